What follows belongs to an exercise in optimizing a design on an open flow for small area, a short achievable clock period and few clock cycles per item; a production flow would make more cautious choices.
Where RTL was checked, it was by simulation tests only, not by an equivalence proof against the original.
Order is by start time. A run may have started before the one above it ended, and the first run may already hold edits.
Not every run is shown, and edits may drop behaviour that the tests do not exercise.
The RTL of runs 3 to 6, 8, 11, 24, 26, 29, 30 and 32 to 34 was laid out without a check of its function.
Power and IR drop assume default switching activity.

**design.v**
```verilog
`default_nettype none
`timescale 1ns / 1ps
module mul #(
    WIDTH=25,   
    FBITS=20    
    )(
    input wire signed [WIDTH-1:0] a,    
    input wire signed [WIDTH-1:0] b,    
    output reg signed [WIDTH-1:0] val   
    );
    localparam IBITS = WIDTH - FBITS;     
    localparam MSB = 2*WIDTH - IBITS - 1;  
    localparam LSB = WIDTH - IBITS;        
    localparam HALF = {1'b1, {FBITS-1{1'b0}}}; 
    reg sig_diff;   
    reg signed [WIDTH-1:0] a1, b1;   
    reg signed [WIDTH-1:0] prod_t;   
    reg signed [2*WIDTH-1:0] prod;   
    reg [FBITS-1:0] rbits;           
    reg round;   
    reg even;    
    reg signed [WIDTH-1:0] u_result;    
    always @(*) begin
        sig_diff = a[WIDTH-1] ^ b[WIDTH-1];
        a1 = a[WIDTH-1] ? -a : a;    
        b1 = b[WIDTH-1] ? -b : b;    
        prod = a1 * b1;  
        prod_t = prod[MSB:LSB];  
        rbits  = prod[FBITS-1:0];  
        round  = prod[FBITS-1];    
        even  = ~prod[FBITS];      
         u_result = (round && !(even && rbits == HALF)) ? prod_t + 25'b1 : prod_t;  
         val = sig_diff ? -u_result : u_result;
        end
endmodule
`timescale 1ns / 1ps
 module random(
  output wire [31:0] out,
  input wire clk,  
  input wire reset,
  input wire request        
  ); 
  parameter [31:0] mod = 32'b1000_0000_0000_0000_0000_0000_0000_0000;  
  parameter [31:0] a = 32'd22695477;    
  parameter [31:0] c = 32'b1;            
  reg [31:0] temp;              
  reg [63:0] temp1;             
  reg [31:0] temp2;             
  reg [31:0] temp_out;          
  reg [1:0] state;              
always @(posedge clk) begin
        if(state == 2'b00)
            temp1 <= temp * a + c;   
        else if(state == 2'b01)
            temp2 <= temp1 % mod;    
end
always @(posedge clk or posedge reset) begin
        if (reset) begin
            temp <= 32'd13;
            state <= 2'b00;
            temp_out <= 32'd0;
        end
        else begin
            if(state == 2'b00) begin 
                state <= 2'b01;
            end
            else if(state == 2'b01) begin
                state <= 2'b10;
            end
            else begin
                temp <= temp2;         
                if(request) 
                    state <= 2'b00;    
            end
            if (request)
                temp_out <= temp2;
        end
end
assign out = temp_out;
 endmodule
`default_nettype none
`timescale 1ns / 1ps
module barnsley #(
    FP_WIDTH=25,    
    FP_INT=5       
    ) (
    input  wire clk,                                     
    input wire reset,                                    
    output wire [19:0] iter_max,                          
    input wire iter_change,                              
    output reg done,                                     
    output wire complete,                                
    output reg signed [FP_WIDTH-1:0] xn,                 
    output reg signed [FP_WIDTH-1:0] yn
    );
    reg signed [FP_WIDTH-1:0] mul_a_1, mul_b_1, mul_a_2, mul_b_2;
    wire signed [FP_WIDTH-1:0] mul_val_1, mul_val_2;
    mul #(.WIDTH(FP_WIDTH), .FBITS(FP_WIDTH - FP_INT)) mul_inst_0 (
        /*verilator lint_on PINCONNECTEMPTY*/
        .a(mul_a_1),
        .b(mul_b_1),
        .val(mul_val_1)
    );
    mul #(.WIDTH(FP_WIDTH), .FBITS(FP_WIDTH - FP_INT)) mul_inst_1 (
        /*verilator lint_on PINCONNECTEMPTY*/
        .a(mul_a_2),
        .b(mul_b_2),
        .val(mul_val_2)
    );
    wire [31:0] random_out;
    random random_inst(.out(random_out), .clk(clk), .reset(reset), .request(done) );
    reg [19:0] n;
    reg signed [FP_WIDTH-1:0] x;
    reg signed [FP_WIDTH-1:0] y;
    reg [3:0] state;  
    reg [19:0] iter_value;
    reg iter_reg;
    wire iter_button;
    always @(posedge clk) 
    begin
        iter_reg <= iter_change;
    end
    assign iter_button = iter_change & ~iter_reg;
    localparam signed [FP_WIDTH-1:0] FP_0_16 = 25'b0000000101000111101011100;  
    localparam signed [FP_WIDTH-1:0] FP_0_15 = 25'b0000000100110011001100110;  
    localparam signed [FP_WIDTH-1:0] NFP_0_15 = 25'b1111111011001100110011010;  
    localparam signed [FP_WIDTH-1:0] FP_0_85 = 25'b0000011011001100110011001;  
    localparam signed [FP_WIDTH-1:0] FP_0_04 = 25'b0000000001010001111010111;   
    localparam signed [FP_WIDTH-1:0] NFP_0_04 = 25'b1111110011001100110011010;  
    localparam signed [FP_WIDTH-1:0] FP_0_2  = 25'b0000000110011001100110011;   
    localparam signed [FP_WIDTH-1:0] FP_0_23 = 25'b0000000111010111000010100;  
    localparam signed [FP_WIDTH-1:0] FP_0_22 = 25'b0000000111000010100011110;  
    localparam signed [FP_WIDTH-1:0] FP_0_24 = 25'b0000000111101011100001010;  
    localparam signed [FP_WIDTH-1:0] FP_0_26 = 25'b0000001000010100011110101;  
    localparam signed [FP_WIDTH-1:0] NFP_0_26 = 25'b1111110111101011100001011; 
    localparam signed [FP_WIDTH-1:0] FP_0_28 = 25'b0000001000111101011100001;  
    localparam signed [FP_WIDTH-1:0] FP_1_5  = 25'b0000110000000000000000000;  
    assign complete = (n >= iter_value);
    always @(posedge clk or posedge reset) 
    begin
        if (reset) 
            begin
                x <= 0;  y <= 0;
                xn <= 0; yn <= 0;
                n <= 0;  done <= 0;
                state <= 0;
                iter_value <= 1000;
            end
        else if (iter_button) 
            begin
                done <= 0;
                if (iter_value < 10000)
                    iter_value <= iter_value + 3000; 
            end
        else if (complete)
            done <= 0;
        else
            begin
                case (state)
                    4'b0000: 
                    begin
                        done <= 0;
                        state <= 4'b0001;
                    end
                    4'b0001: 
                    begin
                        done <= 0;
                        if (random_out < 32'd21474836)
                                xn <= 0;
                        else if (random_out < 32'd1846835936)
                            begin 
                                mul_a_1 <= x;
                                mul_b_1 <= FP_0_85;  
                                mul_a_2 <= y;
                                mul_b_2 <= FP_0_04;  
                            end
                        else if (random_out < 32'd1997159792)
                            begin 
                                mul_a_1 <= x;
                                mul_b_1 <= FP_0_2;  
                                mul_a_2 <= y;
                                mul_b_2 <= (FP_0_26);  
                            end
                        else 
                            begin
                                mul_a_1 <= x;
                                mul_b_1 <= (FP_0_15);  
                                mul_a_2 <= y;
                                mul_b_2 <= FP_0_28;  
                            end
                        state <= 4'b0010;
                    end
                    4'b0010: 
                    begin
                        done <= 0;
                        if (random_out < 32'd21474836)
                                xn <= 0;
                        else if (random_out < 32'd1846835936)
                            begin
                                xn <= mul_val_1 + mul_val_2; 
                            end
                        else if (random_out < 32'd1997159792)
                            begin 
                                xn <= mul_val_1 - mul_val_2; 
                            end
                        else 
                            begin
                                xn <= -mul_val_1 + mul_val_2;
                            end
                        state <= 4'b0011;
                    end
                    4'b0011: 
                    begin
                        done <= 0;
                        if (random_out < 32'd21474836)
                            begin
                                mul_a_1 <= FP_0_16;  
                                mul_b_1 <= y; 
                            end
                        else if (random_out < 32'd1846835936)
                            begin 
                                mul_a_1 <= x;
                                mul_b_1 <= (FP_0_04);  
                                mul_a_2 <= y;
                                mul_b_2 <= FP_0_85;  
                            end
                        else if (random_out < 32'd1997159792)
                            begin 
                                mul_a_1 <= x;
                                mul_b_1 <= FP_0_23;  
                                mul_a_2 <= y;
                                mul_b_2 <= FP_0_22;  
                            end
                        else 
                            begin
                                mul_a_1 <= x;
                                mul_b_1 <= FP_0_26;  
                                mul_a_2 <= y;
                                mul_b_2 <= FP_0_24;  
                            end
                        state <= 4'b0100;
                    end 
                    4'b0100: 
                    begin
                        done <= 0;
                        if (random_out < 32'd21474836)
                            begin
                                yn <= mul_val_1;
                            end
                        else if (random_out < 32'd1846835936) 
                            begin 
                                yn <= -mul_val_1 + mul_val_2 + FP_1_5;
                            end
                        else if (random_out < 32'd1997159792)
                            begin 
                                yn <= mul_val_1 + mul_val_2 + FP_1_5;
                            end
                        else 
                            begin
                                yn <= mul_val_1 + mul_val_2;
                            end
                        state <= 4'b0101;
                    end                     
                    4'b0101:
                    begin
                        x <= xn;
                        y <= yn;
                        n <= n + 1;
                        done <= 1;
                        state <= 4'b0000;
                    end
                endcase
            end
    end
    assign iter_max = iter_value;
endmodule
```
**run.sh**
```bash
#!/bin/bash
# synth_recipe.tcl (not shown) runs the flow's synth.tcl, then flattens the netlist and writes it again
# the make line also repeats each setting of config.mk as NAME=value (left out here)
make -C /OpenROAD-flow-scripts/flow DESIGN_CONFIG=/design/flow/config.mk WORK_HOME=/design/flow/orfs CLKGATE_MAP_FILE= SYNTH_SCRIPT=/design/flow/synth_recipe.tcl finish
```
**config.mk**
```make
export PLATFORM = sky130hd
export DESIGN_NAME = barnsley
export DESIGN_NICKNAME = barnsley
export VERILOG_FILES = /design/flow/design.v
export SDC_FILE = /design/flow/constraint.sdc
export NUM_CORES = 4
export LEC_CHECK = 0
export CAP_MARGIN = 20
export CORE_MARGIN = 2
export CORE_UTILIZATION = 40
export SLEW_MARGIN = 20
```
**constraint.sdc**
```tcl
create_clock -name core_clock -period 15.0 [get_ports {clk}]
set_input_delay 3.0000 -clock core_clock [delete_from_list [all_inputs] [get_ports {clk}]]
set_output_delay 3.0000 -clock core_clock [all_outputs]
set_load 0.01 [all_outputs]
```
==> results of run 1 <==
[kinds of logic after synthesis]
| group | Yosys count |
|---|---|
| buf+inv | 1942 |
| simple gates | 1839 |
| fa+ha+maj | 1828 |
| compound gates | 843 |
| xor+xnor | 414 |
| flops | 355 |
| mux | 115 |
| other cells | 1 |
[area by class of cell]
class / count / share of cell area
tap: 2233 / 0.0373
antenna: 1 / 0.0000334
multi-input combinational: 5042 / 0.698
sequential: 355 / 0.129
clock inverter: 28 / 0.00538
timing repair buffer: 283 / 0.0311
inverter: 1667 / 0.0837
clock buffer: 52 / 0.0155
[worst reg2reg max path, delay by kind of cell (launching register included)]
family	cells	cell delay [ps]
compound gates	14	3490
mux	1	370
fa+ha+maj	9	4190
simple gates	13	3750
xor+xnor	6	1300
buf+inv	7	670
flops	1	500
[synth_stat cells, types with 12 or more instances]
master | instances | share of area
sky130_fd_sc_hd__a211oi_1 | 36 | 0.0039
sky130_fd_sc_hd__a21o_1 | 54 | 0.0059
sky130_fd_sc_hd__a21oi_1 | 193 | 0.014
sky130_fd_sc_hd__a221o_1 | 18 | 0.0026
sky130_fd_sc_hd__a221oi_1 | 17 | 0.0022
sky130_fd_sc_hd__a22o_1 | 15 | 0.0019
sky130_fd_sc_hd__a22oi_1 | 30 | 0.0033
sky130_fd_sc_hd__a31oi_1 | 19 | 0.0017
sky130_fd_sc_hd__and2_1 | 263 | 0.024
sky130_fd_sc_hd__and3_1 | 38 | 0.0035
sky130_fd_sc_hd__buf_1 | 12 | 0.00066
sky130_fd_sc_hd__clkbuf_1 | 247 | 0.013
sky130_fd_sc_hd__dfrtp_1 | 194 | 0.071
sky130_fd_sc_hd__edfxtp_1 | 151 | 0.066
sky130_fd_sc_hd__fa_1 | 1264 | 0.37
sky130_fd_sc_hd__ha_1 | 564 | 0.10
sky130_fd_sc_hd__inv_1 | 1665 | 0.091
sky130_fd_sc_hd__mux2_2 | 104 | 0.017
sky130_fd_sc_hd__nand2_1 | 631 | 0.034
sky130_fd_sc_hd__nand2b_1 | 43 | 0.0039
sky130_fd_sc_hd__nand3_1 | 61 | 0.0044
sky130_fd_sc_hd__nand4_1 | 31 | 0.0028
sky130_fd_sc_hd__nor2_1 | 508 | 0.028
sky130_fd_sc_hd__nor2b_1 | 44 | 0.0040
sky130_fd_sc_hd__nor3_1 | 76 | 0.0055
sky130_fd_sc_hd__nor4_1 | 26 | 0.0024
sky130_fd_sc_hd__o211ai_1 | 12 | 0.0013
sky130_fd_sc_hd__o21a_1 | 19 | 0.0021
sky130_fd_sc_hd__o21ai_0 | 182 | 0.013
sky130_fd_sc_hd__o21bai_1 | 54 | 0.0059
sky130_fd_sc_hd__o221ai_1 | 15 | 0.0019
sky130_fd_sc_hd__o22ai_1 | 30 | 0.0027
sky130_fd_sc_hd__o31ai_1 | 28 | 0.0031
sky130_fd_sc_hd__or2_2 | 16 | 0.0015
sky130_fd_sc_hd__or3_1 | 25 | 0.0023
sky130_fd_sc_hd__or4_1 | 27 | 0.0030
sky130_fd_sc_hd__xnor2_1 | 285 | 0.036
sky130_fd_sc_hd__xor2_1 | 124 | 0.016
[cells in the final DEF, fill, tap and decap left out, types with 61 or more instances in the layout]
master,Yosys,final
sky130_fd_sc_hd__a21oi_1,193,189
sky130_fd_sc_hd__and2_1,263,263
sky130_fd_sc_hd__buf_4,4,209
sky130_fd_sc_hd__clkdlybuf4s50_1,0,71
sky130_fd_sc_hd__dfrtp_1,194,194
sky130_fd_sc_hd__edfxtp_1,151,151
sky130_fd_sc_hd__fa_1,1264,1264
sky130_fd_sc_hd__ha_1,564,562
sky130_fd_sc_hd__inv_1,1665,1664
sky130_fd_sc_hd__mux2_2,104,104
sky130_fd_sc_hd__nand2_1,631,631
sky130_fd_sc_hd__nand3_1,61,61
sky130_fd_sc_hd__nor2_1,508,503
sky130_fd_sc_hd__nor3_1,76,73
sky130_fd_sc_hd__o21ai_0,182,179
sky130_fd_sc_hd__xnor2_1,285,266
sky130_fd_sc_hd__xor2_1,124,112
[metal layers]
metal | vias up | part of all wire | track usage
met1 | 26020 | 0.41 | 0.319
met3 | 344 | 0.058 | 0.0290
met5 | - | 0 | 0
met2 | 1647 | 0.48 | 0.415
li1 | 22880 | - | -
met4 | 0 | 0.051 | 0.105
[worst paths after layout]
check	from	end	slack, ps	depth (start not counted)
max	mul_a_1[2]$_DFFE_PP_	yn[24]$_DFFE_PP0P_	620	50
max reg2reg	mul_a_1[2]$_DFFE_PP_	yn[24]$_DFFE_PP0P_	620	50
min reg2reg	random_inst.temp1[8]$_DFFE_PP_	random_inst.temp2[8]$_DFFE_PP_	410	0
min	random_inst.temp1[8]$_DFFE_PP_	random_inst.temp2[8]$_DFFE_PP_	410	0
max in group asynchronous	reset	iter_value[4]$_DFFE_PP0P_	10430	3
min in group asynchronous	reset	random_inst.temp[18]$_DFFE_PP0P_	3270	2
[per-stage QoR]
| step | setup slack, ps | setup TNS (ps) |
|---|---|---|
| 6_report | 624 | 0 |
| 5_1_grt | -33.9 | -61.9 |
| 4_1_cts | 193 | 0 |
| 3_5_place_dp | 273 | 0 |
| 3_3_place_gp | 487 | 0 |
| 2_1_floorplan | 857 | 0 |
[repair_timing]
item,CTS,global route
buffers inserted,0,11
hold endpoints to repair,0,0
setup endpoints to repair,0,12
resized for setup,0,48
==> summary.md, run 1 <==
| Metric | Value |
|---|---|
| Cell area after layout | 0.0748 mm2 |
| Max-slew violation count | 0 |
| Core region area | 0.171 mm2 |
| Critical path capture point type | flip-flop |
| Number of vias after detailed routing | 50891 |
| Final worst path period need | 14380 ps |
| Vias in the first global route | 54489 |
| Fin. Hold Viols | 0 |
| Detailed Routing Iterations Pass 1 | 5 |
| Fraction of registers with async set or reset after synthesis | 0.572 |
| Status | complete, no violations |
| # hold bufs at CTS | 0 |
| Pin count of the biggest net entering global routing | 90 |
| Cell type with the highest occurrence count on the critical path | sky130_fd_sc_hd__fa_1 |
| Filler cell count in the final layout | 16613 |
| Routed vias/inst | 5.27 |
| Most used flip-flop cell after synthesis | sky130_fd_sc_hd__dfrtp_1 |
| # nets final | 9223 |
| Relative slew slack | 0.226 |
| DIE WIDTH | 418 um |
| Worst setup path category | flip-flop to flip-flop |
| CTS H-tree depth | 2 |
| Number of buffers created by CTS | 43 |
| Combined area of all synthesized cells | 0.0687 mm2 |
| Critical path arrival | 14900 ps |
| Pin slew with the least headroom to its limit | 1150 ps |
| Combined area of the multi-input logic cells | 0.0522 mm2 |
| Share of the synthesized area in compound gates (AO/OA/AOI/OAI) | 0.0833 |
| DRC marker count from the first detailed-route iteration | 3635 |
| Gpl congestion | 0.984 |
| Maximum number of buffers from clock root to sink | 3 |
| Mean area per synthesized cell | 9.36 um2 |
| Number of rows created at floorplan | 152 |
| CTS tree | done |
| Final global-route overflow total | 0 |
| GRT Resource Usage Total | 0.246 |
| Register Area | 0.00965 mm2 |
| Count of nets left with antenna violations after detail routing | 0 |
| Full die area | 0.175 mm2 |
| First-pass GRT wire length | 328000 um |
| Final hold slack | 415 ps |
| Critical-path maximum fanout | 7 |
| Clock root buffer | sky130_fd_sc_hd__clkbuf_16 |
| Simple-gate share of the synthesized area | 0.126 |
| Final Setup Violations | 0 |
| Main combinational cell family by area after synthesis | adder cells |
| Largest delay share family, worst path | adder cells |
| Clock Sink Count | 355 |
| Sequential fraction of the synthesis area | 0.140 |
| Placed inst area | 0.0729 mm2 |
| Nature of the critical path startpoint | flip-flop |
| Io pins | 75 |
| Arithmetic-cell share of the synthesized area counting full adders, half adders and majority gates | 0.471 |
| Yosys warnings | 3 |
| Initial core utilization | 0.401 |
| Clock-pin transition on the worst setup and hold timing paths | 60 ps |
| Non-Filler Instances | 9661 |
| Number of violations of the max-capacitance limit | 0 |
| Port Buf Inserts | 71 |
| Instance count after placement with tap cells included | 9566 |
| Fmax | 0.0696 GHz |
| Final HPWL from detailed placement | 174000 um |
| Required @ worst endpoint | 15520 ps |
| Post-detailed-route wirelength per cell | 21.7 um |
| Post-synthesis cell count | 7337 |
| Number of design rule violations left after detail routing | 0 |
| Antenna violations before repair | 3 |
| Count of flip-flops with a built-in enable after synthesis | 151 |
| CP peak stage delay | 580 ps |
| Area growth, synth to finish | 8.96% |
| Fraction of synthesized cell area in xor and xnor cells | 0.0536 |
| CP max-delay cell | sky130_fd_sc_hd__fa_1 |
| Die outline height | 418 um |
| Total Routed Length | 210000 um |
| Regs by FF count | random_inst.temp1 (31), random_inst.temp2 (31), random_inst.temp (31) |
| Period utilisation layout | 0.958 |
| Clock skew after layout | 54.8 ps |
| Final Core Density | 0.437 |
| Number of synthesized register bits | 355 |
| Clock insertion delay at the later pin of the skew report | 650 ps |
| Fraction of final layout cells with drive strength greater than 1 | 0.0719 |
| Count of distinct cell types in the synthesized netlist | 106 |
| Crit path buffers/inverters | 7 |
| Multiplexer area fraction after synthesis | 0.0187 |
| Hold/Removal Path Class | flip-flop to flip-flop |
Testbench counts, summed over its fixed seeds: cycles 480,024, points 80,000.
Power of run 1 is left out: the tool's default activity adds up to more than one toggle a clock period on the data nets, which glitch-free logic cannot reach.
--- run 2: outline of the changes from run 1 ---
design.v: 276 -> 2677 lines; modules unchanged: 0
  mul: edited, 33 -> 2605 lines, shown in part
  random: edited, 44 -> 21 lines
  barnsley: edited, 194 -> 45 lines
  code outside the modules changed too, not shown
==> module mul, changes in run 2, first 47 of 2637 lines <==
@@ -1,33 +1,2605 @@
-module mul #(
-    WIDTH=25,   
-    FBITS=20    
-    )(
-    input wire signed [WIDTH-1:0] a,    
-    input wire signed [WIDTH-1:0] b,    
-    output reg signed [WIDTH-1:0] val   
+module mul(
+    input  wire [24:0] x,
+    input  wire [24:0] y,
+    input  wire [3:0]  m,
+    output wire [24:0] xo,
+    output wire [24:0] yo
     );
-    localparam IBITS = WIDTH - FBITS;     
-    localparam MSB = 2*WIDTH - IBITS - 1;  
-    localparam LSB = WIDTH - IBITS;        
-    localparam HALF = {1'b1, {FBITS-1{1'b0}}}; 
-    reg sig_diff;   
-    reg signed [WIDTH-1:0] a1, b1;   
-    reg signed [WIDTH-1:0] prod_t;   
-    reg signed [2*WIDTH-1:0] prod;   
-    reg [FBITS-1:0] rbits;           
-    reg round;   
-    reg even;    
-    reg signed [WIDTH-1:0] u_result;    
-    always @(*) begin
-        sig_diff = a[WIDTH-1] ^ b[WIDTH-1];
-        a1 = a[WIDTH-1] ? -a : a;    
-        b1 = b[WIDTH-1] ? -b : b;    
-        prod = a1 * b1;  
-        prod_t = prod[MSB:LSB];  
-        rbits  = prod[FBITS-1:0];  
-        round  = prod[FBITS-1];    
-        even  = ~prod[FBITS];      
-         u_result = (round && !(even && rbits == HALF)) ? prod_t + 25'b1 : prod_t;  
-         val = sig_diff ? -u_result : u_result;
-        end
+    wire p0_0 = (x[0] & m[1]) | (~x[0] & m[2]);
+    wire p0_1 = (x[1] & m[1]) | (~x[1] & m[2]) | (x[0] & m[3]);
+    wire p0_2 = (x[2] & m[1]) | (~x[2] & m[2]) | (x[1] & m[3]);
+    wire p0_3 = (x[3] & m[1]) | (~x[3] & m[2]) | (x[2] & m[3]);
+    wire p0_4 = (x[4] & m[1]) | (~x[4] & m[2]) | (x[3] & m[3]);
+    wire p0_5 = (x[5] & m[1]) | (~x[5] & m[2]) | (x[4] & m[3]);
+    wire p0_6 = (x[6] & m[1]) | (~x[6] & m[2]) | (x[5] & m[3]);
+    wire p0_7 = (x[7] & m[1]) | (~x[7] & m[2]) | (x[6] & m[3]);
==> module random as of run 2 <==
module random(
    input  wire clk,
    input  wire reset,
    input  wire request,
    output reg  [3:0] m
    );
    reg [30:0] t;
    wire [30:0] t_next = t * 31'd22695477 + 31'd1;
    wire [3:0] m_t = (t < 31'd21474836)   ? 4'b0001 :
                     (t < 31'd1846835936) ? 4'b0010 :
                     (t < 31'd1997159792) ? 4'b0100 : 4'b1000;
    always @(posedge clk or posedge reset) begin
        if (reset) begin
            t <= 31'd295041202;    
            m <= 4'b0001;          
        end else if (request) begin
            t <= t_next;
            m <= m_t;
        end
    end
endmodule
==> module barnsley as of run 2 <==
module barnsley #(
    parameter FP_WIDTH=25,
    parameter FP_INT=5
    ) (
    input  wire clk,
    input  wire reset,
    output wire [19:0] iter_max,
    input  wire iter_change,
    output reg  done,
    output wire complete,
    output reg  signed [FP_WIDTH-1:0] xn,
    output reg  signed [FP_WIDTH-1:0] yn
    );
    reg  [13:0] n;           
    reg  [1:0]  lvl;         
    reg         iter_reg;
    always @(posedge clk)
        iter_reg <= iter_change;
    wire iter_button = iter_change & ~iter_reg;
    assign iter_max = (lvl == 2'd0) ? 20'd1000 :
                      (lvl == 2'd1) ? 20'd4000 :
                      (lvl == 2'd2) ? 20'd7000 : 20'd10000;
    assign complete = (n == iter_max[13:0]);
    wire gen = ~complete;
    wire [3:0] m;
    random random_inst(.clk(clk), .reset(reset), .request(gen), .m(m));
    wire [FP_WIDTH-1:0] x_nxt, y_nxt;
    mul step_inst(.x(xn), .y(yn), .m(m), .xo(x_nxt), .yo(y_nxt));
    always @(posedge clk or posedge reset) begin
        if (reset) begin
            xn <= 0; yn <= 0;
            n <= 0; done <= 0;
            lvl <= 0;
        end else begin
            if (iter_button && lvl != 2'd3)
                lvl <= lvl + 2'd1;
            done <= gen;
            n <= n + {13'd0, gen};
            if (gen) begin
                xn <= x_nxt;
                yn <= y_nxt;
            end
        end
    end
endmodule
==> run 2 against run 1 <==
Net effect:
- synthesized area fell by 39%
- final cell count fell by 37%
- largest cell class unchanged
- setup slack improved by 2400 ps
- first-iteration DRC count rose by 17%
- die area fell by 38%
- still clean on timing, DRC and antenna
- clock skew fell by 17 ps
- register-to-register slack improved by 2400 ps
- highest routed layer is now met5
- critical endpoint is now yn[23]$_DFFE_PP0N_
- sequential cell count fell by 252
==> summary.md, run 2 <==
| Metric | Value |
|---|---|
| Fraction of synthesized cell area in xor and xnor cells | 0.0422 (-0.0114) |
| Final hold slack | 499 ps (+84.1 ps) |
| Critical-path maximum fanout | 32 (+25) |
| First-pass GRT wire length | 230000 um (-30%) |
| Antenna violations before repair | 7 (+4) |
| Total Routed Length | 152000 um (-27%) |
| Multiplexer area fraction after synthesis | 0.00274 (-0.0159) |
| Start point of the critical path | random_inst.m[3]$_DFFE_PP0N_ |
| Mean area per synthesized cell | 8.77 um2 (-6.3%) |
| Worst flop-to-flop path endpoint | yn[23]$_DFFE_PP0N_ |
| Most used flip-flop cell after synthesis | sky130_fd_sc_hd__dfrtp_1 |
| Number of vias after detailed routing | 33833 (-34%) |
| Gpl congestion | 1.04 (+5.8%) |
| Main combinational cell family by area after synthesis | adder cells |
| Area growth, synth to finish | 5.68% |
| Setup total negative slack | 0 ps (unchanged) |
| Post-synthesis cell count | 4796 (-35%) |
| Clock-pin transition on the worst setup and hold timing paths | 80 ps (+20 ps) |
| Fraction of final layout cells with drive strength greater than 1 | 0.0307 (-0.0412) |
| Number of design rule violations left after detail routing | 0 (unchanged) |
| Filler cell count in the final layout | 10480 (-37%) |
| CP peak stage delay | 770 ps (+190 ps) |
| Relative slew slack | 0.152 (-0.0748) |
| Port Buf Inserts | 63 (-11%) |
| Fmax | 0.0836 GHz (+20%) |
| # hold bufs at CTS | 0 (unchanged) |
| Nature of the critical path startpoint | flip-flop |
| Die outline height | 328 um (-22%) |
| Number of buffers created by CTS | 9 (-79%) |
| Clock insertion delay at the later pin of the skew report | 440 ps (-210 ps) |
| Register-to-register setup slack | 3040 ps (+2420 ps) |
| Post-detailed-route wirelength per cell | 24.8 um (+14%) |
| Sequential fraction of the synthesis area | 0.0616 (-0.0788) |
| Required @ worst endpoint | 15300 ps (-220 ps) |
| Fraction of registers with async set or reset after synthesis | 0.990 (+0.418) |
| Full die area | 0.108 mm2 (-38%) |
| Fin. Hold Viols | 0 (unchanged) |
| Clock skew after layout | 38.1 ps (-16.7 ps) |
| Number of violations of the max-capacitance limit | 0 (unchanged) |
| Number of flip-flops in the largest register | 31 |
| Simple-gate share of the synthesized area | 0.121 (-0.00460) |
| Combined area of all synthesized cells | 0.0421 mm2 (-39%) |
| Yosys warnings | 2 (-1) |
| End point of the critical path | yn[23]$_DFFE_PP0N_ |
| Detailed Routing Iterations Pass 1 | 6 (+1) |
| Critical path arrival | 12260 ps (-2640 ps) |
| Dominant cell type by area after synthesis | sky130_fd_sc_hd__fa_1 |
| Highest-count cells in the layout ignoring fill and taps | 1220 x sky130_fd_sc_hd__inv_1, 950 x sky130_fd_sc_hd__fa_1, 405 x sky130_fd_sc_hd__nand2_1, 332 x sky130_fd_sc_hd__nor2_1, 291 x sky130_fd_sc_hd__ha_1 |
| GRT Resource Usage Total | 0.290 (+0.0445) |
| Max-slew violation count | 0 (unchanged) |
| Final Setup Violations | 0 (unchanged) |
| CTS tree | done |
| Cell type with the highest occurrence count on the critical path | sky130_fd_sc_hd__fa_1 |
| Number of synthesized register bits | 103 (-71%) |
| Status | complete, no violations |
| Arithmetic-cell share of the synthesized area counting full adders, half adders and majority gates | 0.540 (+0.0686) |
| Count of nets left with antenna violations after detail routing | 0 (unchanged) |
| # nets final | 5988 (-35%) |
| Register containing the most flip-flops in the final layout | random_inst.t |
| DRC marker count from the first detailed-route iteration | 4268 (+17%) |
| Io pins | 75 (unchanged) |
| Most common cell after layout, fill and taps aside | sky130_fd_sc_hd__inv_1 |
| Clock root buffer | sky130_fd_sc_hd__clkbuf_16 |
| Vias in the first global route | 35105 (-36%) |
| Final worst path period need | 11960 ps (-2420 ps) |
| Initial core utilization | 0.405 (+0.00341) |
| DIE WIDTH | 328 um (-22%) |
| Number of rows created at floorplan | 118 (-22%) |
| Pin slew with the least headroom to its limit | 1270 ps (+115 ps) |
| Most frequent cells after synthesis | 1222 x sky130_fd_sc_hd__inv_1, 950 x sky130_fd_sc_hd__fa_1, 405 x sky130_fd_sc_hd__nand2_1 |
| Routed vias/inst | 5.52 (+4.8%) |
| Period utilisation layout | 0.797 (-0.161) |
| Clock Sink Count | 103 (-71%) |
| Share of the synthesized area in compound gates (AO/OA/AOI/OAI) | 0.104 (+0.0202) |
| Dominant cell by count in the synthesized netlist | sky130_fd_sc_hd__inv_1 |
| Worst-case reg-to-reg path depth | 39 (-22%) |
| CP max-delay cell | sky130_fd_sc_hd__inv_2 |
| Buffers inserted by post-CTS timing repair | 0 (unchanged) |
| Worst setup path category | flip-flop to flip-flop |
| Final global-route overflow total | 0 (unchanged) |
| Regs by FF count | random_inst.t (31), xn (25), yn (25) |
| Count of flip-flops with a built-in enable after synthesis | 0 (-100%) |
| Hold/Removal Path Class | flip-flop to flip-flop |
| Share of Yosys cell area claimed by the top area cell type | 0.452 (+0.0837) |
| Pin count of the biggest net entering global routing | 98 (+8.9%) |
| Critical path capture point type | flip-flop |
| Cts repair resizes | 0 (unchanged) |
| CTS H-tree depth | 3 (+1) |
| Final HPWL from detailed placement | 127000 um (-27%) |
| Maximum number of buffers from clock root to sink | 2 (-1) |
| Unrepaired setup endpoints after global routing | no |
| Synth area leaders | sky130_fd_sc_hd__fa_1 45%, sky130_fd_sc_hd__inv_1 11%, sky130_fd_sc_hd__ha_1 8.7%, sky130_fd_sc_hd__dfrtp_1 5.1%, sky130_fd_sc_hd__nand2_1 3.6% |
| Core region area | 0.104 mm2 (-39%) |
| Count of distinct cell types in the synthesized netlist | 97 (-8.5%) |
| Startpoint of the worst register-to-register path | random_inst.m[3]$_DFFE_PP0N_ |
[run 2: layout make-up]
cell class | count | area (um2) | area share
Antenna cell | 1 | 2.50 | 0.0000563
Clock buffer | 9 | 225 | 0.00507
Clock inverter | 7 | 66.3 | 0.00149
Inverter | 1230 | 4620 | 0.104
Multi-Input combinational cell | 3278 | 34100 | 0.768
Sequential cell | 103 | 2600 | 0.0586
Tap cell | 1380 | 1730 | 0.0388
Timing Repair Buffer | 121 | 1080 | 0.0243
[run 2: critical path, delay by kind of cell, from the launching register on]
| kind | cells | cell delay [ps] |
|---|---|---|
| adder cells (fa/ha/maj) | 16 | 6320 |
| multiplexers | 1 | 270 |
| XOR/XNOR | 1 | 90 |
| AO/OA/AOI/OAI | 8 | 1420 |
| buffers and inverters | 7 | 1640 |
| AND/OR/NAND/NOR | 6 | 1350 |
| flip-flops | 1 | 650 |
[run 2: worst min path at each step]
stage,start,endpoint,cells after the start
after floorplan,n[13]$_DFF_PP0_,n[13]$_DFF_PP0_,1
after global placement,n[13]$_DFF_PP0_,n[13]$_DFF_PP0_,1
after detailed placement,n[13]$_DFF_PP0_,n[13]$_DFF_PP0_,1
after CTS,n[13]$_DFF_PP0_,n[13]$_DFF_PP0_,1
after global routing,n[13]$_DFF_PP0_,n[13]$_DFF_PP0_,1
final,n[13]$_DFF_PP0_,n[13]$_DFF_PP0_,1
[run 2: metrics by stage]
step / cell area, um2 / setup WS, ps / std cells / utilization
global placement: 44100 / 3350 / 6112 / 0.425
finish: 44400 / 3040 / 6129 / 0.428
detailed placement: 44200 / 3200 / 6112 / 0.425
global route: 44400 / 2590 / 6128 / 0.428
floorplan: 42100 / 3680 / 4805 / -
CTS: 44400 / 3160 / 6128 / 0.428
[run 2: cell families after synthesis]
logic type | after synthesis
buffers and inverters | 1424
adder cells (fa/ha/maj) | 1245
AND/OR/NAND/NOR | 1119
AO/OA/AOI/OAI | 698
XOR/XNOR | 194
flip-flops | 103
multiplexers | 11
other | 2
[run 2: layer usage]
metal | wire length, um | GRT usage
met1 | 62500 | 0.405
met2 | 66300 | 0.434
met3 | 15600 | 0.0684
met4 | 7600 | 0.122
met5 | 60 | 0
Testbench counts for the RTL of run 2, summed over its fixed seeds: cycles 80,000, points 80,000.
Power of run 2 is not shown: the default activity estimate is doubtful for this run.
==> run 3: too many edits to list; what changed since run 2 <==
design.v: 2677 -> 3822 lines; modules unchanged: 0
  fa: new, 4 lines
  ha: new, 4 lines
  mul: edited, 2605 -> 3218 lines, shown in part
  random: edited, 21 -> 545 lines, not shown
  barnsley: edited, 45 -> 45 lines
==> module fa as of run 3 <==
module fa(input wire a, input wire b, input wire c, output wire s, output wire co);
    assign s  = a ^ b ^ c;
    assign co = (a & b) | (a & c) | (b & c);
endmodule
==> module ha as of run 3 <==
module ha(input wire a, input wire b, output wire s, output wire co);
    assign s  = a ^ b;
    assign co = a & b;
endmodule
==> module mul, changes in run 3, first 34 of 5817 lines <==
@@ -1,2605 +1,3218 @@
 module mul(
     input  wire [24:0] x,
     input  wire [24:0] y,
-    input  wire [3:0]  m,
+    input  wire [3:0]  m0,
+    input  wire [3:0]  m1,
+    input  wire [3:0]  m2,
+    input  wire [3:0]  m3,
     output wire [24:0] xo,
     output wire [24:0] yo
     );
-    wire p0_0 = (x[0] & m[1]) | (~x[0] & m[2]);
-    wire p0_1 = (x[1] & m[1]) | (~x[1] & m[2]) | (x[0] & m[3]);
-    wire p0_2 = (x[2] & m[1]) | (~x[2] & m[2]) | (x[1] & m[3]);
-    wire p0_3 = (x[3] & m[1]) | (~x[3] & m[2]) | (x[2] & m[3]);
-    wire p0_4 = (x[4] & m[1]) | (~x[4] & m[2]) | (x[3] & m[3]);
-    wire p0_5 = (x[5] & m[1]) | (~x[5] & m[2]) | (x[4] & m[3]);
-    wire p0_6 = (x[6] & m[1]) | (~x[6] & m[2]) | (x[5] & m[3]);
-    wire p0_7 = (x[7] & m[1]) | (~x[7] & m[2]) | (x[6] & m[3]);
-    wire p0_8 = (x[8] & m[1]) | (~x[8] & m[2]) | (x[7] & m[3]);
-    wire p0_9 = (x[9] & m[1]) | (~x[9] & m[2]) | (x[8] & m[3]);
-    wire p0_10 = (x[10] & m[1]) | (~x[10] & m[2]) | (x[9] & m[3]);
-    wire p0_11 = (x[11] & m[1]) | (~x[11] & m[2]) | (x[10] & m[3]);
-    wire p0_12 = (x[12] & m[1]) | (~x[12] & m[2]) | (x[11] & m[3]);
-    wire p0_13 = (x[13] & m[1]) | (~x[13] & m[2]) | (x[12] & m[3]);
-    wire p0_14 = (x[14] & m[1]) | (~x[14] & m[2]) | (x[13] & m[3]);
-    wire p0_15 = (x[15] & m[1]) | (~x[15] & m[2]) | (x[14] & m[3]);
-    wire p0_16 = (x[16] & m[1]) | (~x[16] & m[2]) | (x[15] & m[3]);
-    wire p0_17 = (x[17] & m[1]) | (~x[17] & m[2]) | (x[16] & m[3]);
-    wire p0_18 = (x[18] & m[1]) | (~x[18] & m[2]) | (x[17] & m[3]);
-    wire p0_19 = (x[19] & m[1]) | (~x[19] & m[2]) | (x[18] & m[3]);
-    wire p0_20 = (x[20] & m[1]) | (~x[20] & m[2]) | (x[19] & m[3]);
-    wire p0_21 = (x[21] & m[1]) | (~x[21] & m[2]) | (x[20] & m[3]);
==> module barnsley, changes in run 3 <==
@@ -22,10 +22,10 @@
                       (lvl == 2'd2) ? 20'd7000 : 20'd10000;
     assign complete = (n == iter_max[13:0]);
     wire gen = ~complete;
-    wire [3:0] m;
-    random random_inst(.clk(clk), .reset(reset), .request(gen), .m(m));
+    wire [3:0] m0, m1, m2, m3;
+    random random_inst(.clk(clk), .reset(reset), .request(gen), .m0(m0), .m1(m1), .m2(m2), .m3(m3));
     wire [FP_WIDTH-1:0] x_nxt, y_nxt;
-    mul step_inst(.x(xn), .y(yn), .m(m), .xo(x_nxt), .yo(y_nxt));
+    mul step_inst(.x(xn), .y(yn), .m0(m0), .m1(m1), .m2(m2), .m3(m3), .xo(x_nxt), .yo(y_nxt));
     always @(posedge clk or posedge reset) begin
         if (reset) begin
             xn <= 0; yn <= 0;
--- a/config.mk
+++ b/config.mk
@@ -9,3 +9,4 @@
 export CORE_MARGIN = 2
 export CORE_UTILIZATION = 40
 export SLEW_MARGIN = 20
+export SYNTH_HIERARCHICAL = 1
==> run 3 against run 2 <==
Net effect:
- sequential cell count unchanged
- global-route usage decreased by 3.8 points
- utilization decreased by 0.23 points
- wire length decreased by 23%
- critical path type unchanged
- synthesized cell count decreased by 21%
- via count decreased by 18%
- count of clock-buffer cells in the layout unchanged
- clock skew decreased by 9.4 ps
- sequential share of layout area increased by 0.80 points
- setup slack improved by 1700 ps
- still clean on timing, DRC and antenna
- hold slack got worse by 2.0 ps
==> summary.md, run 3 <==
| Metric | Value |
|---|---|
| Count of nets left with antenna violations after detail routing | 0 (unchanged) |
| Antenna violations before repair | 0 (-7) |
| Number of vias after detailed routing | 27837 (-18%) |
| Critical path arrival | 10610 ps (-1650 ps) |
| Required @ worst endpoint | 15310 ps (about the same) |
| Clock skew after layout | 28.7 ps (-9.37 ps) |
| Initial core utilization | 0.404 (about the same) |
| Startpoint of the worst register-to-register path | random_inst.m2[2]$_DFFE_PP0P_ |
| Period utilisation layout | 0.686 (-0.111) |
| First-pass GRT wire length | 181000 um (-22%) |
| Crit path buffers/inverters | 3 (-4) |
| Maximum number of buffers from clock root to sink | 2 (unchanged) |
| Critical path capture point type | flip-flop |
| Detailed Routing Iterations Pass 1 | 6 (unchanged) |
| Max-slew violation count | 0 (unchanged) |
| Hold/Removal Path Class | flip-flop to flip-flop |
| Depth of the worst hold-timing path | 1 (unchanged) |
| Die outline height | 309 um (-5.9%) |
| Pin slew with the least headroom to its limit | 1110 ps (-156 ps) |
| Port Buf Inserts | 63 (unchanged) |
| Combined area of all synthesized cells | 0.0372 mm2 (-12%) |
| CP max-delay cell | sky130_fd_sc_hd__dfrtp_4 |
| DRC marker count from the first detailed-route iteration | 2777 (-35%) |
| Nature of the critical path startpoint | flip-flop |
| CP peak stage delay | 880 ps (+110 ps) |
| Clock-pin transition on the worst setup and hold timing paths | 110 ps (+30 ps) |
| Unrepaired setup endpoints after global routing | no |
| Clock root buffer | sky130_fd_sc_hd__clkbuf_16 |
| GRT Resource Usage Total | 0.253 (-0.0380) |
| DIE WIDTH | 309 um (-5.9%) |
| Smallest setup slack after layout | 4700 ps (+1670 ps) |
| Register containing the most flip-flops in the final layout | random_inst.t |
| Gpl congestion | 0.977 (-6.2%) |
| Launch point of the worst hold path | n[13]$_DFF_PP0_ |
| Most common cell after layout, fill and taps aside | sky130_fd_sc_hd__fa_1 |
| Final global-route overflow total | 0 (unchanged) |
| Fraction of final layout cells with drive strength greater than 1 | 0.0562 (+0.0255) |
| Setup total negative slack | 0 ps (unchanged) |
| Pin count of the biggest net entering global routing | 115 (+17%) |
| Final worst path period need | 10300 ps (-1670 ps) |
| Clock Sink Count | 103 (unchanged) |
| Regs by FF count | random_inst.t (31), xn (25), yn (25) |
| Inserted Diodes | 0 (-1) |
| CTS H-tree depth | 3 (unchanged) |
| Number of design rule violations left after detail routing | 0 (unchanged) |
| End point of the worst hold path | n[13]$_DFF_PP0_ |
| Cell type with the highest occurrence count on the critical path | sky130_fd_sc_hd__fa_1 |
| Register-to-register setup slack | 4700 ps (+1670 ps) |
| Vias in the first global route | 29302 (-17%) |
| Buffers inserted by post-CTS timing repair | 0 (unchanged) |
| Yosys warnings | 8 (+6) |
| Total Routed Length | 117000 um (-23%) |
| Critical-path maximum fanout | 114 (+260%) |
| Number of flip-flops in the largest register | 31 (unchanged) |
| Io pins | 75 (unchanged) |
| CTS tree | done |
| # nets final | 4863 (-19%) |
| Largest delay share family, worst path | adder cells |
| Number of buffers created by CTS | 9 (unchanged) |
| Highest-count cells in the layout ignoring fill and taps | 888 x sky130_fd_sc_hd__fa_1, 619 x sky130_fd_sc_hd__nand2_1, 308 x sky130_fd_sc_hd__inv_1, 295 x sky130_fd_sc_hd__ha_1, 242 x sky130_fd_sc_hd__o21ai_0 |
| Worst Setup Slack post-DPL | 4850 ps (+1650 ps) |
| Relative slew slack | 0.258 (+0.106) |
| Post-detailed-route wirelength per cell | 23.8 um (-4.2%) |
| Number of violations of the max-capacitance limit | 0 (unchanged) |
| # hold bufs at CTS | 0 (unchanged) |
| Routed vias/inst | 5.65 (+2.4%) |
| Cts repair resizes | 0 (unchanged) |
| Final Setup Violations | 0 (unchanged) |
| Worst flop-to-flop path endpoint | yn[24]$_DFFE_PP0N_ |
| Number of rows created at floorplan | 111 (-5.9%) |
| Mean area per synthesized cell | 9.86 um2 (+12%) |
| Fin. Hold Viols | 0 (unchanged) |
| Clock insertion delay at the later pin of the skew report | 430 ps (about the same) |
| Worst-case reg-to-reg path depth | 32 (-18%) |
| Post-synthesis cell count | 3770 (-21%) |
| Worst setup path category | flip-flop to flip-flop |
| Fmax | 0.0971 GHz (+16%) |
| Area growth, synth to finish | 5.18% |
| Full die area | 0.0954 mm2 (-11%) |
| Status | complete, no violations |
| Core region area | 0.0919 mm2 (-12%) |
| Final HPWL from detailed placement | 96200 um (-24%) |
==> run 3: how the worst max path moves through the flow <==
| stage | from | endpoint | depth (start not counted) |
|---|---|---|---|
| floorplan | random_inst.m2[2]$_DFFE_PP0P_ | xn[18]$_DFFE_PP0N_ | 36 |
| global placement | random_inst.m2[2]$_DFFE_PP0P_ | yn[24]$_DFFE_PP0N_ | 32 |
| detailed placement | random_inst.m2[2]$_DFFE_PP0P_ | yn[24]$_DFFE_PP0N_ | 32 |
| CTS | random_inst.m2[2]$_DFFE_PP0P_ | yn[24]$_DFFE_PP0N_ | 32 |
| global route | random_inst.m2[2]$_DFFE_PP0P_ | yn[24]$_DFFE_PP0N_ | 32 |
| finish | random_inst.m2[2]$_DFFE_PP0P_ | yn[24]$_DFFE_PP0N_ | 32 |
==> run 3: metrics by stage <==
stage                     utilization  area, um2  instances  hold WS [ps]
final                           0.425      39100       4925           497
after global routing            0.425      39100       4925           515
after CTS                       0.425      39100       4924           509
after detailed placement        0.422      38800       4908           497
after global placement          0.422      38800       4908           480
after floorplan                     -      37200       3779           464
==> run 3: final cells by class <==
cell class | count | area (um2)
Sequential cell | 103 | 2600
Tap cell | 1243 | 1560
Timing Repair Buffer | 148 | 1290
Inverter | 313 | 1180
Clock inverter | 7 | 76.3
Fill cell | 8989 | 52800
Clock buffer | 9 | 225
Multi-Input combinational cell | 3102 | 32200
==> run 3: worst reg2reg max path, delay by kind of cell, from the launching register on <==
family / cells / cell delay, ps
adder cells (fa/ha/maj): 10 / 4050
AO/OA/AOI/OAI: 8 / 1900
AND/OR/NAND/NOR: 8 / 1580
buffers and inverters: 3 / 1270
flip-flops: 1 / 880
XOR/XNOR: 2 / 260
multiplexers: 1 / 260
==> run 3: metal layers <==
metal,global-route usage,vias to the layer above,wire [um]
met3,0.0484,219,9340
met4,0.0812,0,4250
met5,0,-,0
li1,-,11994,-
met2,0.413,1365,55800
met1,0.339,14259,47700
Power of run 3 is not shown: the default activity estimate is doubtful for this run.
--- run 4: outline of the changes from run 3 ---
design.v: 3822 -> 4084 lines; modules unchanged: 2
  mul: edited, 3218 -> 3451 lines, shown in part
  random: edited, 545 -> 574 lines, not shown
  barnsley: edited, 45 -> 45 lines
==> module mul as of run 4, first 39 of 3451 lines <==
module mul(
    input  wire [24:0] x,
    input  wire [24:0] y,
    input  wire [37-1:0] ctl,
    output wire [24:0] xo,
    output wire [24:0] yo
    );
    wire pp0_0 = (x[0] & ctl[0]);
    wire pp0_1 = (x[1] & ctl[0]);
    wire pp0_2 = (x[2] & ctl[0]) | (x[0] & ctl[1]);
    wire pp0_3 = (x[3] & ctl[0]) | (x[1] & ctl[1]);
    wire pp0_4 = (x[4] & ctl[0]) | (x[2] & ctl[1]);
    wire pp0_5 = (x[5] & ctl[0]) | (x[3] & ctl[1]);
    wire pp0_6 = (x[6] & ctl[0]) | (x[4] & ctl[1]);
    wire pp0_7 = (x[7] & ctl[0]) | (x[5] & ctl[1]);
    wire pp0_8 = (x[8] & ctl[0]) | (x[6] & ctl[1]);
    wire pp0_9 = (x[9] & ctl[0]) | (x[7] & ctl[1]);
    wire pp0_10 = (x[10] & ctl[0]) | (x[8] & ctl[1]);
    wire pp0_11 = (x[11] & ctl[0]) | (x[9] & ctl[1]);
    wire pp0_12 = (x[12] & ctl[0]) | (x[10] & ctl[1]);
    wire pp0_13 = (x[13] & ctl[0]) | (x[11] & ctl[1]);
    wire pp0_14 = (x[14] & ctl[0]) | (x[12] & ctl[1]);
    wire pp0_15 = (x[15] & ctl[0]) | (x[13] & ctl[1]);
    wire pp0_16 = (x[16] & ctl[0]) | (x[14] & ctl[1]);
    wire pp0_17 = (x[17] & ctl[0]) | (x[15] & ctl[1]);
    wire pp0_18 = (x[18] & ctl[0]) | (x[16] & ctl[1]);
    wire pp0_19 = (x[19] & ctl[0]) | (x[17] & ctl[1]);
    wire pp0_20 = (x[20] & ctl[0]) | (x[18] & ctl[1]);
    wire pp0_21 = (x[21] & ctl[0]) | (x[19] & ctl[1]);
    wire pp0_22 = (x[22] & ctl[0]) | (x[20] & ctl[1]);
    wire pp0_23 = (x[23] & ctl[0]) | (x[21] & ctl[1]);
    wire pp0_24 = (~x[24] & ctl[0]) | (x[22] & ctl[1]);
    wire pp0_25 = (x[23] & ctl[1]);
    wire pp0_26 = (~x[24] & ctl[1]);
    wire pp0_27 = (x[0] & ctl[0]);
    wire pp0_28 = (x[1] & ctl[0]);
    wire pp0_29 = (x[2] & ctl[0]) | (x[0] & ctl[2]);
    wire pp0_30 = (x[3] & ctl[0]) | (x[1] & ctl[2]);
    wire pp0_31 = (x[4] & ctl[0]) | (x[2] & ctl[2]);
==> module barnsley, changes in run 4 <==
@@ -1,6 +1,6 @@
 module barnsley #(
-    parameter FP_WIDTH=25,
-    parameter FP_INT=5
+    parameter FP_WIDTH = 25,
+    parameter FP_INT = 5
     ) (
     input  wire clk,
     input  wire reset,
@@ -22,10 +22,10 @@
                       (lvl == 2'd2) ? 20'd7000 : 20'd10000;
     assign complete = (n == iter_max[13:0]);
     wire gen = ~complete;
-    wire [3:0] m0, m1, m2, m3;
-    random random_inst(.clk(clk), .reset(reset), .request(gen), .m0(m0), .m1(m1), .m2(m2), .m3(m3));
+    wire [37-1:0] ctl;
+    random random_inst(.clk(clk), .reset(reset), .request(gen), .ctl(ctl));
     wire [FP_WIDTH-1:0] x_nxt, y_nxt;
-    mul step_inst(.x(xn), .y(yn), .m0(m0), .m1(m1), .m2(m2), .m3(m3), .xo(x_nxt), .yo(y_nxt));
+    mul step_inst(.x(xn), .y(yn), .ctl(ctl), .xo(x_nxt), .yo(y_nxt));
     always @(posedge clk or posedge reset) begin
         if (reset) begin
             xn <= 0; yn <= 0;
==> run 4 against run 3 <==
Net effect:
- register-to-register slack improved by 1400 ps
- setup slack improved by 1400 ps
- utilization fell by 0.25 points
- critical path depth down 5
- non-clock buffer count down 8
- first-iteration DRC count is 1.2% lower
- hold slack lost 4.3 ps
- count of clock-buffer cells in the layout is 8 higher
==> summary.md, run 4 <==
| Metric | Value |
|---|---|
| Final global-route overflow total | 0 (unchanged) |
| Buffers inserted by post-CTS timing repair | 0 (unchanged) |
| Share of Yosys cell area claimed by the top area cell type | 0.462 |
| Maximum number of buffers from clock root to sink | 2 (unchanged) |
| Clock-pin transition on the worst setup and hold timing paths | 60 ps (-50 ps) |
| Most common cell after layout, fill and taps aside | sky130_fd_sc_hd__fa_1 |
| Max-slew violation count | 0 (unchanged) |
| Crit path buffers/inverters | 2 (-1) |
| Inserted Diodes | 0 (unchanged) |
| CP peak stage delay | 920 ps (+40 ps) |
| CTS tree | done |
| Pin count of the biggest net entering global routing | 71 (-38%) |
| Pin slew with the least headroom to its limit | 1140 ps (+25.7 ps) |
| Sequential fraction of the synthesis area | 0.0754 |
| Full die area | 0.0970 mm2 (+1.7%) |
| Dominant cell type by area after synthesis | sky130_fd_sc_hd__fa_1 |
| Final Setup Violations | 0 (unchanged) |
| Mean area per synthesized cell | 10.0 um2 (+1.7%) |
| Period utilisation layout | 0.593 (-0.0931) |
| Number of rows created at floorplan | 112 (+0.90%) |
| Filler cell count in the final layout | 9091 (+1.1%) |
| Worst setup path category | flip-flop to flip-flop |
| Post-synthesis cell count | 3770 (unchanged) |
| Fraction of registers with async set or reset after synthesis | 0.991 |
| Setup total negative slack | 0 ps (unchanged) |
| Clock Sink Count | 113 (+9.7%) |
| Die outline height | 312 um (+0.85%) |
| Clock skew after layout | 22.9 ps (-5.80 ps) |
| Critical path capture point type | flip-flop |
| Combined area of all synthesized cells | 0.0378 mm2 (+1.7%) |
| Status | complete, no violations |
| Total Routed Length | 124000 um (+6.3%) |
| Gpl congestion | 0.943 (-3.4%) |
| Count of nets left with antenna violations after detail routing | 0 (unchanged) |
| Routed vias/inst | 5.88 (+4.1%) |
| Relative slew slack | 0.241 (-0.0171) |
| Number of buffers created by CTS | 17 (+8) |
| # nets final | 4749 (-2.3%) |
| Clock root buffer | sky130_fd_sc_hd__clkbuf_16 |
| Antenna violations before repair | 1 (+1) |
| Area growth, synth to finish | 4.50% |
| Regs by FF count | random_inst.t (31), xn (25), yn (25) |
| Critical-path maximum fanout | 70 (-39%) |
| Cell type with the highest occurrence count on the critical path | sky130_fd_sc_hd__fa_1 |
| Count of distinct cell types in the synthesized netlist | 88 |
| Register containing the most flip-flops in the final layout | random_inst.t |
| # hold bufs at CTS | 0 (unchanged) |
| Unrepaired setup endpoints after global routing | no |
| GRT Resource Usage Total | 0.261 (+0.00845) |
| CTS H-tree depth | 4 (+1) |
| Number of synthesized register bits | 113 |
| Fin. Hold Viols | 0 (unchanged) |
| Most frequent cells after synthesis | 872 x sky130_fd_sc_hd__fa_1, 536 x sky130_fd_sc_hd__nand2_1, 310 x sky130_fd_sc_hd__o21ai_0 |
| Dominant cell by count in the synthesized netlist | sky130_fd_sc_hd__fa_1 |
| Critical path arrival | 9270 ps (-1340 ps) |
| Detailed Routing Iterations Pass 1 | 8 (+2) |
| Vias in the first global route | 30917 (+5.5%) |
| Yosys warnings | 8 (unchanged) |
| Highest-count cells in the layout ignoring fill and taps | 872 x sky130_fd_sc_hd__fa_1, 536 x sky130_fd_sc_hd__nand2_1, 310 x sky130_fd_sc_hd__o21ai_0, 299 x sky130_fd_sc_hd__ha_1, 245 x sky130_fd_sc_hd__inv_1 |
| Largest delay share family, worst path | compound AO/OA/AOI/OAI gates |
| Core region area | 0.0935 mm2 (+1.7%) |
| Final worst path period need | 8900 ps (-1400 ps) |
| DRC marker count from the first detailed-route iteration | 2744 (-1.2%) |
| Clock insertion delay at the later pin of the skew report | 500 ps (+70 ps) |
| Synth area leaders | sky130_fd_sc_hd__fa_1 46%, sky130_fd_sc_hd__ha_1 9.9%, sky130_fd_sc_hd__dfrtp_1 6.0%, sky130_fd_sc_hd__nand2_1 5.3%, sky130_fd_sc_hd__o21ai_0 4.1% |
| Most used flip-flop cell after synthesis | sky130_fd_sc_hd__dfrtp_1 |
| Hold/Removal Path Class | flip-flop to flip-flop |
| Number of design rule violations left after detail routing | 0 (unchanged) |
| Count of flip-flops with a built-in enable after synthesis | 0 |
| Port Buf Inserts | 63 (unchanged) |
| CP max-delay cell | sky130_fd_sc_hd__dfrtp_4 |
| Fraction of final layout cells with drive strength greater than 1 | 0.0622 (+0.00593) |
| Io pins | 75 (unchanged) |
| Number of vias after detailed routing | 28494 (+2.4%) |
| Post-detailed-route wirelength per cell | 25.7 um (+8.2%) |
| Nature of the critical path startpoint | flip-flop |
| Final HPWL from detailed placement | 93000 um (-3.4%) |
| Cts repair resizes | 0 (unchanged) |
| First-pass GRT wire length | 192000 um (+6.1%) |
| Number of flip-flops in the largest register | 31 (unchanged) |
| Initial core utilization | 0.405 (about the same) |
| Required @ worst endpoint | 15370 ps (+60 ps) |
| Number of violations of the max-capacitance limit | 0 (unchanged) |
| Fmax | 0.112 GHz (+16%) |
| DIE WIDTH | 312 um (+0.85%) |
| Final hold slack | 493 ps (-4.29 ps) |
==> run 4: layout make-up <==
cell class,count,area [um2],share of cell area
repair buffers,140,1210,0.0306
clock buffers,17,425,0.0108
flip-flops and latches,113,2870,0.0727
multi-input cells,3052,32300,0.818
well taps,1254,1570,0.0397
inverters,251,943,0.0239
clock inverters,15,163,0.00412
==> run 4: cell families (layout without fill, tap and decap cells) <==
group | count (synthesis) | after routing | share of synthesized area
adders and majority gates | 1171 | 1171 | 0.560
other | 2 | 11 | 0.000199
buffers and inverters | 614 | 423 | 0.0705
AOI/OAI and AO/OA | 765 | 765 | 0.131
xor gates and xnor gates | 78 | 78 | 0.0181
DFF | 113 | 113 | 0.0754
and+or+nand+nor | 945 | 945 | 0.117
muxes | 82 | 82 | 0.0284
==> run 4: metrics by stage <==
stage	setup slack, ps	instances	area, um2	util
detailed placement	6290	4810	38900	0.417
finish	6100	4842	39500	0.423
global placement	6400	4810	38900	0.417
global route	5680	4842	39500	0.423
CTS	6250	4842	39500	0.423
floorplan	8230	3779	37900	-
==> run 4: path summary, 6_finish.rpt <==
kind,endpoint,slack (ps),cells past startpoint,start
worst max-delay path,yn[23]$_DFFE_PP0N_,6100,27,random_inst.ctl[24]$_DFFE_PP0P_
max in group asynchronous,yn[15]$_DFFE_PP0N_,10850,3,reset
worst min register to register,n[13]$_DFF_PP0_,490,1,n[13]$_DFF_PP0_
worst max register to register,yn[23]$_DFFE_PP0N_,6100,27,random_inst.ctl[24]$_DFFE_PP0P_
min in group asynchronous,xn[18]$_DFFE_PP0N_,3060,2,reset
worst min-delay path,n[13]$_DFF_PP0_,490,1,n[13]$_DFF_PP0_
==> run 4: metal layers <==
metal | GRT usage | vias up | part of all wire
li1 | - | 12036 | -
met1 | 0.334 | 14524 | 0.39
met2 | 0.421 | 1578 | 0.47
met3 | 0.0609 | 356 | 0.092
met4 | 0.117 | 0 | 0.048
met5 | 0 | - | 0
==> run 4: modules after synthesis (local to each module, per instance) <==
module / times used / flip-flops and latches / cells
barnsley: 1 / 68 / 202
fa: 856 / 0 / 1
ha: 72 / 0 / 1
mul: 1 / 0 / 2260
random: 1 / 45 / 380
Power of run 4 is not shown: the default activity estimate is doubtful for this run.
--- run 5: outline of the changes from run 4 ---
design.v: 4084 -> 4085 lines; modules unchanged: 4
  lc: new, 3 lines
  mul: edited, 3451 -> 3449 lines, shown in part
==> module lc as of run 5 <==
module lc(input wire g, input wire p, input wire c, input wire x, output wire s);
    assign s = x ^ (g | (p & c));
endmodule
==> module mul, changes in run 5, first 47 of 1583 lines <==
@@ -2658,794 +2658,792 @@
     wire P3190 = P3174 & P3110;
     wire G3191 = G3175 | (P3176 & G3111);
     wire P3192 = P3176 & P3112;
-    wire L3193 = g2967 | (p2968 & c2965);
-    wire L3194 = G3015 | (P3016 & c2965);
-    wire L3195 = G3061 | (P3062 & c2965);
-    wire L3196 = G3063 | (P3064 & c2965);
-    wire L3197 = G3105 | (P3106 & c2965);
-    wire L3198 = G3107 | (P3108 & c2965);
-    wire L3199 = G3109 | (P3110 & c2965);
-    wire L3200 = G3111 | (P3112 & c2965);
-    wire L3201 = G3145 | (P3146 & c2965);
-    wire L3202 = G3147 | (P3148 & c2965);
-    wire L3203 = G3149 | (P3150 & c2965);
-    wire L3204 = G3151 | (P3152 & c2965);
-    wire L3205 = G3153 | (P3154 & c2965);
-    wire L3206 = G3155 | (P3156 & c2965);
-    wire L3207 = G3157 | (P3158 & c2965);
-    wire L3208 = G3159 | (P3160 & c2965);
-    wire L3209 = G3177 | (P3178 & c2965);
-    wire L3210 = G3179 | (P3180 & c2965);
-    wire L3211 = G3181 | (P3182 & c2965);
-    wire L3212 = G3183 | (P3184 & c2965);
-    wire L3213 = G3185 | (P3186 & c2965);
-    wire L3214 = G3187 | (P3188 & c2965);
-    wire L3215 = G3189 | (P3190 & c2965);
-    wire L3216 = G3191 | (P3192 & c2965);
-    wire S3217 = p2968 ^ c2965;
-    wire S3218 = p2970 ^ L3193;
-    wire S3219 = p2972 ^ L3194;
-    wire S3220 = p2974 ^ L3195;
-    wire S3221 = p2976 ^ L3196;
-    wire S3222 = p2978 ^ L3197;
-    wire S3223 = p2980 ^ L3198;
-    wire S3224 = p2982 ^ L3199;
-    wire S3225 = p2984 ^ L3200;
-    wire S3226 = p2986 ^ L3201;
-    wire S3227 = p2988 ^ L3202;
-    wire S3228 = p2990 ^ L3203;
-    wire S3229 = p2992 ^ L3204;
-    wire S3230 = p2994 ^ L3205;
-    wire S3231 = p2996 ^ L3206;
-    wire S3232 = p2998 ^ L3207;
-    wire S3233 = p3000 ^ L3208;
-    wire S3234 = p3002 ^ L3209;
-    wire S3235 = p3004 ^ L3210;
==> run 5 against run 4 <==
Net effect:
- clock skew is 10 ps higher
- global-route usage is 0.68 points higher
- utilization barely moved
- non-clock buffer count up 3
- first-iteration DRC count rose by 3.5%
- count of clock-buffer cells in the layout stayed put
- synthesized area up 2.0%
- wire length grew 3.4%
- still clean
- sequential share of layout area decreased by 0.14 points
- critical path depth decreased by 5
==> summary.md, run 5 <==
| Metric | Value |
|---|---|
| Cts repair resizes | 0 (unchanged) |
| Regs by FF count | random_inst.t (31), xn (25), yn (25) |
| Filler cell count in the final layout | 9219 (+1.4%) |
| Setup total negative slack | 0 ps (unchanged) |
| Yosys warnings | 8 (unchanged) |
| Number of violations of the max-capacitance limit | 0 (unchanged) |
| Dominant cell type by area after synthesis | sky130_fd_sc_hd__fa_1 |
| Routed vias/inst | 5.98 (+1.7%) |
| Nature of the critical path startpoint | flip-flop |
| Dominant cell by count in the synthesized netlist | sky130_fd_sc_hd__fa_1 |
| DIE WIDTH | 315 um (+0.99%) |
| Fmax | 0.117 GHz (+4.3%) |
| GRT Resource Usage Total | 0.268 (+0.00683) |
| Post-synthesis cell count | 3882 (+3.0%) |
| Share of Yosys cell area claimed by the top area cell type | 0.451 (-0.0102) |
| # nets final | 4862 (+2.4%) |
| First-pass GRT wire length | 199000 um (+3.9%) |
| Clock skew after layout | 33.2 ps (+10.3 ps) |
| Highest-count cells in the layout ignoring fill and taps | 870 x sky130_fd_sc_hd__fa_1, 549 x sky130_fd_sc_hd__nand2_1, 308 x sky130_fd_sc_hd__o21ai_0, 299 x sky130_fd_sc_hd__ha_1, 253 x sky130_fd_sc_hd__inv_1 |
| Core region area | 0.0953 mm2 (+2.0%) |
| Maximum number of buffers from clock root to sink | 2 (unchanged) |
| Fin. Hold Viols | 0 (unchanged) |
| Synth area leaders | sky130_fd_sc_hd__fa_1 45%, sky130_fd_sc_hd__ha_1 9.7%, sky130_fd_sc_hd__dfrtp_1 5.8%, sky130_fd_sc_hd__nand2_1 5.3%, sky130_fd_sc_hd__o21ai_0 4.0% |
| Most used flip-flop cell after synthesis | sky130_fd_sc_hd__dfrtp_1 |
| Worst setup path category | flip-flop to flip-flop |
| Critical-path maximum fanout | 59 (-16%) |
| Final hold slack | 508 ps (+15.0 ps) |
| Port Buf Inserts | 63 (unchanged) |
| Number of design rule violations left after detail routing | 0 (unchanged) |
| Combined area of all synthesized cells | 0.0386 mm2 (+2.0%) |
| Worst Setup Slack post-DPL | 6590 ps (+301 ps) |
| Clock root buffer | sky130_fd_sc_hd__clkbuf_16 |
| Clock-pin transition on the worst setup and hold timing paths | 60 ps (about the same) |
| Fraction of final layout cells with drive strength greater than 1 | 0.0724 (+0.0102) |
| Final global-route overflow total | 0 (unchanged) |
| Buffers inserted by post-CTS timing repair | 0 (unchanged) |
| Mean area per synthesized cell | 9.94 um2 (-0.93%) |
| Pin slew with the least headroom to its limit | 1090 ps (-46.0 ps) |
| Required @ worst endpoint | 15370 ps (about the same) |
| Gpl congestion | 0.967 (+2.5%) |
| Count of flip-flops with a built-in enable after synthesis | 0 (unchanged) |
| Register containing the most flip-flops in the final layout | random_inst.t |
| Full die area | 0.0990 mm2 (+2.0%) |
| Max-slew violation count | 0 (unchanged) |
| Number of synthesized register bits | 113 (unchanged) |
| Number of flip-flops in the largest register | 31 (unchanged) |
| Final worst path period need | 8540 ps (-364 ps) |
| Initial core utilization | 0.405 (about the same) |
| Area growth, synth to finish | 4.48% (about the same) |
| Detailed Routing Iterations Pass 1 | 8 (unchanged) |
| Number of buffers created by CTS | 17 (unchanged) |
| Most frequent cells after synthesis | 870 x sky130_fd_sc_hd__fa_1, 549 x sky130_fd_sc_hd__nand2_1, 308 x sky130_fd_sc_hd__o21ai_0 |
| Sequential fraction of the synthesis area | 0.0739 (-0.00149) |
| Total Routed Length | 129000 um (+3.4%) |
| Final Setup Violations | 0 (unchanged) |
| # hold bufs at CTS | 0 (unchanged) |
| Number of rows created at floorplan | 113 (+0.89%) |
| Cell area after layout | 0.0403 mm2 (+2.0%) |
| CTS tree | done |
| Hold/Removal Path Class | flip-flop to flip-flop |
| Period utilisation layout | 0.569 (-0.0242) |
| Smallest setup slack after layout | 6460 ps (+364 ps) |
| Clock insertion delay at the later pin of the skew report | 510 ps (about the same) |
| Relative slew slack | 0.271 (+0.0306) |
| Placed inst area | 0.0397 mm2 (+2.1%) |
| Vias in the first global route | 32008 (+3.5%) |
| Final HPWL from detailed placement | 95500 um (+2.7%) |
| Io pins | 75 (unchanged) |
| Count of distinct cell types in the synthesized netlist | 90 (+2.3%) |
| Clock Sink Count | 113 (unchanged) |
| Fraction of registers with async set or reset after synthesis | 0.991 (unchanged) |
| Critical path arrival | 8900 ps (-370 ps) |
| Number of vias after detailed routing | 29725 (+4.3%) |
| DRC marker count from the first detailed-route iteration | 2840 (+3.5%) |
| CTS H-tree depth | 4 (unchanged) |
| Post-detailed-route wirelength per cell | 25.9 um (+0.75%) |
| Antenna violations before repair | 1 (unchanged) |
| Die outline height | 315 um (+0.99%) |
| Unrepaired setup endpoints after global routing | no |
| Count of nets left with antenna violations after detail routing | 0 (unchanged) |
| Critical path capture point type | flip-flop |
| Status | complete, no violations |
| Pin count of the biggest net entering global routing | 129 (+82%) |
| Most common cell after layout, fill and taps aside | sky130_fd_sc_hd__fa_1 |
## run 5: cell count changes in the layout (fill, tap and decap cells not counted), sizes merged, moves of 5 or more
| cell | before | now |
|---|---|---|
| a21oi | 91 | 143 |
| a21o | 31 | 52 |
| xnor2 | 60 | 76 |
| nand2 | 536 | 549 |
| and3 | 9 | 20 |
| inv | 257 | 266 |
| nand3 | 31 | 39 |
| xor2 | 18 | 10 |
| nor2 | 78 | 71 |
| nor2b | 27 | 20 |
| a211oi | 10 | 5 |
| nand2b | 74 | 69 |
| o21a | 17 | 12 |
## run 5: metal layers
metal | vias up | GRT usage | wire length [um]
met5 | - | 0 | 0
met4 | 0 | 0.119 | 6240
met3 | 341 | 0.0576 | 11700
met2 | 1647 | 0.431 | 60600
met1 | 15261 | 0.347 | 50200
li1 | 12476 | - | -
## run 5: worst paths after layout
kind	start	to	slack [ps]	cells after the start
max	random_inst.ctl[34]$_DFFE_PP0P_	yn[18]$_DFFE_PP0N_	6460	22
min	n[13]$_DFF_PP0_	n[13]$_DFF_PP0_	510	1
min in group asynchronous	reset	random_inst.ctl[24]$_DFFE_PP0P_	3060	3
max in group asynchronous	reset	yn[16]$_DFFE_PP0N_	11390	3
min reg2reg	n[13]$_DFF_PP0_	n[13]$_DFF_PP0_	510	1
max reg2reg	random_inst.ctl[34]$_DFFE_PP0P_	yn[18]$_DFFE_PP0N_	6460	22
## run 5: critical path: stages, from the launching register on
cell	delay, ps
sky130_fd_sc_hd__dfrtp_4	560
sky130_fd_sc_hd__buf_4	520
sky130_fd_sc_hd__buf_4	560
sky130_fd_sc_hd__buf_4	650
sky130_fd_sc_hd__mux2i_1	150
sky130_fd_sc_hd__o21ai_0	140
sky130_fd_sc_hd__fa_1	490
sky130_fd_sc_hd__fa_1	420
sky130_fd_sc_hd__fa_1	540
sky130_fd_sc_hd__fa_1	440
sky130_fd_sc_hd__fa_1	410
sky130_fd_sc_hd__fa_1	420
sky130_fd_sc_hd__fa_1	470
sky130_fd_sc_hd__ha_1	370
sky130_fd_sc_hd__a2111o_1	430
sky130_fd_sc_hd__a31oi_1	410
sky130_fd_sc_hd__o21ai_0	280
sky130_fd_sc_hd__a21oi_1	340
sky130_fd_sc_hd__o32a_1	200
sky130_fd_sc_hd__nand3b_1	100
sky130_fd_sc_hd__a21oi_2	140
sky130_fd_sc_hd__xnor2_1	70
sky130_fd_sc_hd__mux2_4	260
## run 5: per-module statistics from Yosys (local to each module, per instance)
module / times used / cells inside / flops+latches / area [um2]
lc: 46 / 2 / 0 / 17.5
fa: 856 / 1 / 0 / 20.0
ha: 72 / 1 / 0 / 12.5
random: 1 / 380 / 45 / 3510
barnsley: 1 / 202 / 68 / 3070
mul: 1 / 2280 / 0 / 13200
## run 5: through the flow
step | utilization | cells
3_3_place_gp | 0.417 | 4936
2_1_floorplan | - | 3891
5_1_grt | 0.423 | 4968
3_5_place_dp | 0.417 | 4936
4_1_cts | 0.423 | 4968
6_report | 0.423 | 4969
## run 5: area by class of cell
class | count | area, um2 | share of cell area
multi-input cells | 3155 | 33100 | 0.820
flip-flops and latches | 113 | 2870 | 0.0713
well taps | 1265 | 1580 | 0.0393
repair buffers | 143 | 1250 | 0.0309
inverters | 260 | 977 | 0.0242
clock buffers | 17 | 425 | 0.0106
clock inverters | 15 | 138 | 0.00341
diodes | 1 | 2.50 | 0.0000621
## run 5: cells by family (layout without fill, tap and decap cells)
| family | after synthesis | after routing | synth area share |
|---|---|---|---|
| fa+ha+maj | 1169 | 1169 | 0.548 |
| simple gates | 964 | 964 | 0.117 |
| compound gates | 843 | 843 | 0.144 |
| buf+inv | 623 | 435 | 0.0700 |
| flops | 113 | 113 | 0.0739 |
| xor+xnor | 86 | 86 | 0.0195 |
| mux | 82 | 82 | 0.0278 |
| other cells | 2 | 12 | 0.000195 |
Power of run 5 is not shown: the default activity estimate is doubtful for this run.
==> run 6: too many edits to list; what changed since run 5 <==
design.v: 4085 -> 4129 lines; modules unchanged: 3
  mul: edited, 3449 -> 3449 lines, shown in part
  random: edited, 574 -> 618 lines, not shown
  barnsley: edited, 45 -> 45 lines
==> module mul as of run 6, first 39 of 3449 lines <==
module mul(
    input  wire [24:0] x,
    input  wire [24:0] y,
    input  wire [81-1:0] ctl,
    output wire [24:0] xo,
    output wire [24:0] yo
    );
    wire pp0_0 = (x[0] & ctl[0]);
    wire pp0_1 = (x[1] & ctl[0]);
    wire pp0_2 = (x[2] & ctl[0]) | (x[0] & ctl[1]);
    wire pp0_3 = (x[3] & ctl[0]) | (x[1] & ctl[1]);
    wire pp0_4 = (x[4] & ctl[0]) | (x[2] & ctl[1]);
    wire pp0_5 = (x[5] & ctl[0]) | (x[3] & ctl[1]);
    wire pp0_6 = (x[6] & ctl[0]) | (x[4] & ctl[1]);
    wire pp0_7 = (x[7] & ctl[0]) | (x[5] & ctl[1]);
    wire pp0_8 = (x[8] & ctl[0]) | (x[6] & ctl[1]);
    wire pp0_9 = (x[9] & ctl[0]) | (x[7] & ctl[1]);
    wire pp0_10 = (x[10] & ctl[0]) | (x[8] & ctl[1]);
    wire pp0_11 = (x[11] & ctl[0]) | (x[9] & ctl[1]);
    wire pp0_12 = (x[12] & ctl[0]) | (x[10] & ctl[1]);
    wire pp0_13 = (x[13] & ctl[0]) | (x[11] & ctl[1]);
    wire pp0_14 = (x[14] & ctl[0]) | (x[12] & ctl[1]);
    wire pp0_15 = (x[15] & ctl[0]) | (x[13] & ctl[1]);
    wire pp0_16 = (x[16] & ctl[0]) | (x[14] & ctl[1]);
    wire pp0_17 = (x[17] & ctl[0]) | (x[15] & ctl[1]);
    wire pp0_18 = (x[18] & ctl[0]) | (x[16] & ctl[1]);
    wire pp0_19 = (x[19] & ctl[0]) | (x[17] & ctl[1]);
    wire pp0_20 = (x[20] & ctl[0]) | (x[18] & ctl[1]);
    wire pp0_21 = (x[21] & ctl[0]) | (x[19] & ctl[1]);
    wire pp0_22 = (x[22] & ctl[0]) | (x[20] & ctl[1]);
    wire pp0_23 = (x[23] & ctl[0]) | (x[21] & ctl[1]);
    wire pp0_24 = (~x[24] & ctl[0]) | (x[22] & ctl[1]);
    wire pp0_25 = (x[23] & ctl[1]);
    wire pp0_26 = (~x[24] & ctl[1]);
    wire pp0_27 = (x[0] & ctl[2]);
    wire pp0_28 = (x[1] & ctl[2]);
    wire pp0_29 = (x[2] & ctl[2]) | (x[0] & ctl[3]);
    wire pp0_30 = (x[3] & ctl[2]) | (x[1] & ctl[3]);
    wire pp0_31 = (x[4] & ctl[2]) | (x[2] & ctl[3]);
==> module barnsley, changes in run 6 <==
@@ -22,7 +22,7 @@
                       (lvl == 2'd2) ? 20'd7000 : 20'd10000;
     assign complete = (n == iter_max[13:0]);
     wire gen = ~complete;
-    wire [37-1:0] ctl;
+    wire [81-1:0] ctl;
     random random_inst(.clk(clk), .reset(reset), .request(gen), .ctl(ctl));
     wire [FP_WIDTH-1:0] x_nxt, y_nxt;
     mul step_inst(.x(xn), .y(yn), .ctl(ctl), .xo(x_nxt), .yo(y_nxt));
==> run 6 against run 5 <==
Net effect:
- setup slack improved by 420 ps
- wire length decreased by 1.0%
- global-route usage decreased by 1.4 points
- die area is 3.8% higher
==> summary.md, run 6 <==
| Metric | Value |
|---|---|
| Count of flip-flops with a built-in enable after synthesis | 0 (unchanged) |
| Final HPWL from detailed placement | 86900 um (-9.0%) |
| Number of synthesized register bits | 113 (unchanged) |
| Regs by FF count | random_inst.t (31), xn (25), yn (25) |
| Nature of the critical path startpoint | flip-flop |
| Worst setup path category | flip-flop to flip-flop |
| Area growth, synth to finish | 3.32% |
| Routed vias/inst | 6.02 (+0.68%) |
| Setup total negative slack | 0 ps (unchanged) |
| Detailed Routing Iterations Pass 1 | 6 (-2) |
| Pin slew with the least headroom to its limit | 1050 ps (-45.9 ps) |
| Critical path arrival | 8470 ps (-430 ps) |
| Highest-count cells in the layout ignoring fill and taps | 870 x sky130_fd_sc_hd__fa_1, 447 x sky130_fd_sc_hd__nand2_1, 301 x sky130_fd_sc_hd__ha_1, 278 x sky130_fd_sc_hd__inv_1, 270 x sky130_fd_sc_hd__o21ai_0 |
| Total Routed Length | 127000 um (-1.0%) |
| Final Setup Violations | 0 (unchanged) |
| Required @ worst endpoint | 15350 ps (-20 ps) |
| Worst Setup Slack post-DPL | 7020 ps (+433 ps) |
| Die outline height | 321 um (+1.9%) |
| Yosys warnings | 8 (unchanged) |
| Core region area | 0.0997 mm2 (+4.6%) |
| Io pins | 75 (unchanged) |
| Number of buffers created by CTS | 17 (unchanged) |
| Most common cell after layout, fill and taps aside | sky130_fd_sc_hd__fa_1 |
| Number of flip-flops in the largest register | 31 (unchanged) |
| Full die area | 0.103 mm2 (+3.8%) |
| Pin count of the biggest net entering global routing | 153 (+19%) |
| Sequential fraction of the synthesis area | 0.0711 (-0.00276) |
| Hold/Removal Path Class | flip-flop to flip-flop |
| Fraction of final layout cells with drive strength greater than 1 | 0.0882 (+0.0158) |
| Filler cell count in the final layout | 9476 (+2.8%) |
| Clock skew after layout | 19.0 ps (-14.2 ps) |
| Dominant cell type by area after synthesis | sky130_fd_sc_hd__fa_1 |
| Critical path capture point type | flip-flop |
| Count of nets left with antenna violations after detail routing | 0 (unchanged) |
| Final global-route overflow total | 0 (unchanged) |
| Number of violations of the max-capacitance limit | 0 (unchanged) |
| Period utilisation layout | 0.541 (-0.0282) |
| Clock-pin transition on the worst setup and hold timing paths | 60 ps (about the same) |
| Buffers inserted by post-CTS timing repair | 0 (unchanged) |
| GRT Resource Usage Total | 0.254 (-0.0141) |
| CTS tree | done |
| Inserted Diodes | 0 (-1) |
| # hold bufs at CTS | 0 (unchanged) |
| Number of rows created at floorplan | 116 (+2.7%) |
| Unrepaired setup endpoints after global routing | no |
| Clock insertion delay at the later pin of the skew report | 480 ps (-30 ps) |
| Gpl congestion | 0.901 (-6.8%) |
| Number of vias after detailed routing | 30350 (+2.1%) |
| Antenna violations before repair | 3 (+2) |
| Fraction of registers with async set or reset after synthesis | 0.991 (unchanged) |
| Cts repair resizes | 0 (unchanged) |
| Critical-path maximum fanout | 144 (+140%) |
| CTS H-tree depth | 4 (unchanged) |
| Most frequent cells after synthesis | 870 x sky130_fd_sc_hd__fa_1, 447 x sky130_fd_sc_hd__nand2_1, 301 x sky130_fd_sc_hd__ha_1 |
| First-pass GRT wire length | 200000 um (+0.10%) |
| Final Core Density | 0.415 (-0.00770) |
| Most used flip-flop cell after synthesis | sky130_fd_sc_hd__dfrtp_1 |
| Combined area of all synthesized cells | 0.0401 mm2 (+3.9%) |
| Final worst path period need | 8110 ps (-423 ps) |
| Vias in the first global route | 33200 (+3.7%) |
| # nets final | 4902 (+0.82%) |
| Clock Sink Count | 113 (unchanged) |
| Number of design rule violations left after detail routing | 0 (unchanged) |
| Relative slew slack | 0.301 (+0.0298) |
| DIE WIDTH | 321 um (+1.9%) |
| Register containing the most flip-flops in the final layout | random_inst.t |
| Synth area leaders | sky130_fd_sc_hd__fa_1 43%, sky130_fd_sc_hd__ha_1 9.4%, sky130_fd_sc_hd__dfrtp_1 5.6%, sky130_fd_sc_hd__nand2_1 4.2%, sky130_fd_sc_hd__o21ai_0 3.4% |
| DRC marker count from the first detailed-route iteration | 3074 (+8.2%) |
| Status | complete, no violations |
| Clock root buffer | sky130_fd_sc_hd__clkbuf_16 |
| Share of Yosys cell area claimed by the top area cell type | 0.434 (-0.0169) |
| Mean area per synthesized cell | 10.0 um2 (+0.79%) |
| Maximum number of buffers from clock root to sink | 2 (unchanged) |
| Smallest setup slack after layout | 6890 ps (+423 ps) |
| Post-synthesis cell count | 4001 (+3.1%) |
| Post-detailed-route wirelength per cell | 25.3 um (-2.4%) |
| Fin. Hold Viols | 0 (unchanged) |
| Initial core utilization | 0.402 (-0.00290) |
| Port Buf Inserts | 63 (unchanged) |
| Dominant cell by count in the synthesized netlist | sky130_fd_sc_hd__fa_1 |
| Count of distinct cell types in the synthesized netlist | 82 (-8.9%) |
| Fmax | 0.123 GHz (+5.2%) |
| Max-slew violation count | 0 (unchanged) |
## run 6: cell count changes after synthesis, sizes merged, moves of 28 or more
cell    before  now
a22o        47  106
and2       140  177
buf        117  163
clkbuf     246  287
inv        256  284
mux2        52  103
nand2      549  447
nand2b      69    8
o21ai      314  281
o22ai       39   71
## run 6: through the flow
step / std cells / area (um2) / hold slack, ps
after detailed placement: 5007 / 40900 / 474
final: 5039 / 41400 / 484
after global routing: 5039 / 41400 / 508
after global placement: 5007 / 40900 / 471
after CTS: 5039 / 41400 / 487
after floorplan: 4010 / 40100 / 462
## run 6: cell families after synthesis
| logic type | synth area share |
|---|---|
| DFF | 0.0711 |
| other | 0.000187 |
| muxes | 0.0466 |
| AOI/OAI and AO/OA | 0.152 |
| and+or+nand+nor | 0.101 |
| buffers and inverters | 0.0819 |
| xor gates and xnor gates | 0.0188 |
| adders and majority gates | 0.528 |
## run 6: modules after synthesis, one instance, submodules excluded
module    cells inside  flip-flops and latches  copies in the design
ha                   1                       0                    72
lc                   2                       0                    46
barnsley           202                      68                     1
random             420                      45                     1
fa                   1                       0                   856
mul               2359                       0                     1
## run 6: metal layers
| metal | global-route usage | vias to the layer above | routed length, um | part of all wire |
|---|---|---|---|---|
| li1 | - | 12761 | - | - |
| met1 | 0.313 | 15619 | 48500 | 0.38 |
| met2 | 0.426 | 1567 | 62300 | 0.49 |
| met3 | 0.0448 | 401 | 9730 | 0.076 |
| met4 | 0.131 | 2 | 6790 | 0.053 |
| met5 | 0 | - | 17 | 0.00013 |
## run 6: layout make-up
cell class                 count  area, um2  share of cell area
sequential                   113       2870              0.0694
timing repair buffer         149       1300              0.0314
multi-input combinational   3162      34000               0.821
clock inverter                15        138             0.00332
inverter                     285       1070              0.0259
tap                         1298       1620              0.0392
clock buffer                  17        425              0.0103
## run 6: final timing paths
kind                                            startpoint                              end  slack (ps)  depth (start not counted)
max                        random_inst.ctl[54]$_DFFE_PP0P_               xn[21]$_DFFE_PP0N_        6890                         20
min                        random_inst.ctl[76]$_DFFE_PP0P_  random_inst.ctl[76]$_DFFE_PP0P_         480                          1
max reg2reg                random_inst.ctl[54]$_DFFE_PP0P_               xn[21]$_DFFE_PP0N_        6890                         20
min reg2reg                random_inst.ctl[76]$_DFFE_PP0P_  random_inst.ctl[76]$_DFFE_PP0P_         480                          1
max in group asynchronous                            reset               xn[24]$_DFFE_PP0N_       11040                          3
min in group asynchronous                            reset                   n[9]$_DFF_PP0_        2820                          2
## run 6: worst max-delay path, stage by stage, from the launching register on
cell and delay (ps):
sky130_fd_sc_hd__dfrtp_4 870, sky130_fd_sc_hd__buf_12 590, sky130_fd_sc_hd__inv_1 600, sky130_fd_sc_hd__o221ai_1 420
sky130_fd_sc_hd__fa_1 510, sky130_fd_sc_hd__fa_1 400, sky130_fd_sc_hd__fa_1 530, sky130_fd_sc_hd__fa_1 430
sky130_fd_sc_hd__fa_1 520, sky130_fd_sc_hd__fa_1 430, sky130_fd_sc_hd__ha_1 290, sky130_fd_sc_hd__ha_1 350
sky130_fd_sc_hd__a21o_1 230, sky130_fd_sc_hd__a31o_4 270, sky130_fd_sc_hd__o311a_1 360, sky130_fd_sc_hd__or3_4 420
sky130_fd_sc_hd__a21oi_2 180, sky130_fd_sc_hd__o21ai_1 90, sky130_fd_sc_hd__a21oi_2 120, sky130_fd_sc_hd__xnor2_1 70
sky130_fd_sc_hd__mux2_4 260
Power of run 6 is not shown: the default activity estimate is doubtful for this run.
## Run 7: large edit since run 6, in outline
design.v: 4129 -> 4155 lines; modules unchanged: 3
  mul: edited, 3449 -> 3464 lines, shown in part
  random: edited, 618 -> 627 lines, not shown
  barnsley: edited, 45 -> 47 lines
==> module mul as of run 7, first 46 of 3464 lines <==
module mul(
    input  wire [24:0] x,
    input  wire [24:0] y,
    input  wire [83-1:0] ctl,
    output wire [24:0] xo,
    output wire [24:0] yo
    );
    wire pp0_0 = (~x[0] & ctl[0]);
    wire pp0_1 = (~x[1] & ctl[0]);
    wire pp0_2 = (~x[2] & ctl[0]);
    wire pp0_3 = (~x[3] & ctl[0]);
    wire pp0_4 = (~x[4] & ctl[0]);
    wire pp0_5 = (~x[5] & ctl[0]);
    wire pp0_6 = (~x[6] & ctl[0]);
    wire pp0_7 = (~x[7] & ctl[0]);
    wire pp0_8 = (~x[8] & ctl[0]);
    wire pp0_9 = (~x[9] & ctl[0]);
    wire pp0_10 = (~x[10] & ctl[0]);
    wire pp0_11 = (~x[11] & ctl[0]);
    wire pp0_12 = (~x[12] & ctl[0]);
    wire pp0_13 = (~x[13] & ctl[0]);
    wire pp0_14 = (~x[14] & ctl[0]);
    wire pp0_15 = (~x[15] & ctl[0]);
    wire pp0_16 = (~x[16] & ctl[0]);
    wire pp0_17 = (~x[17] & ctl[0]);
    wire pp0_18 = (~x[18] & ctl[0]);
    wire pp0_19 = (~x[19] & ctl[0]);
    wire pp0_20 = (~x[20] & ctl[0]);
    wire pp0_21 = (~x[21] & ctl[0]);
    wire pp0_22 = (~x[22] & ctl[0]);
    wire pp0_23 = (~x[23] & ctl[0]);
    wire pp0_24 = (x[24] & ctl[0]);
    wire pp0_25 = (~x[0] & ctl[1]);
    wire pp0_26 = (~x[1] & ctl[1]);
    wire pp0_27 = (~x[2] & ctl[1]);
    wire pp0_28 = (~x[3] & ctl[1]) | (x[0] & ctl[2]);
    wire pp0_29 = (~x[4] & ctl[1]) | (x[1] & ctl[2]);
    wire pp0_30 = (~x[5] & ctl[1]) | (x[2] & ctl[2]);
    wire pp0_31 = (~x[6] & ctl[1]) | (x[3] & ctl[2]);
    wire pp0_32 = (~x[7] & ctl[1]) | (x[4] & ctl[2]);
    wire pp0_33 = (~x[8] & ctl[1]) | (x[5] & ctl[2]);
    wire pp0_34 = (~x[9] & ctl[1]) | (x[6] & ctl[2]);
    wire pp0_35 = (~x[10] & ctl[1]) | (x[7] & ctl[2]);
    wire pp0_36 = (~x[11] & ctl[1]) | (x[8] & ctl[2]);
    wire pp0_37 = (~x[12] & ctl[1]) | (x[9] & ctl[2]);
    wire pp0_38 = (~x[13] & ctl[1]) | (x[10] & ctl[2]);
==> module barnsley as of run 7 <==
module barnsley #(
    parameter FP_WIDTH = 25,
    parameter FP_INT = 5
    ) (
    input  wire clk,
    input  wire reset,
    output wire [19:0] iter_max,
    input  wire iter_change,
    output reg  done,
    output wire complete,
    output reg  signed [FP_WIDTH-1:0] xn,
    output reg  signed [FP_WIDTH-1:0] yn
    );
    reg  [13:0] n;           
    reg  [1:0]  lvl;         
    reg         iter_reg;
    always @(posedge clk)
        iter_reg <= iter_change;
    wire iter_button = iter_change & ~iter_reg;
    assign iter_max = (lvl == 2'd0) ? 20'd1000 :
                      (lvl == 2'd1) ? 20'd4000 :
                      (lvl == 2'd2) ? 20'd7000 : 20'd10000;
    assign complete = (n == iter_max[13:0]);
    wire gen = ~complete;
    wire [13:0] n_d = n + {13'd0, gen};
    wire [1:0] lvl_d = (iter_button && lvl != 2'd3) ? lvl + 2'd1 : lvl;
    wire hold = (n_d == ((lvl_d == 2'd0) ? 14'd1000 :
                         (lvl_d == 2'd1) ? 14'd4000 :
                         (lvl_d == 2'd2) ? 14'd7000 : 14'd10000));
    wire [83-1:0] ctl;
    random random_inst(.clk(clk), .reset(reset), .request(gen), .hold(hold), .ctl(ctl));
    wire [FP_WIDTH-1:0] x_nxt, y_nxt;
    mul step_inst(.x(xn), .y(yn), .ctl(ctl), .xo(x_nxt), .yo(y_nxt));
    always @(posedge clk or posedge reset) begin
        if (reset) begin
            xn <= 0; yn <= 0;
            n <= 0; done <= 0;
            lvl <= 0;
        end else begin
            lvl <= lvl_d;
            done <= gen;
            n <= n_d;
            xn <= x_nxt;
            yn <= y_nxt;
        end
    end
endmodule
==> run 7 against run 6 <==
Net effect:
- still clean
- via count increased by 0.53%
- sequential share of layout area grew 0.49 points
- hold slack improved by 100 ps
- global-route usage is 0.43 points higher
- design area decreased by 0.74%
- non-clock buffer count is 4 lower
- utilization increased by 0.23 points
- wire length increased by 1.8%
- critical path type unchanged
- critical endpoint is now xn[23]$_DFF_PP0_
- largest cell class unchanged
==> summary.md, run 7 <==
| Metric | Value |
|---|---|
| Fraction of final layout cells with drive strength greater than 1 | 0.0838 (-0.00440) |
| Register-to-register setup slack | 6960 ps (+80 ps) |
| Startpoint of the worst register-to-register path | random_inst.ctl[54]$_DFF_PP0_ |
| Total met2 wirelength after detailed routing | 62100 um (-0.30%) |
| Gpl congestion | 0.898 (-0.33%) |
| Worst setup path category | flip-flop to flip-flop |
| Buffers inserted by post-CTS timing repair | 0 (unchanged) |
| Clock skew after layout | 33.6 ps (+14.6 ps) |
| Io pins | 75 (unchanged) |
| Cts repair resizes | 0 (unchanged) |
| Initial core utilization | 0.404 (+0.00177) |
| Filler cell count in the final layout | 9597 (+1.3%) |
| Post-synthesis cell count | 3941 (-1.5%) |
| DIE WIDTH | 319 um (-0.43%) |
| Regs by FF count | random_inst.t (31), xn (25), yn (25) |
| Clock insertion delay at the later pin of the skew report | 520 ps (+40 ps) |
| Number of design rule violations left after detail routing | 0 (unchanged) |
| Number of buffers created by CTS | 17 (unchanged) |
| Hold/Removal Path Class | flip-flop to flip-flop |
| Number of vias after detailed routing | 30512 (+0.53%) |
| Register containing the most flip-flops in the final layout | random_inst.t |
| First-pass GRT wire length | 201000 um (+0.65%) |
| Vias in the first global route | 32630 (-1.7%) |
| Dominant cell by count in the synthesized netlist | sky130_fd_sc_hd__fa_1 |
| Worst flop-to-flop path endpoint | xn[23]$_DFF_PP0_ |
| Register Area | 0.00305 mm2 (+6.2%) |
| Area growth, synth to finish | 3.45% |
| Net switching power | 272 uW |
| Combined area of the multi-input logic cells | 0.0335 mm2 (-1.4%) |
| Launch point of the worst hold path | n[12]$_DFF_PP0_ |
| Final HPWL from detailed placement | 88600 um (+2.0%) |
| Most common cell after layout, fill and taps aside | sky130_fd_sc_hd__fa_1 |
| CTS tree | done |
| Number of rows created at floorplan | 115 (-0.86%) |
| Clock root buffer | sky130_fd_sc_hd__clkbuf_16 |
| Total leakage power | 0.0172 uW |
| Share of Yosys cell area claimed by the top area cell type | 0.441 (+0.00680) |
| Critical path arrival | 8410 ps (-60 ps) |
| Final hold slack | 586 ps (+102 ps) |
| # nets final | 4858 (-0.90%) |
| DRC marker count from the first detailed-route iteration | 3229 (+5.0%) |
| Antenna violations before repair | 3 (unchanged) |
| Clock Sink Count | 120 (+6.2%) |
| Fmax | 0.124 GHz (+0.96%) |
| Count of flip-flops with a built-in enable after synthesis | 0 (unchanged) |
| Yosys warnings | 8 (unchanged) |
| Clock power frac | 0.489 |
| GRT Resource Usage Total | 0.258 (+0.00430) |
| Port Buf Inserts | 63 (unchanged) |
| Dominant cell type by area after synthesis | sky130_fd_sc_hd__fa_1 |
| Unrepaired setup endpoints after global routing | no |
| Post-detailed-route wirelength per cell | 26.1 um (+3.1%) |
| Part of the power in registers | 0.380 |
| Routed vias/inst | 6.13 (+1.8%) |
| Full die area | 0.102 mm2 (-0.85%) |
| Max layer used | met5 |
| Critical-path maximum fanout | 63 (-56%) |
| Period utilisation layout | 0.536 (-0.00515) |
| Internal power contribution | 600 uW |
| Final global-route overflow total | 0 (unchanged) |
| Worst vdd ir | 0.000113 V |
| Critical path capture point type | flip-flop |
| Count of nets left with antenna violations after detail routing | 0 (unchanged) |
| Fraction of registers with async set or reset after synthesis | 0.992 (about the same) |
| Number of synthesized register bits | 120 (+6.2%) |
| # hold bufs at CTS | 0 (unchanged) |
| Number of violations of the max-capacitance limit | 0 (unchanged) |
| Highest-count cells in the layout ignoring fill and taps | 876 x sky130_fd_sc_hd__fa_1, 346 x sky130_fd_sc_hd__nand2_1, 305 x sky130_fd_sc_hd__ha_1, 290 x sky130_fd_sc_hd__inv_1, 271 x sky130_fd_sc_hd__o21ai_0 |
| Start point of the critical path | random_inst.ctl[54]$_DFF_PP0_ |
| Share of total power consumed by net switching | 0.312 |
| Met1 wire length | 50700 um (+4.4%) |
| Maximum number of buffers from clock root to sink | 2 (unchanged) |
| Final worst path period need | 8040 ps (-77.3 ps) |
| CTS H-tree depth | 4 (unchanged) |
| Worst-case reg-to-reg path depth | 19 (-5.0%) |
| Total Routed Length | 130000 um (+1.8%) |
| Areal power density over the cells | 21.2 mW/mm2 |
| Nature of the critical path startpoint | flip-flop |
| Most used flip-flop cell after synthesis | sky130_fd_sc_hd__dfrtp_1 |
| Status | complete, no violations |
| Relative slew slack | 0.320 (+0.0189) |
| Routed length on met3 | 11000 um (+13%) |
| Die outline height | 319 um (-0.43%) |
| Number of flip-flops in the largest register | 31 (unchanged) |
| Pin count of the biggest net entering global routing | 158 (+3.3%) |
| Pin slew with the least headroom to its limit | 1020 ps (-28.3 ps) |
| Final Setup Violations | 0 (unchanged) |
| Clock-pin transition on the worst setup and hold timing paths | 70 ps (about the same) |
| Synth area leaders | sky130_fd_sc_hd__fa_1 44%, sky130_fd_sc_hd__ha_1 9.6%, sky130_fd_sc_hd__dfrtp_1 6.0%, sky130_fd_sc_hd__o21ai_0 3.4%, sky130_fd_sc_hd__nand2_1 3.3% |
| Count of distinct cell types in the synthesized netlist | 89 (+8.5%) |
| Combined area of all synthesized cells | 0.0397 mm2 (-0.86%) |
| Part of the total power dissipated in combinational logic | 0.131 |
| Required @ worst endpoint | 15370 ps (+20 ps) |
| Sequential fraction of the synthesis area | 0.0762 (+0.00509) |
| Core region area | 0.0984 mm2 (-1.3%) |
| Setup total negative slack | 0 ps (unchanged) |
| Max-slew violation count | 0 (unchanged) |
| Most frequent cells after synthesis | 876 x sky130_fd_sc_hd__fa_1, 346 x sky130_fd_sc_hd__nand2_1, 305 x sky130_fd_sc_hd__ha_1 |
| Detailed Routing Iterations Pass 1 | 8 (+2) |
| Mean area per synthesized cell | 10.1 um2 (+0.65%) |
| Fin. Hold Viols | 0 (unchanged) |
| End point of the critical path | xn[23]$_DFF_PP0_ |
run 7: worst max-delay path, cell delays in order, from the launching register on:
cell and delay [ps]:
sky130_fd_sc_hd__dfrtp_4 810, sky130_fd_sc_hd__buf_4 660, sky130_fd_sc_hd__clkinv_1 680, sky130_fd_sc_hd__o221ai_1 410, sky130_fd_sc_hd__fa_1 490, sky130_fd_sc_hd__fa_1 420, sky130_fd_sc_hd__fa_1 530, sky130_fd_sc_hd__fa_1 440
sky130_fd_sc_hd__fa_1 540, sky130_fd_sc_hd__fa_1 430, sky130_fd_sc_hd__ha_1 290, sky130_fd_sc_hd__ha_1 350, sky130_fd_sc_hd__and3_1 260, sky130_fd_sc_hd__and4_4 280, sky130_fd_sc_hd__and4_1 330, sky130_fd_sc_hd__nand2_2 130
sky130_fd_sc_hd__nor3_1 360, sky130_fd_sc_hd__and3_1 240, sky130_fd_sc_hd__a21oi_2 60, sky130_fd_sc_hd__xnor2_1 140
run 7: metal layers:
metal	GRT usage	up-vias
met1	0.330	15724
li1	-	12693
met2	0.429	1717
met3	0.0459	372
met5	0	-
met4	0.111	6
run 7: how the worst min path moves through the flow:
stage | endpoint | cells past startpoint
finish | n[12]$_DFF_PP0_ | 1
global route | n[0]$_DFF_PP0_ | 1
CTS | n[0]$_DFF_PP0_ | 1
detailed placement | n[0]$_DFF_PP0_ | 1
global placement | n[0]$_DFF_PP0_ | 1
floorplan | random_inst.mnext[2]$_DFF_PP0_ | 2
run 7: cells by family after synthesis:
family                   synth area share
AND/OR/NAND/NOR                    0.0947
buffers and inverters              0.0823
other                            0.000189
adder cells (fa/ha/maj)             0.537
XOR/XNOR                           0.0200
flip-flops                         0.0762
AO/OA/AOI/OAI                       0.158
multiplexers                       0.0312
run 7: cell type report:
type                    instances  area share
diodes                          1   0.0000609
repair buffers                145      0.0310
flip-flops and latches        120      0.0743
inverters                     298      0.0272
multi-input cells            3092       0.815
well taps                    1287      0.0392
clock buffers                  19      0.0108
clock inverters                13     0.00268
run 7: modules after synthesis, one instance, submodules excluded:
module	copies in the design	area (um2)
mul	1	14100
random	1	4040
barnsley	1	2580
fa	862	20.0
lc	46	17.5
ha	74	12.5
run 7: power groups by stage:
stage                     sequential [uW]  clock (uW)  combinational (uW)
after global routing                  332         447                 126
after CTS                             331         440                 116
final                                 331         426                 115
after floorplan                       336           0                71.5
after detailed placement              337           0                 114
after global placement                337           0                 113
run 7: through the flow:
stage	instances	worst slack, ps	total power, uW	area, um2	utilization
after floorplan	3950	8150	407	39800	-
after global placement	4942	7160	449	40600	0.412
after detailed placement	4942	7110	451	40600	0.412
after CTS	4974	7100	887	41100	0.418
after global routing	4974	6640	905	41100	0.418
final	4975	6960	872	41100	0.418
Testbench counts for the RTL of run 7, summed over its fixed seeds: cycles 80,000, points 80,000.
--- run 8: outline of the changes from run 7 ---
design.v: 4155 -> 4104 lines; modules unchanged: 3
  mul: edited, 3464 -> 3464 lines, shown in part
  random: edited, 627 -> 576 lines, not shown
  barnsley: edited, 47 -> 47 lines
==> module mul as of run 8, first 46 of 3464 lines <==
module mul(
    input  wire [24:0] x,
    input  wire [24:0] y,
    input  wire [32-1:0] ctl,
    output wire [24:0] xo,
    output wire [24:0] yo
    );
    wire pp0_0 = (~x[0] & ~ctl[0]);
    wire pp0_1 = (~x[1] & ctl[1]);
    wire pp0_2 = (~x[2] & ~ctl[0]);
    wire pp0_3 = (~x[3] & ctl[1]);
    wire pp0_4 = (~x[4] & ~ctl[0]);
    wire pp0_5 = (~x[5] & ctl[1]);
    wire pp0_6 = (~x[6] & ~ctl[0]);
    wire pp0_7 = (~x[7] & ctl[1]);
    wire pp0_8 = (~x[8] & ~ctl[0]);
    wire pp0_9 = (~x[9] & ctl[1]);
    wire pp0_10 = (~x[10] & ~ctl[0]);
    wire pp0_11 = (~x[11] & ctl[1]);
    wire pp0_12 = (~x[12] & ~ctl[0]);
    wire pp0_13 = (~x[13] & ctl[1]);
    wire pp0_14 = (~x[14] & ~ctl[0]);
    wire pp0_15 = (~x[15] & ctl[1]);
    wire pp0_16 = (~x[16] & ~ctl[0]);
    wire pp0_17 = (~x[17] & ctl[1]);
    wire pp0_18 = (~x[18] & ~ctl[0]);
    wire pp0_19 = (~x[19] & ctl[1]);
    wire pp0_20 = (~x[20] & ~ctl[0]);
    wire pp0_21 = (~x[21] & ctl[1]);
    wire pp0_22 = (~x[22] & ~ctl[0]);
    wire pp0_23 = (~x[23] & ctl[1]);
    wire pp0_24 = (x[24] & ~ctl[0]);
    wire pp0_25 = (~x[0] & ~ctl[2]);
    wire pp0_26 = (~x[1] & ctl[3]);
    wire pp0_27 = (~x[2] & ~ctl[2]);
    wire pp0_28 = (~x[3] & ctl[3]) | (x[0] & ~ctl[4]);
    wire pp0_29 = (~x[4] & ~ctl[2]) | (x[1] & ctl[5]);
    wire pp0_30 = (~x[5] & ctl[3]) | (x[2] & ~ctl[4]);
    wire pp0_31 = (~x[6] & ~ctl[2]) | (x[3] & ctl[5]);
    wire pp0_32 = (~x[7] & ctl[3]) | (x[4] & ~ctl[4]);
    wire pp0_33 = (~x[8] & ~ctl[2]) | (x[5] & ctl[5]);
    wire pp0_34 = (~x[9] & ctl[3]) | (x[6] & ~ctl[4]);
    wire pp0_35 = (~x[10] & ~ctl[2]) | (x[7] & ctl[5]);
    wire pp0_36 = (~x[11] & ctl[3]) | (x[8] & ~ctl[4]);
    wire pp0_37 = (~x[12] & ~ctl[2]) | (x[9] & ctl[5]);
    wire pp0_38 = (~x[13] & ctl[3]) | (x[10] & ~ctl[4]);
==> module barnsley, changes in run 8 <==
@@ -27,7 +27,7 @@
     wire hold = (n_d == ((lvl_d == 2'd0) ? 14'd1000 :
                          (lvl_d == 2'd1) ? 14'd4000 :
                          (lvl_d == 2'd2) ? 14'd7000 : 14'd10000));
-    wire [83-1:0] ctl;
+    wire [32-1:0] ctl;
     random random_inst(.clk(clk), .reset(reset), .request(gen), .hold(hold), .ctl(ctl));
     wire [FP_WIDTH-1:0] x_nxt, y_nxt;
     mul step_inst(.x(xn), .y(yn), .ctl(ctl), .xo(x_nxt), .yo(y_nxt));
--- a/config.mk
+++ b/config.mk
@@ -5,8 +5,8 @@
 export SDC_FILE = /design/flow/constraint.sdc
 export NUM_CORES = 4
 export LEC_CHECK = 0
-export CAP_MARGIN = 20
+export CAP_MARGIN = 50
 export CORE_MARGIN = 2
 export CORE_UTILIZATION = 40
-export SLEW_MARGIN = 20
+export SLEW_MARGIN = 75
 export SYNTH_HIERARCHICAL = 1
==> run 8 against run 7 <==
Net effect:
- clock skew is 15 ps lower
- setup slack improved by 530 ps
- utilization rose by 2.1 points
- critical endpoint is now yn[24]$_DFF_PP0_
==> summary.md, run 8 <==
| Metric | Value |
|---|---|
| Cts repair resizes | 0 (unchanged) |
| Io pins | 75 (unchanged) |
| Depth of the worst hold-timing path | 1 (unchanged) |
| Die outline height | 313 um (-1.9%) |
| Worst vdd ir | 0.0000489 V (-57%) |
| Hold/Removal Path Class | flip-flop to flip-flop |
| Clock insertion delay at the later pin of the skew report | 480 ps (-40 ps) |
| Non-Filler Instances | 4990 (+0.30%) |
| Max-slew violation count | 0 (unchanged) |
| Number of synthesized register bits | 135 (+13%) |
| Most common cell after layout, fill and taps aside | sky130_fd_sc_hd__fa_1 |
| Sequential fraction of the synthesis area | 0.0894 (+0.0132) |
| Core region area | 0.0949 mm2 (-3.6%) |
| Regs by FF count | random_inst.ctl (32), random_inst.t (31) |
| Highest-count cells in the layout ignoring fill and taps | 875 x sky130_fd_sc_hd__fa_1, 428 x sky130_fd_sc_hd__nand2_1, 303 x sky130_fd_sc_hd__ha_1, 263 x sky130_fd_sc_hd__inv_1, 223 x sky130_fd_sc_hd__o21ai_0 |
| Status | complete, no violations |
| Post-detailed-route wirelength per cell | 29.2 um (+12%) |
| Unrepaired setup endpoints after global routing | no |
| Filler cell count in the final layout | 9074 (-5.4%) |
| Fraction of registers with async set or reset after synthesis | 0.993 (about the same) |
| Clock-pin transition on the worst setup and hold timing paths | 70 ps (about the same) |
| Count of distinct cell types in the synthesized netlist | 90 (+1.1%) |
| DIE WIDTH | 313 um (-1.9%) |
| Combined area of all synthesized cells | 0.0382 mm2 (-3.9%) |
| Register containing the most flip-flops in the final layout | random_inst.ctl |
| Number of vias after detailed routing | 31599 (+3.6%) |
| Worst setup path category | flip-flop to flip-flop |
| Area growth, synth to finish | 8.96% |
| Antenna violations before repair | 2 (-1) |
| Smallest setup slack after layout | 7490 ps (+525 ps) |
| Total leakage power | 0.0176 uW (+2.2%) |
| Number of flip-flops in the largest register | 32 (+3.2%) |
| Fin. Hold Viols | 0 (unchanged) |
| Most frequent cells after synthesis | 876 x sky130_fd_sc_hd__fa_1, 429 x sky130_fd_sc_hd__nand2_1, 303 x sky130_fd_sc_hd__ha_1, 303 x sky130_fd_sc_hd__inv_1, 289 x sky130_fd_sc_hd__o21ai_0 |
| Worst Setup Slack post-DPL | 7640 ps (+531 ps) |
| GRT Resource Usage Total | 0.302 (+0.0439) |
| Instance count after placement with tap cells included | 4947 (+0.10%) |
| Clock root buffer | sky130_fd_sc_hd__clkbuf_16 |
| Mean area per synthesized cell | 10.0 um2 (-0.71%) |
| Dominant cell type by area after synthesis | sky130_fd_sc_hd__fa_1 |
| Final global-route overflow total | 0 (unchanged) |
| Clock skew after layout | 19.0 ps (-14.7 ps) |
| Full die area | 0.0980 mm2 (-3.8%) |
| Post-synthesis cell count | 3815 (-3.2%) |
| Port Buf Inserts | 63 (unchanged) |
| Critical-path maximum fanout | 50 (-21%) |
| Number of design rule violations left after detail routing | 0 (unchanged) |
| Gpl congestion | 1.03 (+15%) |
| Start point of the critical path | random_inst.ctl[2]$_DFF_PP1_ |
| # nets final | 4891 (+0.68%) |
| Worst-case reg-to-reg path depth | 23 (+4) |
| Total Routed Length | 146000 um (+12%) |
| Dominant cell by count in the synthesized netlist | sky130_fd_sc_hd__fa_1 |
| Final worst path period need | 7510 ps (-525 ps) |
| Count of flip-flops with a built-in enable after synthesis | 0 (unchanged) |
| First-pass GRT wire length | 219000 um (+8.8%) |
| Startpoint of the worst register-to-register path | random_inst.ctl[2]$_DFF_PP1_ |
| Final HPWL from detailed placement | 109000 um (+23%) |
| Required @ worst endpoint | 15410 ps (+40 ps) |
| Number of rows created at floorplan | 113 (-1.7%) |
| Fraction of final layout cells with drive strength greater than 1 | 0.117 (+0.0331) |
| DRC marker count from the first detailed-route iteration | 4374 (+35%) |
| Most used flip-flop cell after synthesis | sky130_fd_sc_hd__dfrtp_1 |
| Number of violations of the max-capacitance limit | 0 (unchanged) |
| Fmax | 0.133 GHz (+7.0%) |
| Clock Sink Count | 135 (+13%) |
| Maximum number of buffers from clock root to sink | 2 (unchanged) |
| Initial core utilization | 0.403 (-0.00118) |
| CTS tree | done |
| Count of nets left with antenna violations after detail routing | 0 (unchanged) |
| # hold bufs at CTS | 0 (unchanged) |
| Areal power density over the cells | 22.8 mW/mm2 (+7.3%) |
| Critical path capture point type | flip-flop |
| Nature of the critical path startpoint | flip-flop |
| Period utilisation layout | 0.501 (-0.0350) |
| Synth area leaders | sky130_fd_sc_hd__fa_1 46%, sky130_fd_sc_hd__ha_1 9.9%, sky130_fd_sc_hd__dfrtp_1 6.7%, sky130_fd_sc_hd__nand2_1 4.2%, sky130_fd_sc_hd__o21ai_0 3.8% |
| Vias in the first global route | 33514 (+2.7%) |
| Tot Pwr | 947 uW (+8.7%) |
| Critical path arrival | 7920 ps (-490 ps) |
| Final Setup Violations | 0 (unchanged) |
| Routed vias/inst | 6.33 (+3.3%) |
| Detailed Routing Iterations Pass 1 | 8 (unchanged) |
| Number of buffers created by CTS | 17 (unchanged) |
| Pin count of the biggest net entering global routing | 53 (-66%) |
| Share of Yosys cell area claimed by the top area cell type | 0.459 (+0.0179) |
| Buffers inserted by post-CTS timing repair | 0 (unchanged) |
| Setup total negative slack | 0 ps (unchanged) |
| Yosys warnings | 8 (unchanged) |
| Launch point of the worst hold path | n[13]$_DFF_PP0_ |
| CTS H-tree depth | 4 (unchanged) |
[run 8: cell types whose count changed after synthesis, sizes merged, moves of 19 or more]
cell,delta
a22o,-89
nand2,+82
o22ai,+33
clkinv,+21
inv,+19
nor2b,-92
nor2,+113
o221ai,+24
a22oi,-21
and2,-62
mux2i,+19
mux2,-70
buf,-79
clkbuf,-45
[run 8: layer usage]
layer  vias to the layer above  track usage  part of all wire
met5                         -            0          0.000089
met4                         2        0.180             0.078
met3                       753        0.104              0.12
met2                      2398        0.463              0.44
met1                     15815        0.369              0.36
li1                      12631            -                 -
[run 8: cell type report]
cell class | count | area [um2] | share of cell area
Multi-Input combinational cell | 3034 | 32600 | 0.784
Sequential cell | 135 | 3490 | 0.0839
Timing Repair Buffer | 183 | 1960 | 0.0471
Tap cell | 1265 | 1580 | 0.0380
Inverter | 338 | 1340 | 0.0322
Clock buffer | 19 | 443 | 0.0106
Clock inverter | 13 | 159 | 0.00382
Antenna cell | 3 | 7.51 | 0.000180
[run 8: per-module statistics from Yosys, one instance, submodules excluded]
| module | cells inside | copies in the design | flops+latches | area (um2) |
|---|---|---|---|---|
| random | 405 | 1 | 67 | 4090 |
| ha | 1 | 74 | 0 | 12.5 |
| fa | 1 | 862 | 0 | 20.0 |
| barnsley | 178 | 1 | 68 | 2520 |
| lc | 2 | 46 | 0 | 17.5 |
| mul | 2204 | 1 | 0 | 12600 |
[run 8: power by group]
group | total, uW | internal [uW] | switching (uW)
clock | 446 | 254 | 193
sequential | 371 | 367 | 3.32
combinational | 131 | 61.6 | 69.0
[run 8: critical path: stages, from the launching register on]
cell,delay (ps)
sky130_fd_sc_hd__dfstp_4,830
sky130_fd_sc_hd__buf_12,200
sky130_fd_sc_hd__buf_12,250
sky130_fd_sc_hd__buf_12,240
sky130_fd_sc_hd__nor2_1,110
sky130_fd_sc_hd__a221o_1,320
sky130_fd_sc_hd__fa_1,480
sky130_fd_sc_hd__fa_1,390
sky130_fd_sc_hd__fa_1,450
sky130_fd_sc_hd__fa_1,390
sky130_fd_sc_hd__fa_1,560
sky130_fd_sc_hd__fa_1,520
sky130_fd_sc_hd__ha_1,200
sky130_fd_sc_hd__ha_1,180
sky130_fd_sc_hd__ha_1,350
sky130_fd_sc_hd__a211oi_1,280
sky130_fd_sc_hd__o21bai_2,140
sky130_fd_sc_hd__o311a_1,360
sky130_fd_sc_hd__nor2_1,280
sky130_fd_sc_hd__o41ai_4,130
sky130_fd_sc_hd__buf_1,140
sky130_fd_sc_hd__a311o_1,350
sky130_fd_sc_hd__a21oi_2,120
sky130_fd_sc_hd__xnor2_1,120
[run 8: final timing paths]
kind	end	slack, ps
setup / recovery	yn[24]$_DFF_PP0_	7490
hold / removal	n[13]$_DFF_PP0_	540
setup reg to reg	yn[24]$_DFF_PP0_	7490
hold reg to reg	n[13]$_DFF_PP0_	540
max in group asynchronous	random_inst.ctl[6]$_DFF_PP1_	11440
min in group asynchronous	done$_DFF_PP0_	2880
[run 8: logic make-up (layout without fill, tap and decap cells)]
group	count (synthesis)	count (layout)	synth area share
compound gates	885	885	0.152
xor+xnor	89	89	0.0204
fa+ha+maj	1179	1179	0.558
buf+inv	655	553	0.0711
flops	135	135	0.0894
mux	64	64	0.0168
other cells	2	14	0.000197
simple gates	806	806	0.0916
[run 8: metrics by stage]
stage / hold WS [ps] / instance area, um2 / utilization
finish: 536 / 41600 / 0.439
global route: 565 / 41600 / 0.439
CTS: 536 / 41300 / 0.435
detailed placement: 524 / 40700 / 0.428
global placement: 524 / 39700 / 0.419
floorplan: 498 / 38200 / -
==> run 9, diff against run 8 <==
==> design.v: back to that of run 7 <==
--- a/config.mk
+++ b/config.mk
@@ -5,8 +5,8 @@
 export SDC_FILE = /design/flow/constraint.sdc
 export NUM_CORES = 4
 export LEC_CHECK = 0
-export CAP_MARGIN = 50
+export CAP_MARGIN = 85
 export CORE_MARGIN = 2
 export CORE_UTILIZATION = 40
-export SLEW_MARGIN = 75
+export SLEW_MARGIN = 90
 export SYNTH_HIERARCHICAL = 1
==> run 9 against run 8 <==
Net effect:
- the layout now fails its checks (setup timing)
- first-iteration DRC count up 110%
- register-to-register slack worse by 7500 ps
- final cell count grew 29%
- die area is 4.0% higher
- power up 5.5%
- largest power group unchanged
- via count rose by 53%
- utilization is 27 points higher
==> summary.md, run 9 <==
| Metric | Value |
|---|---|
| Critical path capture point type | flip-flop |
| Number of vias after detailed routing | 48463 (+53%) |
| Cell type with the highest occurrence count on the critical path | sky130_fd_sc_hd__clkdlybuf4s50_1 |
| Number of flip-flops in the largest register | 31 (-3.1%) |
| CP peak stage delay | 600 ps (-230 ps) |
| Worst setup path category | flip-flop to flip-flop |
| Number of rows created at floorplan | 115 (+1.8%) |
| CTS tree | done |
| Final Setup Violations | 1 (+1) |
| DIE WIDTH | 319 um (+2.0%) |
| # nets final | 6285 (+29%) |
| Nature of the critical path startpoint | flip-flop |
| Number of design rule violations left after detail routing | 0 (unchanged) |
| Number of synthesized register bits | 120 (-11%) |
| Critical path arrival | 15560 ps (+7640 ps) |
| Dominant cell type by area after synthesis | sky130_fd_sc_hd__fa_1 |
| Clock insertion delay at the later pin of the skew report | 560 ps (+80 ps) |
| Register-to-register setup slack | -60 ps (-7550 ps) |
| GRT Resource Usage Total | 0.383 (+0.0809) |
| Fin. Hold Viols | 0 (unchanged) |
| Dominant cell by count in the synthesized netlist | sky130_fd_sc_hd__fa_1 |
| Most used flip-flop cell after synthesis | sky130_fd_sc_hd__dfrtp_1 |
| Count of flip-flops with a built-in enable after synthesis | 0 (unchanged) |
| Vias in the first global route | 44947 (+34%) |
| Cell area after layout | 0.0693 mm2 (+67%) |
| CTS H-tree depth | 4 (unchanged) |
| Met1 wire length | 78000 um (+51%) |
| Worst-case reg-to-reg path depth | 48 (+110%) |
| Most frequent cells after synthesis | 876 x sky130_fd_sc_hd__fa_1, 346 x sky130_fd_sc_hd__nand2_1, 305 x sky130_fd_sc_hd__ha_1 |
| Final worst path period need | 15060 ps (+7550 ps) |
| Final HPWL from detailed placement | 146000 um (+34%) |
| Smallest setup slack after layout | -58.0 ps (-7550 ps) |
| Period utilisation layout | 1.00 (+0.503) |
| First-pass GRT wire length | 288000 um (+32%) |
| Final hold slack | 537 ps (+0.964 ps) |
| Worst Setup Slack post-DPL | -5800 ps (-13440 ps) |
| Yosys warnings | 8 (unchanged) |
| End point of the worst hold path | n[12]$_DFF_PP0_ |
| Mean area per synthesized cell | 10.1 um2 (+0.72%) |
| DRC marker count from the first detailed-route iteration | 9033 (+110%) |
| Total Routed Length | 276000 um (+89%) |
| Depth of the worst hold-timing path | 1 (unchanged) |
| Required @ worst endpoint | 15500 ps (+90 ps) |
| Gpl congestion | 0.898 (-13%) |
| Regs by FF count | random_inst.t (31), xn (25), yn (25) |
| Max-slew violation count | 0 (unchanged) |
| Port Buf Inserts | 63 (unchanged) |
| Clock-pin transition on the worst setup and hold timing paths | 120 ps (+50 ps) |
| Areal power density over the cells | 14.4 mW/mm2 (-37%) |
| Clock skew after layout | 48.2 ps (+29.2 ps) |
| Detailed Routing Iterations Pass 1 | 12 (+4) |
| Clock root buffer | sky130_fd_sc_hd__clkbuf_16 |
| Register containing the most flip-flops in the final layout | random_inst.t |
| CP max-delay cell | sky130_fd_sc_hd__clkdlybuf4s50_1 |
| Routed length on met3 | 51400 um (+190%) |
| Highest-count cells in the layout ignoring fill and taps | 715 x sky130_fd_sc_hd__fa_1, 533 x sky130_fd_sc_hd__clkdlybuf4s50_1, 287 x sky130_fd_sc_hd__buf_6, 225 x sky130_fd_sc_hd__o21ai_4, 201 x sky130_fd_sc_hd__inv_1 |
| # hold bufs at CTS | 0 (unchanged) |
| Antenna violations before repair | 23 (+21) |
| Initial core utilization | 0.404 (+0.00118) |
| Fraction of final layout cells with drive strength greater than 1 | 0.537 (+0.420) |
| Fraction of registers with async set or reset after synthesis | 0.992 (about the same) |
| Synth area leaders | sky130_fd_sc_hd__fa_1 44%, sky130_fd_sc_hd__ha_1 9.6%, sky130_fd_sc_hd__dfrtp_1 6.0%, sky130_fd_sc_hd__o21ai_0 3.4%, sky130_fd_sc_hd__nand2_1 3.3% |
| Core region area | 0.0984 mm2 (+3.7%) |
| Fmax | 0.0664 GHz (-50%) |
| Sequential fraction of the synthesis area | 0.0762 (-0.0132) |
| Layout Check Failures | setup timing |
| Clock Sink Count | 120 (-11%) |
| Combined area of all synthesized cells | 0.0397 mm2 (+4.0%) |
| Worst vdd ir | 0.000128 V (+160%) |
| Max layer used | met5 |
| Number of buffers created by CTS | 17 (unchanged) |
| Critical-path maximum fanout | 10 (-80%) |
| Pin count of the biggest net entering global routing | 21 (-60%) |
| Count of distinct cell types in the synthesized netlist | 89 (-1.1%) |
| Post-synthesis cell count | 3941 (+3.3%) |
| Hold/Removal Path Class | flip-flop to flip-flop |
| Status | failed layout checks |
| Pin slew with the least headroom to its limit | 743 ps |
| Total leakage power | 0.0276 uW (+57%) |
| Die outline height | 319 um (+2.0%) |
| Count of nets left with antenna violations after detail routing | 0 (unchanged) |
| Final Core Density | 0.704 (+0.266) |
| Area growth, synth to finish | 74.4% |
| Share of Yosys cell area claimed by the top area cell type | 0.441 (-0.0179) |
| Startpoint of the worst register-to-register path | random_inst.ctl[72]$_DFF_PP0_ |
| Launch point of the worst hold path | n[12]$_DFF_PP0_ |
| Instance count after placement with tap cells included | 6032 (+22%) |
| Post-detailed-route wirelength per cell | 43.0 um (+47%) |
| Full die area | 0.102 mm2 (+4.0%) |
| Routed vias/inst | 7.54 (+19%) |
| Final global-route overflow total | 0 (unchanged) |
| Most common cell after layout, fill and taps aside | sky130_fd_sc_hd__fa_1 |
| Io pins | 75 (unchanged) |
| Placed inst area | 0.0625 mm2 (+54%) |
| Total met2 wirelength after detailed routing | 106000 um (+64%) |
| Non-Filler Instances | 6425 (+29%) |
| Maximum number of buffers from clock root to sink | 2 (unchanged) |
| Worst flop-to-flop path endpoint | yn[13]$_DFF_PP0_ |
| Number of violations of the max-capacitance limit | 0 (unchanged) |
| Relative slew slack | 0.503 |
run 9: cell count changes in the layout (fill, tap and decap cells not counted), moves of 144 or more:
cell,delta
sky130_fd_sc_hd__clkdlybuf4s50_1,+470
sky130_fd_sc_hd__o21ai_0,-222
sky130_fd_sc_hd__buf_6,+258
sky130_fd_sc_hd__buf_8,+170
sky130_fd_sc_hd__nor2_1,-162
sky130_fd_sc_hd__o21ai_4,+221
sky130_fd_sc_hd__nand2_4,+168
sky130_fd_sc_hd__o22ai_1,-144
sky130_fd_sc_hd__nand2_1,-324
sky130_fd_sc_hd__fa_1,-160
run 9: cell type report:
cell class | instances | area [um2]
diodes | 24 | 60.1
repair buffers | 1572 | 16100
clock buffers | 20 | 457
fillers | 5201 | 29100
inverters | 298 | 1570
well taps | 1287 | 1610
multi-input cells | 3092 | 46100
flip-flops and latches | 120 | 3340
clock inverters | 12 | 118
run 9: worst max path at each step:
stage	start	end	slack [ps]	depth (start not counted)
floorplan	random_inst.ctl[54]$_DFF_PP0_	xn[24]$_DFF_PP0_	8150	23
global placement	random_inst.ctl[54]$_DFF_PP0_	xn[24]$_DFF_PP0_	7160	20
detailed placement	random_inst.ctl[72]$_DFF_PP0_	xn[4]$_DFF_PP0_	-5800	62
CTS	random_inst.ctl[54]$_DFF_PP0_	yn[13]$_DFF_PP0_	110	46
global route	random_inst.ctl[72]$_DFF_PP0_	yn[13]$_DFF_PP0_	-140	48
finish	random_inst.ctl[72]$_DFF_PP0_	yn[13]$_DFF_PP0_	-60	48
run 9: cells by family after synthesis:
family,share of synthesized area
compound gates,0.158
xor+xnor,0.0200
fa+ha+maj,0.537
buf+inv,0.0823
flops,0.0762
mux,0.0312
other cells,0.000189
simple gates,0.0947
run 9: through the flow:
stage               total power [uW]  TNS, ps
global route                    1020     -232
CTS                              945        0
global placement                 449        0
detailed placement               493  -247030
floorplan                        407        0
finish                           999    -58.0
run 9: report_power, final:
part	switching, uW	leakage, uW	internal [uW]	total, uW
Combinational	102	0.0260	94.2	196
Clock	230	0.000270	238	469
Sequential	6.60	0.00133	328	335
run 9: critical path: cells and delay by family (launching register included):
family          cells  cell delay, ps
flops               1             430
xor+xnor            1             140
buf+inv            35           11550
compound gates      8            1160
fa+ha+maj           4            1750
run 9: per-layer routing:
| layer | vias to the layer above | global-route usage |
|---|---|---|
| met3 | 3248 | 0.175 |
| met2 | 6417 | 0.580 |
| li1 | 15684 | - |
| met5 | - | 0.0151 |
| met4 | 99 | 0.319 |
| met1 | 23015 | 0.407 |
run 9: what timing repair did:
action                     4_1_cts  5_1_grt
setup endpoints to repair       50       61
pin swaps                       13       37
cloned                           1        0
gates resized for setup         36       59
setup buffers                    7       37
run 9: Yosys stat by module (local to each module, per instance):
module / flops+latches / area, um2 / copies in the design
random: 52 / 4040 / 1
fa: 0 / 20.0 / 862
barnsley: 68 / 2580 / 1
ha: 0 / 12.5 / 74
lc: 0 / 17.5 / 46
mul: 0 / 14100 / 1
Testbench counts for the RTL of run 9, summed over its fixed seeds: cycles 80,000, points 80,000.
==> run 10, diff against run 9 <==
--- a/config.mk
+++ b/config.mk
@@ -5,8 +5,8 @@
 export SDC_FILE = /design/flow/constraint.sdc
 export NUM_CORES = 4
 export LEC_CHECK = 0
-export CAP_MARGIN = 85
+export CAP_MARGIN = 50
 export CORE_MARGIN = 2
 export CORE_UTILIZATION = 40
-export SLEW_MARGIN = 90
+export SLEW_MARGIN = 75
 export SYNTH_HIERARCHICAL = 1
==> run 10 against run 9 <==
Net effect:
- now clean on timing, DRC and antenna
- synthesized cell count is the same
- design area shrank 39%
- setup slack gained 7600 ps
- first-iteration DRC count shrank 67%
- sequential share of layout area grew 2.5 points
- maximum frequency grew 100%
- sequential power shrank 1%
- utilization shrank 27 points
- hold slack gained 34 ps
- die area is the same
- synthesized area is the same
==> summary.md, run 10 <==
| Metric | Value |
|---|---|
| Final worst path period need | 7480 ps (-7580 ps) |
| DIE WIDTH | 319 um (unchanged) |
| Period utilisation layout | 0.498 (-0.506) |
| Number of vias after detailed routing | 30520 (-37%) |
| Antenna violations before repair | 1 (-96%) |
| Yosys warnings | 8 (unchanged) |
| Full die area | 0.102 mm2 (unchanged) |
| Critical path capture point type | flip-flop |
| Die outline height | 319 um (unchanged) |
| Worst-case reg-to-reg path depth | 23 (-52%) |
| Area growth, synth to finish | 6.99% |
| Nature of the critical path startpoint | flip-flop |
| Number of rows created at floorplan | 115 (unchanged) |
| Most common cell after layout, fill and taps aside | sky130_fd_sc_hd__fa_1 |
| Number of violations of the max-capacitance limit | 0 (unchanged) |
| Unrepaired setup endpoints after global routing | no |
| Detailed Routing Iterations Pass 1 | 6 (-6) |
| Startpoint of the worst register-to-register path | random_inst.ctl[72]$_DFF_PP0_ |
| Routed vias/inst | 6.09 (-19%) |
| Depth of the worst hold-timing path | 1 (unchanged) |
| Total Routed Length | 129000 um (-53%) |
| Number of flip-flops in the largest register | 31 (unchanged) |
| Post-detailed-route wirelength per cell | 25.8 um (-40%) |
| Post-synthesis cell count | 3941 (unchanged) |
| Count of flip-flops with a built-in enable after synthesis | 0 (unchanged) |
| Areal power density over the cells | 20.8 mW/mm2 (+44%) |
| Number of design rule violations left after detail routing | 0 (unchanged) |
| Worst setup path category | flip-flop to flip-flop |
| Placed inst area | 0.0418 mm2 (-33%) |
| Dominant cell by count in the synthesized netlist | sky130_fd_sc_hd__fa_1 |
| Io pins | 75 (unchanged) |
| Initial core utilization | 0.404 (unchanged) |
| Fraction of final layout cells with drive strength greater than 1 | 0.116 (-0.421) |
| Setup total negative slack | 0 ps (+58.0 ps) |
| Mean area per synthesized cell | 10.1 um2 (unchanged) |
| Clock-pin transition on the worst setup and hold timing paths | 70 ps (-50 ps) |
| CTS tree | done |
| Net switching power | 277 uW (-18%) |
| Combined area of all synthesized cells | 0.0397 mm2 (unchanged) |
| Clock insertion delay at the later pin of the skew report | 500 ps (-60 ps) |
| Fraction of registers with async set or reset after synthesis | 0.992 (unchanged) |
| Most used flip-flop cell after synthesis | sky130_fd_sc_hd__dfrtp_1 |
| Status | complete, no violations |
| Sequential fraction of the synthesis area | 0.0762 (unchanged) |
| DRC marker count from the first detailed-route iteration | 2995 (-67%) |
| End point of the worst hold path | n[0]$_DFF_PP0_ |
| Required @ worst endpoint | 15360 ps (-140 ps) |
| Critical-path maximum fanout | 47 (+37) |
| Clock root buffer | sky130_fd_sc_hd__clkbuf_16 |
| Clock power frac | 0.490 (+0.021) |
| Critical path arrival | 7830 ps (-7730 ps) |
| Final global-route overflow total | 0 (unchanged) |
| Part of the power in registers | 0.375 (+0.040) |
| # hold bufs at CTS | 0 (unchanged) |
| Clock Sink Count | 120 (unchanged) |
| Buffers inserted by post-CTS timing repair | 0 (-7) |
| Max-slew violation count | 0 (unchanged) |
| Port Buf Inserts | 63 (unchanged) |
| Gpl congestion | 0.898 (unchanged) |
| Core region area | 0.0984 mm2 (unchanged) |
| Share of total power consumed by net switching | 0.314 (-0.0251) |
| Cell area after layout | 0.0425 mm2 (-39%) |
| Highest-count cells in the layout ignoring fill and taps | 876 x sky130_fd_sc_hd__fa_1, 346 x sky130_fd_sc_hd__nand2_1, 305 x sky130_fd_sc_hd__ha_1, 256 x sky130_fd_sc_hd__inv_1, 250 x sky130_fd_sc_hd__o21ai_0 |
| Maximum number of buffers from clock root to sink | 2 (unchanged) |
| Number of buffers created by CTS | 17 (unchanged) |
| Hold/Removal Path Class | flip-flop to flip-flop |
| Pin count of the biggest net entering global routing | 53 (+150%) |
| CTS H-tree depth | 4 (unchanged) |
| Inserted Diodes | 0 (-100%) |
| Vias in the first global route | 32637 (-27%) |
| Fmax | 0.134 GHz (+100%) |
| Worst vdd ir | 0.000101 V (-21%) |
| Total leakage power | 0.0177 uW (-36%) |
| Worst Setup Slack post-DPL | 7650 ps (+13450 ps) |
| Final HPWL from detailed placement | 91800 um (-37%) |
| # nets final | 4896 (-22%) |
| Count of nets left with antenna violations after detail routing | 0 (unchanged) |
| First-pass GRT wire length | 201000 um (-30%) |
| Dominant cell type by area after synthesis | sky130_fd_sc_hd__fa_1 |
| Final Setup Violations | 0 (-1) |
| Worst flop-to-flop path endpoint | yn[20]$_DFF_PP0_ |
| GRT Resource Usage Total | 0.258 (-0.125) |
| Internal power contribution | 606 uW (-8.3%) |
| Synth area leaders | sky130_fd_sc_hd__fa_1 44%, sky130_fd_sc_hd__ha_1 9.6%, sky130_fd_sc_hd__dfrtp_1 6.0%, sky130_fd_sc_hd__o21ai_0 3.4%, sky130_fd_sc_hd__nand2_1 3.3% |
| Regs by FF count | random_inst.t (31), xn (25), yn (25) |
| Filler cell count in the final layout | 9425 (+81%) |
| Cts repair resizes | 0 (-100%) |
| Part of the total power dissipated in combinational logic | 0.135 (-0.061) |
| Smallest setup slack after layout | 7520 ps (+7580 ps) |
| Clock skew after layout | 24.8 ps (-23.4 ps) |
| Register containing the most flip-flops in the final layout | random_inst.t |
| Share of Yosys cell area claimed by the top area cell type | 0.441 (unchanged) |
| Final hold slack | 571 ps (+33.7 ps) |
| Count of distinct cell types in the synthesized netlist | 89 (unchanged) |
| Launch point of the worst hold path | n[0]$_DFF_PP0_ |
| Most frequent cells after synthesis | 876 x sky130_fd_sc_hd__fa_1, 346 x sky130_fd_sc_hd__nand2_1, 305 x sky130_fd_sc_hd__ha_1 |
| Fin. Hold Viols | 0 (unchanged) |
| Number of synthesized register bits | 120 (unchanged) |
| Register-to-register setup slack | 7520 ps (+7580 ps) |
## run 10: per-module statistics from Yosys (local to each module, per instance)
module    cells inside  cell area, um2  flip-flops and latches  times used
lc                   2            17.5                       0          46
barnsley           194            2580                      68           1
random             437            4040                      52           1
mul               2282           14100                       0           1
fa                   1            20.0                       0         862
ha                   1            12.5                       0          74
## run 10: metrics by stage
stage                     total power [uW]   util  instances
final                                  883  0.432       5012
after global placement                 449  0.412       4942
after global routing                   919  0.432       5012
after floorplan                        407      -       3950
after detailed placement               457  0.425       4977
after CTS                              904  0.430       5009
## run 10: worst max-delay path, stage by stage, from the launching register on
cell,delay (ps)
sky130_fd_sc_hd__dfrtp_4,560
sky130_fd_sc_hd__buf_12,230
sky130_fd_sc_hd__buf_12,230
sky130_fd_sc_hd__buf_12,260
sky130_fd_sc_hd__inv_1,140
sky130_fd_sc_hd__buf_4,240
sky130_fd_sc_hd__o221ai_1,260
sky130_fd_sc_hd__fa_1,480
sky130_fd_sc_hd__fa_1,420
sky130_fd_sc_hd__fa_1,460
sky130_fd_sc_hd__fa_1,410
sky130_fd_sc_hd__fa_1,570
sky130_fd_sc_hd__fa_1,430
sky130_fd_sc_hd__ha_1,220
sky130_fd_sc_hd__ha_1,280
sky130_fd_sc_hd__ha_1,380
sky130_fd_sc_hd__and4_1,300
sky130_fd_sc_hd__and4_1,310
sky130_fd_sc_hd__nand3_1,130
sky130_fd_sc_hd__nor2_1,220
sky130_fd_sc_hd__nand3_1,220
sky130_fd_sc_hd__nor3_1,290
sky130_fd_sc_hd__a21oi_2,90
sky130_fd_sc_hd__xnor2_1,140
## run 10: logic make-up (layout without fill, tap and decap cells)
logic type	Yosys count	in the layout	synth area share
compound gates	917	917	0.158
mux	115	115	0.0312
buf+inv	738	513	0.0823
flops	120	120	0.0762
fa+ha+maj	1181	1181	0.537
other cells	2	11	0.000189
xor+xnor	90	90	0.0200
simple gates	778	778	0.0947
## run 10: worst max-delay path by stage
| stage | start | end | slack (ps) | depth (start not counted) |
|---|---|---|---|---|
| 2_1_floorplan | random_inst.ctl[54]$_DFF_PP0_ | xn[24]$_DFF_PP0_ | 8150 | 23 |
| 3_3_place_gp | random_inst.ctl[54]$_DFF_PP0_ | xn[24]$_DFF_PP0_ | 7160 | 20 |
| 3_5_place_dp | random_inst.ctl[54]$_DFF_PP0_ | xn[23]$_DFF_PP0_ | 7650 | 24 |
| 4_1_cts | random_inst.ctl[54]$_DFF_PP0_ | xn[23]$_DFF_PP0_ | 7600 | 24 |
| 5_1_grt | random_inst.ctl[72]$_DFF_PP0_ | yn[24]$_DFF_PP0_ | 7220 | 23 |
| 6_report | random_inst.ctl[72]$_DFF_PP0_ | yn[20]$_DFF_PP0_ | 7520 | 23 |
## run 10: area by class of cell
cell class | instances | area (um2) | share of cell area
multi-input cells | 3092 | 33800 | 0.794
inverters | 298 | 1160 | 0.0273
flip-flops and latches | 120 | 3130 | 0.0736
well taps | 1287 | 1610 | 0.0379
clock buffers | 18 | 439 | 0.0103
clock inverters | 14 | 128 | 0.00300
repair buffers | 183 | 2300 | 0.0540
## run 10: power groups by stage
stage,Combinational [uW],Clock [uW],Sequential [uW]
after floorplan,71.5,0,336
after global placement,113,0,337
after detailed placement,120,0,337
after CTS,121,452,331
after global routing,129,458,332
final,119,432,331
## run 10: layer usage
layer | vias up | routed length (um) | GRT usage | share of wire
met3 | 364 | 10100 | 0.0425 | 0.078
met1 | 15724 | 50600 | 0.332 | 0.39
met4 | 0 | 6110 | 0.119 | 0.047
li1 | 12785 | - | - | -
met5 | - | 0 | 0 | 0
met2 | 1647 | 62600 | 0.426 | 0.48
## Run 11: large edit since run 10, in outline
design.v: 4155 -> 4026 lines; modules unchanged: 3
  mul: edited, 3464 -> 3339 lines, shown in part
  random: edited, 627 -> 619 lines, not shown
  barnsley: edited, 47 -> 51 lines
==> module mul as of run 11, first 39 of 3339 lines <==
module mul(
    input  wire [23-1:0] x,
    input  wire [24:0] y,
    input  wire [63-1:0] ctl,
    output wire [23-1:0] xo,
    output wire [24:0] yo
    );
    wire pp0_0 = (~x[0] & ~ctl[0]);
    wire pp0_1 = (~x[1] & ctl[1]);
    wire pp0_2 = (~x[2] & ~ctl[2]);
    wire pp0_3 = (~x[3] & ctl[3]) | (~x[0] & ~ctl[4]);
    wire pp0_4 = (~x[4] & ~ctl[0]) | (~x[1] & ctl[5]);
    wire pp0_5 = (~x[5] & ctl[1]) | (~x[2] & ~ctl[6]);
    wire pp0_6 = (~x[6] & ~ctl[2]) | (~x[3] & ctl[7]);
    wire pp0_7 = (~x[7] & ctl[3]) | (~x[4] & ~ctl[4]);
    wire pp0_8 = (~x[8] & ~ctl[0]) | (~x[5] & ctl[5]);
    wire pp0_9 = (~x[9] & ctl[1]) | (~x[6] & ~ctl[6]);
    wire pp0_10 = (~x[10] & ~ctl[2]) | (~x[7] & ctl[7]);
    wire pp0_11 = (~x[11] & ctl[3]) | (~x[8] & ~ctl[4]);
    wire pp0_12 = (~x[12] & ~ctl[0]) | (~x[9] & ctl[5]);
    wire pp0_13 = (~x[13] & ctl[1]) | (~x[10] & ~ctl[6]);
    wire pp0_14 = (~x[14] & ~ctl[2]) | (~x[11] & ctl[7]);
    wire pp0_15 = (~x[15] & ctl[3]) | (~x[12] & ~ctl[4]);
    wire pp0_16 = (~x[16] & ~ctl[0]) | (~x[13] & ctl[5]);
    wire pp0_17 = (~x[17] & ctl[1]) | (~x[14] & ~ctl[6]);
    wire pp0_18 = (~x[18] & ~ctl[2]) | (~x[15] & ctl[7]);
    wire pp0_19 = (~x[19] & ctl[3]) | (~x[16] & ~ctl[4]);
    wire pp0_20 = (~x[20] & ~ctl[0]) | (~x[17] & ctl[5]);
    wire pp0_21 = (~x[21] & ctl[1]) | (~x[18] & ~ctl[6]);
    wire pp0_22 = (x[22] & ~ctl[2]) | (~x[19] & ctl[7]);
    wire pp0_23 = (~x[20] & ~ctl[4]);
    wire pp0_24 = (~x[21] & ctl[5]);
    wire pp0_25 = (x[22] & ~ctl[6]);
    wire pp0_26 = (x[0] & ctl[3]);
    wire pp0_27 = (x[1] & ~ctl[0]);
    wire pp0_28 = (x[2] & ctl[1]) | (x[0] & ctl[7]);
    wire pp0_29 = (x[3] & ~ctl[2]) | (x[1] & ~ctl[4]);
    wire pp0_30 = (x[4] & ctl[3]) | (x[2] & ctl[5]);
    wire pp0_31 = (x[5] & ~ctl[0]) | (x[3] & ~ctl[6]);
==> module barnsley as of run 11 <==
module barnsley #(
    parameter FP_WIDTH = 25,
    parameter FP_INT = 5
    ) (
    input  wire clk,
    input  wire reset,
    output wire [19:0] iter_max,
    input  wire iter_change,
    output reg  done,
    output wire complete,
    output wire signed [FP_WIDTH-1:0] xn,
    output reg  signed [FP_WIDTH-1:0] yn
    );
    reg  [13:0] n;           
    reg  [1:0]  lvl;         
    reg         iter_reg;
    always @(posedge clk)
        iter_reg <= iter_change;
    wire iter_button = iter_change & ~iter_reg;
    assign iter_max = (lvl == 2'd0) ? 20'd1000 :
                      (lvl == 2'd1) ? 20'd4000 :
                      (lvl == 2'd2) ? 20'd7000 : 20'd10000;
    assign complete = (n == iter_max[13:0]);
    wire gen = ~complete;
    wire [13:0] n_d = n + {13'd0, gen};
    wire [1:0] lvl_d = (iter_button && lvl != 2'd3) ? lvl + 2'd1 : lvl;
    wire hold = (n_d == ((lvl_d == 2'd0) ? 14'd1000 :
                         (lvl_d == 2'd1) ? 14'd4000 :
                         (lvl_d == 2'd2) ? 14'd7000 : 14'd10000));
    wire [63-1:0] ctl;
    random random_inst(.clk(clk), .reset(reset), .request(gen), .hold(hold), .ctl(ctl));
    reg  [23-1:0] x;
    assign xn = {{2{x[22]}}, x};
    wire [23-1:0] x_nxt;
    wire [FP_WIDTH-1:0] y_nxt;
    mul step_inst(.x(x), .y(yn), .ctl(ctl), .xo(x_nxt), .yo(y_nxt));
    always @(posedge clk or posedge reset) begin
        if (reset) begin
            n <= 0; done <= 0;
            lvl <= 0;
        end else begin
            lvl <= lvl_d;
            done <= gen;
            n <= n_d;
        end
    end
    always @(posedge clk) begin
        x  <= x_nxt;
        yn <= y_nxt;
    end
endmodule
==> run 11 against run 10 <==
Net effect:
- setup slack improved by 76 ps
- sequential cell count grew 52
- clock skew is 4.3 ps lower
- register-to-register slack improved by 80 ps
- maximum frequency up 1.0%
- highest routed layer is now met5
- critical path type unchanged
- global-route usage grew 6.6 points
- synthesized area decreased by 3.0%
- design area down 0.32%
- non-clock buffer count rose by 10
==> summary.md, run 11 <==
| Metric | Value |
|---|---|
| Maximum number of buffers from clock root to sink | 2 (unchanged) |
| Final hold slack | 499 ps (-72.1 ps) |
| Period utilisation layout | 0.493 (-0.00506) |
| Setup total negative slack | 0 ps (unchanged) |
| Required @ worst endpoint | 15390 ps (+30 ps) |
| CTS tree | done |
| Area growth, synth to finish | 10.0% |
| Hold/Removal Path Class | flip-flop to flip-flop |
| Routed vias/inst | 6.58 (+8.1%) |
| Number of flip-flops in the largest register | 63 (+100%) |
| Most frequent cells after synthesis | 841 x sky130_fd_sc_hd__fa_1, 345 x sky130_fd_sc_hd__inv_1, 305 x sky130_fd_sc_hd__ha_1 |
| Number of buffers created by CTS | 17 (unchanged) |
| Final Core Density | 0.445 (+0.0127) |
| GRT Resource Usage Total | 0.324 (+0.0660) |
| Antenna violations before repair | 3 (+2) |
| Clock insertion delay at the later pin of the skew report | 500 ps (about the same) |
| Yosys warnings | 8 (unchanged) |
| Post-synthesis cell count | 3880 (-1.5%) |
| Combined area of all synthesized cells | 0.0385 mm2 (-3.0%) |
| Detailed Routing Iterations Pass 1 | 12 (+6) |
| Gpl congestion | 1.03 (+14%) |
| DRC marker count from the first detailed-route iteration | 5327 (+78%) |
| Number of synthesized register bits | 172 (+43%) |
| Post-detailed-route wirelength per cell | 31.3 um (+21%) |
| Depth of the worst hold-timing path | 1 (unchanged) |
| Synth area leaders | sky130_fd_sc_hd__fa_1 44%, sky130_fd_sc_hd__ha_1 9.9%, sky130_fd_sc_hd__dfrtp_1 4.7%, sky130_fd_sc_hd__o22ai_1 3.5%, sky130_fd_sc_hd__dfstp_2 3.5% |
| Count of nets left with antenna violations after detail routing | 0 (unchanged) |
| Nature of the critical path startpoint | flip-flop |
| Pin count of the biggest net entering global routing | 57 (+7.5%) |
| Fmax | 0.135 GHz (+1.0%) |
| Io pins | 75 (unchanged) |
| Full die area | 0.0988 mm2 (-3.0%) |
| Number of vias after detailed routing | 33248 (+8.9%) |
| Highest-count cells in the layout ignoring fill and taps | 836 x sky130_fd_sc_hd__fa_1, 305 x sky130_fd_sc_hd__ha_1, 287 x sky130_fd_sc_hd__nand2_1, 286 x sky130_fd_sc_hd__inv_1, 286 x sky130_fd_sc_hd__nor2_1 |
| Combined area of the multi-input logic cells | 0.0323 mm2 (-4.4%) |
| Mean area per synthesized cell | 9.93 um2 (-1.5%) |
| Total Routed Length | 158000 um (+22%) |
| Worst-case reg-to-reg path depth | 22 (-4.3%) |
| Clock-pin transition on the worst setup and hold timing paths | 90 ps (+20 ps) |
| Port Buf Inserts | 63 (unchanged) |
| Unrepaired setup endpoints after global routing | no |
| # hold bufs at CTS | 0 (unchanged) |
| Register containing the most flip-flops in the final layout | random_inst.ctl |
| Filler cell count in the final layout | 9115 (-3.3%) |
| Count of distinct cell types in the synthesized netlist | 93 (+4.5%) |
| # nets final | 4912 (+0.33%) |
| Number of design rule violations left after detail routing | 0 (unchanged) |
| Final HPWL from detailed placement | 113000 um (+23%) |
| Regs by FF count | random_inst.ctl (63), random_inst.t (31), yn (25) |
| Most common cell after layout, fill and taps aside | sky130_fd_sc_hd__fa_1 |
| Initial core utilization | 0.404 (+0.000533) |
| Fin. Hold Viols | 0 (unchanged) |
| Vias in the first global route | 34842 (+6.8%) |
| Number of rows created at floorplan | 113 (-1.7%) |
| Fraction of registers with async set or reset after synthesis | 0.715 (-0.277) |
| CTS H-tree depth | 4 (unchanged) |
| Clock skew after layout | 20.5 ps (-4.26 ps) |
| Dominant cell by count in the synthesized netlist | sky130_fd_sc_hd__fa_1 |
| Critical path capture point type | flip-flop |
| First-pass GRT wire length | 232000 um (+16%) |
| Critical path arrival | 7790 ps (-40 ps) |
| Final global-route overflow total | 0 (unchanged) |
| Worst setup path category | flip-flop to flip-flop |
| Buffers inserted by post-CTS timing repair | 0 (unchanged) |
| Dominant cell type by area after synthesis | sky130_fd_sc_hd__fa_1 |
| Share of Yosys cell area claimed by the top area cell type | 0.437 (-0.00431) |
| Clock Sink Count | 172 (+43%) |
| Cts repair resizes | 0 (unchanged) |
| Fraction of final layout cells with drive strength greater than 1 | 0.127 (+0.0103) |
| Number of violations of the max-capacitance limit | 0 (unchanged) |
| Status | complete, no violations |
| Final worst path period need | 7400 ps (-75.9 ps) |
| Final Setup Violations | 0 (unchanged) |
| Most used flip-flop cell after synthesis | sky130_fd_sc_hd__dfrtp_1 |
| Die outline height | 314 um (-1.5%) |
| Max-slew violation count | 0 (unchanged) |
| Count of flip-flops with a built-in enable after synthesis | 0 (unchanged) |
| Register Area | 0.00423 mm2 (+35%) |
| Sequential fraction of the synthesis area | 0.107 (+0.0308) |
| Clock root buffer | sky130_fd_sc_hd__clkbuf_16 |
| DIE WIDTH | 314 um (-1.5%) |
| Core region area | 0.0953 mm2 (-3.2%) |
| Critical-path maximum fanout | 29 (-38%) |
run 11: changes by cell type after synthesis, sizes merged, moves of 60 or more:
cell   change
o22ai    +100
and2      -60
a22o      -89
nor2     +200
mux2      -68
buf       -76
nor2b     -76
run 11: critical path: stages (launching register included):
cell	delay (ps)
sky130_fd_sc_hd__dfstp_2	540
sky130_fd_sc_hd__buf_8	260
sky130_fd_sc_hd__buf_12	260
sky130_fd_sc_hd__clkinv_1	320
sky130_fd_sc_hd__buf_4	330
sky130_fd_sc_hd__a22oi_1	180
sky130_fd_sc_hd__ha_1	170
sky130_fd_sc_hd__inv_1	50
sky130_fd_sc_hd__fa_1	380
sky130_fd_sc_hd__fa_1	430
sky130_fd_sc_hd__fa_1	520
sky130_fd_sc_hd__fa_1	420
sky130_fd_sc_hd__ha_1	200
sky130_fd_sc_hd__fa_1	500
sky130_fd_sc_hd__fa_1	420
sky130_fd_sc_hd__ha_1	400
sky130_fd_sc_hd__nand4_2	150
sky130_fd_sc_hd__or3_4	470
sky130_fd_sc_hd__or4_4	570
sky130_fd_sc_hd__nor3_2	280
sky130_fd_sc_hd__and3_1	210
sky130_fd_sc_hd__a21oi_2	60
sky130_fd_sc_hd__xnor2_1	130
run 11: layer usage:
metal  wire, um  vias up  global-route usage  part of all wire
met2      67200     2919               0.478              0.43
met5        248        -             0.00919            0.0016
met4      13400        6               0.202             0.085
met1      54700    16470               0.393              0.35
met3      22400      983               0.131              0.14
li1           -    12870                   -                 -
run 11: path summary, 6_finish.rpt:
path / start / endpoint / slack [ps]
min in group asynchronous: reset / done$_DFF_PP0_ / 2900
worst max-delay path: random_inst.ctl[4]$_DFF_PP1_ / yn[23]$_DFF_P_ / 7600
max in group asynchronous: reset / random_inst.ctl[55]$_DFF_PP1_ / 11210
worst min-delay path: random_inst.mreg[0]$_DFFE_PP0P_ / random_inst.mreg[0]$_DFFE_PP0P_ / 500
worst max register to register: random_inst.ctl[4]$_DFF_PP1_ / yn[23]$_DFF_P_ / 7600
worst min register to register: random_inst.mreg[0]$_DFFE_PP0P_ / random_inst.mreg[0]$_DFFE_PP0P_ / 500
run 11: final cells by class:
class	count	share of cell area
antenna	9	0.000531
clock buffer	17	0.0100
clock inverter	15	0.00472
inverter	359	0.0348
multi-input combinational	3020	0.761
sequential	172	0.0999
tap	1265	0.0373
timing repair buffer	193	0.0515
run 11: per-stage QoR:
stage	setup WS [ps]	instances	area [um2]
4_1_cts	7850	5030	41900
2_1_floorplan	8180	3889	38600
6_report	7600	5050	42400
5_1_grt	7390	5041	42400
3_5_place_dp	7870	4998	41300
3_3_place_gp	6980	4975	40000
run 11: cells by family (layout without fill, tap and decap cells):
| family | count (synthesis) | count (layout) | synth area share |
|---|---|---|---|
| adders and majority gates | 1146 | 1146 | 0.536 |
| AOI/OAI and AO/OA | 946 | 946 | 0.161 |
| and+or+nand+nor | 788 | 788 | 0.0908 |
| buffers and inverters | 697 | 584 | 0.0744 |
| DFF | 172 | 172 | 0.107 |
| xor gates and xnor gates | 91 | 91 | 0.0209 |
| muxes | 38 | 38 | 0.0100 |
| other | 2 | 20 | 0.000195 |
run 11: per-module statistics from Yosys (local to each module, per instance):
| module | cell area (um2) | times used |
|---|---|---|
| mul | 12500 | 1 |
| fa | 20.0 | 827 |
| lc | 17.5 | 44 |
| ha | 12.5 | 74 |
| random | 5430 | 1 |
| barnsley | 2300 | 1 |
Power of run 11 is not shown: the default activity estimate is doubtful for this run.
## Run 12: large edit since run 11, in outline
design.v: 4026 -> 3985 lines; modules unchanged: 3
  mul: edited, 3339 -> 3339 lines, shown in part
  random: edited, 619 -> 578 lines, not shown
  barnsley: edited, 51 -> 51 lines
==> module mul, changes in run 12, first 39 of 2301 lines <==
@@ -1,255 +1,255 @@
 module mul(
     input  wire [23-1:0] x,
     input  wire [24:0] y,
-    input  wire [63-1:0] ctl,
+    input  wire [34-1:0] ctl,
     output wire [23-1:0] xo,
     output wire [24:0] yo
     );
     wire pp0_0 = (~x[0] & ~ctl[0]);
     wire pp0_1 = (~x[1] & ctl[1]);
-    wire pp0_2 = (~x[2] & ~ctl[2]);
-    wire pp0_3 = (~x[3] & ctl[3]) | (~x[0] & ~ctl[4]);
-    wire pp0_4 = (~x[4] & ~ctl[0]) | (~x[1] & ctl[5]);
-    wire pp0_5 = (~x[5] & ctl[1]) | (~x[2] & ~ctl[6]);
-    wire pp0_6 = (~x[6] & ~ctl[2]) | (~x[3] & ctl[7]);
-    wire pp0_7 = (~x[7] & ctl[3]) | (~x[4] & ~ctl[4]);
-    wire pp0_8 = (~x[8] & ~ctl[0]) | (~x[5] & ctl[5]);
-    wire pp0_9 = (~x[9] & ctl[1]) | (~x[6] & ~ctl[6]);
-    wire pp0_10 = (~x[10] & ~ctl[2]) | (~x[7] & ctl[7]);
-    wire pp0_11 = (~x[11] & ctl[3]) | (~x[8] & ~ctl[4]);
-    wire pp0_12 = (~x[12] & ~ctl[0]) | (~x[9] & ctl[5]);
-    wire pp0_13 = (~x[13] & ctl[1]) | (~x[10] & ~ctl[6]);
-    wire pp0_14 = (~x[14] & ~ctl[2]) | (~x[11] & ctl[7]);
-    wire pp0_15 = (~x[15] & ctl[3]) | (~x[12] & ~ctl[4]);
-    wire pp0_16 = (~x[16] & ~ctl[0]) | (~x[13] & ctl[5]);
-    wire pp0_17 = (~x[17] & ctl[1]) | (~x[14] & ~ctl[6]);
-    wire pp0_18 = (~x[18] & ~ctl[2]) | (~x[15] & ctl[7]);
-    wire pp0_19 = (~x[19] & ctl[3]) | (~x[16] & ~ctl[4]);
-    wire pp0_20 = (~x[20] & ~ctl[0]) | (~x[17] & ctl[5]);
-    wire pp0_21 = (~x[21] & ctl[1]) | (~x[18] & ~ctl[6]);
-    wire pp0_22 = (x[22] & ~ctl[2]) | (~x[19] & ctl[7]);
-    wire pp0_23 = (~x[20] & ~ctl[4]);
-    wire pp0_24 = (~x[21] & ctl[5]);
-    wire pp0_25 = (x[22] & ~ctl[6]);
-    wire pp0_26 = (x[0] & ctl[3]);
+    wire pp0_2 = (~x[2] & ~ctl[0]);
+    wire pp0_3 = (~x[3] & ctl[1]) | (~x[0] & ~ctl[2]);
+    wire pp0_4 = (~x[4] & ~ctl[0]) | (~x[1] & ctl[3]);
==> module barnsley, changes in run 12 <==
@@ -27,7 +27,7 @@
     wire hold = (n_d == ((lvl_d == 2'd0) ? 14'd1000 :
                          (lvl_d == 2'd1) ? 14'd4000 :
                          (lvl_d == 2'd2) ? 14'd7000 : 14'd10000));
-    wire [63-1:0] ctl;
+    wire [34-1:0] ctl;
     random random_inst(.clk(clk), .reset(reset), .request(gen), .hold(hold), .ctl(ctl));
     reg  [23-1:0] x;
     assign xn = {{2{x[22]}}, x};
--- a/config.mk
+++ b/config.mk
@@ -7,6 +7,6 @@
 export LEC_CHECK = 0
 export CAP_MARGIN = 50
 export CORE_MARGIN = 2
-export CORE_UTILIZATION = 40
+export CORE_UTILIZATION = 60
 export SLEW_MARGIN = 75
 export SYNTH_HIERARCHICAL = 1
==> run 12 against run 11 <==
Net effect:
- critical endpoint is now x[19]$_DFF_P_
- count of clock-buffer cells in the layout increased by 2
- wire length fell by 5.5%
- first-iteration DRC count shrank 16%
==> summary.md, run 12 <==
| Metric | Value |
|---|---|
| Number of flip-flops in the largest register | 34 (-46%) |
| Fmax | 0.132 GHz (-2.5%) |
| Share of Yosys cell area claimed by the top area cell type | 0.458 (+0.0214) |
| Filler cell count in the final layout | 4905 (-46%) |
| Depth of the worst hold-timing path | 1 (unchanged) |
| Combined area of all synthesized cells | 0.0367 mm2 (-4.7%) |
| Worst-case reg-to-reg path depth | 22 (unchanged) |
| Critical path capture point type | flip-flop |
| Max-slew violation count | 0 (unchanged) |
| Total leakage power | 0.0171 uW |
| Initial core utilization | 0.607 (+0.203) |
| Maximum number of buffers from clock root to sink | 2 (unchanged) |
| Clock-pin transition on the worst setup and hold timing paths | 70 ps (-20 ps) |
| Mean area per synthesized cell | 9.82 um2 (-1.2%) |
| CTS H-tree depth | 4 (unchanged) |
| Buffers inserted by post-CTS timing repair | 0 (unchanged) |
| DIE WIDTH | 251 um (-20%) |
| Critical-path maximum fanout | 22 (-24%) |
| Cts repair resizes | 0 (unchanged) |
| Register containing the most flip-flops in the final layout | random_inst.ctl |
| Count of nets left with antenna violations after detail routing | 0 (unchanged) |
| Number of design rule violations left after detail routing | 0 (unchanged) |
| Worst setup path category | flip-flop to flip-flop |
| CTS tree | done |
| Clock skew after layout | 15.1 ps (-5.44 ps) |
| Fraction of registers with async set or reset after synthesis | 0.637 (-0.0781) |
| Detailed Routing Iterations Pass 1 | 15 (+3) |
| Sequential fraction of the synthesis area | 0.0865 (-0.0205) |
| First-pass GRT wire length | 220000 um (-5.3%) |
| Most used flip-flop cell after synthesis | sky130_fd_sc_hd__dfrtp_1 |
| Area growth, synth to finish | 8.26% |
| Placed inst area | 0.0387 mm2 (-6.2%) |
| Vias in the first global route | 33736 (-3.2%) |
| Nature of the critical path startpoint | flip-flop |
| Gpl congestion | 1.08 (+5.5%) |
| Number of rows created at floorplan | 90 (-20%) |
| Post-detailed-route wirelength per cell | 33.3 um (+6.5%) |
| Die outline height | 251 um (-20%) |
| Routed vias/inst | 7.12 (+8.1%) |
| Worst vdd ir | 0.0000793 V |
| Number of violations of the max-capacitance limit | 0 (unchanged) |
| Io pins | 75 (unchanged) |
| Clock insertion delay at the later pin of the skew report | 450 ps (-50 ps) |
| Regs by FF count | random_inst.ctl (34), random_inst.t (31), yn (25) |
| Cell area after layout | 0.0398 mm2 (-6.2%) |
| Number of buffers created by CTS | 17 (unchanged) |
| Post-synthesis cell count | 3742 (-3.6%) |
| Critical path arrival | 7920 ps (+130 ps) |
| Clock root buffer | sky130_fd_sc_hd__clkbuf_16 |
| Status | complete, no violations |
| Yosys warnings | 8 (unchanged) |
| Count of flip-flops with a built-in enable after synthesis | 0 (unchanged) |
| # nets final | 4826 (-1.8%) |
| Period utilisation layout | 0.506 (+0.0126) |
| Fin. Hold Viols | 0 (unchanged) |
| Total Routed Length | 149000 um (-5.5%) |
| Core region area | 0.0605 mm2 (-37%) |
| Clock Sink Count | 135 (-22%) |
| Final global-route overflow total | 0 (unchanged) |
| Count of distinct cell types in the synthesized netlist | 94 (+1.1%) |
| Full die area | 0.0632 mm2 (-36%) |
| Required @ worst endpoint | 15330 ps (-60 ps) |
| Final Setup Violations | 0 (unchanged) |
| Unrepaired setup endpoints after global routing | no |
| DRC marker count from the first detailed-route iteration | 4492 (-16%) |
| Number of vias after detailed routing | 31870 (-4.1%) |
| # hold bufs at CTS | 0 (unchanged) |
| Number of synthesized register bits | 135 (-22%) |
| GRT Resource Usage Total | 0.484 (+0.160) |
| Final HPWL from detailed placement | 112000 um (-0.95%) |
| Areal power density over the cells | 23.2 mW/mm2 |
| Antenna violations before repair | 9 (+6) |
| Hold/Removal Path Class | flip-flop to flip-flop |
| Final worst path period need | 7590 ps (+189 ps) |
| Dominant cell type by area after synthesis | sky130_fd_sc_hd__fa_1 |
| Most common cell after layout, fill and taps aside | sky130_fd_sc_hd__fa_1 |
| Port Buf Inserts | 63 (unchanged) |
| Synth area leaders | sky130_fd_sc_hd__fa_1 46%, sky130_fd_sc_hd__ha_1 10%, sky130_fd_sc_hd__nand2_1 4.9%, sky130_fd_sc_hd__o21ai_0 3.9%, sky130_fd_sc_hd__dfrtp_1 3.5% |
| Most frequent cells after synthesis | 841 x sky130_fd_sc_hd__fa_1, 480 x sky130_fd_sc_hd__nand2_1, 303 x sky130_fd_sc_hd__ha_1 |
| Highest-count cells in the layout ignoring fill and taps | 834 x sky130_fd_sc_hd__fa_1, 477 x sky130_fd_sc_hd__nand2_1, 302 x sky130_fd_sc_hd__ha_1, 254 x sky130_fd_sc_hd__nor2_1, 242 x sky130_fd_sc_hd__inv_1 |
| Dominant cell by count in the synthesized netlist | sky130_fd_sc_hd__fa_1 |
| Fraction of final layout cells with drive strength greater than 1 | 0.122 (-0.00443) |
| Setup total negative slack | 0 ps (unchanged) |
| Pin count of the biggest net entering global routing | 45 (-21%) |
| Register-to-register setup slack | 7410 ps (-190 ps) |
[run 12: cell types whose count changed in the layout (fill, tap and decap cells not counted), moves of 15 or more]
cell,delta
sky130_fd_sc_hd__a21oi_1,-15
sky130_fd_sc_hd__a22oi_1,-41
sky130_fd_sc_hd__and2_1,+15
sky130_fd_sc_hd__inv_1,-44
sky130_fd_sc_hd__inv_4,-21
sky130_fd_sc_hd__nand2_1,+190
sky130_fd_sc_hd__nor2_1,-32
sky130_fd_sc_hd__o211ai_1,+29
sky130_fd_sc_hd__o21ai_0,+17
sky130_fd_sc_hd__o22ai_1,-141
[run 12: worst paths after layout]
path / start / to
min reg2reg: n[0]$_DFF_PP0_ / n[0]$_DFF_PP0_
max in group asynchronous: reset / random_inst.ctl[22]$_DFF_PP1_
min in group asynchronous: reset / n[9]$_DFF_PP0_
max reg2reg: random_inst.ctl[2]$_DFF_PP1_ / x[19]$_DFF_P_
min: n[0]$_DFF_PP0_ / n[0]$_DFF_PP0_
max: random_inst.ctl[2]$_DFF_PP1_ / x[19]$_DFF_P_
[run 12: logic make-up after synthesis]
logic type / count (synthesis) / share of synthesized area
compound gates: 783 / 0.139
mux: 38 / 0.0108
buf+inv: 605 / 0.0693
other cells: 2 / 0.000204
fa+ha+maj: 1144 / 0.562
simple gates: 950 / 0.112
flops: 135 / 0.0865
xor+xnor: 85 / 0.0207
[run 12: stage by stage]
step	worst slack [ps]	total power, uW	utilization	hold WS, ps	std cells
after CTS	7760	929	0.650	550	4458
final	7410	922	0.658	552	4478
after floorplan	8330	447	-	490	3751
after global routing	7320	956	0.657	593	4475
after global placement	7460	488	0.622	514	4382
after detailed placement	7790	495	0.641	533	4426
[run 12: layer usage]
| layer | vias up | track usage | routed length, um |
|---|---|---|---|
| li1 | 12262 | - | - |
| met1 | 15831 | 0.555 | 48600 |
| met2 | 2777 | 0.713 | 63900 |
| met3 | 982 | 0.210 | 20900 |
| met4 | 18 | 0.369 | 15500 |
| met5 | - | 0.0363 | 333 |
[run 12: report_power, final]
group          internal [uW]  switching, uW
registers                364           5.74
clock network            238            191
logic                   61.0           62.7
[run 12: modules after synthesis (local to each module, per instance)]
module    flip-flops and latches  cells inside  copies in the design
mul                            0          2157                     1
ha                             0             1                    74
barnsley                      66           191                     1
lc                             0             2                    44
random                        69           405                     1
fa                             0             1                   827
[run 12: area by class of cell]
type	count	area, um2	share of cell area
Multi-Input combinational cell	3011	31600	0.794
Clock inverter	13	139	0.00349
Timing Repair Buffer	208	2130	0.0536
Sequential cell	135	3280	0.0824
Antenna cell	4	10.0	0.000252
Tap cell	782	978	0.0246
Clock buffer	19	443	0.0111
Inverter	306	1200	0.0303
[run 12: worst max-delay path, stage by stage, from the launching register on]
cell and delay, ps:
sky130_fd_sc_hd__dfstp_2 520, sky130_fd_sc_hd__buf_6 280, sky130_fd_sc_hd__clkinv_1 420, sky130_fd_sc_hd__buf_6 320
sky130_fd_sc_hd__buf_8 180, sky130_fd_sc_hd__nand2_1 190, sky130_fd_sc_hd__nand2_1 170, sky130_fd_sc_hd__fa_1 640
sky130_fd_sc_hd__fa_1 470, sky130_fd_sc_hd__fa_1 540, sky130_fd_sc_hd__fa_1 420, sky130_fd_sc_hd__ha_1 210
sky130_fd_sc_hd__fa_1 500, sky130_fd_sc_hd__fa_1 420, sky130_fd_sc_hd__ha_1 400, sky130_fd_sc_hd__and4_1 270
sky130_fd_sc_hd__and2_1 180, sky130_fd_sc_hd__and3_1 340, sky130_fd_sc_hd__and4_1 280, sky130_fd_sc_hd__nand2_1 170
sky130_fd_sc_hd__nor3_1 270, sky130_fd_sc_hd__a21oi_2 90, sky130_fd_sc_hd__xnor2_1 130
Testbench counts for the RTL of run 12, summed over its fixed seeds: cycles 80,000, points 80,000.
==> run 13, diff against run 12 <==
--- a/config.mk
+++ b/config.mk
@@ -7,6 +7,6 @@
 export LEC_CHECK = 0
 export CAP_MARGIN = 50
 export CORE_MARGIN = 2
-export CORE_UTILIZATION = 60
+export CORE_UTILIZATION = 40
 export SLEW_MARGIN = 75
 export SYNTH_HIERARCHICAL = 1
==> run 13 against run 12 <==
Net effect:
- sequential power is essentially flat
- utilization fell by 22 points
- first-iteration DRC count is 11% lower
- global-route usage down 17 points
- setup slack better by 180 ps
- design area up 1.0%
- clock skew fell by 1.0 ps
- die area increased by 49%
- non-clock buffer count shrank 8
- maximum frequency rose by 2.4%
- combinational power shrank 8%
- critical endpoint unchanged
- largest power group unchanged
==> summary.md, run 13 <==
| Metric | Value |
|---|---|
| Register Area | 0.00326 mm2 (-0.53%) |
| Share of total power consumed by net switching | 0.265 (-0.0161) |
| Number of synthesized register bits | 135 (unchanged) |
| DRC marker count from the first detailed-route iteration | 3984 (-11%) |
| Most common cell after layout, fill and taps aside | sky130_fd_sc_hd__fa_1 |
| Register containing the most flip-flops in the final layout | random_inst.ctl |
| # hold bufs at CTS | 0 (unchanged) |
| Internal power contribution | 683 uW (+3.0%) |
| Highest-count cells in the layout ignoring fill and taps | 835 x sky130_fd_sc_hd__fa_1, 480 x sky130_fd_sc_hd__nand2_1, 303 x sky130_fd_sc_hd__ha_1, 254 x sky130_fd_sc_hd__nor2_1, 249 x sky130_fd_sc_hd__inv_1 |
| Final Core Density | 0.440 (-0.218) |
| Part of the total power dissipated in combinational logic | 0.123 (-0.011) |
| Mean area per synthesized cell | 9.82 um2 (unchanged) |
| Unrepaired setup endpoints after global routing | no |
| Dominant cell by count in the synthesized netlist | sky130_fd_sc_hd__fa_1 |
| First-pass GRT wire length | 212000 um (-3.5%) |
| Met3 track utilization from global routing | 0.107 (-0.104) |
| Fraction of final layout cells with drive strength greater than 1 | 0.119 (-0.00272) |
| Core region area | 0.0914 mm2 (+51%) |
| Net switching power | 246 uW (-5.0%) |
| Full die area | 0.0943 mm2 (+49%) |
| Post-synthesis cell count | 3742 (unchanged) |
| Post-detailed-route wirelength per cell | 29.3 um (-12%) |
| Number of vias after detailed routing | 30555 (-4.1%) |
| Initial core utilization | 0.402 (-0.205) |
| Count of flip-flops with a built-in enable after synthesis | 0 (unchanged) |
| Yosys warnings | 8 (unchanged) |
| Antenna violations before repair | 2 (-7) |
| Critical path capture point type | flip-flop |
| Critical path arrival | 7780 ps (-140 ps) |
| CTS H-tree depth | 4 (unchanged) |
| Total leakage power | 0.0171 uW (-0.25%) |
| Worst vdd ir | 0.0000937 V (+18%) |
| Status | complete, no violations |
| Clock-pin transition on the worst setup and hold timing paths | 60 ps (about the same) |
| Cts repair resizes | 0 (unchanged) |
| Die outline height | 307 um (+22%) |
| Number of flip-flops in the largest register | 34 (unchanged) |
| Clock skew after layout | 14.1 ps (-1.01 ps) |
| Number of design rule violations left after detail routing | 0 (unchanged) |
| Total Routed Length | 143000 um (-4.3%) |
| Final Setup Violations | 0 (unchanged) |
| Clock Sink Count | 135 (unchanged) |
| Vias in the first global route | 32246 (-4.4%) |
| Clock insertion delay at the later pin of the skew report | 490 ps (+40 ps) |
| Clock power frac | 0.479 (+0.014) |
| Areal power density over the cells | 23.1 mW/mm2 (-0.27%) |
| Filler cell count in the final layout | 8796 (+79%) |
| Number of rows created at floorplan | 111 (+23%) |
| Fmax | 0.135 GHz (+2.4%) |
| Io pins | 75 (unchanged) |
| Fin. Hold Viols | 0 (unchanged) |
| CTS tree | done |
| Buffers inserted by post-CTS timing repair | 0 (unchanged) |
| Final worst path period need | 7410 ps (-181 ps) |
| Nature of the critical path startpoint | flip-flop |
| Most used flip-flop cell after synthesis | sky130_fd_sc_hd__dfrtp_1 |
| Combined area of the multi-input logic cells | 0.0316 mm2 (about the same) |
| Final global-route overflow total | 0 (unchanged) |
| GRT Resource Usage Total | 0.309 (-0.175) |
| Count of distinct cell types in the synthesized netlist | 94 (unchanged) |
| Share of Yosys cell area claimed by the top area cell type | 0.458 (unchanged) |
| Number of violations of the max-capacitance limit | 0 (unchanged) |
| Detailed Routing Iterations Pass 1 | 8 (-7) |
| Routed vias/inst | 6.27 (-12%) |
| Count of nets left with antenna violations after detail routing | 0 (unchanged) |
| GRT met1 Usage | 0.376 (-0.179) |
| Setup total negative slack | 0 ps (unchanged) |
| Max-slew violation count | 0 (unchanged) |
| Required @ worst endpoint | 15370 ps (+40 ps) |
| Number of buffers created by CTS | 17 (unchanged) |
| Port Buf Inserts | 63 (unchanged) |
| Part of the power in registers | 0.398 (-0.003) |
| Maximum number of buffers from clock root to sink | 2 (unchanged) |
| Peak-usage layer in the global routing report | met2 |
| Synth area leaders | sky130_fd_sc_hd__fa_1 46%, sky130_fd_sc_hd__ha_1 10%, sky130_fd_sc_hd__nand2_1 4.9%, sky130_fd_sc_hd__o21ai_0 3.9%, sky130_fd_sc_hd__dfrtp_1 3.5% |
| Sequential fraction of the synthesis area | 0.0865 (unchanged) |
| Area growth, synth to finish | 9.37% |
| Final HPWL from detailed placement | 108000 um (-3.1%) |
| Critical-path maximum fanout | 20 (-9.1%) |
| Period utilisation layout | 0.494 (-0.0121) |
| Pin count of the biggest net entering global routing | 50 (+11%) |
| Dominant cell type by area after synthesis | sky130_fd_sc_hd__fa_1 |
| Combined area of all synthesized cells | 0.0367 mm2 (unchanged) |
| Most frequent cells after synthesis | 841 x sky130_fd_sc_hd__fa_1, 480 x sky130_fd_sc_hd__nand2_1, 303 x sky130_fd_sc_hd__ha_1 |
| Worst setup path category | flip-flop to flip-flop |
| Fraction of met2 tracks used by global routing | 0.465 (-0.248) |
| Hold/Removal Path Class | flip-flop to flip-flop |
| Clock root buffer | sky130_fd_sc_hd__clkbuf_16 |
| Gpl congestion | 1.02 (-6.0%) |
| Regs by FF count | random_inst.ctl (34), random_inst.t (31), yn (25) |
| # nets final | 4818 (-0.17%) |
| Fraction of registers with async set or reset after synthesis | 0.637 (unchanged) |
| DIE WIDTH | 307 um (+22%) |
## run 13: cell counts after synthesis
Identical to the previous run, type by type.
## run 13: area by class of cell
class	instances	share of cell area
multi-input combinational	3011	0.787
sequential	135	0.0811
timing repair buffer	200	0.0500
tap	1186	0.0369
inverter	306	0.0298
clock buffer	20	0.0116
clock inverter	12	0.00346
antenna	3	0.000187
## run 13: cell families after synthesis
kind of cell,count (synthesis),synth area share
AOI/OAI and AO/OA,783,0.139
xor gates and xnor gates,85,0.0207
adders and majority gates,1144,0.562
buffers and inverters,605,0.0693
DFF,135,0.0865
muxes,38,0.0108
other,2,0.000204
and+or+nand+nor,950,0.112
## run 13: through the flow
stage / setup WS (ps) / instance area, um2 / std cells / power, uW / hold WS, ps
2_1_floorplan: 8330 / 36800 / 3751 / 447 / 490
5_1_grt: 7430 / 40200 / 4871 / 971 / 567
6_report: 7590 / 40200 / 4873 / 929 / 542
3_3_place_gp: 7270 / 38100 / 4786 / 488 / 512
4_1_cts: 7740 / 39800 / 4858 / 946 / 553
3_5_place_dp: 7610 / 39200 / 4826 / 492 / 541
## run 13: per-layer routing
layer	routed length, um	vias up
met4	11700	4
met2	62700	2325
met3	17300	691
li1	-	12250
met5	37	-
met1	51100	15285
## run 13: power by group through the flow
stage	Combinational [uW]	Sequential, uW	Clock, uW
after detailed placement	116	377	0
after global routing	126	370	474
after CTS	116	370	460
after floorplan	72.0	375	0
final	114	370	446
after global placement	111	377	0
## run 13: path summary, 6_finish.rpt
path / from / end / slack [ps] / depth (start not counted)
max: random_inst.ctl[0]$_DFF_PP1_ / x[19]$_DFF_P_ / 7590 / 22
min: n[13]$_DFF_PP0_ / n[13]$_DFF_PP0_ / 540 / 1
max reg2reg: random_inst.ctl[0]$_DFF_PP1_ / x[19]$_DFF_P_ / 7590 / 22
min reg2reg: n[13]$_DFF_PP0_ / n[13]$_DFF_PP0_ / 540 / 1
max in group asynchronous: reset / random_inst.ctl[6]$_DFF_PP1_ / 11410 / 5
min in group asynchronous: reset / done$_DFF_PP0_ / 2840 / 2
## run 13: critical path, cell delays in order (launching register included)
cell and delay [ps]:
sky130_fd_sc_hd__dfstp_4 570, sky130_fd_sc_hd__inv_2 340, sky130_fd_sc_hd__buf_4 430, sky130_fd_sc_hd__nand2_1 290
sky130_fd_sc_hd__and2_1 290, sky130_fd_sc_hd__ha_1 290, sky130_fd_sc_hd__inv_1 50, sky130_fd_sc_hd__fa_1 440
sky130_fd_sc_hd__fa_1 380, sky130_fd_sc_hd__fa_1 500, sky130_fd_sc_hd__fa_1 410, sky130_fd_sc_hd__ha_1 200
sky130_fd_sc_hd__fa_1 500, sky130_fd_sc_hd__fa_1 410, sky130_fd_sc_hd__ha_1 390, sky130_fd_sc_hd__and4_1 280
sky130_fd_sc_hd__and2_1 190, sky130_fd_sc_hd__and3_1 330, sky130_fd_sc_hd__and4_1 280, sky130_fd_sc_hd__nand2_1 170
sky130_fd_sc_hd__nor3_1 280, sky130_fd_sc_hd__a21oi_2 90, sky130_fd_sc_hd__xnor2_1 140
## run 13: Yosys stat by module, one instance, submodules excluded
| module | area, um2 | cells | copies in the design |
|---|---|---|---|
| ha | 12.5 | 1 | 74 |
| lc | 17.5 | 2 | 44 |
| barnsley | 2300 | 191 | 1 |
| random | 4080 | 405 | 1 |
| fa | 20.0 | 1 | 827 |
| mul | 12100 | 2157 | 1 |
==> run 14, diff against run 13 <==
--- a/config.mk
+++ b/config.mk
@@ -8,5 +8,6 @@
 export CAP_MARGIN = 50
 export CORE_MARGIN = 2
 export CORE_UTILIZATION = 40
+export PLACE_DENSITY = 0.85
 export SLEW_MARGIN = 75
 export SYNTH_HIERARCHICAL = 1
==> run 14 against run 13 <==
Net effect:
- via count increased by 3.0%
- clock power decreased by 5.6%
- synthesized area is the same
- clock skew fell by 1.1 ps
- combinational power hardly changed
- final cell count up 0.14%
- wire length fell by 0.99%
- critical path type unchanged
- largest cell class unchanged
==> summary.md, run 14 <==
| Metric | Value |
|---|---|
| Status | complete, no violations |
| Number of violations of the max-capacitance limit | 0 (unchanged) |
| Non-Filler Instances | 4880 (+0.14%) |
| Area growth, synth to finish | 9.38% (about the same) |
| Clock root buffer | sky130_fd_sc_hd__clkbuf_16 |
| Final HPWL from detailed placement | 108000 um (about the same) |
| CTS tree | done |
| Number of rows created at floorplan | 111 (unchanged) |
| Total Routed Length | 141000 um (-0.99%) |
| Highest-count cells in the layout ignoring fill and taps | 835 x sky130_fd_sc_hd__fa_1, 477 x sky130_fd_sc_hd__nand2_1, 303 x sky130_fd_sc_hd__ha_1, 256 x sky130_fd_sc_hd__nor2_1, 244 x sky130_fd_sc_hd__inv_1 |
| Sequential fraction of the synthesis area | 0.0865 (unchanged) |
| Maximum number of buffers from clock root to sink | 2 (unchanged) |
| Total leakage power | 0.0171 uW (about the same) |
| Vias in the first global route | 33600 (+4.2%) |
| Unrepaired setup endpoints after global routing | no |
| Combined area of all synthesized cells | 0.0367 mm2 (unchanged) |
| Most frequent cells after synthesis | 841 x sky130_fd_sc_hd__fa_1, 480 x sky130_fd_sc_hd__nand2_1, 303 x sky130_fd_sc_hd__ha_1 |
| GRT Resource Usage Total | 0.304 (-0.00449) |
| Mean area per synthesized cell | 9.82 um2 (unchanged) |
| Pin count of the biggest net entering global routing | 60 (+20%) |
| Count of flip-flops with a built-in enable after synthesis | 0 (unchanged) |
| Required @ worst endpoint | 15370 ps (about the same) |
| CP max-delay cell | sky130_fd_sc_hd__dfstp_2 |
| Clock Sink Count | 135 (unchanged) |
| Full die area | 0.0943 mm2 (unchanged) |
| DIE WIDTH | 307 um (unchanged) |
| Max-slew violation count | 0 (unchanged) |
| Number of buffers created by CTS | 17 (unchanged) |
| Instance count after placement with tap cells included | 4829 (+0.062%) |
| Setup total negative slack | 0 ps (unchanged) |
| Clock skew after layout | 13.0 ps (-1.06 ps) |
| Nature of the critical path startpoint | flip-flop |
| CTS H-tree depth | 4 (unchanged) |
| Detailed Routing Iterations Pass 1 | 8 (unchanged) |
| Regs by FF count | random_inst.ctl (34), random_inst.t (31), yn (25) |
| Port Buf Inserts | 63 (unchanged) |
| Routed vias/inst | 6.45 (+2.9%) |
| Count of distinct cell types in the synthesized netlist | 94 (unchanged) |
| Core region area | 0.0914 mm2 (unchanged) |
| Dominant cell type by area after synthesis | sky130_fd_sc_hd__fa_1 |
| Buffers inserted by post-CTS timing repair | 0 (unchanged) |
| Worst vdd ir | 0.0000870 V (-7.2%) |
| Final Setup Violations | 0 (unchanged) |
| Yosys warnings | 8 (unchanged) |
| CP peak stage delay | 540 ps (-30 ps) |
| Count of nets left with antenna violations after detail routing | 0 (unchanged) |
| Number of design rule violations left after detail routing | 0 (unchanged) |
| DRC marker count from the first detailed-route iteration | 4772 (+20%) |
| Critical-path maximum fanout | 32 (+60%) |
| Gpl congestion | 1.10 (+8.4%) |
| Period utilisation layout | 0.498 (+0.00453) |
| Most used flip-flop cell after synthesis | sky130_fd_sc_hd__dfrtp_1 |
| Post-synthesis cell count | 3742 (unchanged) |
| Critical path arrival | 7840 ps (+60 ps) |
| Cts repair resizes | 0 (unchanged) |
| Number of vias after detailed routing | 31480 (+3.0%) |
| Critical path capture point type | flip-flop |
| Final worst path period need | 7480 ps (+68.0 ps) |
| Areal power density over the cells | 22.5 mW/mm2 (-2.6%) |
| Hold/Removal Path Class | flip-flop to flip-flop |
| Post-detailed-route wirelength per cell | 29.0 um (-1.1%) |
| Io pins | 75 (unchanged) |
| Clock-pin transition on the worst setup and hold timing paths | 70 ps (about the same) |
| Crit path buffers/inverters | 2 (-1) |
| Clock insertion delay at the later pin of the skew report | 480 ps (about the same) |
| Register containing the most flip-flops in the final layout | random_inst.ctl |
| Dominant cell by count in the synthesized netlist | sky130_fd_sc_hd__fa_1 |
| Fmax | 0.134 GHz (-0.91%) |
| Fraction of registers with async set or reset after synthesis | 0.637 (unchanged) |
| Number of flip-flops in the largest register | 34 (unchanged) |
| Share of Yosys cell area claimed by the top area cell type | 0.458 (unchanged) |
| Worst setup path category | flip-flop to flip-flop |
| Final global-route overflow total | 0 (unchanged) |
| Fin. Hold Viols | 0 (unchanged) |
| First-pass GRT wire length | 212000 um (-0.28%) |
| Die outline height | 307 um (unchanged) |
| CP Cell Sequence | clkbuf_8, clkinv_1, nand2_1, o21ai_0, fa_1, fa_1, fa_1, fa_1, fa_1, ha_1, fa_1, fa_1, ha_1, and4_1, and2_1, and3_1, and4_1, nand2_1, nor3_1, a21oi_2, xnor2_1 |
| Initial core utilization | 0.402 (unchanged) |
| Synth area leaders | sky130_fd_sc_hd__fa_1 46%, sky130_fd_sc_hd__ha_1 10%, sky130_fd_sc_hd__nand2_1 4.9%, sky130_fd_sc_hd__o21ai_0 3.9%, sky130_fd_sc_hd__dfrtp_1 3.5% |
| # nets final | 4822 (+0.083%) |
| Fraction of final layout cells with drive strength greater than 1 | 0.121 (+0.00204) |
| # hold bufs at CTS | 0 (unchanged) |
| Number of synthesized register bits | 135 (unchanged) |
| Most common cell after layout, fill and taps aside | sky130_fd_sc_hd__fa_1 |
| Largest delay share family, worst path | adder cells |
| Cell type with the highest occurrence count on the critical path | sky130_fd_sc_hd__fa_1 |
| Antenna violations before repair | 7 (+5) |
## run 14: cell types whose count changed in the layout (fill, tap and decap cells not counted), sizes merged, moves of 2 or more
cell,before,now
buf,129,131
bufinv,2,0
clkinv,22,25
diode,3,6
inv,292,295
## run 14: area by class of cell
| class | count | area, um2 |
|---|---|---|
| fill | 8445 | 51200 |
| clock inverter | 15 | 154 |
| tap | 1186 | 1480 |
| inverter | 306 | 1190 |
| clock buffer | 17 | 425 |
| multi-input combinational | 3011 | 31600 |
| timing repair buffer | 204 | 2060 |
| sequential | 135 | 3250 |
| antenna | 6 | 15.0 |
## run 14: power breakdown
| group | total (uW) | switching, uW | internal, uW |
|---|---|---|---|
| combinational | 114 | 56.1 | 58.2 |
| sequential | 370 | 4.95 | 365 |
| clock | 421 | 200 | 221 |
## run 14: cell families (layout without fill, tap and decap cells)
family / count (synthesis) / count (layout) / share of synthesized area
adders and majority gates: 1144 / 1144 / 0.562
and+or+nand+nor: 950 / 950 / 0.112
AOI/OAI and AO/OA: 783 / 783 / 0.139
buffers and inverters: 605 / 542 / 0.0693
DFF: 135 / 135 / 0.0865
xor gates and xnor gates: 85 / 85 / 0.0207
muxes: 38 / 38 / 0.0108
other: 2 / 17 / 0.000204
## run 14: per-module statistics from Yosys (local to each module, per instance)
| module | area [um2] | flip-flops and latches | cells |
|---|---|---|---|
| ha | 12.5 | 0 | 1 |
| mul | 12100 | 0 | 2157 |
| barnsley | 2300 | 66 | 191 |
| random | 4080 | 69 | 405 |
| fa | 20.0 | 0 | 1 |
| lc | 17.5 | 0 | 2 |
## run 14: path summary, 6_finish.rpt
path,end,slack [ps],startpoint,cells after the start
max,x[19]$_DFF_P_,7520,random_inst.ctl[6]$_DFF_PP1_,21
min,n[13]$_DFF_PP0_,550,n[13]$_DFF_PP0_,1
max reg2reg,x[19]$_DFF_P_,7520,random_inst.ctl[6]$_DFF_PP1_,21
min reg2reg,n[13]$_DFF_PP0_,550,n[13]$_DFF_PP0_,1
max in group asynchronous,random_inst.ctl[24]$_DFF_PP1_,11600,reset,4
min in group asynchronous,done$_DFF_PP0_,2850,reset,2
## run 14: per-layer routing
| layer | routed length (um) | global-route usage |
|---|---|---|
| met1 | 47700 | 0.353 |
| met2 | 61400 | 0.456 |
| met3 | 19800 | 0.130 |
| met4 | 12300 | 0.207 |
| met5 | 190 | 0.00724 |
## run 14: per-stage QoR
stage	total power [uW]	utilization	worst slack (ps)	area (um2)	hold WS, ps
final	905	0.440	7520	40200	551
after global routing	941	0.439	7340	40200	578
after CTS	917	0.435	7680	39700	552
after detailed placement	492	0.429	7700	39200	542
after global placement	485	0.417	7610	38100	510
after floorplan	447	-	8330	36800	490
## Run 15: large edit since run 14, in outline
design.v: 3985 -> 3832 lines; modules unchanged: 3
  mul: edited, 3339 -> 3177 lines, shown in part
  random: edited, 578 -> 587 lines, not shown
  barnsley: edited, 51 -> 51 lines
==> module mul as of run 15, first 37 of 3177 lines <==
module mul(
    input  wire [23-1:0] x,
    input  wire [24:0] y,
    input  wire [31-1:0] ctl,
    output wire [23-1:0] xo,
    output wire [24:0] yo
    );
    wire pp0_0 = (x[0] & ctl[0]);
    wire pp0_1 = (x[1] & ctl[1]);
    wire pp0_2 = (x[2] & ctl[0]) | (x[0] & ctl[2]);
    wire pp0_3 = (x[3] & ctl[1]) | (x[1] & ctl[3]);
    wire pp0_4 = (x[4] & ctl[0]) | (x[2] & ctl[2]);
    wire pp0_5 = (x[5] & ctl[1]) | (x[3] & ctl[3]);
    wire pp0_6 = (x[6] & ctl[0]) | (x[4] & ctl[2]);
    wire pp0_7 = (x[7] & ctl[1]) | (x[5] & ctl[3]);
    wire pp0_8 = (x[8] & ctl[0]) | (x[6] & ctl[2]);
    wire pp0_9 = (x[9] & ctl[1]) | (x[7] & ctl[3]);
    wire pp0_10 = (x[10] & ctl[0]) | (x[8] & ctl[2]);
    wire pp0_11 = (x[11] & ctl[1]) | (x[9] & ctl[3]);
    wire pp0_12 = (x[12] & ctl[0]) | (x[10] & ctl[2]);
    wire pp0_13 = (x[13] & ctl[1]) | (x[11] & ctl[3]);
    wire pp0_14 = (x[14] & ctl[0]) | (x[12] & ctl[2]);
    wire pp0_15 = (x[15] & ctl[1]) | (x[13] & ctl[3]);
    wire pp0_16 = (x[16] & ctl[0]) | (x[14] & ctl[2]);
    wire pp0_17 = (x[17] & ctl[1]) | (x[15] & ctl[3]);
    wire pp0_18 = (x[18] & ctl[0]) | (x[16] & ctl[2]);
    wire pp0_19 = (x[19] & ctl[1]) | (x[17] & ctl[3]);
    wire pp0_20 = (x[20] & ctl[0]) | (x[18] & ctl[2]);
    wire pp0_21 = (x[21] & ctl[1]) | (x[19] & ctl[3]);
    wire pp0_22 = (~x[22] & ctl[0]) | (x[20] & ctl[2]);
    wire pp0_23 = (x[21] & ctl[3]);
    wire pp0_24 = (~x[22] & ctl[2]);
    wire pp0_25 = (~x[0] & ctl[1]) | (x[0] & ctl[4]);
    wire pp0_26 = (~x[1] & ctl[0]) | (x[1] & ctl[5]) | (x[0] & ctl[6]);
    wire pp0_27 = (~x[2] & ctl[1]) | (x[2] & ctl[4]) | (x[1] & ctl[7]);
    wire pp0_28 = (~x[3] & ctl[0]) | (x[3] & ctl[5]) | (x[2] & ctl[6]);
    wire pp0_29 = (~x[4] & ctl[1]) | (x[4] & ctl[4]) | (x[3] & ctl[7]);
==> module barnsley, changes in run 15 <==
@@ -27,7 +27,7 @@
     wire hold = (n_d == ((lvl_d == 2'd0) ? 14'd1000 :
                          (lvl_d == 2'd1) ? 14'd4000 :
                          (lvl_d == 2'd2) ? 14'd7000 : 14'd10000));
-    wire [34-1:0] ctl;
+    wire [31-1:0] ctl;
     random random_inst(.clk(clk), .reset(reset), .request(gen), .hold(hold), .ctl(ctl));
     reg  [23-1:0] x;
     assign xn = {{2{x[22]}}, x};
--- a/config.mk
+++ b/config.mk
@@ -8,6 +8,5 @@
 export CAP_MARGIN = 50
 export CORE_MARGIN = 2
 export CORE_UTILIZATION = 40
-export PLACE_DENSITY = 0.85
 export SLEW_MARGIN = 75
 export SYNTH_HIERARCHICAL = 1
==> run 15 against run 14 <==
Net effect:
- setup slack improved by 290 ps
- die area grew 1.0%
- critical path depth increased by 4
- critical path type unchanged
- highest routed layer unchanged
==> summary.md, run 15 <==
| Metric | Value |
|---|---|
| Status | complete, no violations |
| Full die area | 0.0952 mm2 (+1.0%) |
| Antenna violations before repair | 3 (-4) |
| Post-synthesis cell count | 3716 (-0.69%) |
| Number of synthesized register bits | 140 (+3.7%) |
| Fraction of synthesized cell area in xor and xnor cells | 0.0217 (+0.000929) |
| Io pins | 75 (unchanged) |
| Most common cell after layout, fill and taps aside | sky130_fd_sc_hd__fa_1 |
| Required @ worst endpoint | 15370 ps (about the same) |
| Share of the synthesized area in compound gates (AO/OA/AOI/OAI) | 0.129 (-0.0101) |
| Part of the total power dissipated in combinational logic | 0.122 (-0.004) |
| Smallest setup slack after layout | 7810 ps (+286 ps) |
| Synth area leaders | sky130_fd_sc_hd__fa_1 45%, sky130_fd_sc_hd__ha_1 10%, sky130_fd_sc_hd__nand2_1 5.3%, sky130_fd_sc_hd__dfrtp_1 4.9%, sky130_fd_sc_hd__inv_1 2.7% |
| Critical-path maximum fanout | 39 (+22%) |
| Worst Setup Slack post-DPL | 7950 ps (+244 ps) |
| CP peak stage delay | 480 ps (-60 ps) |
| Crit path buffers/inverters | 7 (+5) |
| Clock root buffer | sky130_fd_sc_hd__clkbuf_16 |
| Cts repair resizes | 0 (unchanged) |
| Number of buffers created by CTS | 17 (unchanged) |
| Die outline height | 309 um (+0.52%) |
| DIE WIDTH | 309 um (+0.52%) |
| GRT Resource Usage Total | 0.287 (-0.0172) |
| Clock power frac | 0.472 (+0.007) |
| Period utilisation layout | 0.479 (-0.0191) |
| Area growth, synth to finish | 9.14% |
| Final hold slack | 476 ps (-74.8 ps) |
| Buffers inserted by post-CTS timing repair | 0 (unchanged) |
| Worst vdd ir | 0.0000785 V (-9.8%) |
| Part of the power in registers | 0.405 (-0.003) |
| Port Buf Inserts | 63 (unchanged) |
| Max-slew violation count | 0 (unchanged) |
| Vias in the first global route | 31618 (-5.9%) |
| Highest-count cells in the layout ignoring fill and taps | 838 x sky130_fd_sc_hd__fa_1, 523 x sky130_fd_sc_hd__nand2_1, 300 x sky130_fd_sc_hd__ha_1, 250 x sky130_fd_sc_hd__inv_1, 151 x sky130_fd_sc_hd__and2_1 |
| Final Setup Violations | 0 (unchanged) |
| Maximum number of buffers from clock root to sink | 2 (unchanged) |
| Fin. Hold Viols | 0 (unchanged) |
| Detailed Routing Iterations Pass 1 | 11 (+3) |
| Instance count after placement with tap cells included | 4861 (+0.66%) |
| Count of distinct cell types in the synthesized netlist | 92 (-2.1%) |
| CP max-delay cell | sky130_fd_sc_hd__fa_1 |
| Inserted Diodes | 0 (-6) |
| Sequential fraction of the synthesis area | 0.0884 (+0.00193) |
| Initial core utilization | 0.404 (+0.00240) |
| Net switching power | 288 uW (+10%) |
| Clock-pin transition on the worst setup and hold timing paths | 70 ps (about the same) |
| Final HPWL from detailed placement | 104000 um (-4.0%) |
| Number of rows created at floorplan | 111 (unchanged) |
| Gpl congestion | 1.02 (-7.8%) |
| Dominant cell type by area after synthesis | sky130_fd_sc_hd__fa_1 |
| Count of nets left with antenna violations after detail routing | 0 (unchanged) |
| Final global-route overflow total | 0 (unchanged) |
| DRC marker count from the first detailed-route iteration | 3309 (-31%) |
| Setup total negative slack | 0 ps (unchanged) |
| Count of flip-flops with a built-in enable after synthesis | 0 (unchanged) |
| Fraction of final layout cells with drive strength greater than 1 | 0.102 (-0.0193) |
| Nature of the critical path startpoint | flip-flop |
| Non-Filler Instances | 4904 (+0.49%) |
| Dominant cell by count in the synthesized netlist | sky130_fd_sc_hd__fa_1 |
| Pin count of the biggest net entering global routing | 40 (-33%) |
| Areal power density over the cells | 23.3 mW/mm2 (+3.4%) |
| Post-detailed-route wirelength per cell | 27.2 um (-6.0%) |
| Unrepaired setup endpoints after global routing | no |
| Most frequent cells after synthesis | 838 x sky130_fd_sc_hd__fa_1, 524 x sky130_fd_sc_hd__nand2_1, 301 x sky130_fd_sc_hd__ha_1 |
| Total Routed Length | 134000 um (-5.6%) |
| Fmax | 0.139 GHz (+4.0%) |
| Final worst path period need | 7190 ps (-286 ps) |
| Total leakage power | 0.0176 uW (+3.0%) |
| Share of total power consumed by net switching | 0.305 (+0.0163) |
| Simple-gate share of the synthesized area | 0.133 (+0.0210) |
| Clock skew after layout | 22.6 ps (+9.60 ps) |
| Clock Sink Count | 140 (+3.7%) |
| Critical path capture point type | flip-flop |
| Number of violations of the max-capacitance limit | 0 (unchanged) |
| Cell type with the highest occurrence count on the critical path | sky130_fd_sc_hd__fa_1 |
| Arithmetic-cell share of the synthesized area counting full adders, half adders and majority gates | 0.553 (-0.00816) |
| Placed inst area | 0.0396 mm2 (+1.0%) |
| Multiplexer area fraction after synthesis | 0.00839 (-0.00241) |
| Yosys warnings | 8 (unchanged) |
| Internal power contribution | 657 uW (+1.9%) |
| Clock insertion delay at the later pin of the skew report | 490 ps (about the same) |
| Share of Yosys cell area claimed by the top area cell type | 0.452 (-0.00641) |
| Combined area of all synthesized cells | 0.0371 mm2 (+1.1%) |
| Critical path arrival | 7560 ps (-280 ps) |
| # hold bufs at CTS | 0 (unchanged) |
| Number of design rule violations left after detail routing | 0 (unchanged) |
| Mean area per synthesized cell | 9.99 um2 (+1.8%) |
| Core region area | 0.0918 mm2 (+0.46%) |
| Worst setup path category | flip-flop to flip-flop |
| Largest delay share family, worst path | adder cells |
| # nets final | 4790 (-0.66%) |
| Most used flip-flop cell after synthesis | sky130_fd_sc_hd__dfrtp_1 |
| Regs by FF count | random_inst.ctl (31), random_inst.t (31), yn (25) |
| First-pass GRT wire length | 202000 um (-4.6%) |
| Number of vias after detailed routing | 29782 (-5.4%) |
| Hold/Removal Path Class | flip-flop to flip-flop |
| CTS tree | done |
| CTS H-tree depth | 4 (unchanged) |
| Routed vias/inst | 6.07 (-5.9%) |
| Fraction of registers with async set or reset after synthesis | 0.650 (+0.0130) |
| Main combinational cell family by area after synthesis | adder cells |
| Cell area after layout | 0.0405 mm2 (+0.83%) |
-- run 15: worst min-delay path, stage by stage, from the launching register on --
cell and delay [ps]:
sky130_fd_sc_hd__dfrtp_1 330, sky130_fd_sc_hd__mux2i_1 70, sky130_fd_sc_hd__inv_1 50
-- run 15: worst paths after layout --
kind	startpoint	slack [ps]	endpoint	depth (start not counted)
max	random_inst.ctl[6]$_DFF_PP0_	7810	yn[21]$_DFF_P_	25
min	random_inst.mnext2[2]$_DFF_PP0_	480	random_inst.mnext2[2]$_DFF_PP0_	2
max reg2reg	random_inst.ctl[6]$_DFF_PP0_	7810	yn[21]$_DFF_P_	25
min reg2reg	random_inst.mnext2[2]$_DFF_PP0_	480	random_inst.mnext2[2]$_DFF_PP0_	2
max in group asynchronous	reset	11350	random_inst.ctl[12]$_DFF_PP0_	5
min in group asynchronous	reset	2870	random_inst.t[6]$_DFFE_PP0P_	2
-- run 15: power by group through the flow --
stage	clock [uW]	sequential, uW	combinational [uW]
floorplan	0	389	70.4
global placement	0	390	110
detailed placement	0	390	117
CTS	463	383	117
global route	474	383	126
finish	446	383	115
-- run 15: layout make-up --
type / instances / area, um2
Clock buffer: 17 / 425
Clock inverter: 15 / 170
Fill cell: 8758 / 51300
Inverter: 277 / 1060
Multi-Input combinational cell: 3007 / 31900
Sequential cell: 140 / 3360
Tap cell: 1243 / 1560
Timing Repair Buffer: 205 / 2000
-- run 15: logic make-up after synthesis --
kind of cell             count (synthesis)
AND/OR/NAND/NOR                       1055
flip-flops                             140
XOR/XNOR                                91
adder cells (fa/ha/maj)               1139
buffers and inverters                  578
AO/OA/AOI/OAI                          680
multiplexers                            31
other                                    2
-- run 15: routing by layer --
metal | track usage | vias up | part of all wire | wire [um]
li1 | - | 12138 | - | -
met1 | 0.364 | 15075 | 0.38 | 50200
met2 | 0.445 | 2031 | 0.45 | 60300
met3 | 0.0890 | 534 | 0.11 | 15100
met4 | 0.142 | 4 | 0.059 | 7910
met5 | 0 | - | 0.00022 | 30
-- run 15: modules after synthesis, one instance, submodules excluded --
module	area [um2]	flip-flops and latches	times used
fa	20.0	0	824
ha	12.5	0	70
random	4590	74	1
barnsley	2300	66	1
lc	17.5	0	44
mul	12100	0	1
-- run 15: metrics by stage --
| stage | total power (uW) | util |
|---|---|---|
| after floorplan | 459 | - |
| after global placement | 499 | 0.421 |
| after detailed placement | 507 | 0.431 |
| after CTS | 963 | 0.437 |
| after global routing | 983 | 0.441 |
| final | 944 | 0.441 |
Testbench counts for the RTL of run 15, summed over its fixed seeds: cycles 80,000, points 80,000.
==> run 16, diff against run 15 <==
--- a/config.mk
+++ b/config.mk
@@ -5,8 +5,8 @@
 export SDC_FILE = /design/flow/constraint.sdc
 export NUM_CORES = 4
 export LEC_CHECK = 0
-export CAP_MARGIN = 50
+export CAP_MARGIN = 35
 export CORE_MARGIN = 2
 export CORE_UTILIZATION = 40
-export SLEW_MARGIN = 75
+export SLEW_MARGIN = 60
 export SYNTH_HIERARCHICAL = 1
==> run 16 against run 15 <==
Net effect:
- sequential share of layout area increased by 0.067 points
- critical path type unchanged
- highest routed layer unchanged
- global-route usage increased by 0.053 points
- largest cell class unchanged
- critical path depth down 3
==> summary.md, run 16 <==
| Metric | Value |
|---|---|
| Areal power density over the cells | 24.9 mW/mm2 (+7.0%) |
| # hold bufs at CTS | 0 (unchanged) |
| Count of flip-flops with a built-in enable after synthesis | 0 (unchanged) |
| Final global-route overflow total | 0 (unchanged) |
| Most common cell after layout, fill and taps aside | sky130_fd_sc_hd__fa_1 |
| Mean area per synthesized cell | 9.99 um2 (unchanged) |
| Gpl congestion | 1.02 (unchanged) |
| Sequential fraction of the synthesis area | 0.0884 (unchanged) |
| Total Routed Length | 134000 um (about the same) |
| Final Setup Violations | 0 (unchanged) |
| Worst Setup Slack post-DPL | 7620 ps (-330 ps) |
| Number of buffers created by CTS | 17 (unchanged) |
| Fmax | 0.133 GHz (-4.6%) |
| Post-detailed-route wirelength per cell | 27.5 um (+0.86%) |
| Routed vias/inst | 6.03 (-0.66%) |
| Count of nets left with antenna violations after detail routing | 0 (unchanged) |
| Maximum number of buffers from clock root to sink | 2 (unchanged) |
| Initial core utilization | 0.404 (unchanged) |
| Dominant cell by count in the synthesized netlist | sky130_fd_sc_hd__fa_1 |
| GRT Resource Usage Total | 0.288 (+0.000534) |
| First-pass GRT wire length | 201000 um (-0.31%) |
| Area growth, synth to finish | 6.41% |
| Period utilisation layout | 0.502 (+0.0230) |
| Setup total negative slack | 0 ps (unchanged) |
| Yosys warnings | 8 (unchanged) |
| Required @ worst endpoint | 15380 ps (about the same) |
| CTS tree | done |
| Hold/Removal Path Class | flip-flop to flip-flop |
| Fraction of final layout cells with drive strength greater than 1 | 0.0763 (-0.0259) |
| Highest-count cells in the layout ignoring fill and taps | 838 x sky130_fd_sc_hd__fa_1, 524 x sky130_fd_sc_hd__nand2_1, 301 x sky130_fd_sc_hd__ha_1, 263 x sky130_fd_sc_hd__inv_1, 152 x sky130_fd_sc_hd__o21ai_0 |
| Relative slew slack | 0.567 |
| Number of vias after detailed routing | 29339 (-1.5%) |
| Worst setup path category | flip-flop to flip-flop |
| Io pins | 75 (unchanged) |
| Unrepaired setup endpoints after global routing | no |
| Full die area | 0.0952 mm2 (unchanged) |
| Non-Filler Instances | 4863 (-0.84%) |
| Max-slew violation count | 0 (unchanged) |
| Total leakage power | 0.0173 uW (-1.9%) |
| Clock insertion delay at the later pin of the skew report | 500 ps (about the same) |
| Number of rows created at floorplan | 111 (unchanged) |
| DIE WIDTH | 309 um (unchanged) |
| Filler cell count in the final layout | 8874 (+1.3%) |
| Cts repair resizes | 0 (unchanged) |
| Instance count after placement with tap cells included | 4826 (-0.72%) |
| Clock Sink Count | 140 (unchanged) |
| Fin. Hold Viols | 0 (unchanged) |
| Synth area leaders | sky130_fd_sc_hd__fa_1 45%, sky130_fd_sc_hd__ha_1 10%, sky130_fd_sc_hd__nand2_1 5.3%, sky130_fd_sc_hd__dfrtp_1 4.9%, sky130_fd_sc_hd__inv_1 2.7% |
| Critical-path maximum fanout | 33 (-15%) |
| Critical path arrival | 7920 ps (+360 ps) |
| Final worst path period need | 7530 ps (+345 ps) |
| Count of distinct cell types in the synthesized netlist | 92 (unchanged) |
| Dominant cell type by area after synthesis | sky130_fd_sc_hd__fa_1 |
| Buffers inserted by post-CTS timing repair | 0 (unchanged) |
| DRC marker count from the first detailed-route iteration | 3457 (+4.5%) |
| Combined area of all synthesized cells | 0.0371 mm2 (unchanged) |
| Pin count of the biggest net entering global routing | 69 (+73%) |
| Detailed Routing Iterations Pass 1 | 7 (-4) |
| CTS H-tree depth | 4 (unchanged) |
| Number of design rule violations left after detail routing | 0 (unchanged) |
| Clock root buffer | sky130_fd_sc_hd__clkbuf_16 |
| Share of Yosys cell area claimed by the top area cell type | 0.452 (unchanged) |
| Pin slew with the least headroom to its limit | 646 ps |
| # nets final | 4746 (-0.92%) |
| Post-synthesis cell count | 3716 (unchanged) |
| Port Buf Inserts | 63 (unchanged) |
| Worst-case reg-to-reg path depth | 22 (-12%) |
| Status | complete, no violations |
| Antenna violations before repair | 3 (unchanged) |
| Clock-pin transition on the worst setup and hold timing paths | 70 ps (about the same) |
| Critical path capture point type | flip-flop |
| Final Core Density | 0.430 (-0.0110) |
| Most used flip-flop cell after synthesis | sky130_fd_sc_hd__dfrtp_1 |
| Die outline height | 309 um (unchanged) |
| Regs by FF count | random_inst.ctl (31), random_inst.t (31), yn (25) |
| Depth of the worst hold-timing path | 2 (unchanged) |
| Vias in the first global route | 31227 (-1.2%) |
| Nature of the critical path startpoint | flip-flop |
| Fraction of registers with async set or reset after synthesis | 0.650 (unchanged) |
| Core region area | 0.0918 mm2 (unchanged) |
| Clock skew after layout | 24.2 ps (+1.57 ps) |
| Number of synthesized register bits | 140 (unchanged) |
| Most frequent cells after synthesis | 838 x sky130_fd_sc_hd__fa_1, 524 x sky130_fd_sc_hd__nand2_1, 301 x sky130_fd_sc_hd__ha_1 |
| Number of violations of the max-capacitance limit | 0 (unchanged) |
| Worst vdd ir | 0.0000869 V (+11%) |
| Smallest setup slack after layout | 7470 ps (-345 ps) |
| Final HPWL from detailed placement | 103000 um (-1.1%) |
[run 16: cell counts after synthesis]
Identical to the previous run, type by type.
[run 16: kinds of logic after synthesis]
logic type      Yosys count  share of synthesized area
flops                   140                     0.0884
xor+xnor                 91                     0.0217
other cells               2                   0.000202
fa+ha+maj              1139                      0.553
buf+inv                 578                     0.0661
simple gates           1055                      0.133
compound gates          680                      0.129
mux                      31                    0.00839
[run 16: through the flow]
stage / hold slack, ps / cell area [um2] / total power, uW
detailed placement: 466 / 38800 / 502
finish: 478 / 39500 / 985
global placement: 459 / 38600 / 499
global route: 524 / 39500 / 1020
floorplan: 438 / 37200 / 459
CTS: 484 / 39400 / 1000
[run 16: cell type report]
type,count,area [um2],share of cell area
inverters,277,1050,0.0265
clock inverters,15,220,0.00558
well taps,1243,1560,0.0394
multi-input cells,3007,31500,0.798
flip-flops and latches,140,3300,0.0836
clock buffers,17,425,0.0108
diodes,3,7.51,0.000190
repair buffers,161,1430,0.0363
[run 16: final timing paths]
check	end	startpoint	slack, ps
min in group asynchronous	random_inst.t[9]$_DFFE_PP0P_	reset	2830
hold reg to reg	random_inst.mnext2[2]$_DFF_PP0_	random_inst.mnext2[2]$_DFF_PP0_	480
max in group asynchronous	random_inst.ctl[12]$_DFF_PP0_	reset	11360
hold / removal	random_inst.mnext2[2]$_DFF_PP0_	random_inst.mnext2[2]$_DFF_PP0_	480
setup reg to reg	yn[21]$_DFF_P_	random_inst.ctl[3]$_DFF_PP0_	7470
setup / recovery	yn[21]$_DFF_P_	random_inst.ctl[3]$_DFF_PP0_	7470
[run 16: worst max-delay path: stages, from the launching register on]
cell and delay (ps):
sky130_fd_sc_hd__dfrtp_1 340, sky130_fd_sc_hd__buf_4 440, sky130_fd_sc_hd__inv_1 430, sky130_fd_sc_hd__buf_4 420, sky130_fd_sc_hd__nor2_1 450, sky130_fd_sc_hd__fa_1 510
sky130_fd_sc_hd__fa_1 470, sky130_fd_sc_hd__fa_1 440, sky130_fd_sc_hd__fa_1 400, sky130_fd_sc_hd__fa_1 480, sky130_fd_sc_hd__fa_1 400, sky130_fd_sc_hd__fa_1 460
sky130_fd_sc_hd__ha_1 370, sky130_fd_sc_hd__nand4_1 210, sky130_fd_sc_hd__nor3_2 370, sky130_fd_sc_hd__and2_1 230, sky130_fd_sc_hd__nand2_1 100, sky130_fd_sc_hd__inv_1 120
sky130_fd_sc_hd__and2_1 170, sky130_fd_sc_hd__and3_1 210, sky130_fd_sc_hd__and2_1 150, sky130_fd_sc_hd__a21oi_2 60, sky130_fd_sc_hd__xnor2_1 130
[run 16: routing by layer]
layer,global-route usage,up-vias,part of all wire
met3,0.0829,481,0.11
met5,0.00404,-,0.00052
li1,-,12063,-
met2,0.446,1894,0.45
met4,0.141,4,0.055
met1,0.368,14897,0.38
[run 16: Yosys stat by module, one instance, submodules excluded]
| module | cells inside | flops+latches |
|---|---|---|
| random | 467 | 74 |
| mul | 2073 | 0 |
| ha | 1 | 0 |
| barnsley | 194 | 66 |
| fa | 1 | 0 |
| lc | 2 | 0 |
[run 16: power by group]
| group | internal, uW | total [uW] | switching (uW) |
|---|---|---|---|
| clock network | 272 | 491 | 220 |
| logic | 53.5 | 112 | 58.0 |
| registers | 378 | 382 | 3.82 |
| total | 704 | 985 | 282 |
==> run 17, diff against run 16 <==
==> flow/run.sh (new file) <==
#!/bin/bash
set -e
cp standard.sh standard.sh.txt
export SETUP_SLACK_MARGIN=8
bash standard.sh > standard.log 2>&1
==> standard.sh (new file) <==
#!/bin/bash
# synth_recipe.tcl (not shown) runs the flow's synth.tcl, then flattens the netlist and writes it again
# the make line also repeats each setting of config.mk as NAME=value (left out here)
make -C /OpenROAD-flow-scripts/flow DESIGN_CONFIG=/design/flow/config.mk WORK_HOME=/design/flow/orfs CLKGATE_MAP_FILE= SYNTH_SCRIPT=/design/flow/synth_recipe.tcl "${@:-finish}"
--- a/config.mk
+++ b/config.mk
@@ -5,8 +5,8 @@
 export SDC_FILE = /design/flow/constraint.sdc
 export NUM_CORES = 4
 export LEC_CHECK = 0
-export CAP_MARGIN = 35
+export CAP_MARGIN = 50
 export CORE_MARGIN = 2
 export CORE_UTILIZATION = 40
-export SLEW_MARGIN = 60
+export SLEW_MARGIN = 75
 export SYNTH_HIERARCHICAL = 1
removed: run.sh
==> run 17 against run 16 <==
Net effect:
- sequential share of layout area shrank 0.14 points
- wire length grew 1.3%
- sequential power is essentially flat
- still clean
- non-clock buffer count grew 55
- critical path type unchanged
==> summary.md, run 17 <==
| Metric | Value |
|---|---|
| GRT Resource Usage Total | 0.287 (-0.000534) |
| Pin count of the biggest net entering global routing | 40 (-42%) |
| Startpoint of the worst register-to-register path | x[20]$_DFF_P_ |
| Dominant cell type by area after synthesis | sky130_fd_sc_hd__fa_1 |
| Fmax | 0.145 GHz (+9.4%) |
| Status | complete, no violations |
| Mean area per synthesized cell | 9.99 um2 (unchanged) |
| Critical path capture point type | flip-flop |
| Highest-count cells in the layout ignoring fill and taps | 836 x sky130_fd_sc_hd__fa_1, 523 x sky130_fd_sc_hd__nand2_1, 296 x sky130_fd_sc_hd__ha_1, 249 x sky130_fd_sc_hd__inv_1, 150 x sky130_fd_sc_hd__and2_1 |
| DIE WIDTH | 309 um (unchanged) |
| DRC marker count from the first detailed-route iteration | 3393 (-1.9%) |
| Most used flip-flop cell after synthesis | sky130_fd_sc_hd__dfrtp_1 |
| Number of synthesized register bits | 140 (unchanged) |
| Worst setup path category | flip-flop to flip-flop |
| Most common cell after layout, fill and taps aside | sky130_fd_sc_hd__fa_1 |
| Core region area | 0.0918 mm2 (unchanged) |
| CP Cell Sequence | buf_4, inv_2, nand2_1, nand3_1, fa_1, fa_1, fa_1, fa_1, fa_1, fa_1, ha_1, ha_1, a21o_1, a31o_4, a22o_1, o22a_2, a221o_2, a21o_2, a21oi_2, xnor2_1 |
| Dominant cell by count in the synthesized netlist | sky130_fd_sc_hd__fa_1 |
| Synth area leaders | sky130_fd_sc_hd__fa_1 45%, sky130_fd_sc_hd__ha_1 10%, sky130_fd_sc_hd__nand2_1 5.3%, sky130_fd_sc_hd__dfrtp_1 4.9%, sky130_fd_sc_hd__inv_1 2.7% |
| Io pins | 75 (unchanged) |
| Number of vias after detailed routing | 29907 (+1.9%) |
| Yosys warnings | 8 (unchanged) |
| Count of distinct cell types in the synthesized netlist | 92 (unchanged) |
| Fin. Hold Viols | 0 (unchanged) |
| Clock insertion delay at the later pin of the skew report | 490 ps (about the same) |
| CP max-delay cell | sky130_fd_sc_hd__fa_1 |
| Required @ worst endpoint | 15400 ps (+20 ps) |
| Hold/Removal Path Class | flip-flop to flip-flop |
| CTS tree | done |
| Part of the total power dissipated in combinational logic | 0.123 (+0.010) |
| Final Setup Violations | 0 (unchanged) |
| Count of nets left with antenna violations after detail routing | 0 (unchanged) |
| Final hold slack | 478 ps (+0.0440 ps) |
| Gpl congestion | 1.02 (unchanged) |
| Detailed Routing Iterations Pass 1 | 10 (+3) |
| Clock-pin transition on the worst setup and hold timing paths | 70 ps (about the same) |
| # nets final | 4801 (+1.2%) |
| Initial core utilization | 0.404 (unchanged) |
| Port Buf Inserts | 63 (unchanged) |
| Launch point of the worst hold path | random_inst.mnext2[2]$_DFF_PP0_ |
| Regs by FF count | random_inst.ctl (31), random_inst.t (31), yn (25) |
| Total leakage power | 0.0178 uW (+2.8%) |
| Clock root buffer | sky130_fd_sc_hd__clkbuf_16 |
| Cell type with the highest occurrence count on the critical path | sky130_fd_sc_hd__fa_1 |
| Full die area | 0.0952 mm2 (unchanged) |
| Fraction of registers with async set or reset after synthesis | 0.650 (unchanged) |
| Share of Yosys cell area claimed by the top area cell type | 0.452 (unchanged) |
| Share of total power consumed by net switching | 0.305 (+0.0188) |
| Nature of the critical path startpoint | flip-flop |
| Areal power density over the cells | 23.1 mW/mm2 (-7.4%) |
| Maximum number of buffers from clock root to sink | 2 (unchanged) |
| Most frequent cells after synthesis | 838 x sky130_fd_sc_hd__fa_1, 524 x sky130_fd_sc_hd__nand2_1, 301 x sky130_fd_sc_hd__ha_1 |
| Max-slew violation count | 0 (unchanged) |
| # hold bufs at CTS | 0 (unchanged) |
| Worst vdd ir | 0.0000785 V (-9.7%) |
| Filler cell count in the final layout | 8709 (-1.9%) |
| Number of rows created at floorplan | 111 (unchanged) |
| Part of the power in registers | 0.405 (+0.017) |
| Number of buffers created by CTS | 17 (unchanged) |
| Clock Sink Count | 140 (unchanged) |
| Setup total negative slack | 0 ps (unchanged) |
| Final global-route overflow total | 0 (unchanged) |
| Post-synthesis cell count | 3716 (unchanged) |
| Area growth, synth to finish | 10.2% |
| Final worst path period need | 6890 ps (-649 ps) |
| Routed vias/inst | 6.08 (+0.84%) |
| Clock skew after layout | 21.4 ps (-2.73 ps) |
| Count of flip-flops with a built-in enable after synthesis | 0 (unchanged) |
| Combined area of all synthesized cells | 0.0371 mm2 (unchanged) |
| Net switching power | 288 uW (+2.1%) |
| Critical-path maximum fanout | 14 (-58%) |
| Internal power contribution | 656 uW (-6.7%) |
| CTS H-tree depth | 4 (unchanged) |
| Fraction of final layout cells with drive strength greater than 1 | 0.108 (+0.0318) |
| Start point of the critical path | x[20]$_DFF_P_ |
| Clock power frac | 0.472 (-0.027) |
| Die outline height | 309 um (unchanged) |
| Final Core Density | 0.446 (+0.0153) |
| Register Area | 0.00336 mm2 (+1.8%) |
| Sequential fraction of the synthesis area | 0.0884 (unchanged) |
| Period utilisation layout | 0.459 (-0.0432) |
| CP peak stage delay | 570 ps (+60 ps) |
| Final HPWL from detailed placement | 104000 um (+1.1%) |
| Combined area of the multi-input logic cells | 0.0320 mm2 (+1.7%) |
| Total Routed Length | 135000 um (+1.3%) |
| Vias in the first global route | 31626 (+1.3%) |
| First-pass GRT wire length | 202000 um (+0.35%) |
| Number of violations of the max-capacitance limit | 0 (unchanged) |
| Post-detailed-route wirelength per cell | 27.5 um (+0.23%) |
| Unrepaired setup endpoints after global routing | yes |
| Number of design rule violations left after detail routing | 0 (unchanged) |
| Critical path arrival | 7280 ps (-640 ps) |
| Antenna violations before repair | 3 (unchanged) |
[run 17: cell count changes in the layout (fill, tap and decap cells not counted), moves of 16 or more]
| cell | change |
|---|---|
| sky130_fd_sc_hd__buf_6 | +17 |
| sky130_fd_sc_hd__buf_4 | -35 |
| sky130_fd_sc_hd__buf_1 | +23 |
| sky130_fd_sc_hd__o21ai_1 | +17 |
| sky130_fd_sc_hd__o21ai_0 | -26 |
| sky130_fd_sc_hd__o221ai_1 | -16 |
[run 17: critical path, delay by kind of cell (launching register included)]
kind / cells / cell delay [ps]
flops: 1 / 310
compound gates: 7 / 1720
buf+inv: 2 / 510
simple gates: 2 / 610
xor+xnor: 1 / 140
fa+ha+maj: 8 / 3490
[run 17: cell type report]
class / instances / share of cell area
clock buffer: 17 / 0.0104
timing repair buffer: 216 / 0.0556
multi-input combinational: 3007 / 0.783
tap: 1243 / 0.0380
inverter: 277 / 0.0263
sequential: 140 / 0.0822
clock inverter: 15 / 0.00416
antenna: 1 / 0.0000612
[run 17: Yosys stat by module (local to each module, per instance)]
module,flip-flops and latches,cell area (um2),cells inside,times used
fa,0,20.0,1,824
mul,0,12100,2073,1
random,74,4590,467,1
barnsley,66,2300,194,1
ha,0,12.5,1,70
lc,0,17.5,2,44
[run 17: what timing repair did]
action	in CTS	in global routing
gates resized for setup	7	40
gates cloned	0	5
pin swaps	2	2
setup endpoints to repair	3	9
buffers inserted	1	4
[run 17: power groups by stage]
| stage | combinational, uW | clock [uW] | sequential [uW] |
|---|---|---|---|
| global placement | 110 | 0 | 390 |
| global route | 126 | 474 | 383 |
| floorplan | 70.4 | 0 | 389 |
| detailed placement | 117 | 0 | 390 |
| CTS | 117 | 463 | 383 |
| finish | 116 | 446 | 383 |
[run 17: per-stage QoR]
| step | instance area [um2] | setup WS (ps) | std cells | power (uW) |
|---|---|---|---|---|
| after floorplan | 37200 | 8360 | 3725 | 459 |
| after global placement | 38600 | 7440 | 4820 | 499 |
| after detailed placement | 39600 | 7950 | 4861 | 507 |
| after CTS | 40200 | 8030 | 4894 | 963 |
| after global routing | 40900 | 7980 | 4916 | 982 |
| final | 40900 | 8110 | 4916 | 944 |
[run 17: cell families after synthesis]
family / after synthesis / synth area share
AND/OR/NAND/NOR: 1055 / 0.133
AO/OA/AOI/OAI: 680 / 0.129
flip-flops: 140 / 0.0884
other: 2 / 0.000202
multiplexers: 31 / 0.00839
adder cells (fa/ha/maj): 1139 / 0.553
buffers and inverters: 578 / 0.0661
XOR/XNOR: 91 / 0.0217
[run 17: worst paths after layout]
check | slack [ps] | cells past startpoint | to
max | 8110 | 20 | x[21]$_DFF_P_
min | 480 | 2 | random_inst.mnext2[2]$_DFF_PP0_
max reg2reg | 8110 | 20 | x[21]$_DFF_P_
min reg2reg | 480 | 2 | random_inst.mnext2[2]$_DFF_PP0_
max in group asynchronous | 11350 | 5 | random_inst.ctl[4]$_DFF_PP0_
min in group asynchronous | 2870 | 2 | random_inst.t[6]$_DFFE_PP0P_
[run 17: routing by layer]
metal / wire length [um] / track usage
met5: 125 / 0
met4: 8330 / 0.143
met3: 15300 / 0.0861
met2: 60800 / 0.445
met1: 50700 / 0.365
==> run 18, diff against run 17 <==
==> flow/run.sh (replaced) <==
#!/bin/bash
set -e
cp standard.sh standard.sh.txt
export SETUP_SLACK_MARGIN=10
bash standard.sh > standard.log 2>&1
==> run 18 against run 17 <==
Net effect:
- design area is 10% higher
- critical endpoint is now yn[21]$_DFF_P_
- setup slack gained 560 ps
- sequential share of layout area is 0.69 points lower
- via count up 4.4%
- critical path type unchanged
- synthesized area unchanged
- non-clock buffer count grew 185
- highest routed layer unchanged
- combinational power grew 48%
- count of clock-buffer cells in the layout grew 4
- largest cell class unchanged
- register-to-register slack gained 560 ps
==> summary.md, run 18 <==
| Metric | Value |
|---|---|
| Dominant cell by count in the synthesized netlist | sky130_fd_sc_hd__fa_1 |
| Max-slew violation count | 0 (unchanged) |
| Worst vdd ir | 0.0000854 V (+8.8%) |
| Final Setup Violations | 0 (unchanged) |
| Antenna violations before repair | 7 (+4) |
| Startpoint of the worst register-to-register path | random_inst.ctl[0]$_DFF_PP0_ |
| Gpl congestion | 1.01 (-0.51%) |
| Die outline height | 309 um (unchanged) |
| Fin. Hold Viols | 0 (unchanged) |
| Initial core utilization | 0.404 (unchanged) |
| Launch point of the worst hold path | random_inst.mnext2[2]$_DFF_PP0_ |
| Unrepaired setup endpoints after global routing | yes |
| Number of violations of the max-capacitance limit | 0 (unchanged) |
| Critical path arrival | 6710 ps (-570 ps) |
| Core region area | 0.0918 mm2 (unchanged) |
| Post-synthesis cell count | 3716 (unchanged) |
| Crit path buffers/inverters | 5 (+3) |
| Clock skew after layout | 45.4 ps (+24.0 ps) |
| Area growth, synth to finish | 21.4% |
| Share of Yosys cell area claimed by the top area cell type | 0.452 (unchanged) |
| Final worst path period need | 6330 ps (-558 ps) |
| Worst Setup Slack post-DPL | 8180 ps (+230 ps) |
| Hold/Removal Path Class | flip-flop to flip-flop |
| Synth area leaders | sky130_fd_sc_hd__fa_1 45%, sky130_fd_sc_hd__ha_1 10%, sky130_fd_sc_hd__nand2_1 5.3%, sky130_fd_sc_hd__dfrtp_1 4.9%, sky130_fd_sc_hd__inv_1 2.7% |
| Cell type with the highest occurrence count on the critical path | sky130_fd_sc_hd__fa_2 |
| Critical-path maximum fanout | 15 (+1) |
| First-pass GRT wire length | 213000 um (+5.4%) |
| Register-to-register setup slack | 8670 ps (+560 ps) |
| Depth of the worst hold-timing path | 2 (unchanged) |
| Port Buf Inserts | 63 (unchanged) |
| Most common cell after layout, fill and taps aside | sky130_fd_sc_hd__fa_1 |
| Most used flip-flop cell after synthesis | sky130_fd_sc_hd__dfrtp_1 |
| Count of distinct cell types in the synthesized netlist | 92 (unchanged) |
| Worst setup path category | flip-flop to flip-flop |
| Combined area of all synthesized cells | 0.0371 mm2 (unchanged) |
| Final HPWL from detailed placement | 104000 um (+0.53%) |
| Count of nets left with antenna violations after detail routing | 0 (unchanged) |
| Routed vias/inst | 6.12 (+0.62%) |
| Sequential fraction of the synthesis area | 0.0884 (unchanged) |
| Final global-route overflow total | 0 (unchanged) |
| Highest-count cells in the layout ignoring fill and taps | 720 x sky130_fd_sc_hd__fa_1, 471 x sky130_fd_sc_hd__nand2_1, 258 x sky130_fd_sc_hd__ha_1, 226 x sky130_fd_sc_hd__inv_1, 170 x sky130_fd_sc_hd__buf_4 |
| Post-detailed-route wirelength per cell | 28.3 um (+3.0%) |
| Count of flip-flops with a built-in enable after synthesis | 0 (unchanged) |
| Maximum number of buffers from clock root to sink | 2 (unchanged) |
| Clock Sink Count | 140 (unchanged) |
| Setup total negative slack | 0 ps (unchanged) |
| Mean area per synthesized cell | 9.99 um2 (unchanged) |
| Detailed Routing Iterations Pass 1 | 9 (-1) |
| Clock-pin transition on the worst setup and hold timing paths | 60 ps (about the same) |
| Clock insertion delay at the later pin of the skew report | 530 ps (+40 ps) |
| Clock root buffer | sky130_fd_sc_hd__clkbuf_16 |
| Period utilisation layout | 0.422 (-0.0372) |
| Total leakage power | 0.0190 uW (+7.2%) |
| Placed inst area | 0.0403 mm2 (+1.8%) |
| Full die area | 0.0952 mm2 (unchanged) |
| Fraction of registers with async set or reset after synthesis | 0.650 (unchanged) |
| # nets final | 4986 (+3.9%) |
| CTS tree | done |
| Number of synthesized register bits | 140 (unchanged) |
| Vias in the first global route | 32696 (+3.4%) |
| GRT Resource Usage Total | 0.307 (+0.0195) |
| Tot Pwr | 1010 uW (+6.6%) |
| CP max-delay cell | sky130_fd_sc_hd__fa_2 |
| Required @ worst endpoint | 15380 ps (-20 ps) |
| Cell area after layout | 0.0451 mm2 (+10%) |
| Areal power density over the cells | 22.3 mW/mm2 (-3.2%) |
| Yosys warnings | 8 (unchanged) |
| Largest delay share family, worst path | adder cells |
| Fmax | 0.158 GHz (+8.8%) |
| Most frequent cells after synthesis | 838 x sky130_fd_sc_hd__fa_1, 524 x sky130_fd_sc_hd__nand2_1, 301 x sky130_fd_sc_hd__ha_1 |
| CTS H-tree depth | 4 (unchanged) |
| Pin count of the biggest net entering global routing | 50 (+25%) |
| End point of the worst hold path | random_inst.mnext2[2]$_DFF_PP0_ |
| Dominant cell type by area after synthesis | sky130_fd_sc_hd__fa_1 |
| Critical path capture point type | flip-flop |
| Number of design rule violations left after detail routing | 0 (unchanged) |
| DRC marker count from the first detailed-route iteration | 3880 (+14%) |
| Fraction of final layout cells with drive strength greater than 1 | 0.245 (+0.137) |
| CP Cell Sequence | buf_12, buf_16, buf_16, mux2i_1, o211ai_1, buf_2, fa_2, fa_2, fa_1, fa_1, ha_4, fa_2, fa_2, ha_4, nand2_4, nor3_4, and2_4, nand2_4, inv_4, and2_4, and3_4, and2_1, a21oi_2, xnor2_1 |
| Io pins | 75 (unchanged) |
| Worst flop-to-flop path endpoint | yn[21]$_DFF_P_ |
| Number of buffers created by CTS | 17 (unchanged) |
| Number of rows created at floorplan | 111 (unchanged) |
| Nature of the critical path startpoint | flip-flop |
| CP peak stage delay | 570 ps (about the same) |
| Status | complete, no violations |
| DIE WIDTH | 309 um (unchanged) |
| Regs by FF count | random_inst.ctl (31), random_inst.t (31), yn (25) |
| Total Routed Length | 145000 um (+6.9%) |
| Worst-case reg-to-reg path depth | 24 (+20%) |
| Smallest setup slack after layout | 8670 ps (+558 ps) |
| Number of vias after detailed routing | 31236 (+4.4%) |
==> run 18: cell counts after synthesis <==
No cell type changed its count.
==> run 18: worst register-to-register path, cell delays in order (launching register included) <==
cell                       delay, ps
sky130_fd_sc_hd__dfrtp_2         430
sky130_fd_sc_hd__buf_12          160
sky130_fd_sc_hd__buf_16          170
sky130_fd_sc_hd__buf_16          180
sky130_fd_sc_hd__mux2i_1         240
sky130_fd_sc_hd__o211ai_1        200
sky130_fd_sc_hd__buf_2           200
sky130_fd_sc_hd__fa_2            570
sky130_fd_sc_hd__fa_2            450
sky130_fd_sc_hd__fa_1            520
sky130_fd_sc_hd__fa_1            450
sky130_fd_sc_hd__ha_4            180
sky130_fd_sc_hd__fa_2            530
sky130_fd_sc_hd__fa_2            450
sky130_fd_sc_hd__ha_4            300
sky130_fd_sc_hd__nand2_4          60
sky130_fd_sc_hd__nor3_4          160
sky130_fd_sc_hd__and2_4          200
sky130_fd_sc_hd__nand2_4          70
sky130_fd_sc_hd__inv_4            80
sky130_fd_sc_hd__and2_4          140
sky130_fd_sc_hd__and3_4          190
sky130_fd_sc_hd__and2_1          140
sky130_fd_sc_hd__a21oi_2          60
sky130_fd_sc_hd__xnor2_1         120
==> run 18: timing repair <==
item | in CTS | in global routing
hold buffers | 0 | 0
endpoints found under the setup margin | 101 | 88
gates resized for setup | 304 | 179
pin swaps | 118 | 117
cloned | 19 | 1
buffers inserted | 103 | 72
==> run 18: cell type report <==
| class | instances | area [um2] |
|---|---|---|
| inverters | 277 | 1160 |
| fillers | 8274 | 46800 |
| clock inverters | 11 | 104 |
| clock buffers | 21 | 482 |
| repair buffers | 401 | 4330 |
| multi-input cells | 3007 | 34000 |
| well taps | 1243 | 1560 |
| diodes | 3 | 7.51 |
| flip-flops and latches | 140 | 3390 |
==> run 18: routing by layer <==
metal  GRT usage  part of all wire  wire [um]
met1       0.377              0.36      52000
met2       0.478              0.45      65400
met3      0.0976              0.12      16900
met4       0.171             0.070      10100
met5           0           0.00068         99
==> run 18: stage by stage <==
step / util / hold WS, ps / std cells
after CTS: 0.472 / 493 / 5015
after floorplan: - / 438 / 3725
final: 0.491 / 507 / 5103
after global routing: 0.491 / 527 / 5102
after detailed placement: 0.438 / 472 / 4861
after global placement: 0.428 / 459 / 4817
==> run 18: kinds of logic after synthesis <==
family	share of synthesized area
fa+ha+maj	0.553
xor+xnor	0.0217
compound gates	0.129
flops	0.0884
mux	0.00839
other cells	0.000202
simple gates	0.133
buf+inv	0.0661
==> run 18: modules after synthesis (local to each module, per instance) <==
module | area [um2] | copies in the design
mul | 12100 | 1
random | 4590 | 1
barnsley | 2300 | 1
fa | 20.0 | 824
lc | 17.5 | 44
ha | 12.5 | 70
==> run 18: how the worst max path moves through the flow <==
| stage | start | endpoint | cells after the start |
|---|---|---|---|
| 6_report | random_inst.ctl[0]$_DFF_PP0_ | yn[21]$_DFF_P_ | 24 |
| 5_1_grt | random_inst.ctl[6]$_DFF_PP0_ | x[22]$_DFF_P_ | 20 |
| 4_1_cts | random_inst.ctl[0]$_DFF_PP0_ | x[21]$_DFF_P_ | 21 |
| 3_5_place_dp | x[17]$_DFF_P_ | x[22]$_DFF_P_ | 20 |
| 3_3_place_gp | random_inst.ctl[3]$_DFF_PP0_ | x[22]$_DFF_P_ | 20 |
| 2_1_floorplan | random_inst.ctl[0]$_DFF_PP0_ | x[22]$_DFF_P_ | 23 |
==> run 18: power breakdown <==
part | leakage, uW | switching [uW] | internal, uW
sequential | 0.00146 | 5.02 | 378
combinational | 0.0173 | 81.9 | 90.6
clock | 0.000286 | 203 | 248
==> run 19, diff against run 18 <==
==> flow/run.sh (replaced) <==
#!/bin/bash
set -e
cp standard.sh standard.sh.txt
export SETUP_SLACK_MARGIN=9
bash standard.sh > standard.log 2>&1
==> run 19 against run 18 <==
Net effect:
- maximum frequency decreased by 1.3%
- non-clock buffer count decreased by 64
- wire length decreased by 0.48%
- clock power increased by 6.2%
- utilization decreased by 1.8 points
==> summary.md, run 19 <==
| Metric | Value |
|---|---|
| Port Buf Inserts | 63 (unchanged) |
| Maximum number of buffers from clock root to sink | 2 (unchanged) |
| Critical path capture point type | flip-flop |
| DIE WIDTH | 309 um (unchanged) |
| First-pass GRT wire length | 211000 um (-0.94%) |
| Share of Yosys cell area claimed by the top area cell type | 0.452 (unchanged) |
| Required @ worst endpoint | 15420 ps (+40 ps) |
| Unrepaired setup endpoints after global routing | yes |
| Number of buffers created by CTS | 17 (unchanged) |
| Number of synthesized register bits | 140 (unchanged) |
| Count of nets left with antenna violations after detail routing | 0 (unchanged) |
| Number of design rule violations left after detail routing | 0 (unchanged) |
| Highest-count cells in the layout ignoring fill and taps | 776 x sky130_fd_sc_hd__fa_1, 501 x sky130_fd_sc_hd__nand2_1, 280 x sky130_fd_sc_hd__ha_1, 239 x sky130_fd_sc_hd__inv_1, 144 x sky130_fd_sc_hd__and2_1 |
| Multiplexer area fraction after synthesis | 0.00839 (unchanged) |
| Clock Sink Count | 140 (unchanged) |
| GRT Resource Usage Total | 0.303 (-0.00365) |
| Fraction of final layout cells with drive strength greater than 1 | 0.184 (-0.0610) |
| Antenna violations before repair | 8 (+1) |
| CTS H-tree depth | 4 (unchanged) |
| Vias in the first global route | 32255 (-1.3%) |
| Simple-gate share of the synthesized area | 0.133 (unchanged) |
| Die outline height | 309 um (unchanged) |
| Number of rows created at floorplan | 111 (unchanged) |
| Share of the synthesized area in compound gates (AO/OA/AOI/OAI) | 0.129 (unchanged) |
| Critical-path maximum fanout | 6 (-9) |
| Yosys warnings | 8 (unchanged) |
| Areal power density over the cells | 22.8 mW/mm2 (+2.2%) |
| Full die area | 0.0952 mm2 (unchanged) |
| # hold bufs at CTS | 0 (unchanged) |
| Area growth, synth to finish | 16.9% |
| Post-detailed-route wirelength per cell | 28.6 um (+0.82%) |
| Pin count of the biggest net entering global routing | 53 (+6.0%) |
| Fmax | 0.156 GHz (-1.3%) |
| DRC marker count from the first detailed-route iteration | 4072 (+4.9%) |
| Final Setup Violations | 0 (unchanged) |
| Post-synthesis cell count | 3716 (unchanged) |
| Final HPWL from detailed placement | 104000 um (-0.31%) |
| Tot Pwr | 991 uW (-1.6%) |
| Depth of the worst hold-timing path | 2 (unchanged) |
| Final worst path period need | 6410 ps (+86.2 ps) |
| Period utilisation layout | 0.428 (+0.00574) |
| Most frequent cells after synthesis | 838 x sky130_fd_sc_hd__fa_1, 524 x sky130_fd_sc_hd__nand2_1, 301 x sky130_fd_sc_hd__ha_1 |
| Count of flip-flops with a built-in enable after synthesis | 0 (unchanged) |
| Final Core Density | 0.472 (-0.0182) |
| Regs by FF count | random_inst.ctl (31), random_inst.t (31), yn (25) |
| Total leakage power | 0.0186 uW (-2.4%) |
| Fraction of synthesized cell area in xor and xnor cells | 0.0217 (unchanged) |
| Most common cell after layout, fill and taps aside | sky130_fd_sc_hd__fa_1 |
| Sequential fraction of the synthesis area | 0.0884 (unchanged) |
| Arithmetic-cell share of the synthesized area counting full adders, half adders and majority gates | 0.553 (unchanged) |
| Number of vias after detailed routing | 31034 (-0.65%) |
| Worst-case reg-to-reg path depth | 21 (-13%) |
| Detailed Routing Iterations Pass 1 | 12 (+3) |
| Core region area | 0.0918 mm2 (unchanged) |
| # nets final | 4922 (-1.3%) |
| Hold/Removal Path Class | flip-flop to flip-flop |
| Mean area per synthesized cell | 9.99 um2 (unchanged) |
| CTS tree | done |
| Setup total negative slack | 0 ps (unchanged) |
| Clock root buffer | sky130_fd_sc_hd__clkbuf_16 |
| Max-slew violation count | 0 (unchanged) |
| Synth area leaders | sky130_fd_sc_hd__fa_1 45%, sky130_fd_sc_hd__ha_1 10%, sky130_fd_sc_hd__nand2_1 5.3%, sky130_fd_sc_hd__dfrtp_1 4.9%, sky130_fd_sc_hd__inv_1 2.7% |
| Io pins | 75 (unchanged) |
| Nature of the critical path startpoint | flip-flop |
| Count of distinct cell types in the synthesized netlist | 92 (unchanged) |
| Main combinational cell family by area after synthesis | adder cells |
| Worst setup path category | flip-flop to flip-flop |
| Initial core utilization | 0.404 (unchanged) |
| Dominant cell by count in the synthesized netlist | sky130_fd_sc_hd__fa_1 |
| Clock skew after layout | 42.2 ps (-3.19 ps) |
| Combined area of all synthesized cells | 0.0371 mm2 (unchanged) |
| Clock-pin transition on the worst setup and hold timing paths | 100 ps (+40 ps) |
| Most used flip-flop cell after synthesis | sky130_fd_sc_hd__dfrtp_1 |
| Number of violations of the max-capacitance limit | 0 (unchanged) |
| Status | complete, no violations |
| Filler cell count in the final layout | 8455 (+2.2%) |
| Fin. Hold Viols | 0 (unchanged) |
| Total Routed Length | 144000 um (-0.48%) |
| Worst vdd ir | 0.0000503 V (-41%) |
| Fraction of registers with async set or reset after synthesis | 0.650 (unchanged) |
| Final global-route overflow total | 0 (unchanged) |
| Clock insertion delay at the later pin of the skew report | 520 ps (about the same) |
| Routed vias/inst | 6.16 (+0.66%) |
| Dominant cell type by area after synthesis | sky130_fd_sc_hd__fa_1 |
| Critical path arrival | 6830 ps (+120 ps) |
| Register-to-register setup slack | 8590 ps (-90 ps) |
| Gpl congestion | 1.04 (+2.9%) |
## run 19: changes by cell type in the layout (fill, tap and decap cells not counted), moves of 13 or more
cell and change:
sky130_fd_sc_hd__nand2_2 -21, sky130_fd_sc_hd__nand2_1 +30, sky130_fd_sc_hd__a21oi_4 -20, sky130_fd_sc_hd__ha_1 +22, sky130_fd_sc_hd__ha_4 -19, sky130_fd_sc_hd__buf_6 -24
sky130_fd_sc_hd__buf_4 -49, sky130_fd_sc_hd__fa_2 -54, sky130_fd_sc_hd__fa_1 +56, sky130_fd_sc_hd__inv_1 +13
## run 19: per-module statistics from Yosys, one instance, submodules excluded
module / flops+latches / times used / cells inside / area (um2)
fa: 0 / 824 / 1 / 20.0
random: 74 / 1 / 467 / 4590
lc: 0 / 44 / 2 / 17.5
mul: 0 / 1 / 2073 / 12100
ha: 0 / 70 / 1 / 12.5
barnsley: 66 / 1 / 194 / 2300
## run 19: path summary, 6_finish.rpt
path,startpoint,to
setup / recovery,random_inst.ctl[0]$_DFF_PP0_,x[21]$_DFF_P_
hold reg to reg,random_inst.mnext2[2]$_DFF_PP0_,random_inst.mnext2[2]$_DFF_PP0_
max in group asynchronous,reset,random_inst.mreg[1]$_DFFE_PP1P_
min in group asynchronous,reset,random_inst.t[9]$_DFFE_PP0P_
setup reg to reg,random_inst.ctl[0]$_DFF_PP0_,x[21]$_DFF_P_
hold / removal,random_inst.mnext2[2]$_DFF_PP0_,random_inst.mnext2[2]$_DFF_PP0_
## run 19: critical path, cell delays in order (launching register included)
cell and delay [ps]:
sky130_fd_sc_hd__dfrtp_4 510, sky130_fd_sc_hd__buf_12 160, sky130_fd_sc_hd__buf_16 160, sky130_fd_sc_hd__nand2b_4 90, sky130_fd_sc_hd__nand3_4 110, sky130_fd_sc_hd__fa_2 390, sky130_fd_sc_hd__fa_2 380, sky130_fd_sc_hd__fa_2 410
sky130_fd_sc_hd__fa_1 510, sky130_fd_sc_hd__fa_1 410, sky130_fd_sc_hd__ha_2 190, sky130_fd_sc_hd__fa_2 530, sky130_fd_sc_hd__fa_2 460, sky130_fd_sc_hd__ha_4 180, sky130_fd_sc_hd__a21o_1 200, sky130_fd_sc_hd__a31o_4 280
sky130_fd_sc_hd__a22o_1 240, sky130_fd_sc_hd__o22a_2 210, sky130_fd_sc_hd__a221o_2 390, sky130_fd_sc_hd__a21o_2 220, sky130_fd_sc_hd__a21oi_2 110, sky130_fd_sc_hd__xnor2_1 130
## run 19: timing repair
item	in CTS	in global routing
pin swaps	59	48
setup buffers	56	54
setup endpoints to repair	55	51
resized for setup	189	95
cloned	14	7
## run 19: area by class of cell
cell class / count / area, um2 / share of cell area
multi-input cells: 3007 / 33000 / 0.760
clock inverters: 12 / 155 / 0.00358
well taps: 1243 / 1560 / 0.0359
flip-flops and latches: 140 / 3390 / 0.0781
inverters: 277 / 1150 / 0.0266
diodes: 1 / 2.50 / 0.0000577
clock buffers: 20 / 457 / 0.0105
repair buffers: 337 / 3690 / 0.0851
## run 19: report_power, final
group | switching, uW | internal [uW]
clock network | 220 | 259
registers | 4.19 | 378
logic | 64.0 | 65.5
total | 288 | 703
## run 19: kinds of logic after synthesis
kind of cell,after synthesis
other,2
and+or+nand+nor,1055
muxes,31
AOI/OAI and AO/OA,680
buffers and inverters,578
xor gates and xnor gates,91
adders and majority gates,1139
DFF,140
## run 19: metrics by stage
| step | cells | cell area, um2 | hold WS, ps | worst slack, ps |
|---|---|---|---|---|
| 2_1_floorplan | 3725 | 37500 | 438 | 8850 |
| 3_3_place_gp | 4813 | 38800 | 455 | 7970 |
| 3_5_place_dp | 4853 | 39700 | 458 | 8020 |
| 4_1_cts | 4955 | 42000 | 475 | 8680 |
| 5_1_grt | 5036 | 43400 | 500 | 8500 |
| 6_report | 5037 | 43400 | 480 | 8590 |
## run 19: per-layer routing
metal	vias to the layer above	routed length, um	track usage
met5	-	89	0
met1	15552	52500	0.376
met2	2293	63500	0.461
met4	14	10200	0.170
li1	12443	-	-
met3	732	17700	0.104
==> run 20, diff against run 19 <==
--- a/config.mk
+++ b/config.mk
@@ -5,8 +5,8 @@
 export SDC_FILE = /design/flow/constraint.sdc
 export NUM_CORES = 4
 export LEC_CHECK = 0
-export CAP_MARGIN = 50
+export CAP_MARGIN = 20
 export CORE_MARGIN = 2
 export CORE_UTILIZATION = 40
-export SLEW_MARGIN = 75
+export SLEW_MARGIN = 20
 export SYNTH_HIERARCHICAL = 1
==> run 20 against run 19 <==
Net effect:
- global-route usage rose by 0.20 points
- hold slack improved by 2.3 ps
- first-iteration DRC count fell by 2.7%
- final cell count fell by 1.4%
- clock skew rose by 7.8 ps
- critical endpoint is now yn[21]$_DFF_P_
- largest cell class unchanged
==> summary.md, run 20 <==
| Metric | Value |
|---|---|
| Status | complete, no violations |
| # nets final | 4847 (-1.5%) |
| Maximum number of buffers from clock root to sink | 2 (unchanged) |
| Most used flip-flop cell after synthesis | sky130_fd_sc_hd__dfrtp_1 |
| Post-synthesis cell count | 3716 (unchanged) |
| Final global-route overflow total | 0 (unchanged) |
| Share of total power consumed by net switching | 0.304 (+0.0130) |
| Max-slew violation count | 0 (unchanged) |
| Routed vias/inst | 6.16 (about the same) |
| Number of buffers created by CTS | 17 (unchanged) |
| Period utilisation layout | 0.431 (+0.00369) |
| Count of distinct cell types in the synthesized netlist | 92 (unchanged) |
| Vias in the first global route | 31914 (-1.1%) |
| Final Setup Violations | 0 (unchanged) |
| Worst vdd ir | 0.0000503 V (+0.17%) |
| Gpl congestion | 1.04 (unchanged) |
| Number of vias after detailed routing | 30587 (-1.4%) |
| Nature of the critical path startpoint | flip-flop |
| Post-detailed-route wirelength per cell | 28.7 um (+0.40%) |
| DIE WIDTH | 309 um (unchanged) |
| Fraction of registers with async set or reset after synthesis | 0.650 (unchanged) |
| Required @ worst endpoint | 15390 ps (-30 ps) |
| Worst setup path category | flip-flop to flip-flop |
| Number of design rule violations left after detail routing | 0 (unchanged) |
| Net switching power | 295 uW (+2.4%) |
| Detailed Routing Iterations Pass 1 | 14 (+2) |
| Setup total negative slack | 0 ps (unchanged) |
| Combined area of all synthesized cells | 0.0371 mm2 (unchanged) |
| Critical-path maximum fanout | 25 (+19) |
| Critical path arrival | 6860 ps (+30 ps) |
| Number of violations of the max-capacitance limit | 0 (unchanged) |
| First-pass GRT wire length | 211000 um (-0.14%) |
| Count of flip-flops with a built-in enable after synthesis | 0 (unchanged) |
| Number of synthesized register bits | 140 (unchanged) |
| Final worst path period need | 6470 ps (+55.4 ps) |
| Mean area per synthesized cell | 9.99 um2 (unchanged) |
| Most common cell after layout, fill and taps aside | sky130_fd_sc_hd__fa_1 |
| Smallest setup slack after layout | 8530 ps (-55.4 ps) |
| Clock root buffer | sky130_fd_sc_hd__clkbuf_16 |
| Internal power contribution | 676 uW (-3.8%) |
| Clock skew after layout | 50.0 ps (+7.84 ps) |
| Critical path capture point type | flip-flop |
| Die outline height | 309 um (unchanged) |
| Fraction of final layout cells with drive strength greater than 1 | 0.155 (-0.0288) |
| Hold/Removal Path Class | flip-flop to flip-flop |
| Highest-count cells in the layout ignoring fill and taps | 774 x sky130_fd_sc_hd__fa_1, 497 x sky130_fd_sc_hd__nand2_1, 284 x sky130_fd_sc_hd__ha_1, 245 x sky130_fd_sc_hd__inv_1, 148 x sky130_fd_sc_hd__and2_1 |
| GRT Resource Usage Total | 0.305 (+0.00201) |
| Final HPWL from detailed placement | 104000 um (-0.36%) |
| Regs by FF count | random_inst.ctl (31), random_inst.t (31), yn (25) |
| Port Buf Inserts | 63 (unchanged) |
| Number of rows created at floorplan | 111 (unchanged) |
| # hold bufs at CTS | 0 (unchanged) |
| Clock-pin transition on the worst setup and hold timing paths | 70 ps (-30 ps) |
| Clock insertion delay at the later pin of the skew report | 530 ps (about the same) |
| Unrepaired setup endpoints after global routing | yes |
| DRC marker count from the first detailed-route iteration | 3964 (-2.7%) |
| Areal power density over the cells | 23.1 mW/mm2 (+1.2%) |
| Fmax | 0.155 GHz (-0.86%) |
| Part of the total power dissipated in combinational logic | 0.125 (-0.006) |
| Dominant cell by count in the synthesized netlist | sky130_fd_sc_hd__fa_1 |
| Antenna violations before repair | 5 (-3) |
| Share of Yosys cell area claimed by the top area cell type | 0.452 (unchanged) |
| Most frequent cells after synthesis | 838 x sky130_fd_sc_hd__fa_1, 524 x sky130_fd_sc_hd__nand2_1, 301 x sky130_fd_sc_hd__ha_1 |
| Pin slew with the least headroom to its limit | 854 ps |
| Synth area leaders | sky130_fd_sc_hd__fa_1 45%, sky130_fd_sc_hd__ha_1 10%, sky130_fd_sc_hd__nand2_1 5.3%, sky130_fd_sc_hd__dfrtp_1 4.9%, sky130_fd_sc_hd__inv_1 2.7% |
| Core region area | 0.0918 mm2 (unchanged) |
| Pin count of the biggest net entering global routing | 59 (+11%) |
| Total Routed Length | 142000 um (-1.0%) |
| Dominant cell type by area after synthesis | sky130_fd_sc_hd__fa_1 |
| Total leakage power | 0.0180 uW (-3.2%) |
| Io pins | 75 (unchanged) |
| Count of nets left with antenna violations after detail routing | 0 (unchanged) |
| Sequential fraction of the synthesis area | 0.0884 (unchanged) |
| Part of the power in registers | 0.394 (+0.008) |
| CTS H-tree depth | 4 (unchanged) |
| Clock power frac | 0.481 (-0.003) |
| Area growth, synth to finish | 13.1% |
| Full die area | 0.0952 mm2 (unchanged) |
| Fin. Hold Viols | 0 (unchanged) |
| Initial core utilization | 0.404 (unchanged) |
| CTS tree | done |
| Relative slew slack | 0.431 |
| Clock Sink Count | 140 (unchanged) |
| Worst Setup Slack post-DPL | 7910 ps (-115 ps) |
| Tot Pwr | 971 uW (-2.0%) |
| Yosys warnings | 8 (unchanged) |
## run 20: cell counts after synthesis
Identical to the previous run, type by type.
## run 20: modules after synthesis, one instance, submodules excluded
module    cells inside  times used  flip-flops and latches
mul               2073           1                       0
lc                   2          44                       0
barnsley           194           1                      66
fa                   1         824                       0
ha                   1          70                       0
random             467           1                      74
## run 20: cells by family (layout without fill, tap and decap cells)
group / after synthesis / in the layout / synth area share
buf+inv: 578 / 571 / 0.0661
compound gates: 680 / 680 / 0.129
xor+xnor: 91 / 91 / 0.0217
flops: 140 / 140 / 0.0884
mux: 31 / 31 / 0.00839
other cells: 2 / 16 / 0.000202
simple gates: 1055 / 1055 / 0.133
fa+ha+maj: 1139 / 1139 / 0.553
## run 20: stage by stage
stage | utilization | cell area, um2 | cells | hold WS, ps
3_5_place_dp | 0.422 | 38800 | 4813 | 465
4_1_cts | 0.449 | 41200 | 4926 | 488
6_report | 0.457 | 42000 | 4966 | 482
3_3_place_gp | 0.422 | 38800 | 4813 | 455
5_1_grt | 0.457 | 42000 | 4962 | 524
2_1_floorplan | - | 37500 | 3725 | 438
## run 20: timing repair
item,in CTS,in global routing
gates cloned,17,3
setup buffers,64,32
resized for setup,249,98
pin swaps,56,49
setup endpoints to repair,53,57
## run 20: per-layer routing
layer / track usage / part of all wire / vias to the layer above
met3: 0.114 / 0.12 / 696
met5: 0.0111 / 0.0020 / -
met1: 0.372 / 0.36 / 15354
met4: 0.179 / 0.075 / 14
met2: 0.461 / 0.44 / 2245
li1: - / - / 12278
## run 20: worst paths after layout
check	start	to	slack [ps]	depth (start not counted)
setup / recovery	random_inst.ctl[19]$_DFF_PP0_	yn[21]$_DFF_P_	8530	21
hold / removal	random_inst.mnext2[3]$_DFF_PP0_	random_inst.mnext2[3]$_DFF_PP0_	480	2
setup reg to reg	random_inst.ctl[19]$_DFF_PP0_	yn[21]$_DFF_P_	8530	21
hold reg to reg	random_inst.mnext2[3]$_DFF_PP0_	random_inst.mnext2[3]$_DFF_PP0_	480	2
max in group asynchronous	reset	random_inst.ctl[16]$_DFF_PP0_	10940	3
min in group asynchronous	reset	random_inst.t[6]$_DFFE_PP0P_	2820	2
## run 20: area by class of cell
cell class	count	area, um2
fill	8591	49800
multi-input combinational	3007	32400
sequential	140	3360
timing repair buffer	261	2900
tap	1243	1560
inverter	277	1160
clock buffer	17	425
clock inverter	15	175
antenna	5	12.5
timing repair inverter	1	7.51
## run 20: power groups by stage
stage	logic (uW)	registers, uW	clock network [uW]
floorplan	70.4	389	0
global placement	110	390	0
detailed placement	111	390	0
CTS	113	382	481
global route	132	384	490
finish	121	383	467
## run 20: critical path: stages (launching register included)
cell	delay [ps]
sky130_fd_sc_hd__dfrtp_1	350
sky130_fd_sc_hd__buf_6	220
sky130_fd_sc_hd__inv_4	190
sky130_fd_sc_hd__o211ai_1	640
sky130_fd_sc_hd__fa_2	610
sky130_fd_sc_hd__fa_2	380
sky130_fd_sc_hd__fa_2	380
sky130_fd_sc_hd__fa_1	390
sky130_fd_sc_hd__fa_2	350
sky130_fd_sc_hd__fa_1	420
sky130_fd_sc_hd__fa_1	510
sky130_fd_sc_hd__ha_4	310
sky130_fd_sc_hd__nand4_1	170
sky130_fd_sc_hd__nor3_4	330
sky130_fd_sc_hd__and2_4	210
sky130_fd_sc_hd__nand2_1	100
sky130_fd_sc_hd__inv_2	100
sky130_fd_sc_hd__and2_4	150
sky130_fd_sc_hd__and3_4	180
sky130_fd_sc_hd__and2_1	140
sky130_fd_sc_hd__a21oi_2	60
sky130_fd_sc_hd__xnor2_1	120
==> run 21, diff against run 20 <==
--- a/config.mk
+++ b/config.mk
@@ -5,8 +5,8 @@
 export SDC_FILE = /design/flow/constraint.sdc
 export NUM_CORES = 4
 export LEC_CHECK = 0
-export CAP_MARGIN = 20
+export CAP_MARGIN = 35
 export CORE_MARGIN = 2
 export CORE_UTILIZATION = 40
-export SLEW_MARGIN = 20
+export SLEW_MARGIN = 50
 export SYNTH_HIERARCHICAL = 1
==> run 21 against run 20 <==
Net effect:
- setup slack better by 73 ps
- largest power group unchanged
- critical path depth stayed put
- highest routed layer unchanged
- register-to-register slack better by 70 ps
- critical endpoint unchanged
- via count is 0.83% higher
- power is 1.7% higher
==> summary.md, run 21 <==
| Metric | Value |
|---|---|
| Number of violations of the max-capacitance limit | 0 (unchanged) |
| Clock-pin transition on the worst setup and hold timing paths | 70 ps (about the same) |
| Clock power frac | 0.473 (-0.008) |
| Worst setup path category | flip-flop to flip-flop |
| GRT met1 Usage | 0.376 (+0.00422) |
| Count of flip-flops with a built-in enable after synthesis | 0 (unchanged) |
| Fmax | 0.156 GHz (+1.1%) |
| Simple-gate share of the synthesized area | 0.133 (unchanged) |
| Peak-usage layer in the global routing report | met2 |
| Post-detailed-route wirelength per cell | 28.7 um (+0.18%) |
| Dominant cell by count in the synthesized netlist | sky130_fd_sc_hd__fa_1 |
| Total leakage power | 0.0183 uW (+1.9%) |
| Post-synthesis cell count | 3716 (unchanged) |
| DIE WIDTH | 309 um (unchanged) |
| Register Area | 0.00338 mm2 (+0.45%) |
| Final global-route overflow total | 0 (unchanged) |
| Area growth, synth to finish | 15.4% |
| Part of the power in registers | 0.387 (-0.007) |
| Clock root buffer | sky130_fd_sc_hd__clkbuf_16 |
| Required @ worst endpoint | 15390 ps (about the same) |
| Number of rows created at floorplan | 111 (unchanged) |
| Number of vias after detailed routing | 30841 (+0.83%) |
| Fraction of met2 tracks used by global routing | 0.466 (+0.00517) |
| Critical-path maximum fanout | 25 (unchanged) |
| Fraction of synthesized cell area in xor and xnor cells | 0.0217 (unchanged) |
| Net switching power | 300 uW (+1.6%) |
| Critical path arrival | 6780 ps (-80 ps) |
| Final HPWL from detailed placement | 104000 um (-0.11%) |
| Regs by FF count | random_inst.ctl (31), random_inst.t (31), yn (25) |
| Worst vdd ir | 0.0000624 V (+24%) |
| Full die area | 0.0952 mm2 (unchanged) |
| Final Setup Violations | 0 (unchanged) |
| Share of Yosys cell area claimed by the top area cell type | 0.452 (unchanged) |
| Status | complete, no violations |
| Max-slew violation count | 0 (unchanged) |
| Arithmetic-cell share of the synthesized area counting full adders, half adders and majority gates | 0.553 (unchanged) |
| Hold/Removal Path Class | flip-flop to flip-flop |
| Synth area leaders | sky130_fd_sc_hd__fa_1 45%, sky130_fd_sc_hd__ha_1 10%, sky130_fd_sc_hd__nand2_1 5.3%, sky130_fd_sc_hd__dfrtp_1 4.9%, sky130_fd_sc_hd__inv_1 2.7% |
| Part of the total power dissipated in combinational logic | 0.141 (+0.016) |
| Initial core utilization | 0.404 (unchanged) |
| Critical path capture point type | flip-flop |
| Setup total negative slack | 0 ps (unchanged) |
| Detailed Routing Iterations Pass 1 | 12 (-2) |
| Die outline height | 309 um (unchanged) |
| Nature of the critical path startpoint | flip-flop |
| Multiplexer area fraction after synthesis | 0.00839 (unchanged) |
| Filler cell count in the final layout | 8534 (-0.66%) |
| Most frequent cells after synthesis | 838 x sky130_fd_sc_hd__fa_1, 524 x sky130_fd_sc_hd__nand2_1, 301 x sky130_fd_sc_hd__ha_1 |
| Main combinational cell family by area after synthesis | adder cells |
| Fraction of final layout cells with drive strength greater than 1 | 0.178 (+0.0227) |
| Placed inst area | 0.0388 mm2 (about the same) |
| Register-to-register setup slack | 8600 ps (+70 ps) |
| Vias in the first global route | 32665 (+2.4%) |
| Instance count after placement with tap cells included | 4813 (unchanged) |
| Core region area | 0.0918 mm2 (unchanged) |
| Antenna violations before repair | 7 (+2) |
| Number of buffers created by CTS | 17 (unchanged) |
| Clock insertion delay at the later pin of the skew report | 530 ps (about the same) |
| Period utilisation layout | 0.426 (-0.00490) |
| Unrepaired setup endpoints after global routing | yes |
| DRC marker count from the first detailed-route iteration | 4065 (+2.5%) |
| Total Routed Length | 144000 um (+1.2%) |
| Gpl congestion | 1.04 (unchanged) |
| Io pins | 75 (unchanged) |
| Pin count of the biggest net entering global routing | 59 (unchanged) |
| # nets final | 4901 (+1.1%) |
| Internal power contribution | 687 uW (+1.7%) |
| Combined area of all synthesized cells | 0.0371 mm2 (unchanged) |
| First-pass GRT wire length | 214000 um (+1.6%) |
| Highest-count cells in the layout ignoring fill and taps | 770 x sky130_fd_sc_hd__fa_1, 489 x sky130_fd_sc_hd__nand2_1, 279 x sky130_fd_sc_hd__ha_1, 242 x sky130_fd_sc_hd__inv_1, 179 x sky130_fd_sc_hd__buf_4 |
| Number of synthesized register bits | 140 (unchanged) |
| Routed vias/inst | 6.15 (-0.21%) |
| CTS tree | done |
| Final worst path period need | 6400 ps (-73.5 ps) |
| Mean area per synthesized cell | 9.99 um2 (unchanged) |
| Sequential fraction of the synthesis area | 0.0884 (unchanged) |
| Clock Sink Count | 140 (unchanged) |
| Non-Filler Instances | 5018 (+1.0%) |
| Port Buf Inserts | 63 (unchanged) |
| Final hold slack | 482 ps (-0.0910 ps) |
| CTS H-tree depth | 4 (unchanged) |
| Maximum number of buffers from clock root to sink | 2 (unchanged) |
| Dominant cell type by area after synthesis | sky130_fd_sc_hd__fa_1 |
| Combined area of the multi-input logic cells | 0.0327 mm2 (+0.94%) |
| Relative slew slack | 0.463 (+0.0325) |
| Fin. Hold Viols | 0 (unchanged) |
| Count of distinct cell types in the synthesized netlist | 92 (unchanged) |
| Share of total power consumed by net switching | 0.304 (about the same) |
| Most common cell after layout, fill and taps aside | sky130_fd_sc_hd__fa_1 |
| Met3 track utilization from global routing | 0.114 (+0.000822) |
| Areal power density over the cells | 23.1 mW/mm2 (-0.32%) |
| Fraction of registers with async set or reset after synthesis | 0.650 (unchanged) |
| Share of the synthesized area in compound gates (AO/OA/AOI/OAI) | 0.129 (unchanged) |
| Yosys warnings | 8 (unchanged) |
| Count of nets left with antenna violations after detail routing | 0 (unchanged) |
| Clock skew after layout | 48.0 ps (-2.07 ps) |
| Number of design rule violations left after detail routing | 0 (unchanged) |
| Cell area after layout | 0.0428 mm2 (+2.0%) |
| Pin slew with the least headroom to its limit | 805 ps (-48.8 ps) |
| Most used flip-flop cell after synthesis | sky130_fd_sc_hd__dfrtp_1 |
| GRT Resource Usage Total | 0.310 (+0.00484) |
==> run 21: cell counts after synthesis <==
Identical to the previous run, type by type.
==> run 21: power by group through the flow <==
stage	combinational (uW)	sequential (uW)	clock [uW]
4_1_cts	113	382	482
2_1_floorplan	70.4	389	0
6_report	139	382	467
3_3_place_gp	110	390	0
5_1_grt	150	382	490
3_5_place_dp	111	390	0
==> run 21: cell type report <==
cell class,instances,area share
clock inverter,15,0.00403
clock buffer,17,0.00994
timing repair buffer,315,0.0796
antenna,3,0.000175
sequential,140,0.0789
tap,1243,0.0363
timing repair inverter,1,0.000205
multi-input combinational,3007,0.763
inverter,277,0.0274
==> run 21: per-layer routing <==
metal,vias to the layer above,routed length (um)
met5,-,263
met4,16,11000
met3,780,18100
met2,2210,62900
met1,15447,51900
li1,12388,-
==> run 21: path summary, 6_finish.rpt <==
kind	from	to	depth (start not counted)
setup / recovery	random_inst.ctl[19]$_DFF_PP0_	yn[21]$_DFF_P_	21
hold reg to reg	random_inst.mnext2[3]$_DFF_PP0_	random_inst.mnext2[3]$_DFF_PP0_	2
setup reg to reg	random_inst.ctl[19]$_DFF_PP0_	yn[21]$_DFF_P_	21
hold / removal	random_inst.mnext2[3]$_DFF_PP0_	random_inst.mnext2[3]$_DFF_PP0_	2
min in group asynchronous	reset	random_inst.t[6]$_DFFE_PP0P_	2
max in group asynchronous	reset	random_inst.ctl[18]$_DFF_PP0_	3
==> run 21: cells by family (layout without fill, tap and decap cells) <==
group	Yosys count	in the layout
buf+inv	578	625
xor+xnor	91	91
other cells	2	14
flops	140	140
simple gates	1055	1055
fa+ha+maj	1139	1139
compound gates	680	680
mux	31	31
==> run 21: per-stage QoR <==
stage | utilization | worst slack, ps | power, uW
floorplan | - | 8850 | 459
global placement | 0.422 | 7970 | 500
detailed placement | 0.422 | 7910 | 501
CTS | 0.458 | 8730 | 976
global route | 0.466 | 8480 | 1020
finish | 0.466 | 8600 | 987
==> run 21: critical path, cell delays in order (launching register included) <==
cell                       delay (ps)
sky130_fd_sc_hd__dfrtp_1          350
sky130_fd_sc_hd__buf_6            220
sky130_fd_sc_hd__inv_6            150
sky130_fd_sc_hd__o211ai_1         610
sky130_fd_sc_hd__fa_2             600
sky130_fd_sc_hd__fa_1             470
sky130_fd_sc_hd__fa_1             530
sky130_fd_sc_hd__fa_1             420
sky130_fd_sc_hd__ha_2             190
sky130_fd_sc_hd__fa_1             460
sky130_fd_sc_hd__fa_1             520
sky130_fd_sc_hd__ha_4             300
sky130_fd_sc_hd__nand2_2           90
sky130_fd_sc_hd__nor3_4           280
sky130_fd_sc_hd__and2_4           200
sky130_fd_sc_hd__nand2_1           90
sky130_fd_sc_hd__inv_2             80
sky130_fd_sc_hd__and2_4           150
sky130_fd_sc_hd__and3_4           190
sky130_fd_sc_hd__and2_1           130
sky130_fd_sc_hd__a21oi_2           60
sky130_fd_sc_hd__xnor2_1          130
==> run 21: timing repair <==
item | in CTS | in global routing
pin swaps | 73 | 50
endpoints found under the setup margin | 53 | 57
gates cloned | 20 | 0
hold buffers | 0 | 0
resized for setup | 314 | 97
setup buffers | 98 | 50
==> run 21: Yosys stat by module, one instance, submodules excluded <==
module	flops+latches	cell area, um2	cells
random	74	4590	467
mul	0	12100	2073
barnsley	66	2300	194
fa	0	20.0	1
ha	0	12.5	1
lc	0	17.5	2
==> run 22: too many edits to list; what changed since run 21 <==
design.v: 3832 -> 3818 lines; modules unchanged: 3
  mul: edited, 3177 -> 3177 lines, shown in part
  random: edited, 587 -> 573 lines, not shown
  barnsley: edited, 51 -> 51 lines
==> module mul as of run 22, first 37 of 3177 lines <==
module mul(
    input  wire [23-1:0] x,
    input  wire [24:0] y,
    input  wire [17-1:0] ctl,
    output wire [23-1:0] xo,
    output wire [24:0] yo
    );
    wire pp0_0 = (x[0] & ctl[0]);
    wire pp0_1 = (x[1] & ctl[0]);
    wire pp0_2 = (x[2] & ctl[0]) | (x[0] & ctl[1]);
    wire pp0_3 = (x[3] & ctl[0]) | (x[1] & ctl[1]);
    wire pp0_4 = (x[4] & ctl[0]) | (x[2] & ctl[1]);
    wire pp0_5 = (x[5] & ctl[0]) | (x[3] & ctl[1]);
    wire pp0_6 = (x[6] & ctl[0]) | (x[4] & ctl[1]);
    wire pp0_7 = (x[7] & ctl[0]) | (x[5] & ctl[1]);
    wire pp0_8 = (x[8] & ctl[0]) | (x[6] & ctl[1]);
    wire pp0_9 = (x[9] & ctl[0]) | (x[7] & ctl[1]);
    wire pp0_10 = (x[10] & ctl[0]) | (x[8] & ctl[1]);
    wire pp0_11 = (x[11] & ctl[0]) | (x[9] & ctl[1]);
    wire pp0_12 = (x[12] & ctl[0]) | (x[10] & ctl[1]);
    wire pp0_13 = (x[13] & ctl[0]) | (x[11] & ctl[1]);
    wire pp0_14 = (x[14] & ctl[0]) | (x[12] & ctl[1]);
    wire pp0_15 = (x[15] & ctl[0]) | (x[13] & ctl[1]);
    wire pp0_16 = (x[16] & ctl[0]) | (x[14] & ctl[1]);
    wire pp0_17 = (x[17] & ctl[0]) | (x[15] & ctl[1]);
    wire pp0_18 = (x[18] & ctl[0]) | (x[16] & ctl[1]);
    wire pp0_19 = (x[19] & ctl[0]) | (x[17] & ctl[1]);
    wire pp0_20 = (x[20] & ctl[0]) | (x[18] & ctl[1]);
    wire pp0_21 = (x[21] & ctl[0]) | (x[19] & ctl[1]);
    wire pp0_22 = (~x[22] & ctl[0]) | (x[20] & ctl[1]);
    wire pp0_23 = (x[21] & ctl[1]);
    wire pp0_24 = (~x[22] & ctl[1]);
    wire pp0_25 = (~x[0] & ctl[0]) | (x[0] & ctl[2]);
    wire pp0_26 = (~x[1] & ctl[0]) | (x[1] & ctl[2]) | (x[0] & ctl[3]);
    wire pp0_27 = (~x[2] & ctl[0]) | (x[2] & ctl[2]) | (x[1] & ctl[3]);
    wire pp0_28 = (~x[3] & ctl[0]) | (x[3] & ctl[2]) | (x[2] & ctl[3]);
    wire pp0_29 = (~x[4] & ctl[0]) | (x[4] & ctl[2]) | (x[3] & ctl[3]);
==> module barnsley, changes in run 22 <==
@@ -27,7 +27,7 @@
     wire hold = (n_d == ((lvl_d == 2'd0) ? 14'd1000 :
                          (lvl_d == 2'd1) ? 14'd4000 :
                          (lvl_d == 2'd2) ? 14'd7000 : 14'd10000));
-    wire [31-1:0] ctl;
+    wire [17-1:0] ctl;
     random random_inst(.clk(clk), .reset(reset), .request(gen), .hold(hold), .ctl(ctl));
     reg  [23-1:0] x;
     assign xn = {{2{x[22]}}, x};
--- a/config.mk
+++ b/config.mk
@@ -5,8 +5,8 @@
 export SDC_FILE = /design/flow/constraint.sdc
 export NUM_CORES = 4
 export LEC_CHECK = 0
-export CAP_MARGIN = 35
+export CAP_MARGIN = 50
 export CORE_MARGIN = 2
 export CORE_UTILIZATION = 40
-export SLEW_MARGIN = 50
+export SLEW_MARGIN = 75
 export SYNTH_HIERARCHICAL = 1
==> run 22 against run 21 <==
Net effect:
- synthesized area down 6.2%
- maximum frequency up 3.6%
- hold slack better by 73 ps
- count of clock-buffer cells in the layout up 3
- wire length down 14%
- register-to-register slack better by 220 ps
- critical path type unchanged
- largest power group unchanged
==> summary.md, run 22 <==
| Metric | Value |
|---|---|
| Status | complete, no violations |
| Detailed Routing Iterations Pass 1 | 8 (-4) |
| Clock Sink Count | 118 (-16%) |
| Worst setup path category | flip-flop to flip-flop |
| Total Routed Length | 124000 um (-14%) |
| Number of rows created at floorplan | 108 (-2.7%) |
| Highest-count cells in the layout ignoring fill and taps | 775 x sky130_fd_sc_hd__fa_1, 397 x sky130_fd_sc_hd__nand2_1, 276 x sky130_fd_sc_hd__ha_1, 224 x sky130_fd_sc_hd__inv_1, 123 x sky130_fd_sc_hd__nor2_1 |
| Full die area | 0.0894 mm2 (-6.1%) |
| Number of design rule violations left after detail routing | 0 (unchanged) |
| Clock insertion delay at the later pin of the skew report | 480 ps (-50 ps) |
| Nature of the critical path startpoint | flip-flop |
| Combined area of all synthesized cells | 0.0348 mm2 (-6.2%) |
| Final worst path period need | 6170 ps (-223 ps) |
| DIE WIDTH | 299 um (-3.1%) |
| Die outline height | 299 um (-3.1%) |
| Fraction of final layout cells with drive strength greater than 1 | 0.174 (-0.00318) |
| Final global-route overflow total | 0 (unchanged) |
| Io pins | 75 (unchanged) |
| Core region area | 0.0865 mm2 (-5.8%) |
| Critical-path maximum fanout | 7 (-72%) |
| Regs by FF count | random_inst.t (31), yn (25), x (23) |
| Post-synthesis cell count | 3415 (-8.1%) |
| Post-detailed-route wirelength per cell | 26.6 um (-7.5%) |
| Clock skew after layout | 13.2 ps (-34.7 ps) |
| Number of synthesized register bits | 118 (-16%) |
| Period utilisation layout | 0.412 (-0.0149) |
| Fmax | 0.162 GHz (+3.6%) |
| Most used flip-flop cell after synthesis | sky130_fd_sc_hd__dfrtp_1 |
| Maximum number of buffers from clock root to sink | 2 (unchanged) |
| Final Setup Violations | 0 (unchanged) |
| Total leakage power | 0.0176 uW (-3.9%) |
| Fin. Hold Viols | 0 (unchanged) |
| Final hold slack | 554 ps (+72.5 ps) |
| Synth area leaders | sky130_fd_sc_hd__fa_1 48%, sky130_fd_sc_hd__ha_1 11%, sky130_fd_sc_hd__nand2_1 4.7%, sky130_fd_sc_hd__dfrtp_1 3.8%, sky130_fd_sc_hd__dfxtp_1 2.8% |
| Critical path arrival | 6540 ps (-240 ps) |
| CTS H-tree depth | 4 (unchanged) |
| Unrepaired setup endpoints after global routing | yes |
| Worst vdd ir | 0.0000583 V (-6.6%) |
| Number of buffers created by CTS | 17 (unchanged) |
| Pin count of the biggest net entering global routing | 44 (-25%) |
| Hold/Removal Path Class | flip-flop to flip-flop |
| Fraction of registers with async set or reset after synthesis | 0.585 (-0.0653) |
| Dominant cell type by area after synthesis | sky130_fd_sc_hd__fa_1 |
| Mean area per synthesized cell | 10.2 um2 (+2.1%) |
| Yosys warnings | 8 (unchanged) |
| GRT Resource Usage Total | 0.282 (-0.0281) |
| Filler cell count in the final layout | 8148 (-4.5%) |
| Combined area of the multi-input logic cells | 0.0314 mm2 (-3.9%) |
| Final HPWL from detailed placement | 98100 um (-5.3%) |
| Count of flip-flops with a built-in enable after synthesis | 0 (unchanged) |
| Sequential fraction of the synthesis area | 0.0784 (-0.0100) |
| Dominant cell by count in the synthesized netlist | sky130_fd_sc_hd__fa_1 |
| Initial core utilization | 0.403 (-0.00180) |
| First-pass GRT wire length | 187000 um (-13%) |
| Number of flip-flops in the largest register | 31 |
| Area growth, synth to finish | 15.0% |
| Register Area | 0.00286 mm2 (-15%) |
| Areal power density over the cells | 21.6 mW/mm2 (-6.2%) |
| Clock-pin transition on the worst setup and hold timing paths | 60 ps (about the same) |
| Register containing the most flip-flops in the final layout | random_inst.t |
| Most common cell after layout, fill and taps aside | sky130_fd_sc_hd__fa_1 |
| Most frequent cells after synthesis | 838 x sky130_fd_sc_hd__fa_1, 436 x sky130_fd_sc_hd__nand2_1, 300 x sky130_fd_sc_hd__ha_1 |
| Count of distinct cell types in the synthesized netlist | 79 (-14%) |
| Share of Yosys cell area claimed by the top area cell type | 0.482 (+0.0299) |
| Setup total negative slack | 0 ps (unchanged) |
| Routed vias/inst | 5.89 (-4.1%) |
| Port Buf Inserts | 63 (unchanged) |
| Critical path capture point type | flip-flop |
| Max-slew violation count | 0 (unchanged) |
| Register-to-register setup slack | 8830 ps (+220 ps) |
| Gpl congestion | 1.01 (-3.1%) |
| Count of nets left with antenna violations after detail routing | 0 (unchanged) |
| Number of vias after detailed routing | 27513 (-11%) |
| # nets final | 4642 (-5.3%) |
| CTS tree | done |
| Vias in the first global route | 29536 (-9.6%) |
| Number of violations of the max-capacitance limit | 0 (unchanged) |
| DRC marker count from the first detailed-route iteration | 3084 (-24%) |
| Clock root buffer | sky130_fd_sc_hd__clkbuf_16 |
| Required @ worst endpoint | 15360 ps (-30 ps) |
| Antenna violations before repair | 0 (-7) |
run 22: area by class of cell:
| class | count | share of cell area |
|---|---|---|
| Inverter | 251 | 0.0247 |
| Clock buffer | 20 | 0.0112 |
| Timing Repair inverter | 1 | 0.000219 |
| Sequential cell | 118 | 0.0713 |
| Tap cell | 1155 | 0.0361 |
| Timing Repair Buffer | 284 | 0.0691 |
| Antenna cell | 1 | 0.0000625 |
| Clock inverter | 12 | 0.00325 |
| Multi-Input combinational cell | 2828 | 0.784 |
run 22: cells by family after synthesis:
group / after synthesis / share of synthesized area
adder cells (fa/ha/maj): 1138 / 0.590
AO/OA/AOI/OAI: 524 / 0.102
other: 2 / 0.000216
XOR/XNOR: 88 / 0.0224
AND/OR/NAND/NOR: 1065 / 0.148
buffers and inverters: 478 / 0.0588
flip-flops: 118 / 0.0784
multiplexers: 2 / 0.000647
run 22: where the power goes:
part           switching (uW)  leakage [uW]  internal, uW
Combinational            69.3        0.0161          57.8
Clock                     171      0.000268           247
Sequential               3.94       0.00121           317
run 22: metrics by stage:
stage	cells	utilization	instance area (um2)	setup WS [ps]	total power [uW]
2_1_floorplan	3424	-	35100	8950	398
6_report	4670	0.463	40000	8830	866
5_1_grt	4669	0.463	40000	8650	901
3_3_place_gp	4471	0.421	36400	7810	445
4_1_cts	4636	0.454	39300	8830	873
3_5_place_dp	4537	0.430	37200	8180	446
run 22: worst paths after layout:
check | startpoint | endpoint | depth (start not counted)
setup reg to reg | random_inst.ctl[0]$_DFF_PP0_ | yn[24]$_DFF_P_ | 22
setup / recovery | random_inst.ctl[0]$_DFF_PP0_ | yn[24]$_DFF_P_ | 22
hold reg to reg | n[0]$_DFF_PP0_ | n[0]$_DFF_PP0_ | 1
min in group asynchronous | reset | done$_DFF_PP0_ | 2
max in group asynchronous | reset | random_inst.t[23]$_DFFE_PP1P_ | 4
hold / removal | n[0]$_DFF_PP0_ | n[0]$_DFF_PP0_ | 1
run 22: critical path, cell delays in order, from the launching register on:
cell and delay, ps:
sky130_fd_sc_hd__dfrtp_4 490, sky130_fd_sc_hd__buf_12 150, sky130_fd_sc_hd__buf_16 140, sky130_fd_sc_hd__bufbuf_16 280
sky130_fd_sc_hd__nand2b_4 100, sky130_fd_sc_hd__o211ai_1 120, sky130_fd_sc_hd__buf_2 180, sky130_fd_sc_hd__buf_1 110
sky130_fd_sc_hd__fa_2 440, sky130_fd_sc_hd__fa_2 380, sky130_fd_sc_hd__fa_2 390, sky130_fd_sc_hd__fa_2 360
sky130_fd_sc_hd__fa_2 550, sky130_fd_sc_hd__fa_2 430, sky130_fd_sc_hd__ha_1 330, sky130_fd_sc_hd__ha_4 310
sky130_fd_sc_hd__and4_4 260, sky130_fd_sc_hd__a21oi_4 80, sky130_fd_sc_hd__o21ai_4 240, sky130_fd_sc_hd__nand4_1 200
sky130_fd_sc_hd__a311oi_2 330, sky130_fd_sc_hd__a21oi_2 60, sky130_fd_sc_hd__xnor2_1 120
run 22: layer usage:
layer / part of all wire / track usage / vias up
met4: 0.055 / 0.130 / 0
met1: 0.39 / 0.363 / 14166
met5: 0 / 0 / -
li1: - / - / 11341
met2: 0.46 / 0.446 / 1599
met3: 0.096 / 0.0736 / 407
run 22: repair_timing:
item | CTS | global route
setup buffers | 58 | 26
hold buffers | 0 | 0
setup endpoints to repair | 49 | 48
pin swaps | 76 | 71
gates resized for setup | 209 | 83
gates cloned | 9 | 4
run 22: Yosys stat by module (local to each module, per instance):
module	area [um2]	cells inside	times used
mul	10800	1866	1
random	3520	373	1
barnsley	2300	194	1
fa	20.0	1	824
lc	17.5	2	44
ha	12.5	1	70
Testbench counts for the RTL of run 22, summed over its fixed seeds: cycles 80,000, points 80,000.
==> run 23, diff against run 22 <==
==> flow/run.sh (replaced) <==
#!/bin/bash
set -e
cp standard.sh standard.sh.txt
export SETUP_SLACK_MARGIN=10
bash standard.sh > standard.log 2>&1
==> run 23 against run 22 <==
Net effect:
- first-iteration DRC count rose by 5.0%
- design area rose by 3.3%
- non-clock buffer count rose by 57
- critical path depth fell by 3
- power rose by 5.2%
- synthesized area did not move
- clock skew rose by 13 ps
- utilization rose by 1.5 points
- highest routed layer is now met5
==> summary.md, run 23 <==
| Metric | Value |
|---|---|
| Status | complete, no violations |
| Total leakage power | 0.0181 uW (+2.6%) |
| Share of total power consumed by net switching | 0.304 (+0.0225) |
| Number of violations of the max-capacitance limit | 0 (unchanged) |
| CTS tree | done |
| Final global-route overflow total | 0 (unchanged) |
| Antenna violations before repair | 5 (+5) |
| Clock insertion delay at the later pin of the skew report | 490 ps (about the same) |
| Pin count of the biggest net entering global routing | 33 (-25%) |
| Initial core utilization | 0.403 (unchanged) |
| Count of nets left with antenna violations after detail routing | 0 (unchanged) |
| Number of buffers created by CTS | 17 (unchanged) |
| Combined area of all synthesized cells | 0.0348 mm2 (unchanged) |
| Final Setup Violations | 0 (unchanged) |
| Worst vdd ir | 0.0000833 V (+43%) |
| Final HPWL from detailed placement | 97300 um (-0.85%) |
| Maximum number of buffers from clock root to sink | 2 (unchanged) |
| Non-Filler Instances | 4731 (+1.3%) |
| Clock skew after layout | 26.4 ps (+13.2 ps) |
| DRC marker count from the first detailed-route iteration | 3239 (+5.0%) |
| Most frequent cells after synthesis | 838 x sky130_fd_sc_hd__fa_1, 436 x sky130_fd_sc_hd__nand2_1, 300 x sky130_fd_sc_hd__ha_1 |
| Part of the power in registers | 0.353 (-0.017) |
| Smallest setup slack after layout | 8860 ps (+28.3 ps) |
| Routed vias/inst | 5.94 (+0.81%) |
| Synth area leaders | sky130_fd_sc_hd__fa_1 48%, sky130_fd_sc_hd__ha_1 11%, sky130_fd_sc_hd__nand2_1 4.7%, sky130_fd_sc_hd__dfrtp_1 3.8%, sky130_fd_sc_hd__dfxtp_1 2.8% |
| Clock Sink Count | 118 (unchanged) |
| # hold bufs at CTS | 0 (unchanged) |
| Io pins | 75 (unchanged) |
| GRT Resource Usage Total | 0.290 (+0.00844) |
| Final Core Density | 0.478 (+0.0152) |
| Dominant cell by count in the synthesized netlist | sky130_fd_sc_hd__fa_1 |
| Dominant cell type by area after synthesis | sky130_fd_sc_hd__fa_1 |
| Die outline height | 299 um (unchanged) |
| Area growth, synth to finish | 18.8% |
| Core region area | 0.0865 mm2 (unchanged) |
| Required @ worst endpoint | 15350 ps (about the same) |
| Hold/Removal Path Class | flip-flop to flip-flop |
| CTS H-tree depth | 4 (unchanged) |
| Critical-path maximum fanout | 12 (+5) |
| Number of design rule violations left after detail routing | 0 (unchanged) |
| Clock power frac | 0.462 (-0.021) |
| Most common cell after layout, fill and taps aside | sky130_fd_sc_hd__fa_1 |
| Worst setup path category | flip-flop to flip-flop |
| Gpl congestion | 1.03 (+2.1%) |
| Vias in the first global route | 30199 (+2.2%) |
| Most used flip-flop cell after synthesis | sky130_fd_sc_hd__dfrtp_1 |
| Fin. Hold Viols | 0 (unchanged) |
| Fmax | 0.163 GHz (+0.46%) |
| Final hold slack | 546 ps (-8.25 ps) |
| Number of synthesized register bits | 118 (unchanged) |
| DIE WIDTH | 299 um (unchanged) |
| Number of vias after detailed routing | 28098 (+2.1%) |
| Areal power density over the cells | 22.0 mW/mm2 (+1.8%) |
| Final worst path period need | 6140 ps (-28.3 ps) |
| Critical path arrival | 6500 ps (-40 ps) |
| Nature of the critical path startpoint | flip-flop |
| Instance count after placement with tap cells included | 4536 (-0.022%) |
| Net switching power | 277 uW (+14%) |
| Full die area | 0.0894 mm2 (unchanged) |
| Number of rows created at floorplan | 108 (unchanged) |
| First-pass GRT wire length | 192000 um (+2.9%) |
| Internal power contribution | 633 uW (+1.9%) |
| Max-slew violation count | 0 (unchanged) |
| Filler cell count in the final layout | 7974 (-2.1%) |
| Share of Yosys cell area claimed by the top area cell type | 0.482 (unchanged) |
| Yosys warnings | 8 (unchanged) |
| Part of the total power dissipated in combinational logic | 0.185 (+0.038) |
| Count of flip-flops with a built-in enable after synthesis | 0 (unchanged) |
| Critical path capture point type | flip-flop |
| Sequential fraction of the synthesis area | 0.0784 (unchanged) |
| Clock-pin transition on the worst setup and hold timing paths | 80 ps (+20 ps) |
| Period utilisation layout | 0.410 (-0.00189) |
| Unrepaired setup endpoints after global routing | yes |
| Port Buf Inserts | 63 (unchanged) |
| # nets final | 4699 (+1.2%) |
| Highest-count cells in the layout ignoring fill and taps | 738 x sky130_fd_sc_hd__fa_1, 365 x sky130_fd_sc_hd__nand2_1, 264 x sky130_fd_sc_hd__ha_1, 216 x sky130_fd_sc_hd__inv_1, 147 x sky130_fd_sc_hd__buf_4 |
| Worst Setup Slack post-DPL | 8140 ps (-36.9 ps) |
| Post-detailed-route wirelength per cell | 27.0 um (+1.5%) |
| Count of distinct cell types in the synthesized netlist | 79 (unchanged) |
| Regs by FF count | random_inst.t (31), yn (25), x (23) |
| Fraction of registers with async set or reset after synthesis | 0.585 (unchanged) |
| Detailed Routing Iterations Pass 1 | 8 (unchanged) |
| Post-synthesis cell count | 3415 (unchanged) |
| Clock root buffer | sky130_fd_sc_hd__clkbuf_16 |
| Setup total negative slack | 0 ps (unchanged) |
| Worst-case reg-to-reg path depth | 19 (-14%) |
| Number of flip-flops in the largest register | 31 (unchanged) |
| Register containing the most flip-flops in the final layout | random_inst.t |
| Depth of the worst hold-timing path | 2 (+1) |
| Mean area per synthesized cell | 10.2 um2 (unchanged) |
| Total Routed Length | 128000 um (+2.8%) |
| Fraction of final layout cells with drive strength greater than 1 | 0.228 (+0.0535) |
==> run 23: metrics by stage <==
step	cell area, um2	power (uW)
6_report	41400	910
5_1_grt	41300	947
4_1_cts	40000	917
3_5_place_dp	37300	456
3_3_place_gp	36500	451
2_1_floorplan	35300	406
==> run 23: logic make-up (layout without fill, tap and decap cells) <==
kind of cell	after synthesis	after routing	share of synthesized area
flip-flops	118	118	0.0784
other	2	16	0.000216
adder cells (fa/ha/maj)	1138	1138	0.590
XOR/XNOR	88	88	0.0224
buffers and inverters	478	625	0.0588
AO/OA/AOI/OAI	524	524	0.102
AND/OR/NAND/NOR	1065	1065	0.148
multiplexers	2	2	0.000647
==> run 23: worst paths after layout <==
path	startpoint	end	slack, ps
worst max-delay path	random_inst.ctl[3]$_DFF_PP0_	yn[24]$_DFF_P_	8860
worst min-delay path	random_inst.mnext[3]$_DFF_PP0_	random_inst.mnext[3]$_DFF_PP0_	550
worst max register to register	random_inst.ctl[3]$_DFF_PP0_	yn[24]$_DFF_P_	8860
worst min register to register	random_inst.mnext[3]$_DFF_PP0_	random_inst.mnext[3]$_DFF_PP0_	550
max in group asynchronous	reset	random_inst.t[20]$_DFFE_PP1P_	11670
min in group asynchronous	reset	done$_DFF_PP0_	2870
==> run 23: cell type report <==
type	instances	area, um2	area share
multi-input combinational	2828	32100	0.775
timing repair buffer	341	3360	0.0812
sequential	118	2880	0.0697
tap	1155	1450	0.0349
inverter	251	1010	0.0245
clock buffer	18	429	0.0104
clock inverter	14	140	0.00339
antenna	5	12.5	0.000303
timing repair inverter	1	8.76	0.000212
==> run 23: per-layer routing <==
metal	vias up	wire, um	track usage
met3	549	13300	0.0848
met1	14312	47000	0.363
met5	-	148	0
met2	1747	58200	0.451
li1	11484	-	-
met4	6	8900	0.164
==> run 23: power groups by stage <==
stage               Sequential (uW)  Clock (uW)  Combinational [uW]
detailed placement              328           0                 128
finish                          322         421                 168
CTS                             322         437                 159
global route                    322         444                 182
floorplan                       329           0                77.2
global placement                330           0                 122
==> run 23: critical path, stage by stage, from the launching register on <==
cell                       delay [ps]
sky130_fd_sc_hd__dfrtp_4          580
sky130_fd_sc_hd__buf_6            160
sky130_fd_sc_hd__buf_16           150
sky130_fd_sc_hd__nand2_1          170
sky130_fd_sc_hd__nand4_1          280
sky130_fd_sc_hd__fa_2             520
sky130_fd_sc_hd__fa_1             440
sky130_fd_sc_hd__fa_2             400
sky130_fd_sc_hd__fa_2             370
sky130_fd_sc_hd__fa_2             370
sky130_fd_sc_hd__fa_1             480
sky130_fd_sc_hd__fa_1             520
sky130_fd_sc_hd__ha_4             300
sky130_fd_sc_hd__and4_4           220
sky130_fd_sc_hd__a21oi_4           80
sky130_fd_sc_hd__o21ai_4          220
sky130_fd_sc_hd__nand4_1          220
sky130_fd_sc_hd__a311oi_2         340
sky130_fd_sc_hd__a21oi_2           60
sky130_fd_sc_hd__xnor2_1          120
==> run 23: repair_timing <==
item	4_1_cts	5_1_grt
setup buffers	86	45
resized for setup	278	193
endpoints found under the setup margin	82	67
pin swaps	78	56
gates cloned	17	3
==> run 23: Yosys stat by module (local to each module, per instance) <==
module,cells,copies in the design
lc,2,44
barnsley,194,1
fa,1,824
mul,1866,1
ha,1,70
random,373,1
==> run 24, diff against run 23 <==
--- a/design.v
+++ b/design.v
@@ -2491,702 +2491,704 @@
     wire P2983 = P2955 & P2973;
     wire G2984 = G2956 | (P2957 & G2972);
     wire P2985 = P2957 & P2973;
-    wire S2986 = p2853 ^ c2850;
-    wire S2987;
-    lc u2988(.g(g2852), .p(p2853), .c(c2850), .x(p2855), .s(S2987));
-    wire S2989;
-    lc u2990(.g(G2896), .p(P2897), .c(c2850), .x(p2857), .s(S2989));
-    wire S2991;
-    lc u2992(.g(G2918), .p(P2919), .c(c2850), .x(p2859), .s(S2991));
-    wire S2993;
-    lc u2994(.g(G2920), .p(P2921), .c(c2850), .x(p2861), .s(S2993));
-    wire S2995;
-    lc u2996(.g(G2938), .p(P2939), .c(c2850), .x(p2863), .s(S2995));
-    wire S2997;
-    lc u2998(.g(G2940), .p(P2941), .c(c2850), .x(p2865), .s(S2997));
-    wire S2999;
-    lc u3000(.g(G2942), .p(P2943), .c(c2850), .x(p2867), .s(S2999));
-    wire S3001;
-    lc u3002(.g(G2944), .p(P2945), .c(c2850), .x(p2869), .s(S3001));
-    wire S3003;
-    lc u3004(.g(G2958), .p(P2959), .c(c2850), .x(p2871), .s(S3003));
-    wire S3005;
-    lc u3006(.g(G2960), .p(P2961), .c(c2850), .x(p2873), .s(S3005));
-    wire S3007;
-    lc u3008(.g(G2962), .p(P2963), .c(c2850), .x(p2875), .s(S3007));
-    wire S3009;
-    lc u3010(.g(G2964), .p(P2965), .c(c2850), .x(p2877), .s(S3009));
-    wire S3011;
-    lc u3012(.g(G2966), .p(P2967), .c(c2850), .x(p2879), .s(S3011));
-    wire S3013;
-    lc u3014(.g(G2968), .p(P2969), .c(c2850), .x(p2881), .s(S3013));
-    wire S3015;
-    lc u3016(.g(G2970), .p(P2971), .c(c2850), .x(p2883), .s(S3015));
-    wire S3017;
-    lc u3018(.g(G2972), .p(P2973), .c(c2850), .x(p2885), .s(S3017));
-    wire S3019;
-    lc u3020(.g(G2974), .p(P2975), .c(c2850), .x(p2887), .s(S3019));
-    wire S3021;
-    lc u3022(.g(G2976), .p(P2977), .c(c2850), .x(p2889), .s(S3021));
-    wire S3023;
-    lc u3024(.g(G2978), .p(P2979), .c(c2850), .x(p2891), .s(S3023));
-    wire S3025;
-    lc u3026(.g(G2980), .p(P2981), .c(c2850), .x(p2893), .s(S3025));
-    wire S3027;
-    lc u3028(.g(G2982), .p(P2983), .c(c2850), .x(p2895), .s(S3027));
-    assign xo = {S3027, S3025, S3023, S3021, S3019, S3017, S3015, S3013, S3011, S3009, S3007, S3005, S3003, S3001, S2999, S2997, S2995, S2993, S2991, S2989, S2987, S2986, s2849};
-    wire s3029, c3030;
-    fa u3031(.a(c1498), .b(s1515), .c(c2123), .s(s3029), .co(c3030));
-    wire s3032, c3033;
-    ha u3034(.a(s2149), .b(s3029), .s(s3032), .co(c3033));
-    wire s3035, c3036;
-    fa u3037(.a(pp2_1153), .b(pp2_1174), .c(pp2_1189), .s(s3035), .co(c3036));
-    wire s3038, c3039;
-    fa u3040(.a(pp2_1207), .b(pp2_1240), .c(pp2_1260), .s(s3038), .co(c3039));
-    wire s3041, c3042;
-    fa u3043(.a(pp2_1294), .b(pp3_1607), .c(pp3_1626), .s(s3041), .co(c3042));
-    wire s3044, c3045;
-    fa u3046(.a(pp3_1664), .b(pp3_1691), .c(pp3_1719), .s(s3044), .co(c3045));
-    wire s3047, c3048;
-    fa u3049(.a(pp3_1738), .b(pp3_1757), .c(pp3_1779), .s(s3047), .co(c3048));
-    wire s3050, c3051;
-    fa u3052(.a(pp3_1812), .b(pp3_1842), .c(c1501), .s(s3050), .co(c3051));
-    wire s3053, c3054;
-    fa u3055(.a(c1504), .b(c2126), .c(c2129), .s(s3053), .co(c3054));
-    wire s3056, c3057;
-    fa u3058(.a(c2132), .b(s3035), .c(s3038), .s(s3056), .co(c3057));
-    wire s3059, c3060;
-    fa u3061(.a(s3041), .b(s3044), .c(s3047), .s(s3059), .co(c3060));
-    wire s3062, c3063;
-    fa u3064(.a(c1507), .b(c2135), .c(s3050), .s(s3062), .co(c3063));
-    wire s3065, c3066;
-    fa u3067(.a(s3053), .b(c2138), .c(s3056), .s(s3065), .co(c3066));
-    wire s3068, c3069;
-    fa u3070(.a(s3059), .b(c1510), .c(c2141), .s(s3068), .co(c3069));
-    wire s3071, c3072;
-    fa u3073(.a(s3062), .b(s3065), .c(c2144), .s(s3071), .co(c3072));
-    wire s3074, c3075;
-    fa u3076(.a(c1513), .b(s3068), .c(c1516), .s(s3074), .co(c3075));
-    wire s3077, c3078;
-    fa u3079(.a(c2147), .b(s3071), .c(c2150), .s(s3077), .co(c3078));
-    wire s3080, c3081;
-    fa u3082(.a(s3074), .b(c3030), .c(s3077), .s(s3080), .co(c3081));
-    wire s3083, c3084;
-    fa u3085(.a(ctl[1]), .b(pp2_1154), .c(pp2_1175), .s(s3083), .co(c3084));
-    wire s3086, c3087;
-    fa u3088(.a(pp2_1190), .b(pp2_1208), .c(pp2_1241), .s(s3086), .co(c3087));
-    wire s3089, c3090;
-    fa u3091(.a(pp2_1261), .b(pp2_1295), .c(pp3_1608), .s(s3089), .co(c3090));
-    wire s3092, c3093;
-    fa u3094(.a(pp3_1627), .b(pp3_1665), .c(pp3_1692), .s(s3092), .co(c3093));
-    wire s3095, c3096;
-    fa u3097(.a(pp3_1720), .b(pp3_1739), .c(pp3_1758), .s(s3095), .co(c3096));
-    wire s3098, c3099;
-    fa u3100(.a(pp3_1780), .b(pp3_1813), .c(pp3_1843), .s(s3098), .co(c3099));
-    wire s3101, c3102;
-    fa u3103(.a(c3036), .b(c3039), .c(c3042), .s(s3101), .co(c3102));
-    wire s3104, c3105;
-    fa u3106(.a(c3045), .b(c3048), .c(s3083), .s(s3104), .co(c3105));
-    wire s3107, c3108;
-    fa u3109(.a(s3086), .b(s3089), .c(s3092), .s(s3107), .co(c3108));
-    wire s3110, c3111;
-    fa u3112(.a(s3095), .b(s3098), .c(c3051), .s(s3110), .co(c3111));
-    wire s3113, c3114;
-    fa u3115(.a(c3054), .b(s3101), .c(c3057), .s(s3113), .co(c3114));
-    wire s3116, c3117;
-    fa u3118(.a(c3060), .b(s3104), .c(s3107), .s(s3116), .co(c3117));
-    wire s3119, c3120;
-    fa u3121(.a(c3063), .b(s3110), .c(c3066), .s(s3119), .co(c3120));
-    wire s3122, c3123;
-    fa u3124(.a(s3113), .b(s3116), .c(c3069), .s(s3122), .co(c3123));
-    wire s3125, c3126;
-    fa u3127(.a(s3119), .b(c3072), .c(s3122), .s(s3125), .co(c3126));
-    wire s3128, c3129;
-    fa u3130(.a(c3075), .b(s3125), .c(c3078), .s(s3128), .co(c3129));
-    wire s3131, c3132;
-    fa u3133(.a(ctl[1]), .b(pp2_1176), .c(pp2_1191), .s(s3131), .co(c3132));
-    wire s3134, c3135;
-    fa u3136(.a(pp2_1209), .b(pp2_1242), .c(pp2_1262), .s(s3134), .co(c3135));
-    wire s3137, c3138;
-    fa u3139(.a(pp2_1296), .b(pp3_1609), .c(pp3_1628), .s(s3137), .co(c3138));
-    wire s3140, c3141;
-    fa u3142(.a(pp3_1666), .b(pp3_1693), .c(pp3_1721), .s(s3140), .co(c3141));
-    wire s3143, c3144;
-    fa u3145(.a(pp3_1740), .b(pp3_1759), .c(pp3_1781), .s(s3143), .co(c3144));
-    wire s3146, c3147;
-    fa u3148(.a(pp3_1814), .b(pp3_1844), .c(c3084), .s(s3146), .co(c3147));
-    wire s3149, c3150;
-    fa u3151(.a(c3087), .b(c3090), .c(c3093), .s(s3149), .co(c3150));
-    wire s3152, c3153;
-    fa u3154(.a(c3096), .b(c3099), .c(s3131), .s(s3152), .co(c3153));
-    wire s3155, c3156;
-    fa u3157(.a(s3134), .b(s3137), .c(s3140), .s(s3155), .co(c3156));
-    wire s3158, c3159;
-    fa u3160(.a(s3143), .b(c3102), .c(s3146), .s(s3158), .co(c3159));
-    wire s3161, c3162;
-    fa u3163(.a(s3149), .b(c3105), .c(c3108), .s(s3161), .co(c3162));
-    wire s3164, c3165;
-    fa u3166(.a(s3152), .b(s3155), .c(c3111), .s(s3164), .co(c3165));
-    wire s3167, c3168;
-    fa u3169(.a(c3114), .b(s3158), .c(c3117), .s(s3167), .co(c3168));
-    wire s3170, c3171;
-    fa u3172(.a(s3161), .b(s3164), .c(c3120), .s(s3170), .co(c3171));
-    wire s3173, c3174;
-    fa u3175(.a(s3167), .b(c3123), .c(s3170), .s(s3173), .co(c3174));
-    wire s3176, c3177;
-    ha u3178(.a(c3126), .b(s3173), .s(s3176), .co(c3177));
-    wire s3179, c3180;
-    fa u3181(.a(ctl[0]), .b(pp2_1177), .c(pp2_1192), .s(s3179), .co(c3180));
-    wire s3182, c3183;
-    fa u3184(.a(pp2_1210), .b(pp2_1243), .c(pp2_1263), .s(s3182), .co(c3183));
-    wire s3185, c3186;
-    fa u3187(.a(pp2_1297), .b(pp3_1610), .c(pp3_1629), .s(s3185), .co(c3186));
-    wire s3188, c3189;
-    fa u3190(.a(pp3_1667), .b(pp3_1694), .c(pp3_1722), .s(s3188), .co(c3189));
-    wire s3191, c3192;
-    fa u3193(.a(pp3_1741), .b(pp3_1760), .c(pp3_1782), .s(s3191), .co(c3192));
-    wire s3194, c3195;
-    fa u3196(.a(pp3_1815), .b(pp3_1845), .c(c3132), .s(s3194), .co(c3195));
-    wire s3197, c3198;
-    fa u3199(.a(c3135), .b(c3138), .c(c3141), .s(s3197), .co(c3198));
-    wire s3200, c3201;
-    fa u3202(.a(c3144), .b(s3179), .c(s3182), .s(s3200), .co(c3201));
-    wire s3203, c3204;
-    fa u3205(.a(s3185), .b(s3188), .c(s3191), .s(s3203), .co(c3204));
-    wire s3206, c3207;
-    fa u3208(.a(c3147), .b(c3150), .c(s3194), .s(s3206), .co(c3207));
-    wire s3209, c3210;
-    fa u3211(.a(s3197), .b(c3153), .c(c3156), .s(s3209), .co(c3210));
-    wire s3212, c3213;
-    fa u3214(.a(s3200), .b(s3203), .c(c3159), .s(s3212), .co(c3213));
-    wire s3215, c3216;
-    fa u3217(.a(c3162), .b(s3206), .c(s3209), .s(s3215), .co(c3216));
-    wire s3218, c3219;
-    fa u3220(.a(c3165), .b(c3168), .c(s3212), .s(s3218), .co(c3219));
-    wire s3221, c3222;
-    fa u3223(.a(s3215), .b(c3171), .c(s3218), .s(s3221), .co(c3222));
-    wire s3224, c3225;
-    ha u3226(.a(c3174), .b(s3221), .s(s3224), .co(c3225));
-    wire s3227, c3228;
-    fa u3229(.a(pp2_1178), .b(pp2_1193), .c(pp2_1211), .s(s3227), .co(c3228));
-    wire s3230, c3231;
-    fa u3232(.a(pp2_1244), .b(pp2_1264), .c(pp2_1298), .s(s3230), .co(c3231));
-    wire s3233, c3234;
-    fa u3235(.a(pp3_1611), .b(pp3_1630), .c(pp3_1668), .s(s3233), .co(c3234));
-    wire s3236, c3237;
-    fa u3238(.a(pp3_1695), .b(pp3_1723), .c(pp3_1742), .s(s3236), .co(c3237));
-    wire s3239, c3240;
-    fa u3241(.a(pp3_1761), .b(pp3_1783), .c(pp3_1816), .s(s3239), .co(c3240));
-    wire s3242, c3243;
-    fa u3244(.a(pp3_1846), .b(c3180), .c(c3183), .s(s3242), .co(c3243));
-    wire s3245, c3246;
-    fa u3247(.a(c3186), .b(c3189), .c(c3192), .s(s3245), .co(c3246));
-    wire s3248, c3249;
-    fa u3250(.a(s3227), .b(s3230), .c(s3233), .s(s3248), .co(c3249));
-    wire s3251, c3252;
-    fa u3253(.a(s3236), .b(s3239), .c(c3195), .s(s3251), .co(c3252));
-    wire s3254, c3255;
-    fa u3256(.a(c3198), .b(s3242), .c(s3245), .s(s3254), .co(c3255));
-    wire s3257, c3258;
-    fa u3259(.a(c3201), .b(c3204), .c(s3248), .s(s3257), .co(c3258));
-    wire s3260, c3261;
-    fa u3262(.a(c3207), .b(c3210), .c(s3251), .s(s3260), .co(c3261));
-    wire s3263, c3264;
-    fa u3265(.a(s3254), .b(s3257), .c(c3213), .s(s3263), .co(c3264));
-    wire s3266, c3267;
-    fa u3268(.a(c3216), .b(s3260), .c(c3219), .s(s3266), .co(c3267));
-    wire s3269, c3270;
-    fa u3271(.a(s3263), .b(c3222), .c(s3266), .s(s3269), .co(c3270));
-    wire s3272, c3273;
-    fa u3274(.a(ctl[8]), .b(pp2_1194), .c(pp2_1212), .s(s3272), .co(c3273));
-    wire s3275, c3276;
-    fa u3277(.a(pp2_1245), .b(pp2_1265), .c(pp2_1299), .s(s3275), .co(c3276));
-    wire s3278, c3279;
-    fa u3280(.a(pp3_1612), .b(pp3_1631), .c(pp3_1669), .s(s3278), .co(c3279));
-    wire s3281, c3282;
-    fa u3283(.a(pp3_1696), .b(pp3_1724), .c(pp3_1743), .s(s3281), .co(c3282));
-    wire s3284, c3285;
-    fa u3286(.a(pp3_1762), .b(pp3_1784), .c(pp3_1817), .s(s3284), .co(c3285));
-    wire s3287, c3288;
-    fa u3289(.a(pp3_1847), .b(c3228), .c(c3231), .s(s3287), .co(c3288));
-    wire s3290, c3291;
-    fa u3292(.a(c3234), .b(c3237), .c(c3240), .s(s3290), .co(c3291));
-    wire s3293, c3294;
-    fa u3295(.a(s3272), .b(s3275), .c(s3278), .s(s3293), .co(c3294));
-    wire s3296, c3297;
-    fa u3298(.a(s3281), .b(s3284), .c(c3243), .s(s3296), .co(c3297));
-    wire s3299, c3300;
-    fa u3301(.a(c3246), .b(s3287), .c(s3290), .s(s3299), .co(c3300));
-    wire s3302, c3303;
-    fa u3304(.a(c3249), .b(s3293), .c(c3252), .s(s3302), .co(c3303));
-    wire s3305, c3306;
-    fa u3307(.a(c3255), .b(s3296), .c(s3299), .s(s3305), .co(c3306));
-    wire s3308, c3309;
-    fa u3310(.a(c3258), .b(c3261), .c(s3302), .s(s3308), .co(c3309));
-    wire s3311, c3312;
-    fa u3313(.a(s3305), .b(c3264), .c(s3308), .s(s3311), .co(c3312));
-    wire s3314, c3315;
-    ha u3316(.a(c3267), .b(s3311), .s(s3314), .co(c3315));
-    wire s3317, c3318;
-    fa u3319(.a(ctl[13]), .b(pp2_1195), .c(pp2_1213), .s(s3317), .co(c3318));
-    wire s3320, c3321;
-    fa u3322(.a(pp2_1246), .b(pp2_1266), .c(pp2_1300), .s(s3320), .co(c3321));
-    wire s3323, c3324;
-    fa u3325(.a(pp3_1613), .b(pp3_1632), .c(pp3_1670), .s(s3323), .co(c3324));
-    wire s3326, c3327;
-    fa u3328(.a(pp3_1697), .b(pp3_1744), .c(pp3_1763), .s(s3326), .co(c3327));
-    wire s3329, c3330;
-    fa u3331(.a(pp3_1785), .b(pp3_1818), .c(pp3_1848), .s(s3329), .co(c3330));
-    wire s3332, c3333;
-    fa u3334(.a(c3273), .b(c3276), .c(c3279), .s(s3332), .co(c3333));
-    wire s3335, c3336;
-    fa u3337(.a(c3282), .b(c3285), .c(s3317), .s(s3335), .co(c3336));
-    wire s3338, c3339;
-    fa u3340(.a(s3320), .b(s3323), .c(s3326), .s(s3338), .co(c3339));
-    wire s3341, c3342;
-    fa u3343(.a(s3329), .b(c3288), .c(c3291), .s(s3341), .co(c3342));
-    wire s3344, c3345;
-    fa u3346(.a(s3332), .b(c3294), .c(s3335), .s(s3344), .co(c3345));
-    wire s3347, c3348;
-    fa u3349(.a(s3338), .b(c3297), .c(c3300), .s(s3347), .co(c3348));
-    wire s3350, c3351;
-    fa u3352(.a(s3341), .b(s3344), .c(c3303), .s(s3350), .co(c3351));
-    wire s3353, c3354;
-    fa u3355(.a(c3306), .b(s3347), .c(c3309), .s(s3353), .co(c3354));
-    wire s3356, c3357;
-    fa u3358(.a(s3350), .b(c3312), .c(s3353), .s(s3356), .co(c3357));
-    wire s3359, c3360;
-    fa u3361(.a(ctl[14]), .b(pp2_1196), .c(pp2_1214), .s(s3359), .co(c3360));
-    wire s3362, c3363;
-    fa u3364(.a(pp2_1247), .b(pp2_1267), .c(pp3_1614), .s(s3362), .co(c3363));
-    wire s3365, c3366;
-    fa u3367(.a(pp3_1633), .b(pp3_1671), .c(pp3_1745), .s(s3365), .co(c3366));
-    wire s3368, c3369;
-    fa u3370(.a(pp3_1764), .b(pp3_1786), .c(pp3_1819), .s(s3368), .co(c3369));
-    wire s3371, c3372;
-    fa u3373(.a(pp3_1849), .b(c3318), .c(c3321), .s(s3371), .co(c3372));
-    wire s3374, c3375;
-    fa u3376(.a(c3324), .b(c3327), .c(c3330), .s(s3374), .co(c3375));
-    wire s3377, c3378;
-    fa u3379(.a(s3359), .b(s3362), .c(s3365), .s(s3377), .co(c3378));
-    wire s3380, c3381;
-    fa u3382(.a(s3368), .b(c3333), .c(s3371), .s(s3380), .co(c3381));
-    wire s3383, c3384;
-    fa u3385(.a(s3374), .b(c3336), .c(c3339), .s(s3383), .co(c3384));
-    wire s3386, c3387;
-    fa u3388(.a(s3377), .b(c3342), .c(s3380), .s(s3386), .co(c3387));
-    wire s3389, c3390;
-    fa u3391(.a(c3345), .b(s3383), .c(c3348), .s(s3389), .co(c3390));
-    wire s3392, c3393;
-    fa u3394(.a(s3386), .b(c3351), .c(s3389), .s(s3392), .co(c3393));
-    wire s3395, c3396;
-    ha u3397(.a(c3354), .b(s3392), .s(s3395), .co(c3396));
-    wire s3398, c3399;
-    fa u3400(.a(ctl[3]), .b(pp2_1197), .c(pp2_1215), .s(s3398), .co(c3399));
-    wire s3401, c3402;
-    fa u3403(.a(pp2_1248), .b(pp2_1268), .c(pp3_1615), .s(s3401), .co(c3402));
-    wire s3404, c3405;
-    fa u3406(.a(pp3_1634), .b(pp3_1672), .c(pp3_1746), .s(s3404), .co(c3405));
-    wire s3407, c3408;
-    fa u3409(.a(pp3_1765), .b(pp3_1787), .c(pp3_1820), .s(s3407), .co(c3408));
-    wire s3410, c3411;
-    fa u3412(.a(pp3_1850), .b(c3360), .c(c3363), .s(s3410), .co(c3411));
-    wire s3413, c3414;
-    fa u3415(.a(c3366), .b(c3369), .c(s3398), .s(s3413), .co(c3414));
-    wire s3416, c3417;
-    fa u3418(.a(s3401), .b(s3404), .c(s3407), .s(s3416), .co(c3417));
-    wire s3419, c3420;
-    fa u3421(.a(c3372), .b(c3375), .c(s3410), .s(s3419), .co(c3420));
-    wire s3422, c3423;
-    fa u3424(.a(c3378), .b(s3413), .c(s3416), .s(s3422), .co(c3423));
-    wire s3425, c3426;
-    fa u3427(.a(c3381), .b(c3384), .c(s3419), .s(s3425), .co(c3426));
-    wire s3428, c3429;
-    fa u3430(.a(s3422), .b(c3387), .c(s3425), .s(s3428), .co(c3429));
-    wire s3431, c3432;
-    fa u3433(.a(c3390), .b(s3428), .c(c3393), .s(s3431), .co(c3432));
-    wire s3434, c3435;
-    fa u3436(.a(ctl[13]), .b(pp2_1198), .c(pp2_1216), .s(s3434), .co(c3435));
-    wire s3437, c3438;
-    fa u3439(.a(pp2_1249), .b(pp2_1269), .c(pp3_1616), .s(s3437), .co(c3438));
-    wire s3440, c3441;
-    fa u3442(.a(pp3_1635), .b(pp3_1747), .c(pp3_1766), .s(s3440), .co(c3441));
-    wire s3443, c3444;
-    fa u3445(.a(pp3_1788), .b(pp3_1821), .c(pp3_1851), .s(s3443), .co(c3444));
-    wire s3446, c3447;
-    fa u3448(.a(c3399), .b(c3402), .c(c3405), .s(s3446), .co(c3447));
-    wire s3449, c3450;
-    fa u3451(.a(c3408), .b(s3434), .c(s3437), .s(s3449), .co(c3450));
-    wire s3452, c3453;
-    fa u3454(.a(s3440), .b(s3443), .c(c3411), .s(s3452), .co(c3453));
-    wire s3455, c3456;
-    fa u3457(.a(s3446), .b(c3414), .c(c3417), .s(s3455), .co(c3456));
-    wire s3458, c3459;
-    fa u3460(.a(s3449), .b(c3420), .c(s3452), .s(s3458), .co(c3459));
-    wire s3461, c3462;
-    fa u3463(.a(c3423), .b(s3455), .c(c3426), .s(s3461), .co(c3462));
-    wire s3464, c3465;
-    fa u3466(.a(s3458), .b(c3429), .c(s3461), .s(s3464), .co(c3465));
-    wire s3467, c3468;
-    fa u3469(.a(ctl[3]), .b(pp2_1199), .c(pp2_1217), .s(s3467), .co(c3468));
-    wire s3470, c3471;
-    fa u3472(.a(pp2_1250), .b(pp2_1270), .c(pp3_1617), .s(s3470), .co(c3471));
-    wire s3473, c3474;
-    fa u3475(.a(pp3_1636), .b(pp3_1748), .c(pp3_1767), .s(s3473), .co(c3474));
-    wire s3476, c3477;
-    fa u3478(.a(pp3_1789), .b(pp3_1822), .c(pp3_1852), .s(s3476), .co(c3477));
-    wire s3479, c3480;
-    fa u3481(.a(c3435), .b(c3438), .c(c3441), .s(s3479), .co(c3480));
-    wire s3482, c3483;
-    fa u3484(.a(c3444), .b(s3467), .c(s3470), .s(s3482), .co(c3483));
-    wire s3485, c3486;
-    fa u3487(.a(s3473), .b(s3476), .c(c3447), .s(s3485), .co(c3486));
-    wire s3488, c3489;
-    fa u3490(.a(s3479), .b(c3450), .c(s3482), .s(s3488), .co(c3489));
-    wire s3491, c3492;
-    fa u3493(.a(c3453), .b(c3456), .c(s3485), .s(s3491), .co(c3492));
-    wire s3494, c3495;
-    fa u3496(.a(s3488), .b(c3459), .c(s3491), .s(s3494), .co(c3495));
-    wire s3497, c3498;
-    ha u3499(.a(c3462), .b(s3494), .s(s3497), .co(c3498));
-    wire s3500, c3501;
-    fa u3502(.a(ctl[2]), .b(pp2_1200), .c(pp2_1218), .s(s3500), .co(c3501));
-    wire s3503, c3504;
-    fa u3505(.a(pp2_1251), .b(pp2_1271), .c(pp3_1618), .s(s3503), .co(c3504));
-    wire s3506, c3507;
-    fa u3508(.a(pp3_1637), .b(pp3_1749), .c(pp3_1768), .s(s3506), .co(c3507));
-    wire s3509, c3510;
-    fa u3511(.a(pp3_1790), .b(pp3_1823), .c(pp3_1853), .s(s3509), .co(c3510));
-    wire s3512, c3513;
-    fa u3514(.a(c3468), .b(c3471), .c(c3474), .s(s3512), .co(c3513));
-    wire s3515, c3516;
-    fa u3517(.a(c3477), .b(s3500), .c(s3503), .s(s3515), .co(c3516));
-    wire s3518, c3519;
-    fa u3520(.a(s3506), .b(s3509), .c(c3480), .s(s3518), .co(c3519));
-    wire s3521, c3522;
-    fa u3523(.a(s3512), .b(c3483), .c(s3515), .s(s3521), .co(c3522));
-    wire s3524, c3525;
-    fa u3526(.a(c3486), .b(s3518), .c(c3489), .s(s3524), .co(c3525));
-    wire s3527, c3528;
-    fa u3529(.a(s3521), .b(c3492), .c(s3524), .s(s3527), .co(c3528));
-    wire s3530, c3531;
-    ha u3532(.a(c3495), .b(s3527), .s(s3530), .co(c3531));
-    wire s3533, c3534;
-    fa u3535(.a(ctl[9]), .b(pp2_1201), .c(pp2_1219), .s(s3533), .co(c3534));
-    wire s3536, c3537;
-    fa u3538(.a(pp2_1272), .b(pp3_1619), .c(pp3_1638), .s(s3536), .co(c3537));
-    wire s3539, c3540;
-    fa u3541(.a(pp3_1769), .b(pp3_1791), .c(pp3_1824), .s(s3539), .co(c3540));
-    wire s3542, c3543;
-    fa u3544(.a(pp3_1854), .b(c3501), .c(c3504), .s(s3542), .co(c3543));
-    wire s3545, c3546;
-    fa u3547(.a(c3507), .b(c3510), .c(s3533), .s(s3545), .co(c3546));
-    wire s3548, c3549;
-    fa u3550(.a(s3536), .b(s3539), .c(c3513), .s(s3548), .co(c3549));
-    wire s3551, c3552;
-    fa u3553(.a(s3542), .b(c3516), .c(s3545), .s(s3551), .co(c3552));
-    wire s3554, c3555;
-    fa u3556(.a(c3519), .b(s3548), .c(c3522), .s(s3554), .co(c3555));
-    wire s3557, c3558;
-    fa u3559(.a(s3551), .b(c3525), .c(s3554), .s(s3557), .co(c3558));
-    wire s3560, c3561;
-    ha u3562(.a(c3528), .b(s3557), .s(s3560), .co(c3561));
-    wire s3563, c3564;
-    fa u3565(.a(ctl[11]), .b(pp2_1202), .c(pp2_1220), .s(s3563), .co(c3564));
-    wire s3566, c3567;
-    fa u3568(.a(pp2_1273), .b(pp3_1620), .c(pp3_1639), .s(s3566), .co(c3567));
-    wire s3569, c3570;
-    fa u3571(.a(pp3_1770), .b(pp3_1792), .c(pp3_1825), .s(s3569), .co(c3570));
-    wire s3572, c3573;
-    fa u3574(.a(c3534), .b(c3537), .c(c3540), .s(s3572), .co(c3573));
-    wire s3575, c3576;
-    fa u3577(.a(s3563), .b(s3566), .c(s3569), .s(s3575), .co(c3576));
-    wire s3578, c3579;
-    fa u3580(.a(c3543), .b(s3572), .c(c3546), .s(s3578), .co(c3579));
-    wire s3581, c3582;
-    fa u3583(.a(s3575), .b(c3549), .c(c3552), .s(s3581), .co(c3582));
-    wire s3584, c3585;
-    fa u3586(.a(s3578), .b(c3555), .c(s3581), .s(s3584), .co(c3585));
-    wire s3587, c3588;
-    ha u3589(.a(c3558), .b(s3584), .s(s3587), .co(c3588));
-    wire s3590, c3591;
-    fa u3592(.a(ctl[11]), .b(pp2_1203), .c(pp2_1221), .s(s3590), .co(c3591));
-    wire s3593, c3594;
-    fa u3595(.a(pp2_1274), .b(pp3_1621), .c(pp3_1640), .s(s3593), .co(c3594));
-    wire s3596, c3597;
-    fa u3598(.a(pp3_1771), .b(pp3_1793), .c(pp3_1826), .s(s3596), .co(c3597));
-    wire s3599, c3600;
-    fa u3601(.a(c3564), .b(c3567), .c(c3570), .s(s3599), .co(c3600));
-    wire s3602, c3603;
-    fa u3604(.a(s3590), .b(s3593), .c(s3596), .s(s3602), .co(c3603));
-    wire s3605, c3606;
-    fa u3607(.a(c3573), .b(s3599), .c(c3576), .s(s3605), .co(c3606));
-    wire s3608, c3609;
-    fa u3610(.a(s3602), .b(c3579), .c(s3605), .s(s3608), .co(c3609));
-    wire s3611, c3612;
-    fa u3613(.a(c3582), .b(s3608), .c(c3585), .s(s3611), .co(c3612));
-    wire s3614, c3615;
-    fa u3616(.a(ctl[1]), .b(pp2_1222), .c(pp2_1275), .s(s3614), .co(c3615));
-    wire s3617, c3618;
-    fa u3619(.a(pp3_1641), .b(pp3_1772), .c(pp3_1794), .s(s3617), .co(c3618));
-    wire s3620, c3621;
-    fa u3622(.a(pp3_1827), .b(c3591), .c(c3594), .s(s3620), .co(c3621));
-    wire s3623, c3624;
-    fa u3625(.a(c3597), .b(s3614), .c(s3617), .s(s3623), .co(c3624));
-    wire s3626, c3627;
-    fa u3628(.a(c3600), .b(s3620), .c(c3603), .s(s3626), .co(c3627));
-    wire s3629, c3630;
-    fa u3631(.a(s3623), .b(c3606), .c(s3626), .s(s3629), .co(c3630));
-    wire s3632, c3633;
-    ha u3634(.a(c3609), .b(s3629), .s(s3632), .co(c3633));
-    wire s3635, c3636;
-    fa u3637(.a(ctl[13]), .b(pp2_1223), .c(pp2_1276), .s(s3635), .co(c3636));
-    wire s3638, c3639;
-    fa u3640(.a(pp3_1642), .b(pp3_1773), .c(pp3_1795), .s(s3638), .co(c3639));
-    wire s3641, c3642;
-    fa u3643(.a(c3615), .b(c3618), .c(s3635), .s(s3641), .co(c3642));
-    wire s3644, c3645;
-    fa u3646(.a(s3638), .b(c3621), .c(c3624), .s(s3644), .co(c3645));
-    wire s3647, c3648;
-    fa u3649(.a(s3641), .b(c3627), .c(s3644), .s(s3647), .co(c3648));
-    wire s3650, c3651;
-    ha u3652(.a(c3630), .b(s3647), .s(s3650), .co(c3651));
-    wire s3653, c3654;
-    fa u3655(.a(ctl[14]), .b(pp2_1224), .c(pp3_1643), .s(s3653), .co(c3654));
-    wire s3656, c3657;
-    fa u3658(.a(pp3_1774), .b(pp3_1796), .c(c3636), .s(s3656), .co(c3657));
-    wire s3659, c3660;
-    fa u3661(.a(c3639), .b(s3653), .c(s3656), .s(s3659), .co(c3660));
-    wire s3662, c3663;
-    fa u3664(.a(c3642), .b(c3645), .c(s3659), .s(s3662), .co(c3663));
-    wire s3665, c3666;
-    ha u3667(.a(c3648), .b(s3662), .s(s3665), .co(c3666));
-    wire s3668, c3669;
-    fa u3670(.a(ctl[5]), .b(pp2_1225), .c(pp3_1644), .s(s3668), .co(c3669));
-    wire s3671, c3672;
-    fa u3673(.a(pp3_1775), .b(pp3_1797), .c(c3654), .s(s3671), .co(c3672));
-    wire s3674, c3675;
-    fa u3676(.a(s3668), .b(c3657), .c(s3671), .s(s3674), .co(c3675));
-    wire s3677, c3678;
-    fa u3679(.a(c3660), .b(s3674), .c(c3663), .s(s3677), .co(c3678));
-    wire s3680, c3681;
-    fa u3682(.a(ctl[14]), .b(pp2_1226), .c(pp3_1645), .s(s3680), .co(c3681));
-    wire s3683, c3684;
-    fa u3685(.a(pp3_1798), .b(c3669), .c(s3680), .s(s3683), .co(c3684));
-    wire s3686, c3687;
-    fa u3688(.a(c3672), .b(s3683), .c(c3675), .s(s3686), .co(c3687));
-    wire s3689, c3690;
-    fa u3691(.a(ctl[5]), .b(pp3_1646), .c(pp3_1799), .s(s3689), .co(c3690));
-    wire s3692, c3693;
-    fa u3694(.a(c3681), .b(s3689), .c(c3684), .s(s3692), .co(c3693));
-    wire s3695, c3696;
-    fa u3697(.a(ctl[2]), .b(pp3_1800), .c(c3690), .s(s3695), .co(c3696));
-    wire s3698, c3699;
-    ha u3700(.a(ctl[15]), .b(pp3_1801), .s(s3698), .co(c3699));
-    wire s3701, c3702;
-    ha u3703(.a(ctl[16]), .b(pp3_1802), .s(s3701), .co(c3702));
-    wire s3704, c3705;
-    fa u3706(.a(s3032), .b(u2_1596), .c(u3_2230), .s(s3704), .co(c3705));
-    wire g3707 = c3033 & s3080;
-    wire p3708 = c3033 ^ s3080;
-    wire g3709 = c3081 & s3128;
-    wire p3710 = c3081 ^ s3128;
-    wire g3711 = s3176 & c3129;
-    wire p3712 = s3176 ^ c3129;
-    wire g3713 = c3177 & s3224;
-    wire p3714 = c3177 ^ s3224;
-    wire g3715 = c3225 & s3269;
-    wire p3716 = c3225 ^ s3269;
-    wire g3717 = s3314 & c3270;
-    wire p3718 = s3314 ^ c3270;
-    wire g3719 = c3315 & s3356;
-    wire p3720 = c3315 ^ s3356;
-    wire g3721 = s3395 & c3357;
-    wire p3722 = s3395 ^ c3357;
-    wire g3723 = c3396 & s3431;
-    wire p3724 = c3396 ^ s3431;
-    wire g3725 = s3464 & c3432;
-    wire p3726 = s3464 ^ c3432;
-    wire g3727 = s3497 & c3465;
-    wire p3728 = s3497 ^ c3465;
-    wire g3729 = c3498 & s3530;
-    wire p3730 = c3498 ^ s3530;
-    wire g3731 = c3531 & s3560;
-    wire p3732 = c3531 ^ s3560;
-    wire g3733 = c3561 & s3587;
-    wire p3734 = c3561 ^ s3587;
-    wire g3735 = c3588 & s3611;
-    wire p3736 = c3588 ^ s3611;
-    wire g3737 = s3632 & c3612;
-    wire p3738 = s3632 ^ c3612;
-    wire g3739 = c3633 & s3650;
-    wire p3740 = c3633 ^ s3650;
-    wire g3741 = c3651 & s3665;
-    wire p3742 = c3651 ^ s3665;
-    wire g3743 = c3666 & s3677;
-    wire p3744 = c3666 ^ s3677;
-    wire g3745 = s3686 & c3678;
-    wire p3746 = s3686 ^ c3678;
-    wire g3747 = s3692 & c3687;
-    wire p3748 = s3692 ^ c3687;
-    wire g3749 = s3695 & c3693;
-    wire p3750 = s3695 ^ c3693;
-    wire g3751 = s3698 & c3696;
-    wire p3752 = s3698 ^ c3696;
-    wire g3753 = c3699 & s3701;
-    wire p3754 = c3699 ^ s3701;
-    wire G3755 = g3709 | (p3710 & g3707);
-    wire P3756 = p3710 & p3708;
-    wire G3757 = g3713 | (p3714 & g3711);
-    wire P3758 = p3714 & p3712;
-    wire G3759 = g3717 | (p3718 & g3715);
-    wire P3760 = p3718 & p3716;
-    wire G3761 = g3721 | (p3722 & g3719);
-    wire P3762 = p3722 & p3720;
-    wire G3763 = g3725 | (p3726 & g3723);
-    wire P3764 = p3726 & p3724;
-    wire G3765 = g3729 | (p3730 & g3727);
-    wire P3766 = p3730 & p3728;
-    wire G3767 = g3733 | (p3734 & g3731);
-    wire P3768 = p3734 & p3732;
-    wire G3769 = g3737 | (p3738 & g3735);
-    wire P3770 = p3738 & p3736;
-    wire G3771 = g3741 | (p3742 & g3739);
-    wire P3772 = p3742 & p3740;
-    wire G3773 = g3745 | (p3746 & g3743);
-    wire P3774 = p3746 & p3744;
-    wire G3775 = g3749 | (p3750 & g3747);
-    wire P3776 = p3750 & p3748;
-    wire G3777 = g3753 | (p3754 & g3751);
-    wire P3778 = p3754 & p3752;
-    wire G3779 = g3711 | (p3712 & G3755);
-    wire P3780 = p3712 & P3756;
-    wire G3781 = G3757 | (P3758 & G3755);
-    wire P3782 = P3758 & P3756;
-    wire G3783 = g3719 | (p3720 & G3759);
-    wire P3784 = p3720 & P3760;
-    wire G3785 = G3761 | (P3762 & G3759);
-    wire P3786 = P3762 & P3760;
-    wire G3787 = g3727 | (p3728 & G3763);
-    wire P3788 = p3728 & P3764;
-    wire G3789 = G3765 | (P3766 & G3763);
-    wire P3790 = P3766 & P3764;
-    wire G3791 = g3735 | (p3736 & G3767);
-    wire P3792 = p3736 & P3768;
-    wire G3793 = G3769 | (P3770 & G3767);
-    wire P3794 = P3770 & P3768;
-    wire G3795 = g3743 | (p3744 & G3771);
-    wire P3796 = p3744 & P3772;
-    wire G3797 = G3773 | (P3774 & G3771);
-    wire P3798 = P3774 & P3772;
-    wire G3799 = g3751 | (p3752 & G3775);
-    wire P3800 = p3752 & P3776;
-    wire G3801 = G3777 | (P3778 & G3775);
-    wire P3802 = P3778 & P3776;
-    wire G3803 = g3715 | (p3716 & G3781);
-    wire P3804 = p3716 & P3782;
-    wire G3805 = G3759 | (P3760 & G3781);
-    wire P3806 = P3760 & P3782;
-    wire G3807 = G3783 | (P3784 & G3781);
-    wire P3808 = P3784 & P3782;
-    wire G3809 = G3785 | (P3786 & G3781);
-    wire P3810 = P3786 & P3782;
-    wire G3811 = g3731 | (p3732 & G3789);
-    wire P3812 = p3732 & P3790;
-    wire G3813 = G3767 | (P3768 & G3789);
-    wire P3814 = P3768 & P3790;
-    wire G3815 = G3791 | (P3792 & G3789);
-    wire P3816 = P3792 & P3790;
-    wire G3817 = G3793 | (P3794 & G3789);
-    wire P3818 = P3794 & P3790;
-    wire G3819 = g3747 | (p3748 & G3797);
-    wire P3820 = p3748 & P3798;
-    wire G3821 = G3775 | (P3776 & G3797);
-    wire P3822 = P3776 & P3798;
-    wire G3823 = G3799 | (P3800 & G3797);
-    wire P3824 = P3800 & P3798;
-    wire G3825 = G3801 | (P3802 & G3797);
-    wire P3826 = P3802 & P3798;
-    wire G3827 = g3723 | (p3724 & G3809);
-    wire P3828 = p3724 & P3810;
-    wire G3829 = G3763 | (P3764 & G3809);
-    wire P3830 = P3764 & P3810;
-    wire G3831 = G3787 | (P3788 & G3809);
-    wire P3832 = P3788 & P3810;
-    wire G3833 = G3789 | (P3790 & G3809);
-    wire P3834 = P3790 & P3810;
-    wire G3835 = G3811 | (P3812 & G3809);
-    wire P3836 = P3812 & P3810;
-    wire G3837 = G3813 | (P3814 & G3809);
-    wire P3838 = P3814 & P3810;
-    wire G3839 = G3815 | (P3816 & G3809);
-    wire P3840 = P3816 & P3810;
-    wire G3841 = G3817 | (P3818 & G3809);
-    wire P3842 = P3818 & P3810;
-    wire G3843 = g3739 | (p3740 & G3841);
-    wire P3844 = p3740 & P3842;
-    wire G3845 = G3771 | (P3772 & G3841);
-    wire P3846 = P3772 & P3842;
-    wire G3847 = G3795 | (P3796 & G3841);
-    wire P3848 = P3796 & P3842;
-    wire G3849 = G3797 | (P3798 & G3841);
-    wire P3850 = P3798 & P3842;
-    wire G3851 = G3819 | (P3820 & G3841);
-    wire P3852 = P3820 & P3842;
-    wire G3853 = G3821 | (P3822 & G3841);
-    wire P3854 = P3822 & P3842;
-    wire G3855 = G3823 | (P3824 & G3841);
-    wire P3856 = P3824 & P3842;
-    wire G3857 = G3825 | (P3826 & G3841);
-    wire P3858 = P3826 & P3842;
-    wire S3859 = p3708 ^ c3705;
-    wire S3860;
-    lc u3861(.g(g3707), .p(p3708), .c(c3705), .x(p3710), .s(S3860));
-    wire S3862;
-    lc u3863(.g(G3755), .p(P3756), .c(c3705), .x(p3712), .s(S3862));
-    wire S3864;
-    lc u3865(.g(G3779), .p(P3780), .c(c3705), .x(p3714), .s(S3864));
-    wire S3866;
-    lc u3867(.g(G3781), .p(P3782), .c(c3705), .x(p3716), .s(S3866));
-    wire S3868;
-    lc u3869(.g(G3803), .p(P3804), .c(c3705), .x(p3718), .s(S3868));
-    wire S3870;
-    lc u3871(.g(G3805), .p(P3806), .c(c3705), .x(p3720), .s(S3870));
-    wire S3872;
-    lc u3873(.g(G3807), .p(P3808), .c(c3705), .x(p3722), .s(S3872));
-    wire S3874;
-    lc u3875(.g(G3809), .p(P3810), .c(c3705), .x(p3724), .s(S3874));
-    wire S3876;
-    lc u3877(.g(G3827), .p(P3828), .c(c3705), .x(p3726), .s(S3876));
-    wire S3878;
-    lc u3879(.g(G3829), .p(P3830), .c(c3705), .x(p3728), .s(S3878));
-    wire S3880;
-    lc u3881(.g(G3831), .p(P3832), .c(c3705), .x(p3730), .s(S3880));
-    wire S3882;
-    lc u3883(.g(G3833), .p(P3834), .c(c3705), .x(p3732), .s(S3882));
-    wire S3884;
-    lc u3885(.g(G3835), .p(P3836), .c(c3705), .x(p3734), .s(S3884));
-    wire S3886;
-    lc u3887(.g(G3837), .p(P3838), .c(c3705), .x(p3736), .s(S3886));
-    wire S3888;
-    lc u3889(.g(G3839), .p(P3840), .c(c3705), .x(p3738), .s(S3888));
-    wire S3890;
-    lc u3891(.g(G3841), .p(P3842), .c(c3705), .x(p3740), .s(S3890));
-    wire S3892;
-    lc u3893(.g(G3843), .p(P3844), .c(c3705), .x(p3742), .s(S3892));
-    wire S3894;
-    lc u3895(.g(G3845), .p(P3846), .c(c3705), .x(p3744), .s(S3894));
-    wire S3896;
-    lc u3897(.g(G3847), .p(P3848), .c(c3705), .x(p3746), .s(S3896));
-    wire S3898;
-    lc u3899(.g(G3849), .p(P3850), .c(c3705), .x(p3748), .s(S3898));
-    wire S3900;
-    lc u3901(.g(G3851), .p(P3852), .c(c3705), .x(p3750), .s(S3900));
-    wire S3902;
-    lc u3903(.g(G3853), .p(P3854), .c(c3705), .x(p3752), .s(S3902));
-    wire S3904;
-    lc u3905(.g(G3855), .p(P3856), .c(c3705), .x(p3754), .s(S3904));
-    assign yo = {S3904, S3902, S3900, S3898, S3896, S3894, S3892, S3890, S3888, S3886, S3884, S3882, S3880, S3878, S3876, S3874, S3872, S3870, S3868, S3866, S3864, S3862, S3860, S3859, s3704};
+    wire L2986 = g2852 | (p2853 & c2850);
+    wire L2987 = G2896 | (P2897 & c2850);
+    wire L2988 = G2918 | (P2919 & c2850);
+    wire L2989 = G2920 | (P2921 & c2850);
+    wire L2990 = G2938 | (P2939 & c2850);
+    wire L2991 = G2940 | (P2941 & c2850);
+    wire L2992 = G2942 | (P2943 & c2850);
+    wire L2993 = G2944 | (P2945 & c2850);
+    wire L2994 = G2958 | (P2959 & c2850);
+    wire L2995 = G2960 | (P2961 & c2850);
+    wire L2996 = G2962 | (P2963 & c2850);
+    wire L2997 = G2964 | (P2965 & c2850);
+    wire L2998 = G2966 | (P2967 & c2850);
+    wire L2999 = G2968 | (P2969 & c2850);
+    wire L3000 = G2970 | (P2971 & c2850);
+    wire L3001 = G2972 | (P2973 & c2850);
+    wire L3002 = G2974 | (P2975 & c2850);
+    wire L3003 = G2976 | (P2977 & c2850);
+    wire L3004 = G2978 | (P2979 & c2850);
+    wire L3005 = G2980 | (P2981 & c2850);
+    wire L3006 = G2982 | (P2983 & c2850);
+    wire L3007 = G2984 | (P2985 & c2850);
+    wire S3008 = p2853 ^ c2850;
+    wire S3009 = p2855 ^ L2986;
+    wire S3010 = p2857 ^ L2987;
+    wire S3011 = p2859 ^ L2988;
+    wire S3012 = p2861 ^ L2989;
+    wire S3013 = p2863 ^ L2990;
+    wire S3014 = p2865 ^ L2991;
+    wire S3015 = p2867 ^ L2992;
+    wire S3016 = p2869 ^ L2993;
+    wire S3017 = p2871 ^ L2994;
+    wire S3018 = p2873 ^ L2995;
+    wire S3019 = p2875 ^ L2996;
+    wire S3020 = p2877 ^ L2997;
+    wire S3021 = p2879 ^ L2998;
+    wire S3022 = p2881 ^ L2999;
+    wire S3023 = p2883 ^ L3000;
+    wire S3024 = p2885 ^ L3001;
+    wire S3025 = p2887 ^ L3002;
+    wire S3026 = p2889 ^ L3003;
+    wire S3027 = p2891 ^ L3004;
+    wire S3028 = p2893 ^ L3005;
+    wire S3029 = p2895 ^ L3006;
+    assign xo = {S3029, S3028, S3027, S3026, S3025, S3024, S3023, S3022, S3021, S3020, S3019, S3018, S3017, S3016, S3015, S3014, S3013, S3012, S3011, S3010, S3009, S3008, s2849};
+    wire s3030, c3031;
+    fa u3032(.a(c1498), .b(s1515), .c(c2123), .s(s3030), .co(c3031));
+    wire s3033, c3034;
+    ha u3035(.a(s2149), .b(s3030), .s(s3033), .co(c3034));
+    wire s3036, c3037;
+    fa u3038(.a(pp2_1153), .b(pp2_1174), .c(pp2_1189), .s(s3036), .co(c3037));
+    wire s3039, c3040;
+    fa u3041(.a(pp2_1207), .b(pp2_1240), .c(pp2_1260), .s(s3039), .co(c3040));
+    wire s3042, c3043;
+    fa u3044(.a(pp2_1294), .b(pp3_1607), .c(pp3_1626), .s(s3042), .co(c3043));
+    wire s3045, c3046;
+    fa u3047(.a(pp3_1664), .b(pp3_1691), .c(pp3_1719), .s(s3045), .co(c3046));
+    wire s3048, c3049;
+    fa u3050(.a(pp3_1738), .b(pp3_1757), .c(pp3_1779), .s(s3048), .co(c3049));
+    wire s3051, c3052;
+    fa u3053(.a(pp3_1812), .b(pp3_1842), .c(c1501), .s(s3051), .co(c3052));
+    wire s3054, c3055;
+    fa u3056(.a(c1504), .b(c2126), .c(c2129), .s(s3054), .co(c3055));
+    wire s3057, c3058;
+    fa u3059(.a(c2132), .b(s3036), .c(s3039), .s(s3057), .co(c3058));
+    wire s3060, c3061;
+    fa u3062(.a(s3042), .b(s3045), .c(s3048), .s(s3060), .co(c3061));
+    wire s3063, c3064;
+    fa u3065(.a(c1507), .b(c2135), .c(s3051), .s(s3063), .co(c3064));
+    wire s3066, c3067;
+    fa u3068(.a(s3054), .b(c2138), .c(s3057), .s(s3066), .co(c3067));
+    wire s3069, c3070;
+    fa u3071(.a(s3060), .b(c1510), .c(c2141), .s(s3069), .co(c3070));
+    wire s3072, c3073;
+    fa u3074(.a(s3063), .b(s3066), .c(c2144), .s(s3072), .co(c3073));
+    wire s3075, c3076;
+    fa u3077(.a(c1513), .b(s3069), .c(c1516), .s(s3075), .co(c3076));
+    wire s3078, c3079;
+    fa u3080(.a(c2147), .b(s3072), .c(c2150), .s(s3078), .co(c3079));
+    wire s3081, c3082;
+    fa u3083(.a(s3075), .b(c3031), .c(s3078), .s(s3081), .co(c3082));
+    wire s3084, c3085;
+    fa u3086(.a(ctl[1]), .b(pp2_1154), .c(pp2_1175), .s(s3084), .co(c3085));
+    wire s3087, c3088;
+    fa u3089(.a(pp2_1190), .b(pp2_1208), .c(pp2_1241), .s(s3087), .co(c3088));
+    wire s3090, c3091;
+    fa u3092(.a(pp2_1261), .b(pp2_1295), .c(pp3_1608), .s(s3090), .co(c3091));
+    wire s3093, c3094;
+    fa u3095(.a(pp3_1627), .b(pp3_1665), .c(pp3_1692), .s(s3093), .co(c3094));
+    wire s3096, c3097;
+    fa u3098(.a(pp3_1720), .b(pp3_1739), .c(pp3_1758), .s(s3096), .co(c3097));
+    wire s3099, c3100;
+    fa u3101(.a(pp3_1780), .b(pp3_1813), .c(pp3_1843), .s(s3099), .co(c3100));
+    wire s3102, c3103;
+    fa u3104(.a(c3037), .b(c3040), .c(c3043), .s(s3102), .co(c3103));
+    wire s3105, c3106;
+    fa u3107(.a(c3046), .b(c3049), .c(s3084), .s(s3105), .co(c3106));
+    wire s3108, c3109;
+    fa u3110(.a(s3087), .b(s3090), .c(s3093), .s(s3108), .co(c3109));
+    wire s3111, c3112;
+    fa u3113(.a(s3096), .b(s3099), .c(c3052), .s(s3111), .co(c3112));
+    wire s3114, c3115;
+    fa u3116(.a(c3055), .b(s3102), .c(c3058), .s(s3114), .co(c3115));
+    wire s3117, c3118;
+    fa u3119(.a(c3061), .b(s3105), .c(s3108), .s(s3117), .co(c3118));
+    wire s3120, c3121;
+    fa u3122(.a(c3064), .b(s3111), .c(c3067), .s(s3120), .co(c3121));
+    wire s3123, c3124;
+    fa u3125(.a(s3114), .b(s3117), .c(c3070), .s(s3123), .co(c3124));
+    wire s3126, c3127;
+    fa u3128(.a(s3120), .b(c3073), .c(s3123), .s(s3126), .co(c3127));
+    wire s3129, c3130;
+    fa u3131(.a(c3076), .b(s3126), .c(c3079), .s(s3129), .co(c3130));
+    wire s3132, c3133;
+    fa u3134(.a(ctl[1]), .b(pp2_1176), .c(pp2_1191), .s(s3132), .co(c3133));
+    wire s3135, c3136;
+    fa u3137(.a(pp2_1209), .b(pp2_1242), .c(pp2_1262), .s(s3135), .co(c3136));
+    wire s3138, c3139;
+    fa u3140(.a(pp2_1296), .b(pp3_1609), .c(pp3_1628), .s(s3138), .co(c3139));
+    wire s3141, c3142;
+    fa u3143(.a(pp3_1666), .b(pp3_1693), .c(pp3_1721), .s(s3141), .co(c3142));
+    wire s3144, c3145;
+    fa u3146(.a(pp3_1740), .b(pp3_1759), .c(pp3_1781), .s(s3144), .co(c3145));
+    wire s3147, c3148;
+    fa u3149(.a(pp3_1814), .b(pp3_1844), .c(c3085), .s(s3147), .co(c3148));
+    wire s3150, c3151;
+    fa u3152(.a(c3088), .b(c3091), .c(c3094), .s(s3150), .co(c3151));
+    wire s3153, c3154;
+    fa u3155(.a(c3097), .b(c3100), .c(s3132), .s(s3153), .co(c3154));
+    wire s3156, c3157;
+    fa u3158(.a(s3135), .b(s3138), .c(s3141), .s(s3156), .co(c3157));
+    wire s3159, c3160;
+    fa u3161(.a(s3144), .b(c3103), .c(s3147), .s(s3159), .co(c3160));
+    wire s3162, c3163;
+    fa u3164(.a(s3150), .b(c3106), .c(c3109), .s(s3162), .co(c3163));
+    wire s3165, c3166;
+    fa u3167(.a(s3153), .b(s3156), .c(c3112), .s(s3165), .co(c3166));
+    wire s3168, c3169;
+    fa u3170(.a(c3115), .b(s3159), .c(c3118), .s(s3168), .co(c3169));
+    wire s3171, c3172;
+    fa u3173(.a(s3162), .b(s3165), .c(c3121), .s(s3171), .co(c3172));
+    wire s3174, c3175;
+    fa u3176(.a(s3168), .b(c3124), .c(s3171), .s(s3174), .co(c3175));
+    wire s3177, c3178;
+    ha u3179(.a(c3127), .b(s3174), .s(s3177), .co(c3178));
+    wire s3180, c3181;
+    fa u3182(.a(ctl[0]), .b(pp2_1177), .c(pp2_1192), .s(s3180), .co(c3181));
+    wire s3183, c3184;
+    fa u3185(.a(pp2_1210), .b(pp2_1243), .c(pp2_1263), .s(s3183), .co(c3184));
+    wire s3186, c3187;
+    fa u3188(.a(pp2_1297), .b(pp3_1610), .c(pp3_1629), .s(s3186), .co(c3187));
+    wire s3189, c3190;
+    fa u3191(.a(pp3_1667), .b(pp3_1694), .c(pp3_1722), .s(s3189), .co(c3190));
+    wire s3192, c3193;
+    fa u3194(.a(pp3_1741), .b(pp3_1760), .c(pp3_1782), .s(s3192), .co(c3193));
+    wire s3195, c3196;
+    fa u3197(.a(pp3_1815), .b(pp3_1845), .c(c3133), .s(s3195), .co(c3196));
+    wire s3198, c3199;
+    fa u3200(.a(c3136), .b(c3139), .c(c3142), .s(s3198), .co(c3199));
+    wire s3201, c3202;
+    fa u3203(.a(c3145), .b(s3180), .c(s3183), .s(s3201), .co(c3202));
+    wire s3204, c3205;
+    fa u3206(.a(s3186), .b(s3189), .c(s3192), .s(s3204), .co(c3205));
+    wire s3207, c3208;
+    fa u3209(.a(c3148), .b(c3151), .c(s3195), .s(s3207), .co(c3208));
+    wire s3210, c3211;
+    fa u3212(.a(s3198), .b(c3154), .c(c3157), .s(s3210), .co(c3211));
+    wire s3213, c3214;
+    fa u3215(.a(s3201), .b(s3204), .c(c3160), .s(s3213), .co(c3214));
+    wire s3216, c3217;
+    fa u3218(.a(c3163), .b(s3207), .c(s3210), .s(s3216), .co(c3217));
+    wire s3219, c3220;
+    fa u3221(.a(c3166), .b(c3169), .c(s3213), .s(s3219), .co(c3220));
+    wire s3222, c3223;
+    fa u3224(.a(s3216), .b(c3172), .c(s3219), .s(s3222), .co(c3223));
+    wire s3225, c3226;
+    ha u3227(.a(c3175), .b(s3222), .s(s3225), .co(c3226));
+    wire s3228, c3229;
+    fa u3230(.a(pp2_1178), .b(pp2_1193), .c(pp2_1211), .s(s3228), .co(c3229));
+    wire s3231, c3232;
+    fa u3233(.a(pp2_1244), .b(pp2_1264), .c(pp2_1298), .s(s3231), .co(c3232));
+    wire s3234, c3235;
+    fa u3236(.a(pp3_1611), .b(pp3_1630), .c(pp3_1668), .s(s3234), .co(c3235));
+    wire s3237, c3238;
+    fa u3239(.a(pp3_1695), .b(pp3_1723), .c(pp3_1742), .s(s3237), .co(c3238));
+    wire s3240, c3241;
+    fa u3242(.a(pp3_1761), .b(pp3_1783), .c(pp3_1816), .s(s3240), .co(c3241));
+    wire s3243, c3244;
+    fa u3245(.a(pp3_1846), .b(c3181), .c(c3184), .s(s3243), .co(c3244));
+    wire s3246, c3247;
+    fa u3248(.a(c3187), .b(c3190), .c(c3193), .s(s3246), .co(c3247));
+    wire s3249, c3250;
+    fa u3251(.a(s3228), .b(s3231), .c(s3234), .s(s3249), .co(c3250));
+    wire s3252, c3253;
+    fa u3254(.a(s3237), .b(s3240), .c(c3196), .s(s3252), .co(c3253));
+    wire s3255, c3256;
+    fa u3257(.a(c3199), .b(s3243), .c(s3246), .s(s3255), .co(c3256));
+    wire s3258, c3259;
+    fa u3260(.a(c3202), .b(c3205), .c(s3249), .s(s3258), .co(c3259));
+    wire s3261, c3262;
+    fa u3263(.a(c3208), .b(c3211), .c(s3252), .s(s3261), .co(c3262));
+    wire s3264, c3265;
+    fa u3266(.a(s3255), .b(s3258), .c(c3214), .s(s3264), .co(c3265));
+    wire s3267, c3268;
+    fa u3269(.a(c3217), .b(s3261), .c(c3220), .s(s3267), .co(c3268));
+    wire s3270, c3271;
+    fa u3272(.a(s3264), .b(c3223), .c(s3267), .s(s3270), .co(c3271));
+    wire s3273, c3274;
+    fa u3275(.a(ctl[8]), .b(pp2_1194), .c(pp2_1212), .s(s3273), .co(c3274));
+    wire s3276, c3277;
+    fa u3278(.a(pp2_1245), .b(pp2_1265), .c(pp2_1299), .s(s3276), .co(c3277));
+    wire s3279, c3280;
+    fa u3281(.a(pp3_1612), .b(pp3_1631), .c(pp3_1669), .s(s3279), .co(c3280));
+    wire s3282, c3283;
+    fa u3284(.a(pp3_1696), .b(pp3_1724), .c(pp3_1743), .s(s3282), .co(c3283));
+    wire s3285, c3286;
+    fa u3287(.a(pp3_1762), .b(pp3_1784), .c(pp3_1817), .s(s3285), .co(c3286));
+    wire s3288, c3289;
+    fa u3290(.a(pp3_1847), .b(c3229), .c(c3232), .s(s3288), .co(c3289));
+    wire s3291, c3292;
+    fa u3293(.a(c3235), .b(c3238), .c(c3241), .s(s3291), .co(c3292));
+    wire s3294, c3295;
+    fa u3296(.a(s3273), .b(s3276), .c(s3279), .s(s3294), .co(c3295));
+    wire s3297, c3298;
+    fa u3299(.a(s3282), .b(s3285), .c(c3244), .s(s3297), .co(c3298));
+    wire s3300, c3301;
+    fa u3302(.a(c3247), .b(s3288), .c(s3291), .s(s3300), .co(c3301));
+    wire s3303, c3304;
+    fa u3305(.a(c3250), .b(s3294), .c(c3253), .s(s3303), .co(c3304));
+    wire s3306, c3307;
+    fa u3308(.a(c3256), .b(s3297), .c(s3300), .s(s3306), .co(c3307));
+    wire s3309, c3310;
+    fa u3311(.a(c3259), .b(c3262), .c(s3303), .s(s3309), .co(c3310));
+    wire s3312, c3313;
+    fa u3314(.a(s3306), .b(c3265), .c(s3309), .s(s3312), .co(c3313));
+    wire s3315, c3316;
+    ha u3317(.a(c3268), .b(s3312), .s(s3315), .co(c3316));
+    wire s3318, c3319;
+    fa u3320(.a(ctl[13]), .b(pp2_1195), .c(pp2_1213), .s(s3318), .co(c3319));
+    wire s3321, c3322;
+    fa u3323(.a(pp2_1246), .b(pp2_1266), .c(pp2_1300), .s(s3321), .co(c3322));
+    wire s3324, c3325;
+    fa u3326(.a(pp3_1613), .b(pp3_1632), .c(pp3_1670), .s(s3324), .co(c3325));
+    wire s3327, c3328;
+    fa u3329(.a(pp3_1697), .b(pp3_1744), .c(pp3_1763), .s(s3327), .co(c3328));
+    wire s3330, c3331;
+    fa u3332(.a(pp3_1785), .b(pp3_1818), .c(pp3_1848), .s(s3330), .co(c3331));
+    wire s3333, c3334;
+    fa u3335(.a(c3274), .b(c3277), .c(c3280), .s(s3333), .co(c3334));
+    wire s3336, c3337;
+    fa u3338(.a(c3283), .b(c3286), .c(s3318), .s(s3336), .co(c3337));
+    wire s3339, c3340;
+    fa u3341(.a(s3321), .b(s3324), .c(s3327), .s(s3339), .co(c3340));
+    wire s3342, c3343;
+    fa u3344(.a(s3330), .b(c3289), .c(c3292), .s(s3342), .co(c3343));
+    wire s3345, c3346;
+    fa u3347(.a(s3333), .b(c3295), .c(s3336), .s(s3345), .co(c3346));
+    wire s3348, c3349;
+    fa u3350(.a(s3339), .b(c3298), .c(c3301), .s(s3348), .co(c3349));
+    wire s3351, c3352;
+    fa u3353(.a(s3342), .b(s3345), .c(c3304), .s(s3351), .co(c3352));
+    wire s3354, c3355;
+    fa u3356(.a(c3307), .b(s3348), .c(c3310), .s(s3354), .co(c3355));
+    wire s3357, c3358;
+    fa u3359(.a(s3351), .b(c3313), .c(s3354), .s(s3357), .co(c3358));
+    wire s3360, c3361;
+    fa u3362(.a(ctl[14]), .b(pp2_1196), .c(pp2_1214), .s(s3360), .co(c3361));
+    wire s3363, c3364;
+    fa u3365(.a(pp2_1247), .b(pp2_1267), .c(pp3_1614), .s(s3363), .co(c3364));
+    wire s3366, c3367;
+    fa u3368(.a(pp3_1633), .b(pp3_1671), .c(pp3_1745), .s(s3366), .co(c3367));
+    wire s3369, c3370;
+    fa u3371(.a(pp3_1764), .b(pp3_1786), .c(pp3_1819), .s(s3369), .co(c3370));
+    wire s3372, c3373;
+    fa u3374(.a(pp3_1849), .b(c3319), .c(c3322), .s(s3372), .co(c3373));
+    wire s3375, c3376;
+    fa u3377(.a(c3325), .b(c3328), .c(c3331), .s(s3375), .co(c3376));
+    wire s3378, c3379;
+    fa u3380(.a(s3360), .b(s3363), .c(s3366), .s(s3378), .co(c3379));
+    wire s3381, c3382;
+    fa u3383(.a(s3369), .b(c3334), .c(s3372), .s(s3381), .co(c3382));
+    wire s3384, c3385;
+    fa u3386(.a(s3375), .b(c3337), .c(c3340), .s(s3384), .co(c3385));
+    wire s3387, c3388;
+    fa u3389(.a(s3378), .b(c3343), .c(s3381), .s(s3387), .co(c3388));
+    wire s3390, c3391;
+    fa u3392(.a(c3346), .b(s3384), .c(c3349), .s(s3390), .co(c3391));
+    wire s3393, c3394;
+    fa u3395(.a(s3387), .b(c3352), .c(s3390), .s(s3393), .co(c3394));
+    wire s3396, c3397;
+    ha u3398(.a(c3355), .b(s3393), .s(s3396), .co(c3397));
+    wire s3399, c3400;
+    fa u3401(.a(ctl[3]), .b(pp2_1197), .c(pp2_1215), .s(s3399), .co(c3400));
+    wire s3402, c3403;
+    fa u3404(.a(pp2_1248), .b(pp2_1268), .c(pp3_1615), .s(s3402), .co(c3403));
+    wire s3405, c3406;
+    fa u3407(.a(pp3_1634), .b(pp3_1672), .c(pp3_1746), .s(s3405), .co(c3406));
+    wire s3408, c3409;
+    fa u3410(.a(pp3_1765), .b(pp3_1787), .c(pp3_1820), .s(s3408), .co(c3409));
+    wire s3411, c3412;
+    fa u3413(.a(pp3_1850), .b(c3361), .c(c3364), .s(s3411), .co(c3412));
+    wire s3414, c3415;
+    fa u3416(.a(c3367), .b(c3370), .c(s3399), .s(s3414), .co(c3415));
+    wire s3417, c3418;
+    fa u3419(.a(s3402), .b(s3405), .c(s3408), .s(s3417), .co(c3418));
+    wire s3420, c3421;
+    fa u3422(.a(c3373), .b(c3376), .c(s3411), .s(s3420), .co(c3421));
+    wire s3423, c3424;
+    fa u3425(.a(c3379), .b(s3414), .c(s3417), .s(s3423), .co(c3424));
+    wire s3426, c3427;
+    fa u3428(.a(c3382), .b(c3385), .c(s3420), .s(s3426), .co(c3427));
+    wire s3429, c3430;
+    fa u3431(.a(s3423), .b(c3388), .c(s3426), .s(s3429), .co(c3430));
+    wire s3432, c3433;
+    fa u3434(.a(c3391), .b(s3429), .c(c3394), .s(s3432), .co(c3433));
+    wire s3435, c3436;
+    fa u3437(.a(ctl[13]), .b(pp2_1198), .c(pp2_1216), .s(s3435), .co(c3436));
+    wire s3438, c3439;
+    fa u3440(.a(pp2_1249), .b(pp2_1269), .c(pp3_1616), .s(s3438), .co(c3439));
+    wire s3441, c3442;
+    fa u3443(.a(pp3_1635), .b(pp3_1747), .c(pp3_1766), .s(s3441), .co(c3442));
+    wire s3444, c3445;
+    fa u3446(.a(pp3_1788), .b(pp3_1821), .c(pp3_1851), .s(s3444), .co(c3445));
+    wire s3447, c3448;
+    fa u3449(.a(c3400), .b(c3403), .c(c3406), .s(s3447), .co(c3448));
+    wire s3450, c3451;
+    fa u3452(.a(c3409), .b(s3435), .c(s3438), .s(s3450), .co(c3451));
+    wire s3453, c3454;
+    fa u3455(.a(s3441), .b(s3444), .c(c3412), .s(s3453), .co(c3454));
+    wire s3456, c3457;
+    fa u3458(.a(s3447), .b(c3415), .c(c3418), .s(s3456), .co(c3457));
+    wire s3459, c3460;
+    fa u3461(.a(s3450), .b(c3421), .c(s3453), .s(s3459), .co(c3460));
+    wire s3462, c3463;
+    fa u3464(.a(c3424), .b(s3456), .c(c3427), .s(s3462), .co(c3463));
+    wire s3465, c3466;
+    fa u3467(.a(s3459), .b(c3430), .c(s3462), .s(s3465), .co(c3466));
+    wire s3468, c3469;
+    fa u3470(.a(ctl[3]), .b(pp2_1199), .c(pp2_1217), .s(s3468), .co(c3469));
+    wire s3471, c3472;
+    fa u3473(.a(pp2_1250), .b(pp2_1270), .c(pp3_1617), .s(s3471), .co(c3472));
+    wire s3474, c3475;
+    fa u3476(.a(pp3_1636), .b(pp3_1748), .c(pp3_1767), .s(s3474), .co(c3475));
+    wire s3477, c3478;
+    fa u3479(.a(pp3_1789), .b(pp3_1822), .c(pp3_1852), .s(s3477), .co(c3478));
+    wire s3480, c3481;
+    fa u3482(.a(c3436), .b(c3439), .c(c3442), .s(s3480), .co(c3481));
+    wire s3483, c3484;
+    fa u3485(.a(c3445), .b(s3468), .c(s3471), .s(s3483), .co(c3484));
+    wire s3486, c3487;
+    fa u3488(.a(s3474), .b(s3477), .c(c3448), .s(s3486), .co(c3487));
+    wire s3489, c3490;
+    fa u3491(.a(s3480), .b(c3451), .c(s3483), .s(s3489), .co(c3490));
+    wire s3492, c3493;
+    fa u3494(.a(c3454), .b(c3457), .c(s3486), .s(s3492), .co(c3493));
+    wire s3495, c3496;
+    fa u3497(.a(s3489), .b(c3460), .c(s3492), .s(s3495), .co(c3496));
+    wire s3498, c3499;
+    ha u3500(.a(c3463), .b(s3495), .s(s3498), .co(c3499));
+    wire s3501, c3502;
+    fa u3503(.a(ctl[2]), .b(pp2_1200), .c(pp2_1218), .s(s3501), .co(c3502));
+    wire s3504, c3505;
+    fa u3506(.a(pp2_1251), .b(pp2_1271), .c(pp3_1618), .s(s3504), .co(c3505));
+    wire s3507, c3508;
+    fa u3509(.a(pp3_1637), .b(pp3_1749), .c(pp3_1768), .s(s3507), .co(c3508));
+    wire s3510, c3511;
+    fa u3512(.a(pp3_1790), .b(pp3_1823), .c(pp3_1853), .s(s3510), .co(c3511));
+    wire s3513, c3514;
+    fa u3515(.a(c3469), .b(c3472), .c(c3475), .s(s3513), .co(c3514));
+    wire s3516, c3517;
+    fa u3518(.a(c3478), .b(s3501), .c(s3504), .s(s3516), .co(c3517));
+    wire s3519, c3520;
+    fa u3521(.a(s3507), .b(s3510), .c(c3481), .s(s3519), .co(c3520));
+    wire s3522, c3523;
+    fa u3524(.a(s3513), .b(c3484), .c(s3516), .s(s3522), .co(c3523));
+    wire s3525, c3526;
+    fa u3527(.a(c3487), .b(s3519), .c(c3490), .s(s3525), .co(c3526));
+    wire s3528, c3529;
+    fa u3530(.a(s3522), .b(c3493), .c(s3525), .s(s3528), .co(c3529));
+    wire s3531, c3532;
+    ha u3533(.a(c3496), .b(s3528), .s(s3531), .co(c3532));
+    wire s3534, c3535;
+    fa u3536(.a(ctl[9]), .b(pp2_1201), .c(pp2_1219), .s(s3534), .co(c3535));
+    wire s3537, c3538;
+    fa u3539(.a(pp2_1272), .b(pp3_1619), .c(pp3_1638), .s(s3537), .co(c3538));
+    wire s3540, c3541;
+    fa u3542(.a(pp3_1769), .b(pp3_1791), .c(pp3_1824), .s(s3540), .co(c3541));
+    wire s3543, c3544;
+    fa u3545(.a(pp3_1854), .b(c3502), .c(c3505), .s(s3543), .co(c3544));
+    wire s3546, c3547;
+    fa u3548(.a(c3508), .b(c3511), .c(s3534), .s(s3546), .co(c3547));
+    wire s3549, c3550;
+    fa u3551(.a(s3537), .b(s3540), .c(c3514), .s(s3549), .co(c3550));
+    wire s3552, c3553;
+    fa u3554(.a(s3543), .b(c3517), .c(s3546), .s(s3552), .co(c3553));
+    wire s3555, c3556;
+    fa u3557(.a(c3520), .b(s3549), .c(c3523), .s(s3555), .co(c3556));
+    wire s3558, c3559;
+    fa u3560(.a(s3552), .b(c3526), .c(s3555), .s(s3558), .co(c3559));
+    wire s3561, c3562;
+    ha u3563(.a(c3529), .b(s3558), .s(s3561), .co(c3562));
+    wire s3564, c3565;
+    fa u3566(.a(ctl[11]), .b(pp2_1202), .c(pp2_1220), .s(s3564), .co(c3565));
+    wire s3567, c3568;
+    fa u3569(.a(pp2_1273), .b(pp3_1620), .c(pp3_1639), .s(s3567), .co(c3568));
+    wire s3570, c3571;
+    fa u3572(.a(pp3_1770), .b(pp3_1792), .c(pp3_1825), .s(s3570), .co(c3571));
+    wire s3573, c3574;
+    fa u3575(.a(c3535), .b(c3538), .c(c3541), .s(s3573), .co(c3574));
+    wire s3576, c3577;
+    fa u3578(.a(s3564), .b(s3567), .c(s3570), .s(s3576), .co(c3577));
+    wire s3579, c3580;
+    fa u3581(.a(c3544), .b(s3573), .c(c3547), .s(s3579), .co(c3580));
+    wire s3582, c3583;
+    fa u3584(.a(s3576), .b(c3550), .c(c3553), .s(s3582), .co(c3583));
+    wire s3585, c3586;
+    fa u3587(.a(s3579), .b(c3556), .c(s3582), .s(s3585), .co(c3586));
+    wire s3588, c3589;
+    ha u3590(.a(c3559), .b(s3585), .s(s3588), .co(c3589));
+    wire s3591, c3592;
+    fa u3593(.a(ctl[11]), .b(pp2_1203), .c(pp2_1221), .s(s3591), .co(c3592));
+    wire s3594, c3595;
+    fa u3596(.a(pp2_1274), .b(pp3_1621), .c(pp3_1640), .s(s3594), .co(c3595));
+    wire s3597, c3598;
+    fa u3599(.a(pp3_1771), .b(pp3_1793), .c(pp3_1826), .s(s3597), .co(c3598));
+    wire s3600, c3601;
+    fa u3602(.a(c3565), .b(c3568), .c(c3571), .s(s3600), .co(c3601));
+    wire s3603, c3604;
+    fa u3605(.a(s3591), .b(s3594), .c(s3597), .s(s3603), .co(c3604));
+    wire s3606, c3607;
+    fa u3608(.a(c3574), .b(s3600), .c(c3577), .s(s3606), .co(c3607));
+    wire s3609, c3610;
+    fa u3611(.a(s3603), .b(c3580), .c(s3606), .s(s3609), .co(c3610));
+    wire s3612, c3613;
+    fa u3614(.a(c3583), .b(s3609), .c(c3586), .s(s3612), .co(c3613));
+    wire s3615, c3616;
+    fa u3617(.a(ctl[1]), .b(pp2_1222), .c(pp2_1275), .s(s3615), .co(c3616));
+    wire s3618, c3619;
+    fa u3620(.a(pp3_1641), .b(pp3_1772), .c(pp3_1794), .s(s3618), .co(c3619));
+    wire s3621, c3622;
+    fa u3623(.a(pp3_1827), .b(c3592), .c(c3595), .s(s3621), .co(c3622));
+    wire s3624, c3625;
+    fa u3626(.a(c3598), .b(s3615), .c(s3618), .s(s3624), .co(c3625));
+    wire s3627, c3628;
+    fa u3629(.a(c3601), .b(s3621), .c(c3604), .s(s3627), .co(c3628));
+    wire s3630, c3631;
+    fa u3632(.a(s3624), .b(c3607), .c(s3627), .s(s3630), .co(c3631));
+    wire s3633, c3634;
+    ha u3635(.a(c3610), .b(s3630), .s(s3633), .co(c3634));
+    wire s3636, c3637;
+    fa u3638(.a(ctl[13]), .b(pp2_1223), .c(pp2_1276), .s(s3636), .co(c3637));
+    wire s3639, c3640;
+    fa u3641(.a(pp3_1642), .b(pp3_1773), .c(pp3_1795), .s(s3639), .co(c3640));
+    wire s3642, c3643;
+    fa u3644(.a(c3616), .b(c3619), .c(s3636), .s(s3642), .co(c3643));
+    wire s3645, c3646;
+    fa u3647(.a(s3639), .b(c3622), .c(c3625), .s(s3645), .co(c3646));
+    wire s3648, c3649;
+    fa u3650(.a(s3642), .b(c3628), .c(s3645), .s(s3648), .co(c3649));
+    wire s3651, c3652;
+    ha u3653(.a(c3631), .b(s3648), .s(s3651), .co(c3652));
+    wire s3654, c3655;
+    fa u3656(.a(ctl[14]), .b(pp2_1224), .c(pp3_1643), .s(s3654), .co(c3655));
+    wire s3657, c3658;
+    fa u3659(.a(pp3_1774), .b(pp3_1796), .c(c3637), .s(s3657), .co(c3658));
+    wire s3660, c3661;
+    fa u3662(.a(c3640), .b(s3654), .c(s3657), .s(s3660), .co(c3661));
+    wire s3663, c3664;
+    fa u3665(.a(c3643), .b(c3646), .c(s3660), .s(s3663), .co(c3664));
+    wire s3666, c3667;
+    ha u3668(.a(c3649), .b(s3663), .s(s3666), .co(c3667));
+    wire s3669, c3670;
+    fa u3671(.a(ctl[5]), .b(pp2_1225), .c(pp3_1644), .s(s3669), .co(c3670));
+    wire s3672, c3673;
+    fa u3674(.a(pp3_1775), .b(pp3_1797), .c(c3655), .s(s3672), .co(c3673));
+    wire s3675, c3676;
+    fa u3677(.a(s3669), .b(c3658), .c(s3672), .s(s3675), .co(c3676));
+    wire s3678, c3679;
+    fa u3680(.a(c3661), .b(s3675), .c(c3664), .s(s3678), .co(c3679));
+    wire s3681, c3682;
+    fa u3683(.a(ctl[14]), .b(pp2_1226), .c(pp3_1645), .s(s3681), .co(c3682));
+    wire s3684, c3685;
+    fa u3686(.a(pp3_1798), .b(c3670), .c(s3681), .s(s3684), .co(c3685));
+    wire s3687, c3688;
+    fa u3689(.a(c3673), .b(s3684), .c(c3676), .s(s3687), .co(c3688));
+    wire s3690, c3691;
+    fa u3692(.a(ctl[5]), .b(pp3_1646), .c(pp3_1799), .s(s3690), .co(c3691));
+    wire s3693, c3694;
+    fa u3695(.a(c3682), .b(s3690), .c(c3685), .s(s3693), .co(c3694));
+    wire s3696, c3697;
+    fa u3698(.a(ctl[2]), .b(pp3_1800), .c(c3691), .s(s3696), .co(c3697));
+    wire s3699, c3700;
+    ha u3701(.a(ctl[15]), .b(pp3_1801), .s(s3699), .co(c3700));
+    wire s3702, c3703;
+    ha u3704(.a(ctl[16]), .b(pp3_1802), .s(s3702), .co(c3703));
+    wire s3705, c3706;
+    fa u3707(.a(s3033), .b(u2_1596), .c(u3_2230), .s(s3705), .co(c3706));
+    wire g3708 = c3034 & s3081;
+    wire p3709 = c3034 ^ s3081;
+    wire g3710 = c3082 & s3129;
+    wire p3711 = c3082 ^ s3129;
+    wire g3712 = s3177 & c3130;
+    wire p3713 = s3177 ^ c3130;
+    wire g3714 = c3178 & s3225;
+    wire p3715 = c3178 ^ s3225;
+    wire g3716 = c3226 & s3270;
+    wire p3717 = c3226 ^ s3270;
+    wire g3718 = s3315 & c3271;
+    wire p3719 = s3315 ^ c3271;
+    wire g3720 = c3316 & s3357;
+    wire p3721 = c3316 ^ s3357;
+    wire g3722 = s3396 & c3358;
+    wire p3723 = s3396 ^ c3358;
+    wire g3724 = c3397 & s3432;
+    wire p3725 = c3397 ^ s3432;
+    wire g3726 = s3465 & c3433;
+    wire p3727 = s3465 ^ c3433;
+    wire g3728 = s3498 & c3466;
+    wire p3729 = s3498 ^ c3466;
+    wire g3730 = c3499 & s3531;
+    wire p3731 = c3499 ^ s3531;
+    wire g3732 = c3532 & s3561;
+    wire p3733 = c3532 ^ s3561;
+    wire g3734 = c3562 & s3588;
+    wire p3735 = c3562 ^ s3588;
+    wire g3736 = c3589 & s3612;
+    wire p3737 = c3589 ^ s3612;
+    wire g3738 = s3633 & c3613;
+    wire p3739 = s3633 ^ c3613;
+    wire g3740 = c3634 & s3651;
+    wire p3741 = c3634 ^ s3651;
+    wire g3742 = c3652 & s3666;
+    wire p3743 = c3652 ^ s3666;
+    wire g3744 = c3667 & s3678;
+    wire p3745 = c3667 ^ s3678;
+    wire g3746 = s3687 & c3679;
+    wire p3747 = s3687 ^ c3679;
+    wire g3748 = s3693 & c3688;
+    wire p3749 = s3693 ^ c3688;
+    wire g3750 = s3696 & c3694;
+    wire p3751 = s3696 ^ c3694;
+    wire g3752 = s3699 & c3697;
+    wire p3753 = s3699 ^ c3697;
+    wire g3754 = c3700 & s3702;
+    wire p3755 = c3700 ^ s3702;
+    wire G3756 = g3710 | (p3711 & g3708);
+    wire P3757 = p3711 & p3709;
+    wire G3758 = g3714 | (p3715 & g3712);
+    wire P3759 = p3715 & p3713;
+    wire G3760 = g3718 | (p3719 & g3716);
+    wire P3761 = p3719 & p3717;
+    wire G3762 = g3722 | (p3723 & g3720);
+    wire P3763 = p3723 & p3721;
+    wire G3764 = g3726 | (p3727 & g3724);
+    wire P3765 = p3727 & p3725;
+    wire G3766 = g3730 | (p3731 & g3728);
+    wire P3767 = p3731 & p3729;
+    wire G3768 = g3734 | (p3735 & g3732);
+    wire P3769 = p3735 & p3733;
+    wire G3770 = g3738 | (p3739 & g3736);
+    wire P3771 = p3739 & p3737;
+    wire G3772 = g3742 | (p3743 & g3740);
+    wire P3773 = p3743 & p3741;
+    wire G3774 = g3746 | (p3747 & g3744);
+    wire P3775 = p3747 & p3745;
+    wire G3776 = g3750 | (p3751 & g3748);
+    wire P3777 = p3751 & p3749;
+    wire G3778 = g3754 | (p3755 & g3752);
+    wire P3779 = p3755 & p3753;
+    wire G3780 = g3712 | (p3713 & G3756);
+    wire P3781 = p3713 & P3757;
+    wire G3782 = G3758 | (P3759 & G3756);
+    wire P3783 = P3759 & P3757;
+    wire G3784 = g3720 | (p3721 & G3760);
+    wire P3785 = p3721 & P3761;
+    wire G3786 = G3762 | (P3763 & G3760);
+    wire P3787 = P3763 & P3761;
+    wire G3788 = g3728 | (p3729 & G3764);
+    wire P3789 = p3729 & P3765;
+    wire G3790 = G3766 | (P3767 & G3764);
+    wire P3791 = P3767 & P3765;
+    wire G3792 = g3736 | (p3737 & G3768);
+    wire P3793 = p3737 & P3769;
+    wire G3794 = G3770 | (P3771 & G3768);
+    wire P3795 = P3771 & P3769;
+    wire G3796 = g3744 | (p3745 & G3772);
+    wire P3797 = p3745 & P3773;
+    wire G3798 = G3774 | (P3775 & G3772);
+    wire P3799 = P3775 & P3773;
+    wire G3800 = g3752 | (p3753 & G3776);
+    wire P3801 = p3753 & P3777;
+    wire G3802 = G3778 | (P3779 & G3776);
+    wire P3803 = P3779 & P3777;
+    wire G3804 = g3716 | (p3717 & G3782);
+    wire P3805 = p3717 & P3783;
+    wire G3806 = G3760 | (P3761 & G3782);
+    wire P3807 = P3761 & P3783;
+    wire G3808 = G3784 | (P3785 & G3782);
+    wire P3809 = P3785 & P3783;
+    wire G3810 = G3786 | (P3787 & G3782);
+    wire P3811 = P3787 & P3783;
+    wire G3812 = g3732 | (p3733 & G3790);
+    wire P3813 = p3733 & P3791;
+    wire G3814 = G3768 | (P3769 & G3790);
+    wire P3815 = P3769 & P3791;
+    wire G3816 = G3792 | (P3793 & G3790);
+    wire P3817 = P3793 & P3791;
+    wire G3818 = G3794 | (P3795 & G3790);
+    wire P3819 = P3795 & P3791;
+    wire G3820 = g3748 | (p3749 & G3798);
+    wire P3821 = p3749 & P3799;
+    wire G3822 = G3776 | (P3777 & G3798);
+    wire P3823 = P3777 & P3799;
+    wire G3824 = G3800 | (P3801 & G3798);
+    wire P3825 = P3801 & P3799;
+    wire G3826 = G3802 | (P3803 & G3798);
+    wire P3827 = P3803 & P3799;
+    wire G3828 = g3724 | (p3725 & G3810);
+    wire P3829 = p3725 & P3811;
+    wire G3830 = G3764 | (P3765 & G3810);
+    wire P3831 = P3765 & P3811;
+    wire G3832 = G3788 | (P3789 & G3810);
+    wire P3833 = P3789 & P3811;
+    wire G3834 = G3790 | (P3791 & G3810);
+    wire P3835 = P3791 & P3811;
+    wire G3836 = G3812 | (P3813 & G3810);
+    wire P3837 = P3813 & P3811;
+    wire G3838 = G3814 | (P3815 & G3810);
+    wire P3839 = P3815 & P3811;
+    wire G3840 = G3816 | (P3817 & G3810);
+    wire P3841 = P3817 & P3811;
+    wire G3842 = G3818 | (P3819 & G3810);
+    wire P3843 = P3819 & P3811;
+    wire G3844 = g3740 | (p3741 & G3842);
+    wire P3845 = p3741 & P3843;
+    wire G3846 = G3772 | (P3773 & G3842);
+    wire P3847 = P3773 & P3843;
+    wire G3848 = G3796 | (P3797 & G3842);
+    wire P3849 = P3797 & P3843;
+    wire G3850 = G3798 | (P3799 & G3842);
+    wire P3851 = P3799 & P3843;
+    wire G3852 = G3820 | (P3821 & G3842);
+    wire P3853 = P3821 & P3843;
+    wire G3854 = G3822 | (P3823 & G3842);
+    wire P3855 = P3823 & P3843;
+    wire G3856 = G3824 | (P3825 & G3842);
+    wire P3857 = P3825 & P3843;
+    wire G3858 = G3826 | (P3827 & G3842);
+    wire P3859 = P3827 & P3843;
+    wire L3860 = g3708 | (p3709 & c3706);
+    wire L3861 = G3756 | (P3757 & c3706);
+    wire L3862 = G3780 | (P3781 & c3706);
+    wire L3863 = G3782 | (P3783 & c3706);
+    wire L3864 = G3804 | (P3805 & c3706);
+    wire L3865 = G3806 | (P3807 & c3706);
+    wire L3866 = G3808 | (P3809 & c3706);
+    wire L3867 = G3810 | (P3811 & c3706);
+    wire L3868 = G3828 | (P3829 & c3706);
+    wire L3869 = G3830 | (P3831 & c3706);
+    wire L3870 = G3832 | (P3833 & c3706);
+    wire L3871 = G3834 | (P3835 & c3706);
+    wire L3872 = G3836 | (P3837 & c3706);
+    wire L3873 = G3838 | (P3839 & c3706);
+    wire L3874 = G3840 | (P3841 & c3706);
+    wire L3875 = G3842 | (P3843 & c3706);
+    wire L3876 = G3844 | (P3845 & c3706);
+    wire L3877 = G3846 | (P3847 & c3706);
+    wire L3878 = G3848 | (P3849 & c3706);
+    wire L3879 = G3850 | (P3851 & c3706);
+    wire L3880 = G3852 | (P3853 & c3706);
+    wire L3881 = G3854 | (P3855 & c3706);
+    wire L3882 = G3856 | (P3857 & c3706);
+    wire L3883 = G3858 | (P3859 & c3706);
+    wire S3884 = p3709 ^ c3706;
+    wire S3885 = p3711 ^ L3860;
+    wire S3886 = p3713 ^ L3861;
+    wire S3887 = p3715 ^ L3862;
+    wire S3888 = p3717 ^ L3863;
+    wire S3889 = p3719 ^ L3864;
+    wire S3890 = p3721 ^ L3865;
+    wire S3891 = p3723 ^ L3866;
+    wire S3892 = p3725 ^ L3867;
+    wire S3893 = p3727 ^ L3868;
+    wire S3894 = p3729 ^ L3869;
+    wire S3895 = p3731 ^ L3870;
+    wire S3896 = p3733 ^ L3871;
+    wire S3897 = p3735 ^ L3872;
+    wire S3898 = p3737 ^ L3873;
+    wire S3899 = p3739 ^ L3874;
+    wire S3900 = p3741 ^ L3875;
+    wire S3901 = p3743 ^ L3876;
+    wire S3902 = p3745 ^ L3877;
+    wire S3903 = p3747 ^ L3878;
+    wire S3904 = p3749 ^ L3879;
+    wire S3905 = p3751 ^ L3880;
+    wire S3906 = p3753 ^ L3881;
+    wire S3907 = p3755 ^ L3882;
+    assign yo = {S3907, S3906, S3905, S3904, S3903, S3902, S3901, S3900, S3899, S3898, S3897, S3896, S3895, S3894, S3893, S3892, S3891, S3890, S3889, S3888, S3887, S3886, S3885, S3884, s3705};
 endmodule
 `default_nettype none
 `timescale 1ns / 1ps
==> flow/run.sh (replaced) <==
#!/bin/bash
set -e
cp standard.sh standard.sh.txt
export SETUP_SLACK_MARGIN=9
bash standard.sh > standard.log 2>&1
--- a/config.mk
+++ b/config.mk
@@ -5,8 +5,8 @@
 export SDC_FILE = /design/flow/constraint.sdc
 export NUM_CORES = 4
 export LEC_CHECK = 0
-export CAP_MARGIN = 50
+export CAP_MARGIN = 20
 export CORE_MARGIN = 2
 export CORE_UTILIZATION = 40
-export SLEW_MARGIN = 75
+export SLEW_MARGIN = 20
 export SYNTH_HIERARCHICAL = 1
==> run 24 against run 23 <==
Net effect:
- maximum frequency shrank 13%
- critical path type unchanged
- first-iteration DRC count shrank 11%
- still clean on timing, DRC and antenna
- synthesized area shrank 1.5%
- count of clock-buffer cells in the layout grew 1
- die area shrank 1.5%
- final cell count shrank 4.9%
==> summary.md, run 24 <==
| Metric | Value |
|---|---|
| First-pass GRT wire length | 182000 um (-5.4%) |
| Areal power density over the cells | 23.6 mW/mm2 (+7.1%) |
| Fraction of registers with async set or reset after synthesis | 0.585 (unchanged) |
| Core region area | 0.0850 mm2 (-1.7%) |
| Launch point of the worst hold path | n[0]$_DFF_PP0_ |
| Max-slew violation count | 0 (unchanged) |
| Critical path arrival | 7470 ps (+970 ps) |
| Regs by FF count | random_inst.t (31), yn (25), x (23) |
| Period utilisation layout | 0.474 (+0.0639) |
| Clock root buffer | sky130_fd_sc_hd__clkbuf_16 |
| Startpoint of the worst register-to-register path | x[16]$_DFF_P_ |
| Setup total negative slack | 0 ps (unchanged) |
| Fmax | 0.141 GHz (-13%) |
| End point of the worst hold path | n[0]$_DFF_PP0_ |
| Number of synthesized register bits | 118 (unchanged) |
| Area growth, synth to finish | 12.0% |
| Io pins | 75 (unchanged) |
| Hold/Removal Path Class | flip-flop to flip-flop |
| Instance count after placement with tap cells included | 4373 (-3.6%) |
| Critical path capture point type | flip-flop |
| Most used flip-flop cell after synthesis | sky130_fd_sc_hd__dfrtp_1 |
| Share of Yosys cell area claimed by the top area cell type | 0.490 (+0.00859) |
| Post-detailed-route wirelength per cell | 26.5 um (-1.7%) |
| Clock Sink Count | 118 (unchanged) |
| # nets final | 4485 (-4.6%) |
| Required @ worst endpoint | 15370 ps (+20 ps) |
| Number of buffers created by CTS | 17 (unchanged) |
| Clock insertion delay at the later pin of the skew report | 490 ps (about the same) |
| Status | complete, no violations |
| Number of violations of the max-capacitance limit | 0 (unchanged) |
| Sequential fraction of the synthesis area | 0.0796 (+0.00121) |
| Number of design rule violations left after detail routing | 0 (unchanged) |
| Mean area per synthesized cell | 10.3 um2 (+0.91%) |
| GRT Resource Usage Total | 0.277 (-0.0129) |
| Final global-route overflow total | 0 (unchanged) |
| CP peak stage delay | 760 ps (+180 ps) |
| Unrepaired setup endpoints after global routing | yes |
| Dominant cell by count in the synthesized netlist | sky130_fd_sc_hd__fa_1 |
| Worst flop-to-flop path endpoint | x[22]$_DFF_P_ |
| Nature of the critical path startpoint | flip-flop |
| Port Buf Inserts | 63 (unchanged) |
| Final HPWL from detailed placement | 94600 um (-2.8%) |
| Pin count of the biggest net entering global routing | 53 (+61%) |
| Count of flip-flops with a built-in enable after synthesis | 0 (unchanged) |
| Most common cell after layout, fill and taps aside | sky130_fd_sc_hd__fa_1 |
| Filler cell count in the final layout | 8014 (+0.50%) |
| Gpl congestion | 1.01 (-2.1%) |
| DRC marker count from the first detailed-route iteration | 2886 (-11%) |
| CP max-delay cell | sky130_fd_sc_hd__dfxtp_1 |
| Critical-path maximum fanout | 12 (unchanged) |
| DIE WIDTH | 297 um (-0.75%) |
| Total Routed Length | 119000 um (-6.5%) |
| Register containing the most flip-flops in the final layout | random_inst.t |
| Antenna violations before repair | 3 (-2) |
| Most frequent cells after synthesis | 840 x sky130_fd_sc_hd__fa_1, 415 x sky130_fd_sc_hd__nand2_1, 300 x sky130_fd_sc_hd__ha_1 |
| Start point of the critical path | x[16]$_DFF_P_ |
| Worst-case reg-to-reg path depth | 26 (+7) |
| Total leakage power | 0.0168 uW (-7.0%) |
| Final worst path period need | 7100 ps (+958 ps) |
| CTS tree | done |
| Largest delay share family, worst path | compound AO/OA/AOI/OAI gates |
| Fraction of final layout cells with drive strength greater than 1 | 0.128 (-0.100) |
| Number of flip-flops in the largest register | 31 (unchanged) |
| Post-synthesis cell count | 3333 (-2.4%) |
| Combined area of the multi-input logic cells | 0.0305 mm2 (-5.0%) |
| Worst vdd ir | 0.0000485 V (-42%) |
| Yosys warnings | 8 (unchanged) |
| Fin. Hold Viols | 0 (unchanged) |
| CTS H-tree depth | 4 (unchanged) |
| Full die area | 0.0881 mm2 (-1.5%) |
| Pin slew with the least headroom to its limit | 1120 ps |
| Synth area leaders | sky130_fd_sc_hd__fa_1 49%, sky130_fd_sc_hd__ha_1 11%, sky130_fd_sc_hd__nand2_1 4.5%, sky130_fd_sc_hd__dfrtp_1 3.9%, sky130_fd_sc_hd__dfxtp_1 2.9% |
| Crit path buffers/inverters | 0 (-2) |
| Die outline height | 297 um (-0.75%) |
| Combined area of all synthesized cells | 0.0343 mm2 (-1.5%) |
| Number of vias after detailed routing | 26279 (-6.5%) |
| Cell type with the highest occurrence count on the critical path | sky130_fd_sc_hd__fa_1 |
| Vias in the first global route | 28522 (-5.6%) |
| Count of nets left with antenna violations after detail routing | 0 (unchanged) |
| Initial core utilization | 0.403 (+0.000750) |
| Dominant cell type by area after synthesis | sky130_fd_sc_hd__fa_1 |
| Number of rows created at floorplan | 107 (-0.93%) |
| Final Setup Violations | 0 (unchanged) |
| Routed vias/inst | 5.84 (-1.7%) |
| Final Core Density | 0.452 (-0.0265) |
| Detailed Routing Iterations Pass 1 | 6 (-2) |
| Register-to-register setup slack | 7900 ps (-960 ps) |
| Worst setup path category | flip-flop to flip-flop |
| Cell area after layout | 0.0384 mm2 (-7.1%) |
| Relative slew slack | 0.243 |
| Placed inst area | 0.0359 mm2 (-3.8%) |
| Highest-count cells in the layout ignoring fill and taps | 800 x sky130_fd_sc_hd__fa_1, 381 x sky130_fd_sc_hd__nand2_1, 287 x sky130_fd_sc_hd__ha_1, 236 x sky130_fd_sc_hd__inv_1, 129 x sky130_fd_sc_hd__nor2_1 |
| Clock-pin transition on the worst setup and hold timing paths | 60 ps (-20 ps) |
| Count of distinct cell types in the synthesized netlist | 88 (+11%) |
| Depth of the worst hold-timing path | 1 (-1) |
| Register Area | 0.00276 mm2 (-4.3%) |
| Non-Filler Instances | 4500 (-4.9%) |
| Clock skew after layout | 12.1 ps (-14.3 ps) |
| # hold bufs at CTS | 0 (unchanged) |
| Maximum number of buffers from clock root to sink | 2 (unchanged) |
-- run 24: cell types whose count changed after synthesis, moves of 8 or more --
cell,delta
sky130_fd_sc_hd__a21oi_2,-40
sky130_fd_sc_hd__xnor2_1,-23
sky130_fd_sc_hd__nand2_1,-21
sky130_fd_sc_hd__a21o_1,-19
sky130_fd_sc_hd__o21a_1,+15
sky130_fd_sc_hd__and3_1,-13
sky130_fd_sc_hd__and2_1,-12
sky130_fd_sc_hd__nor2_1,+11
sky130_fd_sc_hd__nor3_1,+10
sky130_fd_sc_hd__nand2b_1,+8
-- run 24: cells by family (layout without fill, tap and decap cells) --
family / count (synthesis) / count (layout) / synth area share
buf+inv: 471 / 484 / 0.0589
simple gates: 1058 / 1058 / 0.149
flops: 118 / 118 / 0.0796
fa+ha+maj: 1140 / 1140 / 0.600
other cells: 2 / 12 / 0.000219
mux: 2 / 2 / 0.000657
xor+xnor: 71 / 71 / 0.0184
compound gates: 471 / 471 / 0.0930
-- run 24: final cells by class --
| type | count | area share |
|---|---|---|
| multi-input combinational | 2753 | 0.793 |
| clock buffer | 19 | 0.0113 |
| clock inverter | 13 | 0.00505 |
| timing repair buffer | 208 | 0.0572 |
| antenna | 1 | 0.0000652 |
| inverter | 244 | 0.0242 |
| sequential | 118 | 0.0718 |
| tap | 1144 | 0.0373 |
-- run 24: modules after synthesis, one instance, submodules excluded --
module / cells / area [um2]
random: 374 / 3550
barnsley: 194 / 2300
fa: 1 / 20.0
ha: 1 / 12.5
mul: 1871 / 11100
-- run 24: metrics by stage --
stage | power [uW] | hold WS (ps) | worst slack [ps]
after detailed placement | 447 | 544 | 6780
after CTS | 919 | 558 | 7810
final | 905 | 557 | 7900
after global routing | 942 | 584 | 7730
after global placement | 446 | 543 | 6910
after floorplan | 398 | 513 | 8170
-- run 24: timing repair --
item / CTS / global route
gates cloned: 7 / 1
buffers inserted: 55 / 31
gates resized for setup: 160 / 78
setup endpoints to repair: 49 / 49
pin swaps: 65 / 60
-- run 24: routing by layer --
layer  vias to the layer above  global-route usage  part of all wire
met2                      1537               0.435              0.46
met1                     13447               0.352              0.38
met5                         -                   0           0.00060
met4                         6               0.152             0.068
met3                       399              0.0691             0.096
li1                      10890                   -                 -
-- run 24: worst max path at each step --
stage	endpoint	slack, ps	cells past startpoint
after floorplan	x[22]$_DFF_P_	8170	31
after global routing	x[22]$_DFF_P_	7730	29
final	x[22]$_DFF_P_	7900	26
after detailed placement	x[22]$_DFF_P_	6780	27
after global placement	x[22]$_DFF_P_	6910	27
after CTS	x[22]$_DFF_P_	7810	29
-- run 24: worst register-to-register path: stages (launching register included) --
cell and delay [ps]:
sky130_fd_sc_hd__dfxtp_1 760, sky130_fd_sc_hd__nand2_1 380, sky130_fd_sc_hd__nand2_1 240, sky130_fd_sc_hd__fa_1 480
sky130_fd_sc_hd__fa_1 420, sky130_fd_sc_hd__fa_2 550, sky130_fd_sc_hd__fa_1 410, sky130_fd_sc_hd__ha_2 220
sky130_fd_sc_hd__xor2_2 150, sky130_fd_sc_hd__a31oi_1 180, sky130_fd_sc_hd__o21bai_1 80, sky130_fd_sc_hd__a21o_1 160
sky130_fd_sc_hd__a21o_1 160, sky130_fd_sc_hd__a21oi_2 150, sky130_fd_sc_hd__o21ai_2 70, sky130_fd_sc_hd__a211oi_2 310
sky130_fd_sc_hd__o31ai_2 110, sky130_fd_sc_hd__fa_2 350, sky130_fd_sc_hd__a211o_1 310, sky130_fd_sc_hd__a21oi_4 230
sky130_fd_sc_hd__o21ai_4 120, sky130_fd_sc_hd__a31o_4 260, sky130_fd_sc_hd__a22o_4 220, sky130_fd_sc_hd__o21a_4 220
sky130_fd_sc_hd__o22a_1 230, sky130_fd_sc_hd__a21oi_2 140, sky130_fd_sc_hd__xnor2_1 70
-- run 24: power by group --
group / switching [uW] / internal, uW
Clock: 184 / 279
Combinational: 64.1 / 53.8
Sequential: 4.00 / 320
==> run 25, diff against run 24 <==
==> design.v: back to that of run 22 <==
==> run 25 against run 24 <==
Net effect:
- wire length grew 4.1%
- still clean
- design area grew 1.5%
- critical path type unchanged
- hold slack lost 1.4 ps
- final cell count grew 1.6%
- critical path depth shrank 6
- utilization shrank 0.10 points
- clock skew grew 3.2 ps
- die area grew 1.5%
==> summary.md, run 25 <==
| Metric | Value |
|---|---|
| Status | complete, no violations |
| Initial core utilization | 0.403 (-0.000750) |
| Number of vias after detailed routing | 27222 (+3.6%) |
| Most common cell after layout, fill and taps aside | sky130_fd_sc_hd__fa_1 |
| Pin count of the biggest net entering global routing | 70 (+32%) |
| Mean area per synthesized cell | 10.2 um2 (-0.90%) |
| Area growth, synth to finish | 12.0% (about the same) |
| Post-synthesis cell count | 3415 (+2.5%) |
| Critical path capture point type | flip-flop |
| Max-slew violation count | 0 (unchanged) |
| CTS tree | done |
| Clock root buffer | sky130_fd_sc_hd__clkbuf_16 |
| Worst setup path category | flip-flop to flip-flop |
| Inserted Diodes | 0 (-1) |
| Clock skew after layout | 15.3 ps (+3.22 ps) |
| Part of the power in registers | 0.369 (+0.011) |
| Most used flip-flop cell after synthesis | sky130_fd_sc_hd__dfrtp_1 |
| Fmax | 0.163 GHz (+16%) |
| Detailed Routing Iterations Pass 1 | 9 (+3) |
| Register-to-register setup slack | 8850 ps (+960 ps) |
| Depth of the worst hold-timing path | 1 (unchanged) |
| Worst flop-to-flop path endpoint | yn[18]$_DFF_P_ |
| Nature of the critical path startpoint | flip-flop |
| Count of flip-flops with a built-in enable after synthesis | 0 (unchanged) |
| Vias in the first global route | 29258 (+2.6%) |
| Unrepaired setup endpoints after global routing | yes |
| Number of buffers created by CTS | 17 (unchanged) |
| Final HPWL from detailed placement | 96800 um (+2.3%) |
| Share of total power consumed by net switching | 0.277 (-0.00138) |
| Antenna violations before repair | 2 (-1) |
| Dominant cell type by area after synthesis | sky130_fd_sc_hd__fa_1 |
| Io pins | 75 (unchanged) |
| Critical path arrival | 6510 ps (-960 ps) |
| Final worst path period need | 6150 ps (-957 ps) |
| Full die area | 0.0894 mm2 (+1.5%) |
| Launch point of the worst hold path | n[0]$_DFF_PP0_ |
| Regs by FF count | random_inst.t (31), yn (25), x (23) |
| DIE WIDTH | 299 um (+0.76%) |
| Placed inst area | 0.0364 mm2 (+1.5%) |
| Net switching power | 243 uW (-3.5%) |
| Internal power contribution | 634 uW (-2.9%) |
| Worst vdd ir | 0.0000510 V (+5.2%) |
| Critical-path maximum fanout | 13 (+1) |
| # nets final | 4546 (+1.4%) |
| Yosys warnings | 8 (unchanged) |
| GRT Resource Usage Total | 0.284 (+0.00686) |
| Clock-pin transition on the worst setup and hold timing paths | 60 ps (about the same) |
| Synth area leaders | sky130_fd_sc_hd__fa_1 48%, sky130_fd_sc_hd__ha_1 11%, sky130_fd_sc_hd__nand2_1 4.7%, sky130_fd_sc_hd__dfrtp_1 3.8%, sky130_fd_sc_hd__dfxtp_1 2.8% |
| Setup total negative slack | 0 ps (unchanged) |
| Routed vias/inst | 5.95 (+1.9%) |
| Port Buf Inserts | 63 (unchanged) |
| Number of synthesized register bits | 118 (unchanged) |
| Final global-route overflow total | 0 (unchanged) |
| Startpoint of the worst register-to-register path | random_inst.ctl[2]$_DFF_PP0_ |
| Relative slew slack | 0.413 (+0.169) |
| Register containing the most flip-flops in the final layout | random_inst.t |
| Clock Sink Count | 118 (unchanged) |
| Cell area after layout | 0.0390 mm2 (+1.5%) |
| Final Setup Violations | 0 (unchanged) |
| Dominant cell by count in the synthesized netlist | sky130_fd_sc_hd__fa_1 |
| Die outline height | 299 um (+0.76%) |
| Gpl congestion | 1.01 (about the same) |
| Pin slew with the least headroom to its limit | 880 ps (-243 ps) |
| Fraction of registers with async set or reset after synthesis | 0.585 (unchanged) |
| Share of Yosys cell area claimed by the top area cell type | 0.482 (-0.00859) |
| Maximum number of buffers from clock root to sink | 2 (unchanged) |
| First-pass GRT wire length | 188000 um (+3.2%) |
| Number of rows created at floorplan | 108 (+0.93%) |
| Number of design rule violations left after detail routing | 0 (unchanged) |
| Sequential fraction of the synthesis area | 0.0784 (-0.00121) |
| Number of violations of the max-capacitance limit | 0 (unchanged) |
| Part of the total power dissipated in combinational logic | 0.133 (+0.003) |
| Clock insertion delay at the later pin of the skew report | 480 ps (about the same) |
| Required @ worst endpoint | 15360 ps (about the same) |
| Fraction of final layout cells with drive strength greater than 1 | 0.145 (+0.0178) |
| Areal power density over the cells | 22.5 mW/mm2 (-4.5%) |
| Count of distinct cell types in the synthesized netlist | 79 (-10%) |
| Number of flip-flops in the largest register | 31 (unchanged) |
| Post-detailed-route wirelength per cell | 27.2 um (+2.4%) |
| Combined area of all synthesized cells | 0.0348 mm2 (+1.5%) |
| Total Routed Length | 124000 um (+4.1%) |
| Period utilisation layout | 0.410 (-0.0638) |
| CTS H-tree depth | 4 (unchanged) |
| Worst-case reg-to-reg path depth | 20 (-23%) |
| Hold/Removal Path Class | flip-flop to flip-flop |
| Fin. Hold Viols | 0 (unchanged) |
| Core region area | 0.0865 mm2 (+1.7%) |
| Count of nets left with antenna violations after detail routing | 0 (unchanged) |
| Total leakage power | 0.0172 uW (+2.2%) |
| End point of the worst hold path | n[0]$_DFF_PP0_ |
| Most frequent cells after synthesis | 838 x sky130_fd_sc_hd__fa_1, 436 x sky130_fd_sc_hd__nand2_1, 300 x sky130_fd_sc_hd__ha_1 |
| DRC marker count from the first detailed-route iteration | 2675 (-7.3%) |
| Clock power frac | 0.498 (-0.014) |
| Highest-count cells in the layout ignoring fill and taps | 792 x sky130_fd_sc_hd__fa_1, 381 x sky130_fd_sc_hd__nand2_1, 283 x sky130_fd_sc_hd__ha_1, 238 x sky130_fd_sc_hd__inv_1, 125 x sky130_fd_sc_hd__nor2_1 |
==> run 25: cell types whose count changed in the layout (fill, tap and decap cells not counted), sizes merged, moves of 12 or more <==
cell	before	now
and2	114	126
o21a	45	28
nand2	415	436
a21o	44	63
and3	22	35
buf	139	116
a21oi	102	148
xnor2	48	71
==> run 25: layout make-up <==
class	instances	area, um2
sequential	118	2790
timing repair inverter	1	8.76
inverter	251	995
clock buffer	18	429
fill	8230	47500
timing repair buffer	188	2100
tap	1155	1450
clock inverter	14	176
multi-input combinational	2828	31000
==> run 25: layer usage <==
layer / up-vias / wire length (um) / global-route usage
met3: 482 / 12800 / 0.0817
met2: 1696 / 56600 / 0.443
met4: 4 / 7380 / 0.138
met5: - / 31 / 0
met1: 13883 / 47300 / 0.364
li1: 11157 / - / -
==> run 25: per-stage QoR <==
step                      std cells  hold WS [ps]  total power [uW]  setup slack, ps  utilization
after floorplan                3424           513               398             8950            -
after global placement         4471           533               445             7810        0.421
after detailed placement       4471           548               446             7680        0.421
after CTS                      4557           563               894             8930        0.444
after global routing           4573           583               911             8720        0.451
final                          4573           556               877             8850        0.451
==> run 25: power by group through the flow <==
stage / Combinational (uW) / Clock, uW / Sequential, uW
2_1_floorplan: 69.6 / 0 / 328
3_3_place_gp: 115 / 0 / 329
3_5_place_dp: 116 / 0 / 330
4_1_cts: 119 / 452 / 323
5_1_grt: 127 / 460 / 324
6_report: 117 / 437 / 323
==> run 25: worst max-delay path by stage <==
stage                                  from        endpoint  slack, ps  depth (start not counted)
6_report       random_inst.ctl[2]$_DFF_PP0_  yn[18]$_DFF_P_       8850                         20
5_1_grt        random_inst.ctl[0]$_DFF_PP0_   x[22]$_DFF_P_       8720                         21
4_1_cts                      yn[19]$_DFF_P_  yn[24]$_DFF_P_       8930                         18
3_5_place_dp   random_inst.ctl[2]$_DFF_PP0_  yn[24]$_DFF_P_       7680                         19
3_3_place_gp   random_inst.ctl[2]$_DFF_PP0_  yn[24]$_DFF_P_       7810                         18
2_1_floorplan  random_inst.ctl[2]$_DFF_PP0_  yn[18]$_DFF_P_       8950                         22
==> run 25: critical path, stage by stage, from the launching register on <==
cell,delay [ps]
sky130_fd_sc_hd__dfrtp_4,580
sky130_fd_sc_hd__buf_12,190
sky130_fd_sc_hd__nand2_1,190
sky130_fd_sc_hd__nand4_1,280
sky130_fd_sc_hd__fa_1,480
sky130_fd_sc_hd__fa_1,610
sky130_fd_sc_hd__fa_2,460
sky130_fd_sc_hd__fa_1,580
sky130_fd_sc_hd__fa_1,440
sky130_fd_sc_hd__fa_1,540
sky130_fd_sc_hd__ha_4,210
sky130_fd_sc_hd__a21o_1,180
sky130_fd_sc_hd__a31o_4,250
sky130_fd_sc_hd__a21oi_4,170
sky130_fd_sc_hd__o21ai_4,110
sky130_fd_sc_hd__buf_4,160
sky130_fd_sc_hd__a21oi_2,150
sky130_fd_sc_hd__inv_1,90
sky130_fd_sc_hd__a21o_1,170
sky130_fd_sc_hd__a21oi_2,110
sky130_fd_sc_hd__xnor2_1,80
==> run 25: cells by family after synthesis <==
| kind of cell | count (synthesis) | synth area share |
|---|---|---|
| adders and majority gates | 1138 | 0.590 |
| and+or+nand+nor | 1065 | 0.148 |
| AOI/OAI and AO/OA | 524 | 0.102 |
| buffers and inverters | 478 | 0.0588 |
| DFF | 118 | 0.0784 |
| xor gates and xnor gates | 88 | 0.0224 |
| other | 2 | 0.000216 |
| muxes | 2 | 0.000647 |
==> run 25: Yosys stat by module (local to each module, per instance) <==
module    copies in the design  flip-flops and latches  cells
barnsley                     1                      66    194
fa                         824                       0      1
ha                          70                       0      1
lc                          44                       0      2
mul                          1                       0   1866
random                       1                      52    373
==> run 25: what timing repair did <==
action,4_1_cts,5_1_grt
hold buffers,0,0
setup buffers,45,13
gates cloned,9,3
pin swaps,55,24
endpoints found under the setup margin,49,51
hold endpoints to repair,0,0
gates resized for setup,227,101
Testbench counts for the RTL of run 25, summed over its fixed seeds: cycles 80,000, points 80,000.
--- run 26: outline of the changes from run 25 ---
design.v: 3818 -> 3960 lines; modules unchanged: 5
  mul: edited, 3177 -> 3319 lines, shown in part
==> module mul, changes in run 26, first 47 of 1715 lines <==
@@ -2390,788 +2390,930 @@
     wire p2895 = s2846 ^ c2841;
     wire G2896 = g2854 | (p2855 & g2852);
     wire P2897 = p2855 & p2853;
-    wire G2898 = g2858 | (p2859 & g2856);
-    wire P2899 = p2859 & p2857;
-    wire G2900 = g2862 | (p2863 & g2860);
-    wire P2901 = p2863 & p2861;
-    wire G2902 = g2866 | (p2867 & g2864);
-    wire P2903 = p2867 & p2865;
-    wire G2904 = g2870 | (p2871 & g2868);
-    wire P2905 = p2871 & p2869;
-    wire G2906 = g2874 | (p2875 & g2872);
-    wire P2907 = p2875 & p2873;
-    wire G2908 = g2878 | (p2879 & g2876);
-    wire P2909 = p2879 & p2877;
-    wire G2910 = g2882 | (p2883 & g2880);
-    wire P2911 = p2883 & p2881;
-    wire G2912 = g2886 | (p2887 & g2884);
-    wire P2913 = p2887 & p2885;
-    wire G2914 = g2890 | (p2891 & g2888);
-    wire P2915 = p2891 & p2889;
-    wire G2916 = g2894 | (p2895 & g2892);
-    wire P2917 = p2895 & p2893;
-    wire G2918 = g2856 | (p2857 & G2896);
-    wire P2919 = p2857 & P2897;
-    wire G2920 = G2898 | (P2899 & G2896);
-    wire P2921 = P2899 & P2897;
-    wire G2922 = g2864 | (p2865 & G2900);
-    wire P2923 = p2865 & P2901;
-    wire G2924 = G2902 | (P2903 & G2900);
-    wire P2925 = P2903 & P2901;
-    wire G2926 = g2872 | (p2873 & G2904);
-    wire P2927 = p2873 & P2905;
-    wire G2928 = G2906 | (P2907 & G2904);
-    wire P2929 = P2907 & P2905;
-    wire G2930 = g2880 | (p2881 & G2908);
-    wire P2931 = p2881 & P2909;
-    wire G2932 = G2910 | (P2911 & G2908);
-    wire P2933 = P2911 & P2909;
-    wire G2934 = g2888 | (p2889 & G2912);
-    wire P2935 = p2889 & P2913;
-    wire G2936 = G2914 | (P2915 & G2912);
-    wire P2937 = P2915 & P2913;
-    wire G2938 = g2860 | (p2861 & G2920);
-    wire P2939 = p2861 & P2921;
-    wire G2940 = G2900 | (P2901 & G2920);
==> run 26 against run 25 <==
Net effect:
- register-to-register slack worse by 280 ps
- sequential share of layout area fell by 0.32 points
- sequential cell count is the same
- hold slack better by 19 ps
- combinational power barely moved
- non-clock buffer count rose by 59
- maximum frequency decreased by 4.3%
- highest routed layer unchanged
- setup slack worse by 280 ps
- via count increased by 3.9%
- first-iteration DRC count up 12%
- count of clock-buffer cells in the layout down 1
==> summary.md, run 26 <==
| Metric | Value |
|---|---|
| Status | complete, no violations |
| Most frequent cells after synthesis | 838 x sky130_fd_sc_hd__fa_1, 455 x sky130_fd_sc_hd__nand2_1, 300 x sky130_fd_sc_hd__ha_1 |
| Total leakage power | 0.0180 uW (+5.1%) |
| Register containing the most flip-flops in the final layout | random_inst.t |
| Clock Sink Count | 118 (unchanged) |
| DIE WIDTH | 301 um (+0.53%) |
| Gpl congestion | 1.03 (+1.7%) |
| Fraction of registers with async set or reset after synthesis | 0.585 (unchanged) |
| Regs by FF count | random_inst.t (31), yn (25), x (23) |
| Placed inst area | 0.0369 mm2 (+1.5%) |
| Number of violations of the max-capacitance limit | 0 (unchanged) |
| Part of the total power dissipated in combinational logic | 0.128 (-0.005) |
| Yosys warnings | 8 (unchanged) |
| Port Buf Inserts | 63 (unchanged) |
| Synth area leaders | sky130_fd_sc_hd__fa_1 48%, sky130_fd_sc_hd__ha_1 11%, sky130_fd_sc_hd__nand2_1 4.9%, sky130_fd_sc_hd__dfrtp_1 3.8%, sky130_fd_sc_hd__dfxtp_1 2.8% |
| Most common cell after layout, fill and taps aside | sky130_fd_sc_hd__fa_1 |
| Antenna violations before repair | 2 (unchanged) |
| Largest delay share family, worst path | adder cells |
| Clock root buffer | sky130_fd_sc_hd__clkbuf_16 |
| Setup total negative slack | 0 ps (unchanged) |
| CP Cell Sequence | buf_12, buf_8, nand2b_1, o211ai_1, buf_4, fa_1, fa_1, fa_1, fa_1, fa_1, fa_2, ha_1, ha_4, a21oi_4, o221ai_2, a31oi_4, o21ai_4, a21o_1, a221o_1, a21oi_2, xnor2_1 |
| Areal power density over the cells | 22.2 mW/mm2 (-1.3%) |
| Count of distinct cell types in the synthesized netlist | 86 (+8.9%) |
| Initial core utilization | 0.404 (+0.00181) |
| # hold bufs at CTS | 0 (unchanged) |
| Clock insertion delay at the later pin of the skew report | 500 ps (+20 ps) |
| Required @ worst endpoint | 15390 ps (+30 ps) |
| Instance count after placement with tap cells included | 4539 (+1.5%) |
| CP peak stage delay | 510 ps (-100 ps) |
| Maximum number of buffers from clock root to sink | 2 (unchanged) |
| Count of flip-flops with a built-in enable after synthesis | 0 (unchanged) |
| Depth of the worst hold-timing path | 1 (unchanged) |
| Worst flop-to-flop path endpoint | yn[24]$_DFF_P_ |
| Full die area | 0.0904 mm2 (+1.1%) |
| CTS H-tree depth | 4 (unchanged) |
| Final global-route overflow total | 0 (unchanged) |
| Vias in the first global route | 29909 (+2.2%) |
| Area growth, synth to finish | 15.7% |
| DRC marker count from the first detailed-route iteration | 2983 (+12%) |
| Final Core Density | 0.468 (+0.0169) |
| Tot Pwr | 904 uW (+3.1%) |
| Routed vias/inst | 6.02 (+1.1%) |
| Register-to-register setup slack | 8580 ps (-280 ps) |
| Share of Yosys cell area claimed by the top area cell type | 0.477 (-0.00514) |
| Critical-path maximum fanout | 8 (-5) |
| Detailed Routing Iterations Pass 1 | 10 (+1) |
| Nature of the critical path startpoint | flip-flop |
| Relative slew slack | 0.369 (-0.0435) |
| Clock skew after layout | 16.4 ps (+1.09 ps) |
| Fin. Hold Viols | 0 (unchanged) |
| End point of the worst hold path | n[13]$_DFF_PP0_ |
| Io pins | 75 (unchanged) |
| Number of flip-flops in the largest register | 31 (unchanged) |
| Dominant cell type by area after synthesis | sky130_fd_sc_hd__fa_1 |
| Cell area after layout | 0.0407 mm2 (+4.4%) |
| Number of vias after detailed routing | 28292 (+3.9%) |
| Pin slew with the least headroom to its limit | 942 ps (+62.0 ps) |
| Most used flip-flop cell after synthesis | sky130_fd_sc_hd__dfrtp_1 |
| Dominant cell by count in the synthesized netlist | sky130_fd_sc_hd__fa_1 |
| Highest-count cells in the layout ignoring fill and taps | 763 x sky130_fd_sc_hd__fa_1, 378 x sky130_fd_sc_hd__nand2_1, 276 x sky130_fd_sc_hd__ha_1, 242 x sky130_fd_sc_hd__inv_1, 126 x sky130_fd_sc_hd__buf_4 |
| Max-slew violation count | 0 (unchanged) |
| Fraction of final layout cells with drive strength greater than 1 | 0.186 (+0.0404) |
| Mean area per synthesized cell | 10.1 um2 (-0.90%) |
| Combined area of all synthesized cells | 0.0352 mm2 (+1.1%) |
| Critical path capture point type | flip-flop |
| Post-detailed-route wirelength per cell | 27.6 um (+1.6%) |
| Worst-case reg-to-reg path depth | 21 (+5.0%) |
| Launch point of the worst hold path | n[13]$_DFF_PP0_ |
| Final HPWL from detailed placement | 98600 um (+1.9%) |
| Worst setup path category | flip-flop to flip-flop |
| Critical path arrival | 6810 ps (+300 ps) |
| Unrepaired setup endpoints after global routing | yes |
| Crit path buffers/inverters | 3 (unchanged) |
| Pin count of the biggest net entering global routing | 55 (-21%) |
| Clock power frac | 0.514 (+0.016) |
| Number of design rule violations left after detail routing | 0 (unchanged) |
| Fmax | 0.156 GHz (-4.3%) |
| Final Setup Violations | 0 (unchanged) |
| Clock-pin transition on the worst setup and hold timing paths | 70 ps (about the same) |
| Number of rows created at floorplan | 108 (unchanged) |
| Period utilisation layout | 0.428 (+0.0184) |
| First-pass GRT wire length | 192000 um (+2.2%) |
| Total Routed Length | 130000 um (+4.5%) |
| Die outline height | 301 um (+0.53%) |
| Post-synthesis cell count | 3483 (+2.0%) |
| Final worst path period need | 6420 ps (+276 ps) |
| Count of nets left with antenna violations after detail routing | 0 (unchanged) |
| Number of synthesized register bits | 118 (unchanged) |
| Share of total power consumed by net switching | 0.291 (+0.0141) |
| GRT Resource Usage Total | 0.289 (+0.00472) |
| Core region area | 0.0870 mm2 (+0.63%) |
| CTS tree | done |
| Number of buffers created by CTS | 17 (unchanged) |
| Net switching power | 263 uW (+8.3%) |
| Startpoint of the worst register-to-register path | random_inst.ctl[0]$_DFF_PP0_ |
| CP max-delay cell | sky130_fd_sc_hd__fa_1 |
| Worst vdd ir | 0.0000844 V (+65%) |
| Hold/Removal Path Class | flip-flop to flip-flop |
| Part of the power in registers | 0.358 (-0.011) |
| Non-Filler Instances | 4703 (+2.8%) |
| Sequential fraction of the synthesis area | 0.0775 (-0.000836) |
| # nets final | 4675 (+2.8%) |
| Internal power contribution | 641 uW (+1.0%) |
| Cell type with the highest occurrence count on the critical path | sky130_fd_sc_hd__fa_1 |
[run 26: changes by cell type after synthesis, sizes merged, moves of 6 or more]
cell	change
inv	+7
nor3	+7
and2	-6
nand4	+6
nand3	+11
o21a	+6
nand2	+19
nand2b	+6
[run 26: metrics by stage]
step           worst slack [ps]  hold slack [ps]
2_1_floorplan              8700              515
3_3_place_gp               7850              545
3_5_place_dp               7830              562
4_1_cts                    8610              579
5_1_grt                    8460              600
6_report                   8580              575
[run 26: per-module statistics from Yosys (local to each module, per instance)]
module / flops+latches / copies in the design
random: 52 / 1
barnsley: 66 / 1
fa: 0 / 824
lc: 0 / 44
mul: 0 / 1
ha: 0 / 70
[run 26: what timing repair did]
action                                 4_1_cts  5_1_grt
resized for setup                          296      127
endpoints found under the hold margin        0        0
gates cloned                                12        8
setup endpoints to repair                   48       51
pin swaps                                   64       71
buffers inserted                            77       34
[run 26: metal layers]
metal,vias to the layer above,routed length [um],global-route usage
li1,11568,-,-
met1,14407,46600,0.351
met2,1792,59300,0.458
met3,523,13700,0.0791
met4,2,10100,0.174
met5,-,82,0.00688
[run 26: power by group through the flow]
stage	logic, uW	registers, uW	clock network [uW]
6_report	116	323	465
4_1_cts	118	323	481
2_1_floorplan	69.6	328	0
5_1_grt	130	324	489
3_5_place_dp	116	330	0
3_3_place_gp	115	329	0
[run 26: cell families after synthesis]
logic type | synth area share
AND/OR/NAND/NOR | 0.154
other | 0.000213
XOR/XNOR | 0.0221
buffers and inverters | 0.0586
adder cells (fa/ha/maj) | 0.583
multiplexers | 0.000640
flip-flops | 0.0775
AO/OA/AOI/OAI | 0.104
[run 26: area by class of cell]
cell class | count | area (um2)
flip-flops and latches | 118 | 2780
clock inverters | 15 | 209
multi-input cells | 2892 | 32000
clock buffers | 17 | 425
well taps | 1155 | 1450
fillers | 8252 | 46300
diodes | 1 | 2.50
inverters | 257 | 1030
repair inverters | 1 | 11.3
repair buffers | 247 | 2800
[run 26: worst max-delay path by stage]
stage                                 startpoint        endpoint  slack [ps]  cells after the start
floorplan           random_inst.ctl[1]$_DFF_PP0_   x[19]$_DFF_P_        8700                     23
global placement    random_inst.ctl[3]$_DFF_PP0_  yn[24]$_DFF_P_        7850                     19
detailed placement  random_inst.ctl[3]$_DFF_PP0_  yn[24]$_DFF_P_        7830                     19
CTS                 random_inst.ctl[0]$_DFF_PP0_   x[22]$_DFF_P_        8610                     22
global route        random_inst.ctl[3]$_DFF_PP0_  yn[18]$_DFF_P_        8460                     20
finish              random_inst.ctl[0]$_DFF_PP0_  yn[24]$_DFF_P_        8580                     21
==> run 27, diff against run 26 <==
==> design.v: back to that of run 22 <==
==> flow/run.sh (replaced) <==
#!/bin/bash
set -e
cp standard.sh standard.sh.txt
export SETUP_SLACK_MARGIN=9.5
bash standard.sh > standard.log 2>&1
==> run 27 against run 26 <==
Net effect:
- still clean on timing, DRC and antenna
- sequential share of layout area rose by 0.21 points
- sequential power barely moved
- design area fell by 1.9%
- combinational power rose by 42%
- largest cell class unchanged
==> summary.md, run 27 <==
| Metric | Value |
|---|---|
| Routed vias/inst | 5.92 (-1.5%) |
| Antenna violations before repair | 0 (-2) |
| Post-detailed-route wirelength per cell | 27.4 um (-0.52%) |
| Yosys warnings | 8 (unchanged) |
| Setup total negative slack | 0 ps (unchanged) |
| Status | complete, no violations |
| Io pins | 75 (unchanged) |
| Worst Setup Slack post-DPL | 7720 ps (-111 ps) |
| Gpl congestion | 1.02 (-1.1%) |
| CP Cell Sequence | buf_16, clkinv_4, buf_12, o211ai_1, fa_1, fa_2, fa_2, fa_2, fa_2, fa_1, fa_1, ha_4, and4_4, a21oi_4, o21ai_4, nand4_1, a311oi_2, a21oi_2, xnor2_1 |
| Regs by FF count | random_inst.t (31), yn (25), x (23) |
| Number of design rule violations left after detail routing | 0 (unchanged) |
| Clock skew after layout | 13.7 ps (-2.70 ps) |
| # hold bufs at CTS | 0 (unchanged) |
| Number of buffers created by CTS | 17 (unchanged) |
| Fraction of final layout cells with drive strength greater than 1 | 0.179 (-0.00653) |
| CTS tree | done |
| Fin. Hold Viols | 0 (unchanged) |
| Number of flip-flops in the largest register | 31 (unchanged) |
| Detailed Routing Iterations Pass 1 | 6 (-4) |
| DRC marker count from the first detailed-route iteration | 3046 (+2.1%) |
| # nets final | 4609 (-1.4%) |
| Combined area of all synthesized cells | 0.0348 mm2 (-1.1%) |
| Fraction of registers with async set or reset after synthesis | 0.585 (unchanged) |
| Startpoint of the worst register-to-register path | random_inst.ctl[3]$_DFF_PP0_ |
| Post-synthesis cell count | 3415 (-2.0%) |
| Register containing the most flip-flops in the final layout | random_inst.t |
| Dominant cell type by area after synthesis | sky130_fd_sc_hd__fa_1 |
| Share of Yosys cell area claimed by the top area cell type | 0.482 (+0.00514) |
| Areal power density over the cells | 22.7 mW/mm2 (+2.0%) |
| Synth area leaders | sky130_fd_sc_hd__fa_1 48%, sky130_fd_sc_hd__ha_1 11%, sky130_fd_sc_hd__nand2_1 4.7%, sky130_fd_sc_hd__dfrtp_1 3.8%, sky130_fd_sc_hd__dfxtp_1 2.8% |
| Pin count of the biggest net entering global routing | 54 (-1.8%) |
| Final HPWL from detailed placement | 97000 um (-1.6%) |
| Clock Sink Count | 118 (unchanged) |
| Count of flip-flops with a built-in enable after synthesis | 0 (unchanged) |
| Die outline height | 299 um (-0.53%) |
| Most common cell after layout, fill and taps aside | sky130_fd_sc_hd__fa_1 |
| Maximum number of buffers from clock root to sink | 2 (unchanged) |
| First-pass GRT wire length | 191000 um (-0.62%) |
| Final hold slack | 561 ps (-13.3 ps) |
| Full die area | 0.0894 mm2 (-1.1%) |
| Launch point of the worst hold path | random_inst.mnext[2]$_DFF_PP0_ |
| Clock root buffer | sky130_fd_sc_hd__clkbuf_16 |
| Largest delay share family, worst path | adder cells |
| Max-slew violation count | 0 (unchanged) |
| Core region area | 0.0865 mm2 (-0.62%) |
| Worst setup path category | flip-flop to flip-flop |
| Initial core utilization | 0.403 (-0.00181) |
| Critical path capture point type | flip-flop |
| Final Setup Violations | 0 (unchanged) |
| Crit path buffers/inverters | 3 (unchanged) |
| Clock-pin transition on the worst setup and hold timing paths | 60 ps (about the same) |
| Number of rows created at floorplan | 108 (unchanged) |
| Critical-path maximum fanout | 7 (-1) |
| CTS H-tree depth | 4 (unchanged) |
| Critical path arrival | 6490 ps (-320 ps) |
| Hold/Removal Path Class | flip-flop to flip-flop |
| DIE WIDTH | 299 um (-0.53%) |
| CP max-delay cell | sky130_fd_sc_hd__dfrtp_4 |
| Area growth, synth to finish | 14.7% |
| Required @ worst endpoint | 15370 ps (-20 ps) |
| Cell type with the highest occurrence count on the critical path | sky130_fd_sc_hd__fa_2 |
| Smallest setup slack after layout | 8870 ps (+296 ps) |
| Highest-count cells in the layout ignoring fill and taps | 770 x sky130_fd_sc_hd__fa_1, 383 x sky130_fd_sc_hd__nand2_1, 275 x sky130_fd_sc_hd__ha_1, 230 x sky130_fd_sc_hd__inv_1, 136 x sky130_fd_sc_hd__buf_4 |
| GRT Resource Usage Total | 0.289 (about the same) |
| Number of synthesized register bits | 118 (unchanged) |
| Fmax | 0.163 GHz (+4.8%) |
| Nature of the critical path startpoint | flip-flop |
| Final global-route overflow total | 0 (unchanged) |
| Period utilisation layout | 0.408 (-0.0197) |
| Clock insertion delay at the later pin of the skew report | 480 ps (-20 ps) |
| Most used flip-flop cell after synthesis | sky130_fd_sc_hd__dfrtp_1 |
| Total leakage power | 0.0175 uW (-3.2%) |
| Worst vdd ir | 0.0000847 V (+0.39%) |
| Pin slew with the least headroom to its limit | 839 ps (-103 ps) |
| Start point of the critical path | random_inst.ctl[3]$_DFF_PP0_ |
| Count of distinct cell types in the synthesized netlist | 79 (-8.1%) |
| Count of nets left with antenna violations after detail routing | 0 (unchanged) |
| Sequential fraction of the synthesis area | 0.0784 (+0.000836) |
| Most frequent cells after synthesis | 838 x sky130_fd_sc_hd__fa_1, 436 x sky130_fd_sc_hd__nand2_1, 300 x sky130_fd_sc_hd__ha_1 |
| Number of vias after detailed routing | 27478 (-2.9%) |
| Dominant cell by count in the synthesized netlist | sky130_fd_sc_hd__fa_1 |
| Final worst path period need | 6130 ps (-296 ps) |
| Unrepaired setup endpoints after global routing | yes |
| Mean area per synthesized cell | 10.2 um2 (+0.90%) |
| Number of violations of the max-capacitance limit | 0 (unchanged) |
| Vias in the first global route | 29454 (-1.5%) |
| Port Buf Inserts | 63 (unchanged) |
| CP peak stage delay | 560 ps (+50 ps) |
| Total Routed Length | 127000 um (-1.9%) |
| Relative slew slack | 0.437 (+0.0676) |
## run 27: path summary, 6_finish.rpt
check / to / slack (ps) / depth (start not counted)
worst min register to register: random_inst.mnext[2]$_DFF_PP0_ / 560 / 2
worst min-delay path: random_inst.mnext[2]$_DFF_PP0_ / 560 / 2
worst max-delay path: yn[24]$_DFF_P_ / 8870 / 19
worst max register to register: yn[24]$_DFF_P_ / 8870 / 19
max in group asynchronous: random_inst.ctl[0]$_DFF_PP0_ / 11370 / 3
min in group asynchronous: done$_DFF_PP0_ / 3010 / 2
## run 27: kinds of logic (layout without fill, tap and decap cells)
kind of cell             Yosys count  after routing  synth area share
AO/OA/AOI/OAI                    524            524             0.102
XOR/XNOR                          88             88            0.0224
adder cells (fa/ha/maj)         1138           1138             0.590
buffers and inverters            478            535            0.0588
flip-flops                       118            118            0.0784
multiplexers                       2              2          0.000647
other                              2             13          0.000216
AND/OR/NAND/NOR                 1065           1065             0.148
## run 27: Yosys stat by module (local to each module, per instance)
| module | times used | area (um2) |
|---|---|---|
| barnsley | 1 | 2300 |
| fa | 824 | 20.0 |
| ha | 70 | 12.5 |
| lc | 44 | 17.5 |
| mul | 1 | 10800 |
| random | 1 | 3520 |
## run 27: where the power goes
group	internal, uW	switching, uW	total (uW)
sequential	320	3.56	323
combinational	81.7	82.8	165
clock	231	186	417
## run 27: timing repair
action / 4_1_cts / 5_1_grt
pin swaps: 63 / 58
gates cloned: 14 / 3
resized for setup: 221 / 154
endpoints found under the setup margin: 61 / 61
setup buffers: 76 / 43
## run 27: per-stage QoR
step	total power, uW	cell area, um2	std cells	util
after floorplan	398	35200	3424	-
after global placement	451	36500	4468	0.422
after detailed placement	452	36500	4468	0.422
after CTS	895	38900	4590	0.450
after global routing	941	39900	4636	0.462
final	905	39900	4638	0.462
## run 27: area by class of cell
class | instances | area, um2
repair buffers | 250 | 2730
fillers | 8165 | 46600
repair inverters | 2 | 17.5
multi-input cells | 2828 | 31300
flip-flops and latches | 118 | 2810
diodes | 2 | 5.00
well taps | 1155 | 1450
clock buffers | 17 | 425
clock inverters | 15 | 146
inverters | 251 | 1010
## run 27: worst register-to-register path, delay by kind of cell (launching register included)
| kind | cells | cell delay, ps |
|---|---|---|
| buffers and inverters | 3 | 420 |
| and+or+nand+nor | 2 | 440 |
| DFF | 1 | 560 |
| xor gates and xnor gates | 1 | 120 |
| AOI/OAI and AO/OA | 5 | 1210 |
| adders and majority gates | 8 | 3260 |
## run 27: routing by layer
metal  up-vias  global-route usage  routed length (um)
met5         -             0.00317                   0
met4         0               0.169                9130
met3       515              0.0771               13500
met2      1745               0.450               58300
met1     13931               0.362               46400
li1      11287                   -                   -
Testbench counts for the RTL of run 27, summed over its fixed seeds: cycles 80,000, points 80,000.
==> run 28, diff against run 27 <==
==> flow/run.sh (replaced) <==
#!/bin/bash
set -e
cp standard.sh standard.sh.txt
export SETUP_SLACK_MARGIN=8.5
bash standard.sh > standard.log 2>&1
==> run 28 against run 27 <==
Net effect:
- synthesized cell count is the same
- clock power grew 4.8%
- maximum frequency down 5.4%
- largest power group unchanged
- highest routed layer is now met5
- design area down 5.0%
- via count down 1.7%
- critical endpoint is now yn[18]$_DFF_P_
- power decreased by 3.2%
- register-to-register slack worse by 350 ps
- die area stayed put
- first-iteration DRC count down 2.5%
- critical path type unchanged
==> summary.md, run 28 <==
| Metric | Value |
|---|---|
| Status | complete, no violations |
| Maximum number of buffers from clock root to sink | 2 (unchanged) |
| Pin slew with the least headroom to its limit | 897 ps (+57.7 ps) |
| CP Cell Sequence | buf_4, nand2b_1, nand3_1, fa_1, fa_1, fa_1, fa_1, fa_1, fa_1, fa_1, ha_4, a21o_1, a31o_4, a21oi_4, o21ai_4, a21oi_2, inv_1, a21o_1, a21oi_2, xnor2_1 |
| GRT Resource Usage Total | 0.278 (-0.0103) |
| Total Routed Length | 123000 um (-3.4%) |
| Highest-count cells in the layout ignoring fill and taps | 829 x sky130_fd_sc_hd__fa_1, 427 x sky130_fd_sc_hd__nand2_1, 292 x sky130_fd_sc_hd__ha_1, 239 x sky130_fd_sc_hd__inv_1 |
| Detailed Routing Iterations Pass 1 | 8 (+2) |
| Antenna violations before repair | 4 (+4) |
| Mean area per synthesized cell | 10.2 um2 (unchanged) |
| # nets final | 4538 (-1.5%) |
| Hold/Removal Path Class | flip-flop to flip-flop |
| Clock root buffer | sky130_fd_sc_hd__clkbuf_16 |
| Dominant cell by count in the synthesized netlist | sky130_fd_sc_hd__fa_1 |
| Dominant cell type by area after synthesis | sky130_fd_sc_hd__fa_1 |
| Critical path arrival | 6880 ps (+390 ps) |
| Most common cell after layout, fill and taps aside | sky130_fd_sc_hd__fa_1 |
| Clock-pin transition on the worst setup and hold timing paths | 60 ps (about the same) |
| First-pass GRT wire length | 184000 um (-3.4%) |
| Vias in the first global route | 28457 (-3.4%) |
| Post-detailed-route wirelength per cell | 26.9 um (-1.9%) |
| Final Setup Violations | 0 (unchanged) |
| Relative slew slack | 0.401 (-0.0354) |
| Clock insertion delay at the later pin of the skew report | 500 ps (+20 ps) |
| Number of design rule violations left after detail routing | 0 (unchanged) |
| Combined area of all synthesized cells | 0.0348 mm2 (unchanged) |
| Final HPWL from detailed placement | 97700 um (+0.65%) |
| Share of Yosys cell area claimed by the top area cell type | 0.482 (unchanged) |
| Number of violations of the max-capacitance limit | 0 (unchanged) |
| Register-to-register setup slack | 8520 ps (-350 ps) |
| CP peak stage delay | 570 ps (about the same) |
| Final worst path period need | 6480 ps (+352 ps) |
| Fraction of final layout cells with drive strength greater than 1 | 0.0965 (-0.0828) |
| DIE WIDTH | 299 um (unchanged) |
| Gpl congestion | 1.02 (+0.52%) |
| Critical path capture point type | flip-flop |
| Clock Sink Count | 118 (unchanged) |
| Die outline height | 299 um (unchanged) |
| Regs by FF count | random_inst.t (31), yn (25), x (23) |
| Final hold slack | 551 ps (-10.3 ps) |
| Count of flip-flops with a built-in enable after synthesis | 0 (unchanged) |
| Count of nets left with antenna violations after detail routing | 0 (unchanged) |
| Unrepaired setup endpoints after global routing | yes |
| Fmax | 0.154 GHz (-5.4%) |
| # hold bufs at CTS | 0 (unchanged) |
| Startpoint of the worst register-to-register path | yn[17]$_DFF_P_ |
| Io pins | 75 (unchanged) |
| CTS H-tree depth | 4 (unchanged) |
| Post-synthesis cell count | 3415 (unchanged) |
| Start point of the critical path | yn[17]$_DFF_P_ |
| Most frequent cells after synthesis | 838 x sky130_fd_sc_hd__fa_1, 436 x sky130_fd_sc_hd__nand2_1, 300 x sky130_fd_sc_hd__ha_1 |
| Sequential fraction of the synthesis area | 0.0784 (unchanged) |
| Port Buf Inserts | 63 (unchanged) |
| Full die area | 0.0894 mm2 (unchanged) |
| Register containing the most flip-flops in the final layout | random_inst.t |
| Worst setup path category | flip-flop to flip-flop |
| Count of distinct cell types in the synthesized netlist | 79 (unchanged) |
| CP max-delay cell | sky130_fd_sc_hd__fa_1 |
| Clock skew after layout | 31.3 ps (+17.7 ps) |
| Number of vias after detailed routing | 27013 (-1.7%) |
| Number of synthesized register bits | 118 (unchanged) |
| Worst flop-to-flop path endpoint | yn[18]$_DFF_P_ |
| Number of buffers created by CTS | 17 (unchanged) |
| Initial core utilization | 0.403 (unchanged) |
| Nature of the critical path startpoint | flip-flop |
| Required @ worst endpoint | 15400 ps (+30 ps) |
| Worst vdd ir | 0.0000776 V (-8.4%) |
| Max-slew violation count | 0 (unchanged) |
| Pin count of the biggest net entering global routing | 62 (+15%) |
| Critical-path maximum fanout | 12 (+5) |
| Yosys warnings | 8 (unchanged) |
| Fraction of registers with async set or reset after synthesis | 0.585 (unchanged) |
| Total leakage power | 0.0168 uW (-3.9%) |
| Final Core Density | 0.439 (-0.0229) |
| Worst-case reg-to-reg path depth | 20 (+1) |
| Area growth, synth to finish | 8.99% |
| DRC marker count from the first detailed-route iteration | 2971 (-2.5%) |
| Setup total negative slack | 0 ps (unchanged) |
| Routed vias/inst | 5.91 (-0.16%) |
| Core region area | 0.0865 mm2 (unchanged) |
| Most used flip-flop cell after synthesis | sky130_fd_sc_hd__dfrtp_1 |
| Final global-route overflow total | 0 (unchanged) |
| End point of the critical path | yn[18]$_DFF_P_ |
| Areal power density over the cells | 23.1 mW/mm2 (+1.8%) |
| Cell type with the highest occurrence count on the critical path | sky130_fd_sc_hd__fa_1 |
| Synth area leaders | sky130_fd_sc_hd__fa_1 48%, sky130_fd_sc_hd__ha_1 11%, sky130_fd_sc_hd__nand2_1 4.7%, sky130_fd_sc_hd__dfrtp_1 3.8%, sky130_fd_sc_hd__dfxtp_1 2.8% |
| Number of rows created at floorplan | 108 (unchanged) |
| Period utilisation layout | 0.432 (+0.0235) |
| CTS tree | done |
| Fin. Hold Viols | 0 (unchanged) |
| Number of flip-flops in the largest register | 31 (unchanged) |
run 28: cell counts after synthesis:
Identical to the previous run, type by type.
run 28: area by class of cell:
| class | count | area [um2] |
|---|---|---|
| clock buffers | 17 | 425 |
| fillers | 8245 | 48500 |
| repair buffers | 180 | 1790 |
| flip-flops and latches | 118 | 2760 |
| multi-input cells | 2828 | 30400 |
| inverters | 251 | 971 |
| well taps | 1155 | 1450 |
| clock inverters | 15 | 161 |
| repair inverters | 1 | 5.00 |
| diodes | 2 | 5.00 |
run 28: per-stage QoR:
| stage | power, uW | setup WS, ps | instances | cell area, um2 |
|---|---|---|---|---|
| final | 875 | 8520 | 4567 | 37900 |
| after floorplan | 398 | 8530 | 3424 | 34900 |
| after CTS | 887 | 8490 | 4532 | 37400 |
| after detailed placement | 445 | 7480 | 4473 | 36300 |
| after global routing | 912 | 8370 | 4566 | 37900 |
| after global placement | 445 | 7580 | 4473 | 36300 |
run 28: modules after synthesis, one instance, submodules excluded:
module	copies in the design	cell area, um2	flip-flops and latches	cells inside
barnsley	1	2300	66	194
random	1	3520	52	373
mul	1	10800	0	1866
fa	824	20.0	0	1
lc	44	17.5	0	2
ha	70	12.5	0	1
run 28: cells by family (layout without fill, tap and decap cells):
family / Yosys count / count (layout) / share of synthesized area
compound gates: 524 / 524 / 0.102
xor+xnor: 88 / 88 / 0.0224
fa+ha+maj: 1138 / 1138 / 0.590
buf+inv: 478 / 464 / 0.0588
flops: 118 / 118 / 0.0784
mux: 2 / 2 / 0.000647
other cells: 2 / 13 / 0.000216
simple gates: 1065 / 1065 / 0.148
run 28: critical path: cells and delay by family, from the launching register on:
kind | cells | cell delay, ps
adder cells (fa/ha/maj) | 8 | 3410
AO/OA/AOI/OAI | 7 | 1280
AND/OR/NAND/NOR | 2 | 630
flip-flops | 1 | 560
buffers and inverters | 2 | 390
XOR/XNOR | 1 | 120
run 28: what timing repair did:
item                                    in CTS  in global routing
endpoints found under the setup margin      47                 46
gates resized for setup                     68                 70
hold endpoints to repair                     0                  0
pin swaps                                   16                 22
cloned                                       3                  5
setup buffers                               24                 28
run 28: worst min path at each step:
stage,slack [ps],start,cells after the start,end
2_1_floorplan,510,random_inst.mnext[2]$_DFF_PP0_,2,random_inst.mnext[2]$_DFF_PP0_
3_3_place_gp,530,random_inst.mnext[2]$_DFF_PP0_,2,random_inst.mnext[2]$_DFF_PP0_
3_5_place_dp,540,random_inst.mnext[2]$_DFF_PP0_,2,random_inst.mnext[2]$_DFF_PP0_
4_1_cts,550,random_inst.mnext[2]$_DFF_PP0_,2,random_inst.mnext[2]$_DFF_PP0_
5_1_grt,600,random_inst.mnext[2]$_DFF_PP0_,2,random_inst.mnext[2]$_DFF_PP0_
6_report,550,random_inst.mnext[2]$_DFF_PP0_,2,random_inst.mnext[2]$_DFF_PP0_
run 28: where the power goes:
part / switching (uW) / total (uW) / internal [uW]
sequential: 3.95 / 323 / 319
combinational: 61.9 / 115 / 53.1
clock: 202 / 437 / 235
total: 268 / 875 / 607
run 28: layer usage:
| layer | wire length [um] | vias up | GRT usage |
|---|---|---|---|
| met1 | 46900 | 13786 | 0.362 |
| met3 | 12400 | 435 | 0.0664 |
| met5 | 21 | - | 0 |
| met4 | 7420 | 2 | 0.135 |
| met2 | 56200 | 1668 | 0.438 |
| li1 | - | 11122 | - |
--- run 29: outline of the changes from run 28 ---
design.v: 3818 -> 3839 lines; modules unchanged: 3
  mul: edited, 3177 -> 3197 lines, shown in part
  random: edited, 573 -> 574 lines
  barnsley: edited, 51 -> 51 lines
==> module mul as of run 29, first 39 of 3197 lines <==
module mul(
    input  wire [23-1:0] x,
    input  wire [24:0] y,
    input  wire [18-1:0] ctl,
    output wire [23-1:0] xo,
    output wire [24:0] yo
    );
    wire pp0_0 = (~x[0] & ctl[0]);
    wire pp0_1 = (~x[1] & ctl[0]);
    wire pp0_2 = (~x[2] & ctl[0]);
    wire pp0_3 = (~x[3] & ctl[0]) | (~x[0] & ctl[1]);
    wire pp0_4 = (~x[4] & ctl[0]) | (~x[1] & ctl[1]);
    wire pp0_5 = (~x[5] & ctl[0]) | (~x[2] & ctl[1]);
    wire pp0_6 = (~x[6] & ctl[0]) | (~x[3] & ctl[1]);
    wire pp0_7 = (~x[7] & ctl[0]) | (~x[4] & ctl[1]);
    wire pp0_8 = (~x[8] & ctl[0]) | (~x[5] & ctl[1]);
    wire pp0_9 = (~x[9] & ctl[0]) | (~x[6] & ctl[1]);
    wire pp0_10 = (~x[10] & ctl[0]) | (~x[7] & ctl[1]);
    wire pp0_11 = (~x[11] & ctl[0]) | (~x[8] & ctl[1]);
    wire pp0_12 = (~x[12] & ctl[0]) | (~x[9] & ctl[1]);
    wire pp0_13 = (~x[13] & ctl[0]) | (~x[10] & ctl[1]);
    wire pp0_14 = (~x[14] & ctl[0]) | (~x[11] & ctl[1]);
    wire pp0_15 = (~x[15] & ctl[0]) | (~x[12] & ctl[1]);
    wire pp0_16 = (~x[16] & ctl[0]) | (~x[13] & ctl[1]);
    wire pp0_17 = (~x[17] & ctl[0]) | (~x[14] & ctl[1]);
    wire pp0_18 = (~x[18] & ctl[0]) | (~x[15] & ctl[1]);
    wire pp0_19 = (~x[19] & ctl[0]) | (~x[16] & ctl[1]);
    wire pp0_20 = (~x[20] & ctl[0]) | (~x[17] & ctl[1]);
    wire pp0_21 = (~x[21] & ctl[0]) | (~x[18] & ctl[1]);
    wire pp0_22 = (x[22] & ctl[0]) | (~x[19] & ctl[1]);
    wire pp0_23 = (~x[20] & ctl[1]);
    wire pp0_24 = (~x[21] & ctl[1]);
    wire pp0_25 = (x[22] & ctl[1]);
    wire pp0_26 = (x[0] & ctl[0]);
    wire pp0_27 = (x[1] & ctl[0]);
    wire pp0_28 = (x[2] & ctl[0]) | (x[0] & ctl[1]);
    wire pp0_29 = (x[3] & ctl[0]) | (x[1] & ctl[1]);
    wire pp0_30 = (x[4] & ctl[0]) | (x[2] & ctl[1]);
    wire pp0_31 = (x[5] & ctl[0]) | (x[3] & ctl[1]);
==> module random, changes in run 29 <==
@@ -3,7 +3,7 @@
     input  wire reset,
     input  wire request,
     input  wire hold,
-    output reg  [17-1:0] ctl
+    output reg  [18-1:0] ctl
     );
     reg  [30:0] t;
     reg  [3:0]  mnext;
@@ -535,31 +535,32 @@
                       (t_next < 31'd1997159792) ? 4'b0100 : 4'b1000;
     wire [3:0] mn2 = request ? mreg : mnext2;
     wire [5:0] m2 = hold ? 6'b010000 : {2'b00, mn2};
-    wire [17-1:0] ctl_t;
+    wire [18-1:0] ctl_t;
     assign ctl_t[0] = m[2];
     assign ctl_t[1] = m[1] | m[3];
-    assign ctl_t[2] = m[1];
+    assign ctl_t[2] = m[1] | m[2];
     assign ctl_t[3] = m[3];
-    assign ctl_t[4] = m[1] | m[4];
-    assign ctl_t[5] = m[1] | m[2] | m[3];
-    assign ctl_t[6] = m[1] | m[2];
-    assign ctl_t[7] = m[2] | m[3];
-    assign ctl_t[8] = m[0] | m[1];
-    assign ctl_t[9] = m[0];
-    assign ctl_t[10] = m[0] | m[2] | m[3];
-    assign ctl_t[11] = m[0] | m[1] | m[3];
-    assign ctl_t[12] = m[4];
-    assign ctl_t[13] = m[0] | m[1] | m[2];
-    assign ctl_t[14] = m[0] | m[2];
-    assign ctl_t[15] = m[0] | m[1] | m[2] | m[3];
-    assign ctl_t[16] = m[0] | m[2] | m[3] | m[4];
+    assign ctl_t[4] = m[1] | m[2] | m[3];
+    assign ctl_t[5] = m[1] | m[4];
+    assign ctl_t[6] = m[2] | m[3];
+    assign ctl_t[7] = m[1];
+    assign ctl_t[8] = m[0] | m[1] | m[3];
+    assign ctl_t[9] = m[0] | m[3];
+    assign ctl_t[10] = m[0];
+    assign ctl_t[11] = m[0] | m[1];
+    assign ctl_t[12] = m[0] | m[2] | m[3];
+    assign ctl_t[13] = m[4];
+    assign ctl_t[14] = m[0] | m[1] | m[2];
+    assign ctl_t[15] = m[0] | m[2];
+    assign ctl_t[16] = m[0] | m[1] | m[2] | m[3];
+    assign ctl_t[17] = m[0] | m[2] | m[3] | m[4];
     always @(posedge clk or posedge reset) begin
         if (reset) begin
             t     <= 31'd295041202;    
             mnext <= 4'b0001;          
             mnext2 <= 4'b0001;
             mreg  <= 4'b0010;          
-            ctl   <= 17'b00000000000000000;   
+            ctl   <= 18'b000000000000000000;   
         end else begin
             if (request) begin
                 t    <= t_next;
==> module barnsley, changes in run 29 <==
@@ -27,7 +27,7 @@
     wire hold = (n_d == ((lvl_d == 2'd0) ? 14'd1000 :
                          (lvl_d == 2'd1) ? 14'd4000 :
                          (lvl_d == 2'd2) ? 14'd7000 : 14'd10000));
-    wire [17-1:0] ctl;
+    wire [18-1:0] ctl;
     random random_inst(.clk(clk), .reset(reset), .request(gen), .hold(hold), .ctl(ctl));
     reg  [23-1:0] x;
     assign xn = {{2{x[22]}}, x};
==> flow/run.sh (replaced) <==
#!/bin/bash
set -e
cp standard.sh standard.sh.txt
export SETUP_SLACK_MARGIN=9
bash standard.sh > standard.log 2>&1
==> run 29 against run 28 <==
Net effect:
- synthesized cell count rose by 6.7%
- global-route usage increased by 2.2 points
- via count is 6.8% higher
- non-clock buffer count rose by 43
- first-iteration DRC count rose by 14%
- sequential cell count increased by 1
- count of clock-buffer cells in the layout rose by 3
- power rose by 3.4%
- synthesized area increased by 2.5%
- combinational power grew 6%
- critical path type unchanged
- highest routed layer unchanged
==> summary.md, run 29 <==
| Metric | Value |
|---|---|
| Number of design rule violations left after detail routing | 0 (unchanged) |
| Count of distinct cell types in the synthesized netlist | 90 (+14%) |
| Detailed Routing Iterations Pass 1 | 9 (+1) |
| Yosys warnings | 8 (unchanged) |
| Most used flip-flop cell after synthesis | sky130_fd_sc_hd__dfrtp_1 |
| Share of Yosys cell area claimed by the top area cell type | 0.472 (-0.00990) |
| Initial core utilization | 0.404 (+0.00108) |
| Worst vdd ir | 0.000113 V (+45%) |
| Areal power density over the cells | 22.4 mW/mm2 (-3.1%) |
| Non-Filler Instances | 4821 (+5.6%) |
| Fraction of final layout cells with drive strength greater than 1 | 0.158 (+0.0613) |
| Post-detailed-route wirelength per cell | 28.0 um (+3.9%) |
| Fmax | 0.163 GHz (+5.4%) |
| Fraction of registers with async set or reset after synthesis | 0.588 (+0.00349) |
| Register containing the most flip-flops in the final layout | random_inst.t |
| # nets final | 4788 (+5.5%) |
| GRT Resource Usage Total | 0.301 (+0.0225) |
| Count of flip-flops with a built-in enable after synthesis | 0 (unchanged) |
| Final worst path period need | 6150 ps (-332 ps) |
| Pin slew with the least headroom to its limit | 772 ps (-125 ps) |
| Number of violations of the max-capacitance limit | 0 (unchanged) |
| Routed vias/inst | 5.99 (+1.2%) |
| Critical-path maximum fanout | 17 (+5) |
| Inserted Diodes | 0 (-2) |
| Mean area per synthesized cell | 9.79 um2 (-4.0%) |
| Vias in the first global route | 30223 (+6.2%) |
| # hold bufs at CTS | 0 (unchanged) |
| Number of synthesized register bits | 119 (+0.85%) |
| Relative slew slack | 0.472 (+0.0706) |
| Combined area of all synthesized cells | 0.0357 mm2 (+2.5%) |
| Final HPWL from detailed placement | 102000 um (+4.6%) |
| Critical path capture point type | flip-flop |
| Final Core Density | 0.458 (+0.0195) |
| First-pass GRT wire length | 200000 um (+8.4%) |
| Highest-count cells in the layout ignoring fill and taps | 762 x sky130_fd_sc_hd__fa_1, 620 x sky130_fd_sc_hd__nand2_1, 278 x sky130_fd_sc_hd__ha_1, 237 x sky130_fd_sc_hd__inv_1, 142 x sky130_fd_sc_hd__nor2_1 |
| Max-slew violation count | 0 (unchanged) |
| Number of buffers created by CTS | 17 (unchanged) |
| Setup total negative slack | 0 ps (unchanged) |
| Regs by FF count | random_inst.t (31), yn (25), x (23) |
| Fin. Hold Viols | 0 (unchanged) |
| Instance count after placement with tap cells included | 4695 (+5.0%) |
| Clock Sink Count | 119 (+0.85%) |
| Final Setup Violations | 0 (unchanged) |
| Dominant cell type by area after synthesis | sky130_fd_sc_hd__fa_1 |
| Antenna violations before repair | 1 (-3) |
| Clock root buffer | sky130_fd_sc_hd__clkbuf_16 |
| Number of flip-flops in the largest register | 31 (unchanged) |
| Nature of the critical path startpoint | flip-flop |
| Die outline height | 303 um (+1.2%) |
| Final global-route overflow total | 0 (unchanged) |
| Clock skew after layout | 17.9 ps (-13.5 ps) |
| Clock insertion delay at the later pin of the skew report | 490 ps (about the same) |
| DRC marker count from the first detailed-route iteration | 3376 (+14%) |
| Hold/Removal Path Class | flip-flop to flip-flop |
| CTS H-tree depth | 4 (unchanged) |
| Count of nets left with antenna violations after detail routing | 0 (unchanged) |
| Unrepaired setup endpoints after global routing | yes |
| Maximum number of buffers from clock root to sink | 2 (unchanged) |
| Post-synthesis cell count | 3643 (+6.7%) |
| Total Routed Length | 135000 um (+9.6%) |
| Full die area | 0.0916 mm2 (+2.4%) |
| Clock-pin transition on the worst setup and hold timing paths | 60 ps (about the same) |
| Number of rows created at floorplan | 109 (+0.93%) |
| Period utilisation layout | 0.410 (-0.0221) |
| Total leakage power | 0.0177 uW (+5.7%) |
| Number of vias after detailed routing | 28854 (+6.8%) |
| Io pins | 75 (unchanged) |
| Tot Pwr | 905 uW (+3.4%) |
| Gpl congestion | 1.03 (+1.3%) |
| Sequential fraction of the synthesis area | 0.0772 (-0.00118) |
| DIE WIDTH | 303 um (+1.2%) |
| Pin count of the biggest net entering global routing | 68 (+9.7%) |
| Area growth, synth to finish | 13.5% |
| Critical path arrival | 6550 ps (-330 ps) |
| Core region area | 0.0884 mm2 (+2.2%) |
| Required @ worst endpoint | 15400 ps (about the same) |
| CTS tree | done |
| Status | complete, no violations |
| Most frequent cells after synthesis | 841 x sky130_fd_sc_hd__fa_1, 681 x sky130_fd_sc_hd__nand2_1, 301 x sky130_fd_sc_hd__ha_1 |
| Dominant cell by count in the synthesized netlist | sky130_fd_sc_hd__fa_1 |
| Worst setup path category | flip-flop to flip-flop |
| Port Buf Inserts | 63 (unchanged) |
| Synth area leaders | sky130_fd_sc_hd__fa_1 47%, sky130_fd_sc_hd__ha_1 11%, sky130_fd_sc_hd__nand2_1 7.2%, sky130_fd_sc_hd__dfrtp_1 3.8%, sky130_fd_sc_hd__dfxtp_1 2.8% |
| Most common cell after layout, fill and taps aside | sky130_fd_sc_hd__fa_1 |
run 29: cell types whose count changed after synthesis, moves of 21 or more:
cell	delta
sky130_fd_sc_hd__nand2_1	+245
sky130_fd_sc_hd__nand3_1	-48
sky130_fd_sc_hd__and2_1	-34
sky130_fd_sc_hd__nand4_1	-26
sky130_fd_sc_hd__nor2_1	+22
sky130_fd_sc_hd__o21ai_0	+22
sky130_fd_sc_hd__a21o_1	-21
run 29: final timing paths:
path / startpoint / endpoint / slack (ps) / cells after the start
min in group asynchronous: reset / n[8]$_DFF_PP0_ / 2980 / 2
max in group asynchronous: reset / random_inst.ctl[3]$_DFF_PP0_ / 11340 / 3
worst max-delay path: random_inst.ctl[3]$_DFF_PP0_ / x[15]$_DFF_P_ / 8850 / 19
worst max register to register: random_inst.ctl[3]$_DFF_PP0_ / x[15]$_DFF_P_ / 8850 / 19
worst min register to register: random_inst.mnext[2]$_DFF_PP0_ / random_inst.mnext[2]$_DFF_PP0_ / 540 / 2
worst min-delay path: random_inst.mnext[2]$_DFF_PP0_ / random_inst.mnext[2]$_DFF_PP0_ / 540 / 2
run 29: power by group:
group	internal, uW	switching [uW]	total, uW
combinational	60.3	61.5	122
clock	277	180	457
sequential	322	4.21	326
total	659	246	905
run 29: per-stage QoR:
| step | worst slack (ps) | cell area (um2) | hold slack (ps) |
|---|---|---|---|
| after floorplan | 8910 | 36000 | 485 |
| after global placement | 7800 | 37200 | 512 |
| after detailed placement | 7780 | 37200 | 518 |
| after CTS | 8920 | 39800 | 533 |
| after global routing | 8760 | 40500 | 590 |
| final | 8850 | 40500 | 537 |
run 29: worst max-delay path: stages, from the launching register on:
cell and delay [ps]:
sky130_fd_sc_hd__dfrtp_4 550, sky130_fd_sc_hd__buf_12 160, sky130_fd_sc_hd__bufbuf_16 300, sky130_fd_sc_hd__nand2_1 160
sky130_fd_sc_hd__o211ai_1 170, sky130_fd_sc_hd__fa_1 440, sky130_fd_sc_hd__fa_1 490, sky130_fd_sc_hd__fa_1 460
sky130_fd_sc_hd__fa_1 520, sky130_fd_sc_hd__fa_1 570, sky130_fd_sc_hd__fa_1 460, sky130_fd_sc_hd__ha_4 290
sky130_fd_sc_hd__a21o_1 190, sky130_fd_sc_hd__a31o_4 250, sky130_fd_sc_hd__a21o_4 220, sky130_fd_sc_hd__a2111oi_4 330
sky130_fd_sc_hd__nor2_2 90, sky130_fd_sc_hd__a31o_1 190, sky130_fd_sc_hd__a21oi_2 110, sky130_fd_sc_hd__xnor2_1 120
run 29: area by class of cell:
class | instances | area [um2]
Clock inverter | 12 | 179
Timing Repair Buffer | 223 | 2640
Clock buffer | 20 | 437
Fill cell | 8413 | 47900
Inverter | 263 | 1040
Sequential cell | 119 | 2810
Tap cell | 1165 | 1460
Multi-Input combinational cell | 3019 | 31900
run 29: layer usage:
| metal | vias up | GRT usage | wire length (um) |
|---|---|---|---|
| met1 | 14593 | 0.406 | 52700 |
| met2 | 1985 | 0.435 | 57500 |
| met3 | 445 | 0.0928 | 16300 |
| li1 | 11825 | - | - |
| met5 | - | 0.00725 | 139 |
| met4 | 6 | 0.156 | 8180 |
run 29: cells by family (layout without fill, tap and decap cells):
| logic type | Yosys count | after routing | synth area share |
|---|---|---|---|
| AND/OR/NAND/NOR | 1211 | 1211 | 0.154 |
| flip-flops | 119 | 119 | 0.0772 |
| other | 2 | 11 | 0.000211 |
| multiplexers | 3 | 3 | 0.000877 |
| adder cells (fa/ha/maj) | 1142 | 1142 | 0.578 |
| AO/OA/AOI/OAI | 563 | 563 | 0.107 |
| buffers and inverters | 514 | 518 | 0.0616 |
| XOR/XNOR | 89 | 89 | 0.0219 |
run 29: what timing repair did:
action	4_1_cts	5_1_grt
pin swaps	63	36
gates resized for setup	280	119
setup buffers	53	24
setup endpoints to repair	60	63
gates cloned	15	2
run 29: Yosys stat by module (local to each module, per instance):
module	times used	cell area [um2]
lc	44	17.5
mul	1	11500
fa	827	20.0
ha	74	12.5
barnsley	1	2320
random	1	3560
## Run 30: large edit since run 29, in outline
design.v: 3839 -> 3812 lines; modules unchanged: 4
  mul: edited, 3197 -> 3170 lines, shown in part
  random: edited, 574 -> 574 lines
==> module mul as of run 30, first 46 of 3170 lines <==
module mul(
    input  wire [23-1:0] x,
    input  wire [24:0] y,
    input  wire [18-1:0] ctl,
    output wire [23-1:0] xo,
    output wire [24:0] yo
    );
    wire pp0_0 = (x[0] & ctl[0]);
    wire pp0_1 = (x[1] & ctl[0]);
    wire pp0_2 = (x[2] & ctl[0]);
    wire pp0_3 = (x[3] & ctl[0]);
    wire pp0_4 = (x[4] & ctl[0]);
    wire pp0_5 = (x[5] & ctl[0]);
    wire pp0_6 = (x[6] & ctl[0]);
    wire pp0_7 = (x[7] & ctl[0]);
    wire pp0_8 = (x[8] & ctl[0]);
    wire pp0_9 = (x[9] & ctl[0]);
    wire pp0_10 = (x[10] & ctl[0]);
    wire pp0_11 = (x[11] & ctl[0]);
    wire pp0_12 = (x[12] & ctl[0]);
    wire pp0_13 = (x[13] & ctl[0]);
    wire pp0_14 = (x[14] & ctl[0]);
    wire pp0_15 = (x[15] & ctl[0]);
    wire pp0_16 = (x[16] & ctl[0]);
    wire pp0_17 = (x[17] & ctl[0]);
    wire pp0_18 = (x[18] & ctl[0]);
    wire pp0_19 = (x[19] & ctl[0]);
    wire pp0_20 = (x[20] & ctl[0]);
    wire pp0_21 = (x[21] & ctl[0]);
    wire pp0_22 = (~x[22] & ctl[0]);
    wire pp0_23 = (x[0] & ctl[1]);
    wire pp0_24 = (x[1] & ctl[1]);
    wire pp0_25 = (x[2] & ctl[1]) | (x[0] & ctl[2]);
    wire pp0_26 = (x[3] & ctl[1]) | (x[1] & ctl[2]);
    wire pp0_27 = (x[4] & ctl[1]) | (x[2] & ctl[2]);
    wire pp0_28 = (x[5] & ctl[1]) | (x[3] & ctl[2]);
    wire pp0_29 = (x[6] & ctl[1]) | (x[4] & ctl[2]);
    wire pp0_30 = (x[7] & ctl[1]) | (x[5] & ctl[2]);
    wire pp0_31 = (x[8] & ctl[1]) | (x[6] & ctl[2]);
    wire pp0_32 = (x[9] & ctl[1]) | (x[7] & ctl[2]);
    wire pp0_33 = (x[10] & ctl[1]) | (x[8] & ctl[2]);
    wire pp0_34 = (x[11] & ctl[1]) | (x[9] & ctl[2]);
    wire pp0_35 = (x[12] & ctl[1]) | (x[10] & ctl[2]);
    wire pp0_36 = (x[13] & ctl[1]) | (x[11] & ctl[2]);
    wire pp0_37 = (x[14] & ctl[1]) | (x[12] & ctl[2]);
    wire pp0_38 = (x[15] & ctl[1]) | (x[13] & ctl[2]);
==> module random, changes in run 30 <==
@@ -536,22 +536,22 @@
     wire [3:0] mn2 = request ? mreg : mnext2;
     wire [5:0] m2 = hold ? 6'b010000 : {2'b00, mn2};
     wire [18-1:0] ctl_t;
-    assign ctl_t[0] = m[2];
-    assign ctl_t[1] = m[1] | m[3];
-    assign ctl_t[2] = m[1] | m[2];
-    assign ctl_t[3] = m[3];
-    assign ctl_t[4] = m[1] | m[2] | m[3];
+    assign ctl_t[0] = m[1] | m[2] | m[3];
+    assign ctl_t[1] = m[2];
+    assign ctl_t[2] = m[1] | m[3];
+    assign ctl_t[3] = m[1] | m[2];
+    assign ctl_t[4] = m[3];
     assign ctl_t[5] = m[1] | m[4];
-    assign ctl_t[6] = m[2] | m[3];
-    assign ctl_t[7] = m[1];
+    assign ctl_t[6] = m[1];
+    assign ctl_t[7] = m[2] | m[3];
     assign ctl_t[8] = m[0] | m[1] | m[3];
-    assign ctl_t[9] = m[0] | m[3];
-    assign ctl_t[10] = m[0];
-    assign ctl_t[11] = m[0] | m[1];
-    assign ctl_t[12] = m[0] | m[2] | m[3];
-    assign ctl_t[13] = m[4];
-    assign ctl_t[14] = m[0] | m[1] | m[2];
-    assign ctl_t[15] = m[0] | m[2];
+    assign ctl_t[9] = m[0];
+    assign ctl_t[10] = m[0] | m[1] | m[2];
+    assign ctl_t[11] = m[0] | m[2];
+    assign ctl_t[12] = m[4];
+    assign ctl_t[13] = m[0] | m[1];
+    assign ctl_t[14] = m[0] | m[2] | m[3];
+    assign ctl_t[15] = m[0] | m[3];
     assign ctl_t[16] = m[0] | m[1] | m[2] | m[3];
     assign ctl_t[17] = m[0] | m[2] | m[3] | m[4];
     always @(posedge clk or posedge reset) begin
==> run 30 against run 29 <==
Net effect:
- count of clock-buffer cells in the layout fell by 3
- synthesized area fell by 2.0%
- combinational power fell by 8%
- maximum frequency fell by 5.1%
- clock skew rose by 3.0 ps
- clock power fell by 6.8%
- register-to-register slack got worse by 330 ps
==> summary.md, run 30 <==
| Metric | Value |
|---|---|
| Count of flip-flops with a built-in enable after synthesis | 0 (unchanged) |
| Fraction of final layout cells with drive strength greater than 1 | 0.171 (+0.0132) |
| Post-detailed-route wirelength per cell | 27.0 um (-3.4%) |
| CP max-delay cell | sky130_fd_sc_hd__fa_1 |
| Vias in the first global route | 29069 (-3.8%) |
| Status | complete, no violations |
| Port Buf Inserts | 63 (unchanged) |
| Final hold slack | 547 ps (+10.4 ps) |
| Inserted Diodes | 0 (unchanged) |
| Fmax | 0.154 GHz (-5.1%) |
| Most frequent cells after synthesis | 836 x sky130_fd_sc_hd__fa_1, 424 x sky130_fd_sc_hd__nand2_1, 299 x sky130_fd_sc_hd__ha_1 |
| Routed vias/inst | 5.90 (-1.4%) |
| CP Cell Sequence | buf_12, clkinvlp_4, buf_12, o211ai_1, fa_1, fa_1, fa_1, fa_1, fa_1, fa_1, ha_4, a21o_4, a31o_4, a221o_2, a21oi_4, o21a_4, inv_4, a221o_1, a21oi_2, xnor2_1 |
| Synth area leaders | sky130_fd_sc_hd__fa_1 48%, sky130_fd_sc_hd__ha_1 11%, sky130_fd_sc_hd__nand2_1 4.6%, sky130_fd_sc_hd__dfrtp_1 3.9%, sky130_fd_sc_hd__inv_1 2.9% |
| Fraction of registers with async set or reset after synthesis | 0.588 (unchanged) |
| Instance count after placement with tap cells included | 4483 (-4.5%) |
| Required @ worst endpoint | 15420 ps (+20 ps) |
| # hold bufs at CTS | 0 (unchanged) |
| Die outline height | 300 um (-0.98%) |
| CTS tree | done |
| Sequential fraction of the synthesis area | 0.0787 (+0.00155) |
| # nets final | 4628 (-3.3%) |
| Number of flip-flops in the largest register | 31 (unchanged) |
| Launch point of the worst hold path | random_inst.mnext[0]$_DFF_PP1_ |
| Maximum number of buffers from clock root to sink | 2 (unchanged) |
| Hold/Removal Path Class | flip-flop to flip-flop |
| Total Routed Length | 126000 um (-6.7%) |
| Depth of the worst hold-timing path | 2 (unchanged) |
| Gpl congestion | 1.02 (-1.0%) |
| Number of vias after detailed routing | 27501 (-4.7%) |
| Crit path buffers/inverters | 4 (+2) |
| Number of violations of the max-capacitance limit | 0 (unchanged) |
| End point of the worst hold path | random_inst.mnext[0]$_DFF_PP1_ |
| Highest-count cells in the layout ignoring fill and taps | 779 x sky130_fd_sc_hd__fa_1, 392 x sky130_fd_sc_hd__nand2_1, 283 x sky130_fd_sc_hd__ha_1, 247 x sky130_fd_sc_hd__inv_1, 137 x sky130_fd_sc_hd__and2_1 |
| Critical path arrival | 6890 ps (+340 ps) |
| Largest delay share family, worst path | adder cells |
| Final Setup Violations | 0 (unchanged) |
| Area growth, synth to finish | 14.4% |
| Worst vdd ir | 0.000116 V (+2.6%) |
| Cell type with the highest occurrence count on the critical path | sky130_fd_sc_hd__fa_1 |
| Post-synthesis cell count | 3439 (-5.6%) |
| Combined area of all synthesized cells | 0.0350 mm2 (-2.0%) |
| Worst flop-to-flop path endpoint | yn[24]$_DFF_P_ |
| Unrepaired setup endpoints after global routing | yes |
| Clock Sink Count | 119 (unchanged) |
| First-pass GRT wire length | 187000 um (-6.4%) |
| Max-slew violation count | 0 (unchanged) |
| Full die area | 0.0898 mm2 (-1.9%) |
| Number of design rule violations left after detail routing | 0 (unchanged) |
| GRT Resource Usage Total | 0.284 (-0.0164) |
| Pin slew with the least headroom to its limit | 835 ps (+62.7 ps) |
| Number of synthesized register bits | 119 (unchanged) |
| Dominant cell by count in the synthesized netlist | sky130_fd_sc_hd__fa_1 |
| Period utilisation layout | 0.432 (+0.0219) |
| Register-to-register setup slack | 8520 ps (-330 ps) |
| Antenna violations before repair | 2 (+1) |
| CTS H-tree depth | 4 (unchanged) |
| Worst-case reg-to-reg path depth | 20 (+1) |
| Dominant cell type by area after synthesis | sky130_fd_sc_hd__fa_1 |
| Yosys warnings | 8 (unchanged) |
| Startpoint of the worst register-to-register path | random_inst.ctl[4]$_DFF_PP0_ |
| Setup total negative slack | 0 ps (unchanged) |
| Final worst path period need | 6480 ps (+329 ps) |
| Clock-pin transition on the worst setup and hold timing paths | 70 ps (about the same) |
| Most used flip-flop cell after synthesis | sky130_fd_sc_hd__dfrtp_1 |
| Clock root buffer | sky130_fd_sc_hd__clkbuf_16 |
| Final global-route overflow total | 0 (unchanged) |
| Nature of the critical path startpoint | flip-flop |
| DRC marker count from the first detailed-route iteration | 3138 (-7.0%) |
| Critical-path maximum fanout | 11 (-6) |
| Final HPWL from detailed placement | 94700 um (-7.3%) |
| Io pins | 75 (unchanged) |
| Count of nets left with antenna violations after detail routing | 0 (unchanged) |
| Number of buffers created by CTS | 17 (unchanged) |
| Most common cell after layout, fill and taps aside | sky130_fd_sc_hd__fa_1 |
| Count of distinct cell types in the synthesized netlist | 85 (-5.6%) |
| Detailed Routing Iterations Pass 1 | 9 (unchanged) |
| Pin count of the biggest net entering global routing | 69 (+1.5%) |
| Initial core utilization | 0.403 (-0.000547) |
| Regs by FF count | random_inst.t (31), yn (25), x (23) |
| Core region area | 0.0868 mm2 (-1.8%) |
| Register containing the most flip-flops in the final layout | random_inst.t |
| Mean area per synthesized cell | 10.2 um2 (+3.8%) |
| CP peak stage delay | 590 ps (+20 ps) |
| Clock insertion delay at the later pin of the skew report | 500 ps (about the same) |
| Total leakage power | 0.0176 uW (-0.97%) |
| Share of Yosys cell area claimed by the top area cell type | 0.479 (+0.00661) |
| Relative slew slack | 0.441 (-0.0309) |
| Number of rows created at floorplan | 108 (-0.92%) |
| Non-Filler Instances | 4658 (-3.4%) |
| Critical path capture point type | flip-flop |
| Clock skew after layout | 20.8 ps (+2.97 ps) |
| DIE WIDTH | 300 um (-0.98%) |
| Areal power density over the cells | 21.6 mW/mm2 (-3.4%) |
| Tot Pwr | 864 uW (-4.5%) |
| Worst setup path category | flip-flop to flip-flop |
| Fin. Hold Viols | 0 (unchanged) |
-- run 30: changes by cell type in the layout (fill, tap and decap cells not counted), sizes merged, moves of 23 or more --
cell,before,now
nand2,681,425
nand3,69,144
and2,92,153
nor2,152,94
and3,27,50
o211ai,73,96
-- run 30: cells by family (layout without fill, tap and decap cells) --
logic type,count (synthesis),after routing,synth area share
xor+xnor,88,88,0.0223
other cells,2,11,0.000215
compound gates,499,499,0.0970
flops,119,119,0.0787
mux,3,3,0.000930
fa+ha+maj,1135,1135,0.586
simple gates,1086,1086,0.153
buf+inv,507,562,0.0618
-- run 30: power by group --
| part | switching (uW) | internal (uW) | leakage (uW) | total, uW |
|---|---|---|---|---|
| logic | 58.8 | 53.6 | 0.0161 | 112 |
| clock network | 206 | 220 | 0.000279 | 426 |
| registers | 4.24 | 321 | 0.00122 | 326 |
| total | 269 | 595 | 0.0176 | 864 |
-- run 30: timing repair --
action,in CTS,in global routing
buffers inserted,73,45
pin swaps,41,40
endpoints found under the setup margin,49,51
gates resized for setup,216,116
cloned,18,7
-- run 30: final cells by class --
class | count | area, um2
timing repair buffer | 254 | 2940
clock buffer | 17 | 425
sequential | 119 | 2820
timing repair inverter | 3 | 18.8
fill | 8185 | 46700
multi-input combinational | 2822 | 31100
tap | 1155 | 1450
clock inverter | 15 | 154
inverter | 273 | 1090
-- run 30: routing by layer --
metal / global-route usage / vias up / share of wire
met4: 0.154 / 2 / 0.064
met2: 0.431 / 1709 / 0.44
met1: 0.362 / 13977 / 0.38
met5: 0 / - / 0.00045
met3: 0.0907 / 460 / 0.11
li1: - / 11353 / -
-- run 30: worst reg2reg max path, cell delays in order, from the launching register on --
cell and delay (ps):
sky130_fd_sc_hd__dfrtp_2 420, sky130_fd_sc_hd__buf_12 170, sky130_fd_sc_hd__clkinvlp_4 130, sky130_fd_sc_hd__buf_12 160
sky130_fd_sc_hd__o211ai_1 390, sky130_fd_sc_hd__fa_1 520, sky130_fd_sc_hd__fa_1 520, sky130_fd_sc_hd__fa_1 450
sky130_fd_sc_hd__fa_1 570, sky130_fd_sc_hd__fa_1 450, sky130_fd_sc_hd__fa_1 590, sky130_fd_sc_hd__ha_4 220
sky130_fd_sc_hd__a21o_4 200, sky130_fd_sc_hd__a31o_4 240, sky130_fd_sc_hd__a221o_2 420, sky130_fd_sc_hd__a21oi_4 200
sky130_fd_sc_hd__o21a_4 170, sky130_fd_sc_hd__inv_4 40, sky130_fd_sc_hd__a221o_1 320, sky130_fd_sc_hd__a21oi_2 120
sky130_fd_sc_hd__xnor2_1 110
-- run 30: modules after synthesis, one instance, submodules excluded --
module	flops+latches	copies in the design	cells inside	cell area, um2
barnsley	66	1	194	2300
random	53	1	378	3570
mul	0	1	1888	11000
fa	0	822	1	20.0
lc	0	44	2	17.5
ha	0	69	1	12.5
-- run 30: stage by stage --
step	setup WS [ps]	utilization	area, um2
final	8520	0.461	40000
after global routing	8450	0.461	40000
after CTS	8520	0.450	39100
after detailed placement	7480	0.422	36600
after global placement	7590	0.422	36600
after floorplan	8530	-	35400
-- run 30: worst max-delay path by stage --
| stage | from | end | slack [ps] | cells past startpoint |
|---|---|---|---|---|
| finish | random_inst.ctl[4]$_DFF_PP0_ | yn[24]$_DFF_P_ | 8520 | 20 |
| detailed placement | random_inst.ctl[6]$_DFF_PP0_ | yn[24]$_DFF_P_ | 7480 | 19 |
| global route | x[7]$_DFF_P_ | yn[24]$_DFF_P_ | 8450 | 22 |
| CTS | random_inst.ctl[6]$_DFF_PP0_ | yn[24]$_DFF_P_ | 8520 | 22 |
| floorplan | random_inst.ctl[6]$_DFF_PP0_ | yn[24]$_DFF_P_ | 8530 | 24 |
| global placement | random_inst.ctl[6]$_DFF_PP0_ | yn[24]$_DFF_P_ | 7590 | 19 |
==> run 31, diff against run 30 <==
==> design.v: back to that of run 22 <==
--- a/config.mk
+++ b/config.mk
@@ -8,5 +8,6 @@
 export CAP_MARGIN = 20
 export CORE_MARGIN = 2
 export CORE_UTILIZATION = 40
+export PLACE_DENSITY = 0.7
 export SLEW_MARGIN = 20
 export SYNTH_HIERARCHICAL = 1
==> run 31 against run 30 <==
Net effect:
- still clean
- sequential power hardly changed
- count of clock-buffer cells in the layout unchanged
- design area rose by 0.62%
- critical path type unchanged
==> summary.md, run 31 <==
| Metric | Value |
|---|---|
| Period utilisation layout | 0.410 (-0.0216) |
| Area growth, synth to finish | 15.7% |
| Synth area leaders | sky130_fd_sc_hd__fa_1 48%, sky130_fd_sc_hd__ha_1 11%, sky130_fd_sc_hd__nand2_1 4.7%, sky130_fd_sc_hd__dfrtp_1 3.8%, sky130_fd_sc_hd__dfxtp_1 2.8% |
| Count of distinct cell types in the synthesized netlist | 79 (-7.1%) |
| Post-detailed-route wirelength per cell | 27.1 um (+0.23%) |
| Final HPWL from detailed placement | 94600 um (-0.13%) |
| Fraction of final layout cells with drive strength greater than 1 | 0.189 (+0.0178) |
| Required @ worst endpoint | 15370 ps (-50 ps) |
| Met3 track utilization from global routing | 0.0940 (+0.00333) |
| Pin count of the biggest net entering global routing | 53 (-23%) |
| Clock skew after layout | 12.4 ps (-8.40 ps) |
| Most frequent cells after synthesis | 838 x sky130_fd_sc_hd__fa_1, 436 x sky130_fd_sc_hd__nand2_1, 300 x sky130_fd_sc_hd__ha_1 |
| Start point of the critical path | random_inst.ctl[3]$_DFF_PP0_ |
| CP max-delay cell | sky130_fd_sc_hd__fa_1 |
| Maximum number of buffers from clock root to sink | 2 (unchanged) |
| Critical-path maximum fanout | 7 (-4) |
| Detailed Routing Iterations Pass 1 | 9 (unchanged) |
| Final hold slack | 554 ps (+7.12 ps) |
| Setup total negative slack | 0 ps (unchanged) |
| Relative slew slack | 0.464 (+0.0226) |
| Die outline height | 299 um (-0.22%) |
| # nets final | 4608 (-0.43%) |
| Worst-case reg-to-reg path depth | 21 (+5.0%) |
| Clock-pin transition on the worst setup and hold timing paths | 60 ps (about the same) |
| Hold/Removal Path Class | flip-flop to flip-flop |
| Share of Yosys cell area claimed by the top area cell type | 0.482 (+0.00328) |
| Dominant cell type by area after synthesis | sky130_fd_sc_hd__fa_1 |
| Sequential fraction of the synthesis area | 0.0784 (-0.000368) |
| Tot Pwr | 896 uW (+3.6%) |
| Final global-route overflow total | 0 (unchanged) |
| Antenna violations before repair | 1 (-1) |
| Smallest setup slack after layout | 8850 ps (+323 ps) |
| Number of buffers created by CTS | 17 (unchanged) |
| Number of rows created at floorplan | 108 (unchanged) |
| Core region area | 0.0865 mm2 (-0.31%) |
| GRT met1 Usage | 0.341 (-0.0211) |
| Gpl congestion | 1.07 (+4.1%) |
| Peak-usage layer in the global routing report | met2 |
| Status | complete, no violations |
| Total Routed Length | 125000 um (-0.25%) |
| Number of synthesized register bits | 118 (-0.84%) |
| Pin slew with the least headroom to its limit | 796 ps (-38.9 ps) |
| Mean area per synthesized cell | 10.2 um2 (+0.26%) |
| Areal power density over the cells | 22.2 mW/mm2 (+3.0%) |
| CTS H-tree depth | 4 (unchanged) |
| Clock insertion delay at the later pin of the skew report | 480 ps (-20 ps) |
| Critical path capture point type | flip-flop |
| Initial core utilization | 0.403 (-0.000534) |
| Startpoint of the worst register-to-register path | random_inst.ctl[3]$_DFF_PP0_ |
| Number of flip-flops in the largest register | 31 (unchanged) |
| Io pins | 75 (unchanged) |
| End point of the critical path | yn[24]$_DFF_P_ |
| DRC marker count from the first detailed-route iteration | 3994 (+27%) |
| Clock Sink Count | 118 (-0.84%) |
| CTS tree | done |
| Unrepaired setup endpoints after global routing | yes |
| Worst vdd ir | 0.0000903 V (-22%) |
| Cell type with the highest occurrence count on the critical path | sky130_fd_sc_hd__fa_2 |
| Fmax | 0.163 GHz (+5.3%) |
| Count of flip-flops with a built-in enable after synthesis | 0 (unchanged) |
| CP Cell Sequence | buf_12, buf_12, buf_16, buf_6, nand2_4, nand4_1, fa_2, fa_1, fa_2, fa_2, fa_2, fa_1, fa_1, ha_4, and4_4, a21oi_4, o21ai_4, nand4_1, a311oi_2, a21oi_2, xnor2_1 |
| Number of violations of the max-capacitance limit | 0 (unchanged) |
| Final Setup Violations | 0 (unchanged) |
| Port Buf Inserts | 63 (unchanged) |
| Combined area of all synthesized cells | 0.0348 mm2 (-0.44%) |
| Routed vias/inst | 6.08 (+3.0%) |
| Nature of the critical path startpoint | flip-flop |
| Total leakage power | 0.0177 uW (+0.91%) |
| Worst setup path category | flip-flop to flip-flop |
| Fin. Hold Viols | 0 (unchanged) |
| Clock root buffer | sky130_fd_sc_hd__clkbuf_16 |
| Fraction of registers with async set or reset after synthesis | 0.585 (-0.00349) |
| Highest-count cells in the layout ignoring fill and taps | 741 x sky130_fd_sc_hd__fa_1, 358 x sky130_fd_sc_hd__nand2_1, 279 x sky130_fd_sc_hd__ha_1, 235 x sky130_fd_sc_hd__inv_1, 135 x sky130_fd_sc_hd__buf_4 |
| Worst flop-to-flop path endpoint | yn[24]$_DFF_P_ |
| Regs by FF count | random_inst.t (31), yn (25), x (23) |
| DIE WIDTH | 299 um (-0.22%) |
| Cell area after layout | 0.0403 mm2 (+0.62%) |
| Most common cell after layout, fill and taps aside | sky130_fd_sc_hd__fa_1 |
| Worst Setup Slack post-DPL | 7930 ps (+442 ps) |
| Number of design rule violations left after detail routing | 0 (unchanged) |
| Yosys warnings | 8 (unchanged) |
| Vias in the first global route | 30045 (+3.4%) |
| GRT Resource Usage Total | 0.283 (-0.00136) |
| Full die area | 0.0894 mm2 (-0.44%) |
| Register-to-register setup slack | 8850 ps (+320 ps) |
| Dominant cell by count in the synthesized netlist | sky130_fd_sc_hd__fa_1 |
| Register containing the most flip-flops in the final layout | random_inst.t |
| Fraction of met2 tracks used by global routing | 0.443 (+0.0116) |
| Number of vias after detailed routing | 28184 (+2.5%) |
| CP peak stage delay | 510 ps (-80 ps) |
| Placed inst area | 0.0364 mm2 (-0.54%) |
| Max-slew violation count | 0 (unchanged) |
| Critical path arrival | 6520 ps (-370 ps) |
| Most used flip-flop cell after synthesis | sky130_fd_sc_hd__dfrtp_1 |
| Count of nets left with antenna violations after detail routing | 0 (unchanged) |
| Post-synthesis cell count | 3415 (-0.70%) |
| Final worst path period need | 6150 ps (-323 ps) |
| First-pass GRT wire length | 188000 um (+0.75%) |
==> run 31: how the worst min path moves through the flow <==
stage / slack [ps] / cells past startpoint / startpoint / to
2_1_floorplan: 510 / 2 / random_inst.mnext[2]$_DFF_PP0_ / random_inst.mnext[2]$_DFF_PP0_
3_3_place_gp: 530 / 2 / random_inst.mnext[2]$_DFF_PP0_ / random_inst.mnext[2]$_DFF_PP0_
3_5_place_dp: 540 / 2 / random_inst.mnext[2]$_DFF_PP0_ / random_inst.mnext[2]$_DFF_PP0_
4_1_cts: 550 / 2 / random_inst.mnext[2]$_DFF_PP0_ / random_inst.mnext[2]$_DFF_PP0_
5_1_grt: 580 / 2 / random_inst.mnext[2]$_DFF_PP0_ / random_inst.mnext[2]$_DFF_PP0_
6_report: 550 / 2 / random_inst.mnext[2]$_DFF_PP0_ / random_inst.mnext[2]$_DFF_PP0_
==> run 31: final cells by class <==
class | instances | area [um2]
repair buffers | 250 | 2770
multi-input cells | 2828 | 31600
diodes | 1 | 2.50
well taps | 1155 | 1450
flip-flops and latches | 118 | 2780
inverters | 251 | 995
fillers | 8016 | 46200
clock buffers | 17 | 425
repair inverters | 1 | 8.76
clock inverters | 15 | 196
==> run 31: worst max-delay path: cells and delay by family (launching register included) <==
family	cells	cell delay [ps]
buffers and inverters	4	620
AOI/OAI and AO/OA	4	720
xor gates and xnor gates	1	130
DFF	1	440
adders and majority gates	8	3330
and+or+nand+nor	4	780
==> run 31: logic make-up (layout without fill, tap and decap cells) <==
logic type      Yosys count  in the layout  synth area share
flops                   118            118            0.0784
simple gates           1065           1065             0.148
compound gates          524            524             0.102
buf+inv                 478            534            0.0588
other cells               2             12          0.000216
fa+ha+maj              1138           1138             0.590
xor+xnor                 88             88            0.0224
mux                       2              2          0.000647
==> run 31: per-stage QoR <==
step                      utilization  std cells
after floorplan                     -       3424
after global placement          0.421       4467
after detailed placement        0.421       4467
after CTS                       0.452       4573
after global routing            0.466       4635
final                           0.466       4636
==> run 31: Yosys stat by module (local to each module, per instance) <==
module    times used  cells  flip-flops and latches  cell area [um2]
mul                1   1866                       0            10800
random             1    373                      52             3520
barnsley           1    194                      66             2300
fa               824      1                       0             20.0
lc                44      2                       0             17.5
ha                70      1                       0             12.5
==> run 31: what timing repair did <==
action / CTS / global route
gates resized for setup: 321 / 158
endpoints found under the setup margin: 49 / 53
pin swaps: 77 / 77
hold buffers: 0 / 0
cloned: 13 / 5
buffers inserted: 61 / 57
==> run 31: per-layer routing <==
layer  vias up  share of wire  wire length [um]
li1      11276              -                 -
met1     14290           0.35             43900
met2      2026           0.45             56300
met3       590           0.12             15400
met4         2          0.078              9820
met5         -        0.00037                46
==> run 31: report_power, final <==
| group | switching [uW] | internal (uW) | leakage (uW) |
|---|---|---|---|
| clock network | 185 | 265 | 0.000295 |
| logic | 65.5 | 55.6 | 0.0162 |
| registers | 4.94 | 319 | 0.00122 |
| total | 256 | 640 | 0.0177 |
Testbench counts for the RTL of run 31, summed over its fixed seeds: cycles 80,000, points 80,000.
## Run 32: large edit since run 31, in outline
design.v: 3818 -> 3818 lines; modules unchanged: 5
  mul: edited, 3177 -> 3177 lines, shown in part
==> module mul, changes in run 32, first 45 of 2328 lines <==
@@ -250,154 +250,154 @@
     wire k242 = ctl[0] | pp0_25;
     wire k243 = pp0_26 ~^ k242;
     wire k244 = pp0_26 | k242;
-    wire k245 = pp0_27 ~^ pp0_169;
-    wire k246 = pp0_27 | pp0_169;
-    wire k247 = pp0_28 ~^ pp0_170;
-    wire k248 = pp0_28 | pp0_170;
-    wire k249 = pp0_29 ~^ pp0_171;
-    wire k250 = pp0_29 | pp0_171;
+    wire k245 = pp0_169 ~^ pp0_27;
+    wire k246 = pp0_169 | pp0_27;
+    wire k247 = pp0_170 ~^ pp0_28;
+    wire k248 = pp0_170 | pp0_28;
+    wire k249 = pp0_218 ~^ pp0_171;
+    wire k250 = pp0_218 | pp0_171;
     wire s251, c252;
-    ha u253(.a(pp0_218), .b(k248), .s(s251), .co(c252));
-    wire k254 = pp0_0 ~^ pp0_30;
-    wire k255 = pp0_0 | pp0_30;
+    ha u253(.a(pp0_29), .b(k249), .s(s251), .co(c252));
+    wire k254 = pp0_0 ~^ pp0_219;
+    wire k255 = pp0_0 | pp0_219;
     wire s256, c257;
-    fa u258(.a(pp0_172), .b(pp0_219), .c(k250), .s(s256), .co(c257));
+    fa u258(.a(pp0_172), .b(k254), .c(pp0_30), .s(s256), .co(c257));
     wire s259, c260;
-    ha u261(.a(k254), .b(c252), .s(s259), .co(c260));
-    wire k262 = pp0_1 ~^ pp0_31;
-    wire k263 = pp0_1 | pp0_31;
+    ha u261(.a(k250), .b(c252), .s(s259), .co(c260));
+    wire k262 = pp0_1 ~^ pp0_220;
+    wire k263 = pp0_1 | pp0_220;
     wire s264, c265;
-    fa u266(.a(pp0_173), .b(pp0_220), .c(k255), .s(s264), .co(c265));
+    fa u266(.a(pp0_173), .b(k255), .c(k262), .s(s264), .co(c265));
     wire s267, c268;
-    fa u269(.a(k262), .b(c257), .c(s264), .s(s267), .co(c268));
-    wire k270 = pp0_2 ~^ pp0_32;
-    wire k271 = pp0_2 | pp0_32;
+    fa u269(.a(pp0_31), .b(s264), .c(c257), .s(s267), .co(c268));
+    wire k270 = pp0_221 ~^ pp0_2;
+    wire k271 = pp0_221 | pp0_2;
     wire s272, c273;
-    fa u274(.a(pp0_174), .b(pp0_221), .c(k263), .s(s272), .co(c273));
--- a/config.mk
+++ b/config.mk
@@ -8,6 +8,5 @@
 export CAP_MARGIN = 20
 export CORE_MARGIN = 2
 export CORE_UTILIZATION = 40
-export PLACE_DENSITY = 0.7
 export SLEW_MARGIN = 20
 export SYNTH_HIERARCHICAL = 1
==> run 32 against run 31 <==
Net effect:
- hold slack worse by 6.1 ps
- still clean
- power down 2.0%
- register-to-register slack lost 30 ps
- combinational power is 7% lower
- clock power shrank 2%
- largest power group unchanged
- count of clock-buffer cells in the layout did not move
- first-iteration DRC count fell by 20%
- synthesized cell count fell by 0.41%
- sequential cell count is the same
==> summary.md, run 32 <==
| Metric | Value |
|---|---|
| Pin slew with the least headroom to its limit | 767 ps (-29.3 ps) |
| Highest-count cells in the layout ignoring fill and taps | 798 x sky130_fd_sc_hd__fa_1, 443 x sky130_fd_sc_hd__nand2_1, 278 x sky130_fd_sc_hd__ha_1, 215 x sky130_fd_sc_hd__inv_1, 139 x sky130_fd_sc_hd__nand3_1 |
| Worst setup path category | flip-flop to flip-flop |
| Unrepaired setup endpoints after global routing | yes |
| Final HPWL from detailed placement | 97600 um (+3.1%) |
| Core region area | 0.0865 mm2 (unchanged) |
| Fraction of registers with async set or reset after synthesis | 0.585 (unchanged) |
| Non-Filler Instances | 4597 (-0.84%) |
| Initial core utilization | 0.402 (-0.000608) |
| Gpl congestion | 0.998 (-6.4%) |
| CTS tree | done |
| Total Routed Length | 128000 um (+1.8%) |
| Post-synthesis cell count | 3401 (-0.41%) |
| Area growth, synth to finish | 13.3% |
| Final worst path period need | 6180 ps (+28.9 ps) |
| Synth area leaders | sky130_fd_sc_hd__fa_1 48%, sky130_fd_sc_hd__ha_1 11%, sky130_fd_sc_hd__nand2_1 5.2%, sky130_fd_sc_hd__dfrtp_1 3.8%, sky130_fd_sc_hd__nand2b_1 2.9% |
| Status | complete, no violations |
| Dominant cell type by area after synthesis | sky130_fd_sc_hd__fa_1 |
| Smallest setup slack after layout | 8820 ps (-28.9 ps) |
| CP max-delay cell | sky130_fd_sc_hd__fa_2 |
| Io pins | 75 (unchanged) |
| Critical-path maximum fanout | 5 (-2) |
| Clock Sink Count | 118 (unchanged) |
| Number of buffers created by CTS | 17 (unchanged) |
| Max-slew violation count | 0 (unchanged) |
| Vias in the first global route | 29022 (-3.4%) |
| Number of vias after detailed routing | 27426 (-2.7%) |
| DIE WIDTH | 299 um (about the same) |
| Setup total negative slack | 0 ps (unchanged) |
| Count of flip-flops with a built-in enable after synthesis | 0 (unchanged) |
| Clock insertion delay at the later pin of the skew report | 460 ps (-20 ps) |
| Fmax | 0.162 GHz (-0.47%) |
| Regs by FF count | random_inst.t (31), yn (25), x (23) |
| Most frequent cells after synthesis | 838 x sky130_fd_sc_hd__fa_1, 485 x sky130_fd_sc_hd__nand2_1, 294 x sky130_fd_sc_hd__ha_1 |
| Arithmetic-cell share of the synthesized area counting full adders, half adders and majority gates | 0.588 (-0.00127) |
| Worst vdd ir | 0.000124 V (+37%) |
| Worst Setup Slack post-DPL | 7710 ps (-212 ps) |
| DRC marker count from the first detailed-route iteration | 3215 (-20%) |
| Number of flip-flops in the largest register | 31 (unchanged) |
| Clock-pin transition on the worst setup and hold timing paths | 60 ps (about the same) |
| Period utilisation layout | 0.412 (+0.00193) |
| Main combinational cell family by area after synthesis | adder cells |
| # hold bufs at CTS | 0 (unchanged) |
| Die outline height | 299 um (about the same) |
| Multiplexer area fraction after synthesis | 0.000648 (+0.000000978) |
| Dominant cell by count in the synthesized netlist | sky130_fd_sc_hd__fa_1 |
| Areal power density over the cells | 22.3 mW/mm2 (+0.18%) |
| Cell type with the highest occurrence count on the critical path | sky130_fd_sc_hd__fa_1 |
| Most common cell after layout, fill and taps aside | sky130_fd_sc_hd__fa_1 |
| Share of the synthesized area in compound gates (AO/OA/AOI/OAI) | 0.0981 (-0.00424) |
| Register containing the most flip-flops in the final layout | random_inst.t |
| Critical path arrival | 6560 ps (+40 ps) |
| Combined area of all synthesized cells | 0.0348 mm2 (-0.15%) |
| Largest delay share family, worst path | adder cells |
| Detailed Routing Iterations Pass 1 | 6 (-3) |
| Final global-route overflow total | 0 (unchanged) |
| Number of rows created at floorplan | 108 (unchanged) |
| Fin. Hold Viols | 0 (unchanged) |
| Mean area per synthesized cell | 10.2 um2 (+0.26%) |
| Post-detailed-route wirelength per cell | 27.8 um (+2.6%) |
| First-pass GRT wire length | 187000 um (-0.48%) |
| Placed inst area | 0.0363 mm2 (-0.16%) |
| Crit path buffers/inverters | 4 (unchanged) |
| Nature of the critical path startpoint | flip-flop |
| Clock root buffer | sky130_fd_sc_hd__clkbuf_16 |
| Pin count of the biggest net entering global routing | 72 (+36%) |
| Hold/Removal Path Class | flip-flop to flip-flop |
| # nets final | 4563 (-0.98%) |
| Maximum number of buffers from clock root to sink | 2 (unchanged) |
| Cell area after layout | 0.0394 mm2 (-2.2%) |
| Required @ worst endpoint | 15380 ps (about the same) |
| Antenna violations before repair | 3 (+2) |
| Final Setup Violations | 0 (unchanged) |
| Fraction of synthesized cell area in xor and xnor cells | 0.0224 (+0.0000338) |
| Critical path capture point type | flip-flop |
| Number of design rule violations left after detail routing | 0 (unchanged) |
| Simple-gate share of the synthesized area | 0.155 (+0.00749) |
| Fraction of final layout cells with drive strength greater than 1 | 0.151 (-0.0380) |
| Total leakage power | 0.0175 uW (-1.1%) |
| Port Buf Inserts | 63 (unchanged) |
| CP peak stage delay | 530 ps (+20 ps) |
| Count of nets left with antenna violations after detail routing | 0 (unchanged) |
| Relative slew slack | 0.489 (+0.0253) |
| GRT Resource Usage Total | 0.284 (+0.000590) |
| CP Cell Sequence | buf_12, clkbuf_16, nand2_2, nand2_1, fa_1, fa_1, fa_1, fa_1, ha_2, ha_4, fa_2, fa_2, ha_4, a21o_1, a31o_4, a211oi_4, inv_2, a31oi_4, inv_2, a21o_1, a21oi_2, xnor2_1 |
| Clock skew after layout | 14.4 ps (+1.94 ps) |
| Share of Yosys cell area claimed by the top area cell type | 0.483 (+0.000729) |
| Most used flip-flop cell after synthesis | sky130_fd_sc_hd__dfrtp_1 |
| Number of synthesized register bits | 118 (unchanged) |
| Sequential fraction of the synthesis area | 0.0785 (+0.000118) |
| Count of distinct cell types in the synthesized netlist | 84 (+6.3%) |
| Routed vias/inst | 5.97 (-1.9%) |
| Number of violations of the max-capacitance limit | 0 (unchanged) |
| Yosys warnings | 8 (unchanged) |
| Instance count after placement with tap cells included | 4449 (-0.40%) |
| Full die area | 0.0893 mm2 (-0.15%) |
| CTS H-tree depth | 4 (unchanged) |
run 32: power breakdown:
| group | switching, uW | internal, uW |
|---|---|---|
| sequential | 4.08 | 319 |
| combinational | 59.2 | 53.5 |
| clock | 190 | 252 |
run 32: final timing paths:
path	cells past startpoint	slack, ps	end	startpoint
max	22	8820	x[18]$_DFF_P_	random_inst.ctl[0]$_DFF_PP0_
min	2	550	random_inst.mnext[2]$_DFF_PP0_	random_inst.mnext[2]$_DFF_PP0_
max in group asynchronous	3	11350	random_inst.ctl[5]$_DFF_PP0_	reset
max reg2reg	22	8820	x[18]$_DFF_P_	random_inst.ctl[0]$_DFF_PP0_
min in group asynchronous	2	3000	done$_DFF_PP0_	reset
min reg2reg	2	550	random_inst.mnext[2]$_DFF_PP0_	random_inst.mnext[2]$_DFF_PP0_
run 32: worst reg2reg max path, stage by stage (launching register included):
cell                        delay, ps
sky130_fd_sc_hd__dfrtp_4          510
sky130_fd_sc_hd__buf_12           160
sky130_fd_sc_hd__clkbuf_16        180
sky130_fd_sc_hd__nand2_2          200
sky130_fd_sc_hd__nand2_1          170
sky130_fd_sc_hd__fa_1             480
sky130_fd_sc_hd__fa_1             400
sky130_fd_sc_hd__fa_1             430
sky130_fd_sc_hd__fa_1             490
sky130_fd_sc_hd__ha_2             200
sky130_fd_sc_hd__ha_4             160
sky130_fd_sc_hd__fa_2             530
sky130_fd_sc_hd__fa_2             450
sky130_fd_sc_hd__ha_4             180
sky130_fd_sc_hd__a21o_1           200
sky130_fd_sc_hd__a31o_4           250
sky130_fd_sc_hd__a211oi_4         290
sky130_fd_sc_hd__inv_2            120
sky130_fd_sc_hd__a31oi_4          200
sky130_fd_sc_hd__inv_2             60
sky130_fd_sc_hd__a21o_1           190
sky130_fd_sc_hd__a21oi_2          130
sky130_fd_sc_hd__xnor2_1          130
run 32: area by class of cell:
cell class | instances | area (um2)
fillers | 8212 | 47100
multi-input cells | 2834 | 31000
flip-flops and latches | 118 | 2790
repair buffers | 226 | 2580
well taps | 1155 | 1450
inverters | 229 | 948
clock buffers | 17 | 425
clock inverters | 15 | 183
repair inverters | 2 | 20.0
diodes | 1 | 2.50
run 32: cell families (layout without fill, tap and decap cells):
family                     Yosys count  after routing
and+or+nand+nor                   1113           1113
other                                2             12
adders and majority gates         1132           1132
muxes                                2              2
AOI/OAI and AO/OA                  488            488
DFF                                118            118
xor gates and xnor gates            88             88
buffers and inverters              458            489
run 32: layer usage:
metal  wire, um  global-route usage  vias up
met5          0                   0        -
met1      47900               0.366    14046
met4       8560               0.141        0
li1           -                   -    11214
met2      56100               0.438     1693
met3      15000              0.0810      473
run 32: modules after synthesis, one instance, submodules excluded:
module    area [um2]  cells inside  flip-flops and latches  copies in the design
barnsley        2300           194                      66                     1
fa              20.0             1                       0                   824
ha              12.5             1                       0                    70
lc              17.5             2                       0                    44
mul            10800          1852                       0                     1
random          3520           373                      52                     1
run 32: what timing repair did:
action / CTS / global route
setup endpoints to repair: 49 / 51
gates resized for setup: 175 / 143
buffers inserted: 40 / 54
gates cloned: 8 / 13
pin swaps: 29 / 43
run 32: stage by stage:
step	total power [uW]	util	hold WS (ps)
2_1_floorplan	398	-	513
3_3_place_gp	440	0.420	536
3_5_place_dp	442	0.420	540
4_1_cts	892	0.440	549
5_1_grt	914	0.455	573
6_report	877	0.455	548
==> run 33: too many edits to list; what changed since run 32 <==
design.v: 3818 -> 3818 lines; modules unchanged: 5
  mul: edited, 3177 -> 3177 lines, shown in part
==> module mul, changes in run 33, first 44 of 1834 lines <==
@@ -248,8 +248,8 @@
     wire pp0_240 = (~x[22] & ctl[5]);
     wire k241 = ctl[0] ~^ pp0_25;
     wire k242 = ctl[0] | pp0_25;
-    wire k243 = pp0_26 ~^ k242;
-    wire k244 = pp0_26 | k242;
+    wire k243 = k242 ~^ pp0_26;
+    wire k244 = k242 | pp0_26;
     wire k245 = pp0_169 ~^ pp0_27;
     wire k246 = pp0_169 | pp0_27;
     wire k247 = pp0_170 ~^ pp0_28;
@@ -257,49 +257,49 @@
     wire k249 = pp0_218 ~^ pp0_171;
     wire k250 = pp0_218 | pp0_171;
     wire s251, c252;
-    ha u253(.a(pp0_29), .b(k249), .s(s251), .co(c252));
+    ha u253(.a(k249), .b(pp0_29), .s(s251), .co(c252));
     wire k254 = pp0_0 ~^ pp0_219;
     wire k255 = pp0_0 | pp0_219;
     wire s256, c257;
-    fa u258(.a(pp0_172), .b(k254), .c(pp0_30), .s(s256), .co(c257));
+    fa u258(.a(k254), .b(pp0_172), .c(k250), .s(s256), .co(c257));
     wire s259, c260;
-    ha u261(.a(k250), .b(c252), .s(s259), .co(c260));
+    ha u261(.a(pp0_30), .b(c252), .s(s259), .co(c260));
     wire k262 = pp0_1 ~^ pp0_220;
     wire k263 = pp0_1 | pp0_220;
     wire s264, c265;
-    fa u266(.a(pp0_173), .b(k255), .c(k262), .s(s264), .co(c265));
+    fa u266(.a(k255), .b(k262), .c(pp0_173), .s(s264), .co(c265));
     wire s267, c268;
     fa u269(.a(pp0_31), .b(s264), .c(c257), .s(s267), .co(c268));
-    wire k270 = pp0_221 ~^ pp0_2;
-    wire k271 = pp0_221 | pp0_2;
+    wire k270 = pp0_221 ~^ k263;
+    wire k271 = pp0_221 | k263;
     wire s272, c273;
-    fa u274(.a(pp0_174), .b(k263), .c(pp0_32), .s(s272), .co(c273));
+    fa u274(.a(pp0_2), .b(pp0_174), .c(k270), .s(s272), .co(c273));
     wire s275, c276;
-    fa u277(.a(k270), .b(c265), .c(s272), .s(s275), .co(c276));
+    fa u277(.a(pp0_32), .b(c265), .c(s272), .s(s275), .co(c276));
     wire k278 = pp0_121 ~^ pp0_222;
     wire k279 = pp0_121 | pp0_222;
==> run 33 against run 32 <==
Net effect:
- still clean on timing, DRC and antenna
- sequential cell count is the same
- first-iteration DRC count fell by 9.7%
- hold slack improved by 2.9 ps
- design area shrank 1.4%
- setup slack improved by 22 ps
- via count down 1.5%
- die area is 0.10% higher
- final cell count down 0.52%
- critical path depth is 2 lower
- count of clock-buffer cells in the layout did not move
- power shrank 2.5%
- critical path type unchanged
- highest routed layer is now met5
==> summary.md, run 33 <==
| Metric | Value |
|---|---|
| Tot Pwr | 856 uW (-2.5%) |
| Inserted Diodes | 0 (-1) |
| Final HPWL from detailed placement | 97700 um (+0.17%) |
| Gpl congestion | 1.01 (+1.5%) |
| Sequential fraction of the synthesis area | 0.0784 (-0.0000790) |
| Met1 wire length | 47600 um (-0.62%) |
| Post-detailed-route wirelength per cell | 27.4 um (-1.2%) |
| Total Routed Length | 125000 um (-1.7%) |
| Areal power density over the cells | 22.0 mW/mm2 (-1.1%) |
| Register containing the most flip-flops in the final layout | random_inst.t |
| Number of buffers created by CTS | 17 (unchanged) |
| Number of design rule violations left after detail routing | 0 (unchanged) |
| Full die area | 0.0894 mm2 (+0.10%) |
| Mean area per synthesized cell | 10.2 um2 (+0.25%) |
| Final Setup Violations | 0 (unchanged) |
| Fraction of registers with async set or reset after synthesis | 0.585 (unchanged) |
| CTS H-tree depth | 4 (unchanged) |
| Count of flip-flops with a built-in enable after synthesis | 0 (unchanged) |
| CTS tree | done |
| Final global-route overflow total | 0 (unchanged) |
| Number of synthesized register bits | 118 (unchanged) |
| Share of Yosys cell area claimed by the top area cell type | 0.482 (-0.000486) |
| Vias in the first global route | 28898 (-0.43%) |
| Initial core utilization | 0.402 (+0.000405) |
| Depth of the worst hold-timing path | 2 (unchanged) |
| Clock insertion delay at the later pin of the skew report | 490 ps (+30 ps) |
| Clock power frac | 0.486 (-0.017) |
| Io pins | 75 (unchanged) |
| Total leakage power | 0.0172 uW (-2.0%) |
| Detailed Routing Iterations Pass 1 | 7 (+1) |
| Fin. Hold Viols | 0 (unchanged) |
| Pin slew with the least headroom to its limit | 818 ps (+51.7 ps) |
| Routed vias/inst | 5.91 (-0.96%) |
| Dominant cell type by area after synthesis | sky130_fd_sc_hd__fa_1 |
| # nets final | 4540 (-0.50%) |
| Maximum number of buffers from clock root to sink | 2 (unchanged) |
| Critical path capture point type | flip-flop |
| Net switching power | 260 uW (+2.8%) |
| Period utilisation layout | 0.411 (-0.00146) |
| Final worst path period need | 6160 ps (-21.9 ps) |
| Worst setup path category | flip-flop to flip-flop |
| Worst vdd ir | 0.000111 V (-10%) |
| Post-synthesis cell count | 3396 (-0.15%) |
| Area growth, synth to finish | 11.6% |
| Part of the total power dissipated in combinational logic | 0.136 (+0.008) |
| Routed length on met3 | 13300 um (-11%) |
| Clock-pin transition on the worst setup and hold timing paths | 70 ps (about the same) |
| Count of nets left with antenna violations after detail routing | 0 (unchanged) |
| Combined area of all synthesized cells | 0.0348 mm2 (+0.10%) |
| Worst-case reg-to-reg path depth | 20 (-9.1%) |
| Nature of the critical path startpoint | flip-flop |
| Fraction of final layout cells with drive strength greater than 1 | 0.143 (-0.00805) |
| Smallest setup slack after layout | 8840 ps (+21.9 ps) |
| Most used flip-flop cell after synthesis | sky130_fd_sc_hd__dfrtp_1 |
| Number of flip-flops in the largest register | 31 (unchanged) |
| Regs by FF count | random_inst.t (31), yn (25), x (23) |
| Setup total negative slack | 0 ps (unchanged) |
| Pin count of the biggest net entering global routing | 72 (unchanged) |
| Number of vias after detailed routing | 27022 (-1.5%) |
| Most frequent cells after synthesis | 838 x sky130_fd_sc_hd__fa_1, 491 x sky130_fd_sc_hd__nand2_1, 294 x sky130_fd_sc_hd__ha_1 |
| Yosys warnings | 8 (unchanged) |
| Number of violations of the max-capacitance limit | 0 (unchanged) |
| Critical path arrival | 6540 ps (-20 ps) |
| Hold/Removal Path Class | flip-flop to flip-flop |
| Worst Setup Slack post-DPL | 7870 ps (+157 ps) |
| Unrepaired setup endpoints after global routing | yes |
| Max layer used | met5 |
| Number of rows created at floorplan | 108 (unchanged) |
| Clock Sink Count | 118 (unchanged) |
| Fmax | 0.162 GHz (+0.36%) |
| Filler cell count in the final layout | 8340 (+1.6%) |
| Final Core Density | 0.449 (-0.00654) |
| Part of the power in registers | 0.378 (+0.010) |
| DRC marker count from the first detailed-route iteration | 2903 (-9.7%) |
| Status | complete, no violations |
| Dominant cell by count in the synthesized netlist | sky130_fd_sc_hd__fa_1 |
| Count of distinct cell types in the synthesized netlist | 90 (+7.1%) |
| Antenna violations before repair | 2 (-1) |
| First-pass GRT wire length | 187000 um (about the same) |
| Clock root buffer | sky130_fd_sc_hd__clkbuf_16 |
| Internal power contribution | 596 uW (-4.6%) |
| GRT Resource Usage Total | 0.284 (+0.000374) |
| Share of total power consumed by net switching | 0.304 (+0.0155) |
| Clock skew after layout | 16.0 ps (+1.65 ps) |
| DIE WIDTH | 299 um (about the same) |
| Core region area | 0.0865 mm2 (unchanged) |
| Max-slew violation count | 0 (unchanged) |
| Critical-path maximum fanout | 19 (+14) |
| Die outline height | 299 um (about the same) |
| Total met2 wirelength after detailed routing | 56600 um (+0.72%) |
| Port Buf Inserts | 63 (unchanged) |
| Relative slew slack | 0.452 (-0.0369) |
| Most common cell after layout, fill and taps aside | sky130_fd_sc_hd__fa_1 |
| Synth area leaders | sky130_fd_sc_hd__fa_1 48%, sky130_fd_sc_hd__ha_1 11%, sky130_fd_sc_hd__nand2_1 5.3%, sky130_fd_sc_hd__dfrtp_1 3.8%, sky130_fd_sc_hd__nand2b_1 3.0% |
| Highest-count cells in the layout ignoring fill and taps | 799 x sky130_fd_sc_hd__fa_1, 462 x sky130_fd_sc_hd__nand2_1, 275 x sky130_fd_sc_hd__ha_1, 208 x sky130_fd_sc_hd__inv_1, 148 x sky130_fd_sc_hd__nand2b_1 |
| Required @ worst endpoint | 15380 ps (about the same) |
-- run 33: changes by cell type after synthesis, moves of 4 or more --
cell / before / now
sky130_fd_sc_hd__nand4_1: 34 / 30
sky130_fd_sc_hd__nand2b_1: 162 / 167
sky130_fd_sc_hd__a21oi_1: 74 / 70
sky130_fd_sc_hd__inv_1: 221 / 215
sky130_fd_sc_hd__clkbuf_1: 151 / 142
sky130_fd_sc_hd__and3_2: 1 / 6
sky130_fd_sc_hd__nor2_1: 88 / 102
sky130_fd_sc_hd__and2_1: 105 / 100
sky130_fd_sc_hd__and2_2: 0 / 4
sky130_fd_sc_hd__nand2_1: 485 / 491
sky130_fd_sc_hd__buf_2: 3 / 7
sky130_fd_sc_hd__nor2b_1: 20 / 6
sky130_fd_sc_hd__o21ai_0: 98 / 102
-- run 33: cell type report --
cell class | instances | area [um2] | area share
clock buffer | 17 | 425 | 0.0110
tap | 1155 | 1450 | 0.0372
inverter | 220 | 886 | 0.0228
sequential | 118 | 2780 | 0.0715
multi-input combinational | 2842 | 30900 | 0.797
clock inverter | 15 | 149 | 0.00384
timing repair inverter | 1 | 16.3 | 0.000419
timing repair buffer | 205 | 2170 | 0.0560
-- run 33: worst max-delay path, cell delays in order (launching register included) --
cell	delay, ps
sky130_fd_sc_hd__dfrtp_4	590
sky130_fd_sc_hd__bufbuf_16	360
sky130_fd_sc_hd__nand2b_1	180
sky130_fd_sc_hd__o211ai_1	280
sky130_fd_sc_hd__buf_4	240
sky130_fd_sc_hd__fa_1	420
sky130_fd_sc_hd__fa_1	520
sky130_fd_sc_hd__fa_1	410
sky130_fd_sc_hd__fa_1	460
sky130_fd_sc_hd__fa_1	390
sky130_fd_sc_hd__fa_1	490
sky130_fd_sc_hd__ha_4	320
sky130_fd_sc_hd__nand4_1	190
sky130_fd_sc_hd__nor3_4	240
sky130_fd_sc_hd__buf_6	150
sky130_fd_sc_hd__nand3_2	110
sky130_fd_sc_hd__inv_2	100
sky130_fd_sc_hd__and3_4	210
sky130_fd_sc_hd__and3_4	180
sky130_fd_sc_hd__a21oi_2	50
sky130_fd_sc_hd__xnor2_1	130
-- run 33: what timing repair did --
action	CTS	global route
hold buffers	0	0
pin swaps	14	31
setup endpoints to repair	48	50
resized for setup	129	131
gates cloned	6	5
setup buffers	44	36
-- run 33: cells by family (layout without fill, tap and decap cells) --
family,Yosys count,count (layout),synth area share
xor gates and xnor gates,88,88,0.0224
buffers and inverters,445,458,0.0554
other,2,11,0.000216
DFF,118,118,0.0784
adders and majority gates,1132,1132,0.588
AOI/OAI and AO/OA,483,483,0.0971
and+or+nand+nor,1126,1126,0.158
muxes,2,2,0.000647
-- run 33: modules after synthesis, one instance, submodules excluded --
module	cells	copies in the design	flip-flops and latches	area (um2)
barnsley	194	1	66	2300
random	373	1	52	3520
lc	2	44	0	17.5
fa	1	824	0	20.0
ha	1	70	0	12.5
mul	1847	1	0	10800
-- run 33: layer usage --
metal  global-route usage  up-vias
met1                0.368    13742
met5                    0        -
met4                0.147        2
li1                     -    11160
met2                0.439     1665
met3               0.0744      453
-- run 33: path summary, 6_finish.rpt --
| kind | slack, ps | to | start |
|---|---|---|---|
| max | 8840 | yn[24]$_DFF_P_ | random_inst.ctl[0]$_DFF_PP0_ |
| max in group asynchronous | 11350 | random_inst.ctl[5]$_DFF_PP0_ | reset |
| min | 550 | random_inst.mnext[2]$_DFF_PP0_ | random_inst.mnext[2]$_DFF_PP0_ |
| min in group asynchronous | 2960 | done$_DFF_PP0_ | reset |
| min reg2reg | 550 | random_inst.mnext[2]$_DFF_PP0_ | random_inst.mnext[2]$_DFF_PP0_ |
| max reg2reg | 8840 | yn[24]$_DFF_P_ | random_inst.ctl[0]$_DFF_PP0_ |
-- run 33: power groups by stage --
| stage | sequential (uW) | clock [uW] | combinational, uW |
|---|---|---|---|
| after floorplan | 328 | 0 | 69.6 |
| after global placement | 330 | 0 | 110 |
| after detailed placement | 330 | 0 | 111 |
| after CTS | 323 | 435 | 114 |
| after global routing | 324 | 443 | 129 |
| final | 323 | 416 | 116 |
-- run 33: stage by stage --
step / instances / area (um2) / hold WS (ps)
finish: 4573 / 38800 / 551
global route: 4573 / 38800 / 575
CTS: 4532 / 37900 / 548
detailed placement: 4450 / 36400 / 540
global placement: 4450 / 36400 / 532
floorplan: 3405 / 35100 / 513
==> run 34: too many edits to list; what changed since run 33 <==
design.v: 3818 -> 3778 lines; modules unchanged: 5
  mul: edited, 3177 -> 3137 lines, shown in part
==> module mul, changes in run 34, first 45 of 3052 lines <==
@@ -248,176 +248,176 @@
     wire pp0_240 = (~x[22] & ctl[5]);
     wire k241 = ctl[0] ~^ pp0_25;
     wire k242 = ctl[0] | pp0_25;
-    wire k243 = k242 ~^ pp0_26;
-    wire k244 = k242 | pp0_26;
-    wire k245 = pp0_169 ~^ pp0_27;
-    wire k246 = pp0_169 | pp0_27;
-    wire k247 = pp0_170 ~^ pp0_28;
-    wire k248 = pp0_170 | pp0_28;
-    wire k249 = pp0_218 ~^ pp0_171;
-    wire k250 = pp0_218 | pp0_171;
+    wire k243 = pp0_26 ~^ k242;
+    wire k244 = pp0_26 | k242;
+    wire k245 = pp0_27 ~^ pp0_169;
+    wire k246 = pp0_27 | pp0_169;
+    wire k247 = pp0_28 ~^ pp0_170;
+    wire k248 = pp0_28 | pp0_170;
+    wire k249 = pp0_29 ~^ pp0_171;
+    wire k250 = pp0_29 | pp0_171;
     wire s251, c252;
-    ha u253(.a(k249), .b(pp0_29), .s(s251), .co(c252));
-    wire k254 = pp0_0 ~^ pp0_219;
-    wire k255 = pp0_0 | pp0_219;
+    ha u253(.a(pp0_218), .b(k248), .s(s251), .co(c252));
+    wire k254 = pp0_0 ~^ pp0_30;
+    wire k255 = pp0_0 | pp0_30;
     wire s256, c257;
-    fa u258(.a(k254), .b(pp0_172), .c(k250), .s(s256), .co(c257));
+    fa u258(.a(pp0_172), .b(pp0_219), .c(k250), .s(s256), .co(c257));
     wire s259, c260;
-    ha u261(.a(pp0_30), .b(c252), .s(s259), .co(c260));
-    wire k262 = pp0_1 ~^ pp0_220;
-    wire k263 = pp0_1 | pp0_220;
+    ha u261(.a(k254), .b(c252), .s(s259), .co(c260));
+    wire k262 = pp0_1 ~^ pp0_31;
+    wire k263 = pp0_1 | pp0_31;
     wire s264, c265;
-    fa u266(.a(k255), .b(k262), .c(pp0_173), .s(s264), .co(c265));
+    fa u266(.a(pp0_173), .b(pp0_220), .c(k255), .s(s264), .co(c265));
     wire s267, c268;
-    fa u269(.a(pp0_31), .b(s264), .c(c257), .s(s267), .co(c268));
-    wire k270 = pp0_221 ~^ k263;
-    wire k271 = pp0_221 | k263;
+    fa u269(.a(k262), .b(c257), .c(s264), .s(s267), .co(c268));
==> run 34 against run 33 <==
Net effect:
- wire length shrank 0.84%
- sequential cell count is the same
- register-to-register slack lost 100 ps
- clock skew is 3.2 ps higher
- via count increased by 0.56%
- highest routed layer unchanged
==> summary.md, run 34 <==
| Metric | Value |
|---|---|
| CTS tree | done |
| # hold bufs at CTS | 0 (unchanged) |
| CTS H-tree depth | 4 (unchanged) |
| Worst Setup Slack post-DPL | 7590 ps (-277 ps) |
| Final HPWL from detailed placement | 95800 um (-1.9%) |
| Clock-pin transition on the worst setup and hold timing paths | 60 ps (about the same) |
| Gpl congestion | 1.01 (-0.35%) |
| Total leakage power | 0.0172 uW (about the same) |
| Fmax | 0.160 GHz (-1.6%) |
| Met1 wire length | 47900 um (+0.58%) |
| Max layer used | met5 |
| Combined area of all synthesized cells | 0.0349 mm2 (+0.30%) |
| Unrepaired setup endpoints after global routing | yes |
| Final Setup Violations | 0 (unchanged) |
| Count of distinct cell types in the synthesized netlist | 77 (-14%) |
| Period utilisation layout | 0.418 (+0.00688) |
| Number of flip-flops in the largest register | 31 (unchanged) |
| Clock Sink Count | 118 (unchanged) |
| Part of the power in registers | 0.382 (+0.004) |
| Internal power contribution | 603 uW (+1.3%) |
| Die outline height | 299 um (+0.15%) |
| Most frequent cells after synthesis | 838 x sky130_fd_sc_hd__fa_1, 432 x sky130_fd_sc_hd__nand2_1, 300 x sky130_fd_sc_hd__ha_1 |
| Routed length on met3 | 13700 um (+3.2%) |
| Worst vdd ir | 0.000111 V (-0.28%) |
| Smallest setup slack after layout | 8740 ps (-103 ps) |
| Clock power frac | 0.490 (+0.004) |
| Clock insertion delay at the later pin of the skew report | 490 ps (about the same) |
| Critical-path maximum fanout | 33 (+14) |
| Max-slew violation count | 0 (unchanged) |
| Part of the total power dissipated in combinational logic | 0.129 (-0.007) |
| Required @ worst endpoint | 15370 ps (about the same) |
| Register containing the most flip-flops in the final layout | random_inst.t |
| Count of nets left with antenna violations after detail routing | 0 (unchanged) |
| # nets final | 4552 (+0.26%) |
| Number of vias after detailed routing | 27173 (+0.56%) |
| Count of flip-flops with a built-in enable after synthesis | 0 (unchanged) |
| Yosys warnings | 8 (unchanged) |
| Number of synthesized register bits | 118 (unchanged) |
| Fin. Hold Viols | 0 (unchanged) |
| Setup total negative slack | 0 ps (unchanged) |
| Fraction of registers with async set or reset after synthesis | 0.585 (unchanged) |
| Total Routed Length | 124000 um (-0.84%) |
| Maximum number of buffers from clock root to sink | 2 (unchanged) |
| Critical path arrival | 6630 ps (+90 ps) |
| Net switching power | 244 uW (-6.3%) |
| Detailed Routing Iterations Pass 1 | 9 (+2) |
| Pin count of the biggest net entering global routing | 72 (unchanged) |
| Antenna violations before repair | 5 (+3) |
| Post-synthesis cell count | 3424 (+0.82%) |
| Status | complete, no violations |
| Total met2 wirelength after detailed routing | 55600 um (-1.6%) |
| DRC marker count from the first detailed-route iteration | 3300 (+14%) |
| Sequential fraction of the synthesis area | 0.0782 (-0.000236) |
| Clock skew after layout | 19.2 ps (+3.21 ps) |
| First-pass GRT wire length | 189000 um (+1.2%) |
| Dominant cell type by area after synthesis | sky130_fd_sc_hd__fa_1 |
| Relative slew slack | 0.375 (-0.0768) |
| Share of Yosys cell area claimed by the top area cell type | 0.481 (-0.00145) |
| Most used flip-flop cell after synthesis | sky130_fd_sc_hd__dfrtp_1 |
| Mean area per synthesized cell | 10.2 um2 (-0.52%) |
| Critical path capture point type | flip-flop |
| Most common cell after layout, fill and taps aside | sky130_fd_sc_hd__fa_1 |
| Pin slew with the least headroom to its limit | 933 ps (+115 ps) |
| Synth area leaders | sky130_fd_sc_hd__fa_1 48%, sky130_fd_sc_hd__ha_1 11%, sky130_fd_sc_hd__nand2_1 4.6%, sky130_fd_sc_hd__dfrtp_1 3.8%, sky130_fd_sc_hd__dfxtp_1 2.8% |
| Number of violations of the max-capacitance limit | 0 (unchanged) |
| Final worst path period need | 6260 ps (+103 ps) |
| Number of buffers created by CTS | 17 (unchanged) |
| Areal power density over the cells | 21.6 mW/mm2 (-1.8%) |
| Share of total power consumed by net switching | 0.288 (-0.0162) |
| Clock root buffer | sky130_fd_sc_hd__clkbuf_16 |
| Regs by FF count | random_inst.t (31), yn (25), x (23) |
| Area growth, synth to finish | 12.1% |
| Final global-route overflow total | 0 (unchanged) |
| Vias in the first global route | 29312 (+1.4%) |
| Nature of the critical path startpoint | flip-flop |
| Post-detailed-route wirelength per cell | 27.2 um (-1.1%) |
| Core region area | 0.0866 mm2 (+0.16%) |
| GRT Resource Usage Total | 0.287 (+0.00298) |
| DIE WIDTH | 299 um (+0.15%) |
| Port Buf Inserts | 63 (unchanged) |
| Full die area | 0.0896 mm2 (+0.30%) |
| Hold/Removal Path Class | flip-flop to flip-flop |
| Initial core utilization | 0.403 (+0.000586) |
| Routed vias/inst | 5.93 (+0.34%) |
| Worst setup path category | flip-flop to flip-flop |
| Highest-count cells in the layout ignoring fill and taps | 793 x sky130_fd_sc_hd__fa_1, 393 x sky130_fd_sc_hd__nand2_1, 280 x sky130_fd_sc_hd__ha_1, 238 x sky130_fd_sc_hd__inv_1, 126 x sky130_fd_sc_hd__and2_1 |
| Number of rows created at floorplan | 108 (unchanged) |
| Dominant cell by count in the synthesized netlist | sky130_fd_sc_hd__fa_1 |
| Io pins | 75 (unchanged) |
| Number of design rule violations left after detail routing | 0 (unchanged) |
| Fraction of final layout cells with drive strength greater than 1 | 0.134 (-0.00872) |
run 34: Yosys stat by module (local to each module, per instance):
module | flops+latches | copies in the design | cells inside
random | 52 | 1 | 373
ha | 0 | 70 | 1
mul | 0 | 1 | 1875
lc | 0 | 44 | 2
fa | 0 | 824 | 1
barnsley | 66 | 1 | 194
run 34: worst max-delay path, cell delays in order (launching register included):
cell and delay, ps:
sky130_fd_sc_hd__dfrtp_2 400, sky130_fd_sc_hd__buf_16 240, sky130_fd_sc_hd__inv_16 110, sky130_fd_sc_hd__o211ai_1 500, sky130_fd_sc_hd__fa_2 580, sky130_fd_sc_hd__fa_1 440, sky130_fd_sc_hd__fa_1 450, sky130_fd_sc_hd__fa_1 410
sky130_fd_sc_hd__fa_1 460, sky130_fd_sc_hd__fa_1 390, sky130_fd_sc_hd__fa_1 480, sky130_fd_sc_hd__ha_4 320, sky130_fd_sc_hd__o21a_1 120, sky130_fd_sc_hd__nor2_1 90, sky130_fd_sc_hd__or3_1 360, sky130_fd_sc_hd__o21a_1 220
sky130_fd_sc_hd__o21ai_2 160, sky130_fd_sc_hd__a21o_1 150, sky130_fd_sc_hd__a21oi_2 40, sky130_fd_sc_hd__xnor2_1 130
run 34: what timing repair did:
item	4_1_cts	5_1_grt
gates cloned	12	1
gates resized for setup	216	42
setup buffers	53	8
pin swaps	40	16
hold endpoints to repair	0	0
endpoints found under the setup margin	49	56
run 34: area by class of cell:
| class | count | area (um2) |
|---|---|---|
| repair inverters | 1 | 8.76 |
| inverters | 247 | 967 |
| clock buffers | 18 | 429 |
| multi-input cells | 2839 | 31200 |
| well taps | 1155 | 1450 |
| fillers | 8151 | 47500 |
| repair buffers | 187 | 2140 |
| clock inverters | 14 | 143 |
| diodes | 4 | 10.0 |
| flip-flops and latches | 118 | 2770 |
run 34: final timing paths:
check                                               startpoint                              to  slack [ps]  cells past startpoint
worst max-delay path              random_inst.ctl[2]$_DFF_PP0_                   x[16]$_DFF_P_        8740                     19
worst min-delay path            random_inst.mnext[2]$_DFF_PP0_  random_inst.mnext[2]$_DFF_PP0_         550                      2
worst max register to register    random_inst.ctl[2]$_DFF_PP0_                   x[16]$_DFF_P_        8740                     19
worst min register to register  random_inst.mnext[2]$_DFF_PP0_  random_inst.mnext[2]$_DFF_PP0_         550                      2
max in group asynchronous                                reset    random_inst.ctl[5]$_DFF_PP0_       11350                      3
min in group asynchronous                                reset                  done$_DFF_PP0_        2990                      2
run 34: stage by stage:
step                hold WS (ps)  cell area, um2  std cells  power (uW)   util
floorplan                    513           35400       3433         398      -
global placement             528           36600       4473         438  0.423
finish                       549           39100       4583         847  0.452
CTS                          550           38900       4570         868  0.449
detailed placement           544           36600       4473         438  0.423
global route                 565           39100       4582         887  0.452
run 34: power groups by stage:
| stage | logic (uW) | registers, uW | clock network [uW] |
|---|---|---|---|
| finish | 109 | 323 | 415 |
| global route | 122 | 324 | 441 |
| CTS | 111 | 323 | 434 |
| detailed placement | 108 | 330 | 0 |
| global placement | 108 | 329 | 0 |
| floorplan | 69.6 | 328 | 0 |
run 34: cells by family after synthesis:
kind of cell | after synthesis | synth area share
multiplexers | 2 | 0.000645
AND/OR/NAND/NOR | 1075 | 0.150
adder cells (fa/ha/maj) | 1138 | 0.588
other | 2 | 0.000215
AO/OA/AOI/OAI | 525 | 0.102
XOR/XNOR | 88 | 0.0223
flip-flops | 118 | 0.0782
buffers and inverters | 476 | 0.0585
run 34: metal layers:
layer	global-route usage	up-vias
met5	0	-
met1	0.375	13839
met2	0.438	1703
met4	0.142	2
li1	-	11198
met3	0.0814	431
==> run 35, diff against run 34 <==
==> design.v: back to that of run 22 <==
--- a/config.mk
+++ b/config.mk
@@ -7,6 +7,6 @@
 export LEC_CHECK = 0
 export CAP_MARGIN = 20
 export CORE_MARGIN = 2
-export CORE_UTILIZATION = 40
+export CORE_UTILIZATION = 30
 export SLEW_MARGIN = 20
 export SYNTH_HIERARCHICAL = 1
==> run 35 against run 34 <==
Net effect:
- still clean
- utilization shrank 9.7 points
- wire length grew 4.2%
- sequential cell count is the same
- critical path type unchanged
- power grew 6.0%
- largest power group unchanged
- synthesized area shrank 0.25%
==> summary.md, run 35 <==
| Metric | Value |
|---|---|
| Register-to-register setup slack | 8910 ps (+180 ps) |
| Clock Sink Count | 118 (unchanged) |
| # nets final | 4599 (+1.0%) |
| Worst vdd ir | 0.0000875 V (-21%) |
| Detailed Routing Iterations Pass 1 | 9 (unchanged) |
| Setup total negative slack | 0 ps (unchanged) |
| Number of synthesized register bits | 118 (unchanged) |
| GRT Resource Usage Total | 0.221 (-0.0660) |
| Number of rows created at floorplan | 124 (+15%) |
| Fin. Hold Viols | 0 (unchanged) |
| Clock-pin transition on the worst setup and hold timing paths | 70 ps (about the same) |
| Pin count of the biggest net entering global routing | 43 (-40%) |
| Total Routed Length | 130000 um (+4.2%) |
| Areal power density over the cells | 22.1 mW/mm2 (+2.0%) |
| Sequential fraction of the synthesis area | 0.0784 (+0.000197) |
| Core region area | 0.115 mm2 (+32%) |
| Status | complete, no violations |
| Worst setup path category | flip-flop to flip-flop |
| Count of nets left with antenna violations after detail routing | 0 (unchanged) |
| CTS H-tree depth | 4 (unchanged) |
| Fmax | 0.164 GHz (+2.9%) |
| Number of vias after detailed routing | 27770 (+2.2%) |
| Antenna violations before repair | 0 (-5) |
| Clock insertion delay at the later pin of the skew report | 480 ps (about the same) |
| Critical-path maximum fanout | 10 (-70%) |
| Number of violations of the max-capacitance limit | 0 (unchanged) |
| Start point of the critical path | random_inst.ctl[2]$_DFF_PP0_ |
| Full die area | 0.119 mm2 (+33%) |
| Regs by FF count | random_inst.t (31), yn (25), x (23) |
| Yosys warnings | 8 (unchanged) |
| Hold/Removal Path Class | flip-flop to flip-flop |
| Io pins | 75 (unchanged) |
| Port Buf Inserts | 63 (unchanged) |
| Most frequent cells after synthesis | 838 x sky130_fd_sc_hd__fa_1, 436 x sky130_fd_sc_hd__nand2_1, 300 x sky130_fd_sc_hd__ha_1 |
| Smallest setup slack after layout | 8910 ps (+178 ps) |
| Nature of the critical path startpoint | flip-flop |
| Total leakage power | 0.0178 uW (+3.5%) |
| Worst Setup Slack post-DPL | 7950 ps (+357 ps) |
| End point of the critical path | yn[24]$_DFF_P_ |
| First-pass GRT wire length | 193000 um (+1.8%) |
| Tot Pwr | 898 uW (+6.0%) |
| Mean area per synthesized cell | 10.2 um2 (about the same) |
| Post-detailed-route wirelength per cell | 26.0 um (-4.2%) |
| Unrepaired setup endpoints after global routing | yes |
| Routed vias/inst | 5.57 (-6.0%) |
| Final hold slack | 554 ps (+5.65 ps) |
| Pin slew with the least headroom to its limit | 707 ps (-226 ps) |
| Worst-case reg-to-reg path depth | 20 (+1) |
| Worst flop-to-flop path endpoint | yn[24]$_DFF_P_ |
| Post-synthesis cell count | 3415 (-0.26%) |
| DIE WIDTH | 345 um (+15%) |
| Most used flip-flop cell after synthesis | sky130_fd_sc_hd__dfrtp_1 |
| Dominant cell by count in the synthesized netlist | sky130_fd_sc_hd__fa_1 |
| Number of buffers created by CTS | 17 (unchanged) |
| Clock root buffer | sky130_fd_sc_hd__clkbuf_16 |
| Share of Yosys cell area claimed by the top area cell type | 0.482 (+0.00121) |
| Initial core utilization | 0.304 (-0.0993) |
| DRC marker count from the first detailed-route iteration | 3179 (-3.7%) |
| Count of flip-flops with a built-in enable after synthesis | 0 (unchanged) |
| Required @ worst endpoint | 15360 ps (about the same) |
| Max layer used | met5 |
| Clock skew after layout | 14.3 ps (-4.93 ps) |
| Max-slew violation count | 0 (unchanged) |
| Fraction of registers with async set or reset after synthesis | 0.585 (unchanged) |
| Met1 wire length | 47700 um (-0.36%) |
| Die outline height | 345 um (+15%) |
| Maximum number of buffers from clock root to sink | 2 (unchanged) |
| Critical path capture point type | flip-flop |
| Combined area of all synthesized cells | 0.0348 mm2 (-0.25%) |
| Vias in the first global route | 29596 (+0.97%) |
| Total met2 wirelength after detailed routing | 59500 um (+7.0%) |
| Register containing the most flip-flops in the final layout | random_inst.t |
| Area growth, synth to finish | 16.8% |
| Gpl congestion | 1.04 (+3.1%) |
| Period utilisation layout | 0.406 (-0.0118) |
| Startpoint of the worst register-to-register path | random_inst.ctl[2]$_DFF_PP0_ |
| Most common cell after layout, fill and taps aside | sky130_fd_sc_hd__fa_1 |
| Final worst path period need | 6090 ps (-178 ps) |
| Critical path arrival | 6450 ps (-180 ps) |
| Final HPWL from detailed placement | 98900 um (+3.2%) |
| Dominant cell type by area after synthesis | sky130_fd_sc_hd__fa_1 |
| Fraction of final layout cells with drive strength greater than 1 | 0.182 (+0.0475) |
| Final global-route overflow total | 0 (unchanged) |
| Routed length on met3 | 14400 um (+4.6%) |
| Number of design rule violations left after detail routing | 0 (unchanged) |
| Inserted Diodes | 0 (-4) |
| Highest-count cells in the layout ignoring fill and taps | 755 x sky130_fd_sc_hd__fa_1, 361 x sky130_fd_sc_hd__nand2_1, 281 x sky130_fd_sc_hd__ha_1, 235 x sky130_fd_sc_hd__inv_1, 124 x sky130_fd_sc_hd__nor2_1 |
| Final Setup Violations | 0 (unchanged) |
| Final Core Density | 0.355 (-0.0972) |
| Number of flip-flops in the largest register | 31 (unchanged) |
| CTS tree | done |
| Relative slew slack | 0.523 (+0.148) |
| Count of distinct cell types in the synthesized netlist | 79 (+2.6%) |
| Synth area leaders | sky130_fd_sc_hd__fa_1 48%, sky130_fd_sc_hd__ha_1 11%, sky130_fd_sc_hd__nand2_1 4.7%, sky130_fd_sc_hd__dfrtp_1 3.8%, sky130_fd_sc_hd__dfxtp_1 2.8% |
[run 35: changes by cell type after synthesis, sizes merged, moves of 5 or more]
cell | before | now
a21o | 68 | 63
buf | 77 | 86
clkbuf | 152 | 141
nand2b | 141 | 134
o21ai | 108 | 117
o31ai | 10 | 5
[run 35: area by class of cell]
cell class              count  area, um2
repair buffers            241       2750
repair inverters            1       8.76
flip-flops and latches    118       2780
fillers                 11407      74000
inverters                 251       1010
clock inverters            12        175
multi-input cells        2828      31600
clock buffers              20        457
well taps                1512       1890
[run 35: worst max-delay path, stage by stage, from the launching register on]
cell and delay [ps]:
sky130_fd_sc_hd__dfrtp_2 440, sky130_fd_sc_hd__buf_12 150, sky130_fd_sc_hd__bufbuf_16 300, sky130_fd_sc_hd__nand2_2 180, sky130_fd_sc_hd__nand3_2 170, sky130_fd_sc_hd__fa_2 410
sky130_fd_sc_hd__fa_1 480, sky130_fd_sc_hd__fa_1 400, sky130_fd_sc_hd__fa_2 350, sky130_fd_sc_hd__fa_1 520, sky130_fd_sc_hd__fa_1 430, sky130_fd_sc_hd__fa_1 480
sky130_fd_sc_hd__ha_4 310, sky130_fd_sc_hd__a21o_1 150, sky130_fd_sc_hd__a31o_4 180, sky130_fd_sc_hd__a21oi_4 70, sky130_fd_sc_hd__o21ai_4 230, sky130_fd_sc_hd__nand4_1 190
sky130_fd_sc_hd__a311oi_2 330, sky130_fd_sc_hd__a21oi_2 60, sky130_fd_sc_hd__xnor2_1 130
[run 35: repair_timing]
| action | CTS | global route |
|---|---|---|
| pin swaps | 72 | 84 |
| cloned | 15 | 5 |
| gates resized for setup | 305 | 168 |
| buffers inserted | 60 | 42 |
| hold buffers | 0 | 0 |
| setup endpoints to repair | 49 | 52 |
[run 35: modules after synthesis (local to each module, per instance)]
module,flip-flops and latches,area [um2]
barnsley,66,2300
fa,0,20.0
ha,0,12.5
lc,0,17.5
mul,0,10800
random,52,3520
[run 35: power by group]
part / leakage [uW] / switching [uW] / internal, uW
clock: 0.000306 / 177 / 286
sequential: 0.00122 / 4.11 / 320
combinational: 0.0162 / 57.6 / 53.3
total: 0.0178 / 239 / 659
[run 35: how the worst min path moves through the flow]
stage | depth (start not counted) | end | startpoint | slack (ps)
6_report | 2 | random_inst.mnext[2]$_DFF_PP0_ | random_inst.mnext[2]$_DFF_PP0_ | 550
5_1_grt | 2 | random_inst.mnext[2]$_DFF_PP0_ | random_inst.mnext[2]$_DFF_PP0_ | 580
4_1_cts | 2 | random_inst.mnext[2]$_DFF_PP0_ | random_inst.mnext[2]$_DFF_PP0_ | 550
3_5_place_dp | 1 | n[0]$_DFF_PP0_ | n[0]$_DFF_PP0_ | 540
3_3_place_gp | 2 | random_inst.mnext[2]$_DFF_PP0_ | random_inst.mnext[2]$_DFF_PP0_ | 530
2_1_floorplan | 2 | random_inst.mnext[2]$_DFF_PP0_ | random_inst.mnext[2]$_DFF_PP0_ | 510
[run 35: cells by family (layout without fill, tap and decap cells)]
logic type | count (synthesis) | after routing | share of synthesized area
other | 2 | 11 | 0.000216
adder cells (fa/ha/maj) | 1138 | 1138 | 0.590
multiplexers | 2 | 2 | 0.000647
AND/OR/NAND/NOR | 1065 | 1065 | 0.148
buffers and inverters | 478 | 525 | 0.0588
AO/OA/AOI/OAI | 524 | 524 | 0.102
flip-flops | 118 | 118 | 0.0784
XOR/XNOR | 88 | 88 | 0.0224
[run 35: per-layer routing]
metal / up-vias / global-route usage
li1: 11269 / -
met1: 14170 / 0.273
met2: 1798 / 0.351
met3: 531 / 0.0690
met4: 2 / 0.106
met5: - / 0
[run 35: metrics by stage]
| stage | cells | cell area (um2) |
|---|---|---|
| 6_report | 4983 | 40600 |
| 5_1_grt | 4983 | 40600 |
| 4_1_cts | 4936 | 39600 |
| 3_5_place_dp | 4829 | 36900 |
| 3_3_place_gp | 4829 | 36900 |
| 2_1_floorplan | 3424 | 35100 |
Testbench counts for the RTL of run 35, summed over its fixed seeds: cycles 80,000, points 80,000.

## re-timing with driven ports
In the flow no input, the clock included, has a driving cell. The finished layouts below were timed again as built, in two steps. Step 1: set_driving_cell puts a clkbuf_16 on clk and a buf_2 on each other input, an assumption about the parent block. Step 2 moves the port delays by t, midway between the first and last clock arrival at a register: inputs arrive t later, outputs are due t later. That takes back most of the time a late clock gives input paths. Slacks: ideal / step 1 / step 2; pairs: ideal / step 1.
run | shift t [ns] | slack for setup (ns) | hold slack, ns | clock arrival spread, ns
run 1 | 0.686 | 0.624 / 0.624 / 0.624 | 0.415 / 0.415 / 0.415 | 0.056 / 0.055
run 2 | 0.503 | 3.039 / 3.039 / 3.039 | 0.499 / 0.499 / 0.499 | 0.038 / 0.038
run 3 | 0.482 | 4.705 / 4.705 / 4.705 | 0.497 / 0.497 / 0.497 | 0.029 / 0.029
run 4 | 0.552 | 6.101 / 6.101 / 6.101 | 0.493 / 0.493 / 0.493 | 0.024 / 0.023
run 5 | 0.550 | 6.465 / 6.465 / 6.465 | 0.508 / 0.508 / 0.508 | 0.033 / 0.033
run 6 | 0.526 | 6.887 / 6.887 / 6.887 | 0.484 / 0.484 / 0.484 | 0.019 / 0.019
run 7 | 0.564 | 6.965 / 6.965 / 6.965 | 0.586 / 0.586 / 0.586 | 0.034 / 0.035
run 8 | 0.532 | 7.490 / 7.490 / 7.490 | 0.536 / 0.536 / 0.536 | 0.019 / 0.019
run 9 | 0.603 | -0.058 / -0.058 / -0.058 | 0.537 / 0.537 / 0.537 | 0.048 / 0.048
run 10 | 0.548 | 7.525 / 7.525 / 7.525 | 0.571 / 0.571 / 0.571 | 0.025 / 0.025
run 11 | 0.572 | 7.601 / 7.601 / 7.601 | 0.499 / 0.499 / 0.499 | 0.021 / 0.020
run 12 | 0.510 | 7.411 / 7.411 / 7.411 | 0.552 / 0.552 / 0.552 | 0.015 / 0.015
run 13 | 0.544 | 7.593 / 7.593 / 7.593 | 0.542 / 0.542 / 0.542 | 0.014 / 0.014
run 14 | 0.526 | 7.524 / 7.524 / 7.524 | 0.551 / 0.551 / 0.551 | 0.013 / 0.013
run 15 | 0.558 | 7.811 / 7.811 / 7.811 | 0.476 / 0.476 / 0.476 | 0.023 / 0.023
run 16 | 0.559 | 7.465 / 7.465 / 7.465 | 0.478 / 0.478 / 0.478 | 0.024 / 0.024
run 17 | 0.556 | 8.114 / 8.114 / 8.114 | 0.478 / 0.478 / 0.478 | 0.022 / 0.021
run 18 | 0.581 | 8.672 / 8.672 / 8.672 | 0.507 / 0.507 / 0.507 | 0.045 / 0.046
run 19 | 0.579 | 8.586 / 8.586 / 8.586 | 0.480 / 0.480 / 0.480 | 0.044 / 0.043
run 20 | 0.583 | 8.530 / 8.530 / 8.530 | 0.482 / 0.482 / 0.482 | 0.050 / 0.050
run 21 | 0.587 | 8.604 / 8.604 / 8.604 | 0.482 / 0.482 / 0.482 | 0.049 / 0.049
run 22 | 0.538 | 8.827 / 8.827 / 8.692 | 0.554 / 0.554 / 0.554 | 0.013 / 0.013
run 23 | 0.543 | 8.855 / 8.855 / 8.855 | 0.546 / 0.546 / 0.546 | 0.026 / 0.026
run 24 | 0.548 | 7.897 / 7.897 / 7.897 | 0.557 / 0.557 / 0.557 | 0.012 / 0.012
run 25 | 0.536 | 8.854 / 8.854 / 8.666 | 0.556 / 0.556 / 0.556 | 0.015 / 0.015
run 26 | 0.570 | 8.578 / 8.578 / 8.578 | 0.575 / 0.575 / 0.575 | 0.016 / 0.016
run 27 | 0.531 | 8.874 / 8.874 / 8.874 | 0.561 / 0.561 / 0.561 | 0.014 / 0.014
run 28 | 0.542 | 8.522 / 8.522 / 8.522 | 0.551 / 0.551 / 0.551 | 0.031 / 0.031
run 29 | 0.544 | 8.853 / 8.853 / 8.734 | 0.537 / 0.537 / 0.537 | 0.017 / 0.017
run 30 | 0.550 | 8.524 / 8.524 / 8.524 | 0.547 / 0.547 / 0.547 | 0.021 / 0.021
run 31 | 0.542 | 8.848 / 8.848 / 8.728 | 0.554 / 0.554 / 0.554 | 0.013 / 0.013
run 32 | 0.520 | 8.819 / 8.819 / 8.786 | 0.548 / 0.548 / 0.548 | 0.015 / 0.015
run 33 | 0.550 | 8.841 / 8.841 / 8.762 | 0.551 / 0.551 / 0.551 | 0.016 / 0.016
run 34 | 0.543 | 8.737 / 8.737 / 8.658 | 0.549 / 0.549 / 0.549 | 0.023 / 0.024
run 35 | 0.529 | 8.915 / 8.915 / 8.840 | 0.554 / 0.554 / 0.554 | 0.014 / 0.014
For run 25, which loses most, drivers alone change the setup slack by 0.000 ns; drivers and shift together by -0.188 ns.
